Source: an optimization exercise on an open RTL-to-GDS flow (aim: small area, a short achievable clock period and few clock cycles per item). Production flows keep margins and buffers that such runs may drop.
RTL that was checked went through simulation tests only; none was proved equivalent to the original.
Runs are listed by start time; runs that overlapped did not see each other's results, and the first one shown may already differ from the original design.
Some runs may be left out. An edit can pass the tests and still lose a function that they never use.
Only the layout flow was run in run 10; the RTL was not checked for function there.
Power and IR drop assume default switching activity.

--- flow/design.v ---
module SET ( clk , rst, en, central, radius, mode, busy, valid, candidate );
input clk, rst;
input en;
input [23:0] central;
input [11:0] radius;
input [1:0] mode;
output busy;
output reg valid;
output [7:0] candidate;
assign busy = valid;
always @(posedge clk or posedge rst)
  if (rst) valid <= 1'b0;
  else valid <= en;
wire m0 = (mode == 2'd0);
wire m2 = (mode == 2'd2);
wire m3 = (mode == 2'd3);
wire [3:0] xa = central[23:20];
wire [3:0] ya = central[19:16];
wire [2:0] ra = radius[10:8];
reg [3:0] h_a1;
always @(*) case ({xa, ra})
  {4'd0, 3'd0}: h_a1 = 4'd0;
  {4'd0, 3'd1}: h_a1 = 4'd1;
  {4'd0, 3'd2}: h_a1 = 4'd2;
  {4'd0, 3'd3}: h_a1 = 4'd3;
  {4'd0, 3'd4}: h_a1 = 4'd4;
  {4'd0, 3'd5}: h_a1 = 4'd5;
  {4'd0, 3'd6}: h_a1 = 4'd6;
  {4'd0, 3'd7}: h_a1 = 4'd7;
  {4'd1, 3'd0}: h_a1 = 4'd1;
  {4'd1, 3'd1}: h_a1 = 4'd2;
  {4'd1, 3'd2}: h_a1 = 4'd3;
  {4'd1, 3'd3}: h_a1 = 4'd4;
  {4'd1, 3'd4}: h_a1 = 4'd5;
  {4'd1, 3'd5}: h_a1 = 4'd6;
  {4'd1, 3'd6}: h_a1 = 4'd7;
  {4'd1, 3'd7}: h_a1 = 4'd8;
  {4'd2, 3'd0}: h_a1 = 4'd0;
  {4'd2, 3'd1}: h_a1 = 4'd1;
  {4'd2, 3'd2}: h_a1 = 4'd2;
  {4'd2, 3'd3}: h_a1 = 4'd3;
  {4'd2, 3'd4}: h_a1 = 4'd4;
  {4'd2, 3'd5}: h_a1 = 4'd5;
  {4'd2, 3'd6}: h_a1 = 4'd6;
  {4'd2, 3'd7}: h_a1 = 4'd7;
  {4'd3, 3'd0}: h_a1 = 4'd0;
  {4'd3, 3'd1}: h_a1 = 4'd0;
  {4'd3, 3'd2}: h_a1 = 4'd1;
  {4'd3, 3'd3}: h_a1 = 4'd3;
  {4'd3, 3'd4}: h_a1 = 4'd4;
  {4'd3, 3'd5}: h_a1 = 4'd5;
  {4'd3, 3'd6}: h_a1 = 4'd6;
  {4'd3, 3'd7}: h_a1 = 4'd7;
  {4'd4, 3'd0}: h_a1 = 4'd0;
  {4'd4, 3'd1}: h_a1 = 4'd0;
  {4'd4, 3'd2}: h_a1 = 4'd0;
  {4'd4, 3'd3}: h_a1 = 4'd1;
  {4'd4, 3'd4}: h_a1 = 4'd3;
  {4'd4, 3'd5}: h_a1 = 4'd5;
  {4'd4, 3'd6}: h_a1 = 4'd6;
  {4'd4, 3'd7}: h_a1 = 4'd7;
  {4'd5, 3'd0}: h_a1 = 4'd0;
  {4'd5, 3'd1}: h_a1 = 4'd0;
  {4'd5, 3'd2}: h_a1 = 4'd0;
  {4'd5, 3'd3}: h_a1 = 4'd0;
  {4'd5, 3'd4}: h_a1 = 4'd1;
  {4'd5, 3'd5}: h_a1 = 4'd4;
  {4'd5, 3'd6}: h_a1 = 4'd5;
  {4'd5, 3'd7}: h_a1 = 4'd6;
  {4'd6, 3'd0}: h_a1 = 4'd0;
  {4'd6, 3'd1}: h_a1 = 4'd0;
  {4'd6, 3'd2}: h_a1 = 4'd0;
  {4'd6, 3'd3}: h_a1 = 4'd0;
  {4'd6, 3'd4}: h_a1 = 4'd0;
  {4'd6, 3'd5}: h_a1 = 4'd1;
  {4'd6, 3'd6}: h_a1 = 4'd4;
  {4'd6, 3'd7}: h_a1 = 4'd5;
  {4'd7, 3'd0}: h_a1 = 4'd0;
  {4'd7, 3'd1}: h_a1 = 4'd0;
  {4'd7, 3'd2}: h_a1 = 4'd0;
  {4'd7, 3'd3}: h_a1 = 4'd0;
  {4'd7, 3'd4}: h_a1 = 4'd0;
  {4'd7, 3'd5}: h_a1 = 4'd0;
  {4'd7, 3'd6}: h_a1 = 4'd1;
  {4'd7, 3'd7}: h_a1 = 4'd4;
  {4'd8, 3'd0}: h_a1 = 4'd0;
  {4'd8, 3'd1}: h_a1 = 4'd0;
  {4'd8, 3'd2}: h_a1 = 4'd0;
  {4'd8, 3'd3}: h_a1 = 4'd0;
  {4'd8, 3'd4}: h_a1 = 4'd0;
  {4'd8, 3'd5}: h_a1 = 4'd0;
  {4'd8, 3'd6}: h_a1 = 4'd0;
  {4'd8, 3'd7}: h_a1 = 4'd1;
  {4'd9, 3'd0}: h_a1 = 4'd0;
  {4'd9, 3'd1}: h_a1 = 4'd0;
  {4'd9, 3'd2}: h_a1 = 4'd0;
  {4'd9, 3'd3}: h_a1 = 4'd0;
  {4'd9, 3'd4}: h_a1 = 4'd0;
  {4'd9, 3'd5}: h_a1 = 4'd0;
  {4'd9, 3'd6}: h_a1 = 4'd0;
  {4'd9, 3'd7}: h_a1 = 4'd0;
  default: h_a1 = 4'd0;
endcase
wire [3:0] H_a1 = h_a1;
reg [3:0] h_a2;
always @(*) case ({xa, ra})
  {4'd0, 3'd0}: h_a2 = 4'd0;
  {4'd0, 3'd1}: h_a2 = 4'd0;
  {4'd0, 3'd2}: h_a2 = 4'd1;
  {4'd0, 3'd3}: h_a2 = 4'd3;
  {4'd0, 3'd4}: h_a2 = 4'd4;
  {4'd0, 3'd5}: h_a2 = 4'd5;
  {4'd0, 3'd6}: h_a2 = 4'd6;
  {4'd0, 3'd7}: h_a2 = 4'd7;
  {4'd1, 3'd0}: h_a2 = 4'd0;
  {4'd1, 3'd1}: h_a2 = 4'd1;
  {4'd1, 3'd2}: h_a2 = 4'd2;
  {4'd1, 3'd3}: h_a2 = 4'd3;
  {4'd1, 3'd4}: h_a2 = 4'd4;
  {4'd1, 3'd5}: h_a2 = 4'd5;
  {4'd1, 3'd6}: h_a2 = 4'd6;
  {4'd1, 3'd7}: h_a2 = 4'd7;
  {4'd2, 3'd0}: h_a2 = 4'd1;
  {4'd2, 3'd1}: h_a2 = 4'd2;
  {4'd2, 3'd2}: h_a2 = 4'd3;
  {4'd2, 3'd3}: h_a2 = 4'd4;
  {4'd2, 3'd4}: h_a2 = 4'd5;
  {4'd2, 3'd5}: h_a2 = 4'd6;
  {4'd2, 3'd6}: h_a2 = 4'd7;
  {4'd2, 3'd7}: h_a2 = 4'd8;
  {4'd3, 3'd0}: h_a2 = 4'd0;
  {4'd3, 3'd1}: h_a2 = 4'd1;
  {4'd3, 3'd2}: h_a2 = 4'd2;
  {4'd3, 3'd3}: h_a2 = 4'd3;
  {4'd3, 3'd4}: h_a2 = 4'd4;
  {4'd3, 3'd5}: h_a2 = 4'd5;
  {4'd3, 3'd6}: h_a2 = 4'd6;
  {4'd3, 3'd7}: h_a2 = 4'd7;
  {4'd4, 3'd0}: h_a2 = 4'd0;
  {4'd4, 3'd1}: h_a2 = 4'd0;
  {4'd4, 3'd2}: h_a2 = 4'd1;
  {4'd4, 3'd3}: h_a2 = 4'd3;
  {4'd4, 3'd4}: h_a2 = 4'd4;
  {4'd4, 3'd5}: h_a2 = 4'd5;
  {4'd4, 3'd6}: h_a2 = 4'd6;
  {4'd4, 3'd7}: h_a2 = 4'd7;
  {4'd5, 3'd0}: h_a2 = 4'd0;
  {4'd5, 3'd1}: h_a2 = 4'd0;
  {4'd5, 3'd2}: h_a2 = 4'd0;
  {4'd5, 3'd3}: h_a2 = 4'd1;
  {4'd5, 3'd4}: h_a2 = 4'd3;
  {4'd5, 3'd5}: h_a2 = 4'd5;
  {4'd5, 3'd6}: h_a2 = 4'd6;
  {4'd5, 3'd7}: h_a2 = 4'd7;
  {4'd6, 3'd0}: h_a2 = 4'd0;
  {4'd6, 3'd1}: h_a2 = 4'd0;
  {4'd6, 3'd2}: h_a2 = 4'd0;
  {4'd6, 3'd3}: h_a2 = 4'd0;
  {4'd6, 3'd4}: h_a2 = 4'd1;
  {4'd6, 3'd5}: h_a2 = 4'd4;
  {4'd6, 3'd6}: h_a2 = 4'd5;
  {4'd6, 3'd7}: h_a2 = 4'd6;
  {4'd7, 3'd0}: h_a2 = 4'd0;
  {4'd7, 3'd1}: h_a2 = 4'd0;
  {4'd7, 3'd2}: h_a2 = 4'd0;
  {4'd7, 3'd3}: h_a2 = 4'd0;
  {4'd7, 3'd4}: h_a2 = 4'd0;
  {4'd7, 3'd5}: h_a2 = 4'd1;
  {4'd7, 3'd6}: h_a2 = 4'd4;
  {4'd7, 3'd7}: h_a2 = 4'd5;
  {4'd8, 3'd0}: h_a2 = 4'd0;
  {4'd8, 3'd1}: h_a2 = 4'd0;
  {4'd8, 3'd2}: h_a2 = 4'd0;
  {4'd8, 3'd3}: h_a2 = 4'd0;
  {4'd8, 3'd4}: h_a2 = 4'd0;
  {4'd8, 3'd5}: h_a2 = 4'd0;
  {4'd8, 3'd6}: h_a2 = 4'd1;
  {4'd8, 3'd7}: h_a2 = 4'd4;
  {4'd9, 3'd0}: h_a2 = 4'd0;
  {4'd9, 3'd1}: h_a2 = 4'd0;
  {4'd9, 3'd2}: h_a2 = 4'd0;
  {4'd9, 3'd3}: h_a2 = 4'd0;
  {4'd9, 3'd4}: h_a2 = 4'd0;
  {4'd9, 3'd5}: h_a2 = 4'd0;
  {4'd9, 3'd6}: h_a2 = 4'd0;
  {4'd9, 3'd7}: h_a2 = 4'd1;
  default: h_a2 = 4'd0;
endcase
wire [3:0] H_a2 = h_a2;
reg [3:0] h_a3;
always @(*) case ({xa, ra})
  {4'd0, 3'd0}: h_a3 = 4'd0;
  {4'd0, 3'd1}: h_a3 = 4'd0;
  {4'd0, 3'd2}: h_a3 = 4'd0;
  {4'd0, 3'd3}: h_a3 = 4'd1;
  {4'd0, 3'd4}: h_a3 = 4'd3;
  {4'd0, 3'd5}: h_a3 = 4'd5;
  {4'd0, 3'd6}: h_a3 = 4'd6;
  {4'd0, 3'd7}: h_a3 = 4'd7;
  {4'd1, 3'd0}: h_a3 = 4'd0;
  {4'd1, 3'd1}: h_a3 = 4'd0;
  {4'd1, 3'd2}: h_a3 = 4'd1;
  {4'd1, 3'd3}: h_a3 = 4'd3;
  {4'd1, 3'd4}: h_a3 = 4'd4;
  {4'd1, 3'd5}: h_a3 = 4'd5;
  {4'd1, 3'd6}: h_a3 = 4'd6;
  {4'd1, 3'd7}: h_a3 = 4'd7;
  {4'd2, 3'd0}: h_a3 = 4'd0;
  {4'd2, 3'd1}: h_a3 = 4'd1;
  {4'd2, 3'd2}: h_a3 = 4'd2;
  {4'd2, 3'd3}: h_a3 = 4'd3;
  {4'd2, 3'd4}: h_a3 = 4'd4;
  {4'd2, 3'd5}: h_a3 = 4'd5;
  {4'd2, 3'd6}: h_a3 = 4'd6;
  {4'd2, 3'd7}: h_a3 = 4'd7;
  {4'd3, 3'd0}: h_a3 = 4'd1;
  {4'd3, 3'd1}: h_a3 = 4'd2;
  {4'd3, 3'd2}: h_a3 = 4'd3;
  {4'd3, 3'd3}: h_a3 = 4'd4;
  {4'd3, 3'd4}: h_a3 = 4'd5;
  {4'd3, 3'd5}: h_a3 = 4'd6;
  {4'd3, 3'd6}: h_a3 = 4'd7;
  {4'd3, 3'd7}: h_a3 = 4'd8;
  {4'd4, 3'd0}: h_a3 = 4'd0;
  {4'd4, 3'd1}: h_a3 = 4'd1;
  {4'd4, 3'd2}: h_a3 = 4'd2;
  {4'd4, 3'd3}: h_a3 = 4'd3;
  {4'd4, 3'd4}: h_a3 = 4'd4;
  {4'd4, 3'd5}: h_a3 = 4'd5;
  {4'd4, 3'd6}: h_a3 = 4'd6;
  {4'd4, 3'd7}: h_a3 = 4'd7;
  {4'd5, 3'd0}: h_a3 = 4'd0;
  {4'd5, 3'd1}: h_a3 = 4'd0;
  {4'd5, 3'd2}: h_a3 = 4'd1;
  {4'd5, 3'd3}: h_a3 = 4'd3;
  {4'd5, 3'd4}: h_a3 = 4'd4;
  {4'd5, 3'd5}: h_a3 = 4'd5;
  {4'd5, 3'd6}: h_a3 = 4'd6;
  {4'd5, 3'd7}: h_a3 = 4'd7;
  {4'd6, 3'd0}: h_a3 = 4'd0;
  {4'd6, 3'd1}: h_a3 = 4'd0;
  {4'd6, 3'd2}: h_a3 = 4'd0;
  {4'd6, 3'd3}: h_a3 = 4'd1;
  {4'd6, 3'd4}: h_a3 = 4'd3;
  {4'd6, 3'd5}: h_a3 = 4'd5;
  {4'd6, 3'd6}: h_a3 = 4'd6;
  {4'd6, 3'd7}: h_a3 = 4'd7;
  {4'd7, 3'd0}: h_a3 = 4'd0;
  {4'd7, 3'd1}: h_a3 = 4'd0;
  {4'd7, 3'd2}: h_a3 = 4'd0;
  {4'd7, 3'd3}: h_a3 = 4'd0;
  {4'd7, 3'd4}: h_a3 = 4'd1;
  {4'd7, 3'd5}: h_a3 = 4'd4;
  {4'd7, 3'd6}: h_a3 = 4'd5;
  {4'd7, 3'd7}: h_a3 = 4'd6;
  {4'd8, 3'd0}: h_a3 = 4'd0;
  {4'd8, 3'd1}: h_a3 = 4'd0;
  {4'd8, 3'd2}: h_a3 = 4'd0;
  {4'd8, 3'd3}: h_a3 = 4'd0;
  {4'd8, 3'd4}: h_a3 = 4'd0;
  {4'd8, 3'd5}: h_a3 = 4'd1;
  {4'd8, 3'd6}: h_a3 = 4'd4;
  {4'd8, 3'd7}: h_a3 = 4'd5;
  {4'd9, 3'd0}: h_a3 = 4'd0;
  {4'd9, 3'd1}: h_a3 = 4'd0;
  {4'd9, 3'd2}: h_a3 = 4'd0;
  {4'd9, 3'd3}: h_a3 = 4'd0;
  {4'd9, 3'd4}: h_a3 = 4'd0;
  {4'd9, 3'd5}: h_a3 = 4'd0;
  {4'd9, 3'd6}: h_a3 = 4'd1;
  {4'd9, 3'd7}: h_a3 = 4'd4;
  default: h_a3 = 4'd0;
endcase
wire [3:0] H_a3 = h_a3;
reg [3:0] h_a4;
always @(*) case ({xa, ra})
  {4'd0, 3'd0}: h_a4 = 4'd0;
  {4'd0, 3'd1}: h_a4 = 4'd0;
  {4'd0, 3'd2}: h_a4 = 4'd0;
  {4'd0, 3'd3}: h_a4 = 4'd0;
  {4'd0, 3'd4}: h_a4 = 4'd1;
  {4'd0, 3'd5}: h_a4 = 4'd4;
  {4'd0, 3'd6}: h_a4 = 4'd5;
  {4'd0, 3'd7}: h_a4 = 4'd6;
  {4'd1, 3'd0}: h_a4 = 4'd0;
  {4'd1, 3'd1}: h_a4 = 4'd0;
  {4'd1, 3'd2}: h_a4 = 4'd0;
  {4'd1, 3'd3}: h_a4 = 4'd1;
  {4'd1, 3'd4}: h_a4 = 4'd3;
  {4'd1, 3'd5}: h_a4 = 4'd5;
  {4'd1, 3'd6}: h_a4 = 4'd6;
  {4'd1, 3'd7}: h_a4 = 4'd7;
  {4'd2, 3'd0}: h_a4 = 4'd0;
  {4'd2, 3'd1}: h_a4 = 4'd0;
  {4'd2, 3'd2}: h_a4 = 4'd1;
  {4'd2, 3'd3}: h_a4 = 4'd3;
  {4'd2, 3'd4}: h_a4 = 4'd4;
  {4'd2, 3'd5}: h_a4 = 4'd5;
  {4'd2, 3'd6}: h_a4 = 4'd6;
  {4'd2, 3'd7}: h_a4 = 4'd7;
  {4'd3, 3'd0}: h_a4 = 4'd0;
  {4'd3, 3'd1}: h_a4 = 4'd1;
  {4'd3, 3'd2}: h_a4 = 4'd2;
  {4'd3, 3'd3}: h_a4 = 4'd3;
  {4'd3, 3'd4}: h_a4 = 4'd4;
  {4'd3, 3'd5}: h_a4 = 4'd5;
  {4'd3, 3'd6}: h_a4 = 4'd6;
  {4'd3, 3'd7}: h_a4 = 4'd7;
  {4'd4, 3'd0}: h_a4 = 4'd1;
  {4'd4, 3'd1}: h_a4 = 4'd2;
  {4'd4, 3'd2}: h_a4 = 4'd3;
  {4'd4, 3'd3}: h_a4 = 4'd4;
  {4'd4, 3'd4}: h_a4 = 4'd5;
  {4'd4, 3'd5}: h_a4 = 4'd6;
  {4'd4, 3'd6}: h_a4 = 4'd7;
  {4'd4, 3'd7}: h_a4 = 4'd8;
  {4'd5, 3'd0}: h_a4 = 4'd0;
  {4'd5, 3'd1}: h_a4 = 4'd1;
  {4'd5, 3'd2}: h_a4 = 4'd2;
  {4'd5, 3'd3}: h_a4 = 4'd3;
  {4'd5, 3'd4}: h_a4 = 4'd4;
  {4'd5, 3'd5}: h_a4 = 4'd5;
  {4'd5, 3'd6}: h_a4 = 4'd6;
  {4'd5, 3'd7}: h_a4 = 4'd7;
  {4'd6, 3'd0}: h_a4 = 4'd0;
  {4'd6, 3'd1}: h_a4 = 4'd0;
  {4'd6, 3'd2}: h_a4 = 4'd1;
  {4'd6, 3'd3}: h_a4 = 4'd3;
  {4'd6, 3'd4}: h_a4 = 4'd4;
  {4'd6, 3'd5}: h_a4 = 4'd5;
  {4'd6, 3'd6}: h_a4 = 4'd6;
  {4'd6, 3'd7}: h_a4 = 4'd7;
  {4'd7, 3'd0}: h_a4 = 4'd0;
  {4'd7, 3'd1}: h_a4 = 4'd0;
  {4'd7, 3'd2}: h_a4 = 4'd0;
  {4'd7, 3'd3}: h_a4 = 4'd1;
  {4'd7, 3'd4}: h_a4 = 4'd3;
  {4'd7, 3'd5}: h_a4 = 4'd5;
  {4'd7, 3'd6}: h_a4 = 4'd6;
  {4'd7, 3'd7}: h_a4 = 4'd7;
  {4'd8, 3'd0}: h_a4 = 4'd0;
  {4'd8, 3'd1}: h_a4 = 4'd0;
  {4'd8, 3'd2}: h_a4 = 4'd0;
  {4'd8, 3'd3}: h_a4 = 4'd0;
  {4'd8, 3'd4}: h_a4 = 4'd1;
  {4'd8, 3'd5}: h_a4 = 4'd4;
  {4'd8, 3'd6}: h_a4 = 4'd5;
  {4'd8, 3'd7}: h_a4 = 4'd6;
  {4'd9, 3'd0}: h_a4 = 4'd0;
  {4'd9, 3'd1}: h_a4 = 4'd0;
  {4'd9, 3'd2}: h_a4 = 4'd0;
  {4'd9, 3'd3}: h_a4 = 4'd0;
  {4'd9, 3'd4}: h_a4 = 4'd0;
  {4'd9, 3'd5}: h_a4 = 4'd1;
  {4'd9, 3'd6}: h_a4 = 4'd4;
  {4'd9, 3'd7}: h_a4 = 4'd5;
  default: h_a4 = 4'd0;
endcase
wire [3:0] H_a4 = h_a4;
reg [3:0] h_a5;
always @(*) case ({xa, ra})
  {4'd0, 3'd0}: h_a5 = 4'd0;
  {4'd0, 3'd1}: h_a5 = 4'd0;
  {4'd0, 3'd2}: h_a5 = 4'd0;
  {4'd0, 3'd3}: h_a5 = 4'd0;
  {4'd0, 3'd4}: h_a5 = 4'd0;
  {4'd0, 3'd5}: h_a5 = 4'd1;
  {4'd0, 3'd6}: h_a5 = 4'd4;
  {4'd0, 3'd7}: h_a5 = 4'd5;
  {4'd1, 3'd0}: h_a5 = 4'd0;
  {4'd1, 3'd1}: h_a5 = 4'd0;
  {4'd1, 3'd2}: h_a5 = 4'd0;
  {4'd1, 3'd3}: h_a5 = 4'd0;
  {4'd1, 3'd4}: h_a5 = 4'd1;
  {4'd1, 3'd5}: h_a5 = 4'd4;
  {4'd1, 3'd6}: h_a5 = 4'd5;
  {4'd1, 3'd7}: h_a5 = 4'd6;
  {4'd2, 3'd0}: h_a5 = 4'd0;
  {4'd2, 3'd1}: h_a5 = 4'd0;
  {4'd2, 3'd2}: h_a5 = 4'd0;
  {4'd2, 3'd3}: h_a5 = 4'd1;
  {4'd2, 3'd4}: h_a5 = 4'd3;
  {4'd2, 3'd5}: h_a5 = 4'd5;
  {4'd2, 3'd6}: h_a5 = 4'd6;
  {4'd2, 3'd7}: h_a5 = 4'd7;
  {4'd3, 3'd0}: h_a5 = 4'd0;
  {4'd3, 3'd1}: h_a5 = 4'd0;
  {4'd3, 3'd2}: h_a5 = 4'd1;
  {4'd3, 3'd3}: h_a5 = 4'd3;
  {4'd3, 3'd4}: h_a5 = 4'd4;
  {4'd3, 3'd5}: h_a5 = 4'd5;
  {4'd3, 3'd6}: h_a5 = 4'd6;
  {4'd3, 3'd7}: h_a5 = 4'd7;
  {4'd4, 3'd0}: h_a5 = 4'd0;
  {4'd4, 3'd1}: h_a5 = 4'd1;
  {4'd4, 3'd2}: h_a5 = 4'd2;
  {4'd4, 3'd3}: h_a5 = 4'd3;
  {4'd4, 3'd4}: h_a5 = 4'd4;
  {4'd4, 3'd5}: h_a5 = 4'd5;
  {4'd4, 3'd6}: h_a5 = 4'd6;
  {4'd4, 3'd7}: h_a5 = 4'd7;
  {4'd5, 3'd0}: h_a5 = 4'd1;
  {4'd5, 3'd1}: h_a5 = 4'd2;
  {4'd5, 3'd2}: h_a5 = 4'd3;
  {4'd5, 3'd3}: h_a5 = 4'd4;
  {4'd5, 3'd4}: h_a5 = 4'd5;
  {4'd5, 3'd5}: h_a5 = 4'd6;
  {4'd5, 3'd6}: h_a5 = 4'd7;
  {4'd5, 3'd7}: h_a5 = 4'd8;
  {4'd6, 3'd0}: h_a5 = 4'd0;
  {4'd6, 3'd1}: h_a5 = 4'd1;
  {4'd6, 3'd2}: h_a5 = 4'd2;
  {4'd6, 3'd3}: h_a5 = 4'd3;
  {4'd6, 3'd4}: h_a5 = 4'd4;
  {4'd6, 3'd5}: h_a5 = 4'd5;
  {4'd6, 3'd6}: h_a5 = 4'd6;
  {4'd6, 3'd7}: h_a5 = 4'd7;
  {4'd7, 3'd0}: h_a5 = 4'd0;
  {4'd7, 3'd1}: h_a5 = 4'd0;
  {4'd7, 3'd2}: h_a5 = 4'd1;
  {4'd7, 3'd3}: h_a5 = 4'd3;
  {4'd7, 3'd4}: h_a5 = 4'd4;
  {4'd7, 3'd5}: h_a5 = 4'd5;
  {4'd7, 3'd6}: h_a5 = 4'd6;
  {4'd7, 3'd7}: h_a5 = 4'd7;
  {4'd8, 3'd0}: h_a5 = 4'd0;
  {4'd8, 3'd1}: h_a5 = 4'd0;
  {4'd8, 3'd2}: h_a5 = 4'd0;
  {4'd8, 3'd3}: h_a5 = 4'd1;
  {4'd8, 3'd4}: h_a5 = 4'd3;
  {4'd8, 3'd5}: h_a5 = 4'd5;
  {4'd8, 3'd6}: h_a5 = 4'd6;
  {4'd8, 3'd7}: h_a5 = 4'd7;
  {4'd9, 3'd0}: h_a5 = 4'd0;
  {4'd9, 3'd1}: h_a5 = 4'd0;
  {4'd9, 3'd2}: h_a5 = 4'd0;
  {4'd9, 3'd3}: h_a5 = 4'd0;
  {4'd9, 3'd4}: h_a5 = 4'd1;
  {4'd9, 3'd5}: h_a5 = 4'd4;
  {4'd9, 3'd6}: h_a5 = 4'd5;
  {4'd9, 3'd7}: h_a5 = 4'd6;
  default: h_a5 = 4'd0;
endcase
wire [3:0] H_a5 = h_a5;
reg [3:0] h_a6;
always @(*) case ({xa, ra})
  {4'd0, 3'd0}: h_a6 = 4'd0;
  {4'd0, 3'd1}: h_a6 = 4'd0;
  {4'd0, 3'd2}: h_a6 = 4'd0;
  {4'd0, 3'd3}: h_a6 = 4'd0;
  {4'd0, 3'd4}: h_a6 = 4'd0;
  {4'd0, 3'd5}: h_a6 = 4'd0;
  {4'd0, 3'd6}: h_a6 = 4'd1;
  {4'd0, 3'd7}: h_a6 = 4'd4;
  {4'd1, 3'd0}: h_a6 = 4'd0;
  {4'd1, 3'd1}: h_a6 = 4'd0;
  {4'd1, 3'd2}: h_a6 = 4'd0;
  {4'd1, 3'd3}: h_a6 = 4'd0;
  {4'd1, 3'd4}: h_a6 = 4'd0;
  {4'd1, 3'd5}: h_a6 = 4'd1;
  {4'd1, 3'd6}: h_a6 = 4'd4;
  {4'd1, 3'd7}: h_a6 = 4'd5;
  {4'd2, 3'd0}: h_a6 = 4'd0;
  {4'd2, 3'd1}: h_a6 = 4'd0;
  {4'd2, 3'd2}: h_a6 = 4'd0;
  {4'd2, 3'd3}: h_a6 = 4'd0;
  {4'd2, 3'd4}: h_a6 = 4'd1;
  {4'd2, 3'd5}: h_a6 = 4'd4;
  {4'd2, 3'd6}: h_a6 = 4'd5;
  {4'd2, 3'd7}: h_a6 = 4'd6;
  {4'd3, 3'd0}: h_a6 = 4'd0;
  {4'd3, 3'd1}: h_a6 = 4'd0;
  {4'd3, 3'd2}: h_a6 = 4'd0;
  {4'd3, 3'd3}: h_a6 = 4'd1;
  {4'd3, 3'd4}: h_a6 = 4'd3;
  {4'd3, 3'd5}: h_a6 = 4'd5;
  {4'd3, 3'd6}: h_a6 = 4'd6;
  {4'd3, 3'd7}: h_a6 = 4'd7;
  {4'd4, 3'd0}: h_a6 = 4'd0;
  {4'd4, 3'd1}: h_a6 = 4'd0;
  {4'd4, 3'd2}: h_a6 = 4'd1;
  {4'd4, 3'd3}: h_a6 = 4'd3;
  {4'd4, 3'd4}: h_a6 = 4'd4;
  {4'd4, 3'd5}: h_a6 = 4'd5;
  {4'd4, 3'd6}: h_a6 = 4'd6;
  {4'd4, 3'd7}: h_a6 = 4'd7;
  {4'd5, 3'd0}: h_a6 = 4'd0;
  {4'd5, 3'd1}: h_a6 = 4'd1;
  {4'd5, 3'd2}: h_a6 = 4'd2;
  {4'd5, 3'd3}: h_a6 = 4'd3;
  {4'd5, 3'd4}: h_a6 = 4'd4;
  {4'd5, 3'd5}: h_a6 = 4'd5;
  {4'd5, 3'd6}: h_a6 = 4'd6;
  {4'd5, 3'd7}: h_a6 = 4'd7;
  {4'd6, 3'd0}: h_a6 = 4'd1;
  {4'd6, 3'd1}: h_a6 = 4'd2;
  {4'd6, 3'd2}: h_a6 = 4'd3;
  {4'd6, 3'd3}: h_a6 = 4'd4;
  {4'd6, 3'd4}: h_a6 = 4'd5;
  {4'd6, 3'd5}: h_a6 = 4'd6;
  {4'd6, 3'd6}: h_a6 = 4'd7;
  {4'd6, 3'd7}: h_a6 = 4'd8;
  {4'd7, 3'd0}: h_a6 = 4'd0;
  {4'd7, 3'd1}: h_a6 = 4'd1;
  {4'd7, 3'd2}: h_a6 = 4'd2;
  {4'd7, 3'd3}: h_a6 = 4'd3;
  {4'd7, 3'd4}: h_a6 = 4'd4;
  {4'd7, 3'd5}: h_a6 = 4'd5;
  {4'd7, 3'd6}: h_a6 = 4'd6;
  {4'd7, 3'd7}: h_a6 = 4'd7;
  {4'd8, 3'd0}: h_a6 = 4'd0;
  {4'd8, 3'd1}: h_a6 = 4'd0;
  {4'd8, 3'd2}: h_a6 = 4'd1;
  {4'd8, 3'd3}: h_a6 = 4'd3;
  {4'd8, 3'd4}: h_a6 = 4'd4;
  {4'd8, 3'd5}: h_a6 = 4'd5;
  {4'd8, 3'd6}: h_a6 = 4'd6;
  {4'd8, 3'd7}: h_a6 = 4'd7;
  {4'd9, 3'd0}: h_a6 = 4'd0;
  {4'd9, 3'd1}: h_a6 = 4'd0;
  {4'd9, 3'd2}: h_a6 = 4'd0;
  {4'd9, 3'd3}: h_a6 = 4'd1;
  {4'd9, 3'd4}: h_a6 = 4'd3;
  {4'd9, 3'd5}: h_a6 = 4'd5;
  {4'd9, 3'd6}: h_a6 = 4'd6;
  {4'd9, 3'd7}: h_a6 = 4'd7;
  default: h_a6 = 4'd0;
endcase
wire [3:0] H_a6 = h_a6;
reg [3:0] h_a7;
always @(*) case ({xa, ra})
  {4'd0, 3'd0}: h_a7 = 4'd0;
  {4'd0, 3'd1}: h_a7 = 4'd0;
  {4'd0, 3'd2}: h_a7 = 4'd0;
  {4'd0, 3'd3}: h_a7 = 4'd0;
  {4'd0, 3'd4}: h_a7 = 4'd0;
  {4'd0, 3'd5}: h_a7 = 4'd0;
  {4'd0, 3'd6}: h_a7 = 4'd0;
  {4'd0, 3'd7}: h_a7 = 4'd1;
  {4'd1, 3'd0}: h_a7 = 4'd0;
  {4'd1, 3'd1}: h_a7 = 4'd0;
  {4'd1, 3'd2}: h_a7 = 4'd0;
  {4'd1, 3'd3}: h_a7 = 4'd0;
  {4'd1, 3'd4}: h_a7 = 4'd0;
  {4'd1, 3'd5}: h_a7 = 4'd0;
  {4'd1, 3'd6}: h_a7 = 4'd1;
  {4'd1, 3'd7}: h_a7 = 4'd4;
  {4'd2, 3'd0}: h_a7 = 4'd0;
  {4'd2, 3'd1}: h_a7 = 4'd0;
  {4'd2, 3'd2}: h_a7 = 4'd0;
  {4'd2, 3'd3}: h_a7 = 4'd0;
  {4'd2, 3'd4}: h_a7 = 4'd0;
  {4'd2, 3'd5}: h_a7 = 4'd1;
  {4'd2, 3'd6}: h_a7 = 4'd4;
  {4'd2, 3'd7}: h_a7 = 4'd5;
  {4'd3, 3'd0}: h_a7 = 4'd0;
  {4'd3, 3'd1}: h_a7 = 4'd0;
  {4'd3, 3'd2}: h_a7 = 4'd0;
  {4'd3, 3'd3}: h_a7 = 4'd0;
  {4'd3, 3'd4}: h_a7 = 4'd1;
  {4'd3, 3'd5}: h_a7 = 4'd4;
  {4'd3, 3'd6}: h_a7 = 4'd5;
  {4'd3, 3'd7}: h_a7 = 4'd6;
  {4'd4, 3'd0}: h_a7 = 4'd0;
  {4'd4, 3'd1}: h_a7 = 4'd0;
  {4'd4, 3'd2}: h_a7 = 4'd0;
  {4'd4, 3'd3}: h_a7 = 4'd1;
  {4'd4, 3'd4}: h_a7 = 4'd3;
  {4'd4, 3'd5}: h_a7 = 4'd5;
  {4'd4, 3'd6}: h_a7 = 4'd6;
  {4'd4, 3'd7}: h_a7 = 4'd7;
  {4'd5, 3'd0}: h_a7 = 4'd0;
  {4'd5, 3'd1}: h_a7 = 4'd0;
  {4'd5, 3'd2}: h_a7 = 4'd1;
  {4'd5, 3'd3}: h_a7 = 4'd3;
  {4'd5, 3'd4}: h_a7 = 4'd4;
  {4'd5, 3'd5}: h_a7 = 4'd5;
  {4'd5, 3'd6}: h_a7 = 4'd6;
  {4'd5, 3'd7}: h_a7 = 4'd7;
  {4'd6, 3'd0}: h_a7 = 4'd0;
  {4'd6, 3'd1}: h_a7 = 4'd1;
  {4'd6, 3'd2}: h_a7 = 4'd2;
  {4'd6, 3'd3}: h_a7 = 4'd3;
  {4'd6, 3'd4}: h_a7 = 4'd4;
  {4'd6, 3'd5}: h_a7 = 4'd5;
  {4'd6, 3'd6}: h_a7 = 4'd6;
  {4'd6, 3'd7}: h_a7 = 4'd7;
  {4'd7, 3'd0}: h_a7 = 4'd1;
  {4'd7, 3'd1}: h_a7 = 4'd2;
  {4'd7, 3'd2}: h_a7 = 4'd3;
  {4'd7, 3'd3}: h_a7 = 4'd4;
  {4'd7, 3'd4}: h_a7 = 4'd5;
  {4'd7, 3'd5}: h_a7 = 4'd6;
  {4'd7, 3'd6}: h_a7 = 4'd7;
  {4'd7, 3'd7}: h_a7 = 4'd8;
  {4'd8, 3'd0}: h_a7 = 4'd0;
  {4'd8, 3'd1}: h_a7 = 4'd1;
  {4'd8, 3'd2}: h_a7 = 4'd2;
  {4'd8, 3'd3}: h_a7 = 4'd3;
  {4'd8, 3'd4}: h_a7 = 4'd4;
  {4'd8, 3'd5}: h_a7 = 4'd5;
  {4'd8, 3'd6}: h_a7 = 4'd6;
  {4'd8, 3'd7}: h_a7 = 4'd7;
  {4'd9, 3'd0}: h_a7 = 4'd0;
  {4'd9, 3'd1}: h_a7 = 4'd0;
  {4'd9, 3'd2}: h_a7 = 4'd1;
  {4'd9, 3'd3}: h_a7 = 4'd3;
  {4'd9, 3'd4}: h_a7 = 4'd4;
  {4'd9, 3'd5}: h_a7 = 4'd5;
  {4'd9, 3'd6}: h_a7 = 4'd6;
  {4'd9, 3'd7}: h_a7 = 4'd7;
  default: h_a7 = 4'd0;
endcase
wire [3:0] H_a7 = h_a7;
reg [3:0] h_a8;
always @(*) case ({xa, ra})
  {4'd0, 3'd0}: h_a8 = 4'd0;
  {4'd0, 3'd1}: h_a8 = 4'd0;
  {4'd0, 3'd2}: h_a8 = 4'd0;
  {4'd0, 3'd3}: h_a8 = 4'd0;
  {4'd0, 3'd4}: h_a8 = 4'd0;
  {4'd0, 3'd5}: h_a8 = 4'd0;
  {4'd0, 3'd6}: h_a8 = 4'd0;
  {4'd0, 3'd7}: h_a8 = 4'd0;
  {4'd1, 3'd0}: h_a8 = 4'd0;
  {4'd1, 3'd1}: h_a8 = 4'd0;
  {4'd1, 3'd2}: h_a8 = 4'd0;
  {4'd1, 3'd3}: h_a8 = 4'd0;
  {4'd1, 3'd4}: h_a8 = 4'd0;
  {4'd1, 3'd5}: h_a8 = 4'd0;
  {4'd1, 3'd6}: h_a8 = 4'd0;
  {4'd1, 3'd7}: h_a8 = 4'd1;
  {4'd2, 3'd0}: h_a8 = 4'd0;
  {4'd2, 3'd1}: h_a8 = 4'd0;
  {4'd2, 3'd2}: h_a8 = 4'd0;
  {4'd2, 3'd3}: h_a8 = 4'd0;
  {4'd2, 3'd4}: h_a8 = 4'd0;
  {4'd2, 3'd5}: h_a8 = 4'd0;
  {4'd2, 3'd6}: h_a8 = 4'd1;
  {4'd2, 3'd7}: h_a8 = 4'd4;
  {4'd3, 3'd0}: h_a8 = 4'd0;
  {4'd3, 3'd1}: h_a8 = 4'd0;
  {4'd3, 3'd2}: h_a8 = 4'd0;
  {4'd3, 3'd3}: h_a8 = 4'd0;
  {4'd3, 3'd4}: h_a8 = 4'd0;
  {4'd3, 3'd5}: h_a8 = 4'd1;
  {4'd3, 3'd6}: h_a8 = 4'd4;
  {4'd3, 3'd7}: h_a8 = 4'd5;
  {4'd4, 3'd0}: h_a8 = 4'd0;
  {4'd4, 3'd1}: h_a8 = 4'd0;
  {4'd4, 3'd2}: h_a8 = 4'd0;
  {4'd4, 3'd3}: h_a8 = 4'd0;
  {4'd4, 3'd4}: h_a8 = 4'd1;
  {4'd4, 3'd5}: h_a8 = 4'd4;
  {4'd4, 3'd6}: h_a8 = 4'd5;
  {4'd4, 3'd7}: h_a8 = 4'd6;
  {4'd5, 3'd0}: h_a8 = 4'd0;
  {4'd5, 3'd1}: h_a8 = 4'd0;
  {4'd5, 3'd2}: h_a8 = 4'd0;
  {4'd5, 3'd3}: h_a8 = 4'd1;
  {4'd5, 3'd4}: h_a8 = 4'd3;
  {4'd5, 3'd5}: h_a8 = 4'd5;
  {4'd5, 3'd6}: h_a8 = 4'd6;
  {4'd5, 3'd7}: h_a8 = 4'd7;
  {4'd6, 3'd0}: h_a8 = 4'd0;
  {4'd6, 3'd1}: h_a8 = 4'd0;
  {4'd6, 3'd2}: h_a8 = 4'd1;
  {4'd6, 3'd3}: h_a8 = 4'd3;
  {4'd6, 3'd4}: h_a8 = 4'd4;
  {4'd6, 3'd5}: h_a8 = 4'd5;
  {4'd6, 3'd6}: h_a8 = 4'd6;
  {4'd6, 3'd7}: h_a8 = 4'd7;
  {4'd7, 3'd0}: h_a8 = 4'd0;
  {4'd7, 3'd1}: h_a8 = 4'd1;
  {4'd7, 3'd2}: h_a8 = 4'd2;
  {4'd7, 3'd3}: h_a8 = 4'd3;
  {4'd7, 3'd4}: h_a8 = 4'd4;
  {4'd7, 3'd5}: h_a8 = 4'd5;
  {4'd7, 3'd6}: h_a8 = 4'd6;
  {4'd7, 3'd7}: h_a8 = 4'd7;
  {4'd8, 3'd0}: h_a8 = 4'd1;
  {4'd8, 3'd1}: h_a8 = 4'd2;
  {4'd8, 3'd2}: h_a8 = 4'd3;
  {4'd8, 3'd3}: h_a8 = 4'd4;
  {4'd8, 3'd4}: h_a8 = 4'd5;
  {4'd8, 3'd5}: h_a8 = 4'd6;
  {4'd8, 3'd6}: h_a8 = 4'd7;
  {4'd8, 3'd7}: h_a8 = 4'd8;
  {4'd9, 3'd0}: h_a8 = 4'd0;
  {4'd9, 3'd1}: h_a8 = 4'd1;
  {4'd9, 3'd2}: h_a8 = 4'd2;
  {4'd9, 3'd3}: h_a8 = 4'd3;
  {4'd9, 3'd4}: h_a8 = 4'd4;
  {4'd9, 3'd5}: h_a8 = 4'd5;
  {4'd9, 3'd6}: h_a8 = 4'd6;
  {4'd9, 3'd7}: h_a8 = 4'd7;
  default: h_a8 = 4'd0;
endcase
wire [3:0] H_a8 = h_a8;
reg [3:0] d_a1;
always @(*) case (ya)
  4'd0: d_a1 = 4'd1;
  4'd1: d_a1 = 4'd0;
  4'd2: d_a1 = 4'd1;
  4'd3: d_a1 = 4'd2;
  4'd4: d_a1 = 4'd3;
  4'd5: d_a1 = 4'd4;
  4'd6: d_a1 = 4'd5;
  4'd7: d_a1 = 4'd6;
  4'd8: d_a1 = 4'd7;
  4'd9: d_a1 = 4'd8;
  default: d_a1 = 4'd0;
endcase
reg [3:0] d_a2;
always @(*) case (ya)
  4'd0: d_a2 = 4'd2;
  4'd1: d_a2 = 4'd1;
  4'd2: d_a2 = 4'd0;
  4'd3: d_a2 = 4'd1;
  4'd4: d_a2 = 4'd2;
  4'd5: d_a2 = 4'd3;
  4'd6: d_a2 = 4'd4;
  4'd7: d_a2 = 4'd5;
  4'd8: d_a2 = 4'd6;
  4'd9: d_a2 = 4'd7;
  default: d_a2 = 4'd0;
endcase
reg [3:0] d_a3;
always @(*) case (ya)
  4'd0: d_a3 = 4'd3;
  4'd1: d_a3 = 4'd2;
  4'd2: d_a3 = 4'd1;
  4'd3: d_a3 = 4'd0;
  4'd4: d_a3 = 4'd1;
  4'd5: d_a3 = 4'd2;
  4'd6: d_a3 = 4'd3;
  4'd7: d_a3 = 4'd4;
  4'd8: d_a3 = 4'd5;
  4'd9: d_a3 = 4'd6;
  default: d_a3 = 4'd0;
endcase
reg [3:0] d_a4;
always @(*) case (ya)
  4'd0: d_a4 = 4'd4;
  4'd1: d_a4 = 4'd3;
  4'd2: d_a4 = 4'd2;
  4'd3: d_a4 = 4'd1;
  4'd4: d_a4 = 4'd0;
  4'd5: d_a4 = 4'd1;
  4'd6: d_a4 = 4'd2;
  4'd7: d_a4 = 4'd3;
  4'd8: d_a4 = 4'd4;
  4'd9: d_a4 = 4'd5;
  default: d_a4 = 4'd0;
endcase
reg [3:0] d_a5;
always @(*) case (ya)
  4'd0: d_a5 = 4'd5;
  4'd1: d_a5 = 4'd4;
  4'd2: d_a5 = 4'd3;
  4'd3: d_a5 = 4'd2;
  4'd4: d_a5 = 4'd1;
  4'd5: d_a5 = 4'd0;
  4'd6: d_a5 = 4'd1;
  4'd7: d_a5 = 4'd2;
  4'd8: d_a5 = 4'd3;
  4'd9: d_a5 = 4'd4;
  default: d_a5 = 4'd0;
endcase
reg [3:0] d_a6;
always @(*) case (ya)
  4'd0: d_a6 = 4'd6;
  4'd1: d_a6 = 4'd5;
  4'd2: d_a6 = 4'd4;
  4'd3: d_a6 = 4'd3;
  4'd4: d_a6 = 4'd2;
  4'd5: d_a6 = 4'd1;
  4'd6: d_a6 = 4'd0;
  4'd7: d_a6 = 4'd1;
  4'd8: d_a6 = 4'd2;
  4'd9: d_a6 = 4'd3;
  default: d_a6 = 4'd0;
endcase
reg [3:0] d_a7;
always @(*) case (ya)
  4'd0: d_a7 = 4'd7;
  4'd1: d_a7 = 4'd6;
  4'd2: d_a7 = 4'd5;
  4'd3: d_a7 = 4'd4;
  4'd4: d_a7 = 4'd3;
  4'd5: d_a7 = 4'd2;
  4'd6: d_a7 = 4'd1;
  4'd7: d_a7 = 4'd0;
  4'd8: d_a7 = 4'd1;
  4'd9: d_a7 = 4'd2;
  default: d_a7 = 4'd0;
endcase
reg [3:0] d_a8;
always @(*) case (ya)
  4'd0: d_a8 = 4'd8;
  4'd1: d_a8 = 4'd7;
  4'd2: d_a8 = 4'd6;
  4'd3: d_a8 = 4'd5;
  4'd4: d_a8 = 4'd4;
  4'd5: d_a8 = 4'd3;
  4'd6: d_a8 = 4'd2;
  4'd7: d_a8 = 4'd1;
  4'd8: d_a8 = 4'd0;
  4'd9: d_a8 = 4'd1;
  default: d_a8 = 4'd0;
endcase
wire [3:0] xb = central[15:12];
wire [3:0] yb = central[11:8];
wire [2:0] rb = radius[6:4];
reg [3:0] h_b1;
always @(*) case ({xb, rb})
  {4'd0, 3'd0}: h_b1 = 4'd0;
  {4'd0, 3'd1}: h_b1 = 4'd1;
  {4'd0, 3'd2}: h_b1 = 4'd2;
  {4'd0, 3'd3}: h_b1 = 4'd3;
  {4'd0, 3'd4}: h_b1 = 4'd4;
  {4'd0, 3'd5}: h_b1 = 4'd5;
  {4'd0, 3'd6}: h_b1 = 4'd6;
  {4'd0, 3'd7}: h_b1 = 4'd7;
  {4'd1, 3'd0}: h_b1 = 4'd1;
  {4'd1, 3'd1}: h_b1 = 4'd2;
  {4'd1, 3'd2}: h_b1 = 4'd3;
  {4'd1, 3'd3}: h_b1 = 4'd4;
  {4'd1, 3'd4}: h_b1 = 4'd5;
  {4'd1, 3'd5}: h_b1 = 4'd6;
  {4'd1, 3'd6}: h_b1 = 4'd7;
  {4'd1, 3'd7}: h_b1 = 4'd8;
  {4'd2, 3'd0}: h_b1 = 4'd0;
  {4'd2, 3'd1}: h_b1 = 4'd1;
  {4'd2, 3'd2}: h_b1 = 4'd2;
  {4'd2, 3'd3}: h_b1 = 4'd3;
  {4'd2, 3'd4}: h_b1 = 4'd4;
  {4'd2, 3'd5}: h_b1 = 4'd5;
  {4'd2, 3'd6}: h_b1 = 4'd6;
  {4'd2, 3'd7}: h_b1 = 4'd7;
  {4'd3, 3'd0}: h_b1 = 4'd0;
  {4'd3, 3'd1}: h_b1 = 4'd0;
  {4'd3, 3'd2}: h_b1 = 4'd1;
  {4'd3, 3'd3}: h_b1 = 4'd3;
  {4'd3, 3'd4}: h_b1 = 4'd4;
  {4'd3, 3'd5}: h_b1 = 4'd5;
  {4'd3, 3'd6}: h_b1 = 4'd6;
  {4'd3, 3'd7}: h_b1 = 4'd7;
  {4'd4, 3'd0}: h_b1 = 4'd0;
  {4'd4, 3'd1}: h_b1 = 4'd0;
  {4'd4, 3'd2}: h_b1 = 4'd0;
  {4'd4, 3'd3}: h_b1 = 4'd1;
  {4'd4, 3'd4}: h_b1 = 4'd3;
  {4'd4, 3'd5}: h_b1 = 4'd5;
  {4'd4, 3'd6}: h_b1 = 4'd6;
  {4'd4, 3'd7}: h_b1 = 4'd7;
  {4'd5, 3'd0}: h_b1 = 4'd0;
  {4'd5, 3'd1}: h_b1 = 4'd0;
  {4'd5, 3'd2}: h_b1 = 4'd0;
  {4'd5, 3'd3}: h_b1 = 4'd0;
  {4'd5, 3'd4}: h_b1 = 4'd1;
  {4'd5, 3'd5}: h_b1 = 4'd4;
  {4'd5, 3'd6}: h_b1 = 4'd5;
  {4'd5, 3'd7}: h_b1 = 4'd6;
  {4'd6, 3'd0}: h_b1 = 4'd0;
  {4'd6, 3'd1}: h_b1 = 4'd0;
  {4'd6, 3'd2}: h_b1 = 4'd0;
  {4'd6, 3'd3}: h_b1 = 4'd0;
  {4'd6, 3'd4}: h_b1 = 4'd0;
  {4'd6, 3'd5}: h_b1 = 4'd1;
  {4'd6, 3'd6}: h_b1 = 4'd4;
  {4'd6, 3'd7}: h_b1 = 4'd5;
  {4'd7, 3'd0}: h_b1 = 4'd0;
  {4'd7, 3'd1}: h_b1 = 4'd0;
  {4'd7, 3'd2}: h_b1 = 4'd0;
  {4'd7, 3'd3}: h_b1 = 4'd0;
  {4'd7, 3'd4}: h_b1 = 4'd0;
  {4'd7, 3'd5}: h_b1 = 4'd0;
  {4'd7, 3'd6}: h_b1 = 4'd1;
  {4'd7, 3'd7}: h_b1 = 4'd4;
  {4'd8, 3'd0}: h_b1 = 4'd0;
  {4'd8, 3'd1}: h_b1 = 4'd0;
  {4'd8, 3'd2}: h_b1 = 4'd0;
  {4'd8, 3'd3}: h_b1 = 4'd0;
  {4'd8, 3'd4}: h_b1 = 4'd0;
  {4'd8, 3'd5}: h_b1 = 4'd0;
  {4'd8, 3'd6}: h_b1 = 4'd0;
  {4'd8, 3'd7}: h_b1 = 4'd1;
  {4'd9, 3'd0}: h_b1 = 4'd0;
  {4'd9, 3'd1}: h_b1 = 4'd0;
  {4'd9, 3'd2}: h_b1 = 4'd0;
  {4'd9, 3'd3}: h_b1 = 4'd0;
  {4'd9, 3'd4}: h_b1 = 4'd0;
  {4'd9, 3'd5}: h_b1 = 4'd0;
  {4'd9, 3'd6}: h_b1 = 4'd0;
  {4'd9, 3'd7}: h_b1 = 4'd0;
  default: h_b1 = 4'd0;
endcase
wire [3:0] H_b1 = h_b1 | {m0, 2'b0, m0};
reg [3:0] h_b2;
always @(*) case ({xb, rb})
  {4'd0, 3'd0}: h_b2 = 4'd0;
  {4'd0, 3'd1}: h_b2 = 4'd0;
  {4'd0, 3'd2}: h_b2 = 4'd1;
  {4'd0, 3'd3}: h_b2 = 4'd3;
  {4'd0, 3'd4}: h_b2 = 4'd4;
  {4'd0, 3'd5}: h_b2 = 4'd5;
  {4'd0, 3'd6}: h_b2 = 4'd6;
  {4'd0, 3'd7}: h_b2 = 4'd7;
  {4'd1, 3'd0}: h_b2 = 4'd0;
  {4'd1, 3'd1}: h_b2 = 4'd1;
  {4'd1, 3'd2}: h_b2 = 4'd2;
  {4'd1, 3'd3}: h_b2 = 4'd3;
  {4'd1, 3'd4}: h_b2 = 4'd4;
  {4'd1, 3'd5}: h_b2 = 4'd5;
  {4'd1, 3'd6}: h_b2 = 4'd6;
  {4'd1, 3'd7}: h_b2 = 4'd7;
  {4'd2, 3'd0}: h_b2 = 4'd1;
  {4'd2, 3'd1}: h_b2 = 4'd2;
  {4'd2, 3'd2}: h_b2 = 4'd3;
  {4'd2, 3'd3}: h_b2 = 4'd4;
  {4'd2, 3'd4}: h_b2 = 4'd5;
  {4'd2, 3'd5}: h_b2 = 4'd6;
  {4'd2, 3'd6}: h_b2 = 4'd7;
  {4'd2, 3'd7}: h_b2 = 4'd8;
  {4'd3, 3'd0}: h_b2 = 4'd0;
  {4'd3, 3'd1}: h_b2 = 4'd1;
  {4'd3, 3'd2}: h_b2 = 4'd2;
  {4'd3, 3'd3}: h_b2 = 4'd3;
  {4'd3, 3'd4}: h_b2 = 4'd4;
  {4'd3, 3'd5}: h_b2 = 4'd5;
  {4'd3, 3'd6}: h_b2 = 4'd6;
  {4'd3, 3'd7}: h_b2 = 4'd7;
  {4'd4, 3'd0}: h_b2 = 4'd0;
  {4'd4, 3'd1}: h_b2 = 4'd0;
  {4'd4, 3'd2}: h_b2 = 4'd1;
  {4'd4, 3'd3}: h_b2 = 4'd3;
  {4'd4, 3'd4}: h_b2 = 4'd4;
  {4'd4, 3'd5}: h_b2 = 4'd5;
  {4'd4, 3'd6}: h_b2 = 4'd6;
  {4'd4, 3'd7}: h_b2 = 4'd7;
  {4'd5, 3'd0}: h_b2 = 4'd0;
  {4'd5, 3'd1}: h_b2 = 4'd0;
  {4'd5, 3'd2}: h_b2 = 4'd0;
  {4'd5, 3'd3}: h_b2 = 4'd1;
  {4'd5, 3'd4}: h_b2 = 4'd3;
  {4'd5, 3'd5}: h_b2 = 4'd5;
  {4'd5, 3'd6}: h_b2 = 4'd6;
  {4'd5, 3'd7}: h_b2 = 4'd7;
  {4'd6, 3'd0}: h_b2 = 4'd0;
  {4'd6, 3'd1}: h_b2 = 4'd0;
  {4'd6, 3'd2}: h_b2 = 4'd0;
  {4'd6, 3'd3}: h_b2 = 4'd0;
  {4'd6, 3'd4}: h_b2 = 4'd1;
  {4'd6, 3'd5}: h_b2 = 4'd4;
  {4'd6, 3'd6}: h_b2 = 4'd5;
  {4'd6, 3'd7}: h_b2 = 4'd6;
  {4'd7, 3'd0}: h_b2 = 4'd0;
  {4'd7, 3'd1}: h_b2 = 4'd0;
  {4'd7, 3'd2}: h_b2 = 4'd0;
  {4'd7, 3'd3}: h_b2 = 4'd0;
  {4'd7, 3'd4}: h_b2 = 4'd0;
  {4'd7, 3'd5}: h_b2 = 4'd1;
  {4'd7, 3'd6}: h_b2 = 4'd4;
  {4'd7, 3'd7}: h_b2 = 4'd5;
  {4'd8, 3'd0}: h_b2 = 4'd0;
  {4'd8, 3'd1}: h_b2 = 4'd0;
  {4'd8, 3'd2}: h_b2 = 4'd0;
  {4'd8, 3'd3}: h_b2 = 4'd0;
  {4'd8, 3'd4}: h_b2 = 4'd0;
  {4'd8, 3'd5}: h_b2 = 4'd0;
  {4'd8, 3'd6}: h_b2 = 4'd1;
  {4'd8, 3'd7}: h_b2 = 4'd4;
  {4'd9, 3'd0}: h_b2 = 4'd0;
  {4'd9, 3'd1}: h_b2 = 4'd0;
  {4'd9, 3'd2}: h_b2 = 4'd0;
  {4'd9, 3'd3}: h_b2 = 4'd0;
  {4'd9, 3'd4}: h_b2 = 4'd0;
  {4'd9, 3'd5}: h_b2 = 4'd0;
  {4'd9, 3'd6}: h_b2 = 4'd0;
  {4'd9, 3'd7}: h_b2 = 4'd1;
  default: h_b2 = 4'd0;
endcase
wire [3:0] H_b2 = h_b2 | {m0, 2'b0, m0};
reg [3:0] h_b3;
always @(*) case ({xb, rb})
  {4'd0, 3'd0}: h_b3 = 4'd0;
  {4'd0, 3'd1}: h_b3 = 4'd0;
  {4'd0, 3'd2}: h_b3 = 4'd0;
  {4'd0, 3'd3}: h_b3 = 4'd1;
  {4'd0, 3'd4}: h_b3 = 4'd3;
  {4'd0, 3'd5}: h_b3 = 4'd5;
  {4'd0, 3'd6}: h_b3 = 4'd6;
  {4'd0, 3'd7}: h_b3 = 4'd7;
  {4'd1, 3'd0}: h_b3 = 4'd0;
  {4'd1, 3'd1}: h_b3 = 4'd0;
  {4'd1, 3'd2}: h_b3 = 4'd1;
  {4'd1, 3'd3}: h_b3 = 4'd3;
  {4'd1, 3'd4}: h_b3 = 4'd4;
  {4'd1, 3'd5}: h_b3 = 4'd5;
  {4'd1, 3'd6}: h_b3 = 4'd6;
  {4'd1, 3'd7}: h_b3 = 4'd7;
  {4'd2, 3'd0}: h_b3 = 4'd0;
  {4'd2, 3'd1}: h_b3 = 4'd1;
  {4'd2, 3'd2}: h_b3 = 4'd2;
  {4'd2, 3'd3}: h_b3 = 4'd3;
  {4'd2, 3'd4}: h_b3 = 4'd4;
  {4'd2, 3'd5}: h_b3 = 4'd5;
  {4'd2, 3'd6}: h_b3 = 4'd6;
  {4'd2, 3'd7}: h_b3 = 4'd7;
  {4'd3, 3'd0}: h_b3 = 4'd1;
  {4'd3, 3'd1}: h_b3 = 4'd2;
  {4'd3, 3'd2}: h_b3 = 4'd3;
  {4'd3, 3'd3}: h_b3 = 4'd4;
  {4'd3, 3'd4}: h_b3 = 4'd5;
  {4'd3, 3'd5}: h_b3 = 4'd6;
  {4'd3, 3'd6}: h_b3 = 4'd7;
  {4'd3, 3'd7}: h_b3 = 4'd8;
  {4'd4, 3'd0}: h_b3 = 4'd0;
  {4'd4, 3'd1}: h_b3 = 4'd1;
  {4'd4, 3'd2}: h_b3 = 4'd2;
  {4'd4, 3'd3}: h_b3 = 4'd3;
  {4'd4, 3'd4}: h_b3 = 4'd4;
  {4'd4, 3'd5}: h_b3 = 4'd5;
  {4'd4, 3'd6}: h_b3 = 4'd6;
  {4'd4, 3'd7}: h_b3 = 4'd7;
  {4'd5, 3'd0}: h_b3 = 4'd0;
  {4'd5, 3'd1}: h_b3 = 4'd0;
  {4'd5, 3'd2}: h_b3 = 4'd1;
  {4'd5, 3'd3}: h_b3 = 4'd3;
  {4'd5, 3'd4}: h_b3 = 4'd4;
  {4'd5, 3'd5}: h_b3 = 4'd5;
  {4'd5, 3'd6}: h_b3 = 4'd6;
  {4'd5, 3'd7}: h_b3 = 4'd7;
  {4'd6, 3'd0}: h_b3 = 4'd0;
  {4'd6, 3'd1}: h_b3 = 4'd0;
  {4'd6, 3'd2}: h_b3 = 4'd0;
  {4'd6, 3'd3}: h_b3 = 4'd1;
  {4'd6, 3'd4}: h_b3 = 4'd3;
  {4'd6, 3'd5}: h_b3 = 4'd5;
  {4'd6, 3'd6}: h_b3 = 4'd6;
  {4'd6, 3'd7}: h_b3 = 4'd7;
  {4'd7, 3'd0}: h_b3 = 4'd0;
  {4'd7, 3'd1}: h_b3 = 4'd0;
  {4'd7, 3'd2}: h_b3 = 4'd0;
  {4'd7, 3'd3}: h_b3 = 4'd0;
  {4'd7, 3'd4}: h_b3 = 4'd1;
  {4'd7, 3'd5}: h_b3 = 4'd4;
  {4'd7, 3'd6}: h_b3 = 4'd5;
  {4'd7, 3'd7}: h_b3 = 4'd6;
  {4'd8, 3'd0}: h_b3 = 4'd0;
  {4'd8, 3'd1}: h_b3 = 4'd0;
  {4'd8, 3'd2}: h_b3 = 4'd0;
  {4'd8, 3'd3}: h_b3 = 4'd0;
  {4'd8, 3'd4}: h_b3 = 4'd0;
  {4'd8, 3'd5}: h_b3 = 4'd1;
  {4'd8, 3'd6}: h_b3 = 4'd4;
  {4'd8, 3'd7}: h_b3 = 4'd5;
  {4'd9, 3'd0}: h_b3 = 4'd0;
  {4'd9, 3'd1}: h_b3 = 4'd0;
  {4'd9, 3'd2}: h_b3 = 4'd0;
  {4'd9, 3'd3}: h_b3 = 4'd0;
  {4'd9, 3'd4}: h_b3 = 4'd0;
  {4'd9, 3'd5}: h_b3 = 4'd0;
  {4'd9, 3'd6}: h_b3 = 4'd1;
  {4'd9, 3'd7}: h_b3 = 4'd4;
  default: h_b3 = 4'd0;
endcase
wire [3:0] H_b3 = h_b3 | {m0, 2'b0, m0};
reg [3:0] h_b4;
always @(*) case ({xb, rb})
  {4'd0, 3'd0}: h_b4 = 4'd0;
  {4'd0, 3'd1}: h_b4 = 4'd0;
  {4'd0, 3'd2}: h_b4 = 4'd0;
  {4'd0, 3'd3}: h_b4 = 4'd0;
  {4'd0, 3'd4}: h_b4 = 4'd1;
  {4'd0, 3'd5}: h_b4 = 4'd4;
  {4'd0, 3'd6}: h_b4 = 4'd5;
  {4'd0, 3'd7}: h_b4 = 4'd6;
  {4'd1, 3'd0}: h_b4 = 4'd0;
  {4'd1, 3'd1}: h_b4 = 4'd0;
  {4'd1, 3'd2}: h_b4 = 4'd0;
  {4'd1, 3'd3}: h_b4 = 4'd1;
  {4'd1, 3'd4}: h_b4 = 4'd3;
  {4'd1, 3'd5}: h_b4 = 4'd5;
  {4'd1, 3'd6}: h_b4 = 4'd6;
  {4'd1, 3'd7}: h_b4 = 4'd7;
  {4'd2, 3'd0}: h_b4 = 4'd0;
  {4'd2, 3'd1}: h_b4 = 4'd0;
  {4'd2, 3'd2}: h_b4 = 4'd1;
  {4'd2, 3'd3}: h_b4 = 4'd3;
  {4'd2, 3'd4}: h_b4 = 4'd4;
  {4'd2, 3'd5}: h_b4 = 4'd5;
  {4'd2, 3'd6}: h_b4 = 4'd6;
  {4'd2, 3'd7}: h_b4 = 4'd7;
  {4'd3, 3'd0}: h_b4 = 4'd0;
  {4'd3, 3'd1}: h_b4 = 4'd1;
  {4'd3, 3'd2}: h_b4 = 4'd2;
  {4'd3, 3'd3}: h_b4 = 4'd3;
  {4'd3, 3'd4}: h_b4 = 4'd4;
  {4'd3, 3'd5}: h_b4 = 4'd5;
  {4'd3, 3'd6}: h_b4 = 4'd6;
  {4'd3, 3'd7}: h_b4 = 4'd7;
  {4'd4, 3'd0}: h_b4 = 4'd1;
  {4'd4, 3'd1}: h_b4 = 4'd2;
  {4'd4, 3'd2}: h_b4 = 4'd3;
  {4'd4, 3'd3}: h_b4 = 4'd4;
  {4'd4, 3'd4}: h_b4 = 4'd5;
  {4'd4, 3'd5}: h_b4 = 4'd6;
  {4'd4, 3'd6}: h_b4 = 4'd7;
  {4'd4, 3'd7}: h_b4 = 4'd8;
  {4'd5, 3'd0}: h_b4 = 4'd0;
  {4'd5, 3'd1}: h_b4 = 4'd1;
  {4'd5, 3'd2}: h_b4 = 4'd2;
  {4'd5, 3'd3}: h_b4 = 4'd3;
  {4'd5, 3'd4}: h_b4 = 4'd4;
  {4'd5, 3'd5}: h_b4 = 4'd5;
  {4'd5, 3'd6}: h_b4 = 4'd6;
  {4'd5, 3'd7}: h_b4 = 4'd7;
  {4'd6, 3'd0}: h_b4 = 4'd0;
  {4'd6, 3'd1}: h_b4 = 4'd0;
  {4'd6, 3'd2}: h_b4 = 4'd1;
  {4'd6, 3'd3}: h_b4 = 4'd3;
  {4'd6, 3'd4}: h_b4 = 4'd4;
  {4'd6, 3'd5}: h_b4 = 4'd5;
  {4'd6, 3'd6}: h_b4 = 4'd6;
  {4'd6, 3'd7}: h_b4 = 4'd7;
  {4'd7, 3'd0}: h_b4 = 4'd0;
  {4'd7, 3'd1}: h_b4 = 4'd0;
  {4'd7, 3'd2}: h_b4 = 4'd0;
  {4'd7, 3'd3}: h_b4 = 4'd1;
  {4'd7, 3'd4}: h_b4 = 4'd3;
  {4'd7, 3'd5}: h_b4 = 4'd5;
  {4'd7, 3'd6}: h_b4 = 4'd6;
  {4'd7, 3'd7}: h_b4 = 4'd7;
  {4'd8, 3'd0}: h_b4 = 4'd0;
  {4'd8, 3'd1}: h_b4 = 4'd0;
  {4'd8, 3'd2}: h_b4 = 4'd0;
  {4'd8, 3'd3}: h_b4 = 4'd0;
  {4'd8, 3'd4}: h_b4 = 4'd1;
  {4'd8, 3'd5}: h_b4 = 4'd4;
  {4'd8, 3'd6}: h_b4 = 4'd5;
  {4'd8, 3'd7}: h_b4 = 4'd6;
  {4'd9, 3'd0}: h_b4 = 4'd0;
  {4'd9, 3'd1}: h_b4 = 4'd0;
  {4'd9, 3'd2}: h_b4 = 4'd0;
  {4'd9, 3'd3}: h_b4 = 4'd0;
  {4'd9, 3'd4}: h_b4 = 4'd0;
  {4'd9, 3'd5}: h_b4 = 4'd1;
  {4'd9, 3'd6}: h_b4 = 4'd4;
  {4'd9, 3'd7}: h_b4 = 4'd5;
  default: h_b4 = 4'd0;
endcase
wire [3:0] H_b4 = h_b4 | {m0, 2'b0, m0};
reg [3:0] h_b5;
always @(*) case ({xb, rb})
  {4'd0, 3'd0}: h_b5 = 4'd0;
  {4'd0, 3'd1}: h_b5 = 4'd0;
  {4'd0, 3'd2}: h_b5 = 4'd0;
  {4'd0, 3'd3}: h_b5 = 4'd0;
  {4'd0, 3'd4}: h_b5 = 4'd0;
  {4'd0, 3'd5}: h_b5 = 4'd1;
  {4'd0, 3'd6}: h_b5 = 4'd4;
  {4'd0, 3'd7}: h_b5 = 4'd5;
  {4'd1, 3'd0}: h_b5 = 4'd0;
  {4'd1, 3'd1}: h_b5 = 4'd0;
  {4'd1, 3'd2}: h_b5 = 4'd0;
  {4'd1, 3'd3}: h_b5 = 4'd0;
  {4'd1, 3'd4}: h_b5 = 4'd1;
  {4'd1, 3'd5}: h_b5 = 4'd4;
  {4'd1, 3'd6}: h_b5 = 4'd5;
  {4'd1, 3'd7}: h_b5 = 4'd6;
  {4'd2, 3'd0}: h_b5 = 4'd0;
  {4'd2, 3'd1}: h_b5 = 4'd0;
  {4'd2, 3'd2}: h_b5 = 4'd0;
  {4'd2, 3'd3}: h_b5 = 4'd1;
  {4'd2, 3'd4}: h_b5 = 4'd3;
  {4'd2, 3'd5}: h_b5 = 4'd5;
  {4'd2, 3'd6}: h_b5 = 4'd6;
  {4'd2, 3'd7}: h_b5 = 4'd7;
  {4'd3, 3'd0}: h_b5 = 4'd0;
  {4'd3, 3'd1}: h_b5 = 4'd0;
  {4'd3, 3'd2}: h_b5 = 4'd1;
  {4'd3, 3'd3}: h_b5 = 4'd3;
  {4'd3, 3'd4}: h_b5 = 4'd4;
  {4'd3, 3'd5}: h_b5 = 4'd5;
  {4'd3, 3'd6}: h_b5 = 4'd6;
  {4'd3, 3'd7}: h_b5 = 4'd7;
  {4'd4, 3'd0}: h_b5 = 4'd0;
  {4'd4, 3'd1}: h_b5 = 4'd1;
  {4'd4, 3'd2}: h_b5 = 4'd2;
  {4'd4, 3'd3}: h_b5 = 4'd3;
  {4'd4, 3'd4}: h_b5 = 4'd4;
  {4'd4, 3'd5}: h_b5 = 4'd5;
  {4'd4, 3'd6}: h_b5 = 4'd6;
  {4'd4, 3'd7}: h_b5 = 4'd7;
  {4'd5, 3'd0}: h_b5 = 4'd1;
  {4'd5, 3'd1}: h_b5 = 4'd2;
  {4'd5, 3'd2}: h_b5 = 4'd3;
  {4'd5, 3'd3}: h_b5 = 4'd4;
  {4'd5, 3'd4}: h_b5 = 4'd5;
  {4'd5, 3'd5}: h_b5 = 4'd6;
  {4'd5, 3'd6}: h_b5 = 4'd7;
  {4'd5, 3'd7}: h_b5 = 4'd8;
  {4'd6, 3'd0}: h_b5 = 4'd0;
  {4'd6, 3'd1}: h_b5 = 4'd1;
  {4'd6, 3'd2}: h_b5 = 4'd2;
  {4'd6, 3'd3}: h_b5 = 4'd3;
  {4'd6, 3'd4}: h_b5 = 4'd4;
  {4'd6, 3'd5}: h_b5 = 4'd5;
  {4'd6, 3'd6}: h_b5 = 4'd6;
  {4'd6, 3'd7}: h_b5 = 4'd7;
  {4'd7, 3'd0}: h_b5 = 4'd0;
  {4'd7, 3'd1}: h_b5 = 4'd0;
  {4'd7, 3'd2}: h_b5 = 4'd1;
  {4'd7, 3'd3}: h_b5 = 4'd3;
  {4'd7, 3'd4}: h_b5 = 4'd4;
  {4'd7, 3'd5}: h_b5 = 4'd5;
  {4'd7, 3'd6}: h_b5 = 4'd6;
  {4'd7, 3'd7}: h_b5 = 4'd7;
  {4'd8, 3'd0}: h_b5 = 4'd0;
  {4'd8, 3'd1}: h_b5 = 4'd0;
  {4'd8, 3'd2}: h_b5 = 4'd0;
  {4'd8, 3'd3}: h_b5 = 4'd1;
  {4'd8, 3'd4}: h_b5 = 4'd3;
  {4'd8, 3'd5}: h_b5 = 4'd5;
  {4'd8, 3'd6}: h_b5 = 4'd6;
  {4'd8, 3'd7}: h_b5 = 4'd7;
  {4'd9, 3'd0}: h_b5 = 4'd0;
  {4'd9, 3'd1}: h_b5 = 4'd0;
  {4'd9, 3'd2}: h_b5 = 4'd0;
  {4'd9, 3'd3}: h_b5 = 4'd0;
  {4'd9, 3'd4}: h_b5 = 4'd1;
  {4'd9, 3'd5}: h_b5 = 4'd4;
  {4'd9, 3'd6}: h_b5 = 4'd5;
  {4'd9, 3'd7}: h_b5 = 4'd6;
  default: h_b5 = 4'd0;
endcase
wire [3:0] H_b5 = h_b5 | {m0, 2'b0, m0};
reg [3:0] h_b6;
always @(*) case ({xb, rb})
  {4'd0, 3'd0}: h_b6 = 4'd0;
  {4'd0, 3'd1}: h_b6 = 4'd0;
  {4'd0, 3'd2}: h_b6 = 4'd0;
  {4'd0, 3'd3}: h_b6 = 4'd0;
  {4'd0, 3'd4}: h_b6 = 4'd0;
  {4'd0, 3'd5}: h_b6 = 4'd0;
  {4'd0, 3'd6}: h_b6 = 4'd1;
  {4'd0, 3'd7}: h_b6 = 4'd4;
  {4'd1, 3'd0}: h_b6 = 4'd0;
  {4'd1, 3'd1}: h_b6 = 4'd0;
  {4'd1, 3'd2}: h_b6 = 4'd0;
  {4'd1, 3'd3}: h_b6 = 4'd0;
  {4'd1, 3'd4}: h_b6 = 4'd0;
  {4'd1, 3'd5}: h_b6 = 4'd1;
  {4'd1, 3'd6}: h_b6 = 4'd4;
  {4'd1, 3'd7}: h_b6 = 4'd5;
  {4'd2, 3'd0}: h_b6 = 4'd0;
  {4'd2, 3'd1}: h_b6 = 4'd0;
  {4'd2, 3'd2}: h_b6 = 4'd0;
  {4'd2, 3'd3}: h_b6 = 4'd0;
  {4'd2, 3'd4}: h_b6 = 4'd1;
  {4'd2, 3'd5}: h_b6 = 4'd4;
  {4'd2, 3'd6}: h_b6 = 4'd5;
  {4'd2, 3'd7}: h_b6 = 4'd6;
  {4'd3, 3'd0}: h_b6 = 4'd0;
  {4'd3, 3'd1}: h_b6 = 4'd0;
  {4'd3, 3'd2}: h_b6 = 4'd0;
  {4'd3, 3'd3}: h_b6 = 4'd1;
  {4'd3, 3'd4}: h_b6 = 4'd3;
  {4'd3, 3'd5}: h_b6 = 4'd5;
  {4'd3, 3'd6}: h_b6 = 4'd6;
  {4'd3, 3'd7}: h_b6 = 4'd7;
  {4'd4, 3'd0}: h_b6 = 4'd0;
  {4'd4, 3'd1}: h_b6 = 4'd0;
  {4'd4, 3'd2}: h_b6 = 4'd1;
  {4'd4, 3'd3}: h_b6 = 4'd3;
  {4'd4, 3'd4}: h_b6 = 4'd4;
  {4'd4, 3'd5}: h_b6 = 4'd5;
  {4'd4, 3'd6}: h_b6 = 4'd6;
  {4'd4, 3'd7}: h_b6 = 4'd7;
  {4'd5, 3'd0}: h_b6 = 4'd0;
  {4'd5, 3'd1}: h_b6 = 4'd1;
  {4'd5, 3'd2}: h_b6 = 4'd2;
  {4'd5, 3'd3}: h_b6 = 4'd3;
  {4'd5, 3'd4}: h_b6 = 4'd4;
  {4'd5, 3'd5}: h_b6 = 4'd5;
  {4'd5, 3'd6}: h_b6 = 4'd6;
  {4'd5, 3'd7}: h_b6 = 4'd7;
  {4'd6, 3'd0}: h_b6 = 4'd1;
  {4'd6, 3'd1}: h_b6 = 4'd2;
  {4'd6, 3'd2}: h_b6 = 4'd3;
  {4'd6, 3'd3}: h_b6 = 4'd4;
  {4'd6, 3'd4}: h_b6 = 4'd5;
  {4'd6, 3'd5}: h_b6 = 4'd6;
  {4'd6, 3'd6}: h_b6 = 4'd7;
  {4'd6, 3'd7}: h_b6 = 4'd8;
  {4'd7, 3'd0}: h_b6 = 4'd0;
  {4'd7, 3'd1}: h_b6 = 4'd1;
  {4'd7, 3'd2}: h_b6 = 4'd2;
  {4'd7, 3'd3}: h_b6 = 4'd3;
  {4'd7, 3'd4}: h_b6 = 4'd4;
  {4'd7, 3'd5}: h_b6 = 4'd5;
  {4'd7, 3'd6}: h_b6 = 4'd6;
  {4'd7, 3'd7}: h_b6 = 4'd7;
  {4'd8, 3'd0}: h_b6 = 4'd0;
  {4'd8, 3'd1}: h_b6 = 4'd0;
  {4'd8, 3'd2}: h_b6 = 4'd1;
  {4'd8, 3'd3}: h_b6 = 4'd3;
  {4'd8, 3'd4}: h_b6 = 4'd4;
  {4'd8, 3'd5}: h_b6 = 4'd5;
  {4'd8, 3'd6}: h_b6 = 4'd6;
  {4'd8, 3'd7}: h_b6 = 4'd7;
  {4'd9, 3'd0}: h_b6 = 4'd0;
  {4'd9, 3'd1}: h_b6 = 4'd0;
  {4'd9, 3'd2}: h_b6 = 4'd0;
  {4'd9, 3'd3}: h_b6 = 4'd1;
  {4'd9, 3'd4}: h_b6 = 4'd3;
  {4'd9, 3'd5}: h_b6 = 4'd5;
  {4'd9, 3'd6}: h_b6 = 4'd6;
  {4'd9, 3'd7}: h_b6 = 4'd7;
  default: h_b6 = 4'd0;
endcase
wire [3:0] H_b6 = h_b6 | {m0, 2'b0, m0};
reg [3:0] h_b7;
always @(*) case ({xb, rb})
  {4'd0, 3'd0}: h_b7 = 4'd0;
  {4'd0, 3'd1}: h_b7 = 4'd0;
  {4'd0, 3'd2}: h_b7 = 4'd0;
  {4'd0, 3'd3}: h_b7 = 4'd0;
  {4'd0, 3'd4}: h_b7 = 4'd0;
  {4'd0, 3'd5}: h_b7 = 4'd0;
  {4'd0, 3'd6}: h_b7 = 4'd0;
  {4'd0, 3'd7}: h_b7 = 4'd1;
  {4'd1, 3'd0}: h_b7 = 4'd0;
  {4'd1, 3'd1}: h_b7 = 4'd0;
  {4'd1, 3'd2}: h_b7 = 4'd0;
  {4'd1, 3'd3}: h_b7 = 4'd0;
  {4'd1, 3'd4}: h_b7 = 4'd0;
  {4'd1, 3'd5}: h_b7 = 4'd0;
  {4'd1, 3'd6}: h_b7 = 4'd1;
  {4'd1, 3'd7}: h_b7 = 4'd4;
  {4'd2, 3'd0}: h_b7 = 4'd0;
  {4'd2, 3'd1}: h_b7 = 4'd0;
  {4'd2, 3'd2}: h_b7 = 4'd0;
  {4'd2, 3'd3}: h_b7 = 4'd0;
  {4'd2, 3'd4}: h_b7 = 4'd0;
  {4'd2, 3'd5}: h_b7 = 4'd1;
  {4'd2, 3'd6}: h_b7 = 4'd4;
  {4'd2, 3'd7}: h_b7 = 4'd5;
  {4'd3, 3'd0}: h_b7 = 4'd0;
  {4'd3, 3'd1}: h_b7 = 4'd0;
  {4'd3, 3'd2}: h_b7 = 4'd0;
  {4'd3, 3'd3}: h_b7 = 4'd0;
  {4'd3, 3'd4}: h_b7 = 4'd1;
  {4'd3, 3'd5}: h_b7 = 4'd4;
  {4'd3, 3'd6}: h_b7 = 4'd5;
  {4'd3, 3'd7}: h_b7 = 4'd6;
  {4'd4, 3'd0}: h_b7 = 4'd0;
  {4'd4, 3'd1}: h_b7 = 4'd0;
  {4'd4, 3'd2}: h_b7 = 4'd0;
  {4'd4, 3'd3}: h_b7 = 4'd1;
  {4'd4, 3'd4}: h_b7 = 4'd3;
  {4'd4, 3'd5}: h_b7 = 4'd5;
  {4'd4, 3'd6}: h_b7 = 4'd6;
  {4'd4, 3'd7}: h_b7 = 4'd7;
  {4'd5, 3'd0}: h_b7 = 4'd0;
  {4'd5, 3'd1}: h_b7 = 4'd0;
  {4'd5, 3'd2}: h_b7 = 4'd1;
  {4'd5, 3'd3}: h_b7 = 4'd3;
  {4'd5, 3'd4}: h_b7 = 4'd4;
  {4'd5, 3'd5}: h_b7 = 4'd5;
  {4'd5, 3'd6}: h_b7 = 4'd6;
  {4'd5, 3'd7}: h_b7 = 4'd7;
  {4'd6, 3'd0}: h_b7 = 4'd0;
  {4'd6, 3'd1}: h_b7 = 4'd1;
  {4'd6, 3'd2}: h_b7 = 4'd2;
  {4'd6, 3'd3}: h_b7 = 4'd3;
  {4'd6, 3'd4}: h_b7 = 4'd4;
  {4'd6, 3'd5}: h_b7 = 4'd5;
  {4'd6, 3'd6}: h_b7 = 4'd6;
  {4'd6, 3'd7}: h_b7 = 4'd7;
  {4'd7, 3'd0}: h_b7 = 4'd1;
  {4'd7, 3'd1}: h_b7 = 4'd2;
  {4'd7, 3'd2}: h_b7 = 4'd3;
  {4'd7, 3'd3}: h_b7 = 4'd4;
  {4'd7, 3'd4}: h_b7 = 4'd5;
  {4'd7, 3'd5}: h_b7 = 4'd6;
  {4'd7, 3'd6}: h_b7 = 4'd7;
  {4'd7, 3'd7}: h_b7 = 4'd8;
  {4'd8, 3'd0}: h_b7 = 4'd0;
  {4'd8, 3'd1}: h_b7 = 4'd1;
  {4'd8, 3'd2}: h_b7 = 4'd2;
  {4'd8, 3'd3}: h_b7 = 4'd3;
  {4'd8, 3'd4}: h_b7 = 4'd4;
  {4'd8, 3'd5}: h_b7 = 4'd5;
  {4'd8, 3'd6}: h_b7 = 4'd6;
  {4'd8, 3'd7}: h_b7 = 4'd7;
  {4'd9, 3'd0}: h_b7 = 4'd0;
  {4'd9, 3'd1}: h_b7 = 4'd0;
  {4'd9, 3'd2}: h_b7 = 4'd1;
  {4'd9, 3'd3}: h_b7 = 4'd3;
  {4'd9, 3'd4}: h_b7 = 4'd4;
  {4'd9, 3'd5}: h_b7 = 4'd5;
  {4'd9, 3'd6}: h_b7 = 4'd6;
  {4'd9, 3'd7}: h_b7 = 4'd7;
  default: h_b7 = 4'd0;
endcase
wire [3:0] H_b7 = h_b7 | {m0, 2'b0, m0};
reg [3:0] h_b8;
always @(*) case ({xb, rb})
  {4'd0, 3'd0}: h_b8 = 4'd0;
  {4'd0, 3'd1}: h_b8 = 4'd0;
  {4'd0, 3'd2}: h_b8 = 4'd0;
  {4'd0, 3'd3}: h_b8 = 4'd0;
  {4'd0, 3'd4}: h_b8 = 4'd0;
  {4'd0, 3'd5}: h_b8 = 4'd0;
  {4'd0, 3'd6}: h_b8 = 4'd0;
  {4'd0, 3'd7}: h_b8 = 4'd0;
  {4'd1, 3'd0}: h_b8 = 4'd0;
  {4'd1, 3'd1}: h_b8 = 4'd0;
  {4'd1, 3'd2}: h_b8 = 4'd0;
  {4'd1, 3'd3}: h_b8 = 4'd0;
  {4'd1, 3'd4}: h_b8 = 4'd0;
  {4'd1, 3'd5}: h_b8 = 4'd0;
  {4'd1, 3'd6}: h_b8 = 4'd0;
  {4'd1, 3'd7}: h_b8 = 4'd1;
  {4'd2, 3'd0}: h_b8 = 4'd0;
  {4'd2, 3'd1}: h_b8 = 4'd0;
  {4'd2, 3'd2}: h_b8 = 4'd0;
  {4'd2, 3'd3}: h_b8 = 4'd0;
  {4'd2, 3'd4}: h_b8 = 4'd0;
  {4'd2, 3'd5}: h_b8 = 4'd0;
  {4'd2, 3'd6}: h_b8 = 4'd1;
  {4'd2, 3'd7}: h_b8 = 4'd4;
  {4'd3, 3'd0}: h_b8 = 4'd0;
  {4'd3, 3'd1}: h_b8 = 4'd0;
  {4'd3, 3'd2}: h_b8 = 4'd0;
  {4'd3, 3'd3}: h_b8 = 4'd0;
  {4'd3, 3'd4}: h_b8 = 4'd0;
  {4'd3, 3'd5}: h_b8 = 4'd1;
  {4'd3, 3'd6}: h_b8 = 4'd4;
  {4'd3, 3'd7}: h_b8 = 4'd5;
  {4'd4, 3'd0}: h_b8 = 4'd0;
  {4'd4, 3'd1}: h_b8 = 4'd0;
  {4'd4, 3'd2}: h_b8 = 4'd0;
  {4'd4, 3'd3}: h_b8 = 4'd0;
  {4'd4, 3'd4}: h_b8 = 4'd1;
  {4'd4, 3'd5}: h_b8 = 4'd4;
  {4'd4, 3'd6}: h_b8 = 4'd5;
  {4'd4, 3'd7}: h_b8 = 4'd6;
  {4'd5, 3'd0}: h_b8 = 4'd0;
  {4'd5, 3'd1}: h_b8 = 4'd0;
  {4'd5, 3'd2}: h_b8 = 4'd0;
  {4'd5, 3'd3}: h_b8 = 4'd1;
  {4'd5, 3'd4}: h_b8 = 4'd3;
  {4'd5, 3'd5}: h_b8 = 4'd5;
  {4'd5, 3'd6}: h_b8 = 4'd6;
  {4'd5, 3'd7}: h_b8 = 4'd7;
  {4'd6, 3'd0}: h_b8 = 4'd0;
  {4'd6, 3'd1}: h_b8 = 4'd0;
  {4'd6, 3'd2}: h_b8 = 4'd1;
  {4'd6, 3'd3}: h_b8 = 4'd3;
  {4'd6, 3'd4}: h_b8 = 4'd4;
  {4'd6, 3'd5}: h_b8 = 4'd5;
  {4'd6, 3'd6}: h_b8 = 4'd6;
  {4'd6, 3'd7}: h_b8 = 4'd7;
  {4'd7, 3'd0}: h_b8 = 4'd0;
  {4'd7, 3'd1}: h_b8 = 4'd1;
  {4'd7, 3'd2}: h_b8 = 4'd2;
  {4'd7, 3'd3}: h_b8 = 4'd3;
  {4'd7, 3'd4}: h_b8 = 4'd4;
  {4'd7, 3'd5}: h_b8 = 4'd5;
  {4'd7, 3'd6}: h_b8 = 4'd6;
  {4'd7, 3'd7}: h_b8 = 4'd7;
  {4'd8, 3'd0}: h_b8 = 4'd1;
  {4'd8, 3'd1}: h_b8 = 4'd2;
  {4'd8, 3'd2}: h_b8 = 4'd3;
  {4'd8, 3'd3}: h_b8 = 4'd4;
  {4'd8, 3'd4}: h_b8 = 4'd5;
  {4'd8, 3'd5}: h_b8 = 4'd6;
  {4'd8, 3'd6}: h_b8 = 4'd7;
  {4'd8, 3'd7}: h_b8 = 4'd8;
  {4'd9, 3'd0}: h_b8 = 4'd0;
  {4'd9, 3'd1}: h_b8 = 4'd1;
  {4'd9, 3'd2}: h_b8 = 4'd2;
  {4'd9, 3'd3}: h_b8 = 4'd3;
  {4'd9, 3'd4}: h_b8 = 4'd4;
  {4'd9, 3'd5}: h_b8 = 4'd5;
  {4'd9, 3'd6}: h_b8 = 4'd6;
  {4'd9, 3'd7}: h_b8 = 4'd7;
  default: h_b8 = 4'd0;
endcase
wire [3:0] H_b8 = h_b8 | {m0, 2'b0, m0};
reg [3:0] d_b1;
always @(*) case (yb)
  4'd0: d_b1 = 4'd1;
  4'd1: d_b1 = 4'd0;
  4'd2: d_b1 = 4'd1;
  4'd3: d_b1 = 4'd2;
  4'd4: d_b1 = 4'd3;
  4'd5: d_b1 = 4'd4;
  4'd6: d_b1 = 4'd5;
  4'd7: d_b1 = 4'd6;
  4'd8: d_b1 = 4'd7;
  4'd9: d_b1 = 4'd8;
  default: d_b1 = 4'd0;
endcase
reg [3:0] d_b2;
always @(*) case (yb)
  4'd0: d_b2 = 4'd2;
  4'd1: d_b2 = 4'd1;
  4'd2: d_b2 = 4'd0;
  4'd3: d_b2 = 4'd1;
  4'd4: d_b2 = 4'd2;
  4'd5: d_b2 = 4'd3;
  4'd6: d_b2 = 4'd4;
  4'd7: d_b2 = 4'd5;
  4'd8: d_b2 = 4'd6;
  4'd9: d_b2 = 4'd7;
  default: d_b2 = 4'd0;
endcase
reg [3:0] d_b3;
always @(*) case (yb)
  4'd0: d_b3 = 4'd3;
  4'd1: d_b3 = 4'd2;
  4'd2: d_b3 = 4'd1;
  4'd3: d_b3 = 4'd0;
  4'd4: d_b3 = 4'd1;
  4'd5: d_b3 = 4'd2;
  4'd6: d_b3 = 4'd3;
  4'd7: d_b3 = 4'd4;
  4'd8: d_b3 = 4'd5;
  4'd9: d_b3 = 4'd6;
  default: d_b3 = 4'd0;
endcase
reg [3:0] d_b4;
always @(*) case (yb)
  4'd0: d_b4 = 4'd4;
  4'd1: d_b4 = 4'd3;
  4'd2: d_b4 = 4'd2;
  4'd3: d_b4 = 4'd1;
  4'd4: d_b4 = 4'd0;
  4'd5: d_b4 = 4'd1;
  4'd6: d_b4 = 4'd2;
  4'd7: d_b4 = 4'd3;
  4'd8: d_b4 = 4'd4;
  4'd9: d_b4 = 4'd5;
  default: d_b4 = 4'd0;
endcase
reg [3:0] d_b5;
always @(*) case (yb)
  4'd0: d_b5 = 4'd5;
  4'd1: d_b5 = 4'd4;
  4'd2: d_b5 = 4'd3;
  4'd3: d_b5 = 4'd2;
  4'd4: d_b5 = 4'd1;
  4'd5: d_b5 = 4'd0;
  4'd6: d_b5 = 4'd1;
  4'd7: d_b5 = 4'd2;
  4'd8: d_b5 = 4'd3;
  4'd9: d_b5 = 4'd4;
  default: d_b5 = 4'd0;
endcase
reg [3:0] d_b6;
always @(*) case (yb)
  4'd0: d_b6 = 4'd6;
  4'd1: d_b6 = 4'd5;
  4'd2: d_b6 = 4'd4;
  4'd3: d_b6 = 4'd3;
  4'd4: d_b6 = 4'd2;
  4'd5: d_b6 = 4'd1;
  4'd6: d_b6 = 4'd0;
  4'd7: d_b6 = 4'd1;
  4'd8: d_b6 = 4'd2;
  4'd9: d_b6 = 4'd3;
  default: d_b6 = 4'd0;
endcase
reg [3:0] d_b7;
always @(*) case (yb)
  4'd0: d_b7 = 4'd7;
  4'd1: d_b7 = 4'd6;
  4'd2: d_b7 = 4'd5;
  4'd3: d_b7 = 4'd4;
  4'd4: d_b7 = 4'd3;
  4'd5: d_b7 = 4'd2;
  4'd6: d_b7 = 4'd1;
  4'd7: d_b7 = 4'd0;
  4'd8: d_b7 = 4'd1;
  4'd9: d_b7 = 4'd2;
  default: d_b7 = 4'd0;
endcase
reg [3:0] d_b8;
always @(*) case (yb)
  4'd0: d_b8 = 4'd8;
  4'd1: d_b8 = 4'd7;
  4'd2: d_b8 = 4'd6;
  4'd3: d_b8 = 4'd5;
  4'd4: d_b8 = 4'd4;
  4'd5: d_b8 = 4'd3;
  4'd6: d_b8 = 4'd2;
  4'd7: d_b8 = 4'd1;
  4'd8: d_b8 = 4'd0;
  4'd9: d_b8 = 4'd1;
  default: d_b8 = 4'd0;
endcase
wire [3:0] xc = central[7:4];
wire [3:0] yc = central[3:0];
wire [2:0] rc = radius[2:0];
reg [3:0] h_c1;
always @(*) case ({xc, rc})
  {4'd0, 3'd0}: h_c1 = 4'd0;
  {4'd0, 3'd1}: h_c1 = 4'd1;
  {4'd0, 3'd2}: h_c1 = 4'd2;
  {4'd0, 3'd3}: h_c1 = 4'd3;
  {4'd0, 3'd4}: h_c1 = 4'd4;
  {4'd0, 3'd5}: h_c1 = 4'd5;
  {4'd0, 3'd6}: h_c1 = 4'd6;
  {4'd0, 3'd7}: h_c1 = 4'd7;
  {4'd1, 3'd0}: h_c1 = 4'd1;
  {4'd1, 3'd1}: h_c1 = 4'd2;
  {4'd1, 3'd2}: h_c1 = 4'd3;
  {4'd1, 3'd3}: h_c1 = 4'd4;
  {4'd1, 3'd4}: h_c1 = 4'd5;
  {4'd1, 3'd5}: h_c1 = 4'd6;
  {4'd1, 3'd6}: h_c1 = 4'd7;
  {4'd1, 3'd7}: h_c1 = 4'd8;
  {4'd2, 3'd0}: h_c1 = 4'd0;
  {4'd2, 3'd1}: h_c1 = 4'd1;
  {4'd2, 3'd2}: h_c1 = 4'd2;
  {4'd2, 3'd3}: h_c1 = 4'd3;
  {4'd2, 3'd4}: h_c1 = 4'd4;
  {4'd2, 3'd5}: h_c1 = 4'd5;
  {4'd2, 3'd6}: h_c1 = 4'd6;
  {4'd2, 3'd7}: h_c1 = 4'd7;
  {4'd3, 3'd0}: h_c1 = 4'd0;
  {4'd3, 3'd1}: h_c1 = 4'd0;
  {4'd3, 3'd2}: h_c1 = 4'd1;
  {4'd3, 3'd3}: h_c1 = 4'd3;
  {4'd3, 3'd4}: h_c1 = 4'd4;
  {4'd3, 3'd5}: h_c1 = 4'd5;
  {4'd3, 3'd6}: h_c1 = 4'd6;
  {4'd3, 3'd7}: h_c1 = 4'd7;
  {4'd4, 3'd0}: h_c1 = 4'd0;
  {4'd4, 3'd1}: h_c1 = 4'd0;
  {4'd4, 3'd2}: h_c1 = 4'd0;
  {4'd4, 3'd3}: h_c1 = 4'd1;
  {4'd4, 3'd4}: h_c1 = 4'd3;
  {4'd4, 3'd5}: h_c1 = 4'd5;
  {4'd4, 3'd6}: h_c1 = 4'd6;
  {4'd4, 3'd7}: h_c1 = 4'd7;
  {4'd5, 3'd0}: h_c1 = 4'd0;
  {4'd5, 3'd1}: h_c1 = 4'd0;
  {4'd5, 3'd2}: h_c1 = 4'd0;
  {4'd5, 3'd3}: h_c1 = 4'd0;
  {4'd5, 3'd4}: h_c1 = 4'd1;
  {4'd5, 3'd5}: h_c1 = 4'd4;
  {4'd5, 3'd6}: h_c1 = 4'd5;
  {4'd5, 3'd7}: h_c1 = 4'd6;
  {4'd6, 3'd0}: h_c1 = 4'd0;
  {4'd6, 3'd1}: h_c1 = 4'd0;
  {4'd6, 3'd2}: h_c1 = 4'd0;
  {4'd6, 3'd3}: h_c1 = 4'd0;
  {4'd6, 3'd4}: h_c1 = 4'd0;
  {4'd6, 3'd5}: h_c1 = 4'd1;
  {4'd6, 3'd6}: h_c1 = 4'd4;
  {4'd6, 3'd7}: h_c1 = 4'd5;
  {4'd7, 3'd0}: h_c1 = 4'd0;
  {4'd7, 3'd1}: h_c1 = 4'd0;
  {4'd7, 3'd2}: h_c1 = 4'd0;
  {4'd7, 3'd3}: h_c1 = 4'd0;
  {4'd7, 3'd4}: h_c1 = 4'd0;
  {4'd7, 3'd5}: h_c1 = 4'd0;
  {4'd7, 3'd6}: h_c1 = 4'd1;
  {4'd7, 3'd7}: h_c1 = 4'd4;
  {4'd8, 3'd0}: h_c1 = 4'd0;
  {4'd8, 3'd1}: h_c1 = 4'd0;
  {4'd8, 3'd2}: h_c1 = 4'd0;
  {4'd8, 3'd3}: h_c1 = 4'd0;
  {4'd8, 3'd4}: h_c1 = 4'd0;
  {4'd8, 3'd5}: h_c1 = 4'd0;
  {4'd8, 3'd6}: h_c1 = 4'd0;
  {4'd8, 3'd7}: h_c1 = 4'd1;
  {4'd9, 3'd0}: h_c1 = 4'd0;
  {4'd9, 3'd1}: h_c1 = 4'd0;
  {4'd9, 3'd2}: h_c1 = 4'd0;
  {4'd9, 3'd3}: h_c1 = 4'd0;
  {4'd9, 3'd4}: h_c1 = 4'd0;
  {4'd9, 3'd5}: h_c1 = 4'd0;
  {4'd9, 3'd6}: h_c1 = 4'd0;
  {4'd9, 3'd7}: h_c1 = 4'd0;
  default: h_c1 = 4'd0;
endcase
wire [3:0] H_c1 = m2 ? 4'd9 : (m3 ? h_c1 : 4'd0);
reg [3:0] h_c2;
always @(*) case ({xc, rc})
  {4'd0, 3'd0}: h_c2 = 4'd0;
  {4'd0, 3'd1}: h_c2 = 4'd0;
  {4'd0, 3'd2}: h_c2 = 4'd1;
  {4'd0, 3'd3}: h_c2 = 4'd3;
  {4'd0, 3'd4}: h_c2 = 4'd4;
  {4'd0, 3'd5}: h_c2 = 4'd5;
  {4'd0, 3'd6}: h_c2 = 4'd6;
  {4'd0, 3'd7}: h_c2 = 4'd7;
  {4'd1, 3'd0}: h_c2 = 4'd0;
  {4'd1, 3'd1}: h_c2 = 4'd1;
  {4'd1, 3'd2}: h_c2 = 4'd2;
  {4'd1, 3'd3}: h_c2 = 4'd3;
  {4'd1, 3'd4}: h_c2 = 4'd4;
  {4'd1, 3'd5}: h_c2 = 4'd5;
  {4'd1, 3'd6}: h_c2 = 4'd6;
  {4'd1, 3'd7}: h_c2 = 4'd7;
  {4'd2, 3'd0}: h_c2 = 4'd1;
  {4'd2, 3'd1}: h_c2 = 4'd2;
  {4'd2, 3'd2}: h_c2 = 4'd3;
  {4'd2, 3'd3}: h_c2 = 4'd4;
  {4'd2, 3'd4}: h_c2 = 4'd5;
  {4'd2, 3'd5}: h_c2 = 4'd6;
  {4'd2, 3'd6}: h_c2 = 4'd7;
  {4'd2, 3'd7}: h_c2 = 4'd8;
  {4'd3, 3'd0}: h_c2 = 4'd0;
  {4'd3, 3'd1}: h_c2 = 4'd1;
  {4'd3, 3'd2}: h_c2 = 4'd2;
  {4'd3, 3'd3}: h_c2 = 4'd3;
  {4'd3, 3'd4}: h_c2 = 4'd4;
  {4'd3, 3'd5}: h_c2 = 4'd5;
  {4'd3, 3'd6}: h_c2 = 4'd6;
  {4'd3, 3'd7}: h_c2 = 4'd7;
  {4'd4, 3'd0}: h_c2 = 4'd0;
  {4'd4, 3'd1}: h_c2 = 4'd0;
  {4'd4, 3'd2}: h_c2 = 4'd1;
  {4'd4, 3'd3}: h_c2 = 4'd3;
  {4'd4, 3'd4}: h_c2 = 4'd4;
  {4'd4, 3'd5}: h_c2 = 4'd5;
  {4'd4, 3'd6}: h_c2 = 4'd6;
  {4'd4, 3'd7}: h_c2 = 4'd7;
  {4'd5, 3'd0}: h_c2 = 4'd0;
  {4'd5, 3'd1}: h_c2 = 4'd0;
  {4'd5, 3'd2}: h_c2 = 4'd0;
  {4'd5, 3'd3}: h_c2 = 4'd1;
  {4'd5, 3'd4}: h_c2 = 4'd3;
  {4'd5, 3'd5}: h_c2 = 4'd5;
  {4'd5, 3'd6}: h_c2 = 4'd6;
  {4'd5, 3'd7}: h_c2 = 4'd7;
  {4'd6, 3'd0}: h_c2 = 4'd0;
  {4'd6, 3'd1}: h_c2 = 4'd0;
  {4'd6, 3'd2}: h_c2 = 4'd0;
  {4'd6, 3'd3}: h_c2 = 4'd0;
  {4'd6, 3'd4}: h_c2 = 4'd1;
  {4'd6, 3'd5}: h_c2 = 4'd4;
  {4'd6, 3'd6}: h_c2 = 4'd5;
  {4'd6, 3'd7}: h_c2 = 4'd6;
  {4'd7, 3'd0}: h_c2 = 4'd0;
  {4'd7, 3'd1}: h_c2 = 4'd0;
  {4'd7, 3'd2}: h_c2 = 4'd0;
  {4'd7, 3'd3}: h_c2 = 4'd0;
  {4'd7, 3'd4}: h_c2 = 4'd0;
  {4'd7, 3'd5}: h_c2 = 4'd1;
  {4'd7, 3'd6}: h_c2 = 4'd4;
  {4'd7, 3'd7}: h_c2 = 4'd5;
  {4'd8, 3'd0}: h_c2 = 4'd0;
  {4'd8, 3'd1}: h_c2 = 4'd0;
  {4'd8, 3'd2}: h_c2 = 4'd0;
  {4'd8, 3'd3}: h_c2 = 4'd0;
  {4'd8, 3'd4}: h_c2 = 4'd0;
  {4'd8, 3'd5}: h_c2 = 4'd0;
  {4'd8, 3'd6}: h_c2 = 4'd1;
  {4'd8, 3'd7}: h_c2 = 4'd4;
  {4'd9, 3'd0}: h_c2 = 4'd0;
  {4'd9, 3'd1}: h_c2 = 4'd0;
  {4'd9, 3'd2}: h_c2 = 4'd0;
  {4'd9, 3'd3}: h_c2 = 4'd0;
  {4'd9, 3'd4}: h_c2 = 4'd0;
  {4'd9, 3'd5}: h_c2 = 4'd0;
  {4'd9, 3'd6}: h_c2 = 4'd0;
  {4'd9, 3'd7}: h_c2 = 4'd1;
  default: h_c2 = 4'd0;
endcase
wire [3:0] H_c2 = m2 ? 4'd9 : (m3 ? h_c2 : 4'd0);
reg [3:0] h_c3;
always @(*) case ({xc, rc})
  {4'd0, 3'd0}: h_c3 = 4'd0;
  {4'd0, 3'd1}: h_c3 = 4'd0;
  {4'd0, 3'd2}: h_c3 = 4'd0;
  {4'd0, 3'd3}: h_c3 = 4'd1;
  {4'd0, 3'd4}: h_c3 = 4'd3;
  {4'd0, 3'd5}: h_c3 = 4'd5;
  {4'd0, 3'd6}: h_c3 = 4'd6;
  {4'd0, 3'd7}: h_c3 = 4'd7;
  {4'd1, 3'd0}: h_c3 = 4'd0;
  {4'd1, 3'd1}: h_c3 = 4'd0;
  {4'd1, 3'd2}: h_c3 = 4'd1;
  {4'd1, 3'd3}: h_c3 = 4'd3;
  {4'd1, 3'd4}: h_c3 = 4'd4;
  {4'd1, 3'd5}: h_c3 = 4'd5;
  {4'd1, 3'd6}: h_c3 = 4'd6;
  {4'd1, 3'd7}: h_c3 = 4'd7;
  {4'd2, 3'd0}: h_c3 = 4'd0;
  {4'd2, 3'd1}: h_c3 = 4'd1;
  {4'd2, 3'd2}: h_c3 = 4'd2;
  {4'd2, 3'd3}: h_c3 = 4'd3;
  {4'd2, 3'd4}: h_c3 = 4'd4;
  {4'd2, 3'd5}: h_c3 = 4'd5;
  {4'd2, 3'd6}: h_c3 = 4'd6;
  {4'd2, 3'd7}: h_c3 = 4'd7;
  {4'd3, 3'd0}: h_c3 = 4'd1;
  {4'd3, 3'd1}: h_c3 = 4'd2;
  {4'd3, 3'd2}: h_c3 = 4'd3;
  {4'd3, 3'd3}: h_c3 = 4'd4;
  {4'd3, 3'd4}: h_c3 = 4'd5;
  {4'd3, 3'd5}: h_c3 = 4'd6;
  {4'd3, 3'd6}: h_c3 = 4'd7;
  {4'd3, 3'd7}: h_c3 = 4'd8;
  {4'd4, 3'd0}: h_c3 = 4'd0;
  {4'd4, 3'd1}: h_c3 = 4'd1;
  {4'd4, 3'd2}: h_c3 = 4'd2;
  {4'd4, 3'd3}: h_c3 = 4'd3;
  {4'd4, 3'd4}: h_c3 = 4'd4;
  {4'd4, 3'd5}: h_c3 = 4'd5;
  {4'd4, 3'd6}: h_c3 = 4'd6;
  {4'd4, 3'd7}: h_c3 = 4'd7;
  {4'd5, 3'd0}: h_c3 = 4'd0;
  {4'd5, 3'd1}: h_c3 = 4'd0;
  {4'd5, 3'd2}: h_c3 = 4'd1;
  {4'd5, 3'd3}: h_c3 = 4'd3;
  {4'd5, 3'd4}: h_c3 = 4'd4;
  {4'd5, 3'd5}: h_c3 = 4'd5;
  {4'd5, 3'd6}: h_c3 = 4'd6;
  {4'd5, 3'd7}: h_c3 = 4'd7;
  {4'd6, 3'd0}: h_c3 = 4'd0;
  {4'd6, 3'd1}: h_c3 = 4'd0;
  {4'd6, 3'd2}: h_c3 = 4'd0;
  {4'd6, 3'd3}: h_c3 = 4'd1;
  {4'd6, 3'd4}: h_c3 = 4'd3;
  {4'd6, 3'd5}: h_c3 = 4'd5;
  {4'd6, 3'd6}: h_c3 = 4'd6;
  {4'd6, 3'd7}: h_c3 = 4'd7;
  {4'd7, 3'd0}: h_c3 = 4'd0;
  {4'd7, 3'd1}: h_c3 = 4'd0;
  {4'd7, 3'd2}: h_c3 = 4'd0;
  {4'd7, 3'd3}: h_c3 = 4'd0;
  {4'd7, 3'd4}: h_c3 = 4'd1;
  {4'd7, 3'd5}: h_c3 = 4'd4;
  {4'd7, 3'd6}: h_c3 = 4'd5;
  {4'd7, 3'd7}: h_c3 = 4'd6;
  {4'd8, 3'd0}: h_c3 = 4'd0;
  {4'd8, 3'd1}: h_c3 = 4'd0;
  {4'd8, 3'd2}: h_c3 = 4'd0;
  {4'd8, 3'd3}: h_c3 = 4'd0;
  {4'd8, 3'd4}: h_c3 = 4'd0;
  {4'd8, 3'd5}: h_c3 = 4'd1;
  {4'd8, 3'd6}: h_c3 = 4'd4;
  {4'd8, 3'd7}: h_c3 = 4'd5;
  {4'd9, 3'd0}: h_c3 = 4'd0;
  {4'd9, 3'd1}: h_c3 = 4'd0;
  {4'd9, 3'd2}: h_c3 = 4'd0;
  {4'd9, 3'd3}: h_c3 = 4'd0;
  {4'd9, 3'd4}: h_c3 = 4'd0;
  {4'd9, 3'd5}: h_c3 = 4'd0;
  {4'd9, 3'd6}: h_c3 = 4'd1;
  {4'd9, 3'd7}: h_c3 = 4'd4;
  default: h_c3 = 4'd0;
endcase
wire [3:0] H_c3 = m2 ? 4'd9 : (m3 ? h_c3 : 4'd0);
reg [3:0] h_c4;
always @(*) case ({xc, rc})
  {4'd0, 3'd0}: h_c4 = 4'd0;
  {4'd0, 3'd1}: h_c4 = 4'd0;
  {4'd0, 3'd2}: h_c4 = 4'd0;
  {4'd0, 3'd3}: h_c4 = 4'd0;
  {4'd0, 3'd4}: h_c4 = 4'd1;
  {4'd0, 3'd5}: h_c4 = 4'd4;
  {4'd0, 3'd6}: h_c4 = 4'd5;
  {4'd0, 3'd7}: h_c4 = 4'd6;
  {4'd1, 3'd0}: h_c4 = 4'd0;
  {4'd1, 3'd1}: h_c4 = 4'd0;
  {4'd1, 3'd2}: h_c4 = 4'd0;
  {4'd1, 3'd3}: h_c4 = 4'd1;
  {4'd1, 3'd4}: h_c4 = 4'd3;
  {4'd1, 3'd5}: h_c4 = 4'd5;
  {4'd1, 3'd6}: h_c4 = 4'd6;
  {4'd1, 3'd7}: h_c4 = 4'd7;
  {4'd2, 3'd0}: h_c4 = 4'd0;
  {4'd2, 3'd1}: h_c4 = 4'd0;
  {4'd2, 3'd2}: h_c4 = 4'd1;
  {4'd2, 3'd3}: h_c4 = 4'd3;
  {4'd2, 3'd4}: h_c4 = 4'd4;
  {4'd2, 3'd5}: h_c4 = 4'd5;
  {4'd2, 3'd6}: h_c4 = 4'd6;
  {4'd2, 3'd7}: h_c4 = 4'd7;
  {4'd3, 3'd0}: h_c4 = 4'd0;
  {4'd3, 3'd1}: h_c4 = 4'd1;
  {4'd3, 3'd2}: h_c4 = 4'd2;
  {4'd3, 3'd3}: h_c4 = 4'd3;
  {4'd3, 3'd4}: h_c4 = 4'd4;
  {4'd3, 3'd5}: h_c4 = 4'd5;
  {4'd3, 3'd6}: h_c4 = 4'd6;
  {4'd3, 3'd7}: h_c4 = 4'd7;
  {4'd4, 3'd0}: h_c4 = 4'd1;
  {4'd4, 3'd1}: h_c4 = 4'd2;
  {4'd4, 3'd2}: h_c4 = 4'd3;
  {4'd4, 3'd3}: h_c4 = 4'd4;
  {4'd4, 3'd4}: h_c4 = 4'd5;
  {4'd4, 3'd5}: h_c4 = 4'd6;
  {4'd4, 3'd6}: h_c4 = 4'd7;
  {4'd4, 3'd7}: h_c4 = 4'd8;
  {4'd5, 3'd0}: h_c4 = 4'd0;
  {4'd5, 3'd1}: h_c4 = 4'd1;
  {4'd5, 3'd2}: h_c4 = 4'd2;
  {4'd5, 3'd3}: h_c4 = 4'd3;
  {4'd5, 3'd4}: h_c4 = 4'd4;
  {4'd5, 3'd5}: h_c4 = 4'd5;
  {4'd5, 3'd6}: h_c4 = 4'd6;
  {4'd5, 3'd7}: h_c4 = 4'd7;
  {4'd6, 3'd0}: h_c4 = 4'd0;
  {4'd6, 3'd1}: h_c4 = 4'd0;
  {4'd6, 3'd2}: h_c4 = 4'd1;
  {4'd6, 3'd3}: h_c4 = 4'd3;
  {4'd6, 3'd4}: h_c4 = 4'd4;
  {4'd6, 3'd5}: h_c4 = 4'd5;
  {4'd6, 3'd6}: h_c4 = 4'd6;
  {4'd6, 3'd7}: h_c4 = 4'd7;
  {4'd7, 3'd0}: h_c4 = 4'd0;
  {4'd7, 3'd1}: h_c4 = 4'd0;
  {4'd7, 3'd2}: h_c4 = 4'd0;
  {4'd7, 3'd3}: h_c4 = 4'd1;
  {4'd7, 3'd4}: h_c4 = 4'd3;
  {4'd7, 3'd5}: h_c4 = 4'd5;
  {4'd7, 3'd6}: h_c4 = 4'd6;
  {4'd7, 3'd7}: h_c4 = 4'd7;
  {4'd8, 3'd0}: h_c4 = 4'd0;
  {4'd8, 3'd1}: h_c4 = 4'd0;
  {4'd8, 3'd2}: h_c4 = 4'd0;
  {4'd8, 3'd3}: h_c4 = 4'd0;
  {4'd8, 3'd4}: h_c4 = 4'd1;
  {4'd8, 3'd5}: h_c4 = 4'd4;
  {4'd8, 3'd6}: h_c4 = 4'd5;
  {4'd8, 3'd7}: h_c4 = 4'd6;
  {4'd9, 3'd0}: h_c4 = 4'd0;
  {4'd9, 3'd1}: h_c4 = 4'd0;
  {4'd9, 3'd2}: h_c4 = 4'd0;
  {4'd9, 3'd3}: h_c4 = 4'd0;
  {4'd9, 3'd4}: h_c4 = 4'd0;
  {4'd9, 3'd5}: h_c4 = 4'd1;
  {4'd9, 3'd6}: h_c4 = 4'd4;
  {4'd9, 3'd7}: h_c4 = 4'd5;
  default: h_c4 = 4'd0;
endcase
wire [3:0] H_c4 = m2 ? 4'd9 : (m3 ? h_c4 : 4'd0);
reg [3:0] h_c5;
always @(*) case ({xc, rc})
  {4'd0, 3'd0}: h_c5 = 4'd0;
  {4'd0, 3'd1}: h_c5 = 4'd0;
  {4'd0, 3'd2}: h_c5 = 4'd0;
  {4'd0, 3'd3}: h_c5 = 4'd0;
  {4'd0, 3'd4}: h_c5 = 4'd0;
  {4'd0, 3'd5}: h_c5 = 4'd1;
  {4'd0, 3'd6}: h_c5 = 4'd4;
  {4'd0, 3'd7}: h_c5 = 4'd5;
  {4'd1, 3'd0}: h_c5 = 4'd0;
  {4'd1, 3'd1}: h_c5 = 4'd0;
  {4'd1, 3'd2}: h_c5 = 4'd0;
  {4'd1, 3'd3}: h_c5 = 4'd0;
  {4'd1, 3'd4}: h_c5 = 4'd1;
  {4'd1, 3'd5}: h_c5 = 4'd4;
  {4'd1, 3'd6}: h_c5 = 4'd5;
  {4'd1, 3'd7}: h_c5 = 4'd6;
  {4'd2, 3'd0}: h_c5 = 4'd0;
  {4'd2, 3'd1}: h_c5 = 4'd0;
  {4'd2, 3'd2}: h_c5 = 4'd0;
  {4'd2, 3'd3}: h_c5 = 4'd1;
  {4'd2, 3'd4}: h_c5 = 4'd3;
  {4'd2, 3'd5}: h_c5 = 4'd5;
  {4'd2, 3'd6}: h_c5 = 4'd6;
  {4'd2, 3'd7}: h_c5 = 4'd7;
  {4'd3, 3'd0}: h_c5 = 4'd0;
  {4'd3, 3'd1}: h_c5 = 4'd0;
  {4'd3, 3'd2}: h_c5 = 4'd1;
  {4'd3, 3'd3}: h_c5 = 4'd3;
  {4'd3, 3'd4}: h_c5 = 4'd4;
  {4'd3, 3'd5}: h_c5 = 4'd5;
  {4'd3, 3'd6}: h_c5 = 4'd6;
  {4'd3, 3'd7}: h_c5 = 4'd7;
  {4'd4, 3'd0}: h_c5 = 4'd0;
  {4'd4, 3'd1}: h_c5 = 4'd1;
  {4'd4, 3'd2}: h_c5 = 4'd2;
  {4'd4, 3'd3}: h_c5 = 4'd3;
  {4'd4, 3'd4}: h_c5 = 4'd4;
  {4'd4, 3'd5}: h_c5 = 4'd5;
  {4'd4, 3'd6}: h_c5 = 4'd6;
  {4'd4, 3'd7}: h_c5 = 4'd7;
  {4'd5, 3'd0}: h_c5 = 4'd1;
  {4'd5, 3'd1}: h_c5 = 4'd2;
  {4'd5, 3'd2}: h_c5 = 4'd3;
  {4'd5, 3'd3}: h_c5 = 4'd4;
  {4'd5, 3'd4}: h_c5 = 4'd5;
  {4'd5, 3'd5}: h_c5 = 4'd6;
  {4'd5, 3'd6}: h_c5 = 4'd7;
  {4'd5, 3'd7}: h_c5 = 4'd8;
  {4'd6, 3'd0}: h_c5 = 4'd0;
  {4'd6, 3'd1}: h_c5 = 4'd1;
  {4'd6, 3'd2}: h_c5 = 4'd2;
  {4'd6, 3'd3}: h_c5 = 4'd3;
  {4'd6, 3'd4}: h_c5 = 4'd4;
  {4'd6, 3'd5}: h_c5 = 4'd5;
  {4'd6, 3'd6}: h_c5 = 4'd6;
  {4'd6, 3'd7}: h_c5 = 4'd7;
  {4'd7, 3'd0}: h_c5 = 4'd0;
  {4'd7, 3'd1}: h_c5 = 4'd0;
  {4'd7, 3'd2}: h_c5 = 4'd1;
  {4'd7, 3'd3}: h_c5 = 4'd3;
  {4'd7, 3'd4}: h_c5 = 4'd4;
  {4'd7, 3'd5}: h_c5 = 4'd5;
  {4'd7, 3'd6}: h_c5 = 4'd6;
  {4'd7, 3'd7}: h_c5 = 4'd7;
  {4'd8, 3'd0}: h_c5 = 4'd0;
  {4'd8, 3'd1}: h_c5 = 4'd0;
  {4'd8, 3'd2}: h_c5 = 4'd0;
  {4'd8, 3'd3}: h_c5 = 4'd1;
  {4'd8, 3'd4}: h_c5 = 4'd3;
  {4'd8, 3'd5}: h_c5 = 4'd5;
  {4'd8, 3'd6}: h_c5 = 4'd6;
  {4'd8, 3'd7}: h_c5 = 4'd7;
  {4'd9, 3'd0}: h_c5 = 4'd0;
  {4'd9, 3'd1}: h_c5 = 4'd0;
  {4'd9, 3'd2}: h_c5 = 4'd0;
  {4'd9, 3'd3}: h_c5 = 4'd0;
  {4'd9, 3'd4}: h_c5 = 4'd1;
  {4'd9, 3'd5}: h_c5 = 4'd4;
  {4'd9, 3'd6}: h_c5 = 4'd5;
  {4'd9, 3'd7}: h_c5 = 4'd6;
  default: h_c5 = 4'd0;
endcase
wire [3:0] H_c5 = m2 ? 4'd9 : (m3 ? h_c5 : 4'd0);
reg [3:0] h_c6;
always @(*) case ({xc, rc})
  {4'd0, 3'd0}: h_c6 = 4'd0;
  {4'd0, 3'd1}: h_c6 = 4'd0;
  {4'd0, 3'd2}: h_c6 = 4'd0;
  {4'd0, 3'd3}: h_c6 = 4'd0;
  {4'd0, 3'd4}: h_c6 = 4'd0;
  {4'd0, 3'd5}: h_c6 = 4'd0;
  {4'd0, 3'd6}: h_c6 = 4'd1;
  {4'd0, 3'd7}: h_c6 = 4'd4;
  {4'd1, 3'd0}: h_c6 = 4'd0;
  {4'd1, 3'd1}: h_c6 = 4'd0;
  {4'd1, 3'd2}: h_c6 = 4'd0;
  {4'd1, 3'd3}: h_c6 = 4'd0;
  {4'd1, 3'd4}: h_c6 = 4'd0;
  {4'd1, 3'd5}: h_c6 = 4'd1;
  {4'd1, 3'd6}: h_c6 = 4'd4;
  {4'd1, 3'd7}: h_c6 = 4'd5;
  {4'd2, 3'd0}: h_c6 = 4'd0;
  {4'd2, 3'd1}: h_c6 = 4'd0;
  {4'd2, 3'd2}: h_c6 = 4'd0;
  {4'd2, 3'd3}: h_c6 = 4'd0;
  {4'd2, 3'd4}: h_c6 = 4'd1;
  {4'd2, 3'd5}: h_c6 = 4'd4;
  {4'd2, 3'd6}: h_c6 = 4'd5;
  {4'd2, 3'd7}: h_c6 = 4'd6;
  {4'd3, 3'd0}: h_c6 = 4'd0;
  {4'd3, 3'd1}: h_c6 = 4'd0;
  {4'd3, 3'd2}: h_c6 = 4'd0;
  {4'd3, 3'd3}: h_c6 = 4'd1;
  {4'd3, 3'd4}: h_c6 = 4'd3;
  {4'd3, 3'd5}: h_c6 = 4'd5;
  {4'd3, 3'd6}: h_c6 = 4'd6;
  {4'd3, 3'd7}: h_c6 = 4'd7;
  {4'd4, 3'd0}: h_c6 = 4'd0;
  {4'd4, 3'd1}: h_c6 = 4'd0;
  {4'd4, 3'd2}: h_c6 = 4'd1;
  {4'd4, 3'd3}: h_c6 = 4'd3;
  {4'd4, 3'd4}: h_c6 = 4'd4;
  {4'd4, 3'd5}: h_c6 = 4'd5;
  {4'd4, 3'd6}: h_c6 = 4'd6;
  {4'd4, 3'd7}: h_c6 = 4'd7;
  {4'd5, 3'd0}: h_c6 = 4'd0;
  {4'd5, 3'd1}: h_c6 = 4'd1;
  {4'd5, 3'd2}: h_c6 = 4'd2;
  {4'd5, 3'd3}: h_c6 = 4'd3;
  {4'd5, 3'd4}: h_c6 = 4'd4;
  {4'd5, 3'd5}: h_c6 = 4'd5;
  {4'd5, 3'd6}: h_c6 = 4'd6;
  {4'd5, 3'd7}: h_c6 = 4'd7;
  {4'd6, 3'd0}: h_c6 = 4'd1;
  {4'd6, 3'd1}: h_c6 = 4'd2;
  {4'd6, 3'd2}: h_c6 = 4'd3;
  {4'd6, 3'd3}: h_c6 = 4'd4;
  {4'd6, 3'd4}: h_c6 = 4'd5;
  {4'd6, 3'd5}: h_c6 = 4'd6;
  {4'd6, 3'd6}: h_c6 = 4'd7;
  {4'd6, 3'd7}: h_c6 = 4'd8;
  {4'd7, 3'd0}: h_c6 = 4'd0;
  {4'd7, 3'd1}: h_c6 = 4'd1;
  {4'd7, 3'd2}: h_c6 = 4'd2;
  {4'd7, 3'd3}: h_c6 = 4'd3;
  {4'd7, 3'd4}: h_c6 = 4'd4;
  {4'd7, 3'd5}: h_c6 = 4'd5;
  {4'd7, 3'd6}: h_c6 = 4'd6;
  {4'd7, 3'd7}: h_c6 = 4'd7;
  {4'd8, 3'd0}: h_c6 = 4'd0;
  {4'd8, 3'd1}: h_c6 = 4'd0;
  {4'd8, 3'd2}: h_c6 = 4'd1;
  {4'd8, 3'd3}: h_c6 = 4'd3;
  {4'd8, 3'd4}: h_c6 = 4'd4;
  {4'd8, 3'd5}: h_c6 = 4'd5;
  {4'd8, 3'd6}: h_c6 = 4'd6;
  {4'd8, 3'd7}: h_c6 = 4'd7;
  {4'd9, 3'd0}: h_c6 = 4'd0;
  {4'd9, 3'd1}: h_c6 = 4'd0;
  {4'd9, 3'd2}: h_c6 = 4'd0;
  {4'd9, 3'd3}: h_c6 = 4'd1;
  {4'd9, 3'd4}: h_c6 = 4'd3;
  {4'd9, 3'd5}: h_c6 = 4'd5;
  {4'd9, 3'd6}: h_c6 = 4'd6;
  {4'd9, 3'd7}: h_c6 = 4'd7;
  default: h_c6 = 4'd0;
endcase
wire [3:0] H_c6 = m2 ? 4'd9 : (m3 ? h_c6 : 4'd0);
reg [3:0] h_c7;
always @(*) case ({xc, rc})
  {4'd0, 3'd0}: h_c7 = 4'd0;
  {4'd0, 3'd1}: h_c7 = 4'd0;
  {4'd0, 3'd2}: h_c7 = 4'd0;
  {4'd0, 3'd3}: h_c7 = 4'd0;
  {4'd0, 3'd4}: h_c7 = 4'd0;
  {4'd0, 3'd5}: h_c7 = 4'd0;
  {4'd0, 3'd6}: h_c7 = 4'd0;
  {4'd0, 3'd7}: h_c7 = 4'd1;
  {4'd1, 3'd0}: h_c7 = 4'd0;
  {4'd1, 3'd1}: h_c7 = 4'd0;
  {4'd1, 3'd2}: h_c7 = 4'd0;
  {4'd1, 3'd3}: h_c7 = 4'd0;
  {4'd1, 3'd4}: h_c7 = 4'd0;
  {4'd1, 3'd5}: h_c7 = 4'd0;
  {4'd1, 3'd6}: h_c7 = 4'd1;
  {4'd1, 3'd7}: h_c7 = 4'd4;
  {4'd2, 3'd0}: h_c7 = 4'd0;
  {4'd2, 3'd1}: h_c7 = 4'd0;
  {4'd2, 3'd2}: h_c7 = 4'd0;
  {4'd2, 3'd3}: h_c7 = 4'd0;
  {4'd2, 3'd4}: h_c7 = 4'd0;
  {4'd2, 3'd5}: h_c7 = 4'd1;
  {4'd2, 3'd6}: h_c7 = 4'd4;
  {4'd2, 3'd7}: h_c7 = 4'd5;
  {4'd3, 3'd0}: h_c7 = 4'd0;
  {4'd3, 3'd1}: h_c7 = 4'd0;
  {4'd3, 3'd2}: h_c7 = 4'd0;
  {4'd3, 3'd3}: h_c7 = 4'd0;
  {4'd3, 3'd4}: h_c7 = 4'd1;
  {4'd3, 3'd5}: h_c7 = 4'd4;
  {4'd3, 3'd6}: h_c7 = 4'd5;
  {4'd3, 3'd7}: h_c7 = 4'd6;
  {4'd4, 3'd0}: h_c7 = 4'd0;
  {4'd4, 3'd1}: h_c7 = 4'd0;
  {4'd4, 3'd2}: h_c7 = 4'd0;
  {4'd4, 3'd3}: h_c7 = 4'd1;
  {4'd4, 3'd4}: h_c7 = 4'd3;
  {4'd4, 3'd5}: h_c7 = 4'd5;
  {4'd4, 3'd6}: h_c7 = 4'd6;
  {4'd4, 3'd7}: h_c7 = 4'd7;
  {4'd5, 3'd0}: h_c7 = 4'd0;
  {4'd5, 3'd1}: h_c7 = 4'd0;
  {4'd5, 3'd2}: h_c7 = 4'd1;
  {4'd5, 3'd3}: h_c7 = 4'd3;
  {4'd5, 3'd4}: h_c7 = 4'd4;
  {4'd5, 3'd5}: h_c7 = 4'd5;
  {4'd5, 3'd6}: h_c7 = 4'd6;
  {4'd5, 3'd7}: h_c7 = 4'd7;
  {4'd6, 3'd0}: h_c7 = 4'd0;
  {4'd6, 3'd1}: h_c7 = 4'd1;
  {4'd6, 3'd2}: h_c7 = 4'd2;
  {4'd6, 3'd3}: h_c7 = 4'd3;
  {4'd6, 3'd4}: h_c7 = 4'd4;
  {4'd6, 3'd5}: h_c7 = 4'd5;
  {4'd6, 3'd6}: h_c7 = 4'd6;
  {4'd6, 3'd7}: h_c7 = 4'd7;
  {4'd7, 3'd0}: h_c7 = 4'd1;
  {4'd7, 3'd1}: h_c7 = 4'd2;
  {4'd7, 3'd2}: h_c7 = 4'd3;
  {4'd7, 3'd3}: h_c7 = 4'd4;
  {4'd7, 3'd4}: h_c7 = 4'd5;
  {4'd7, 3'd5}: h_c7 = 4'd6;
  {4'd7, 3'd6}: h_c7 = 4'd7;
  {4'd7, 3'd7}: h_c7 = 4'd8;
  {4'd8, 3'd0}: h_c7 = 4'd0;
  {4'd8, 3'd1}: h_c7 = 4'd1;
  {4'd8, 3'd2}: h_c7 = 4'd2;
  {4'd8, 3'd3}: h_c7 = 4'd3;
  {4'd8, 3'd4}: h_c7 = 4'd4;
  {4'd8, 3'd5}: h_c7 = 4'd5;
  {4'd8, 3'd6}: h_c7 = 4'd6;
  {4'd8, 3'd7}: h_c7 = 4'd7;
  {4'd9, 3'd0}: h_c7 = 4'd0;
  {4'd9, 3'd1}: h_c7 = 4'd0;
  {4'd9, 3'd2}: h_c7 = 4'd1;
  {4'd9, 3'd3}: h_c7 = 4'd3;
  {4'd9, 3'd4}: h_c7 = 4'd4;
  {4'd9, 3'd5}: h_c7 = 4'd5;
  {4'd9, 3'd6}: h_c7 = 4'd6;
  {4'd9, 3'd7}: h_c7 = 4'd7;
  default: h_c7 = 4'd0;
endcase
wire [3:0] H_c7 = m2 ? 4'd9 : (m3 ? h_c7 : 4'd0);
reg [3:0] h_c8;
always @(*) case ({xc, rc})
  {4'd0, 3'd0}: h_c8 = 4'd0;
  {4'd0, 3'd1}: h_c8 = 4'd0;
  {4'd0, 3'd2}: h_c8 = 4'd0;
  {4'd0, 3'd3}: h_c8 = 4'd0;
  {4'd0, 3'd4}: h_c8 = 4'd0;
  {4'd0, 3'd5}: h_c8 = 4'd0;
  {4'd0, 3'd6}: h_c8 = 4'd0;
  {4'd0, 3'd7}: h_c8 = 4'd0;
  {4'd1, 3'd0}: h_c8 = 4'd0;
  {4'd1, 3'd1}: h_c8 = 4'd0;
  {4'd1, 3'd2}: h_c8 = 4'd0;
  {4'd1, 3'd3}: h_c8 = 4'd0;
  {4'd1, 3'd4}: h_c8 = 4'd0;
  {4'd1, 3'd5}: h_c8 = 4'd0;
  {4'd1, 3'd6}: h_c8 = 4'd0;
  {4'd1, 3'd7}: h_c8 = 4'd1;
  {4'd2, 3'd0}: h_c8 = 4'd0;
  {4'd2, 3'd1}: h_c8 = 4'd0;
  {4'd2, 3'd2}: h_c8 = 4'd0;
  {4'd2, 3'd3}: h_c8 = 4'd0;
  {4'd2, 3'd4}: h_c8 = 4'd0;
  {4'd2, 3'd5}: h_c8 = 4'd0;
  {4'd2, 3'd6}: h_c8 = 4'd1;
  {4'd2, 3'd7}: h_c8 = 4'd4;
  {4'd3, 3'd0}: h_c8 = 4'd0;
  {4'd3, 3'd1}: h_c8 = 4'd0;
  {4'd3, 3'd2}: h_c8 = 4'd0;
  {4'd3, 3'd3}: h_c8 = 4'd0;
  {4'd3, 3'd4}: h_c8 = 4'd0;
  {4'd3, 3'd5}: h_c8 = 4'd1;
  {4'd3, 3'd6}: h_c8 = 4'd4;
  {4'd3, 3'd7}: h_c8 = 4'd5;
  {4'd4, 3'd0}: h_c8 = 4'd0;
  {4'd4, 3'd1}: h_c8 = 4'd0;
  {4'd4, 3'd2}: h_c8 = 4'd0;
  {4'd4, 3'd3}: h_c8 = 4'd0;
  {4'd4, 3'd4}: h_c8 = 4'd1;
  {4'd4, 3'd5}: h_c8 = 4'd4;
  {4'd4, 3'd6}: h_c8 = 4'd5;
  {4'd4, 3'd7}: h_c8 = 4'd6;
  {4'd5, 3'd0}: h_c8 = 4'd0;
  {4'd5, 3'd1}: h_c8 = 4'd0;
  {4'd5, 3'd2}: h_c8 = 4'd0;
  {4'd5, 3'd3}: h_c8 = 4'd1;
  {4'd5, 3'd4}: h_c8 = 4'd3;
  {4'd5, 3'd5}: h_c8 = 4'd5;
  {4'd5, 3'd6}: h_c8 = 4'd6;
  {4'd5, 3'd7}: h_c8 = 4'd7;
  {4'd6, 3'd0}: h_c8 = 4'd0;
  {4'd6, 3'd1}: h_c8 = 4'd0;
  {4'd6, 3'd2}: h_c8 = 4'd1;
  {4'd6, 3'd3}: h_c8 = 4'd3;
  {4'd6, 3'd4}: h_c8 = 4'd4;
  {4'd6, 3'd5}: h_c8 = 4'd5;
  {4'd6, 3'd6}: h_c8 = 4'd6;
  {4'd6, 3'd7}: h_c8 = 4'd7;
  {4'd7, 3'd0}: h_c8 = 4'd0;
  {4'd7, 3'd1}: h_c8 = 4'd1;
  {4'd7, 3'd2}: h_c8 = 4'd2;
  {4'd7, 3'd3}: h_c8 = 4'd3;
  {4'd7, 3'd4}: h_c8 = 4'd4;
  {4'd7, 3'd5}: h_c8 = 4'd5;
  {4'd7, 3'd6}: h_c8 = 4'd6;
  {4'd7, 3'd7}: h_c8 = 4'd7;
  {4'd8, 3'd0}: h_c8 = 4'd1;
  {4'd8, 3'd1}: h_c8 = 4'd2;
  {4'd8, 3'd2}: h_c8 = 4'd3;
  {4'd8, 3'd3}: h_c8 = 4'd4;
  {4'd8, 3'd4}: h_c8 = 4'd5;
  {4'd8, 3'd5}: h_c8 = 4'd6;
  {4'd8, 3'd6}: h_c8 = 4'd7;
  {4'd8, 3'd7}: h_c8 = 4'd8;
  {4'd9, 3'd0}: h_c8 = 4'd0;
  {4'd9, 3'd1}: h_c8 = 4'd1;
  {4'd9, 3'd2}: h_c8 = 4'd2;
  {4'd9, 3'd3}: h_c8 = 4'd3;
  {4'd9, 3'd4}: h_c8 = 4'd4;
  {4'd9, 3'd5}: h_c8 = 4'd5;
  {4'd9, 3'd6}: h_c8 = 4'd6;
  {4'd9, 3'd7}: h_c8 = 4'd7;
  default: h_c8 = 4'd0;
endcase
wire [3:0] H_c8 = m2 ? 4'd9 : (m3 ? h_c8 : 4'd0);
reg [3:0] d_c1;
always @(*) case (yc)
  4'd0: d_c1 = 4'd1;
  4'd1: d_c1 = 4'd0;
  4'd2: d_c1 = 4'd1;
  4'd3: d_c1 = 4'd2;
  4'd4: d_c1 = 4'd3;
  4'd5: d_c1 = 4'd4;
  4'd6: d_c1 = 4'd5;
  4'd7: d_c1 = 4'd6;
  4'd8: d_c1 = 4'd7;
  4'd9: d_c1 = 4'd8;
  default: d_c1 = 4'd0;
endcase
reg [3:0] d_c2;
always @(*) case (yc)
  4'd0: d_c2 = 4'd2;
  4'd1: d_c2 = 4'd1;
  4'd2: d_c2 = 4'd0;
  4'd3: d_c2 = 4'd1;
  4'd4: d_c2 = 4'd2;
  4'd5: d_c2 = 4'd3;
  4'd6: d_c2 = 4'd4;
  4'd7: d_c2 = 4'd5;
  4'd8: d_c2 = 4'd6;
  4'd9: d_c2 = 4'd7;
  default: d_c2 = 4'd0;
endcase
reg [3:0] d_c3;
always @(*) case (yc)
  4'd0: d_c3 = 4'd3;
  4'd1: d_c3 = 4'd2;
  4'd2: d_c3 = 4'd1;
  4'd3: d_c3 = 4'd0;
  4'd4: d_c3 = 4'd1;
  4'd5: d_c3 = 4'd2;
  4'd6: d_c3 = 4'd3;
  4'd7: d_c3 = 4'd4;
  4'd8: d_c3 = 4'd5;
  4'd9: d_c3 = 4'd6;
  default: d_c3 = 4'd0;
endcase
reg [3:0] d_c4;
always @(*) case (yc)
  4'd0: d_c4 = 4'd4;
  4'd1: d_c4 = 4'd3;
  4'd2: d_c4 = 4'd2;
  4'd3: d_c4 = 4'd1;
  4'd4: d_c4 = 4'd0;
  4'd5: d_c4 = 4'd1;
  4'd6: d_c4 = 4'd2;
  4'd7: d_c4 = 4'd3;
  4'd8: d_c4 = 4'd4;
  4'd9: d_c4 = 4'd5;
  default: d_c4 = 4'd0;
endcase
reg [3:0] d_c5;
always @(*) case (yc)
  4'd0: d_c5 = 4'd5;
  4'd1: d_c5 = 4'd4;
  4'd2: d_c5 = 4'd3;
  4'd3: d_c5 = 4'd2;
  4'd4: d_c5 = 4'd1;
  4'd5: d_c5 = 4'd0;
  4'd6: d_c5 = 4'd1;
  4'd7: d_c5 = 4'd2;
  4'd8: d_c5 = 4'd3;
  4'd9: d_c5 = 4'd4;
  default: d_c5 = 4'd0;
endcase
reg [3:0] d_c6;
always @(*) case (yc)
  4'd0: d_c6 = 4'd6;
  4'd1: d_c6 = 4'd5;
  4'd2: d_c6 = 4'd4;
  4'd3: d_c6 = 4'd3;
  4'd4: d_c6 = 4'd2;
  4'd5: d_c6 = 4'd1;
  4'd6: d_c6 = 4'd0;
  4'd7: d_c6 = 4'd1;
  4'd8: d_c6 = 4'd2;
  4'd9: d_c6 = 4'd3;
  default: d_c6 = 4'd0;
endcase
reg [3:0] d_c7;
always @(*) case (yc)
  4'd0: d_c7 = 4'd7;
  4'd1: d_c7 = 4'd6;
  4'd2: d_c7 = 4'd5;
  4'd3: d_c7 = 4'd4;
  4'd4: d_c7 = 4'd3;
  4'd5: d_c7 = 4'd2;
  4'd6: d_c7 = 4'd1;
  4'd7: d_c7 = 4'd0;
  4'd8: d_c7 = 4'd1;
  4'd9: d_c7 = 4'd2;
  default: d_c7 = 4'd0;
endcase
reg [3:0] d_c8;
always @(*) case (yc)
  4'd0: d_c8 = 4'd8;
  4'd1: d_c8 = 4'd7;
  4'd2: d_c8 = 4'd6;
  4'd3: d_c8 = 4'd5;
  4'd4: d_c8 = 4'd4;
  4'd5: d_c8 = 4'd3;
  4'd6: d_c8 = 4'd2;
  4'd7: d_c8 = 4'd1;
  4'd8: d_c8 = 4'd0;
  4'd9: d_c8 = 4'd1;
  default: d_c8 = 4'd0;
endcase
wire [63:0] f;
wire pa0 = ((~d_a1[3] & H_a1[3]) | ((~d_a1[3] | H_a1[3]) & ((~d_a1[2] & H_a1[2]) | ((~d_a1[2] | H_a1[2]) & ((~d_a1[1] & H_a1[1]) | ((~d_a1[1] | H_a1[1]) & (~d_a1[0] & H_a1[0])))))));
wire pb0 = ((~d_b1[3] & H_b1[3]) | ((~d_b1[3] | H_b1[3]) & ((~d_b1[2] & H_b1[2]) | ((~d_b1[2] | H_b1[2]) & ((~d_b1[1] & H_b1[1]) | ((~d_b1[1] | H_b1[1]) & (~d_b1[0] & H_b1[0])))))));
wire pc0 = ((~d_c1[3] & H_c1[3]) | ((~d_c1[3] | H_c1[3]) & ((~d_c1[2] & H_c1[2]) | ((~d_c1[2] | H_c1[2]) & ((~d_c1[1] & H_c1[1]) | ((~d_c1[1] | H_c1[1]) & (~d_c1[0] & H_c1[0])))))));
assign f[0] = (pa0 & pb0 & ~pc0) | (pa0 & ~pb0 & pc0) | (~pa0 & pb0 & pc0);
wire pa1 = ((~d_a2[3] & H_a1[3]) | ((~d_a2[3] | H_a1[3]) & ((~d_a2[2] & H_a1[2]) | ((~d_a2[2] | H_a1[2]) & ((~d_a2[1] & H_a1[1]) | ((~d_a2[1] | H_a1[1]) & (~d_a2[0] & H_a1[0])))))));
wire pb1 = ((~d_b2[3] & H_b1[3]) | ((~d_b2[3] | H_b1[3]) & ((~d_b2[2] & H_b1[2]) | ((~d_b2[2] | H_b1[2]) & ((~d_b2[1] & H_b1[1]) | ((~d_b2[1] | H_b1[1]) & (~d_b2[0] & H_b1[0])))))));
wire pc1 = ((~d_c2[3] & H_c1[3]) | ((~d_c2[3] | H_c1[3]) & ((~d_c2[2] & H_c1[2]) | ((~d_c2[2] | H_c1[2]) & ((~d_c2[1] & H_c1[1]) | ((~d_c2[1] | H_c1[1]) & (~d_c2[0] & H_c1[0])))))));
assign f[1] = (pa1 & pb1 & ~pc1) | (pa1 & ~pb1 & pc1) | (~pa1 & pb1 & pc1);
wire pa2 = ((~d_a3[3] & H_a1[3]) | ((~d_a3[3] | H_a1[3]) & ((~d_a3[2] & H_a1[2]) | ((~d_a3[2] | H_a1[2]) & ((~d_a3[1] & H_a1[1]) | ((~d_a3[1] | H_a1[1]) & (~d_a3[0] & H_a1[0])))))));
wire pb2 = ((~d_b3[3] & H_b1[3]) | ((~d_b3[3] | H_b1[3]) & ((~d_b3[2] & H_b1[2]) | ((~d_b3[2] | H_b1[2]) & ((~d_b3[1] & H_b1[1]) | ((~d_b3[1] | H_b1[1]) & (~d_b3[0] & H_b1[0])))))));
wire pc2 = ((~d_c3[3] & H_c1[3]) | ((~d_c3[3] | H_c1[3]) & ((~d_c3[2] & H_c1[2]) | ((~d_c3[2] | H_c1[2]) & ((~d_c3[1] & H_c1[1]) | ((~d_c3[1] | H_c1[1]) & (~d_c3[0] & H_c1[0])))))));
assign f[2] = (pa2 & pb2 & ~pc2) | (pa2 & ~pb2 & pc2) | (~pa2 & pb2 & pc2);
wire pa3 = ((~d_a4[3] & H_a1[3]) | ((~d_a4[3] | H_a1[3]) & ((~d_a4[2] & H_a1[2]) | ((~d_a4[2] | H_a1[2]) & ((~d_a4[1] & H_a1[1]) | ((~d_a4[1] | H_a1[1]) & (~d_a4[0] & H_a1[0])))))));
wire pb3 = ((~d_b4[3] & H_b1[3]) | ((~d_b4[3] | H_b1[3]) & ((~d_b4[2] & H_b1[2]) | ((~d_b4[2] | H_b1[2]) & ((~d_b4[1] & H_b1[1]) | ((~d_b4[1] | H_b1[1]) & (~d_b4[0] & H_b1[0])))))));
wire pc3 = ((~d_c4[3] & H_c1[3]) | ((~d_c4[3] | H_c1[3]) & ((~d_c4[2] & H_c1[2]) | ((~d_c4[2] | H_c1[2]) & ((~d_c4[1] & H_c1[1]) | ((~d_c4[1] | H_c1[1]) & (~d_c4[0] & H_c1[0])))))));
assign f[3] = (pa3 & pb3 & ~pc3) | (pa3 & ~pb3 & pc3) | (~pa3 & pb3 & pc3);
wire pa4 = ((~d_a5[3] & H_a1[3]) | ((~d_a5[3] | H_a1[3]) & ((~d_a5[2] & H_a1[2]) | ((~d_a5[2] | H_a1[2]) & ((~d_a5[1] & H_a1[1]) | ((~d_a5[1] | H_a1[1]) & (~d_a5[0] & H_a1[0])))))));
wire pb4 = ((~d_b5[3] & H_b1[3]) | ((~d_b5[3] | H_b1[3]) & ((~d_b5[2] & H_b1[2]) | ((~d_b5[2] | H_b1[2]) & ((~d_b5[1] & H_b1[1]) | ((~d_b5[1] | H_b1[1]) & (~d_b5[0] & H_b1[0])))))));
wire pc4 = ((~d_c5[3] & H_c1[3]) | ((~d_c5[3] | H_c1[3]) & ((~d_c5[2] & H_c1[2]) | ((~d_c5[2] | H_c1[2]) & ((~d_c5[1] & H_c1[1]) | ((~d_c5[1] | H_c1[1]) & (~d_c5[0] & H_c1[0])))))));
assign f[4] = (pa4 & pb4 & ~pc4) | (pa4 & ~pb4 & pc4) | (~pa4 & pb4 & pc4);
wire pa5 = ((~d_a6[3] & H_a1[3]) | ((~d_a6[3] | H_a1[3]) & ((~d_a6[2] & H_a1[2]) | ((~d_a6[2] | H_a1[2]) & ((~d_a6[1] & H_a1[1]) | ((~d_a6[1] | H_a1[1]) & (~d_a6[0] & H_a1[0])))))));
wire pb5 = ((~d_b6[3] & H_b1[3]) | ((~d_b6[3] | H_b1[3]) & ((~d_b6[2] & H_b1[2]) | ((~d_b6[2] | H_b1[2]) & ((~d_b6[1] & H_b1[1]) | ((~d_b6[1] | H_b1[1]) & (~d_b6[0] & H_b1[0])))))));
wire pc5 = ((~d_c6[3] & H_c1[3]) | ((~d_c6[3] | H_c1[3]) & ((~d_c6[2] & H_c1[2]) | ((~d_c6[2] | H_c1[2]) & ((~d_c6[1] & H_c1[1]) | ((~d_c6[1] | H_c1[1]) & (~d_c6[0] & H_c1[0])))))));
assign f[5] = (pa5 & pb5 & ~pc5) | (pa5 & ~pb5 & pc5) | (~pa5 & pb5 & pc5);
wire pa6 = ((~d_a7[3] & H_a1[3]) | ((~d_a7[3] | H_a1[3]) & ((~d_a7[2] & H_a1[2]) | ((~d_a7[2] | H_a1[2]) & ((~d_a7[1] & H_a1[1]) | ((~d_a7[1] | H_a1[1]) & (~d_a7[0] & H_a1[0])))))));
wire pb6 = ((~d_b7[3] & H_b1[3]) | ((~d_b7[3] | H_b1[3]) & ((~d_b7[2] & H_b1[2]) | ((~d_b7[2] | H_b1[2]) & ((~d_b7[1] & H_b1[1]) | ((~d_b7[1] | H_b1[1]) & (~d_b7[0] & H_b1[0])))))));
wire pc6 = ((~d_c7[3] & H_c1[3]) | ((~d_c7[3] | H_c1[3]) & ((~d_c7[2] & H_c1[2]) | ((~d_c7[2] | H_c1[2]) & ((~d_c7[1] & H_c1[1]) | ((~d_c7[1] | H_c1[1]) & (~d_c7[0] & H_c1[0])))))));
assign f[6] = (pa6 & pb6 & ~pc6) | (pa6 & ~pb6 & pc6) | (~pa6 & pb6 & pc6);
wire pa7 = ((~d_a8[3] & H_a1[3]) | ((~d_a8[3] | H_a1[3]) & ((~d_a8[2] & H_a1[2]) | ((~d_a8[2] | H_a1[2]) & ((~d_a8[1] & H_a1[1]) | ((~d_a8[1] | H_a1[1]) & (~d_a8[0] & H_a1[0])))))));
wire pb7 = ((~d_b8[3] & H_b1[3]) | ((~d_b8[3] | H_b1[3]) & ((~d_b8[2] & H_b1[2]) | ((~d_b8[2] | H_b1[2]) & ((~d_b8[1] & H_b1[1]) | ((~d_b8[1] | H_b1[1]) & (~d_b8[0] & H_b1[0])))))));
wire pc7 = ((~d_c8[3] & H_c1[3]) | ((~d_c8[3] | H_c1[3]) & ((~d_c8[2] & H_c1[2]) | ((~d_c8[2] | H_c1[2]) & ((~d_c8[1] & H_c1[1]) | ((~d_c8[1] | H_c1[1]) & (~d_c8[0] & H_c1[0])))))));
assign f[7] = (pa7 & pb7 & ~pc7) | (pa7 & ~pb7 & pc7) | (~pa7 & pb7 & pc7);
wire pa8 = ((~d_a1[3] & H_a2[3]) | ((~d_a1[3] | H_a2[3]) & ((~d_a1[2] & H_a2[2]) | ((~d_a1[2] | H_a2[2]) & ((~d_a1[1] & H_a2[1]) | ((~d_a1[1] | H_a2[1]) & (~d_a1[0] & H_a2[0])))))));
wire pb8 = ((~d_b1[3] & H_b2[3]) | ((~d_b1[3] | H_b2[3]) & ((~d_b1[2] & H_b2[2]) | ((~d_b1[2] | H_b2[2]) & ((~d_b1[1] & H_b2[1]) | ((~d_b1[1] | H_b2[1]) & (~d_b1[0] & H_b2[0])))))));
wire pc8 = ((~d_c1[3] & H_c2[3]) | ((~d_c1[3] | H_c2[3]) & ((~d_c1[2] & H_c2[2]) | ((~d_c1[2] | H_c2[2]) & ((~d_c1[1] & H_c2[1]) | ((~d_c1[1] | H_c2[1]) & (~d_c1[0] & H_c2[0])))))));
assign f[8] = (pa8 & pb8 & ~pc8) | (pa8 & ~pb8 & pc8) | (~pa8 & pb8 & pc8);
wire pa9 = ((~d_a2[3] & H_a2[3]) | ((~d_a2[3] | H_a2[3]) & ((~d_a2[2] & H_a2[2]) | ((~d_a2[2] | H_a2[2]) & ((~d_a2[1] & H_a2[1]) | ((~d_a2[1] | H_a2[1]) & (~d_a2[0] & H_a2[0])))))));
wire pb9 = ((~d_b2[3] & H_b2[3]) | ((~d_b2[3] | H_b2[3]) & ((~d_b2[2] & H_b2[2]) | ((~d_b2[2] | H_b2[2]) & ((~d_b2[1] & H_b2[1]) | ((~d_b2[1] | H_b2[1]) & (~d_b2[0] & H_b2[0])))))));
wire pc9 = ((~d_c2[3] & H_c2[3]) | ((~d_c2[3] | H_c2[3]) & ((~d_c2[2] & H_c2[2]) | ((~d_c2[2] | H_c2[2]) & ((~d_c2[1] & H_c2[1]) | ((~d_c2[1] | H_c2[1]) & (~d_c2[0] & H_c2[0])))))));
assign f[9] = (pa9 & pb9 & ~pc9) | (pa9 & ~pb9 & pc9) | (~pa9 & pb9 & pc9);
wire pa10 = ((~d_a3[3] & H_a2[3]) | ((~d_a3[3] | H_a2[3]) & ((~d_a3[2] & H_a2[2]) | ((~d_a3[2] | H_a2[2]) & ((~d_a3[1] & H_a2[1]) | ((~d_a3[1] | H_a2[1]) & (~d_a3[0] & H_a2[0])))))));
wire pb10 = ((~d_b3[3] & H_b2[3]) | ((~d_b3[3] | H_b2[3]) & ((~d_b3[2] & H_b2[2]) | ((~d_b3[2] | H_b2[2]) & ((~d_b3[1] & H_b2[1]) | ((~d_b3[1] | H_b2[1]) & (~d_b3[0] & H_b2[0])))))));
wire pc10 = ((~d_c3[3] & H_c2[3]) | ((~d_c3[3] | H_c2[3]) & ((~d_c3[2] & H_c2[2]) | ((~d_c3[2] | H_c2[2]) & ((~d_c3[1] & H_c2[1]) | ((~d_c3[1] | H_c2[1]) & (~d_c3[0] & H_c2[0])))))));
assign f[10] = (pa10 & pb10 & ~pc10) | (pa10 & ~pb10 & pc10) | (~pa10 & pb10 & pc10);
wire pa11 = ((~d_a4[3] & H_a2[3]) | ((~d_a4[3] | H_a2[3]) & ((~d_a4[2] & H_a2[2]) | ((~d_a4[2] | H_a2[2]) & ((~d_a4[1] & H_a2[1]) | ((~d_a4[1] | H_a2[1]) & (~d_a4[0] & H_a2[0])))))));
wire pb11 = ((~d_b4[3] & H_b2[3]) | ((~d_b4[3] | H_b2[3]) & ((~d_b4[2] & H_b2[2]) | ((~d_b4[2] | H_b2[2]) & ((~d_b4[1] & H_b2[1]) | ((~d_b4[1] | H_b2[1]) & (~d_b4[0] & H_b2[0])))))));
wire pc11 = ((~d_c4[3] & H_c2[3]) | ((~d_c4[3] | H_c2[3]) & ((~d_c4[2] & H_c2[2]) | ((~d_c4[2] | H_c2[2]) & ((~d_c4[1] & H_c2[1]) | ((~d_c4[1] | H_c2[1]) & (~d_c4[0] & H_c2[0])))))));
assign f[11] = (pa11 & pb11 & ~pc11) | (pa11 & ~pb11 & pc11) | (~pa11 & pb11 & pc11);
wire pa12 = ((~d_a5[3] & H_a2[3]) | ((~d_a5[3] | H_a2[3]) & ((~d_a5[2] & H_a2[2]) | ((~d_a5[2] | H_a2[2]) & ((~d_a5[1] & H_a2[1]) | ((~d_a5[1] | H_a2[1]) & (~d_a5[0] & H_a2[0])))))));
wire pb12 = ((~d_b5[3] & H_b2[3]) | ((~d_b5[3] | H_b2[3]) & ((~d_b5[2] & H_b2[2]) | ((~d_b5[2] | H_b2[2]) & ((~d_b5[1] & H_b2[1]) | ((~d_b5[1] | H_b2[1]) & (~d_b5[0] & H_b2[0])))))));
wire pc12 = ((~d_c5[3] & H_c2[3]) | ((~d_c5[3] | H_c2[3]) & ((~d_c5[2] & H_c2[2]) | ((~d_c5[2] | H_c2[2]) & ((~d_c5[1] & H_c2[1]) | ((~d_c5[1] | H_c2[1]) & (~d_c5[0] & H_c2[0])))))));
assign f[12] = (pa12 & pb12 & ~pc12) | (pa12 & ~pb12 & pc12) | (~pa12 & pb12 & pc12);
wire pa13 = ((~d_a6[3] & H_a2[3]) | ((~d_a6[3] | H_a2[3]) & ((~d_a6[2] & H_a2[2]) | ((~d_a6[2] | H_a2[2]) & ((~d_a6[1] & H_a2[1]) | ((~d_a6[1] | H_a2[1]) & (~d_a6[0] & H_a2[0])))))));
wire pb13 = ((~d_b6[3] & H_b2[3]) | ((~d_b6[3] | H_b2[3]) & ((~d_b6[2] & H_b2[2]) | ((~d_b6[2] | H_b2[2]) & ((~d_b6[1] & H_b2[1]) | ((~d_b6[1] | H_b2[1]) & (~d_b6[0] & H_b2[0])))))));
wire pc13 = ((~d_c6[3] & H_c2[3]) | ((~d_c6[3] | H_c2[3]) & ((~d_c6[2] & H_c2[2]) | ((~d_c6[2] | H_c2[2]) & ((~d_c6[1] & H_c2[1]) | ((~d_c6[1] | H_c2[1]) & (~d_c6[0] & H_c2[0])))))));
assign f[13] = (pa13 & pb13 & ~pc13) | (pa13 & ~pb13 & pc13) | (~pa13 & pb13 & pc13);
wire pa14 = ((~d_a7[3] & H_a2[3]) | ((~d_a7[3] | H_a2[3]) & ((~d_a7[2] & H_a2[2]) | ((~d_a7[2] | H_a2[2]) & ((~d_a7[1] & H_a2[1]) | ((~d_a7[1] | H_a2[1]) & (~d_a7[0] & H_a2[0])))))));
wire pb14 = ((~d_b7[3] & H_b2[3]) | ((~d_b7[3] | H_b2[3]) & ((~d_b7[2] & H_b2[2]) | ((~d_b7[2] | H_b2[2]) & ((~d_b7[1] & H_b2[1]) | ((~d_b7[1] | H_b2[1]) & (~d_b7[0] & H_b2[0])))))));
wire pc14 = ((~d_c7[3] & H_c2[3]) | ((~d_c7[3] | H_c2[3]) & ((~d_c7[2] & H_c2[2]) | ((~d_c7[2] | H_c2[2]) & ((~d_c7[1] & H_c2[1]) | ((~d_c7[1] | H_c2[1]) & (~d_c7[0] & H_c2[0])))))));
assign f[14] = (pa14 & pb14 & ~pc14) | (pa14 & ~pb14 & pc14) | (~pa14 & pb14 & pc14);
wire pa15 = ((~d_a8[3] & H_a2[3]) | ((~d_a8[3] | H_a2[3]) & ((~d_a8[2] & H_a2[2]) | ((~d_a8[2] | H_a2[2]) & ((~d_a8[1] & H_a2[1]) | ((~d_a8[1] | H_a2[1]) & (~d_a8[0] & H_a2[0])))))));
wire pb15 = ((~d_b8[3] & H_b2[3]) | ((~d_b8[3] | H_b2[3]) & ((~d_b8[2] & H_b2[2]) | ((~d_b8[2] | H_b2[2]) & ((~d_b8[1] & H_b2[1]) | ((~d_b8[1] | H_b2[1]) & (~d_b8[0] & H_b2[0])))))));
wire pc15 = ((~d_c8[3] & H_c2[3]) | ((~d_c8[3] | H_c2[3]) & ((~d_c8[2] & H_c2[2]) | ((~d_c8[2] | H_c2[2]) & ((~d_c8[1] & H_c2[1]) | ((~d_c8[1] | H_c2[1]) & (~d_c8[0] & H_c2[0])))))));
assign f[15] = (pa15 & pb15 & ~pc15) | (pa15 & ~pb15 & pc15) | (~pa15 & pb15 & pc15);
wire pa16 = ((~d_a1[3] & H_a3[3]) | ((~d_a1[3] | H_a3[3]) & ((~d_a1[2] & H_a3[2]) | ((~d_a1[2] | H_a3[2]) & ((~d_a1[1] & H_a3[1]) | ((~d_a1[1] | H_a3[1]) & (~d_a1[0] & H_a3[0])))))));
wire pb16 = ((~d_b1[3] & H_b3[3]) | ((~d_b1[3] | H_b3[3]) & ((~d_b1[2] & H_b3[2]) | ((~d_b1[2] | H_b3[2]) & ((~d_b1[1] & H_b3[1]) | ((~d_b1[1] | H_b3[1]) & (~d_b1[0] & H_b3[0])))))));
wire pc16 = ((~d_c1[3] & H_c3[3]) | ((~d_c1[3] | H_c3[3]) & ((~d_c1[2] & H_c3[2]) | ((~d_c1[2] | H_c3[2]) & ((~d_c1[1] & H_c3[1]) | ((~d_c1[1] | H_c3[1]) & (~d_c1[0] & H_c3[0])))))));
assign f[16] = (pa16 & pb16 & ~pc16) | (pa16 & ~pb16 & pc16) | (~pa16 & pb16 & pc16);
wire pa17 = ((~d_a2[3] & H_a3[3]) | ((~d_a2[3] | H_a3[3]) & ((~d_a2[2] & H_a3[2]) | ((~d_a2[2] | H_a3[2]) & ((~d_a2[1] & H_a3[1]) | ((~d_a2[1] | H_a3[1]) & (~d_a2[0] & H_a3[0])))))));
wire pb17 = ((~d_b2[3] & H_b3[3]) | ((~d_b2[3] | H_b3[3]) & ((~d_b2[2] & H_b3[2]) | ((~d_b2[2] | H_b3[2]) & ((~d_b2[1] & H_b3[1]) | ((~d_b2[1] | H_b3[1]) & (~d_b2[0] & H_b3[0])))))));
wire pc17 = ((~d_c2[3] & H_c3[3]) | ((~d_c2[3] | H_c3[3]) & ((~d_c2[2] & H_c3[2]) | ((~d_c2[2] | H_c3[2]) & ((~d_c2[1] & H_c3[1]) | ((~d_c2[1] | H_c3[1]) & (~d_c2[0] & H_c3[0])))))));
assign f[17] = (pa17 & pb17 & ~pc17) | (pa17 & ~pb17 & pc17) | (~pa17 & pb17 & pc17);
wire pa18 = ((~d_a3[3] & H_a3[3]) | ((~d_a3[3] | H_a3[3]) & ((~d_a3[2] & H_a3[2]) | ((~d_a3[2] | H_a3[2]) & ((~d_a3[1] & H_a3[1]) | ((~d_a3[1] | H_a3[1]) & (~d_a3[0] & H_a3[0])))))));
wire pb18 = ((~d_b3[3] & H_b3[3]) | ((~d_b3[3] | H_b3[3]) & ((~d_b3[2] & H_b3[2]) | ((~d_b3[2] | H_b3[2]) & ((~d_b3[1] & H_b3[1]) | ((~d_b3[1] | H_b3[1]) & (~d_b3[0] & H_b3[0])))))));
wire pc18 = ((~d_c3[3] & H_c3[3]) | ((~d_c3[3] | H_c3[3]) & ((~d_c3[2] & H_c3[2]) | ((~d_c3[2] | H_c3[2]) & ((~d_c3[1] & H_c3[1]) | ((~d_c3[1] | H_c3[1]) & (~d_c3[0] & H_c3[0])))))));
assign f[18] = (pa18 & pb18 & ~pc18) | (pa18 & ~pb18 & pc18) | (~pa18 & pb18 & pc18);
wire pa19 = ((~d_a4[3] & H_a3[3]) | ((~d_a4[3] | H_a3[3]) & ((~d_a4[2] & H_a3[2]) | ((~d_a4[2] | H_a3[2]) & ((~d_a4[1] & H_a3[1]) | ((~d_a4[1] | H_a3[1]) & (~d_a4[0] & H_a3[0])))))));
wire pb19 = ((~d_b4[3] & H_b3[3]) | ((~d_b4[3] | H_b3[3]) & ((~d_b4[2] & H_b3[2]) | ((~d_b4[2] | H_b3[2]) & ((~d_b4[1] & H_b3[1]) | ((~d_b4[1] | H_b3[1]) & (~d_b4[0] & H_b3[0])))))));
wire pc19 = ((~d_c4[3] & H_c3[3]) | ((~d_c4[3] | H_c3[3]) & ((~d_c4[2] & H_c3[2]) | ((~d_c4[2] | H_c3[2]) & ((~d_c4[1] & H_c3[1]) | ((~d_c4[1] | H_c3[1]) & (~d_c4[0] & H_c3[0])))))));
assign f[19] = (pa19 & pb19 & ~pc19) | (pa19 & ~pb19 & pc19) | (~pa19 & pb19 & pc19);
wire pa20 = ((~d_a5[3] & H_a3[3]) | ((~d_a5[3] | H_a3[3]) & ((~d_a5[2] & H_a3[2]) | ((~d_a5[2] | H_a3[2]) & ((~d_a5[1] & H_a3[1]) | ((~d_a5[1] | H_a3[1]) & (~d_a5[0] & H_a3[0])))))));
wire pb20 = ((~d_b5[3] & H_b3[3]) | ((~d_b5[3] | H_b3[3]) & ((~d_b5[2] & H_b3[2]) | ((~d_b5[2] | H_b3[2]) & ((~d_b5[1] & H_b3[1]) | ((~d_b5[1] | H_b3[1]) & (~d_b5[0] & H_b3[0])))))));
wire pc20 = ((~d_c5[3] & H_c3[3]) | ((~d_c5[3] | H_c3[3]) & ((~d_c5[2] & H_c3[2]) | ((~d_c5[2] | H_c3[2]) & ((~d_c5[1] & H_c3[1]) | ((~d_c5[1] | H_c3[1]) & (~d_c5[0] & H_c3[0])))))));
assign f[20] = (pa20 & pb20 & ~pc20) | (pa20 & ~pb20 & pc20) | (~pa20 & pb20 & pc20);
wire pa21 = ((~d_a6[3] & H_a3[3]) | ((~d_a6[3] | H_a3[3]) & ((~d_a6[2] & H_a3[2]) | ((~d_a6[2] | H_a3[2]) & ((~d_a6[1] & H_a3[1]) | ((~d_a6[1] | H_a3[1]) & (~d_a6[0] & H_a3[0])))))));
wire pb21 = ((~d_b6[3] & H_b3[3]) | ((~d_b6[3] | H_b3[3]) & ((~d_b6[2] & H_b3[2]) | ((~d_b6[2] | H_b3[2]) & ((~d_b6[1] & H_b3[1]) | ((~d_b6[1] | H_b3[1]) & (~d_b6[0] & H_b3[0])))))));
wire pc21 = ((~d_c6[3] & H_c3[3]) | ((~d_c6[3] | H_c3[3]) & ((~d_c6[2] & H_c3[2]) | ((~d_c6[2] | H_c3[2]) & ((~d_c6[1] & H_c3[1]) | ((~d_c6[1] | H_c3[1]) & (~d_c6[0] & H_c3[0])))))));
assign f[21] = (pa21 & pb21 & ~pc21) | (pa21 & ~pb21 & pc21) | (~pa21 & pb21 & pc21);
wire pa22 = ((~d_a7[3] & H_a3[3]) | ((~d_a7[3] | H_a3[3]) & ((~d_a7[2] & H_a3[2]) | ((~d_a7[2] | H_a3[2]) & ((~d_a7[1] & H_a3[1]) | ((~d_a7[1] | H_a3[1]) & (~d_a7[0] & H_a3[0])))))));
wire pb22 = ((~d_b7[3] & H_b3[3]) | ((~d_b7[3] | H_b3[3]) & ((~d_b7[2] & H_b3[2]) | ((~d_b7[2] | H_b3[2]) & ((~d_b7[1] & H_b3[1]) | ((~d_b7[1] | H_b3[1]) & (~d_b7[0] & H_b3[0])))))));
wire pc22 = ((~d_c7[3] & H_c3[3]) | ((~d_c7[3] | H_c3[3]) & ((~d_c7[2] & H_c3[2]) | ((~d_c7[2] | H_c3[2]) & ((~d_c7[1] & H_c3[1]) | ((~d_c7[1] | H_c3[1]) & (~d_c7[0] & H_c3[0])))))));
assign f[22] = (pa22 & pb22 & ~pc22) | (pa22 & ~pb22 & pc22) | (~pa22 & pb22 & pc22);
wire pa23 = ((~d_a8[3] & H_a3[3]) | ((~d_a8[3] | H_a3[3]) & ((~d_a8[2] & H_a3[2]) | ((~d_a8[2] | H_a3[2]) & ((~d_a8[1] & H_a3[1]) | ((~d_a8[1] | H_a3[1]) & (~d_a8[0] & H_a3[0])))))));
wire pb23 = ((~d_b8[3] & H_b3[3]) | ((~d_b8[3] | H_b3[3]) & ((~d_b8[2] & H_b3[2]) | ((~d_b8[2] | H_b3[2]) & ((~d_b8[1] & H_b3[1]) | ((~d_b8[1] | H_b3[1]) & (~d_b8[0] & H_b3[0])))))));
wire pc23 = ((~d_c8[3] & H_c3[3]) | ((~d_c8[3] | H_c3[3]) & ((~d_c8[2] & H_c3[2]) | ((~d_c8[2] | H_c3[2]) & ((~d_c8[1] & H_c3[1]) | ((~d_c8[1] | H_c3[1]) & (~d_c8[0] & H_c3[0])))))));
assign f[23] = (pa23 & pb23 & ~pc23) | (pa23 & ~pb23 & pc23) | (~pa23 & pb23 & pc23);
wire pa24 = ((~d_a1[3] & H_a4[3]) | ((~d_a1[3] | H_a4[3]) & ((~d_a1[2] & H_a4[2]) | ((~d_a1[2] | H_a4[2]) & ((~d_a1[1] & H_a4[1]) | ((~d_a1[1] | H_a4[1]) & (~d_a1[0] & H_a4[0])))))));
wire pb24 = ((~d_b1[3] & H_b4[3]) | ((~d_b1[3] | H_b4[3]) & ((~d_b1[2] & H_b4[2]) | ((~d_b1[2] | H_b4[2]) & ((~d_b1[1] & H_b4[1]) | ((~d_b1[1] | H_b4[1]) & (~d_b1[0] & H_b4[0])))))));
wire pc24 = ((~d_c1[3] & H_c4[3]) | ((~d_c1[3] | H_c4[3]) & ((~d_c1[2] & H_c4[2]) | ((~d_c1[2] | H_c4[2]) & ((~d_c1[1] & H_c4[1]) | ((~d_c1[1] | H_c4[1]) & (~d_c1[0] & H_c4[0])))))));
assign f[24] = (pa24 & pb24 & ~pc24) | (pa24 & ~pb24 & pc24) | (~pa24 & pb24 & pc24);
wire pa25 = ((~d_a2[3] & H_a4[3]) | ((~d_a2[3] | H_a4[3]) & ((~d_a2[2] & H_a4[2]) | ((~d_a2[2] | H_a4[2]) & ((~d_a2[1] & H_a4[1]) | ((~d_a2[1] | H_a4[1]) & (~d_a2[0] & H_a4[0])))))));
wire pb25 = ((~d_b2[3] & H_b4[3]) | ((~d_b2[3] | H_b4[3]) & ((~d_b2[2] & H_b4[2]) | ((~d_b2[2] | H_b4[2]) & ((~d_b2[1] & H_b4[1]) | ((~d_b2[1] | H_b4[1]) & (~d_b2[0] & H_b4[0])))))));
wire pc25 = ((~d_c2[3] & H_c4[3]) | ((~d_c2[3] | H_c4[3]) & ((~d_c2[2] & H_c4[2]) | ((~d_c2[2] | H_c4[2]) & ((~d_c2[1] & H_c4[1]) | ((~d_c2[1] | H_c4[1]) & (~d_c2[0] & H_c4[0])))))));
assign f[25] = (pa25 & pb25 & ~pc25) | (pa25 & ~pb25 & pc25) | (~pa25 & pb25 & pc25);
wire pa26 = ((~d_a3[3] & H_a4[3]) | ((~d_a3[3] | H_a4[3]) & ((~d_a3[2] & H_a4[2]) | ((~d_a3[2] | H_a4[2]) & ((~d_a3[1] & H_a4[1]) | ((~d_a3[1] | H_a4[1]) & (~d_a3[0] & H_a4[0])))))));
wire pb26 = ((~d_b3[3] & H_b4[3]) | ((~d_b3[3] | H_b4[3]) & ((~d_b3[2] & H_b4[2]) | ((~d_b3[2] | H_b4[2]) & ((~d_b3[1] & H_b4[1]) | ((~d_b3[1] | H_b4[1]) & (~d_b3[0] & H_b4[0])))))));
wire pc26 = ((~d_c3[3] & H_c4[3]) | ((~d_c3[3] | H_c4[3]) & ((~d_c3[2] & H_c4[2]) | ((~d_c3[2] | H_c4[2]) & ((~d_c3[1] & H_c4[1]) | ((~d_c3[1] | H_c4[1]) & (~d_c3[0] & H_c4[0])))))));
assign f[26] = (pa26 & pb26 & ~pc26) | (pa26 & ~pb26 & pc26) | (~pa26 & pb26 & pc26);
wire pa27 = ((~d_a4[3] & H_a4[3]) | ((~d_a4[3] | H_a4[3]) & ((~d_a4[2] & H_a4[2]) | ((~d_a4[2] | H_a4[2]) & ((~d_a4[1] & H_a4[1]) | ((~d_a4[1] | H_a4[1]) & (~d_a4[0] & H_a4[0])))))));
wire pb27 = ((~d_b4[3] & H_b4[3]) | ((~d_b4[3] | H_b4[3]) & ((~d_b4[2] & H_b4[2]) | ((~d_b4[2] | H_b4[2]) & ((~d_b4[1] & H_b4[1]) | ((~d_b4[1] | H_b4[1]) & (~d_b4[0] & H_b4[0])))))));
wire pc27 = ((~d_c4[3] & H_c4[3]) | ((~d_c4[3] | H_c4[3]) & ((~d_c4[2] & H_c4[2]) | ((~d_c4[2] | H_c4[2]) & ((~d_c4[1] & H_c4[1]) | ((~d_c4[1] | H_c4[1]) & (~d_c4[0] & H_c4[0])))))));
assign f[27] = (pa27 & pb27 & ~pc27) | (pa27 & ~pb27 & pc27) | (~pa27 & pb27 & pc27);
wire pa28 = ((~d_a5[3] & H_a4[3]) | ((~d_a5[3] | H_a4[3]) & ((~d_a5[2] & H_a4[2]) | ((~d_a5[2] | H_a4[2]) & ((~d_a5[1] & H_a4[1]) | ((~d_a5[1] | H_a4[1]) & (~d_a5[0] & H_a4[0])))))));
wire pb28 = ((~d_b5[3] & H_b4[3]) | ((~d_b5[3] | H_b4[3]) & ((~d_b5[2] & H_b4[2]) | ((~d_b5[2] | H_b4[2]) & ((~d_b5[1] & H_b4[1]) | ((~d_b5[1] | H_b4[1]) & (~d_b5[0] & H_b4[0])))))));
wire pc28 = ((~d_c5[3] & H_c4[3]) | ((~d_c5[3] | H_c4[3]) & ((~d_c5[2] & H_c4[2]) | ((~d_c5[2] | H_c4[2]) & ((~d_c5[1] & H_c4[1]) | ((~d_c5[1] | H_c4[1]) & (~d_c5[0] & H_c4[0])))))));
assign f[28] = (pa28 & pb28 & ~pc28) | (pa28 & ~pb28 & pc28) | (~pa28 & pb28 & pc28);
wire pa29 = ((~d_a6[3] & H_a4[3]) | ((~d_a6[3] | H_a4[3]) & ((~d_a6[2] & H_a4[2]) | ((~d_a6[2] | H_a4[2]) & ((~d_a6[1] & H_a4[1]) | ((~d_a6[1] | H_a4[1]) & (~d_a6[0] & H_a4[0])))))));
wire pb29 = ((~d_b6[3] & H_b4[3]) | ((~d_b6[3] | H_b4[3]) & ((~d_b6[2] & H_b4[2]) | ((~d_b6[2] | H_b4[2]) & ((~d_b6[1] & H_b4[1]) | ((~d_b6[1] | H_b4[1]) & (~d_b6[0] & H_b4[0])))))));
wire pc29 = ((~d_c6[3] & H_c4[3]) | ((~d_c6[3] | H_c4[3]) & ((~d_c6[2] & H_c4[2]) | ((~d_c6[2] | H_c4[2]) & ((~d_c6[1] & H_c4[1]) | ((~d_c6[1] | H_c4[1]) & (~d_c6[0] & H_c4[0])))))));
assign f[29] = (pa29 & pb29 & ~pc29) | (pa29 & ~pb29 & pc29) | (~pa29 & pb29 & pc29);
wire pa30 = ((~d_a7[3] & H_a4[3]) | ((~d_a7[3] | H_a4[3]) & ((~d_a7[2] & H_a4[2]) | ((~d_a7[2] | H_a4[2]) & ((~d_a7[1] & H_a4[1]) | ((~d_a7[1] | H_a4[1]) & (~d_a7[0] & H_a4[0])))))));
wire pb30 = ((~d_b7[3] & H_b4[3]) | ((~d_b7[3] | H_b4[3]) & ((~d_b7[2] & H_b4[2]) | ((~d_b7[2] | H_b4[2]) & ((~d_b7[1] & H_b4[1]) | ((~d_b7[1] | H_b4[1]) & (~d_b7[0] & H_b4[0])))))));
wire pc30 = ((~d_c7[3] & H_c4[3]) | ((~d_c7[3] | H_c4[3]) & ((~d_c7[2] & H_c4[2]) | ((~d_c7[2] | H_c4[2]) & ((~d_c7[1] & H_c4[1]) | ((~d_c7[1] | H_c4[1]) & (~d_c7[0] & H_c4[0])))))));
assign f[30] = (pa30 & pb30 & ~pc30) | (pa30 & ~pb30 & pc30) | (~pa30 & pb30 & pc30);
wire pa31 = ((~d_a8[3] & H_a4[3]) | ((~d_a8[3] | H_a4[3]) & ((~d_a8[2] & H_a4[2]) | ((~d_a8[2] | H_a4[2]) & ((~d_a8[1] & H_a4[1]) | ((~d_a8[1] | H_a4[1]) & (~d_a8[0] & H_a4[0])))))));
wire pb31 = ((~d_b8[3] & H_b4[3]) | ((~d_b8[3] | H_b4[3]) & ((~d_b8[2] & H_b4[2]) | ((~d_b8[2] | H_b4[2]) & ((~d_b8[1] & H_b4[1]) | ((~d_b8[1] | H_b4[1]) & (~d_b8[0] & H_b4[0])))))));
wire pc31 = ((~d_c8[3] & H_c4[3]) | ((~d_c8[3] | H_c4[3]) & ((~d_c8[2] & H_c4[2]) | ((~d_c8[2] | H_c4[2]) & ((~d_c8[1] & H_c4[1]) | ((~d_c8[1] | H_c4[1]) & (~d_c8[0] & H_c4[0])))))));
assign f[31] = (pa31 & pb31 & ~pc31) | (pa31 & ~pb31 & pc31) | (~pa31 & pb31 & pc31);
wire pa32 = ((~d_a1[3] & H_a5[3]) | ((~d_a1[3] | H_a5[3]) & ((~d_a1[2] & H_a5[2]) | ((~d_a1[2] | H_a5[2]) & ((~d_a1[1] & H_a5[1]) | ((~d_a1[1] | H_a5[1]) & (~d_a1[0] & H_a5[0])))))));
wire pb32 = ((~d_b1[3] & H_b5[3]) | ((~d_b1[3] | H_b5[3]) & ((~d_b1[2] & H_b5[2]) | ((~d_b1[2] | H_b5[2]) & ((~d_b1[1] & H_b5[1]) | ((~d_b1[1] | H_b5[1]) & (~d_b1[0] & H_b5[0])))))));
wire pc32 = ((~d_c1[3] & H_c5[3]) | ((~d_c1[3] | H_c5[3]) & ((~d_c1[2] & H_c5[2]) | ((~d_c1[2] | H_c5[2]) & ((~d_c1[1] & H_c5[1]) | ((~d_c1[1] | H_c5[1]) & (~d_c1[0] & H_c5[0])))))));
assign f[32] = (pa32 & pb32 & ~pc32) | (pa32 & ~pb32 & pc32) | (~pa32 & pb32 & pc32);
wire pa33 = ((~d_a2[3] & H_a5[3]) | ((~d_a2[3] | H_a5[3]) & ((~d_a2[2] & H_a5[2]) | ((~d_a2[2] | H_a5[2]) & ((~d_a2[1] & H_a5[1]) | ((~d_a2[1] | H_a5[1]) & (~d_a2[0] & H_a5[0])))))));
wire pb33 = ((~d_b2[3] & H_b5[3]) | ((~d_b2[3] | H_b5[3]) & ((~d_b2[2] & H_b5[2]) | ((~d_b2[2] | H_b5[2]) & ((~d_b2[1] & H_b5[1]) | ((~d_b2[1] | H_b5[1]) & (~d_b2[0] & H_b5[0])))))));
wire pc33 = ((~d_c2[3] & H_c5[3]) | ((~d_c2[3] | H_c5[3]) & ((~d_c2[2] & H_c5[2]) | ((~d_c2[2] | H_c5[2]) & ((~d_c2[1] & H_c5[1]) | ((~d_c2[1] | H_c5[1]) & (~d_c2[0] & H_c5[0])))))));
assign f[33] = (pa33 & pb33 & ~pc33) | (pa33 & ~pb33 & pc33) | (~pa33 & pb33 & pc33);
wire pa34 = ((~d_a3[3] & H_a5[3]) | ((~d_a3[3] | H_a5[3]) & ((~d_a3[2] & H_a5[2]) | ((~d_a3[2] | H_a5[2]) & ((~d_a3[1] & H_a5[1]) | ((~d_a3[1] | H_a5[1]) & (~d_a3[0] & H_a5[0])))))));
wire pb34 = ((~d_b3[3] & H_b5[3]) | ((~d_b3[3] | H_b5[3]) & ((~d_b3[2] & H_b5[2]) | ((~d_b3[2] | H_b5[2]) & ((~d_b3[1] & H_b5[1]) | ((~d_b3[1] | H_b5[1]) & (~d_b3[0] & H_b5[0])))))));
wire pc34 = ((~d_c3[3] & H_c5[3]) | ((~d_c3[3] | H_c5[3]) & ((~d_c3[2] & H_c5[2]) | ((~d_c3[2] | H_c5[2]) & ((~d_c3[1] & H_c5[1]) | ((~d_c3[1] | H_c5[1]) & (~d_c3[0] & H_c5[0])))))));
assign f[34] = (pa34 & pb34 & ~pc34) | (pa34 & ~pb34 & pc34) | (~pa34 & pb34 & pc34);
wire pa35 = ((~d_a4[3] & H_a5[3]) | ((~d_a4[3] | H_a5[3]) & ((~d_a4[2] & H_a5[2]) | ((~d_a4[2] | H_a5[2]) & ((~d_a4[1] & H_a5[1]) | ((~d_a4[1] | H_a5[1]) & (~d_a4[0] & H_a5[0])))))));
wire pb35 = ((~d_b4[3] & H_b5[3]) | ((~d_b4[3] | H_b5[3]) & ((~d_b4[2] & H_b5[2]) | ((~d_b4[2] | H_b5[2]) & ((~d_b4[1] & H_b5[1]) | ((~d_b4[1] | H_b5[1]) & (~d_b4[0] & H_b5[0])))))));
wire pc35 = ((~d_c4[3] & H_c5[3]) | ((~d_c4[3] | H_c5[3]) & ((~d_c4[2] & H_c5[2]) | ((~d_c4[2] | H_c5[2]) & ((~d_c4[1] & H_c5[1]) | ((~d_c4[1] | H_c5[1]) & (~d_c4[0] & H_c5[0])))))));
assign f[35] = (pa35 & pb35 & ~pc35) | (pa35 & ~pb35 & pc35) | (~pa35 & pb35 & pc35);
wire pa36 = ((~d_a5[3] & H_a5[3]) | ((~d_a5[3] | H_a5[3]) & ((~d_a5[2] & H_a5[2]) | ((~d_a5[2] | H_a5[2]) & ((~d_a5[1] & H_a5[1]) | ((~d_a5[1] | H_a5[1]) & (~d_a5[0] & H_a5[0])))))));
wire pb36 = ((~d_b5[3] & H_b5[3]) | ((~d_b5[3] | H_b5[3]) & ((~d_b5[2] & H_b5[2]) | ((~d_b5[2] | H_b5[2]) & ((~d_b5[1] & H_b5[1]) | ((~d_b5[1] | H_b5[1]) & (~d_b5[0] & H_b5[0])))))));
wire pc36 = ((~d_c5[3] & H_c5[3]) | ((~d_c5[3] | H_c5[3]) & ((~d_c5[2] & H_c5[2]) | ((~d_c5[2] | H_c5[2]) & ((~d_c5[1] & H_c5[1]) | ((~d_c5[1] | H_c5[1]) & (~d_c5[0] & H_c5[0])))))));
assign f[36] = (pa36 & pb36 & ~pc36) | (pa36 & ~pb36 & pc36) | (~pa36 & pb36 & pc36);
wire pa37 = ((~d_a6[3] & H_a5[3]) | ((~d_a6[3] | H_a5[3]) & ((~d_a6[2] & H_a5[2]) | ((~d_a6[2] | H_a5[2]) & ((~d_a6[1] & H_a5[1]) | ((~d_a6[1] | H_a5[1]) & (~d_a6[0] & H_a5[0])))))));
wire pb37 = ((~d_b6[3] & H_b5[3]) | ((~d_b6[3] | H_b5[3]) & ((~d_b6[2] & H_b5[2]) | ((~d_b6[2] | H_b5[2]) & ((~d_b6[1] & H_b5[1]) | ((~d_b6[1] | H_b5[1]) & (~d_b6[0] & H_b5[0])))))));
wire pc37 = ((~d_c6[3] & H_c5[3]) | ((~d_c6[3] | H_c5[3]) & ((~d_c6[2] & H_c5[2]) | ((~d_c6[2] | H_c5[2]) & ((~d_c6[1] & H_c5[1]) | ((~d_c6[1] | H_c5[1]) & (~d_c6[0] & H_c5[0])))))));
assign f[37] = (pa37 & pb37 & ~pc37) | (pa37 & ~pb37 & pc37) | (~pa37 & pb37 & pc37);
wire pa38 = ((~d_a7[3] & H_a5[3]) | ((~d_a7[3] | H_a5[3]) & ((~d_a7[2] & H_a5[2]) | ((~d_a7[2] | H_a5[2]) & ((~d_a7[1] & H_a5[1]) | ((~d_a7[1] | H_a5[1]) & (~d_a7[0] & H_a5[0])))))));
wire pb38 = ((~d_b7[3] & H_b5[3]) | ((~d_b7[3] | H_b5[3]) & ((~d_b7[2] & H_b5[2]) | ((~d_b7[2] | H_b5[2]) & ((~d_b7[1] & H_b5[1]) | ((~d_b7[1] | H_b5[1]) & (~d_b7[0] & H_b5[0])))))));
wire pc38 = ((~d_c7[3] & H_c5[3]) | ((~d_c7[3] | H_c5[3]) & ((~d_c7[2] & H_c5[2]) | ((~d_c7[2] | H_c5[2]) & ((~d_c7[1] & H_c5[1]) | ((~d_c7[1] | H_c5[1]) & (~d_c7[0] & H_c5[0])))))));
assign f[38] = (pa38 & pb38 & ~pc38) | (pa38 & ~pb38 & pc38) | (~pa38 & pb38 & pc38);
wire pa39 = ((~d_a8[3] & H_a5[3]) | ((~d_a8[3] | H_a5[3]) & ((~d_a8[2] & H_a5[2]) | ((~d_a8[2] | H_a5[2]) & ((~d_a8[1] & H_a5[1]) | ((~d_a8[1] | H_a5[1]) & (~d_a8[0] & H_a5[0])))))));
wire pb39 = ((~d_b8[3] & H_b5[3]) | ((~d_b8[3] | H_b5[3]) & ((~d_b8[2] & H_b5[2]) | ((~d_b8[2] | H_b5[2]) & ((~d_b8[1] & H_b5[1]) | ((~d_b8[1] | H_b5[1]) & (~d_b8[0] & H_b5[0])))))));
wire pc39 = ((~d_c8[3] & H_c5[3]) | ((~d_c8[3] | H_c5[3]) & ((~d_c8[2] & H_c5[2]) | ((~d_c8[2] | H_c5[2]) & ((~d_c8[1] & H_c5[1]) | ((~d_c8[1] | H_c5[1]) & (~d_c8[0] & H_c5[0])))))));
assign f[39] = (pa39 & pb39 & ~pc39) | (pa39 & ~pb39 & pc39) | (~pa39 & pb39 & pc39);
wire pa40 = ((~d_a1[3] & H_a6[3]) | ((~d_a1[3] | H_a6[3]) & ((~d_a1[2] & H_a6[2]) | ((~d_a1[2] | H_a6[2]) & ((~d_a1[1] & H_a6[1]) | ((~d_a1[1] | H_a6[1]) & (~d_a1[0] & H_a6[0])))))));
wire pb40 = ((~d_b1[3] & H_b6[3]) | ((~d_b1[3] | H_b6[3]) & ((~d_b1[2] & H_b6[2]) | ((~d_b1[2] | H_b6[2]) & ((~d_b1[1] & H_b6[1]) | ((~d_b1[1] | H_b6[1]) & (~d_b1[0] & H_b6[0])))))));
wire pc40 = ((~d_c1[3] & H_c6[3]) | ((~d_c1[3] | H_c6[3]) & ((~d_c1[2] & H_c6[2]) | ((~d_c1[2] | H_c6[2]) & ((~d_c1[1] & H_c6[1]) | ((~d_c1[1] | H_c6[1]) & (~d_c1[0] & H_c6[0])))))));
assign f[40] = (pa40 & pb40 & ~pc40) | (pa40 & ~pb40 & pc40) | (~pa40 & pb40 & pc40);
wire pa41 = ((~d_a2[3] & H_a6[3]) | ((~d_a2[3] | H_a6[3]) & ((~d_a2[2] & H_a6[2]) | ((~d_a2[2] | H_a6[2]) & ((~d_a2[1] & H_a6[1]) | ((~d_a2[1] | H_a6[1]) & (~d_a2[0] & H_a6[0])))))));
wire pb41 = ((~d_b2[3] & H_b6[3]) | ((~d_b2[3] | H_b6[3]) & ((~d_b2[2] & H_b6[2]) | ((~d_b2[2] | H_b6[2]) & ((~d_b2[1] & H_b6[1]) | ((~d_b2[1] | H_b6[1]) & (~d_b2[0] & H_b6[0])))))));
wire pc41 = ((~d_c2[3] & H_c6[3]) | ((~d_c2[3] | H_c6[3]) & ((~d_c2[2] & H_c6[2]) | ((~d_c2[2] | H_c6[2]) & ((~d_c2[1] & H_c6[1]) | ((~d_c2[1] | H_c6[1]) & (~d_c2[0] & H_c6[0])))))));
assign f[41] = (pa41 & pb41 & ~pc41) | (pa41 & ~pb41 & pc41) | (~pa41 & pb41 & pc41);
wire pa42 = ((~d_a3[3] & H_a6[3]) | ((~d_a3[3] | H_a6[3]) & ((~d_a3[2] & H_a6[2]) | ((~d_a3[2] | H_a6[2]) & ((~d_a3[1] & H_a6[1]) | ((~d_a3[1] | H_a6[1]) & (~d_a3[0] & H_a6[0])))))));
wire pb42 = ((~d_b3[3] & H_b6[3]) | ((~d_b3[3] | H_b6[3]) & ((~d_b3[2] & H_b6[2]) | ((~d_b3[2] | H_b6[2]) & ((~d_b3[1] & H_b6[1]) | ((~d_b3[1] | H_b6[1]) & (~d_b3[0] & H_b6[0])))))));
wire pc42 = ((~d_c3[3] & H_c6[3]) | ((~d_c3[3] | H_c6[3]) & ((~d_c3[2] & H_c6[2]) | ((~d_c3[2] | H_c6[2]) & ((~d_c3[1] & H_c6[1]) | ((~d_c3[1] | H_c6[1]) & (~d_c3[0] & H_c6[0])))))));
assign f[42] = (pa42 & pb42 & ~pc42) | (pa42 & ~pb42 & pc42) | (~pa42 & pb42 & pc42);
wire pa43 = ((~d_a4[3] & H_a6[3]) | ((~d_a4[3] | H_a6[3]) & ((~d_a4[2] & H_a6[2]) | ((~d_a4[2] | H_a6[2]) & ((~d_a4[1] & H_a6[1]) | ((~d_a4[1] | H_a6[1]) & (~d_a4[0] & H_a6[0])))))));
wire pb43 = ((~d_b4[3] & H_b6[3]) | ((~d_b4[3] | H_b6[3]) & ((~d_b4[2] & H_b6[2]) | ((~d_b4[2] | H_b6[2]) & ((~d_b4[1] & H_b6[1]) | ((~d_b4[1] | H_b6[1]) & (~d_b4[0] & H_b6[0])))))));
wire pc43 = ((~d_c4[3] & H_c6[3]) | ((~d_c4[3] | H_c6[3]) & ((~d_c4[2] & H_c6[2]) | ((~d_c4[2] | H_c6[2]) & ((~d_c4[1] & H_c6[1]) | ((~d_c4[1] | H_c6[1]) & (~d_c4[0] & H_c6[0])))))));
assign f[43] = (pa43 & pb43 & ~pc43) | (pa43 & ~pb43 & pc43) | (~pa43 & pb43 & pc43);
wire pa44 = ((~d_a5[3] & H_a6[3]) | ((~d_a5[3] | H_a6[3]) & ((~d_a5[2] & H_a6[2]) | ((~d_a5[2] | H_a6[2]) & ((~d_a5[1] & H_a6[1]) | ((~d_a5[1] | H_a6[1]) & (~d_a5[0] & H_a6[0])))))));
wire pb44 = ((~d_b5[3] & H_b6[3]) | ((~d_b5[3] | H_b6[3]) & ((~d_b5[2] & H_b6[2]) | ((~d_b5[2] | H_b6[2]) & ((~d_b5[1] & H_b6[1]) | ((~d_b5[1] | H_b6[1]) & (~d_b5[0] & H_b6[0])))))));
wire pc44 = ((~d_c5[3] & H_c6[3]) | ((~d_c5[3] | H_c6[3]) & ((~d_c5[2] & H_c6[2]) | ((~d_c5[2] | H_c6[2]) & ((~d_c5[1] & H_c6[1]) | ((~d_c5[1] | H_c6[1]) & (~d_c5[0] & H_c6[0])))))));
assign f[44] = (pa44 & pb44 & ~pc44) | (pa44 & ~pb44 & pc44) | (~pa44 & pb44 & pc44);
wire pa45 = ((~d_a6[3] & H_a6[3]) | ((~d_a6[3] | H_a6[3]) & ((~d_a6[2] & H_a6[2]) | ((~d_a6[2] | H_a6[2]) & ((~d_a6[1] & H_a6[1]) | ((~d_a6[1] | H_a6[1]) & (~d_a6[0] & H_a6[0])))))));
wire pb45 = ((~d_b6[3] & H_b6[3]) | ((~d_b6[3] | H_b6[3]) & ((~d_b6[2] & H_b6[2]) | ((~d_b6[2] | H_b6[2]) & ((~d_b6[1] & H_b6[1]) | ((~d_b6[1] | H_b6[1]) & (~d_b6[0] & H_b6[0])))))));
wire pc45 = ((~d_c6[3] & H_c6[3]) | ((~d_c6[3] | H_c6[3]) & ((~d_c6[2] & H_c6[2]) | ((~d_c6[2] | H_c6[2]) & ((~d_c6[1] & H_c6[1]) | ((~d_c6[1] | H_c6[1]) & (~d_c6[0] & H_c6[0])))))));
assign f[45] = (pa45 & pb45 & ~pc45) | (pa45 & ~pb45 & pc45) | (~pa45 & pb45 & pc45);
wire pa46 = ((~d_a7[3] & H_a6[3]) | ((~d_a7[3] | H_a6[3]) & ((~d_a7[2] & H_a6[2]) | ((~d_a7[2] | H_a6[2]) & ((~d_a7[1] & H_a6[1]) | ((~d_a7[1] | H_a6[1]) & (~d_a7[0] & H_a6[0])))))));
wire pb46 = ((~d_b7[3] & H_b6[3]) | ((~d_b7[3] | H_b6[3]) & ((~d_b7[2] & H_b6[2]) | ((~d_b7[2] | H_b6[2]) & ((~d_b7[1] & H_b6[1]) | ((~d_b7[1] | H_b6[1]) & (~d_b7[0] & H_b6[0])))))));
wire pc46 = ((~d_c7[3] & H_c6[3]) | ((~d_c7[3] | H_c6[3]) & ((~d_c7[2] & H_c6[2]) | ((~d_c7[2] | H_c6[2]) & ((~d_c7[1] & H_c6[1]) | ((~d_c7[1] | H_c6[1]) & (~d_c7[0] & H_c6[0])))))));
assign f[46] = (pa46 & pb46 & ~pc46) | (pa46 & ~pb46 & pc46) | (~pa46 & pb46 & pc46);
wire pa47 = ((~d_a8[3] & H_a6[3]) | ((~d_a8[3] | H_a6[3]) & ((~d_a8[2] & H_a6[2]) | ((~d_a8[2] | H_a6[2]) & ((~d_a8[1] & H_a6[1]) | ((~d_a8[1] | H_a6[1]) & (~d_a8[0] & H_a6[0])))))));
wire pb47 = ((~d_b8[3] & H_b6[3]) | ((~d_b8[3] | H_b6[3]) & ((~d_b8[2] & H_b6[2]) | ((~d_b8[2] | H_b6[2]) & ((~d_b8[1] & H_b6[1]) | ((~d_b8[1] | H_b6[1]) & (~d_b8[0] & H_b6[0])))))));
wire pc47 = ((~d_c8[3] & H_c6[3]) | ((~d_c8[3] | H_c6[3]) & ((~d_c8[2] & H_c6[2]) | ((~d_c8[2] | H_c6[2]) & ((~d_c8[1] & H_c6[1]) | ((~d_c8[1] | H_c6[1]) & (~d_c8[0] & H_c6[0])))))));
assign f[47] = (pa47 & pb47 & ~pc47) | (pa47 & ~pb47 & pc47) | (~pa47 & pb47 & pc47);
wire pa48 = ((~d_a1[3] & H_a7[3]) | ((~d_a1[3] | H_a7[3]) & ((~d_a1[2] & H_a7[2]) | ((~d_a1[2] | H_a7[2]) & ((~d_a1[1] & H_a7[1]) | ((~d_a1[1] | H_a7[1]) & (~d_a1[0] & H_a7[0])))))));
wire pb48 = ((~d_b1[3] & H_b7[3]) | ((~d_b1[3] | H_b7[3]) & ((~d_b1[2] & H_b7[2]) | ((~d_b1[2] | H_b7[2]) & ((~d_b1[1] & H_b7[1]) | ((~d_b1[1] | H_b7[1]) & (~d_b1[0] & H_b7[0])))))));
wire pc48 = ((~d_c1[3] & H_c7[3]) | ((~d_c1[3] | H_c7[3]) & ((~d_c1[2] & H_c7[2]) | ((~d_c1[2] | H_c7[2]) & ((~d_c1[1] & H_c7[1]) | ((~d_c1[1] | H_c7[1]) & (~d_c1[0] & H_c7[0])))))));
assign f[48] = (pa48 & pb48 & ~pc48) | (pa48 & ~pb48 & pc48) | (~pa48 & pb48 & pc48);
wire pa49 = ((~d_a2[3] & H_a7[3]) | ((~d_a2[3] | H_a7[3]) & ((~d_a2[2] & H_a7[2]) | ((~d_a2[2] | H_a7[2]) & ((~d_a2[1] & H_a7[1]) | ((~d_a2[1] | H_a7[1]) & (~d_a2[0] & H_a7[0])))))));
wire pb49 = ((~d_b2[3] & H_b7[3]) | ((~d_b2[3] | H_b7[3]) & ((~d_b2[2] & H_b7[2]) | ((~d_b2[2] | H_b7[2]) & ((~d_b2[1] & H_b7[1]) | ((~d_b2[1] | H_b7[1]) & (~d_b2[0] & H_b7[0])))))));
wire pc49 = ((~d_c2[3] & H_c7[3]) | ((~d_c2[3] | H_c7[3]) & ((~d_c2[2] & H_c7[2]) | ((~d_c2[2] | H_c7[2]) & ((~d_c2[1] & H_c7[1]) | ((~d_c2[1] | H_c7[1]) & (~d_c2[0] & H_c7[0])))))));
assign f[49] = (pa49 & pb49 & ~pc49) | (pa49 & ~pb49 & pc49) | (~pa49 & pb49 & pc49);
wire pa50 = ((~d_a3[3] & H_a7[3]) | ((~d_a3[3] | H_a7[3]) & ((~d_a3[2] & H_a7[2]) | ((~d_a3[2] | H_a7[2]) & ((~d_a3[1] & H_a7[1]) | ((~d_a3[1] | H_a7[1]) & (~d_a3[0] & H_a7[0])))))));
wire pb50 = ((~d_b3[3] & H_b7[3]) | ((~d_b3[3] | H_b7[3]) & ((~d_b3[2] & H_b7[2]) | ((~d_b3[2] | H_b7[2]) & ((~d_b3[1] & H_b7[1]) | ((~d_b3[1] | H_b7[1]) & (~d_b3[0] & H_b7[0])))))));
wire pc50 = ((~d_c3[3] & H_c7[3]) | ((~d_c3[3] | H_c7[3]) & ((~d_c3[2] & H_c7[2]) | ((~d_c3[2] | H_c7[2]) & ((~d_c3[1] & H_c7[1]) | ((~d_c3[1] | H_c7[1]) & (~d_c3[0] & H_c7[0])))))));
assign f[50] = (pa50 & pb50 & ~pc50) | (pa50 & ~pb50 & pc50) | (~pa50 & pb50 & pc50);
wire pa51 = ((~d_a4[3] & H_a7[3]) | ((~d_a4[3] | H_a7[3]) & ((~d_a4[2] & H_a7[2]) | ((~d_a4[2] | H_a7[2]) & ((~d_a4[1] & H_a7[1]) | ((~d_a4[1] | H_a7[1]) & (~d_a4[0] & H_a7[0])))))));
wire pb51 = ((~d_b4[3] & H_b7[3]) | ((~d_b4[3] | H_b7[3]) & ((~d_b4[2] & H_b7[2]) | ((~d_b4[2] | H_b7[2]) & ((~d_b4[1] & H_b7[1]) | ((~d_b4[1] | H_b7[1]) & (~d_b4[0] & H_b7[0])))))));
wire pc51 = ((~d_c4[3] & H_c7[3]) | ((~d_c4[3] | H_c7[3]) & ((~d_c4[2] & H_c7[2]) | ((~d_c4[2] | H_c7[2]) & ((~d_c4[1] & H_c7[1]) | ((~d_c4[1] | H_c7[1]) & (~d_c4[0] & H_c7[0])))))));
assign f[51] = (pa51 & pb51 & ~pc51) | (pa51 & ~pb51 & pc51) | (~pa51 & pb51 & pc51);
wire pa52 = ((~d_a5[3] & H_a7[3]) | ((~d_a5[3] | H_a7[3]) & ((~d_a5[2] & H_a7[2]) | ((~d_a5[2] | H_a7[2]) & ((~d_a5[1] & H_a7[1]) | ((~d_a5[1] | H_a7[1]) & (~d_a5[0] & H_a7[0])))))));
wire pb52 = ((~d_b5[3] & H_b7[3]) | ((~d_b5[3] | H_b7[3]) & ((~d_b5[2] & H_b7[2]) | ((~d_b5[2] | H_b7[2]) & ((~d_b5[1] & H_b7[1]) | ((~d_b5[1] | H_b7[1]) & (~d_b5[0] & H_b7[0])))))));
wire pc52 = ((~d_c5[3] & H_c7[3]) | ((~d_c5[3] | H_c7[3]) & ((~d_c5[2] & H_c7[2]) | ((~d_c5[2] | H_c7[2]) & ((~d_c5[1] & H_c7[1]) | ((~d_c5[1] | H_c7[1]) & (~d_c5[0] & H_c7[0])))))));
assign f[52] = (pa52 & pb52 & ~pc52) | (pa52 & ~pb52 & pc52) | (~pa52 & pb52 & pc52);
wire pa53 = ((~d_a6[3] & H_a7[3]) | ((~d_a6[3] | H_a7[3]) & ((~d_a6[2] & H_a7[2]) | ((~d_a6[2] | H_a7[2]) & ((~d_a6[1] & H_a7[1]) | ((~d_a6[1] | H_a7[1]) & (~d_a6[0] & H_a7[0])))))));
wire pb53 = ((~d_b6[3] & H_b7[3]) | ((~d_b6[3] | H_b7[3]) & ((~d_b6[2] & H_b7[2]) | ((~d_b6[2] | H_b7[2]) & ((~d_b6[1] & H_b7[1]) | ((~d_b6[1] | H_b7[1]) & (~d_b6[0] & H_b7[0])))))));
wire pc53 = ((~d_c6[3] & H_c7[3]) | ((~d_c6[3] | H_c7[3]) & ((~d_c6[2] & H_c7[2]) | ((~d_c6[2] | H_c7[2]) & ((~d_c6[1] & H_c7[1]) | ((~d_c6[1] | H_c7[1]) & (~d_c6[0] & H_c7[0])))))));
assign f[53] = (pa53 & pb53 & ~pc53) | (pa53 & ~pb53 & pc53) | (~pa53 & pb53 & pc53);
wire pa54 = ((~d_a7[3] & H_a7[3]) | ((~d_a7[3] | H_a7[3]) & ((~d_a7[2] & H_a7[2]) | ((~d_a7[2] | H_a7[2]) & ((~d_a7[1] & H_a7[1]) | ((~d_a7[1] | H_a7[1]) & (~d_a7[0] & H_a7[0])))))));
wire pb54 = ((~d_b7[3] & H_b7[3]) | ((~d_b7[3] | H_b7[3]) & ((~d_b7[2] & H_b7[2]) | ((~d_b7[2] | H_b7[2]) & ((~d_b7[1] & H_b7[1]) | ((~d_b7[1] | H_b7[1]) & (~d_b7[0] & H_b7[0])))))));
wire pc54 = ((~d_c7[3] & H_c7[3]) | ((~d_c7[3] | H_c7[3]) & ((~d_c7[2] & H_c7[2]) | ((~d_c7[2] | H_c7[2]) & ((~d_c7[1] & H_c7[1]) | ((~d_c7[1] | H_c7[1]) & (~d_c7[0] & H_c7[0])))))));
assign f[54] = (pa54 & pb54 & ~pc54) | (pa54 & ~pb54 & pc54) | (~pa54 & pb54 & pc54);
wire pa55 = ((~d_a8[3] & H_a7[3]) | ((~d_a8[3] | H_a7[3]) & ((~d_a8[2] & H_a7[2]) | ((~d_a8[2] | H_a7[2]) & ((~d_a8[1] & H_a7[1]) | ((~d_a8[1] | H_a7[1]) & (~d_a8[0] & H_a7[0])))))));
wire pb55 = ((~d_b8[3] & H_b7[3]) | ((~d_b8[3] | H_b7[3]) & ((~d_b8[2] & H_b7[2]) | ((~d_b8[2] | H_b7[2]) & ((~d_b8[1] & H_b7[1]) | ((~d_b8[1] | H_b7[1]) & (~d_b8[0] & H_b7[0])))))));
wire pc55 = ((~d_c8[3] & H_c7[3]) | ((~d_c8[3] | H_c7[3]) & ((~d_c8[2] & H_c7[2]) | ((~d_c8[2] | H_c7[2]) & ((~d_c8[1] & H_c7[1]) | ((~d_c8[1] | H_c7[1]) & (~d_c8[0] & H_c7[0])))))));
assign f[55] = (pa55 & pb55 & ~pc55) | (pa55 & ~pb55 & pc55) | (~pa55 & pb55 & pc55);
wire pa56 = ((~d_a1[3] & H_a8[3]) | ((~d_a1[3] | H_a8[3]) & ((~d_a1[2] & H_a8[2]) | ((~d_a1[2] | H_a8[2]) & ((~d_a1[1] & H_a8[1]) | ((~d_a1[1] | H_a8[1]) & (~d_a1[0] & H_a8[0])))))));
wire pb56 = ((~d_b1[3] & H_b8[3]) | ((~d_b1[3] | H_b8[3]) & ((~d_b1[2] & H_b8[2]) | ((~d_b1[2] | H_b8[2]) & ((~d_b1[1] & H_b8[1]) | ((~d_b1[1] | H_b8[1]) & (~d_b1[0] & H_b8[0])))))));
wire pc56 = ((~d_c1[3] & H_c8[3]) | ((~d_c1[3] | H_c8[3]) & ((~d_c1[2] & H_c8[2]) | ((~d_c1[2] | H_c8[2]) & ((~d_c1[1] & H_c8[1]) | ((~d_c1[1] | H_c8[1]) & (~d_c1[0] & H_c8[0])))))));
assign f[56] = (pa56 & pb56 & ~pc56) | (pa56 & ~pb56 & pc56) | (~pa56 & pb56 & pc56);
wire pa57 = ((~d_a2[3] & H_a8[3]) | ((~d_a2[3] | H_a8[3]) & ((~d_a2[2] & H_a8[2]) | ((~d_a2[2] | H_a8[2]) & ((~d_a2[1] & H_a8[1]) | ((~d_a2[1] | H_a8[1]) & (~d_a2[0] & H_a8[0])))))));
wire pb57 = ((~d_b2[3] & H_b8[3]) | ((~d_b2[3] | H_b8[3]) & ((~d_b2[2] & H_b8[2]) | ((~d_b2[2] | H_b8[2]) & ((~d_b2[1] & H_b8[1]) | ((~d_b2[1] | H_b8[1]) & (~d_b2[0] & H_b8[0])))))));
wire pc57 = ((~d_c2[3] & H_c8[3]) | ((~d_c2[3] | H_c8[3]) & ((~d_c2[2] & H_c8[2]) | ((~d_c2[2] | H_c8[2]) & ((~d_c2[1] & H_c8[1]) | ((~d_c2[1] | H_c8[1]) & (~d_c2[0] & H_c8[0])))))));
assign f[57] = (pa57 & pb57 & ~pc57) | (pa57 & ~pb57 & pc57) | (~pa57 & pb57 & pc57);
wire pa58 = ((~d_a3[3] & H_a8[3]) | ((~d_a3[3] | H_a8[3]) & ((~d_a3[2] & H_a8[2]) | ((~d_a3[2] | H_a8[2]) & ((~d_a3[1] & H_a8[1]) | ((~d_a3[1] | H_a8[1]) & (~d_a3[0] & H_a8[0])))))));
wire pb58 = ((~d_b3[3] & H_b8[3]) | ((~d_b3[3] | H_b8[3]) & ((~d_b3[2] & H_b8[2]) | ((~d_b3[2] | H_b8[2]) & ((~d_b3[1] & H_b8[1]) | ((~d_b3[1] | H_b8[1]) & (~d_b3[0] & H_b8[0])))))));
wire pc58 = ((~d_c3[3] & H_c8[3]) | ((~d_c3[3] | H_c8[3]) & ((~d_c3[2] & H_c8[2]) | ((~d_c3[2] | H_c8[2]) & ((~d_c3[1] & H_c8[1]) | ((~d_c3[1] | H_c8[1]) & (~d_c3[0] & H_c8[0])))))));
assign f[58] = (pa58 & pb58 & ~pc58) | (pa58 & ~pb58 & pc58) | (~pa58 & pb58 & pc58);
wire pa59 = ((~d_a4[3] & H_a8[3]) | ((~d_a4[3] | H_a8[3]) & ((~d_a4[2] & H_a8[2]) | ((~d_a4[2] | H_a8[2]) & ((~d_a4[1] & H_a8[1]) | ((~d_a4[1] | H_a8[1]) & (~d_a4[0] & H_a8[0])))))));
wire pb59 = ((~d_b4[3] & H_b8[3]) | ((~d_b4[3] | H_b8[3]) & ((~d_b4[2] & H_b8[2]) | ((~d_b4[2] | H_b8[2]) & ((~d_b4[1] & H_b8[1]) | ((~d_b4[1] | H_b8[1]) & (~d_b4[0] & H_b8[0])))))));
wire pc59 = ((~d_c4[3] & H_c8[3]) | ((~d_c4[3] | H_c8[3]) & ((~d_c4[2] & H_c8[2]) | ((~d_c4[2] | H_c8[2]) & ((~d_c4[1] & H_c8[1]) | ((~d_c4[1] | H_c8[1]) & (~d_c4[0] & H_c8[0])))))));
assign f[59] = (pa59 & pb59 & ~pc59) | (pa59 & ~pb59 & pc59) | (~pa59 & pb59 & pc59);
wire pa60 = ((~d_a5[3] & H_a8[3]) | ((~d_a5[3] | H_a8[3]) & ((~d_a5[2] & H_a8[2]) | ((~d_a5[2] | H_a8[2]) & ((~d_a5[1] & H_a8[1]) | ((~d_a5[1] | H_a8[1]) & (~d_a5[0] & H_a8[0])))))));
wire pb60 = ((~d_b5[3] & H_b8[3]) | ((~d_b5[3] | H_b8[3]) & ((~d_b5[2] & H_b8[2]) | ((~d_b5[2] | H_b8[2]) & ((~d_b5[1] & H_b8[1]) | ((~d_b5[1] | H_b8[1]) & (~d_b5[0] & H_b8[0])))))));
wire pc60 = ((~d_c5[3] & H_c8[3]) | ((~d_c5[3] | H_c8[3]) & ((~d_c5[2] & H_c8[2]) | ((~d_c5[2] | H_c8[2]) & ((~d_c5[1] & H_c8[1]) | ((~d_c5[1] | H_c8[1]) & (~d_c5[0] & H_c8[0])))))));
assign f[60] = (pa60 & pb60 & ~pc60) | (pa60 & ~pb60 & pc60) | (~pa60 & pb60 & pc60);
wire pa61 = ((~d_a6[3] & H_a8[3]) | ((~d_a6[3] | H_a8[3]) & ((~d_a6[2] & H_a8[2]) | ((~d_a6[2] | H_a8[2]) & ((~d_a6[1] & H_a8[1]) | ((~d_a6[1] | H_a8[1]) & (~d_a6[0] & H_a8[0])))))));
wire pb61 = ((~d_b6[3] & H_b8[3]) | ((~d_b6[3] | H_b8[3]) & ((~d_b6[2] & H_b8[2]) | ((~d_b6[2] | H_b8[2]) & ((~d_b6[1] & H_b8[1]) | ((~d_b6[1] | H_b8[1]) & (~d_b6[0] & H_b8[0])))))));
wire pc61 = ((~d_c6[3] & H_c8[3]) | ((~d_c6[3] | H_c8[3]) & ((~d_c6[2] & H_c8[2]) | ((~d_c6[2] | H_c8[2]) & ((~d_c6[1] & H_c8[1]) | ((~d_c6[1] | H_c8[1]) & (~d_c6[0] & H_c8[0])))))));
assign f[61] = (pa61 & pb61 & ~pc61) | (pa61 & ~pb61 & pc61) | (~pa61 & pb61 & pc61);
wire pa62 = ((~d_a7[3] & H_a8[3]) | ((~d_a7[3] | H_a8[3]) & ((~d_a7[2] & H_a8[2]) | ((~d_a7[2] | H_a8[2]) & ((~d_a7[1] & H_a8[1]) | ((~d_a7[1] | H_a8[1]) & (~d_a7[0] & H_a8[0])))))));
wire pb62 = ((~d_b7[3] & H_b8[3]) | ((~d_b7[3] | H_b8[3]) & ((~d_b7[2] & H_b8[2]) | ((~d_b7[2] | H_b8[2]) & ((~d_b7[1] & H_b8[1]) | ((~d_b7[1] | H_b8[1]) & (~d_b7[0] & H_b8[0])))))));
wire pc62 = ((~d_c7[3] & H_c8[3]) | ((~d_c7[3] | H_c8[3]) & ((~d_c7[2] & H_c8[2]) | ((~d_c7[2] | H_c8[2]) & ((~d_c7[1] & H_c8[1]) | ((~d_c7[1] | H_c8[1]) & (~d_c7[0] & H_c8[0])))))));
assign f[62] = (pa62 & pb62 & ~pc62) | (pa62 & ~pb62 & pc62) | (~pa62 & pb62 & pc62);
wire pa63 = ((~d_a8[3] & H_a8[3]) | ((~d_a8[3] | H_a8[3]) & ((~d_a8[2] & H_a8[2]) | ((~d_a8[2] | H_a8[2]) & ((~d_a8[1] & H_a8[1]) | ((~d_a8[1] | H_a8[1]) & (~d_a8[0] & H_a8[0])))))));
wire pb63 = ((~d_b8[3] & H_b8[3]) | ((~d_b8[3] | H_b8[3]) & ((~d_b8[2] & H_b8[2]) | ((~d_b8[2] | H_b8[2]) & ((~d_b8[1] & H_b8[1]) | ((~d_b8[1] | H_b8[1]) & (~d_b8[0] & H_b8[0])))))));
wire pc63 = ((~d_c8[3] & H_c8[3]) | ((~d_c8[3] | H_c8[3]) & ((~d_c8[2] & H_c8[2]) | ((~d_c8[2] | H_c8[2]) & ((~d_c8[1] & H_c8[1]) | ((~d_c8[1] | H_c8[1]) & (~d_c8[0] & H_c8[0])))))));
assign f[63] = (pa63 & pb63 & ~pc63) | (pa63 & ~pb63 & pc63) | (~pa63 & pb63 & pc63);
wire t1 = f[0] ^ f[1] ^ f[2];
wire t2 = (f[0] & f[1]) | (f[0] & f[2]) | (f[1] & f[2]);
wire t3 = f[3] ^ f[4] ^ f[5];
wire t4 = (f[3] & f[4]) | (f[3] & f[5]) | (f[4] & f[5]);
wire t5 = f[6] ^ f[7] ^ f[8];
wire t6 = (f[6] & f[7]) | (f[6] & f[8]) | (f[7] & f[8]);
wire t7 = f[9] ^ f[10] ^ f[11];
wire t8 = (f[9] & f[10]) | (f[9] & f[11]) | (f[10] & f[11]);
wire t9 = f[12] ^ f[13] ^ f[14];
wire t10 = (f[12] & f[13]) | (f[12] & f[14]) | (f[13] & f[14]);
wire t11 = f[15] ^ f[16] ^ f[17];
wire t12 = (f[15] & f[16]) | (f[15] & f[17]) | (f[16] & f[17]);
wire t13 = f[18] ^ f[19] ^ f[20];
wire t14 = (f[18] & f[19]) | (f[18] & f[20]) | (f[19] & f[20]);
wire t15 = f[21] ^ f[22] ^ f[23];
wire t16 = (f[21] & f[22]) | (f[21] & f[23]) | (f[22] & f[23]);
wire t17 = f[24] ^ f[25] ^ f[26];
wire t18 = (f[24] & f[25]) | (f[24] & f[26]) | (f[25] & f[26]);
wire t19 = f[27] ^ f[28] ^ f[29];
wire t20 = (f[27] & f[28]) | (f[27] & f[29]) | (f[28] & f[29]);
wire t21 = f[30] ^ f[31] ^ f[32];
wire t22 = (f[30] & f[31]) | (f[30] & f[32]) | (f[31] & f[32]);
wire t23 = f[33] ^ f[34] ^ f[35];
wire t24 = (f[33] & f[34]) | (f[33] & f[35]) | (f[34] & f[35]);
wire t25 = f[36] ^ f[37] ^ f[38];
wire t26 = (f[36] & f[37]) | (f[36] & f[38]) | (f[37] & f[38]);
wire t27 = f[39] ^ f[40] ^ f[41];
wire t28 = (f[39] & f[40]) | (f[39] & f[41]) | (f[40] & f[41]);
wire t29 = f[42] ^ f[43] ^ f[44];
wire t30 = (f[42] & f[43]) | (f[42] & f[44]) | (f[43] & f[44]);
wire t31 = f[45] ^ f[46] ^ f[47];
wire t32 = (f[45] & f[46]) | (f[45] & f[47]) | (f[46] & f[47]);
wire t33 = f[48] ^ f[49] ^ f[50];
wire t34 = (f[48] & f[49]) | (f[48] & f[50]) | (f[49] & f[50]);
wire t35 = f[51] ^ f[52] ^ f[53];
wire t36 = (f[51] & f[52]) | (f[51] & f[53]) | (f[52] & f[53]);
wire t37 = f[54] ^ f[55] ^ f[56];
wire t38 = (f[54] & f[55]) | (f[54] & f[56]) | (f[55] & f[56]);
wire t39 = f[57] ^ f[58] ^ f[59];
wire t40 = (f[57] & f[58]) | (f[57] & f[59]) | (f[58] & f[59]);
wire t41 = f[60] ^ f[61] ^ f[62];
wire t42 = (f[60] & f[61]) | (f[60] & f[62]) | (f[61] & f[62]);
wire t43 = t1 ^ t3 ^ t5;
wire t44 = (t1 & t3) | (t1 & t5) | (t3 & t5);
wire t45 = t7 ^ t9 ^ t11;
wire t46 = (t7 & t9) | (t7 & t11) | (t9 & t11);
wire t47 = t13 ^ t15 ^ t17;
wire t48 = (t13 & t15) | (t13 & t17) | (t15 & t17);
wire t49 = t19 ^ t21 ^ t23;
wire t50 = (t19 & t21) | (t19 & t23) | (t21 & t23);
wire t51 = t25 ^ t27 ^ t29;
wire t52 = (t25 & t27) | (t25 & t29) | (t27 & t29);
wire t53 = t31 ^ t33 ^ t35;
wire t54 = (t31 & t33) | (t31 & t35) | (t33 & t35);
wire t55 = t37 ^ t39 ^ t41;
wire t56 = (t37 & t39) | (t37 & t41) | (t39 & t41);
wire t57 = t2 ^ t4 ^ t6;
wire t58 = (t2 & t4) | (t2 & t6) | (t4 & t6);
wire t59 = t8 ^ t10 ^ t12;
wire t60 = (t8 & t10) | (t8 & t12) | (t10 & t12);
wire t61 = t14 ^ t16 ^ t18;
wire t62 = (t14 & t16) | (t14 & t18) | (t16 & t18);
wire t63 = t20 ^ t22 ^ t24;
wire t64 = (t20 & t22) | (t20 & t24) | (t22 & t24);
wire t65 = t26 ^ t28 ^ t30;
wire t66 = (t26 & t28) | (t26 & t30) | (t28 & t30);
wire t67 = t32 ^ t34 ^ t36;
wire t68 = (t32 & t34) | (t32 & t36) | (t34 & t36);
wire t69 = t38 ^ t40 ^ t42;
wire t70 = (t38 & t40) | (t38 & t42) | (t40 & t42);
wire t71 = t43 ^ t45 ^ t47;
wire t72 = (t43 & t45) | (t43 & t47) | (t45 & t47);
wire t73 = t49 ^ t51 ^ t53;
wire t74 = (t49 & t51) | (t49 & t53) | (t51 & t53);
wire t75 = t44 ^ t46 ^ t48;
wire t76 = (t44 & t46) | (t44 & t48) | (t46 & t48);
wire t77 = t50 ^ t52 ^ t54;
wire t78 = (t50 & t52) | (t50 & t54) | (t52 & t54);
wire t79 = t56 ^ t57 ^ t59;
wire t80 = (t56 & t57) | (t56 & t59) | (t57 & t59);
wire t81 = t61 ^ t63 ^ t65;
wire t82 = (t61 & t63) | (t61 & t65) | (t63 & t65);
wire t83 = t58 ^ t60 ^ t62;
wire t84 = (t58 & t60) | (t58 & t62) | (t60 & t62);
wire t85 = t64 ^ t66 ^ t68;
wire t86 = (t64 & t66) | (t64 & t68) | (t66 & t68);
reg [20:0] ps;
always @(posedge clk) ps <= {t86, t84, t70, t85, t83, t82, t80, t78, t76, t69, t67, t81, t79, t77, t75, t74, t72, f[63], t55, t73, t71};
wire t87 = ps[0] ^ ps[1] ^ ps[2];
wire t88 = (ps[0] & ps[1]) | (ps[0] & ps[2]) | (ps[1] & ps[2]);
wire t89 = ps[4] ^ ps[5] ^ ps[6];
wire t90 = (ps[4] & ps[5]) | (ps[4] & ps[6]) | (ps[5] & ps[6]);
wire t91 = ps[7] ^ ps[8] ^ ps[9];
wire t92 = (ps[7] & ps[8]) | (ps[7] & ps[9]) | (ps[8] & ps[9]);
wire t93 = ps[12] ^ ps[13] ^ ps[14];
wire t94 = (ps[12] & ps[13]) | (ps[12] & ps[14]) | (ps[13] & ps[14]);
wire t95 = ps[15] ^ ps[16] ^ ps[17];
wire t96 = (ps[15] & ps[16]) | (ps[15] & ps[17]) | (ps[16] & ps[17]);
wire t97 = t88 ^ t89 ^ t91;
wire t98 = (t88 & t89) | (t88 & t91) | (t89 & t91);
wire t99 = t90 ^ t92 ^ t93;
wire t100 = (t90 & t92) | (t90 & t93) | (t92 & t93);
wire t101 = t94 ^ t96 ^ ps[19];
wire t102 = (t94 & t96) | (t94 & ps[19]) | (t96 & ps[19]);
wire t103 = t97 ^ ps[10] ^ ps[11];
wire t104 = (t97 & ps[10]) | (t97 & ps[11]) | (ps[10] & ps[11]);
wire t105 = t98 ^ t99 ^ t95;
wire t106 = (t98 & t99) | (t98 & t95) | (t99 & t95);
wire t107 = t100 ^ t101 ^ ps[20];
wire t108 = (t100 & t101) | (t100 & ps[20]) | (t101 & ps[20]);
wire t109 = t104 ^ t105 ^ ps[18];
wire t110 = (t104 & t105) | (t104 & ps[18]) | (t105 & ps[18]);
wire t111 = t110 ^ t106 ^ t107;
wire t112 = (t110 & t106) | (t110 & t107) | (t106 & t107);
wire t113 = t112 ^ t108 ^ t102;
wire t114 = (t112 & t108) | (t112 & t102) | (t108 & t102);
wire [7:0] sa = {1'b0, 1'b0, t114, t113, t111, t109, t103, t87};
wire [7:0] sb = {1'b0, 1'b0, 1'b0, 1'b0, 1'b0, 1'b0, 1'b0, ps[3]};
assign candidate = sa + sb;
endmodule
--- flow/run.sh ---
#!/bin/bash
# synth_recipe.tcl (not shown) runs the flow's synth.tcl, then flattens the netlist and writes it again
# the make line also repeats each setting of config.mk as NAME=value (left out here)
make -C /OpenROAD-flow-scripts/flow DESIGN_CONFIG=/design/flow/config.mk WORK_HOME=/design/flow/orfs CLKGATE_MAP_FILE= SYNTH_SCRIPT=/design/flow/synth_recipe.tcl finish
--- flow/config.mk ---
export PLATFORM = sky130hd
export DESIGN_NAME = SET
export DESIGN_NICKNAME = SET
export VERILOG_FILES = /design/flow/design.v
export SDC_FILE = /design/flow/constraint.sdc
export NUM_CORES = 4
export LEC_CHECK = 0
export CAP_MARGIN = 20
export CORE_MARGIN = 2
export CORE_UTILIZATION = 40
export SLEW_MARGIN = 20
--- flow/constraint.sdc ---
create_clock -name core_clock -period 11.0 [get_ports {clk}]
set_input_delay 2.2000 -clock core_clock [delete_from_list [all_inputs] [get_ports {clk}]]
set_output_delay 2.2000 -clock core_clock [all_outputs]
set_load 0.01 [all_outputs]
==> impl.org, run 1 <==
** Run status
- The flow ran to the end and the layout has no timing, DRC or antenna violations.

** Clocking
- Clock-pin slew was measured on the worst setup and hold paths at 60 ps.
- The number of setup buffers added after CTS is 0.
- Clock tree from TritonCTS :: built
- The tree built by TritonCTS fans out to 22 sinks.
- In this run the number of H-tree levels came out at 1.
- After clock tree synthesis, the repair step resized 0 gates.
- CTS Hold Bufs :: 0
- In this run the clock root is driven by a sky130_fd_sc_hd__clkbuf_16.
- TritonCTS buffer count :: 3
- Max Root-Sink Buffers :: 2

** Yosys
- In the post-synthesis netlist, the biggest area contributors are sky130_fd_sc_hd__maj3_1 (13%), sky130_fd_sc_hd__fa_1 (7.1%), sky130_fd_sc_hd__a21oi_1 (5.9%).
- Multiplexer fraction of the synthesized cell area :: 3.013%
- In this run, synthesis inferred 0 flip-flops with an integrated enable.
- Mean post-synth cell area :: 7.089 sq um
- Top-area cell type share of the netlist area :: 13.27%
- The synthesized netlist devotes 33.65% of its cell area to compound gates.
- Syn. warnings :: 1
- After Yosys synthesis, and, or, nand and nor cells account for 22.94% of the synthesized area.
- The synthesized netlist devotes 26.61% of its cell area to adder and majority cells.
- Counting flops and latches in the post-synthesis netlist gives 22.
- After synthesis, the largest family of logic cells by area is compound AO/OA/AOI/OAI gates.
- Synthesized area :: 15990 sq um
- In the synthesized netlist the async set-or-reset flop fraction comes to 4.545%.
- The synthesized design spends more area on one cell type than any other, namely sky130_fd_sc_hd__maj3_1.
- Summing the areas of all xor and xnor instances in the mapped netlist gives 2.794% of the synthesized area.
- Number of instances in the synthesized netlist :: 2255
- Synthesis produced a netlist with a net count of 2380.
- Most used flip-flop cell after synthesis :: sky130_fd_sc_hd__dfxtp_1
- Synth unique cells :: 122
- Proportion of synthesized chip area in sequential cells :: 2.786%

** STA
- Headroom to the max-slew limit came out at 24.47%.
- Number of pins with negative max-slew slack in the final report :: 0
- At the pin with the least slew margin, the transition time is 1133 ps.
- Hold timing on the final database bottoms out at a slack of 2090 ps.
- Setup repair after global routing left no endpoint under its margin.
- Aggregate negative setup slack :: 0 ps
- Number of failing hold endpoints at the final stage :: 0
- After layout, the minimum clock period comes to 8384 ps.
- Timing would allow up to 119.3 MHz.
- Final setup vio count :: 0
- Period utilisation layout :: 76.22%

** Setup path
- On the worst path, the slowest cell contributes a delay of 1180 ps.
- In this design, the critical path's most frequently occurring cell is sky130_fd_sc_hd__fa_1.
- Critical path startpoint category :: primary input
- Among all stages on the critical path, the largest delay is contributed by sky130_fd_sc_hd__clkdlybuf4s50_1.
- Number of buffer and inverter instances along the worst setup path :: 1
- Required @ worst endpoint :: 11120 ps
- The signal on the critical path passes through clkdlybuf4s50_1 > ha_1 > nor2b_1 > o311ai_1 > a31oi_2 > nor2_1 > a2111oi_0 > a211oi_1 > maj3_1 > xor2_1 > mux2i_1 > fa_1 > fa_1 > fa_1.
- STA classifies the critical path endpoint as a flop.
- In this design, the largest share of critical-path delay is due to adder cells.
- Along the worst path, the maximum fanout reaches 30.
- At the worst endpoint, the arrival time is 8510 ps.
- The critical path runs through a total of 14 cells.
- Classification of the worst setup path :: primary input to flop

** Global routing
- The first global-routing pass estimated 100500 um of wire.
- After global routing the overflow that remains totals 0.
- Largest net degree at the start of global routing :: 61
- Vias in the first global route :: 16140
- Global routing used 31.15% of the available tracks.
- Initial antenna violation count :: 0

** Route
- Average wire per cell in the routed design :: 25.04 um
- Detailed routing inserted a total of 18200 vias.
- The pre-antenna-repair detailed-routing pass consisted of 6 iterations.
- For this block, the routed nets add up to 67340 um of wire.
- In this run the remaining antenna-violating nets after routing total 0.
- Iteration-0 DRC count of the detailed router :: 2218
- After detailed routing, the number of remaining DRC violations is 0.
- Detailed-route vias per instance :: 6.766

** Layout
- Final-stage net count :: 2289
- Leading cell types in the layout, fill and taps excluded :: sky130_fd_sc_hd__nand2_1 (215), sky130_fd_sc_hd__maj3_1 (212), sky130_fd_sc_hd__a21oi_1 (188)
- Area overhead of the layout relative to synthesis :: 2.857%
- After filler insertion, the fill cell instance count of the layout stands at 4153.
- Cells with a size suffix above 1 make up 9.246% of the layout.
- Leaving out fill and tap cells, the most frequent cell in the layout is sky130_fd_sc_hd__nand2_1.
- For this run, the share of the core covered by cells in the final layout is 41.58%.

** Power and ir drop
- The share of total power dissipated in combinational logic is 91.1%.
- Sequential cells account for 5.8% of the total power.
- Peak supply drop :: 0.3392 mV
- Summed over all nets, the switching power comes to 0.001364 W.
- Overall power consumption :: 0.002636 W
- The clock network is responsible for 3.1% of the overall power.
- Net switching is 51.72% of the power.
- Summed over all cells, the static leakage comes to 5.784 nW.
- Internal power comes to 0.001273 W.
- Power per unit of standard cell area :: 160.3 nW/um^2

** Die
- Area of the core region :: 39550 sq um
- Number of rows created at floorplan :: 73
- For this configuration, the core starts out at a cell density of 40.42%.
- Chip height :: 203.9 um
- From left edge to right edge, the die measures 203.9 um.
- DIE AREA :: 41580 sq um
- Pin placement for this block handled 51 I/O pins.

** Placement
- Total of buffers placed on input and output ports :: 46
- Routability-driven placement congestion ratio :: 1.013
- Post-detail-place hpwl :: 52430 um

** Worst hold path
- Hold WC Path Type :: primary input to asynchronous set/reset pin

** Flow run
- Maximum capacitance violations :: 0
[logic make-up after synthesis]
family                     after synthesis
AOI/OAI and AO/OA                      791
and+or+nand+nor                        727
adders and majority gates              354
buffers and inverters                  264
xor gates and xnor gates                51
muxes                                   45
DFF                                     22
other                                    1
[routing by layer]
layer / track usage, % / routed length, um / up-vias
li1: - / - / 8216
met1: 43.65 / 28050 / 8697
met2: 48.43 / 28960 / 1089
met3: 2.423 / 6385 / 193
met4: 14.39 / 3945 / 0
met5: 0 / 0 / -
[final cells by class]
type / instances / area [sq um] / share of cell area [%]
repair buffers: 77 / 655.6 / 3.987
well taps: 525 / 656.9 / 3.995
flip-flops and latches: 22 / 445.4 / 2.709
inverters: 91 / 341.6 / 2.077
clock buffers: 4 / 88.84 / 0.5403
diodes: 1 / 2.502 / 0.01522
multi-input cells: 1969 / 14250 / 86.68
[stage by stage]
step	setup slack (ps)	instance area, sq um	cells
6_report	2616	16440	2689
5_1_grt	2386	16440	2688
4_1_cts	2782	16430	2687
3_5_place_dp	2538	16340	2683
3_3_place_gp	2568	16330	2683
2_1_floorplan	4481	15990	2255
[registers in the layout, indices dropped and copies added (netlist names)]
register / count
ps: 21
valid: 1
[worst max-delay path by stage]
stage,startpoint,endpoint,slack [ps]
final,radius[1],ps[1]$_DFF_P_,2620
after global routing,radius[1],ps[1]$_DFF_P_,2390
after global placement,radius[1],ps[1]$_DFF_P_,2570
after detailed placement,radius[1],ps[1]$_DFF_P_,2540
after CTS,radius[1],ps[1]$_DFF_P_,2780
after floorplan,central[1],ps[0]$_DFF_P_,4480
[power by group through the flow]
| stage | Clock [W] | Combinational (W) | Sequential [W] |
|---|---|---|---|
| final | 0.0000815 | 0.00240 | 0.000154 |
| after global routing | 0.0000868 | 0.00264 | 0.000159 |
| after CTS | 0.0000827 | 0.00240 | 0.000155 |
| after detailed placement | 0 | 0.00240 | 0.000156 |
| after global placement | 0 | 0.00234 | 0.000155 |
| after floorplan | 0 | 0.00154 | 0.000152 |
[Yosys cell counts, types with 12 or more instances]
cell / number
sky130_fd_sc_hd__clkbuf_1: 53
sky130_fd_sc_hd__inv_1: 85
sky130_fd_sc_hd__nand4_1: 16
sky130_fd_sc_hd__or2_2: 12
sky130_fd_sc_hd__a31oi_1: 47
sky130_fd_sc_hd__nor3_1: 37
sky130_fd_sc_hd__a22oi_1: 30
sky130_fd_sc_hd__maj3_1: 212
sky130_fd_sc_hd__nor2_1: 168
sky130_fd_sc_hd__ha_1: 27
sky130_fd_sc_hd__nand3_1: 58
sky130_fd_sc_hd__and2_1: 22
sky130_fd_sc_hd__and3_1: 20
sky130_fd_sc_hd__buf_2: 63
sky130_fd_sc_hd__o21ai_1: 34
sky130_fd_sc_hd__o31ai_1: 21
sky130_fd_sc_hd__a21o_1: 21
sky130_fd_sc_hd__nor3b_1: 12
sky130_fd_sc_hd__o21ai_0: 150
sky130_fd_sc_hd__fa_1: 57
sky130_fd_sc_hd__a211oi_1: 18
sky130_fd_sc_hd__a21oi_1: 188
sky130_fd_sc_hd__dfxtp_1: 21
sky130_fd_sc_hd__mux2i_1: 32
sky130_fd_sc_hd__o21a_1: 25
sky130_fd_sc_hd__nand2_1: 215
sky130_fd_sc_hd__o211ai_1: 31
sky130_fd_sc_hd__o22ai_1: 36
sky130_fd_sc_hd__xor2_1: 20
sky130_fd_sc_hd__maj3_2: 58
sky130_fd_sc_hd__o221ai_1: 18
sky130_fd_sc_hd__nand2b_1: 40
sky130_fd_sc_hd__xnor2_1: 31
sky130_fd_sc_hd__buf_4: 33
sky130_fd_sc_hd__buf_6: 15
sky130_fd_sc_hd__nor2b_1: 44
Testbench counts, summed over its fixed seeds: cycles 520, items 512.
==> inputs of run 2 (changes only) <==
--- a/flow/config.mk
+++ b/flow/config.mk
@@ -9,3 +9,4 @@
 export CORE_MARGIN = 2
-export CORE_UTILIZATION = 40
+export CORE_UTILIZATION = 55
+export SETUP_SLACK_MARGIN = 4
 export SLEW_MARGIN = 20
==> run 2 against run 1 <==
Effect of this change: synthesized cell count unchanged; first-iteration DRC count increased by 26%; die area decreased by 27%; area after synthesis unchanged; wire length increased by 1.1%; design area increased by 4.8%; sequential cell count unchanged; worst setup slack improved by 1400 ps; fmax increased by 20%; critical path depth decreased by 2.
==> impl.org, run 2 <==
** Yosys
- Synth Area in Compound Gates :: 33.65% (unchanged)
- Multiplexer fraction of the synthesized cell area :: 3.013% (unchanged)
- The top-area cell type share of the netlist area is 13.27% (unchanged).
- Number of synthesized flops with an enable pin :: 0 (unchanged)
- The mean cell area of the mapped netlist came to 7.089 sq um (unchanged).
- Biggest area contributors in the synthesized netlist :: sky130_fd_sc_hd__maj3_1 (13%), sky130_fd_sc_hd__fa_1 (7.1%), sky130_fd_sc_hd__a21oi_1 (5.9%)
- The post-synthesis simple-gate area fraction was 22.94% (unchanged).
- Synthesized netlist net count :: 2380 (unchanged)
- Main combinational cell family by area after synthesis :: compound AO/OA/AOI/OAI gates
- The sequential-to-total area share from yosys stat was 2.786% (unchanged).
- Adder-cell share of the synthesized area :: 26.61% (unchanged)
- Syn. warnings :: 1 (unchanged)
- The biggest area contributor in the post-synthesis netlist is sky130_fd_sc_hd__maj3_1.
- Number of synthesized register bits :: 22 (unchanged)
- sky130_fd_sc_hd__nand2_1 is the most common cell in the netlist.
- The unique cell type count in the Yosys netlist is 122 (unchanged).
- Synthesized area :: 15990 sq um (unchanged)
- The synthesized instance count came to 2255 (unchanged).
- Most used flip-flop cell after synthesis :: sky130_fd_sc_hd__dfxtp_1
- The post-synthesis share of cell area spent on xor and xnor gates came to 2.794% (unchanged).
- Ranked by instance count, the synthesized netlist is headed by sky130_fd_sc_hd__nand2_1 (215), sky130_fd_sc_hd__maj3_1 (212), sky130_fd_sc_hd__a21oi_1 (188), sky130_fd_sc_hd__nor2_1 (168), sky130_fd_sc_hd__o21ai_0 (150).
- Post-synthesis async set-or-reset flop share :: 4.545% (unchanged)

** STA
- Period utilisation layout :: 63.48% (-13 points)
- The tightest slew margin relative to the limit is 17.26% (-7.2 points).
- Final Worst Setup Slack :: 4017 ps (+1401 ps)
- Transition time at the pin with the least slew margin :: 1232 ps (+98.63 ps)
- Number of failing hold endpoints at the final stage :: 0 (unchanged)
- Number of pins with negative max-slew slack in the final report :: 0 (unchanged)
- The maximum clock rate came to 143.2 MHz (+20%).
- The setup-violating endpoint count in the final report is 0 (unchanged).
- Unrepaired setup endpoints after global routing :: yes
- Aggregate negative setup slack :: 0 ps (unchanged)
- The final critical delay including setup and external delays came to 6983 ps (-1401 ps).

** Clocking
- Reg clk slew, reported paths :: 60 ps (about the same)
- TritonCTS buffer count :: 3 (unchanged)
- The total clock sinks was 22 (unchanged).
- CTS Hold Bufs :: 0 (unchanged)
- Max Root-Sink Buffers :: 2 (unchanged)
- The maximum level of the CTS H-tree is 1 (unchanged).
- TritonCTS built the clock tree.
- The root buffer cell chosen for the clock tree is sky130_fd_sc_hd__clkbuf_16.

** Die
- The count of boundary I/O pins came to 51 (unchanged).
- The die area came to 30450 sq um (-27%).
- Area of the core region :: 28630 sq um (-28%)
- Chip height :: 174.5 um (-14%)
- The starting utilization of the core area was 55.85% (+15 points).
- Die W :: 174.5 um (-14%)
- Number of rows created at floorplan :: 62 (-15%)

** Layout
- The antenna diode count came to 0 (-1).
- Leaving out fill and tap cells, the most frequent cell in the layout is sky130_fd_sc_hd__nand2_1.
- In the layout the commonest cells are sky130_fd_sc_hd__nand2_1 (211), sky130_fd_sc_hd__maj3_1 (210), sky130_fd_sc_hd__a21oi_1 (176).
- Largest register FFs :: 21 (unchanged)
- Final-stage net count :: 2315 (+1.1%)
- Largest register by flop count :: ps
- Share of layout cells above drive strength 1 :: 15.85% (+6.6 points)
- The area of all placed cells without fillers came to 17240 sq um (+4.8%).
- Area overhead of the layout relative to synthesis :: 7.819%
- In the final layout, the registers with the most flip-flops are ps: 21 flops, valid: 1 flops.

** Setup path
- Max Fanout on Critical Path :: 14 (-53%)
- The worst setup path is launched from a primary input.
- Crit path capture type :: flop
- Classification of the worst setup path :: primary input to flop
- The data required time of the worst path is 11130 ps (about the same).
- Critical Path AT :: 7110 ps (-1400 ps)

** Placement
- Worst setup timing slack at the placement stage :: 2696 ps (+158.3 ps)
- The total of buffers placed on input and output ports came to 46 (unchanged).
- Routability-driven placement congestion ratio :: 1.053 (+4.0%)
- Area after DPL :: 16130 sq um (-1.3%)
- Post-detail-place hpwl :: 51720 um (-1.3%)

** Route
- The via density per instance is 7.208 (+6.5%).
- Wirelength, routed :: 68080 um (+1.1%)
- The remaining antenna violation count after routing came to 0 (unchanged).
- Iteration-0 DRC count of the detailed router :: 2804 (+26%)
- Average wire per cell in the routed design :: 26.46 um (+5.6%)
- The first-pass detailed-route iteration total is 7 (+1).
- The detailed-route DRC error count came to 0 (unchanged).
- Routed vias :: 18550 (+1.9%)

** Global routing
- The overall overflow remaining after global route came to 0 (unchanged).
- The largest net degree at the start of global routing came to 61 (unchanged).
- Initial antenna violation count :: 0 (unchanged)
- The global-route wire length before repair is 99810 um (-0.65%).
- The number of global-route vias before repair is 16320 (+1.1%).
- The global router's overall resource usage is 42.12% (+11 points).

** Worst hold path
- In this run the worst hold path is classified as primary input to asynchronous set/reset pin.

** Run status
- The flow ran to the end and the layout has no timing, DRC or antenna violations.

** Power and ir drop
- Reported leakage power :: 6.147 nW (+6.3%)
- Peak supply drop :: 0.4986 mV (+47%)
- The total power per unit cell area was 158.7 nW/um^2 (-1.0%).

** Flow run
- Maximum capacitance violations :: 0 (unchanged)
[run 2: per-layer routing]
layer	up-vias	part of all wire (%)	global-route usage, %	wire length (um)
li1	8282	-	-	-
met1	8631	38	55.23	25690
met2	1360	42	64.96	28890
met3	272	12	6.365	7989
met4	0	8.1	26.04	5502
met5	-	0	0	0
[run 2: logic make-up (layout without fill, tap and decap cells)]
family                     count (synthesis)  in the layout
xor gates and xnor gates                  51             51
and+or+nand+nor                          727            728
other                                      1              1
adders and majority gates                354            354
AOI/OAI and AO/OA                        791            792
muxes                                     45             45
buffers and inverters                    264            196
DFF                                       22             22
[run 2: metrics by stage]
stage                     hold slack [ps]  utilization [%]  std cells  power [W]
final                                2081            60.22       2573   0.002735
after global routing                 2113            60.22       2573   0.002974
after CTS                            2083            58.14       2551   0.002657
after detailed placement             2350            56.33       2537   0.002526
after global placement               2343            56.32       2537   0.002443
after floorplan                      1929                -       2255   0.001694
[run 2: layout make-up]
| class | count | area (sq um) |
|---|---|---|
| timing repair inverter | 1 | 5.005 |
| clock inverter | 1 | 30.03 |
| sequential | 22 | 445.4 |
| inverter | 91 | 352.8 |
| timing repair buffer | 100 | 943.4 |
| clock buffer | 3 | 75.07 |
| fill | 2705 | 11390 |
| multi-input combinational | 1971 | 14900 |
| tap | 384 | 480.5 |
[run 2: worst paths after layout]
path                       slack [ps]    start              end  depth (start not counted)
max                              4020  mode[0]    ps[1]$_DFF_P_                         12
max in group asynchronous        8830      rst  valid$_DFF_PP0_                          2
min in group core_clock          2410       en  valid$_DFF_PP0_                          1
min                              2080      rst  valid$_DFF_PP0_                          2
[run 2: where the power goes]
part,switching (W),internal [W]
Sequential,0.0000200,0.000136
Clock,0.0000285,0.0000722
Combinational,0.00137,0.00111
Total,0.00142,0.00132
[run 2: repair_timing]
item	CTS	global route
pin swaps	7	12
setup endpoints to repair	20	15
buffers inserted	10	15
endpoints found under the hold margin	0	0
resized for setup	110	114
gates cloned	0	7
[run 2: critical path: stages]
cell                            delay [ps]
sky130_fd_sc_hd__dlygate4sd2_1         720
sky130_fd_sc_hd__and4bb_1              420
sky130_fd_sc_hd__nand2_1               250
sky130_fd_sc_hd__o2bb2ai_2             480
sky130_fd_sc_hd__o21ai_1               260
sky130_fd_sc_hd__maj3_2                350
sky130_fd_sc_hd__maj3_2                310
sky130_fd_sc_hd__maj3_2                350
sky130_fd_sc_hd__mux2_2                300
sky130_fd_sc_hd__fa_1                  490
sky130_fd_sc_hd__fa_1                  550
sky130_fd_sc_hd__fa_1                  420
==> inputs of run 3 (changes only) <==
==> flow/flow/run.sh (new file) <==
#!/bin/bash
# Own flow: the standard layout, with synthesis mapped by a different ABC script.
set -euo pipefail
W=$(pwd)
export FLOW_FLOW_ABC_SCRIPT="$W/flow/area.abc"
cat flow/abc_override.tcl synth_recipe.tcl > my_synth.tcl
sed "s#SYNTH_SCRIPT=[^ ]*#SYNTH_SCRIPT=$W/my_synth.tcl#" standard.sh > my_standard.sh
grep -q "SYNTH_SCRIPT=$W/my_synth.tcl" my_standard.sh
bash my_standard.sh > make_flow.log 2>&1
==> flow/flow/abc_override.tcl (new file) <==
# Same synthesis as synth_recipe.tcl, except that the technology-mapping ABC call
# uses the script in flow/area.abc instead of ORFS's abc_speed.script.
proc abc {args} {
  set i [lsearch -exact $args -script]
  if {$i >= 0} { lset args [expr {$i + 1}] $::env(FLOW_FLOW_ABC_SCRIPT) }
  puts "abc (flow override): $args"
  yosys abc {*}$args
}
==> flow/flow/area.abc (new file) <==
strash
&get -n
&fraig -x
&put
scorr
dc2
dretime
strash
&get -n
&dch -f
&nf
&put
==> flow/standard.sh (new file) <==
#!/bin/bash
# synth_recipe.tcl (not shown) runs the flow's synth.tcl, then flattens the netlist and writes it again
# the make line also repeats each setting of config.mk as NAME=value (left out here)
make -C /OpenROAD-flow-scripts/flow DESIGN_CONFIG=/design/flow/config.mk WORK_HOME=/design/flow/orfs CLKGATE_MAP_FILE= SYNTH_SCRIPT=/design/flow/synth_recipe.tcl "${@:-finish}"
--- a/flow/config.mk
+++ b/flow/config.mk
@@ -9,4 +9,3 @@
 export CORE_MARGIN = 2
-export CORE_UTILIZATION = 55
-export SETUP_SLACK_MARGIN = 4
+export CORE_UTILIZATION = 40
 export SLEW_MARGIN = 20
removed: flow/run.sh
==> run 3 against run 2 <==
Effect of this change: still clean; first-iteration DRC count fell by 3.2%; clock power barely moved; design area fell by 17%; sequential power fell by 3%; sequential share of layout area rose by 0.53 points; wire length fell by 9.5%; count of clock-buffer cells in the layout did not move; sequential cell count did not move; worst setup slack got worse by 1100 ps; via count fell by 6.5%; fmax fell by 13%; critical endpoint unchanged; largest power group unchanged.
==> impl.org, run 3 <==
** Layout
- Share of layout cells above drive strength 1 :: 2.587% (-13 points)
- Area taken by multi-input logic gates :: 12210 sq um (-18%)
- Final core utilization :: 45.16% (-15 points)
- Counting flops per register, the top entry is ps.
- The number of fill cells in the layout is 3373 (+25%).
- The library cells used most frequently in the layout, excluding fill and tap cells, are sky130_fd_sc_hd__nand2_1 (250), sky130_fd_sc_hd__nor2_1 (239), sky130_fd_sc_hd__a21oi_1 (214).
- The area growth from synthesis to layout is 10.47%.
- The sequential cell area was 445.4 sq um (unchanged).
- Most common library cell in the layout ignoring fill and taps :: sky130_fd_sc_hd__nand2_1
- The flip-flop count of the largest register after layout is 21 (unchanged).
- The area of all placed cells without fillers is 14320 sq um (-17%).
- The largest registers in the layout are ps: 21 flops, valid: 1 flops.
- The number of nets at the end of the flow was 2175 (-6.0%).
- The number of standard cells in the layout, taps in and fillers out is 2451 (-4.7%).
- Number of antenna cells inserted :: 0 (unchanged)

** Placement
- The final weighted congestion of routability-driven global placement was 1.039 (-1.3%).
- Number of placed cells counting well taps :: 2446 (-3.6%)
- Post-detail-place hpwl :: 49310 um (-4.7%)
- The total of buffers placed on input and output ports was 46 (unchanged).
- The total cell area at the placement stage is 14180 sq um (-12%).

** STA
- Period utilisation layout :: 73.35% (+9.9 points)
- Transition time at the pin with the least slew margin :: 1147 ps (-84.07 ps)
- The tightest slew margin relative to the limit was 23.50% (+6.2 points).
- The final critical delay including setup and external delays came to 8068 ps (+1085 ps).
- The worst-case hold slack is 2079 ps (-1.880 ps).
- The setup-violating endpoint count in the final report came to 0 (unchanged).
- The number of hold violations in the final report came to 0 (unchanged).
- The sum of negative setup slack came to 0 ps (unchanged).
- Setup repair after global routing left no endpoint under its margin.
- Max Freq :: 123.9 MHz (-13%)
- The count of pins over their slew limit is 0 (unchanged).

** Clocking
- Clock tree from TritonCTS :: built
- The total clock sinks came to 22 (unchanged).
- The number of buffers created by CTS was 3 (unchanged).
- The clock transition at the registers of the reported paths was 60 ps (about the same).
- The count of hold buffers inserted by post-cts repair was 0 (unchanged).
- The number of buffers between clock root and the deepest sink came to 2 (unchanged).
- The post-cts sizing count came to 0 (-100%).
- The maximum level of the CTS H-tree came to 1 (unchanged).
- Post-CTS setup buffers :: 0 (-10)
- Root cell of the clock tree :: sky130_fd_sc_hd__clkbuf_16

** Route
- The detailed-route wire length was 61610 um (-9.5%).
- 1st-pass router iterations :: 6 (-1)
- The remaining antenna violation count after routing is 0 (unchanged).
- Detailed-route vias per instance :: 7.077 (-1.8%)
- Average wire per cell in the routed design :: 25.14 um (-5.0%)
- Sum of met3 wire segment lengths after detailed routing :: 7060 um (-12%)
- After detailed routing, no signal wire sits above met4.
- The met1 wire length came to 25730 um (+0.16%).
- The detailed-route DRC error count was 0 (unchanged).
- The via count came to 17350 (-6.5%).
- The met2 wire length came to 26250 um (-9.1%).
- Iteration-0 DRC count of the detailed router :: 2713 (-3.2%)

** Global routing
- Largest net degree at the start of global routing :: 39 (-36%)
- The number of global-route vias before repair was 14730 (-9.7%).
- The initial antenna violation count is 0 (unchanged).
- First-pass GRT wire length :: 91310 um (-8.5%)
- The global router's overall resource usage is 35.12% (-7.0 points).
- The overall overflow remaining after global route is 0 (unchanged).

** Setup path
- Max Fanout on Critical Path :: 32 (+18)
- The worst setup path is launched from a primary input.
- The worst setup path is of the primary input to flop kind.
- The worst setup path is captured at a flop.
- The signal arrival time at the worst endpoint is 8200 ps (+1090 ps).
- The data required time of the worst path was 11130 ps (about the same).

** Yosys
- Number of synthesized flops with an enable pin :: 0 (unchanged)
- The post-synthesis share of cell area spent on full adders, half adders and majority gates came to 16.50% (-10 points).
- The flip-flop and latch count after synthesis was 22 (unchanged).
- The unique cell type count in the Yosys netlist was 70 (-43%).
- Biggest area contributors in the synthesized netlist :: sky130_fd_sc_hd__fa_1 (8.8%), sky130_fd_sc_hd__a21oi_1 (8.3%), sky130_fd_sc_hd__nand2_1 (7.2%)
- Top-area cell type share of the netlist area :: 8.801% (-4.5 points)
- The post-synthesis simple-gate area fraction was 26.61% (+3.7 points).
- XOR/XNOR Fraction of Synth Area :: 1.081% (-1.7 points)
- Synthesized area :: 12970 sq um (-19%)
- The compound-cell area share of the yosys netlist is 45.15% (+12 points).
- In the synthesized netlist the dominant register cell turns out to be sky130_fd_sc_hd__dfxtp_1.
- The async set-or-reset flop fraction in the synthesized netlist is 4.545% (unchanged).
- Library cell with the highest instance count after synthesis :: sky130_fd_sc_hd__nand2_1
- The mean cell area of the mapped netlist came to 6.602 sq um (-6.9%).
- The mux contribution to synthesized area was 4.555% (+1.5 points).
- Syn. warnings :: 1 (unchanged)
- Synthesized netlist net count :: 2089 (-12%)
- The synthesized instance count came to 1964 (-13%).
- Proportion of synthesized chip area in sequential cells :: 3.435% (+0.65 points)
- Synth cell count leaders :: sky130_fd_sc_hd__nand2_1 (250), sky130_fd_sc_hd__nor2_1 (239), sky130_fd_sc_hd__a21oi_1 (215), sky130_fd_sc_hd__o21ai_0 (157), sky130_fd_sc_hd__clkinv_1 (87)
- After synthesis, the largest family of logic cells by area is compound AO/OA/AOI/OAI gates.
- sky130_fd_sc_hd__fa_1 takes more of the synthesized area than any other cell.

** Die
- The total core area was 31720 sq um (+11%).
- The count of boundary I/O pins came to 51 (unchanged).
- Number of rows created at floorplan :: 65 (+4.8%)
- Die W :: 184.0 um (+5.5%)
- Initial core utilization :: 40.88% (-15 points)
- The die boundary height is 184.0 um (+5.5%).
- DIE AREA :: 33870 sq um (+11%)

** Run status
- The flow ran to the end and the layout has no timing, DRC or antenna violations.

** Power and ir drop
- Part of the total power dissipated in combinational logic :: 90.2% (-0.4 points)
- The switching power came to 0.001355 W (-4.2%).
- The internal power of the cells came to 0.001216 W (-7.8%).
- The register share of total power is 5.9% (+0.2 points).
- Proportion of power drawn by the clock network :: 3.9% (+0.2 points)
- Power per unit of standard cell area :: 179.5 nW/um^2 (+13%)
- Peak supply drop :: 0.3762 mV (-25%)
- The switching power share of the total is 52.70% (+0.96 points).
- Reported leakage power :: 4.961 nW (-19%)

** Flow run
- Maximum capacitance violations :: 0 (unchanged)

** Worst hold path
- The worst hold path belongs to the class primary input to asynchronous set/reset pin.
-- run 3: layout make-up --
type	count	share of cell area (%)
clock buffers	3	0.5241
flip-flops and latches	22	3.110
well taps	402	3.512
multi-input cells	1853	85.21
clock inverters	1	0.2096
repair buffers	83	5.154
inverters	87	2.280
-- run 3: cells by family (layout without fill, tap and decap cells) --
| group | Yosys count | after routing |
|---|---|---|
| XOR/XNOR | 16 | 16 |
| flip-flops | 22 | 22 |
| adder cells (fa/ha/maj) | 150 | 150 |
| AO/OA/AOI/OAI | 883 | 883 |
| buffers and inverters | 89 | 174 |
| other | 1 | 1 |
| multiplexers | 49 | 49 |
| AND/OR/NAND/NOR | 754 | 754 |
-- run 3: critical path, stage by stage --
cell                              delay (ps)
sky130_fd_sc_hd__clkdlybuf4s50_1         460
sky130_fd_sc_hd__buf_4                   310
sky130_fd_sc_hd__clkinv_1                340
sky130_fd_sc_hd__mux2i_1                 270
sky130_fd_sc_hd__mux4_2                  500
sky130_fd_sc_hd__o221ai_1                450
sky130_fd_sc_hd__nand3_1                 360
sky130_fd_sc_hd__maj3_1                  430
sky130_fd_sc_hd__o21ai_0                 680
sky130_fd_sc_hd__a21oi_1                 140
sky130_fd_sc_hd__a21oi_1                 570
sky130_fd_sc_hd__fa_1                    570
sky130_fd_sc_hd__fa_1                    530
sky130_fd_sc_hd__fa_1                    400
-- run 3: metrics by stage --
step	setup WS (ps)	power, W
after global routing	2737	0.002802
final	2932	0.002572
after floorplan	4304	0.001550
after detailed placement	2742	0.002444
after CTS	3001	0.002566
after global placement	2804	0.002441
-- run 3: final timing paths --
kind | startpoint | end | slack [ps] | depth (start not counted)
max | central[12] | ps[1]$_DFF_P_ | 2930 | 14
min | rst | valid$_DFF_PP0_ | 2080 | 2
max in group asynchronous | rst | valid$_DFF_PP0_ | 8840 | 2
min in group core_clock | en | valid$_DFF_PP0_ | 2390 | 1
-- run 3: layer usage --
metal	track usage [%]	up-vias
met5	0	-
met4	10.98	0
met3	4.635	159
met2	54.69	1159
met1	50.05	8179
li1	-	7849
-- run 3: power groups by stage --
| stage | registers [W] | clock network (W) | logic [W] |
|---|---|---|---|
| floorplan | 0.000150 | 0 | 0.00140 |
| global placement | 0.000154 | 0 | 0.00229 |
| detailed placement | 0.000154 | 0 | 0.00229 |
| CTS | 0.000153 | 0.000102 | 0.00231 |
| global route | 0.000157 | 0.000105 | 0.00254 |
| finish | 0.000152 | 0.0000999 | 0.00232 |
==> inputs of run 4 (changes only) <==
==> flow/run.sh (new file) <==
#!/bin/bash
# synth_recipe.tcl (not shown) runs the flow's synth.tcl, then flattens the netlist and writes it again
# the make line also repeats each setting of config.mk as NAME=value (left out here)
make -C /OpenROAD-flow-scripts/flow DESIGN_CONFIG=/design/flow/config.mk WORK_HOME=/design/flow/orfs CLKGATE_MAP_FILE= SYNTH_SCRIPT=/design/flow/synth_recipe.tcl finish
--- a/flow/config.mk
+++ b/flow/config.mk
@@ -9,3 +9,4 @@
 export CORE_MARGIN = 2
-export CORE_UTILIZATION = 40
+export CORE_UTILIZATION = 60
+export SETUP_SLACK_MARGIN = 5
 export SLEW_MARGIN = 20
removed: flow/flow/run.sh
removed: flow/flow/abc_override.tcl
removed: flow/flow/area.abc
removed: flow/standard.sh
==> run 4 against run 3 <==
Effect of this change: via count increased by 18%; first-iteration DRC count increased by 47%; largest power group unchanged; core utilization increased by 31 points.
==> impl.org, run 4 <==
** Setup path
- The slowest stage of the critical path belongs to the cell sky130_fd_sc_hd__fa_2.
- The critical path starts at central[5].
- Most frequent cell on the critical path :: sky130_fd_sc_hd__fa_2
- Crit path capture type :: flop
- Walking the worst path, the cells encountered are clkbuf_4 > bufbuf_16 > nor2b_1 > o21ai_0 > nand3_1 > and3_1 > a21oi_1 > a2bb2oi_1 > o21ai_0 > maj3_1 > nand2_1 > fa_2 > fa_2 > inv_2 > fa_2.
- Critical Path AT :: 6830 ps (-1370 ps)
- The longest individual stage delay on the worst path is 620 ps (-60 ps).
- STA classifies the critical path startpoint as a primary input.
- The maximum fanout count along the critical path came to 30 (-6.3%).
- The data required time of the worst path came to 11200 ps (+70 ps).
- The critical path is of the primary input to flop type.

** Clocking
- In this run the clock root is driven by a sky130_fd_sc_hd__clkbuf_16.
- H-tree levels :: 1 (unchanged)
- The total clock sinks was 22 (unchanged).
- Clock tree from TritonCTS :: built
- TritonCTS buffer count :: 3 (unchanged)
- The number of buffers between clock root and the deepest sink is 2 (unchanged).
- The count of hold buffers inserted by post-cts repair is 0 (unchanged).
- The clock transition at the registers of the reported paths is 60 ps (about the same).

** Run status
- The run finished with no timing, DRC or antenna violations.

** Die
- DIE AREA :: 27970 sq um (-17%)
- The die extent in x came to 167.2 um (-9.1%).
- The number of placement rows was 59 (-9.2%).
- The total core area came to 26130 sq um (-18%).
- The starting utilization of the core area came to 61.17% (+20 points).
- The count of boundary I/O pins was 51 (unchanged).
- The die boundary height is 167.2 um (-9.1%).

** Layout
- Final-stage net count :: 2433 (+12%)
- Leaving out fill and tap cells, the most frequent cell in the layout is sky130_fd_sc_hd__nand2_1.
- Compared with the post-synthesis result, the final layout area differs by 24.29%.
- More flip-flops sit in one register than any other, and that register is ps.
- FILL cells :: 1906 (-43%)
- Leading cell types in the layout, fill and taps excluded :: sky130_fd_sc_hd__nand2_1 (202), sky130_fd_sc_hd__maj3_1 (190), sky130_fd_sc_hd__a21oi_1 (161)
- The share of final-layout standard cells stronger than drive strength 1 is 30.69% (+28 points).
- The area of all placed cells without fillers came to 19870 sq um (+39%).
- Largest register FFs :: 21 (unchanged)
- Registers with the most flip-flops :: ps: 21 flops, valid: 1 flops
- The final core area utilization was 76.03% (+31 points).

** STA
- Setup repair after global routing could not meet its margin everywhere.
- Worst max-slew margin expressed relative to the limit :: 25.03% (+1.5 points)
- The count of pins over their slew limit was 0 (unchanged).
- The final critical delay including setup and external delays came to 6634 ps (-1434 ps).
- The actual slew at the worst max-slew pin is 1113 ps (-34.70 ps).
- The worst-case hold slack came to 2075 ps (-4.640 ps).
- Max Freq :: 150.7 MHz (+22%)
- Number of failing hold endpoints at the final stage :: 0 (unchanged)
- Final setup vio count :: 0 (unchanged)
- The sum of negative setup slack came to 0 ps (unchanged).
- Period utilisation layout :: 60.31% (-13 points)

** Power and ir drop
- The total leakage power was 7.186 nW (+45%).
- The peak ir drop on the vdd network came to 0.4870 mV (+29%).
- The total power per unit cell area came to 152.0 nW/um^2 (-15%).

** Global routing
- Largest net degree at the start of global routing :: 61 (+56%)
- The global-route wire length before repair was 109900 um (+20%).
- Initial antenna violation count :: 1 (+1)
- The number of global-route vias before repair came to 18580 (+26%).
- The overall overflow remaining after global route is 0 (unchanged).
- The global router's overall resource usage was 49.55% (+14 points).

** Route
- The detailed-route wire length was 74050 um (+20%).
- The via density per instance was 7.739 (+9.4%).
- The average detailed-routed wire length per instance is 28.01 um (+11%).
- The via count was 20460 (+18%).
- The remaining antenna violation count after routing came to 0 (unchanged).
- 1st-pass router iterations :: 28 (+22)
- The starting DRC count in detailed routing was 3995 (+47%).
- DRC violations left :: 0 (unchanged)

** Placement
- The final weighted congestion of routability-driven global placement is 1.074 (+3.4%).
- The total cell area at the placement stage is 16250 sq um (+15%).
- Post-detail-place hpwl :: 49860 um (+1.1%)
- Total of buffers placed on input and output ports :: 46 (unchanged)

** Worst hold path
- Hold WC Path Type :: primary input to asynchronous set/reset pin

** Yosys
- Number of synthesized register bits :: 22 (unchanged)
- Synthesized area :: 15990 sq um (+23%)
- Synth unique cells :: 122 (+74%)
- The number of warnings reported in the yosys synthesis log was 1 (unchanged).
- The mean cell area of the mapped netlist came to 7.089 sq um (+7.4%).
- The synthesized instance count came to 2255 (+15%).
- After synthesis, the most frequently instantiated cells are sky130_fd_sc_hd__nand2_1 (215), sky130_fd_sc_hd__maj3_1 (212), sky130_fd_sc_hd__a21oi_1 (188), sky130_fd_sc_hd__nor2_1 (168), sky130_fd_sc_hd__o21ai_0 (150).
- The largest total area in the synthesized netlist belongs to sky130_fd_sc_hd__maj3_1.
- In the synthesized netlist the dominant register cell turns out to be sky130_fd_sc_hd__dfxtp_1.
- Number of synthesized flops with an enable pin :: 0 (unchanged)
- Post-synthesis async set-or-reset flop share :: 4.545% (unchanged)
- Top-area cell type share of the netlist area :: 13.27% (+4.5 points)
- The total nets after synthesis is 2380 (+14%).
- Proportion of synthesized chip area in sequential cells :: 2.786% (-0.65 points)
- By area the synthesized netlist is led by sky130_fd_sc_hd__maj3_1 (13%), sky130_fd_sc_hd__fa_1 (7.1%), sky130_fd_sc_hd__a21oi_1 (5.9%).
- Library cell with the highest instance count after synthesis :: sky130_fd_sc_hd__nand2_1

** Flow run
- Maximum capacitance violations :: 0 (unchanged)
-- run 4: how the worst max path moves through the flow --
| stage | to | slack [ps] |
|---|---|---|
| floorplan | ps[1]$_DFF_P_ | 4810 |
| global placement | ps[0]$_DFF_P_ | 2620 |
| detailed placement | ps[1]$_DFF_P_ | 2500 |
| CTS | ps[1]$_DFF_P_ | 4640 |
| global route | ps[1]$_DFF_P_ | 4260 |
| finish | ps[1]$_DFF_P_ | 4370 |
-- run 4: layout make-up --
type / count / area (sq um) / share of cell area [%]
antenna: 2 / 5.005 / 0.02519
timing repair buffer: 220 / 2391 / 12.03
inverter: 91 / 392.9 / 1.977
clock buffer: 3 / 75.07 / 0.3778
tap: 335 / 419.2 / 2.110
timing repair inverter: 1 / 5.005 / 0.02519
sequential: 22 / 445.4 / 2.242
multi-input combinational: 1969 / 16110 / 81.06
clock inverter: 1 / 30.03 / 0.1511
-- run 4: kinds of logic (layout without fill, tap and decap cells) --
group	after synthesis	in the layout	share of synthesized area [%]
compound gates	791	791	33.65
simple gates	727	727	22.94
mux	45	45	3.013
xor+xnor	51	51	2.794
buf+inv	264	316	8.187
flops	22	22	2.786
other cells	1	3	0.02346
fa+ha+maj	354	354	26.61
-- run 4: what timing repair did --
item                       in CTS  in global routing
gates cloned                   15                  0
setup endpoints to repair      25                 24
pin swaps                     104                 58
setup buffers                 112                 24
resized for setup             525                137
-- run 4: report_power, final --
part           switching, W  total, W  leakage (nW)  internal [W]
combinational       0.00152   0.00276          6.95       0.00124
sequential        0.0000199  0.000156         0.188      0.000136
clock             0.0000282  0.000100        0.0511     0.0000722
total               0.00157   0.00302          7.19       0.00145
-- run 4: metal layers --
layer  global-route usage [%]  vias up  part of all wire [%]
li1                         -     8526                     -
met1                    61.80     9228                    34
met2                    76.33     2063                    42
met3                    9.218      645                    14
met4                    36.90        0                    10
met5                        0        -                     0
-- run 4: worst max-delay path: cells and delay by family --
| family | cells | cell delay, ps |
|---|---|---|
| fa+ha+maj | 4 | 1970 |
| buf+inv | 3 | 600 |
| compound gates | 4 | 1350 |
| simple gates | 4 | 710 |
-- run 4: metrics by stage --
stage,instances,setup WS (ps),total power (W)
after floorplan,2255,4813,0.001713
after global placement,2487,2624,0.002456
after detailed placement,2487,2504,0.002546
after CTS,2618,4643,0.002841
after global routing,2642,4257,0.003240
final,2644,4366,0.003021
==> inputs of run 5 (changes only) <==
==> flow/flow/run.sh (new file) <==
#!/bin/bash
# Own flow: the standard layout (standard.sh), with two changes:
#  - synthesis maps logic with the ABC script in flow/area.abc instead of ORFS's
#    abc_speed.script (everything else in synthesis is synth_recipe.tcl unchanged);
#  - port buffering uses sky130_fd_sc_hd__buf_4 for every input and output port.
set -euo pipefail
W=$(pwd)
export FLOW_FLOW_ABC_SCRIPT="$W/flow/area.abc"
cat flow/abc_override.tcl synth_recipe.tcl > my_synth.tcl
sed -e "s#SYNTH_SCRIPT=[^ ]*#SYNTH_SCRIPT=$W/my_synth.tcl#" \
    -e "s#CLKGATE_MAP_FILE= #CLKGATE_MAP_FILE= 'BUFFER_PORTS_ARGS=-buffer_cell sky130_fd_sc_hd__buf_4' #" \
    standard.sh > my_standard.sh
grep -q "SYNTH_SCRIPT=$W/my_synth.tcl" my_standard.sh
grep -q "BUFFER_PORTS_ARGS" my_standard.sh
bash my_standard.sh > make_flow.log 2>&1
==> flow/flow/abc_override.tcl (new file) <==
# Same synthesis as synth_recipe.tcl, except that the technology-mapping ABC call
# uses the script in flow/area.abc instead of ORFS's abc_speed.script.
proc abc {args} {
  set i [lsearch -exact $args -script]
  if {$i >= 0} { lset args [expr {$i + 1}] $::env(FLOW_FLOW_ABC_SCRIPT) }
  puts "abc (flow override): $args"
  yosys abc {*}$args
}
==> flow/flow/area.abc (new file) <==
strash
&get -n
&fraig -x
&put
scorr
dc2
dretime
strash
&get -n
&dch -f
&nf
&put
==> flow/standard.sh (new file) <==
#!/bin/bash
# synth_recipe.tcl (not shown) runs the flow's synth.tcl, then flattens the netlist and writes it again
# the make line also repeats each setting of config.mk as NAME=value (left out here)
make -C /OpenROAD-flow-scripts/flow DESIGN_CONFIG=/design/flow/config.mk WORK_HOME=/design/flow/orfs CLKGATE_MAP_FILE= SYNTH_SCRIPT=/design/flow/synth_recipe.tcl "${@:-finish}"
removed: flow/run.sh
==> run 5 against run 4 <==
Effect of this change: hold slack worse by 290 ps; combinational power is 6% lower; first-iteration DRC count is 0.90% higher; final cell count is 9.2% lower; die area is 18% lower; sequential share of layout area is 0.47 points higher; area after synthesis is 19% lower; sequential power hardly changed; design area is 17% lower; synthesized cell count is 13% lower; via count is 6.0% lower.
==> impl.org, run 5 <==
** Yosys
- The compound-cell area share of the yosys netlist is 45.15% (+12 points).
- In the synthesized netlist the dominant register cell turns out to be sky130_fd_sc_hd__dfxtp_1.
- The unique cell type count in the Yosys netlist came to 70 (-43%).
- In the post-synthesis netlist, the cell with the most instances is sky130_fd_sc_hd__nand2_1.
- Multiplexer fraction of the synthesized cell area :: 4.555% (+1.5 points)
- The number of synthesized flops with an enable pin was 0 (unchanged).
- The sequential-to-total area share from yosys stat was 3.435% (+0.65 points).
- The top-area cell type share of the netlist area is 8.801% (-4.5 points).
- The post-synthesis share of cell area spent on xor and xnor gates came to 1.081% (-1.7 points).
- The synthesized instance count is 1964 (-13%).
- Synth cell count leaders :: sky130_fd_sc_hd__nand2_1 (250), sky130_fd_sc_hd__nor2_1 (239), sky130_fd_sc_hd__a21oi_1 (215), sky130_fd_sc_hd__o21ai_0 (157), sky130_fd_sc_hd__clkinv_1 (87)
- Largest area contributor in the synthesized netlist :: sky130_fd_sc_hd__fa_1
- Mean post-synth cell area :: 6.602 sq um (-6.9%)
- Synthesized area :: 12970 sq um (-19%)
- The post-synthesis simple-gate area fraction was 26.61% (+3.7 points).
- The flip-flop and latch count after synthesis came to 22 (unchanged).
- Adder-cell share of the synthesized area :: 16.50% (-10 points)
- After synthesis, the largest family of logic cells by area is compound AO/OA/AOI/OAI gates.
- Post-synthesis async set-or-reset flop share :: 4.545% (unchanged)
- The number of warnings reported in the yosys synthesis log came to 1 (unchanged).
- Synthesized netlist net count :: 2089 (-12%)
- In the post-synthesis netlist, the biggest area contributors are sky130_fd_sc_hd__fa_1 (8.8%), sky130_fd_sc_hd__a21oi_1 (8.3%), sky130_fd_sc_hd__nand2_1 (7.2%).

** Layout
- Area of all placed cells without fillers :: 16510 sq um (-17%)
- Share of layout cells above drive strength 1 :: 21.98% (-8.7 points)
- Largest register FFs :: 21 (unchanged)
- Leaving out fill and tap cells, the most frequent cells in the layout are sky130_fd_sc_hd__nand2_1 (239), sky130_fd_sc_hd__nor2_1 (213), sky130_fd_sc_hd__a21oi_1 (183).
- Final-stage net count :: 2251 (-7.5%)
- The register with the most flip-flops in the final layout is ps.
- Number of antenna cells inserted :: 0 (-2)
- Leaving out fill and tap cells, the most frequent cell in the layout is sky130_fd_sc_hd__nand2_1.
- Registers with the most flip-flops :: ps: 21 flops, valid: 1 flops
- Compared with the post-synthesis result, the final layout area differs by 27.30%.

** Setup path
- The data required time of the worst path came to 11130 ps (-70 ps).
- Classification of the worst setup path :: primary input to flop
- Crit path capture type :: flop
- The worst setup path is launched from a primary input.
- The maximum fanout count along the critical path is 6 (-80%).
- Critical Path AT :: 6640 ps (-190 ps)
- Crit path launch :: radius[9]

** STA
- Transition time at the pin with the least slew margin :: 1167 ps (+53.77 ps)
- The tightest slew margin relative to the limit came to 21.63% (-3.4 points).
- Number of failing hold endpoints at the final stage :: 0 (unchanged)
- The setup-violating endpoint count in the final report was 0 (unchanged).
- The final critical-path share of the clock period was 59.25% (-1.1 points).
- Final Hold Slack :: 1782 ps (-292.8 ps)
- Setup repair after global routing could not meet its margin everywhere.
- Max Freq :: 153.4 MHz (+1.8%)
- The final critical delay including setup and external delays was 6518 ps (-116.5 ps).
- The count of pins over their slew limit is 0 (unchanged).
- Aggregate negative setup slack :: 0 ps (unchanged)

** Worst hold path
- In this run the worst hold path is classified as primary input to asynchronous set/reset pin.

** Clocking
- Reg clk slew, reported paths :: 50 ps (about the same)
- Root cell of the clock tree :: sky130_fd_sc_hd__clkbuf_16
- The maximum level of the CTS H-tree came to 1 (unchanged).
- The number of buffers between clock root and the deepest sink was 2 (unchanged).
- TritonCTS buffer count :: 3 (unchanged)
- Clock tree from TritonCTS :: built
- Sink Count :: 22 (unchanged)
- The count of hold buffers inserted by post-cts repair is 0 (unchanged).

** Die
- Die W :: 151.0 um (-9.7%)
- The die area came to 22800 sq um (-18%).
- Chip height :: 151.0 um (-9.7%)
- Number of rows created at floorplan :: 53 (-10%)
- The total core area was 21090 sq um (-19%).
- Initial core utilization :: 61.49% (+0.31 points)
- The count of boundary I/O pins came to 51 (unchanged).

** Global routing
- The initial antenna violation count was 0 (-1).
- Largest net degree at the start of global routing :: 39 (-36%)
- The overall overflow remaining after global route came to 0 (unchanged).
- First-pass GRT wire length :: 92220 um (-16%)
- The number of global-route vias before repair came to 16700 (-10%).
- GRT Total Usage :: 51.46% (+1.9 points)

** Route
- Average wire per cell in the routed design :: 26.23 um (-6.4%)
- 1st-pass router iterations :: 14 (-50%)
- Detailed-route vias per instance :: 8.013 (+3.5%)
- Routed vias :: 19230 (-6.0%)
- The remaining antenna violation count after routing was 0 (unchanged).
- The starting DRC count in detailed routing was 4031 (+0.90%).
- The detailed-route DRC error count is 0 (unchanged).
- The detailed-route wire length was 62950 um (-15%).

** Run status
- Run status :: finished clean

** Flow run
- Maximum capacitance violations :: 0 (unchanged)

** Placement
- The total cell area at the placement stage was 14010 sq um (-14%).
- The final weighted congestion of routability-driven global placement came to 1.093 (+1.7%).
- The final HPWL from detailed placement was 43810 um (-12%).
- The total of buffers placed on input and output ports came to 46 (unchanged).

** Power and ir drop
- The peak ir drop on the vdd network was 0.3480 mV (-29%).
- The total power per unit cell area is 171.7 nW/um^2 (+13%).
- The total leakage power is 5.811 nW (-19%).
- The overall power after layout came to 0.002834 W (-6.2%).
-- run 5: cell types whose count changed after synthesis, sizes merged, moves of 28 or more --
| cell | delta |
|---|---|
| inv | -91 |
| clkinv | +87 |
| buf | -116 |
| o221ai | +32 |
| maj3 | -204 |
| o22ai | +28 |
| clkbuf | -55 |
| nand2 | +31 |
| o21ai | -31 |
| nor2 | +69 |
-- run 5: critical path: stages --
cell and delay [ps]:
sky130_fd_sc_hd__buf_12 110, sky130_fd_sc_hd__ha_4 160, sky130_fd_sc_hd__mux2i_1 180, sky130_fd_sc_hd__a21oi_1 870, sky130_fd_sc_hd__a221o_2 450, sky130_fd_sc_hd__a21oi_4 70
sky130_fd_sc_hd__buf_4 190, sky130_fd_sc_hd__o31ai_4 310, sky130_fd_sc_hd__nand2_1 150, sky130_fd_sc_hd__a21oi_1 200, sky130_fd_sc_hd__a311oi_2 90, sky130_fd_sc_hd__fa_1 580
sky130_fd_sc_hd__clkinv_2 60, sky130_fd_sc_hd__fa_1 550, sky130_fd_sc_hd__clkinv_2 70, sky130_fd_sc_hd__fa_1 420
-- run 5: final timing paths --
path / endpoint / slack [ps] / cells after the start
hold / removal: valid$_DFF_PP0_ / 1780 / 2
min in group core_clock: valid$_DFF_PP0_ / 2060 / 1
max in group asynchronous: valid$_DFF_PP0_ / 9140 / 2
setup / recovery: ps[0]$_DFF_P_ / 4480 / 16
-- run 5: cells by family after synthesis --
family                     Yosys count
DFF                                 22
buffers and inverters               89
muxes                               49
AOI/OAI and AO/OA                  883
and+or+nand+nor                    754
adders and majority gates          150
xor gates and xnor gates            16
other                                1
-- run 5: through the flow --
stage	setup WS, ps	instances	util, %
after detailed placement	3647	2295	66.44
final	4482	2400	78.27
after global placement	3791	2295	66.44
after floorplan	4860	1964	-
after CTS	4769	2358	73.96
after global routing	4372	2400	78.27
-- run 5: per-layer routing --
layer	GRT usage [%]	part of all wire, %
met1	63.94	33
met5	0.4545	0
met4	28.79	9.6
met2	76.43	39
met3	19.40	18
-- run 5: cell type report --
cell class	count	area (sq um)
Tap cell	275	344.1
Multi-Input combinational cell	1856	13850
Fill cell	1520	4582
Timing Repair Buffer	156	1405
Sequential cell	22	447.9
Inverter	87	377.9
Clock buffer	4	78.83
-- run 5: what timing repair did --
item | 4_1_cts | 5_1_grt
pin swaps | 53 | 38
resized for setup | 264 | 145
buffers inserted | 54 | 39
cloned | 5 | 1
setup endpoints to repair | 23 | 22
hold endpoints to repair | 0 | 0
-- run 5: power breakdown --
part	leakage [nW]	switching (W)	internal, W
Combinational	5.58	0.00145	0.00116
Clock	0.0382	0.0000249	0.0000492
Sequential	0.188	0.0000212	0.000135
Total	5.81	0.00149	0.00134
==> inputs of run 6 (changes only) <==
--- a/flow/design.v
+++ b/flow/design.v
@@ -2774,5 +2774,6 @@
 wire t114 = (t112 & t108) | (t112 & t102) | (t108 & t102);
-wire [7:0] sa = {1'b0, 1'b0, t114, t113, t111, t109, t103, t87};
-wire [7:0] sb = {1'b0, 1'b0, 1'b0, 1'b0, 1'b0, 1'b0, 1'b0, ps[3]};
-assign candidate = sa + sb;
+wire [6:0] sa = {1'b0, t114, t113, t111, t109, t103, t87};
+wire [6:0] sb = {1'b0, 1'b0, 1'b0, 1'b0, 1'b0, 1'b0, ps[3]};
+wire [6:0] sum = sa + sb;
+assign candidate = {1'b0, sum};
 endmodule
--- a/flow/flow/run.sh
+++ b/flow/flow/run.sh
@@ -1,5 +1,6 @@
 #!/bin/bash
-# Own flow: the standard layout (standard.sh), with two changes:
+# Own flow: the standard layout (standard.sh), with these changes:
 #  - synthesis maps logic with the ABC script in flow/area.abc instead of ORFS's
 #    abc_speed.script (everything else in synthesis is synth_recipe.tcl unchanged);
+#  - no full/half-adder cell extraction (ADDER_MAP_FILE empty), so ABC maps the adders too;
 #  - port buffering uses sky130_fd_sc_hd__buf_4 for every input and output port.
@@ -10,3 +11,3 @@
 sed -e "s#SYNTH_SCRIPT=[^ ]*#SYNTH_SCRIPT=$W/my_synth.tcl#" \
-    -e "s#CLKGATE_MAP_FILE= #CLKGATE_MAP_FILE= 'BUFFER_PORTS_ARGS=-buffer_cell sky130_fd_sc_hd__buf_4' #" \
+    -e "s#CLKGATE_MAP_FILE= #CLKGATE_MAP_FILE= ADDER_MAP_FILE= 'BUFFER_PORTS_ARGS=-buffer_cell sky130_fd_sc_hd__buf_4' #" \
     standard.sh > my_standard.sh
--- a/flow/config.mk
+++ b/flow/config.mk
@@ -9,4 +9,4 @@
 export CORE_MARGIN = 2
-export CORE_UTILIZATION = 60
-export SETUP_SLACK_MARGIN = 5
+export CORE_UTILIZATION = 50
+export SETUP_SLACK_MARGIN = 4
 export SLEW_MARGIN = 20
==> run 6 against run 5 <==
Effect of this change: synthesized cell count increased by 9.4%; core utilization decreased by 23 points; critical path type unchanged; fmax decreased by 7.1%; critical path depth decreased by 4; sequential share of layout area increased by 0.34 points; combinational power decreased by 15%; wire length increased by 6.2%; area after synthesis increased by 3.4%; clock power increased by 35%; worst setup slack got worse by 500 ps; still clean; total power decreased by 12%.
==> impl.org, run 6 <==
** STA
- Period utilisation layout :: 63.78% (+4.5 points)
- The count of pins over their slew limit was 0 (unchanged).
- Final setup vio count :: 0 (unchanged)
- The sum of negative setup slack is 0 ps (unchanged).
- The final worst setup slack was 3984 ps (-497.7 ps).
- Setup repair after global routing could not meet its margin everywhere.
- Min Tclk post-route :: 7016 ps (+497.7 ps)
- The maximum clock rate was 142.5 MHz (-7.1%).
- The tightest slew margin relative to the limit is 10.92% (-11 points).
- The number of hold violations in the final report was 0 (unchanged).
- Transition time at the pin with the least slew margin :: 1336 ps (+169.7 ps)

** Route
- The via density per instance is 7.694 (-4.0%).
- DRC violations left :: 0 (unchanged)
- The met1 wire length came to 24020 um (+16%).
- Average wire per cell in the routed design :: 26.03 um (-0.76%)
- The remaining antenna violation count after routing came to 0 (unchanged).
- The met2 wire length was 27190 um (+9.9%).
- Wirelength, routed :: 66870 um (+6.2%)
- The starting DRC count in detailed routing was 3605 (-11%).
- Highest routed metal layer :: met4
- The via count came to 19770 (+2.8%).
- 1st-pass router iterations :: 12 (-2)
- Sum of met3 wire segment lengths after detailed routing :: 10190 um (-11%)

** Placement
- Worst setup timing slack at the placement stage :: 3499 ps (-148.0 ps)
- Area after DPL :: 14400 sq um (+2.8%)
- The total of buffers placed on input and output ports is 46 (unchanged).
- Post-detail-place hpwl :: 51640 um (+18%)
- Routability-driven placement congestion ratio :: 1.156 (+5.8%)

** Yosys
- Number of synthesized register bits :: 22 (unchanged)
- Sorting the synthesized cells by how often they occur yields sky130_fd_sc_hd__nand2_1 (256), sky130_fd_sc_hd__nor2_1 (248), sky130_fd_sc_hd__o21ai_0 (234), sky130_fd_sc_hd__a21oi_1 (230), sky130_fd_sc_hd__o22ai_1 (111).
- The synthesized cell area was 13400 sq um (+3.4%).
- Biggest area contributors in the synthesized netlist :: sky130_fd_sc_hd__o21ai_0 (8.7%), sky130_fd_sc_hd__a21oi_1 (8.6%), sky130_fd_sc_hd__nand2_1 (7.2%)
- Post-synthesis async set-or-reset flop share :: 4.545% (unchanged)
- Synthesized netlist net count :: 2190 (+4.8%)
- Syn. warnings :: 1 (unchanged)
- In the synthesized netlist the dominant register cell turns out to be sky130_fd_sc_hd__dfxtp_1.
- The unique cell type count in the Yosys netlist was 72 (+2.9%).
- The synthesized instance count is 2149 (+9.4%).
- Proportion of synthesized chip area in sequential cells :: 3.324% (-0.11 points)
- The mean cell area of the mapped netlist came to 6.236 sq um (-5.5%).
- Number of synthesized flops with an enable pin :: 0 (unchanged)
- Library cell with the highest instance count after synthesis :: sky130_fd_sc_hd__nand2_1
- The top-area cell type share of the netlist area came to 8.739% (-0.062 points).
- Largest area contributor in the synthesized netlist :: sky130_fd_sc_hd__o21ai_0

** Setup path
- Critical path startpoint category :: primary input
- STA classifies the critical path endpoint as a flop.
- The maximum fanout count along the critical path came to 47 (+41).
- Required @ worst endpoint :: 11120 ps (about the same)
- Classification of the worst setup path :: primary input to flop
- The signal arrival time at the worst endpoint was 7130 ps (+490 ps).

** Layout
- Area taken by multi-input logic gates :: 12890 sq um (-6.9%)
- The flip-flop count of the largest register after layout is 21 (unchanged).
- Registers with the most flip-flops :: ps: 21 flops, valid: 1 flops
- The share of final-layout standard cells stronger than drive strength 1 came to 4.745% (-17 points).
- Leaving out fill and tap cells, the most frequent cells in the layout are sky130_fd_sc_hd__nand2_1 (256), sky130_fd_sc_hd__nor2_1 (247), sky130_fd_sc_hd__a21oi_1 (229).
- The area of all placed cells without fillers is 14600 sq um (-12%).
- Largest register by flop count :: ps
- The number of nets at the end of the flow was 2276 (+1.1%).
- The area growth from synthesis to layout is 8.963%.
- The number of fill cells in the layout is 2734 (+80%).
- Number of antenna cells inserted :: 0 (unchanged)
- Leaving out fill and tap cells, the most frequent cell in the layout is sky130_fd_sc_hd__nand2_1.
- The sequential cell area is 445.4 sq um (-0.56%).

** Global routing
- The global router's overall resource usage was 45.30% (-6.2 points).
- The initial antenna violation count is 0 (unchanged).
- First-pass GRT wire length :: 101200 um (+9.7%)
- Largest net degree at the start of global routing :: 48 (+23%)
- The number of global-route vias before repair came to 17290 (+3.5%).
- Overall overflow remaining after global route :: 0 (unchanged)

** Power and ir drop
- Peak supply drop :: 0.2459 mV (-29%)
- The total power per unit cell area is 169.9 nW/um^2 (-1.1%).
- Reported leakage power :: 5.036 nW (-13%)

** Die
- Number of rows created at floorplan :: 59 (+11%)
- Area of the core region :: 26210 sq um (+24%)
- Initial core utilization :: 51.14% (-10 points)
- Die W :: 167.7 um (+11%)
- The die area came to 28130 sq um (+23%).
- Chip height :: 167.7 um (+11%)
- The count of boundary I/O pins came to 51 (unchanged).

** Clocking
- Reg clk slew, reported paths :: 60 ps (about the same)
- The maximum level of the CTS H-tree was 1 (unchanged).
- CTS Hold Bufs :: 0 (unchanged)
- TritonCTS built the clock tree.
- The number of buffers created by CTS came to 3 (unchanged).
- In this run the clock root is driven by a sky130_fd_sc_hd__clkbuf_16.
- Sink Count :: 22 (unchanged)
- Max Root-Sink Buffers :: 2 (unchanged)

** Run status
- Run status :: finished clean

** Worst hold path
- The path class of the tightest hold or removal check is primary input to asynchronous set/reset pin.

** Flow run
- The max-capacitance violation count came to 0 (unchanged).
## run 6: changes by cell type after synthesis, sizes merged, moves of 24 or more
| cell | delta |
|---|---|
| nand3 | +36 |
| fa | -57 |
| ha | -27 |
| xor2 | +24 |
| xnor2 | +48 |
| o22ai | +47 |
| clkinv | -57 |
| o21ai | +77 |
## run 6: per-stage QoR
stage          util (%)  instances  total power (W)  hold slack, ps
6_report          55.72       2569         0.002481            1774
5_1_grt           55.72       2569         0.002667            1773
4_1_cts           55.35       2563         0.002426            1770
3_5_place_dp      54.93       2559         0.002315            2045
3_3_place_gp      54.93       2559         0.002258            2040
2_1_floorplan         -       2149         0.001681            1923
## run 6: what timing repair did
action,CTS,global route
setup endpoints to repair,2,8
setup buffers,0,6
resized for setup,1,7
pin swaps,0,1
## run 6: cell families (layout without fill, tap and decap cells)
group           after synthesis  after routing  synth area share [%]
compound gates             1044           1044                 50.84
xor+xnor                     96             96                 7.152
fa+ha+maj                    63             63                 4.705
buf+inv                      32            117                0.9523
flops                        22             22                 3.324
mux                          39             39                 3.538
other cells                   1              1               0.02798
simple gates                852            852                 29.46
## run 6: report_power, final
| part | internal, W | switching, W |
|---|---|---|
| clock network | 0.0000722 | 0.0000282 |
| logic | 0.000931 | 0.00129 |
| registers | 0.000132 | 0.0000284 |
| total | 0.00114 | 0.00135 |
## run 6: path summary, 6_finish.rpt
kind                             from               to  slack, ps  cells after the start
max in group asynchronous         rst  valid$_DFF_PP0_       9140                      2
worst min-delay path              rst  valid$_DFF_PP0_       1770                      2
worst max-delay path       central[5]   ps[12]$_DFF_P_       3980                     12
min in group core_clock            en  valid$_DFF_PP0_       2050                      1
## run 6: routing by layer
layer	track usage (%)	up-vias
met5	0	-
met4	26.12	0
met3	12.79	419
met2	69.91	1688
met1	56.47	8898
li1	-	8762
## run 6: critical path: stages
cell	delay (ps)
sky130_fd_sc_hd__buf_4	260
sky130_fd_sc_hd__nand4bb_1	340
sky130_fd_sc_hd__or3_1	440
sky130_fd_sc_hd__a211oi_2	960
sky130_fd_sc_hd__a221oi_1	230
sky130_fd_sc_hd__o21ai_0	550
sky130_fd_sc_hd__o21ai_0	300
sky130_fd_sc_hd__maj3_1	500
sky130_fd_sc_hd__o21ai_0	520
sky130_fd_sc_hd__maj3_1	310
sky130_fd_sc_hd__clkinv_1	80
sky130_fd_sc_hd__maj3_1	400
## run 6: area by class of cell
class,count,area share [%]
inverter,30,0.7968
clock buffer,3,0.5141
multi-input combinational,2095,88.30
clock inverter,1,0.2056
sequential,22,3.050
tap,335,2.870
timing repair buffer,83,4.267
Testbench counts for the RTL of run 6, summed over its fixed seeds: cycles 520, items 512.
==> inputs of run 7 (changes only) <==
--- a/flow/config.mk
+++ b/flow/config.mk
@@ -9,4 +9,4 @@
 export CORE_MARGIN = 2
-export CORE_UTILIZATION = 50
-export SETUP_SLACK_MARGIN = 4
+export CORE_UTILIZATION = 45
+export SETUP_SLACK_MARGIN = 5
 export SLEW_MARGIN = 20
==> run 7 against run 6 <==
Effect of this change: final cell count up 4.2%; sequential share of layout area decreased by 0.33 points; still clean on timing, DRC and antenna; design area is 12% higher; total power increased by 5.8%; worst setup slack better by 1100 ps; synthesized cell count is the same; critical endpoint is now ps[20]$_DFF_P_; non-clock buffer count up 54; global-route usage shrank 1.6 points.
==> impl.org, run 7 <==
** Run status
- The run finished with no timing, DRC or antenna violations.

** Power and ir drop
- The peak ir drop on the vdd network came to 0.2112 mV (-14%).
- The register share of total power is 6.0% (-0.5 points).
- The total leakage power is 5.587 nW (+11%).
- The total power per unit cell area is 160.4 nW/um^2 (-5.6%).
- The internal power of the cells came to 0.001217 W (+7.2%).
- The portion of total power attributed to combinational logic came to 90.1% (+0.6 points).
- Switching part of the total :: 53.65% (-0.60 points)
- The switching power came to 0.001408 W (+4.6%).
- Proportion of power drawn by the clock network :: 3.8% (-0.2 points)

** Yosys
- Synth cell count leaders :: sky130_fd_sc_hd__nand2_1 (256), sky130_fd_sc_hd__nor2_1 (248), sky130_fd_sc_hd__o21ai_0 (234), sky130_fd_sc_hd__a21oi_1 (230), sky130_fd_sc_hd__o22ai_1 (111)
- Proportion of synthesized chip area in sequential cells :: 3.324% (unchanged)
- Synthesized area :: 13400 sq um (unchanged)
- Post-synthesis async set-or-reset flop share :: 4.545% (unchanged)
- Top-area cell type share of the netlist area :: 8.739% (unchanged)
- In the post-synthesis netlist, the cell with the most instances is sky130_fd_sc_hd__nand2_1.
- Yosys attributes the largest share of cell area to sky130_fd_sc_hd__o21ai_0 (8.7%), sky130_fd_sc_hd__a21oi_1 (8.6%), sky130_fd_sc_hd__nand2_1 (7.2%).
- The total nets after synthesis was 2190 (unchanged).
- Number of synthesized register bits :: 22 (unchanged)
- Most used flip-flop cell after synthesis :: sky130_fd_sc_hd__dfxtp_1
- Syn. warnings :: 1 (unchanged)
- Synth unique cells :: 72 (unchanged)
- sky130_fd_sc_hd__o21ai_0 takes more of the synthesized area than any other cell.
- Number of synthesized flops with an enable pin :: 0 (unchanged)
- Number of instances in the synthesized netlist :: 2149 (unchanged)
- Mean post-synth cell area :: 6.236 sq um (unchanged)

** Die
- Number of rows created at floorplan :: 63 (+6.8%)
- Initial core utilization :: 45.46% (-5.7 points)
- Die W :: 176.6 um (+5.3%)
- Number of top-level pins :: 51 (unchanged)
- The die area came to 31180 sq um (+11%).
- The die boundary height was 176.6 um (+5.3%).
- Area of the core region :: 29480 sq um (+12%)

** Placement
- Total of buffers placed on input and output ports :: 46 (unchanged)
- Post-detail-place hpwl :: 54140 um (+4.9%)
- Routability-driven placement congestion ratio :: 1.054 (-8.8%)
- Number of placed cells counting well taps :: 2611 (+2.0%)
- The minimum setup slack after placement was 3732 ps (+232.7 ps).

** Setup path
- Required @ worst endpoint :: 11110 ps (about the same)
- Max Fanout on Critical Path :: 19 (-60%)
- The worst setup path is launched from a primary input.
- The signal arrival time at the worst endpoint came to 6060 ps (-1070 ps).
- Classification of the worst setup path :: primary input to flop
- The worst setup path is captured at a flop.

** Layout
- Largest register by flop count :: ps
- The largest registers in the layout are ps: 21 flops, valid: 1 flops.
- The number of nets at the end of the flow was 2330 (+2.4%).
- The number of fill cells in the layout is 3042 (+11%).
- The antenna diode count is 0 (unchanged).
- The share of final-layout standard cells stronger than drive strength 1 is 16.65% (+12 points).
- Largest register FFs :: 21 (unchanged)
- Post-Layout Cell Count :: 2678 (+4.2%)
- Area overhead of the layout relative to synthesis :: 22.15%
- Most common library cell in the layout ignoring fill and taps :: sky130_fd_sc_hd__nand2_1
- The library cells used most frequently in the layout, excluding fill and tap cells, are sky130_fd_sc_hd__nand2_1 (248), sky130_fd_sc_hd__nor2_1 (222), sky130_fd_sc_hd__a21oi_1 (193).

** STA
- Number of failing hold endpoints at the final stage :: 0 (unchanged)
- Min Tclk post-route :: 5948 ps (-1068 ps)
- The final critical-path share of the clock period was 54.07% (-9.7 points).
- The tightest slew margin relative to the limit came to 18.98% (+8.1 points).
- The maximum clock rate was 168.1 MHz (+18%).
- Number of pins with negative max-slew slack in the final report :: 0 (unchanged)
- Setup repair after global routing could not meet its margin everywhere.
- The final worst setup slack came to 5052 ps (+1068 ps).
- Final setup vio count :: 0 (unchanged)
- Aggregate negative setup slack :: 0 ps (unchanged)
- The actual slew at the worst max-slew pin is 1213 ps (-123.4 ps).

** Route
- The remaining antenna violation count after routing was 0 (unchanged).
- Iteration-0 DRC count of the detailed router :: 3035 (-16%)
- The average detailed-routed wire length per instance was 26.77 um (+2.9%).
- Routed vias :: 19910 (+0.70%)
- The detailed-route DRC error count was 0 (unchanged).
- The detailed-route wire length was 71700 um (+7.2%).
- Detailed-route vias per instance :: 7.433 (-3.4%)
- 1st-pass router iterations :: 10 (-2)

** Flow run
- The max-capacitance violation count was 0 (unchanged).

** Global routing
- Overall overflow remaining after global route :: 0 (unchanged)
- The largest net degree at the start of global routing came to 48 (unchanged).
- Vias in the first global route :: 16810 (-2.8%)
- The initial antenna violation count came to 0 (unchanged).
- The global router's overall resource usage came to 43.72% (-1.6 points).
- The global-route wire length before repair is 105300 um (+4.0%).

** Clocking
- TritonCTS buffer count :: 3 (unchanged)
- Max Root-Sink Buffers :: 2 (unchanged)
- The total clock sinks came to 22 (unchanged).
- Root cell of the clock tree :: sky130_fd_sc_hd__clkbuf_16
- Clock tree from TritonCTS :: built
- H-tree levels :: 1 (unchanged)
- Reg clk slew, reported paths :: 60 ps (about the same)

** Worst hold path
- The path class of the tightest hold or removal check is primary input to asynchronous set/reset pin.
-- run 7: power groups by stage --
| stage | combinational (W) | sequential, W | clock (W) |
|---|---|---|---|
| after floorplan | 0.00153 | 0.000154 | 0 |
| after CTS | 0.00223 | 0.000159 | 0.000100 |
| final | 0.00237 | 0.000159 | 0.0000999 |
| after global routing | 0.00254 | 0.000163 | 0.000105 |
| after global placement | 0.00215 | 0.000158 | 0 |
| after detailed placement | 0.00217 | 0.000160 | 0 |
-- run 7: layout make-up --
| type | count | area, sq um | share of cell area (%) |
|---|---|---|---|
| Multi-Input combinational cell | 2095 | 14050 | 85.83 |
| Timing Repair Buffer | 137 | 1137 | 6.948 |
| Sequential cell | 22 | 445.4 | 2.721 |
| Clock inverter | 1 | 30.03 | 0.1834 |
| Inverter | 30 | 143.9 | 0.8790 |
| Tap cell | 390 | 488.0 | 2.981 |
| Clock buffer | 3 | 75.07 | 0.4586 |
-- run 7: layer usage --
layer	vias up	share of wire (%)	track usage, %
met2	1512	42	65.93
li1	8888	-	-
met5	-	0	0
met3	318	11	6.783
met4	0	7.8	25.31
met1	9188	39	58.85
-- run 7: worst max path at each step --
stage,startpoint,to,slack (ps),cells past startpoint
final,central[9],ps[20]$_DFF_P_,5050,12
after global routing,central[17],ps[5]$_DFF_P_,4880,16
after CTS,radius[4],ps[8]$_DFF_P_,4950,14
after detailed placement,central[21],ps[8]$_DFF_P_,3730,14
after global placement,central[21],ps[8]$_DFF_P_,3820,14
after floorplan,radius[4],ps[17]$_DFF_P_,5020,13
-- run 7: cells by family after synthesis --
logic type / after synthesis / share of synthesized area, %
AO/OA/AOI/OAI: 1044 / 50.84
AND/OR/NAND/NOR: 852 / 29.46
XOR/XNOR: 96 / 7.152
adder cells (fa/ha/maj): 63 / 4.705
multiplexers: 39 / 3.538
buffers and inverters: 32 / 0.9523
flip-flops: 22 / 3.324
other: 1 / 0.02798
-- run 7: what timing repair did --
item,CTS,global route
pin swaps,7,28
gates resized for setup,145,221
gates cloned,0,1
endpoints found under the setup margin,20,18
hold buffers,0,0
buffers inserted,19,42
-- run 7: metrics by stage --
| step | power [W] | util (%) | hold WS (ps) | cell area (sq um) |
|---|---|---|---|---|
| final | 0.002625 | 55.53 | 1775 | 16370 |
| after global routing | 0.002811 | 55.53 | 1778 | 16370 |
| after CTS | 0.002488 | 51.57 | 1775 | 15200 |
| after detailed placement | 0.002331 | 49.05 | 2041 | 14460 |
| after global placement | 0.002306 | 49.02 | 2040 | 14450 |
| after floorplan | 0.001681 | - | 1923 | 13420 |
-- run 7: worst max-delay path, stage by stage --
cell and delay, ps:
sky130_fd_sc_hd__buf_4 190, sky130_fd_sc_hd__o21a_1 300, sky130_fd_sc_hd__nor3_1 800, sky130_fd_sc_hd__a2bb2oi_1 240, sky130_fd_sc_hd__a22oi_1 100, sky130_fd_sc_hd__maj3_2 410
sky130_fd_sc_hd__maj3_1 430, sky130_fd_sc_hd__a22oi_2 250, sky130_fd_sc_hd__nor2_1 70, sky130_fd_sc_hd__or2_0 240, sky130_fd_sc_hd__maj3_1 400, sky130_fd_sc_hd__maj3_1 410
--- run 8: outline of the changes from run 7 ---
flow/design.v: 2779 -> 2779 lines; modules unchanged: 0
  SET: edited, 2779 -> 2779 lines, shown in part
==> module SET, changes in run 8, first 12 of 450 lines <==
@@ -2402,257 +2402,257 @@
 wire [63:0] f;
-wire pa0 = ((~d_a1[3] & H_a1[3]) | ((~d_a1[3] | H_a1[3]) & ((~d_a1[2] & H_a1[2]) | ((~d_a1[2] | H_a1[2]) & ((~d_a1[1] & H_a1[1]) | ((~d_a1[1] | H_a1[1]) & (~d_a1[0] & H_a1[0])))))));
-wire pb0 = ((~d_b1[3] & H_b1[3]) | ((~d_b1[3] | H_b1[3]) & ((~d_b1[2] & H_b1[2]) | ((~d_b1[2] | H_b1[2]) & ((~d_b1[1] & H_b1[1]) | ((~d_b1[1] | H_b1[1]) & (~d_b1[0] & H_b1[0])))))));
-wire pc0 = ((~d_c1[3] & H_c1[3]) | ((~d_c1[3] | H_c1[3]) & ((~d_c1[2] & H_c1[2]) | ((~d_c1[2] | H_c1[2]) & ((~d_c1[1] & H_c1[1]) | ((~d_c1[1] | H_c1[1]) & (~d_c1[0] & H_c1[0])))))));
+wire pa0 = ((~d_a1[3] & (H_a1[3] | ((~d_a1[2] & H_a1[2]) | ((~d_a1[2] | H_a1[2]) & ((~d_a1[1] & H_a1[1]) | ((~d_a1[1] | H_a1[1]) & (~d_a1[0] & H_a1[0]))))))) | (H_a1[3] & H_a1[0]));
+wire pb0 = ((~d_b1[3] & (H_b1[3] | ((~d_b1[2] & H_b1[2]) | ((~d_b1[2] | H_b1[2]) & ((~d_b1[1] & H_b1[1]) | ((~d_b1[1] | H_b1[1]) & (~d_b1[0] & H_b1[0]))))))) | (H_b1[3] & H_b1[0]));
+wire pc0 = ((~d_c1[3] & (H_c1[3] | ((~d_c1[2] & H_c1[2]) | ((~d_c1[2] | H_c1[2]) & ((~d_c1[1] & H_c1[1]) | ((~d_c1[1] | H_c1[1]) & (~d_c1[0] & H_c1[0]))))))) | (H_c1[3] & H_c1[0]));
 assign f[0] = (pa0 & pb0 & ~pc0) | (pa0 & ~pb0 & pc0) | (~pa0 & pb0 & pc0);
-wire pa1 = ((~d_a2[3] & H_a1[3]) | ((~d_a2[3] | H_a1[3]) & ((~d_a2[2] & H_a1[2]) | ((~d_a2[2] | H_a1[2]) & ((~d_a2[1] & H_a1[1]) | ((~d_a2[1] | H_a1[1]) & (~d_a2[0] & H_a1[0])))))));
-wire pb1 = ((~d_b2[3] & H_b1[3]) | ((~d_b2[3] | H_b1[3]) & ((~d_b2[2] & H_b1[2]) | ((~d_b2[2] | H_b1[2]) & ((~d_b2[1] & H_b1[1]) | ((~d_b2[1] | H_b1[1]) & (~d_b2[0] & H_b1[0])))))));
-wire pc1 = ((~d_c2[3] & H_c1[3]) | ((~d_c2[3] | H_c1[3]) & ((~d_c2[2] & H_c1[2]) | ((~d_c2[2] | H_c1[2]) & ((~d_c2[1] & H_c1[1]) | ((~d_c2[1] | H_c1[1]) & (~d_c2[0] & H_c1[0])))))));
==> flow/flow/area.abc (replaced) <==
strash
&get -n
&fraig -x
&put
dc2
strash
&get -n
&dch -f
&nf -R 1000 -p
&put
==> run 8 against run 7 <==
Effect of this change: wire length is 14% lower; via count is 8.6% lower; global-route usage is 2.9 points lower; non-clock buffer count is 21 higher; combinational power hardly changed; largest cell class unchanged; highest routed layer unchanged.
==> impl.org, run 8 <==
** Run status
- The run finished with no timing, DRC or antenna violations.

** Route
- Routed vias :: 18200 (-8.6%)
- The remaining antenna violation count after routing is 0 (unchanged).
- The detailed-route DRC error count was 0 (unchanged).
- Average wire per cell in the routed design :: 23.42 um (-13%)
- The first-pass detailed-route iteration total is 7 (-3).
- Detailed-route vias per instance :: 6.932 (-6.7%)
- The detailed-route wire length is 61470 um (-14%).
- The starting DRC count in detailed routing was 2387 (-21%).

** Placement
- Routability-driven placement congestion ratio :: 1.083 (+2.8%)
- The minimum setup slack after placement came to 3744 ps (+12.46 ps).
- The final HPWL from detailed placement was 45800 um (-15%).
- The total of buffers placed on input and output ports came to 46 (unchanged).

** Die
- Die W :: 166.7 um (-5.6%)
- Chip height :: 166.7 um (-5.6%)
- The number of placement rows is 59 (-6.3%).
- Area of the core region :: 25980 sq um (-12%)
- Initial core utilization :: 45.83% (+0.37 points)
- Number of top-level pins :: 51 (unchanged)
- DIE AREA :: 27780 sq um (-11%)

** Global routing
- Overall overflow remaining after global route :: 0 (unchanged)
- Largest net degree at the start of global routing :: 54 (+13%)
- The number of global-route vias before repair came to 15580 (-7.3%).
- The global-route wire length before repair came to 90590 um (-14%).
- Initial antenna violation count :: 0 (unchanged)
- GRT Total Usage :: 40.82% (-2.9 points)

** STA
- The worst-case hold slack was 1779 ps (+4.630 ps).
- The final critical-path share of the clock period came to 55.56% (+1.5 points).
- Final setup vio count :: 0 (unchanged)
- The sum of negative setup slack was 0 ps (unchanged).
- Setup repair after global routing could not meet its margin everywhere.
- The maximum clock rate was 163.6 MHz (-2.7%).
- Final Worst Setup Slack :: 4888 ps (-164.4 ps)
- The number of hold violations in the final report is 0 (unchanged).
- Number of pins with negative max-slew slack in the final report :: 0 (unchanged)
- Transition time at the pin with the least slew margin :: 1057 ps (-155.5 ps)
- The final critical delay including setup and external delays came to 6112 ps (+164.4 ps).
- The tightest slew margin relative to the limit is 28.77% (+9.8 points).

** Yosys
- Proportion of synthesized chip area in sequential cells :: 3.741% (+0.42 points)
- Number of synthesized flops with an enable pin :: 0 (unchanged)
- The flip-flop and latch count after synthesis came to 22 (unchanged).
- The synthesized instance count was 2129 (-0.93%).
- Syn. warnings :: 1 (unchanged)
- Top-area cell type share of the netlist area :: 11.66% (+2.9 points)
- Synth unique cells :: 59 (-18%)
- Mean post-synth cell area :: 5.593 sq um (-10%)
- Summed over all instances, the cell type with the most area after synthesis is sky130_fd_sc_hd__nand2_1.
- Ranked by total cell area, the synthesized netlist is headed by sky130_fd_sc_hd__nand2_1 (12%), sky130_fd_sc_hd__nor2_1 (11%), sky130_fd_sc_hd__a21oi_1 (11%).
- The synthesized cell area came to 11910 sq um (-11%).
- Synthesized netlist net count :: 2170 (-0.91%)
- Synth cell count leaders :: sky130_fd_sc_hd__nand2_1 (370), sky130_fd_sc_hd__nor2_1 (356), sky130_fd_sc_hd__a21oi_1 (250), sky130_fd_sc_hd__o21ai_0 (250), sky130_fd_sc_hd__o22ai_1 (97)
- By instance count, the leading cell after synthesis is sky130_fd_sc_hd__nand2_1.
- The async set-or-reset flop fraction in the synthesized netlist came to 4.545% (unchanged).
- Most used flip-flop cell after synthesis :: sky130_fd_sc_hd__dfxtp_1

** Clocking
- CTS placed an instance of sky130_fd_sc_hd__clkbuf_16 at the clock tree root.
- The total clock sinks came to 22 (unchanged).
- Clock tree from TritonCTS :: built
- Reg clk slew, reported paths :: 50 ps (about the same)
- The maximum level of the CTS H-tree is 1 (unchanged).
- The number of buffers between clock root and the deepest sink was 2 (unchanged).
- The number of buffers created by CTS was 3 (unchanged).

** Layout
- Final-stage net count :: 2332 (+0.086%)
- The register with the most flip-flops in the final layout is ps.
- Registers with the most flip-flops :: ps: 21 flops, valid: 1 flops
- The flip-flop count of the largest register after layout was 21 (unchanged).
- Area overhead of the layout relative to synthesis :: 29.17%
- Number of antenna cells inserted :: 0 (unchanged)
- The share of final-layout standard cells stronger than drive strength 1 was 21.09% (+4.4 points).
- The top cell types in the final layout, fill and taps aside, are sky130_fd_sc_hd__nand2_1 (355), sky130_fd_sc_hd__nor2_1 (302), sky130_fd_sc_hd__a21oi_1 (196).
- The library cell used most frequently in the layout, excluding fill and tap cells, is sky130_fd_sc_hd__nand2_1.

** Power and ir drop
- Peak supply drop :: 0.4785 mV (+130%)
- The total power per unit cell area is 170.9 nW/um^2 (+6.6%).
- Reported leakage power :: 5.856 nW (+4.8%)

** Setup path
- STA classifies the critical path endpoint as a flop.
- Critical path startpoint category :: primary input
- Required @ worst endpoint :: 11160 ps (+50 ps)
- The worst setup path is of the primary input to flop kind.
- The signal arrival time at the worst endpoint is 6280 ps (+220 ps).
- Max Fanout on Critical Path :: 13 (-6)

** Worst hold path
- In this run the worst hold path is classified as primary input to asynchronous set/reset pin.

** Flow run
- The max-capacitance violation count is 0 (unchanged).
run 8: cell count changes in the layout (fill, tap and decap cells not counted), moves of 31 or more:
cell                       delta
sky130_fd_sc_hd__a22oi_1     +35
sky130_fd_sc_hd__maj3_1      -31
sky130_fd_sc_hd__nand2_1    +107
sky130_fd_sc_hd__nor2_1      +80
sky130_fd_sc_hd__o211ai_1    -31
run 8: logic make-up (layout without fill, tap and decap cells):
logic type,after synthesis,in the layout,share of synthesized area [%]
mux,12,12,1.040
buf+inv,23,183,0.7881
compound gates,901,902,46.04
flops,22,22,3.741
fa+ha+maj,43,43,3.615
simple gates,1050,1050,38.85
xor+xnor,77,77,5.895
other cells,1,1,0.03149
run 8: power by group:
part	switching [W]	internal (W)
registers	0.0000292	0.000130
clock network	0.0000268	0.0000721
logic	0.00136	0.00101
run 8: worst max-delay path, cell delays in order:
cell	delay, ps
sky130_fd_sc_hd__buf_4	190
sky130_fd_sc_hd__inv_4	120
sky130_fd_sc_hd__o21ai_2	80
sky130_fd_sc_hd__nor2_2	150
sky130_fd_sc_hd__a21oi_2	70
sky130_fd_sc_hd__a32oi_1	200
sky130_fd_sc_hd__o22ai_1	140
sky130_fd_sc_hd__or3_4	380
sky130_fd_sc_hd__and2_0	200
sky130_fd_sc_hd__o21ai_2	90
sky130_fd_sc_hd__a22oi_1	100
sky130_fd_sc_hd__nor3_2	520
sky130_fd_sc_hd__nor3_1	160
sky130_fd_sc_hd__or4_4	550
sky130_fd_sc_hd__nand2_4	110
sky130_fd_sc_hd__xnor2_4	70
sky130_fd_sc_hd__maj3_2	380
sky130_fd_sc_hd__o21ai_4	250
sky130_fd_sc_hd__xnor2_2	150
sky130_fd_sc_hd__xnor2_1	160
run 8: timing repair:
item / in CTS / in global routing
gates resized for setup: 212 / 280
setup endpoints to repair: 19 / 19
setup buffers: 25 / 45
gates cloned: 1 / 0
hold buffers: 0 / 0
pin swaps: 24 / 62
run 8: area by class of cell:
type / instances / area [sq um]
sequential: 22 / 445.4
clock buffer: 3 / 75.07
inverter: 21 / 100.1
clock inverter: 1 / 30.03
fill: 2622 / 10600
timing repair buffer: 158 / 1326
multi-input combinational: 2085 / 12990
tap: 335 / 419.2
run 8: final timing paths:
check | startpoint | end | slack (ps)
max in group asynchronous | rst | valid$_DFF_PP0_ | 9140
worst min-delay path | rst | valid$_DFF_PP0_ | 1780
worst max-delay path | radius[6] | ps[1]$_DFF_P_ | 4890
min in group core_clock | en | valid$_DFF_PP0_ | 2060
run 8: layer usage:
metal / vias up / GRT usage (%) / part of all wire [%]
met3: 280 / 8.389 / 13
met1: 8305 / 53.94 / 38
met4: 0 / 19.75 / 7.0
li1: 8320 / - / -
met5: - / 0 / 0
met2: 1291 / 63.31 / 42
run 8: per-stage QoR:
stage / instances / area (sq um) / utilization, % / total power [W]
detailed placement: 2550 / 13000 / 50.04 / 0.002106
CTS: 2580 / 14030 / 54.00 / 0.002368
global route: 2625 / 15380 / 59.19 / 0.002807
finish: 2625 / 15380 / 59.19 / 0.002629
floorplan: 2129 / 11930 / - / 0.001506
global placement: 2550 / 13000 / 50.02 / 0.002073
Testbench counts for the RTL of run 8, summed over its fixed seeds: cycles 520, items 512.
==> inputs of run 9 (changes only) <==
--- a/flow/design.v
+++ b/flow/design.v
@@ -2728,30 +2728,30 @@
 wire t70 = (t38 & t40) | (t38 & t42) | (t40 & t42);
-wire t71 = t43 ^ t45 ^ t47;
-wire t72 = (t43 & t45) | (t43 & t47) | (t45 & t47);
-wire t73 = t49 ^ t51 ^ t53;
-wire t74 = (t49 & t51) | (t49 & t53) | (t51 & t53);
-wire t75 = t44 ^ t46 ^ t48;
-wire t76 = (t44 & t46) | (t44 & t48) | (t46 & t48);
-wire t77 = t50 ^ t52 ^ t54;
-wire t78 = (t50 & t52) | (t50 & t54) | (t52 & t54);
-wire t79 = t56 ^ t57 ^ t59;
-wire t80 = (t56 & t57) | (t56 & t59) | (t57 & t59);
-wire t81 = t61 ^ t63 ^ t65;
-wire t82 = (t61 & t63) | (t61 & t65) | (t63 & t65);
-wire t83 = t58 ^ t60 ^ t62;
-wire t84 = (t58 & t60) | (t58 & t62) | (t60 & t62);
-wire t85 = t64 ^ t66 ^ t68;
-wire t86 = (t64 & t66) | (t64 & t68) | (t66 & t68);
-reg [20:0] ps;
-always @(posedge clk) ps <= {t86, t84, t70, t85, t83, t82, t80, t78, t76, t69, t67, t81, t79, t77, t75, t74, t72, f[63], t55, t73, t71};
-wire t87 = ps[0] ^ ps[1] ^ ps[2];
-wire t88 = (ps[0] & ps[1]) | (ps[0] & ps[2]) | (ps[1] & ps[2]);
-wire t89 = ps[4] ^ ps[5] ^ ps[6];
-wire t90 = (ps[4] & ps[5]) | (ps[4] & ps[6]) | (ps[5] & ps[6]);
-wire t91 = ps[7] ^ ps[8] ^ ps[9];
-wire t92 = (ps[7] & ps[8]) | (ps[7] & ps[9]) | (ps[8] & ps[9]);
-wire t93 = ps[12] ^ ps[13] ^ ps[14];
-wire t94 = (ps[12] & ps[13]) | (ps[12] & ps[14]) | (ps[13] & ps[14]);
-wire t95 = ps[15] ^ ps[16] ^ ps[17];
-wire t96 = (ps[15] & ps[16]) | (ps[15] & ps[17]) | (ps[16] & ps[17]);
+reg [28:0] ps;
+always @(posedge clk) ps <= {t70, t68, t66, t64, t62, t60, t58, t69, t67, t65, t63, t61, t59, t57, t56, t54, t52, t50, t48, t46, t44, f[63], t55, t53, t51, t49, t47, t45, t43};
+wire t71 = ps[0] ^ ps[1] ^ ps[2];
+wire t72 = (ps[0] & ps[1]) | (ps[0] & ps[2]) | (ps[1] & ps[2]);
+wire t73 = ps[3] ^ ps[4] ^ ps[5];
+wire t74 = (ps[3] & ps[4]) | (ps[3] & ps[5]) | (ps[4] & ps[5]);
+wire t75 = ps[8] ^ ps[9] ^ ps[10];
+wire t76 = (ps[8] & ps[9]) | (ps[8] & ps[10]) | (ps[9] & ps[10]);
+wire t77 = ps[11] ^ ps[12] ^ ps[13];
+wire t78 = (ps[11] & ps[12]) | (ps[11] & ps[13]) | (ps[12] & ps[13]);
+wire t79 = ps[14] ^ ps[15] ^ ps[16];
+wire t80 = (ps[14] & ps[15]) | (ps[14] & ps[16]) | (ps[15] & ps[16]);
+wire t81 = ps[17] ^ ps[18] ^ ps[19];
+wire t82 = (ps[17] & ps[18]) | (ps[17] & ps[19]) | (ps[18] & ps[19]);
+wire t83 = ps[22] ^ ps[23] ^ ps[24];
+wire t84 = (ps[22] & ps[23]) | (ps[22] & ps[24]) | (ps[23] & ps[24]);
+wire t85 = ps[25] ^ ps[26] ^ ps[27];
+wire t86 = (ps[25] & ps[26]) | (ps[25] & ps[27]) | (ps[26] & ps[27]);
+wire t87 = t71 ^ t73 ^ ps[6];
+wire t88 = (t71 & t73) | (t71 & ps[6]) | (t73 & ps[6]);
+wire t89 = t72 ^ t74 ^ t75;
+wire t90 = (t72 & t74) | (t72 & t75) | (t74 & t75);
+wire t91 = t77 ^ t79 ^ t81;
+wire t92 = (t77 & t79) | (t77 & t81) | (t79 & t81);
+wire t93 = t76 ^ t78 ^ t80;
+wire t94 = (t76 & t78) | (t76 & t80) | (t78 & t80);
+wire t95 = t82 ^ t83 ^ t85;
+wire t96 = (t82 & t83) | (t82 & t85) | (t83 & t85);
 wire t97 = t88 ^ t89 ^ t91;
@@ -2760,12 +2760,12 @@
 wire t100 = (t90 & t92) | (t90 & t93) | (t92 & t93);
-wire t101 = t94 ^ t96 ^ ps[19];
-wire t102 = (t94 & t96) | (t94 & ps[19]) | (t96 & ps[19]);
-wire t103 = t97 ^ ps[10] ^ ps[11];
-wire t104 = (t97 & ps[10]) | (t97 & ps[11]) | (ps[10] & ps[11]);
+wire t101 = t94 ^ t96 ^ t84;
+wire t102 = (t94 & t96) | (t94 & t84) | (t96 & t84);
+wire t103 = t97 ^ ps[20] ^ ps[21];
+wire t104 = (t97 & ps[20]) | (t97 & ps[21]) | (ps[20] & ps[21]);
 wire t105 = t98 ^ t99 ^ t95;
 wire t106 = (t98 & t99) | (t98 & t95) | (t99 & t95);
-wire t107 = t100 ^ t101 ^ ps[20];
-wire t108 = (t100 & t101) | (t100 & ps[20]) | (t101 & ps[20]);
-wire t109 = t104 ^ t105 ^ ps[18];
-wire t110 = (t104 & t105) | (t104 & ps[18]) | (t105 & ps[18]);
+wire t107 = t100 ^ t101 ^ t86;
+wire t108 = (t100 & t101) | (t100 & t86) | (t101 & t86);
+wire t109 = t104 ^ t105 ^ ps[28];
+wire t110 = (t104 & t105) | (t104 & ps[28]) | (t105 & ps[28]);
 wire t111 = t110 ^ t106 ^ t107;
@@ -2775,3 +2775,3 @@
 wire [6:0] sa = {1'b0, t114, t113, t111, t109, t103, t87};
-wire [6:0] sb = {1'b0, 1'b0, 1'b0, 1'b0, 1'b0, 1'b0, ps[3]};
+wire [6:0] sb = {1'b0, 1'b0, 1'b0, 1'b0, 1'b0, 1'b0, ps[7]};
 wire [6:0] sum = sa + sb;
==> run 9 against run 8 <==
Effect of this change: still clean on timing, DRC and antenna; worst setup slack improved by 230 ps; core utilization decreased by 6.8 points; critical endpoint is now ps[11]$_DFF_P_; sequential power increased by 32%; final cell count decreased by 2.5%; wire length decreased by 12%; area after synthesis decreased by 0.50%; combinational power increased by 25%; first-iteration DRC count increased by 20%; sequential cell count increased by 8; non-clock buffer count decreased by 66.
==> impl.org, run 9 <==
** Run status
- Run status :: finished clean

** Route
- The average detailed-routed wire length per instance was 21.04 um (-10%).
- Wirelength, routed :: 53870 um (-12%)
- 1st-pass router iterations :: 10 (+3)
- Routed vias :: 17340 (-4.7%)
- The starting DRC count in detailed routing was 2875 (+20%).
- Detailed-route vias per instance :: 6.775 (-2.3%)
- The detailed-route DRC error count was 0 (unchanged).
- Number of nets with antenna violations after detailed routing :: 0 (unchanged)

** STA
- Final Worst Setup Slack :: 5114 ps (+226.3 ps)
- Number of pins with negative max-slew slack in the final report :: 0 (unchanged)
- The number of hold violations in the final report is 0 (unchanged).
- Max Freq :: 169.9 MHz (+3.8%)
- Transition time at the pin with the least slew margin :: 1095 ps (+37.92 ps)
- The final critical delay including setup and external delays came to 5886 ps (-226.3 ps).
- Worst max-slew margin expressed relative to the limit :: 26.21% (-2.6 points)
- Setup repair after global routing could not meet its margin everywhere.
- The sum of negative setup slack came to 0 ps (unchanged).
- Period utilisation layout :: 53.51% (-2.1 points)
- The setup-violating endpoint count in the final report came to 0 (unchanged).

** Clocking
- Root cell of the clock tree :: sky130_fd_sc_hd__clkbuf_16
- TritonCTS buffer count :: 5 (+2)
- CTS Hold Bufs :: 0 (unchanged)
- H-tree levels :: 2 (+1)
- The clock transition at the registers of the reported paths came to 50 ps (about the same).
- TritonCTS built the clock tree.
- Max Root-Sink Buffers :: 2 (unchanged)
- The total clock sinks came to 30 (+36%).

** Yosys
- The total nets after synthesis was 2168 (-0.092%).
- In the post-synthesis netlist, the biggest area contributors are sky130_fd_sc_hd__nand2_1 (13%), sky130_fd_sc_hd__o21ai_0 (12%), sky130_fd_sc_hd__a21oi_1 (12%).
- The commonest cells after synthesis are sky130_fd_sc_hd__nand2_1 (416), sky130_fd_sc_hd__nor2_1 (332), sky130_fd_sc_hd__o21ai_0 (283), sky130_fd_sc_hd__a21oi_1 (275), sky130_fd_sc_hd__o22ai_1 (119).
- Synthesized area :: 11850 sq um (-0.50%)
- The mean cell area of the mapped netlist is 5.570 sq um (-0.41%).
- Top-area cell type share of the netlist area :: 13.18% (+1.5 points)
- Number of synthesized register bits :: 30 (+36%)
- Post-synthesis async set-or-reset flop share :: 3.333% (-1.2 points)
- The synthesized instance count was 2127 (-0.094%).
- By instance count, the leading cell after synthesis is sky130_fd_sc_hd__nand2_1.
- Largest area contributor in the synthesized netlist :: sky130_fd_sc_hd__nand2_1
- Most used flip-flop cell after synthesis :: sky130_fd_sc_hd__dfxtp_1
- Synth unique cells :: 62 (+5.1%)
- Syn. warnings :: 1 (unchanged)
- Proportion of synthesized chip area in sequential cells :: 5.111% (+1.4 points)
- The number of synthesized flops with an enable pin came to 0 (unchanged).

** Flow run
- Maximum capacitance violations :: 0 (unchanged)

** Global routing
- The global-route met2 utilization is 57.53% (-5.8 points).
- The overall overflow remaining after global route was 0 (unchanged).
- After global routing, the most crowded layer is met2.
- Met1 Usage GRT :: 47.42% (-6.5 points)
- The met3 routing resource usage after global routing came to 5.815% (-2.6 points).
- GRT Total Usage :: 36.03% (-4.8 points)
- Initial antenna violation count :: 2 (+2)
- First-pass GRT wire length :: 80650 um (-11%)
- The largest net degree at the start of global routing came to 50 (-7.4%).
- Vias in the first global route :: 14310 (-8.2%)

** Layout
- Area overhead of the layout relative to synthesis :: 15.00%
- Leaving out fill and tap cells, the most frequent cell in the layout is sky130_fd_sc_hd__nand2_1.
- The antenna diode count came to 0 (unchanged).
- The number of nets at the end of the flow came to 2265 (-2.9%).
- Registers with the most flip-flops :: ps: 29 flops, valid: 1 flops
- Ranked by flip-flop count, first place goes to ps.
- Share of layout cells above drive strength 1 :: 9.258% (-12 points)
- In the layout the commonest cells are sky130_fd_sc_hd__nand2_1 (410), sky130_fd_sc_hd__nor2_1 (310), sky130_fd_sc_hd__o21ai_0 (259), sky130_fd_sc_hd__a21oi_1 (259), sky130_fd_sc_hd__o22ai_1 (116).
- Largest register FFs :: 29 (+38%)

** Placement
- Routability-driven placement congestion ratio :: 1.067 (-1.5%)
- Post-detail-place hpwl :: 41440 um (-9.5%)
- Total of buffers placed on input and output ports :: 46 (unchanged)
- Worst setup timing slack at the placement stage :: 4352 ps (+608.0 ps)

** Power and ir drop
- The total leakage power was 5.173 nW (-12%).
- Peak supply drop :: 1.319 mV (+180%)
- Power per unit of standard cell area :: 244.2 nW/um^2 (+43%)

** Setup path
- Max Fanout on Critical Path :: 13 (unchanged)
- Required @ worst endpoint :: 11190 ps (+30 ps)
- Crit path capture type :: flop
- Critical path startpoint category :: primary input
- Classification of the worst setup path :: primary input to flop
- The signal arrival time at the worst endpoint was 6080 ps (-200 ps).

** Die
- The starting utilization of the core area is 45.59% (-0.23 points).
- The number of placement rows came to 59 (unchanged).
- The die area was 27640 sq um (-0.49%).
- The die extent in x came to 166.3 um (-0.25%).
- Chip height :: 166.3 um (-0.25%)
- Area of the core region :: 25980 sq um (unchanged)
- The count of boundary I/O pins came to 51 (unchanged).

** Worst hold path
- The worst hold path belongs to the class primary input to asynchronous set/reset pin.
## run 9: cell count changes after synthesis, sizes merged, moves of 17 or more
cell    before  now
a211oi      42   19
a21oi      250  275
a22oi       77   29
nand2      370  416
nor2       356  332
nor3        60   43
o211ai       4   21
o21ai      250  283
o22ai       97  119
## run 9: area by class of cell
cell class | count | area, sq um
inverter | 25 | 105.1
sequential | 30 | 606.8
tap | 335 | 419.2
multi-input combinational | 2070 | 11630
clock inverter | 3 | 40.04
timing repair buffer | 92 | 694.4
fill | 2789 | 12360
clock buffer | 5 | 125.1
## run 9: path summary, 6_finish.rpt
| kind | start | slack (ps) | cells after the start | end |
|---|---|---|---|---|
| max | central[1] | 5110 | 12 | ps[11]$_DFF_P_ |
| min in group core_clock | en | 2030 | 1 | valid$_DFF_PP0_ |
| min | rst | 1750 | 2 | valid$_DFF_PP0_ |
| max in group asynchronous | rst | 9170 | 2 | valid$_DFF_PP0_ |
## run 9: timing repair
action	in CTS	in global routing
buffers inserted	0	21
resized for setup	17	125
pin swaps	0	27
setup endpoints to repair	14	32
## run 9: cells by family after synthesis
kind of cell	after synthesis	share of synthesized area (%)
and+or+nand+nor	1013	36.73
AOI/OAI and AO/OA	910	45.46
buffers and inverters	27	0.9188
other	1	0.03165
xor gates and xnor gates	75	5.661
adders and majority gates	52	4.393
DFF	30	5.111
muxes	19	1.690
## run 9: routing by layer
layer | routed length, um | up-vias
li1 | - | 8108
met1 | 20680 | 7783
met5 | 32 | -
met3 | 6512 | 235
met2 | 23360 | 1213
met4 | 3281 | 4
## run 9: report_power, final
part / internal (W) / switching, W / leakage, nW
Combinational: 0.00132 / 0.00164 / 4.83
Sequential: 0.000170 / 0.0000415 / 0.255
Clock: 0.000106 / 0.0000475 / 0.0836
## run 9: stage by stage
| stage | power, W | area (sq um) | util (%) | cells | hold WS [ps] |
|---|---|---|---|---|---|
| 4_1_cts | 0.002804 | 13020 | 50.10 | 2539 | 1752 |
| 3_3_place_gp | 0.002537 | 12800 | 49.27 | 2531 | 2040 |
| 2_1_floorplan | 0.001880 | 11850 | - | 2127 | 1923 |
| 3_5_place_dp | 0.002587 | 12800 | 49.27 | 2531 | 2045 |
| 5_1_grt | 0.003594 | 13620 | 52.43 | 2560 | 1756 |
| 6_report | 0.003327 | 13620 | 52.43 | 2560 | 1753 |
## run 9: worst max-delay path: stages
cell and delay [ps]:
sky130_fd_sc_hd__buf_4 140, sky130_fd_sc_hd__nor2_1 250, sky130_fd_sc_hd__nand2_1 440, sky130_fd_sc_hd__a22oi_2 760, sky130_fd_sc_hd__a211oi_1 220, sky130_fd_sc_hd__o22ai_1 170
sky130_fd_sc_hd__nand2_1 210, sky130_fd_sc_hd__maj3_1 450, sky130_fd_sc_hd__a21oi_1 300, sky130_fd_sc_hd__a21oi_4 90, sky130_fd_sc_hd__o21ai_0 460, sky130_fd_sc_hd__maj3_1 390
Testbench counts for the RTL of run 9, summed over its fixed seeds: cycles 520, items 512.
==> inputs of run 10 (changes only) <==
--- a/flow/design.v
+++ b/flow/design.v
@@ -2700,50 +2700,50 @@
 wire t42 = (f[60] & f[61]) | (f[60] & f[62]) | (f[61] & f[62]);
-wire t43 = t1 ^ t3 ^ t5;
-wire t44 = (t1 & t3) | (t1 & t5) | (t3 & t5);
-wire t45 = t7 ^ t9 ^ t11;
-wire t46 = (t7 & t9) | (t7 & t11) | (t9 & t11);
-wire t47 = t13 ^ t15 ^ t17;
-wire t48 = (t13 & t15) | (t13 & t17) | (t15 & t17);
-wire t49 = t19 ^ t21 ^ t23;
-wire t50 = (t19 & t21) | (t19 & t23) | (t21 & t23);
-wire t51 = t25 ^ t27 ^ t29;
-wire t52 = (t25 & t27) | (t25 & t29) | (t27 & t29);
-wire t53 = t31 ^ t33 ^ t35;
-wire t54 = (t31 & t33) | (t31 & t35) | (t33 & t35);
-wire t55 = t37 ^ t39 ^ t41;
-wire t56 = (t37 & t39) | (t37 & t41) | (t39 & t41);
-wire t57 = t2 ^ t4 ^ t6;
-wire t58 = (t2 & t4) | (t2 & t6) | (t4 & t6);
-wire t59 = t8 ^ t10 ^ t12;
-wire t60 = (t8 & t10) | (t8 & t12) | (t10 & t12);
-wire t61 = t14 ^ t16 ^ t18;
-wire t62 = (t14 & t16) | (t14 & t18) | (t16 & t18);
-wire t63 = t20 ^ t22 ^ t24;
-wire t64 = (t20 & t22) | (t20 & t24) | (t22 & t24);
-wire t65 = t26 ^ t28 ^ t30;
-wire t66 = (t26 & t28) | (t26 & t30) | (t28 & t30);
-wire t67 = t32 ^ t34 ^ t36;
-wire t68 = (t32 & t34) | (t32 & t36) | (t34 & t36);
-wire t69 = t38 ^ t40 ^ t42;
-wire t70 = (t38 & t40) | (t38 & t42) | (t40 & t42);
-reg [28:0] ps;
-always @(posedge clk) ps <= {t70, t68, t66, t64, t62, t60, t58, t69, t67, t65, t63, t61, t59, t57, t56, t54, t52, t50, t48, t46, t44, f[63], t55, t53, t51, t49, t47, t45, t43};
-wire t71 = ps[0] ^ ps[1] ^ ps[2];
-wire t72 = (ps[0] & ps[1]) | (ps[0] & ps[2]) | (ps[1] & ps[2]);
-wire t73 = ps[3] ^ ps[4] ^ ps[5];
-wire t74 = (ps[3] & ps[4]) | (ps[3] & ps[5]) | (ps[4] & ps[5]);
-wire t75 = ps[8] ^ ps[9] ^ ps[10];
-wire t76 = (ps[8] & ps[9]) | (ps[8] & ps[10]) | (ps[9] & ps[10]);
-wire t77 = ps[11] ^ ps[12] ^ ps[13];
-wire t78 = (ps[11] & ps[12]) | (ps[11] & ps[13]) | (ps[12] & ps[13]);
-wire t79 = ps[14] ^ ps[15] ^ ps[16];
-wire t80 = (ps[14] & ps[15]) | (ps[14] & ps[16]) | (ps[15] & ps[16]);
-wire t81 = ps[17] ^ ps[18] ^ ps[19];
-wire t82 = (ps[17] & ps[18]) | (ps[17] & ps[19]) | (ps[18] & ps[19]);
-wire t83 = ps[22] ^ ps[23] ^ ps[24];
-wire t84 = (ps[22] & ps[23]) | (ps[22] & ps[24]) | (ps[23] & ps[24]);
-wire t85 = ps[25] ^ ps[26] ^ ps[27];
-wire t86 = (ps[25] & ps[26]) | (ps[25] & ps[27]) | (ps[26] & ps[27]);
-wire t87 = t71 ^ t73 ^ ps[6];
-wire t88 = (t71 & t73) | (t71 & ps[6]) | (t73 & ps[6]);
+reg [42:0] ps;
+always @(posedge clk) ps <= {t42, t40, t38, t36, t34, t32, t30, t28, t26, t24, t22, t20, t18, t16, t14, t12, t10, t8, t6, t4, t2, f[63], t41, t39, t37, t35, t33, t31, t29, t27, t25, t23, t21, t19, t17, t15, t13, t11, t9, t7, t5, t3, t1};
+wire t43 = ps[0] ^ ps[1] ^ ps[2];
+wire t44 = (ps[0] & ps[1]) | (ps[0] & ps[2]) | (ps[1] & ps[2]);
+wire t45 = ps[3] ^ ps[4] ^ ps[5];
+wire t46 = (ps[3] & ps[4]) | (ps[3] & ps[5]) | (ps[4] & ps[5]);
+wire t47 = ps[6] ^ ps[7] ^ ps[8];
+wire t48 = (ps[6] & ps[7]) | (ps[6] & ps[8]) | (ps[7] & ps[8]);
+wire t49 = ps[9] ^ ps[10] ^ ps[11];
+wire t50 = (ps[9] & ps[10]) | (ps[9] & ps[11]) | (ps[10] & ps[11]);
+wire t51 = ps[12] ^ ps[13] ^ ps[14];
+wire t52 = (ps[12] & ps[13]) | (ps[12] & ps[14]) | (ps[13] & ps[14]);
+wire t53 = ps[15] ^ ps[16] ^ ps[17];
+wire t54 = (ps[15] & ps[16]) | (ps[15] & ps[17]) | (ps[16] & ps[17]);
+wire t55 = ps[18] ^ ps[19] ^ ps[20];
+wire t56 = (ps[18] & ps[19]) | (ps[18] & ps[20]) | (ps[19] & ps[20]);
+wire t57 = ps[22] ^ ps[23] ^ ps[24];
+wire t58 = (ps[22] & ps[23]) | (ps[22] & ps[24]) | (ps[23] & ps[24]);
+wire t59 = ps[25] ^ ps[26] ^ ps[27];
+wire t60 = (ps[25] & ps[26]) | (ps[25] & ps[27]) | (ps[26] & ps[27]);
+wire t61 = ps[28] ^ ps[29] ^ ps[30];
+wire t62 = (ps[28] & ps[29]) | (ps[28] & ps[30]) | (ps[29] & ps[30]);
+wire t63 = ps[31] ^ ps[32] ^ ps[33];
+wire t64 = (ps[31] & ps[32]) | (ps[31] & ps[33]) | (ps[32] & ps[33]);
+wire t65 = ps[34] ^ ps[35] ^ ps[36];
+wire t66 = (ps[34] & ps[35]) | (ps[34] & ps[36]) | (ps[35] & ps[36]);
+wire t67 = ps[37] ^ ps[38] ^ ps[39];
+wire t68 = (ps[37] & ps[38]) | (ps[37] & ps[39]) | (ps[38] & ps[39]);
+wire t69 = ps[40] ^ ps[41] ^ ps[42];
+wire t70 = (ps[40] & ps[41]) | (ps[40] & ps[42]) | (ps[41] & ps[42]);
+wire t71 = t43 ^ t45 ^ t47;
+wire t72 = (t43 & t45) | (t43 & t47) | (t45 & t47);
+wire t73 = t49 ^ t51 ^ t53;
+wire t74 = (t49 & t51) | (t49 & t53) | (t51 & t53);
+wire t75 = t44 ^ t46 ^ t48;
+wire t76 = (t44 & t46) | (t44 & t48) | (t46 & t48);
+wire t77 = t50 ^ t52 ^ t54;
+wire t78 = (t50 & t52) | (t50 & t54) | (t52 & t54);
+wire t79 = t56 ^ t57 ^ t59;
+wire t80 = (t56 & t57) | (t56 & t59) | (t57 & t59);
+wire t81 = t61 ^ t63 ^ t65;
+wire t82 = (t61 & t63) | (t61 & t65) | (t63 & t65);
+wire t83 = t58 ^ t60 ^ t62;
+wire t84 = (t58 & t60) | (t58 & t62) | (t60 & t62);
+wire t85 = t64 ^ t66 ^ t68;
+wire t86 = (t64 & t66) | (t64 & t68) | (t66 & t68);
+wire t87 = t71 ^ t73 ^ t55;
+wire t88 = (t71 & t73) | (t71 & t55) | (t73 & t55);
 wire t89 = t72 ^ t74 ^ t75;
@@ -2762,4 +2762,4 @@
 wire t102 = (t94 & t96) | (t94 & t84) | (t96 & t84);
-wire t103 = t97 ^ ps[20] ^ ps[21];
-wire t104 = (t97 & ps[20]) | (t97 & ps[21]) | (ps[20] & ps[21]);
+wire t103 = t97 ^ t67 ^ t69;
+wire t104 = (t97 & t67) | (t97 & t69) | (t67 & t69);
 wire t105 = t98 ^ t99 ^ t95;
@@ -2768,4 +2768,4 @@
 wire t108 = (t100 & t101) | (t100 & t86) | (t101 & t86);
-wire t109 = t104 ^ t105 ^ ps[28];
-wire t110 = (t104 & t105) | (t104 & ps[28]) | (t105 & ps[28]);
+wire t109 = t104 ^ t105 ^ t70;
+wire t110 = (t104 & t105) | (t104 & t70) | (t105 & t70);
 wire t111 = t110 ^ t106 ^ t107;
@@ -2775,3 +2775,3 @@
 wire [6:0] sa = {1'b0, t114, t113, t111, t109, t103, t87};
-wire [6:0] sb = {1'b0, 1'b0, 1'b0, 1'b0, 1'b0, 1'b0, ps[7]};
+wire [6:0] sb = {1'b0, 1'b0, 1'b0, 1'b0, 1'b0, 1'b0, ps[21]};
 wire [6:0] sum = sa + sb;
==> run 10 against run 9 <==
Effect of this change: sequential share of layout area rose by 2.0 points; clock power decreased by 4%; combinational power increased by 68%; synthesized cell count rose by 2.1%; core utilization down 0.60 points; sequential power increased by 39%; count of clock-buffer cells in the layout increased by 2; final cell count is 2.3% higher; die area up 3.7%; via count increased by 0.43%; critical endpoint is now candidate[6].
==> impl.org, run 10 <==
** Run status
- Run status :: finished clean

** Die
- Area of the core region :: 26880 sq um (+3.4%)
- Chip height :: 169.3 um (+1.8%)
- The starting utilization of the core area is 45.74% (+0.15 points).
- The number of placement rows is 60 (+1.7%).
- The count of boundary I/O pins was 51 (unchanged).
- The die area is 28660 sq um (+3.7%).
- Die W :: 169.3 um (+1.8%)

** Yosys
- The synthesized design spends more area on one cell type than any other, namely sky130_fd_sc_hd__a21oi_1.
- The sequential-to-total area share from yosys stat came to 7.206% (+2.1 points).
- The number of warnings reported in the yosys synthesis log came to 1 (unchanged).
- Number of synthesized register bits :: 44 (+47%)
- Synth cell count leaders :: sky130_fd_sc_hd__nand2_1 (401), sky130_fd_sc_hd__a21oi_1 (327), sky130_fd_sc_hd__nor2_1 (302), sky130_fd_sc_hd__o21ai_0 (288), sky130_fd_sc_hd__o22ai_1 (106)
- For this run, the leading register cell type out of synthesis is sky130_fd_sc_hd__dfxtp_1.
- Biggest area contributors in the synthesized netlist :: sky130_fd_sc_hd__a21oi_1 (13%), sky130_fd_sc_hd__nand2_1 (12%), sky130_fd_sc_hd__o21ai_0 (12%)
- The mean cell area of the mapped netlist came to 5.662 sq um (+1.7%).
- The synthesized cell area was 12290 sq um (+3.8%).
- Post-synthesis async set-or-reset flop share :: 2.273% (-1.1 points)
- The total nets after synthesis was 2212 (+2.0%).
- The top-area cell type share of the netlist area came to 13.31% (+0.13 points).
- The unique cell type count in the Yosys netlist was 58 (-6.5%).
- Number of synthesized flops with an enable pin :: 0 (unchanged)
- Library cell with the highest instance count after synthesis :: sky130_fd_sc_hd__nand2_1
- Number of instances in the synthesized netlist :: 2171 (+2.1%)

** Layout
- Largest register by flop count :: ps
- Post-Layout Cell Count :: 2619 (+2.3%)
- Share of layout cells above drive strength 1 :: 7.817% (-1.4 points)
- In the final layout, the registers with the most flip-flops are ps: 43 flops, valid: 1 flops.
- FILL cells :: 2825 (+1.3%)
- Compared with the post-synthesis result, the final layout area differs by 13.32%.
- The top cell types in the final layout, fill and taps aside, are sky130_fd_sc_hd__nand2_1 (397), sky130_fd_sc_hd__a21oi_1 (321), sky130_fd_sc_hd__nor2_1 (293).
- Final-stage net count :: 2317 (+2.3%)
- Most common library cell in the layout ignoring fill and taps :: sky130_fd_sc_hd__nand2_1
- Largest register FFs :: 43 (+48%)

** STA
- The worst-case hold slack was 1748 ps (-5.170 ps).
- Final setup vio count :: 0 (unchanged)
- Number of failing hold endpoints at the final stage :: 0 (unchanged)
- Max Freq :: 155.1 MHz (-8.7%)
- The sum of negative setup slack was 0 ps (unchanged).
- The final critical-path share of the clock period was 58.62% (+5.1 points).
- Min Tclk post-route :: 6449 ps (+562.7 ps)
- The count of pins over their slew limit came to 0 (unchanged).
- Transition time at the pin with the least slew margin :: 1113 ps (+17.98 ps)
- Setup repair after global routing could not meet its margin everywhere.
- The tightest slew margin relative to the limit is 25.00% (-1.2 points).

** Power and ir drop
- The internal power of the cells is 0.002701 W (+69%).
- The total leakage power came to 5.410 nW (+4.6%).
- The portion of total power attributed to combinational logic was 91.9% (+2.9 points).
- The peak ir drop on the vdd network is 0.7368 mV (-44%).
- The switching power was 0.002722 W (+57%).
- Proportion of power drawn by the clock network :: 2.7% (-1.9 points)
- Power per unit of standard cell area :: 389.3 nW/um^2 (+59%)
- Switching part of the total :: 50.19% (-1.8 points)
- Share of power burned in registers :: 5.4% (-0.9 points)
- The overall power after layout is 0.005423 W (+63%).

** Placement
- Routability-driven placement congestion ratio :: 1.025 (-4.0%)
- The final HPWL from detailed placement was 44920 um (+8.4%).
- Total of buffers placed on input and output ports :: 46 (unchanged)
- Number of placed cells counting well taps :: 2589 (+2.3%)

** Setup path
- Critical path startpoint category :: flop
- Critical Path AT :: 4250 ps (-1830 ps)
- Slowest-stage cell, CP :: sky130_fd_sc_hd__or3_4
- Ordered cell list for the critical path :: maj3_2 > a21o_1 > maj3_2 > a21o_1 > or2_1 > nand2_2 > a21o_1 > nand2_2 > xnor2_2 > or3_4 > a21o_1 > a21oi_2 > a21o_1 > and2_4 > nor4_4 > o21ai_2 > o21a_1 > a21oi_4 > buf_6 > nor3_4 > buf_6
- The number of buffer and inverter stages on the critical path was 2 (+1).
- In this design, the largest share of critical-path delay is due to compound AO/OA/AOI/OAI gates.
- Crit path capture type :: primary output
- The longest individual stage delay on the worst path is 400 ps (-360 ps).
- Most frequent cell on the critical path :: sky130_fd_sc_hd__a21o_1
- The data required time of the worst path is 8800 ps (-2390 ps).
- Classification of the worst setup path :: flop to primary output
- Max Fanout on Critical Path :: 3 (-10)

** Route
- The via count is 17420 (+0.43%).
- Wirelength, routed :: 58110 um (+7.9%)
- The detailed-route DRC error count came to 0 (unchanged).
- The via density per instance is 6.650 (-1.8%).
- The average detailed-routed wire length per instance came to 22.19 um (+5.4%).
- The first-pass detailed-route iteration total was 8 (-2).
- The starting DRC count in detailed routing came to 2643 (-8.1%).
- Number of nets with antenna violations after detailed routing :: 0 (unchanged)

** Global routing
- The overall overflow remaining after global route came to 0 (unchanged).
- Vias in the first global route :: 14750 (+3.1%)
- The global-route wire length before repair was 86920 um (+7.8%).
- The initial antenna violation count was 2 (unchanged).
- Largest net degree at the start of global routing :: 53 (+6.0%)
- GRT Total Usage :: 38.96% (+2.9 points)

** Clocking
- CTS Hold Bufs :: 0 (unchanged)
- Clock tree from TritonCTS :: built
- The maximum level of the CTS H-tree was 2 (unchanged).
- The total clock sinks came to 44 (+47%).
- Root cell of the clock tree :: sky130_fd_sc_hd__clkbuf_16
- Reg clk slew, reported paths :: 60 ps (about the same)
- TritonCTS buffer count :: 5 (unchanged)
- Max Root-Sink Buffers :: 2 (unchanged)

** Flow run
- Maximum capacitance violations :: 0 (unchanged)

** Worst hold path
- Hold WC Path Type :: primary input to asynchronous set/reset pin
[run 10: cell count changes in the layout (fill, tap and decap cells not counted), sizes merged, moves of 13 or more]
cell and delta:
xor2 +14, nor3 +20, nor2 -30, dfxtp +14, o22ai -13, a21oi +52
nand2 -15
[run 10: logic make-up (layout without fill, tap and decap cells)]
| kind of cell | count (synthesis) | count (layout) | share of synthesized area (%) |
|---|---|---|---|
| AOI/OAI and AO/OA | 933 | 933 | 43.94 |
| xor gates and xnor gates | 90 | 90 | 6.412 |
| adders and majority gates | 58 | 58 | 4.723 |
| buffers and inverters | 34 | 140 | 1.099 |
| DFF | 44 | 44 | 7.206 |
| muxes | 20 | 20 | 1.639 |
| other | 1 | 2 | 0.03051 |
| and+or+nand+nor | 991 | 991 | 34.95 |
[run 10: what timing repair did]
action                     4_1_cts  5_1_grt
setup buffers                   12        8
hold endpoints to repair         0        0
pin swaps                       24       16
setup endpoints to repair        8       21
gates resized for setup         30       34
[run 10: layout make-up]
class,count,area (sq um),share of cell area [%]
antenna,1,2.502,0.01796
clock buffer,7,142.6,1.024
clock inverter,1,7.507,0.05389
inverter,32,120.1,0.8622
tap,341,426.7,3.063
timing repair buffer,100,765.7,5.497
sequential,44,897.1,6.440
multi-input combinational,2093,11570,83.04
[run 10: routing by layer]
metal	vias up	wire length, um	track usage (%)
met5	-	0	0
met4	0	3160	17.91
met3	191	6717	6.157
met2	1129	24710	60.04
met1	7829	23520	53.26
li1	8268	-	-
[run 10: how the worst max path moves through the flow]
stage,depth (start not counted),from,slack [ps],endpoint
floorplan,23,ps[28]$_DFF_P_,4990,candidate[5]
global placement,16,radius[6],4560,ps[12]$_DFF_P_
detailed placement,24,ps[28]$_DFF_P_,4520,candidate[5]
CTS,24,ps[30]$_DFF_P_,4610,candidate[5]
global route,19,ps[11]$_DFF_P_,4340,candidate[5]
finish,21,ps[9]$_DFF_P_,4550,candidate[6]
[run 10: stage by stage]
step | setup slack [ps] | utilization (%) | area [sq um]
after global placement | 4558 | 49.75 | 13370
after detailed placement | 4518 | 49.79 | 13380
final | 4552 | 51.83 | 13930
after floorplan | 4987 | - | 12360
after global routing | 4344 | 51.82 | 13930
after CTS | 4612 | 51.12 | 13740
[run 10: power by group through the flow]
stage	Combinational, W	Sequential (W)	Clock, W
finish	0.00498	0.000294	0.000147
global placement	0.00377	0.000287	0
floorplan	0.00276	0.000281	0
detailed placement	0.00385	0.000292	0
CTS	0.00453	0.000291	0.000149
global route	0.00536	0.000304	0.000157
==> inputs of run 11 (changes only) <==
==> flow/design.v: back to that of run 9 <==
--- a/flow/flow/run.sh
+++ b/flow/flow/run.sh
@@ -5,2 +5,3 @@
 #  - no full/half-adder cell extraction (ADDER_MAP_FILE empty), so ABC maps the adders too;
+#  - timing repair aims for 5.5 ns of setup slack (SETUP_SLACK_MARGIN=5.5); the clock stays 11 ns;
 #  - port buffering uses sky130_fd_sc_hd__buf_4 for every input and output port.
@@ -11,3 +12,3 @@
 sed -e "s#SYNTH_SCRIPT=[^ ]*#SYNTH_SCRIPT=$W/my_synth.tcl#" \
-    -e "s#CLKGATE_MAP_FILE= #CLKGATE_MAP_FILE= ADDER_MAP_FILE= 'BUFFER_PORTS_ARGS=-buffer_cell sky130_fd_sc_hd__buf_4' #" \
+    -e "s#CLKGATE_MAP_FILE= #CLKGATE_MAP_FILE= ADDER_MAP_FILE= SETUP_SLACK_MARGIN=5.5 'BUFFER_PORTS_ARGS=-buffer_cell sky130_fd_sc_hd__buf_4' #" \
     standard.sh > my_standard.sh
--- a/flow/config.mk
+++ b/flow/config.mk
@@ -10,3 +10,2 @@
 export CORE_UTILIZATION = 45
-export SETUP_SLACK_MARGIN = 5
 export SLEW_MARGIN = 20
==> run 11 against run 10 <==
Effect of this change: still clean; hold slack better by 15 ps; design area up 9.9%; sequential power shrank 27%; count of clock-buffer cells in the layout unchanged; first-iteration DRC count is 9.3% higher; fmax grew 13%; total power down 33%; core utilization increased by 7.1 points; critical path type unchanged; largest power group unchanged; synthesized cell count fell by 2.0%; non-clock buffer count grew 49; critical path depth fell by 3.
==> impl.org, run 11 <==
** Placement
- Post-detail-place hpwl :: 42110 um (-6.2%)
- The final weighted congestion of routability-driven global placement was 1.025 (about the same).
- Total of buffers placed on input and output ports :: 46 (unchanged)
- Number of placed cells counting well taps :: 2530 (-2.3%)

** Power and ir drop
- The total power per unit cell area was 239.1 nW/um^2 (-39%).
- Reported leakage power :: 5.778 nW (+6.8%)
- The peak ir drop on the vdd network is 1.794 mV (+140%).

** Yosys
- Fraction of the mapped netlist area in simple logic gates :: 36.73% (+1.8 points)
- Biggest area contributors in the synthesized netlist :: sky130_fd_sc_hd__nand2_1 (13%), sky130_fd_sc_hd__o21ai_0 (12%), sky130_fd_sc_hd__a21oi_1 (12%)
- The total nets after synthesis was 2168 (-2.0%).
- Synth unique cells :: 62 (+6.9%)
- Proportion of synthesized chip area in sequential cells :: 5.111% (-2.1 points)
- Library cell with the highest instance count after synthesis :: sky130_fd_sc_hd__nand2_1
- XOR/XNOR Fraction of Synth Area :: 5.661% (-0.75 points)
- Number of synthesized register bits :: 30 (-32%)
- The mux contribution to synthesized area was 1.690% (+0.051 points).
- By area, the combinational part of the netlist is dominated by compound AO/OA/AOI/OAI gates.
- The top-area cell type share of the netlist area came to 13.18% (-0.13 points).
- The mean cell area of the mapped netlist is 5.570 sq um (-1.6%).
- The number of warnings reported in the yosys synthesis log is 1 (unchanged).
- The synthesized cell area came to 11850 sq um (-3.6%).
- Synth cell count leaders :: sky130_fd_sc_hd__nand2_1 (416), sky130_fd_sc_hd__nor2_1 (332), sky130_fd_sc_hd__o21ai_0 (283), sky130_fd_sc_hd__a21oi_1 (275), sky130_fd_sc_hd__o22ai_1 (119)
- The compound-cell area share of the yosys netlist is 45.46% (+1.5 points).
- The most used flip-flop cell after synthesis is sky130_fd_sc_hd__dfxtp_1.
- The async set-or-reset flop fraction in the synthesized netlist is 3.333% (+1.1 points).
- The post-synthesis share of cell area spent on full adders, half adders and majority gates was 4.393% (-0.33 points).
- Number of synthesized flops with an enable pin :: 0 (unchanged)
- Largest area contributor in the synthesized netlist :: sky130_fd_sc_hd__nand2_1
- Number of instances in the synthesized netlist :: 2127 (-2.0%)

** Layout
- The library cells used most frequently in the layout, excluding fill and tap cells, are sky130_fd_sc_hd__nand2_1 (389), sky130_fd_sc_hd__nor2_1 (288), sky130_fd_sc_hd__a21oi_1 (209).
- The share of final-layout standard cells stronger than drive strength 1 is 20.79% (+13 points).
- Area overhead of the layout relative to synthesis :: 29.17%
- The number of fill cells in the layout was 2592 (-8.2%).
- The flip-flop count of the largest register after layout is 29 (-33%).
- The number of nets at the end of the flow is 2325 (+0.35%).
- The library cell used most frequently in the layout, excluding fill and tap cells, is sky130_fd_sc_hd__nand2_1.
- The antenna diode count came to 0 (-1).
- Registers with the most flip-flops :: ps: 29 flops, valid: 1 flops
- Post-Layout Cell Count :: 2620 (+0.038%)
- Counting flops per register, the top entry is ps.

** Setup path
- Critical Path AT :: 3510 ps (-740 ps)
- Crit path launch :: ps[1]$_DFF_P_
- Required @ worst endpoint :: 8800 ps (about the same)
- Crit path capture type :: primary output
- Classification of the worst setup path :: flop to primary output
- The maximum fanout count along the critical path came to 4 (+1).
- STA classifies the critical path startpoint as a flop.
- Following the worst setup path forward leads to its endpoint at candidate[5].

** STA
- Worst max-slew margin expressed relative to the limit :: 20.34% (-4.7 points)
- Unrepaired setup endpoints after global routing :: yes
- Max Freq :: 175.1 MHz (+13%)
- Final setup vio count :: 0 (unchanged)
- The actual slew at the worst max-slew pin is 1182 ps (+69.29 ps).
- The count of pins over their slew limit was 0 (unchanged).
- The number of hold violations in the final report was 0 (unchanged).
- The final critical-path share of the clock period came to 51.92% (-6.7 points).
- Min Tclk post-route :: 5711 ps (-737.6 ps)
- The sum of negative setup slack is 0 ps (unchanged).

** Clocking
- The number of buffers created by CTS is 5 (unchanged).
- Max Root-Sink Buffers :: 2 (unchanged)
- The clock transition at the registers of the reported paths is 50 ps (about the same).
- H-tree levels :: 2 (unchanged)
- TritonCTS built the clock tree.
- Sink Count :: 30 (-32%)
- The tree is rooted in a sky130_fd_sc_hd__clkbuf_16.

** Route
- 1st-pass router iterations :: 7 (-1)
- Routed vias :: 17850 (+2.5%)
- Wirelength, routed :: 57070 um (-1.8%)
- The starting DRC count in detailed routing came to 2889 (+9.3%).
- The via density per instance was 6.812 (+2.4%).
- Average wire per cell in the routed design :: 21.78 um (-1.8%)
- The remaining antenna violation count after routing was 0 (unchanged).
- DRC violations left :: 0 (unchanged)

** Die
- The die area came to 27640 sq um (-3.5%).
- Area of the core region :: 25980 sq um (-3.3%)
- The starting utilization of the core area was 45.59% (-0.15 points).
- Chip height :: 166.3 um (-1.8%)
- Number of top-level pins :: 51 (unchanged)
- Die W :: 166.3 um (-1.8%)
- The number of placement rows was 59 (-1.7%).

** Global routing
- Largest net degree at the start of global routing :: 50 (-5.7%)
- The global router's overall resource usage is 37.20% (-1.8 points).
- The initial antenna violation count came to 0 (-2).
- The number of global-route vias before repair came to 14930 (+1.3%).
- The global-route wire length before repair came to 83610 um (-3.8%).
- Overall overflow remaining after global route :: 0 (unchanged)

** Flow run
- The max-capacitance violation count is 0 (unchanged).

** Run status
- The flow ran to the end and the layout has no timing, DRC or antenna violations.

** Worst hold path
- Hold WC Path Type :: primary input to asynchronous set/reset pin
==> run 11: cell count changes in the layout (fill, tap and decap cells not counted), moves of 18 or more <==
cell,change
sky130_fd_sc_hd__a21oi_1,-112
sky130_fd_sc_hd__a21oi_2,+51
sky130_fd_sc_hd__buf_4,+37
sky130_fd_sc_hd__nor2_2,+18
sky130_fd_sc_hd__nor3_1,-29
sky130_fd_sc_hd__o21ai_0,-80
sky130_fd_sc_hd__o21ai_1,+46
sky130_fd_sc_hd__o21ai_2,+23
==> run 11: layout make-up <==
class	count	area, sq um	share of cell area (%)
multi-input cells	2073	12800	83.63
clock buffers	7	142.6	0.9321
well taps	335	419.2	2.739
flip-flops and latches	30	613.1	4.006
inverters	25	118.9	0.7767
clock inverters	1	5.005	0.03270
repair buffers	149	1206	7.882
==> run 11: worst min path at each step <==
stage	start	endpoint	slack, ps
after global placement	rst	valid$_DFF_PP0_	2040
final	rst	valid$_DFF_PP0_	1760
after detailed placement	rst	valid$_DFF_PP0_	2040
after global routing	rst	valid$_DFF_PP0_	1760
after floorplan	rst	valid$_DFF_PP0_	1920
after CTS	rst	valid$_DFF_PP0_	1760
==> run 11: per-stage QoR <==
stage               total power [W]  area, sq um  hold WS [ps]  utilization [%]  setup slack, ps
finish                     0.003659        15300          1762            58.89             5289
global route               0.003906        15300          1758            58.89             5117
CTS                        0.003051        13780          1758            53.03             5299
detailed placement         0.002590        12800          2043            49.26             4311
global placement           0.002551        12790          2041            49.24             4378
floorplan                  0.001881        11860          1923                -             5495
==> run 11: cells by family after synthesis <==
kind of cell,Yosys count
XOR/XNOR,75
multiplexers,19
buffers and inverters,27
adder cells (fa/ha/maj),52
other,1
AND/OR/NAND/NOR,1013
AO/OA/AOI/OAI,910
flip-flops,30
==> run 11: power breakdown <==
part           switching [W]  internal, W  total [W]
Combinational        0.00178      0.00153    0.00331
Sequential         0.0000424     0.000172   0.000214
Clock              0.0000454    0.0000895   0.000135
==> run 11: metal layers <==
metal | part of all wire [%] | track usage [%] | up-vias
li1 | - | - | 8249
met1 | 37 | 48.30 | 8089
met2 | 43 | 58.60 | 1231
met3 | 13 | 5.958 | 279
met4 | 7.7 | 21.14 | 0
met5 | 0 | 0 | -
==> run 11: worst max-delay path: stages, from the launching register on <==
cell,delay (ps)
sky130_fd_sc_hd__dfxtp_2,330
sky130_fd_sc_hd__maj3_2,340
sky130_fd_sc_hd__a21o_1,240
sky130_fd_sc_hd__nor2_4,150
sky130_fd_sc_hd__a21oi_4,50
sky130_fd_sc_hd__nor2_2,130
sky130_fd_sc_hd__nor2_2,60
sky130_fd_sc_hd__xor2_1,170
sky130_fd_sc_hd__maj3_1,370
sky130_fd_sc_hd__and2_4,170
sky130_fd_sc_hd__nor2_2,140
sky130_fd_sc_hd__nor2_4,60
sky130_fd_sc_hd__nor2_4,150
sky130_fd_sc_hd__o21ai_4,90
sky130_fd_sc_hd__or3_4,360
sky130_fd_sc_hd__o31ai_4,70
sky130_fd_sc_hd__o22a_1,170
sky130_fd_sc_hd__nor2_1,40
sky130_fd_sc_hd__buf_4,130
==> run 11: what timing repair did <==
| item | CTS | global route |
|---|---|---|
| cloned | 0 | 4 |
| hold buffers | 0 | 0 |
| pin swaps | 30 | 77 |
| gates resized for setup | 188 | 322 |
| setup buffers | 23 | 55 |
| setup endpoints to repair | 33 | 32 |
Testbench counts for the RTL of run 11, summed over its fixed seeds: cycles 520, items 512.
==> inputs of run 12 (changes only) <==
--- a/flow/flow/run.sh
+++ b/flow/flow/run.sh
@@ -5,3 +5,2 @@
 #  - no full/half-adder cell extraction (ADDER_MAP_FILE empty), so ABC maps the adders too;
-#  - timing repair aims for 5.5 ns of setup slack (SETUP_SLACK_MARGIN=5.5); the clock stays 11 ns;
 #  - port buffering uses sky130_fd_sc_hd__buf_4 for every input and output port.
@@ -12,3 +11,3 @@
 sed -e "s#SYNTH_SCRIPT=[^ ]*#SYNTH_SCRIPT=$W/my_synth.tcl#" \
-    -e "s#CLKGATE_MAP_FILE= #CLKGATE_MAP_FILE= ADDER_MAP_FILE= SETUP_SLACK_MARGIN=5.5 'BUFFER_PORTS_ARGS=-buffer_cell sky130_fd_sc_hd__buf_4' #" \
+    -e "s#CLKGATE_MAP_FILE= #CLKGATE_MAP_FILE= ADDER_MAP_FILE= 'BUFFER_PORTS_ARGS=-buffer_cell sky130_fd_sc_hd__buf_4' #" \
     standard.sh > my_standard.sh
--- a/flow/config.mk
+++ b/flow/config.mk
@@ -7,5 +7,6 @@
 export LEC_CHECK = 0
-export CAP_MARGIN = 20
+export CAP_MARGIN = 0
 export CORE_MARGIN = 2
 export CORE_UTILIZATION = 45
-export SLEW_MARGIN = 20
+export SETUP_SLACK_MARGIN = 5
+export SLEW_MARGIN = 0
==> run 12 against run 11 <==
Effect of this change: design area decreased by 11%; critical path type is now primary input to flop; total power shrank 9.1%; hold slack worse by 9.2 ps; wire length shrank 5.9%; largest power group unchanged; non-clock buffer count down 59.
==> impl.org, run 12 <==
** STA
- The setup-violating endpoint count in the final report came to 0 (unchanged).
- The maximum clock rate was 170.5 MHz (-2.6%).
- Aggregate negative setup slack :: 0 ps (unchanged)
- The worst-case hold slack was 1753 ps (-9.200 ps).
- Transition time at the pin with the least slew margin :: 1305 ps (+122.5 ps)
- The tightest slew margin relative to the limit is 12.68% (-7.7 points).
- The count of pins over their slew limit was 0 (unchanged).
- The final critical-path share of the clock period was 53.32% (+1.4 points).
- Number of failing hold endpoints at the final stage :: 0 (unchanged)
- Unrepaired setup endpoints after global routing :: yes
- Min Tclk post-route :: 5865 ps (+154.4 ps)

** Clocking
- TritonCTS buffer count :: 5 (unchanged)
- Reg clk slew, reported paths :: 50 ps (about the same)
- TritonCTS built the clock tree.
- CTS Hold Bufs :: 0 (unchanged)
- Root cell of the clock tree :: sky130_fd_sc_hd__clkbuf_16
- The total clock sinks was 30 (unchanged).
- The maximum level of the CTS H-tree is 2 (unchanged).
- Max Root-Sink Buffers :: 2 (unchanged)

** Yosys
- The async set-or-reset flop fraction in the synthesized netlist was 3.333% (unchanged).
- The number of synthesized flops with an enable pin is 0 (unchanged).
- Synthesized area :: 11850 sq um (unchanged)
- Proportion of synthesized chip area in sequential cells :: 5.111% (unchanged)
- Library cell with the highest instance count after synthesis :: sky130_fd_sc_hd__nand2_1
- The synthesized instance count was 2127 (unchanged).
- Mean post-synth cell area :: 5.570 sq um (unchanged)
- sky130_fd_sc_hd__nand2_1 takes more of the synthesized area than any other cell.
- The flip-flop and latch count after synthesis came to 30 (unchanged).
- Synth cell count leaders :: sky130_fd_sc_hd__nand2_1 (416), sky130_fd_sc_hd__nor2_1 (332), sky130_fd_sc_hd__o21ai_0 (283), sky130_fd_sc_hd__a21oi_1 (275), sky130_fd_sc_hd__o22ai_1 (119)
- Synth unique cells :: 62 (unchanged)
- The top-area cell type share of the netlist area is 13.18% (unchanged).
- Yosys attributes the largest share of cell area to sky130_fd_sc_hd__nand2_1 (13%), sky130_fd_sc_hd__o21ai_0 (12%), sky130_fd_sc_hd__a21oi_1 (12%).
- Syn. warnings :: 1 (unchanged)
- Most used flip-flop cell after synthesis :: sky130_fd_sc_hd__dfxtp_1
- Synthesized netlist net count :: 2168 (unchanged)

** Layout
- Relative to the synthesized area, the layout overhead comes to 14.82%.
- Share of layout cells above drive strength 1 :: 9.087% (-12 points)
- The top cell types in the final layout, fill and taps aside, are sky130_fd_sc_hd__nand2_1 (410), sky130_fd_sc_hd__nor2_1 (311), sky130_fd_sc_hd__a21oi_1 (260).
- More flip-flops sit in one register than any other, and that register is ps.
- The number of fill cells in the layout is 2784 (+7.4%).
- The number of nets at the end of the flow came to 2263 (-2.7%).
- Leaving out fill and tap cells, the most frequent cell in the layout is sky130_fd_sc_hd__nand2_1.
- Registers with the most flip-flops :: ps: 29 flops, valid: 1 flops
- The flip-flop count of the largest register after layout was 29 (unchanged).
- Number of antenna cells inserted :: 0 (unchanged)

** Placement
- The final HPWL from detailed placement is 41440 um (-1.6%).
- The total of buffers placed on input and output ports came to 46 (unchanged).
- The final weighted congestion of routability-driven global placement came to 1.067 (+4.1%).

** Setup path
- On the critical path, the stage with the largest delay is an instance of sky130_fd_sc_hd__a22oi_2.
- Required @ worst endpoint :: 11190 ps (+2390 ps)
- Max Fanout on Critical Path :: 13 (+9)
- Slowest stage delay, CP :: 770 ps (+400 ps)
- Critical Path AT :: 6060 ps (+2550 ps)
- The setup path with the least slack is of type primary input to flop.
- The critical path goes through buf_4 > nor2_1 > nand2_1 > a22oi_2 > a211oi_1 > o22ai_1 > nand2_1 > maj3_1 > a21oi_1 > a21oi_4 > o21ai_0 > maj3_1.
- STA classifies the critical path endpoint as a flop.
- The worst setup path is launched from a primary input.

** Route
- Number of nets with antenna violations after detailed routing :: 0 (unchanged)
- The starting DRC count in detailed routing was 2774 (-4.0%).
- The first-pass detailed-route iteration total was 10 (+3).
- The detailed-route DRC error count is 0 (unchanged).
- The via density per instance is 6.753 (-0.87%).
- Wirelength, routed :: 53730 um (-5.9%)
- The via count was 17270 (-3.2%).
- Average wire per cell in the routed design :: 21.00 um (-3.6%)

** Worst hold path
- The path class of the tightest hold or removal check is primary input to asynchronous set/reset pin.

** Flow run
- Maximum capacitance violations :: 0 (unchanged)

** Die
- The die area was 27640 sq um (unchanged).
- The die boundary height was 166.3 um (unchanged).
- Number of top-level pins :: 51 (unchanged)
- Number of rows created at floorplan :: 59 (unchanged)
- Area of the core region :: 25980 sq um (unchanged)
- The starting utilization of the core area is 45.59% (unchanged).
- The die extent in x came to 166.3 um (unchanged).

** Global routing
- The overall overflow remaining after global route is 0 (unchanged).
- Largest net degree at the start of global routing :: 50 (unchanged)
- The initial antenna violation count was 2 (+2).
- GRT Total Usage :: 36.03% (-1.2 points)
- The global-route wire length before repair was 80650 um (-3.5%).
- Vias in the first global route :: 14310 (-4.2%)

** Power and ir drop
- The total leakage power came to 5.162 nW (-11%).
- Power per unit of standard cell area :: 244.5 nW/um^2 (+2.3%)
- The peak ir drop on the vdd network is 1.318 mV (-27%).

** Run status
- Run status :: finished clean
## run 12: through the flow
stage / area [sq um] / std cells / util (%) / power, W / setup WS, ps
final: 13600 / 2558 / 52.35 / 0.003326 / 5135
after global routing: 13600 / 2558 / 52.35 / 0.003595 / 4924
after CTS: 13020 / 2539 / 50.10 / 0.002804 / 4915
after detailed placement: 12800 / 2531 / 49.27 / 0.002587 / 4352
after global placement: 12800 / 2531 / 49.27 / 0.002537 / 4480
after floorplan: 11850 / 2127 / - / 0.001880 / 5039
## run 12: kinds of logic (layout without fill, tap and decap cells)
| logic type | after synthesis | after routing | synth area share, % |
|---|---|---|---|
| AND/OR/NAND/NOR | 1013 | 1013 | 36.73 |
| buffers and inverters | 27 | 123 | 0.9188 |
| AO/OA/AOI/OAI | 910 | 910 | 45.46 |
| multiplexers | 19 | 19 | 1.690 |
| XOR/XNOR | 75 | 75 | 5.661 |
| flip-flops | 30 | 30 | 5.111 |
| adder cells (fa/ha/maj) | 52 | 52 | 4.393 |
| other | 1 | 1 | 0.03165 |
## run 12: repair_timing
item,4_1_cts,5_1_grt
gates resized for setup,17,130
pin swaps,0,29
endpoints found under the setup margin,14,32
buffers inserted,0,19
## run 12: critical path: cells and delay by family
kind	cells	cell delay [ps]
adders and majority gates	2	820
AOI/OAI and AO/OA	6	1980
and+or+nand+nor	3	920
buffers and inverters	1	140
## run 12: area by class of cell
type | count | area [sq um] | area share (%)
Clock buffer | 5 | 125.1 | 0.9198
Clock inverter | 3 | 40.04 | 0.2943
Inverter | 25 | 105.1 | 0.7726
Multi-Input combinational cell | 2070 | 11630 | 85.48
Sequential cell | 30 | 606.8 | 4.461
Tap cell | 335 | 419.2 | 3.081
Timing Repair Buffer | 90 | 679.4 | 4.995
## run 12: layer usage
layer / up-vias / part of all wire (%) / GRT usage (%)
met5: - / 0.060 / 0
met3: 237 / 12 / 5.815
li1: 8116 / - / -
met2: 1160 / 43 / 57.53
met4: 4 / 6.2 / 17.17
met1: 7757 / 38 / 47.42
## run 12: final timing paths
path | startpoint | to | slack [ps] | depth (start not counted)
hold / removal | rst | valid$_DFF_PP0_ | 1750 | 2
max in group asynchronous | rst | valid$_DFF_PP0_ | 9170 | 2
setup / recovery | central[1] | ps[11]$_DFF_P_ | 5130 | 12
min in group core_clock | en | valid$_DFF_PP0_ | 2030 | 1
## run 12: power breakdown
part | leakage, nW | switching [W] | internal, W
Sequential | 0.255 | 0.0000415 | 0.000170
Clock | 0.0836 | 0.0000475 | 0.000106
Combinational | 4.82 | 0.00164 | 0.00132
Total | 5.16 | 0.00173 | 0.00160

## afterwards: timing with drivers on the ports
The results above use ideal ports. As a check the final layouts listed here were re-extracted and re-timed, cells and wires unchanged. Step 1, drivers: a clkbuf_16 drives clk and a buf_2 each remaining input, both assumed. Step 2 also shifts input and output timing later by t, the mid clock arrival at the registers, as if the neighbouring blocks saw the same clock. Slacks: ideal / step 1 / step 2; pairs: ideal / step 1.
| run | t (ns) | slack for setup (ns) | hold WS [ns] | clock arrival spread, ns | pins driven straight from the clock port |
|---|---|---|---|---|---|
| run 1 | 0.275 | 2.616 / 2.604 / 2.329 | 2.090 / 2.087 / 2.362 | 0.004 / 0.003 | 1 |
| run 2 | 0.282 | 4.017 / 4.021 / 3.739 | 2.081 / 2.080 / 2.362 | 0.001 / 0.002 | 1 |
| run 3 | 0.281 | 2.932 / 2.935 / 2.654 | 2.079 / 2.073 / 2.354 | 0.003 / 0.004 | 1 |
| run 4 | 0.277 | 4.366 / 4.297 / 4.021 | 2.075 / 2.075 / 2.352 | 0.003 / 0.003 | 1 |
| run 5 | 0.274 | 4.482 / 4.387 / 4.113 | 1.782 / 1.780 / 2.054 | 0.001 / 0.001 | 1 |
| run 6 | 0.286 | 3.984 / 3.995 / 3.709 | 1.774 / 1.765 / 2.051 | 0.004 / 0.004 | 1 |
| run 7 | 0.290 | 5.052 / 5.058 / 4.768 | 1.775 / 1.757 / 2.047 | 0.002 / 0.002 | 1 |
| run 8 | 0.279 | 4.888 / 4.896 / 4.617 | 1.779 / 1.781 / 2.060 | 0.002 / 0.002 | 1 |
| run 9 | 0.309 | 5.114 / 5.117 / 4.818 | 1.753 / 1.745 / 2.054 | 0.003 / 0.003 | 1 |
| run 10 | 0.321 | 4.551 / 4.513 / 4.834 | 1.748 / 1.740 / 2.061 | 0.005 / 0.004 | 1 |
| run 11 | 0.300 | 5.289 / 5.258 / 5.253 | 1.762 / 1.760 / 2.060 | 0.004 / 0.004 | 1 |
| run 12 | 0.309 | 5.135 / 5.118 / 4.838 | 1.753 / 1.745 / 2.054 | 0.003 / 0.003 | 1 |
After both steps every run listed still meets setup and hold. The setup slack of run 5, which loses most, moves by -0.095 ns with the drivers and by -0.369 ns with both steps.
